From an optimization exercise on the open Yosys and OpenROAD flow, aimed at small area, a short achievable clock period and few clock cycles; shortcuts taken in it are not production practice.
RTL that was checked went through simulation tests only; none was proved equivalent to the original.
The runs stand in the order in which they began. Some may have run side by side, so a run need not build on the results above it, and the first need not be the original design.
The series may have gaps, and a smaller design here may also do less where the tests do not look.
No functional check of the RTL was part of runs 3 to 5, 10, 30, 34, 36, 37, 40 to 43, 48, 49 and 55 to 58.
Power is estimated from default activity; no workload was simulated.

==> flow/design.v <==
module control_unit (
    input wire clk,
    input wire reset,
    input wire [3:0] opcode,
    input wire zero_flag,
    input wire carry_flag,
    output reg pc_inc,
    output reg pc_load,
    output reg ir_load,
    output reg acc_load,
    output reg mar_load,
    output reg mdr_load,
    output reg addr_sel,
    output reg mem_write
);
    localparam [2:0] 
        FETCH     = 3'b000,
        DECODE    = 3'b001,
        EXECUTE   = 3'b010,
        MEM_READ  = 3'b011,
        MEM_WRITE = 3'b100;
    reg [2:0] current_state, next_state;
    always @(posedge clk or posedge reset) begin
        if (reset)
            current_state <= FETCH;
        else
            current_state <= next_state;
    end
    always @(*) begin
        next_state = current_state;  
        case (current_state)
            FETCH: next_state = DECODE;
            DECODE: next_state = EXECUTE;
            EXECUTE: begin
                case (opcode)
                    4'b0001, 4'b0010, 4'b0011: next_state = MEM_READ;  
                    4'b0100: next_state = MEM_READ;   
                    4'b0101: next_state = MEM_WRITE;  
                    4'b1001: next_state = FETCH;      
                    4'b1010: next_state = FETCH;      
                    4'b1011: next_state = FETCH;      
                    default: next_state = FETCH;
                endcase
            end
            MEM_READ: next_state = FETCH;
            MEM_WRITE: next_state = FETCH;
            default: next_state = FETCH;
        endcase
    end
always @(*) begin
    pc_inc = 1'b0;
    pc_load = 1'b0;
    ir_load = 1'b0;
    acc_load = 1'b0;
    mar_load = 1'b0;
    mdr_load = 1'b0;
    addr_sel = 1'b0;
    mem_write = 1'b0;
    case (current_state)
        FETCH: begin
            pc_inc = 1'b1;
            ir_load = 1'b1;
        end
        DECODE: begin
            mar_load = 1'b1;
        end
        EXECUTE: begin
            case (opcode)
                4'b0101: begin   
                    mdr_load = 1'b1;
                end
                4'b0110: begin   
                    acc_load = 1'b1;
                end
                4'b0111: begin   
                    acc_load = 1'b1;
                end
                4'b1000: begin   
                    acc_load = 1'b1;
                end
                4'b1001: begin   
                    pc_load = 1'b1;
                end
                4'b1010: begin   
                    pc_load = zero_flag;
                end
                4'b1011: begin   
                    pc_load = carry_flag;
                end
                default: begin   
                end
            endcase
        end
        MEM_READ: begin   
            addr_sel = 1'b1;
            acc_load = 1'b1;
        end
        MEM_WRITE: begin
            addr_sel = 1'b1;
            mem_write = 1'b1;
        end
    endcase
end
endmodule
module datapath (
    input wire clk,
    input wire reset,
    input wire [7:0] data_in,
    input wire pc_inc,
    input wire pc_load,
    input wire ir_load,
    input wire acc_load,
    input wire mar_load,
    input wire mdr_load,
    input wire addr_sel,
    output reg [7:0] instruction,
    output reg [3:0] opcode,
    output reg [3:0] operand,
    output reg [7:0] alu_result,
    output reg zero_flag,
    output reg carry_flag,
    output reg [7:0] data_out,
    output reg [7:0] address
);
    reg [7:0] pc;         
    reg [7:0] acc;        
    reg [7:0] mar;        
    reg [7:0] mdr;        
    reg       carry;      
    reg [8:0] alu_temp;   
    always @(posedge clk or posedge reset) begin
        if (reset)
            instruction <= 8'b0;
        else if (ir_load)
            instruction <= data_in;
    end
    always @(*) begin
        opcode = instruction[7:4];
        operand = instruction[3:0];
    end
    always @(posedge clk or posedge reset) begin
        if (reset)
            pc <= 8'b0;
        else if (pc_load)
            pc <= {4'b0, operand};   
        else if (pc_inc)
            pc <= pc + 1;            
    end
    always @(posedge clk or posedge reset) begin
        if (reset) begin
            acc <= 8'b0;
            carry <= 1'b0;
        end else if (acc_load) begin
            acc <= alu_result;
            carry <= alu_temp[8];
        end
    end
    always @(posedge clk or posedge reset) begin
        if (reset)
            mar <= 8'b0;
        else if (mar_load)
            mar <= {4'b0, operand};  
    end
    always @(posedge clk or posedge reset) begin
        if (reset)
            mdr <= 8'b0;
        else if (mdr_load)
            mdr <= acc;  
    end
    always @(*) begin
        alu_temp = 9'b0;
        case (opcode)
            4'b0001: alu_temp = {1'b0, acc} + {1'b0, data_in};  
            4'b0010: alu_temp = {1'b0, acc} - {1'b0, data_in};  
            4'b0011: alu_temp = acc & data_in;                  
            4'b0100: alu_temp = data_in;                        
            4'b0110: alu_temp = ~{1'b0, acc};                   
            4'b0111: alu_temp = {acc, 1'b0};                    
            4'b1000: alu_temp = {1'b0, acc[7:1]};               
            default: alu_temp = {1'b0, acc};
        endcase
        alu_result = alu_temp[7:0];
        carry_flag = carry;
        zero_flag = (acc == 8'b0);
    end
    always @(*) begin
        data_out = mdr;
        address = (addr_sel) ? mar : pc;
    end
endmodule
module cpu_8bit (
    input wire clk,
    input wire reset,
    input wire [7:0] data_in,
    output wire [7:0] data_out,
    output wire [7:0] address,
    output wire mem_write
);
    wire [7:0] instruction;
    wire [3:0] opcode;
    wire [3:0] operand;
    wire [7:0] alu_result;
    wire zero_flag;
    wire carry_flag;
    wire pc_inc;
    wire pc_load;
    wire ir_load;
    wire acc_load;
    wire mar_load;
    wire mdr_load;
    wire addr_sel;
    control_unit ctrl (
        .clk(clk),
        .reset(reset),
        .opcode(opcode),
        .zero_flag(zero_flag),
        .carry_flag(carry_flag),
        .pc_inc(pc_inc),
        .pc_load(pc_load),
        .ir_load(ir_load),
        .acc_load(acc_load),
        .mar_load(mar_load),
        .mdr_load(mdr_load),
        .addr_sel(addr_sel),
        .mem_write(mem_write)
    );
    datapath dp (
        .clk(clk),
        .reset(reset),
        .data_in(data_in),
        .pc_inc(pc_inc),
        .pc_load(pc_load),
        .ir_load(ir_load),
        .acc_load(acc_load),
        .mar_load(mar_load),
        .mdr_load(mdr_load),
        .addr_sel(addr_sel),
        .instruction(instruction),
        .opcode(opcode),
        .operand(operand),
        .alu_result(alu_result),
        .zero_flag(zero_flag),
        .carry_flag(carry_flag),
        .data_out(data_out),
        .address(address)
    );
endmodule
==> flow/run.sh <==
#!/bin/bash
# synth_recipe.tcl (not shown) runs the flow's synth.tcl, then flattens the netlist and writes it again
# the make line also repeats each setting of config.mk as NAME=value (left out here)
make -C /OpenROAD-flow-scripts/flow DESIGN_CONFIG=/design/flow/config.mk WORK_HOME=/design/flow/orfs CLKGATE_MAP_FILE= SYNTH_SCRIPT=/design/flow/synth_recipe.tcl finish
==> flow/config.mk <==
export PLATFORM = sky130hd
export DESIGN_NAME = cpu_8bit
export DESIGN_NICKNAME = cpu_8bit
export VERILOG_FILES = /design/flow/design.v
export SDC_FILE = /design/flow/constraint.sdc
export NUM_CORES = 4
export LEC_CHECK = 0
export CAP_MARGIN = 20
export CORE_MARGIN = 2
export CORE_UTILIZATION = 40
export SLEW_MARGIN = 20
==> flow/constraint.sdc <==
create_clock -name core_clock -period 4.0 [get_ports {clk}]
set_input_delay 0.8000 -clock core_clock [delete_from_list [all_inputs] [get_ports {clk}]]
set_output_delay 0.8000 -clock core_clock [all_outputs]
set_load 0.01 [all_outputs]
==> results_dict.tcl, run 1 <==
set metrics [dict create \
    post_cts_resized 0 \
    root_buffer "clkbuf_8" \
    grt_overflow_total 0 \
    avgSynthCellArea_um2 9.56 \
    r2r_cells 10 \
    placed_cells 413 \
    tns_ps 0 \
    outcome "no timing/DRC/antenna violations" \
    synth-warning-count 2 \
    p_int_mw 1.50 \
    yosys-top-cells-count "40 x dfrtp_1, 24 x nand2_1, 22 x a21oi_1, 22 x mux2_2, 21 x nor2_1" \
    cts.sinks 40 \
    p_sw_frac 0.441 \
    pwr-share-clk 0.133 \
    yosysSeqAreaShare 0.350 \
    tightest_slew_ps 835 \
    async_flop_share 1.00 \
    routabilityCongestion 0.839 \
    synth_simple_gate_area_frac 0.209 \
    synth-xor-area-share 0.0582 \
    antenna_cells 0 \
    synth_cells 299 \
    crit_required_ps 3200 \
    die_y_um 88.5 \
    grt_setup_unrepaired "false" \
    layout_setup_ws_ps 786 \
    start_kind "flip-flop" \
    peakVddDrop_v 0.000329 \
    arrival_ps 2410 \
    first_pass_iters 5 \
    min_period_over_period 0.803 \
    yosys_most_used_dff "dfrtp_1" \
    synth_compound_area_frac 0.176 \
    cts_tree "done" \
    holdBufCountCts 0 \
    postLayoutCellArea_um2 3310 \
    grt_pass1_wl_um 12000 \
    ff2ff_setup_slack_ps 1180 \
    cap_viol_max_count 0 \
    synth_top_cell_area_share 0.350 \
    placed_cell_area_um2 3190 \
    max_freq_mhz 311 \
    whs_path_depth 2 \
    dieArea_um2 7840 \
    chipWidth_um 88.5 \
    ant_nets 0 \
    via_per_inst 5.58 \
    fillers 640 \
    crit_path_max_fanout 10 \
    p_switching_mw 1.18 \
    clk_pin_slew_ps 80 \
    final_cells 421 \
    syn_nets 321 \
    synth-seq-cells 40 \
    synth_cell_types 58 \
    area_delta_synth_final_pct 15.8 \
    numCtsBuffers 5 \
    seqPwrFrac 0.291 \
    critPathKind "reg -> out" \
    synth_edf_count 0 \
    wl_per_cell_um 17.0 \
    drive_gt1_frac 0.145 \
    muxShareOfSynthArea 0.101 \
    vias 2349 \
    core_area_um2 6870 \
    place_ws_ps 531 \
    yosysMostFrequentCell "dfrtp_1" \
    antenna_found_initial 0 \
    drt_wl_total_um 7170 \
    grt_usage 0.199 \
    synth_area_um2 2860 \
    rows 30 \
    finalCriticalPeriod_ps 3210 \
    combinationalPowerShare 0.576 \
    worstSkewPairLatency_ps 300 \
    finalHoldViolations 0 \
    grt_pass1_vias 2263 \
    drt_iter0_drc 238 \
    hold_path.class "reg -> reg" \
    p_leak_nw 1.40 \
    synth_top_cell_by_area "dfrtp_1" \
    fin_skew_ps 7.85 \
    port_buffers 26 \
    yosys.area_share.adder 0.0551 \
    max_slew_margin 0.443 \
    end_kind "primary output" \
    final_nets 346 \
    cts_htree_levels 2 \
    drc 0 \
    grt_max_degree 41 \
    dp_hpwl_um 5210 \
    io_pins 27 \
    postCtsSetupRepairBufs 0 \
    synth_top_family_by_area "simple AND/OR/NAND/NOR gates" \
    start_util 0.416 \
    setup_viol 0 \
    clockBufferDepth 2 \
    pwr_density_cell_nw_per_um2 809 \
    slew_viol_final 0 \
    synth.area.top_cells "dfrtp_1 35%, mux2_2 8.7%, ha_1 4.8%, a21oi_1 3.9%, xor2_1 3.7%" \
]
[critical path, cell delays in order (launching register included)]
cell,delay (ps)
dfrtp_1,500
nor2b_1,180
a21oi_1,540
mux2_2,400
clkdlybuf4s50_1,490
[layer usage]
layer  up-vias  global-route usage  part of all wire
met5         -                   0                 0
met4         0              0.0565             0.019
met3         9              0.0382             0.054
met2        83               0.294              0.45
met1      1126               0.296              0.48
li1       1131                   -                 -
[kinds of logic (layout without fill, tap and decap cells)]
| logic type | after synthesis | after routing |
|---|---|---|
| buf+inv | 27 | 53 |
| mux | 26 | 26 |
| simple gates | 101 | 101 |
| fa+ha+maj | 12 | 12 |
| compound gates | 74 | 74 |
| flops | 40 | 40 |
| xor+xnor | 19 | 19 |
[registers in the layout (all words and copies together), names as in the netlist]
signal	count
dp.carry	1
dp.instruction	8
ctrl.current_state	3
dp.acc	8
dp.pc	8
dp.mar	4
dp.mdr	8
[worst paths after layout]
kind	from	to
min in group asynchronous	reset	dp.instruction[3]
max in group asynchronous	reset	dp.acc[7]
setup reg to reg	dp.instruction[4]	dp.carry
setup / recovery	ctrl.current_state[0]	address[3]
hold / removal	dp.mdr[0]	dp.mdr[0]
hold reg to reg	dp.mdr[0]	dp.mdr[0]
[metrics by stage]
step	hold slack [ps]	utilization	power, mW
6_report	495	0.482	2.68
5_1_grt	516	0.482	2.90
4_1_cts	504	0.482	2.68
3_5_place_dp	481	0.464	2.32
3_3_place_gp	483	0.464	2.31
2_1_floorplan	461	-	1.91
[cell type report]
type                            instances  area (um2)  area share
Inverter                               13        48.8      0.0147
Multi-Input combinational cell        232        1710       0.518
Clock buffer                            6        82.6      0.0249
Timing Repair Buffer                   32         305      0.0922
Clock inverter                          2        38.8      0.0117
Sequential cell                        40        1000       0.302
Tap cell                               96         120      0.0363
[power by group through the flow]
| stage | Sequential (mW) | Clock (mW) | Combinational (mW) |
|---|---|---|---|
| after floorplan | 0.707 | 0 | 1.20 |
| after global placement | 0.780 | 0 | 1.53 |
| after detailed placement | 0.783 | 0 | 1.53 |
| after CTS | 0.776 | 0.367 | 1.54 |
| after global routing | 0.805 | 0.385 | 1.71 |
| final | 0.779 | 0.355 | 1.54 |
[placed cells by master (no fill, tap or decap), drive strengths merged, types with 4 or more instances in the layout]
cell           Yosys  layout
nor2              22      22
dfrtp             40      40
nor3b              5       5
nand4              6       6
nand3b             4       4
mux2              22      22
nand2b             6       6
buf               13       6
a21oi             22      22
o31ai              4       4
inv               13      13
nand3              5       5
nand2             24      24
ha                11      11
xnor2              7       7
and3b              4       4
xor2              12      12
o21ai             19      19
nor3               5       5
mux2i              4       4
nor2b              5       5
clkdlybuf4s50      0      26
clkbuf             1       6
and2               5       5
Testbench counts, summed over its fixed seeds: cycles 121,383.
==> run 2, diff against run 1 <==
==> flow/design.v (replaced) <==
module control_unit (
    input wire clk,
    input wire reset,
    input wire [7:0] data_in,
    output reg dph,
    output reg [2:0] mop,
    output reg [3:0] mopd
);
    wire is_mem = (data_in[7:4] != 4'h0) && (data_in[7:4] <= 4'h5);
    always @(posedge clk or posedge reset) begin
        if (reset)
            dph <= 1'b0;
        else
            dph <= !dph && is_mem;
    end
    always @(posedge clk) begin
        if (!dph) begin
            mop  <= data_in[6:4];
            mopd <= data_in[3:0];
        end
    end
endmodule
module datapath (
    input wire clk,
    input wire reset,
    input wire [7:0] data_in,
    input wire dph,
    input wire [2:0] mop,
    output reg [7:0] pc,
    output reg [7:0] acc,
    output reg carry
);
    wire [3:0] op  = data_in[7:4];
    wire [3:0] opd = data_in[3:0];
    wire take = (op == 4'h9) ||
                (op == 4'hA && acc == 8'h00) ||
                (op == 4'hB && carry);
    always @(posedge clk or posedge reset) begin
        if (reset)
            pc <= 8'h00;
        else if (!dph)
            pc <= take ? {4'h0, opd} : pc + 8'h01;
    end
    wire       sub = (mop == 3'b010);
    wire [8:0] sum = {1'b0, acc} + {1'b0, data_in ^ {8{sub}}} + {8'h00, sub};
    reg [7:0] acc_n;
    reg       c_n;
    always @(*) begin
        acc_n = acc;
        c_n   = carry;
        if (dph) begin
            case (mop)
                3'b001, 3'b010: begin acc_n = sum[7:0]; c_n = sum[8] ^ sub; end
                3'b011: begin acc_n = acc & data_in; c_n = 1'b0; end
                3'b100: begin acc_n = data_in; c_n = 1'b0; end
                default: ;
            endcase
        end else begin
            case (op)
                4'h6: begin acc_n = ~acc; c_n = 1'b1; end
                4'h7: begin acc_n = {acc[6:0], 1'b0}; c_n = acc[7]; end
                4'h8: begin acc_n = {1'b0, acc[7:1]}; c_n = 1'b0; end
                default: ;
            endcase
        end
    end
    always @(posedge clk or posedge reset) begin
        if (reset) begin
            acc   <= 8'h00;
            carry <= 1'b0;
        end else begin
            acc   <= acc_n;
            carry <= c_n;
        end
    end
endmodule
module cpu_8bit (
    input wire clk,
    input wire reset,
    input wire [7:0] data_in,
    output wire [7:0] data_out,
    output wire [7:0] address,
    output wire mem_write
);
    wire [7:0] pc;
    wire [7:0] acc;
    wire       carry;
    wire       dph;        
    wire [2:0] mop;        
    wire [3:0] mopd;       
    control_unit ctrl (
        .clk(clk),
        .reset(reset),
        .data_in(data_in),
        .dph(dph),
        .mop(mop),
        .mopd(mopd)
    );
    datapath dp (
        .clk(clk),
        .reset(reset),
        .data_in(data_in),
        .dph(dph),
        .mop(mop),
        .pc(pc),
        .acc(acc),
        .carry(carry)
    );
    assign address   = dph ? {4'b0, mopd} : pc;
    assign data_out  = acc;
    assign mem_write = dph & (mop == 3'b101);
endmodule
==> results_dict.tcl, run 2 <==
set metrics [dict create \
    outcome "no timing/DRC/antenna violations" \
    synth_cell_types 52 \
    routabilityCongestion 0.892 \
    arrival_ps 3370 \
    combinationalPowerShare 0.532 \
    tightest_slew_ps 938 \
    fillers 473 \
    grt_pass1_wl_um 8450 \
    pwr-share-clk 0.116 \
    vias 1838 \
    layout_setup_ws_ps 788 \
    numCtsBuffers 3 \
    pwr.group.clock_uw 156 \
    holdBufCountCts 0 \
    setup_viol 0 \
    end_kind "flip-flop" \
    drt_iter0_drc 72 \
    max_freq_mhz 311 \
    pwr_density_cell_nw_per_um2 563 \
    final_util 0.501 \
    root_buffer "clkbuf_8" \
    drc 0 \
    final_nets 281 \
    p_sw_frac 0.421 \
    dp_hpwl_um 3750 \
    chipWidth_um 75.0 \
    ant_nets 0 \
    yosysMostFrequentCell "nand2_1" \
    critPathKind "reg -> reg" \
    grt_setup_unrepaired "false" \
    path_buf_inv 1 \
    wl_per_cell_um 15.6 \
    start_util 0.422 \
    rows 25 \
    sequentialPower_uw 476 \
    avgSynthCellArea_um2 8.55 \
    power_leader "combinational logic" \
    synth-seq-cells 25 \
    min_period_over_period 0.803 \
    cap_viol_max_count 0 \
    slowest_stage "nor2b_1" \
    drt_wl_total_um 5090 \
    p_comb_uw 717 \
    area_delta_synth_final_pct 18.7 \
    clk_pin_slew_ps 90 \
    p_switching_uw 568 \
    yosysSeqAreaShare 0.327 \
    io_pins 27 \
    synth_edf_count 7 \
    grt_max_degree 23 \
    final_common_cell "nand2_1" \
    reg_top3 "dp.acc (8), dp.pc (8), ctrl.mopd (4)" \
    synth_cells 236 \
    syn_nets 257 \
    p_leak_nw 1.01 \
    crit_path_max_fanout 8 \
    async_flop_share 0.720 \
    antenna_cells 0 \
    crit_top_cell "nor2b_1" \
    synth-warning-count 2 \
    antenna_found_initial 0 \
    grt_usage 0.194 \
    crit_required_ps 4160 \
    synth_area_um2 2020 \
    tns_ps 0 \
    dieArea_um2 5630 \
    fin_skew_ps 2.40 \
    synth.area.top_cells "dfrtp_1 22%, edfxtp_1 10%, ha_1 6.2%, nand2_1 5.2%, a21oi_1 5.0%" \
    cts.sinks 25 \
    max_stage_delay_ps 520 \
    finalCriticalPeriod_ps 3210 \
    die_y_um 75.0 \
    grt_pass1_vias 1691 \
    hold_path.class "reg -> reg" \
    mostFrequentLayoutCells "28 x nand2_1, 26 x clkdlybuf4s50_1, 20 x o21ai_0, 20 x a21oi_1, 18 x dfrtp_1" \
    postLayoutCellArea_um2 2400 \
    seqPwrFrac 0.353 \
    via_per_inst 5.64 \
    place_ws_ps 681 \
    start_kind "flip-flop" \
    port_buffers 26 \
    worstSkewPairLatency_ps 270 \
    total_power_mw 1.35 \
    p_int_uw 781 \
    synth_top_cell_by_area "dfrtp_1" \
    yosys_most_used_dff "dfrtp_1" \
    clockBufferDepth 2 \
    post_cts_resized 0 \
    cts_tree "done" \
    cts_htree_levels 1 \
    placed_cell_area_um2 2350 \
    slew_viol_final 0 \
    core_area_um2 4790 \
    critical_path.cell_chain "buf_4 > nor2b_1 > nor2b_1 > xor2_1 > fa_1 > a211o_1 > o211ai_1 > nand2b_1 > a21oi_1 > xnor2_1 > a221o_1" \
    cp_top_family "simple AND/OR/NAND/NOR gates" \
    max_slew_margin 0.357 \
    synth_top_cell_area_share 0.223 \
    postCtsSetupRepairBufs 0 \
    grt_overflow_total 0 \
    finalHoldViolations 0 \
    yosys-top-cells-count "28 x nand2_1, 20 x a21oi_1, 20 x o21ai_0, 18 x dfrtp_1, 17 x nor2_1" \
    drive_gt1_frac 0.0695 \
    first_pass_iters 4 \
    peakVddDrop_v 0.000279 \
]
-- run 2: cell count changes in the layout (fill, tap and decap cells not counted), moves of 4 or more --
cell | previous run | this run
dfrtp_1 | 40 | 18
inv_1 | 13 | 7
nand2_1 | 24 | 28
and2_1 | 5 | 1
mux2_2 | 22 | 4
nor2_1 | 21 | 17
nor3b_1 | 4 | 0
a21o_1 | 2 | 6
edfxtp_1 | 0 | 7
-- run 2: per-layer routing --
layer,wire [um],track usage
met1,2470,0.277
met2,2400,0.319
met3,176,0.0201
met4,36,0.0437
met5,0,0
-- run 2: worst min-delay path: stages (launching register included) --
cell     delay [ps]
dfrtp_1         370
inv_1            70
a32oi_1          60
-- run 2: cell families (layout without fill, tap and decap cells) --
kind of cell,Yosys count,in the layout,share of synthesized area
fa+ha+maj,11,11,0.0719
flops,25,25,0.327
simple gates,81,81,0.208
xor+xnor,15,15,0.0651
compound gates,77,77,0.250
buf+inv,21,44,0.0446
mux,6,6,0.0322
-- run 2: layout make-up --
cell class	instances	area (um2)	share of cell area
well taps	67	83.8	0.0350
clock buffers	4	45.0	0.0188
inverters	7	26.3	0.0110
multi-input cells	190	1270	0.529
flip-flops and latches	25	661	0.276
repair buffers	33	313	0.131
-- run 2: final timing paths --
path | end | depth (start not counted) | slack [ps] | startpoint
setup / recovery | dp.acc[6] | 11 | 790 | ctrl.mop[1]
max in group asynchronous | dp.acc[2] | 2 | 2540 | reset
min in group asynchronous | dp.pc[7] | 2 | 970 | reset
hold / removal | dp.carry | 2 | 540 | dp.carry
setup reg to reg | dp.acc[6] | 11 | 790 | ctrl.mop[1]
hold reg to reg | dp.carry | 2 | 540 | dp.carry
-- run 2: metrics by stage --
step / hold slack (ps) / std cells
3_3_place_gp: 511 / 322
3_5_place_dp: 520 / 322
4_1_cts: 534 / 326
2_1_floorplan: 486 / 236
6_report: 536 / 326
5_1_grt: 569 / 326
Testbench counts for the RTL of run 2, summed over its fixed seeds: cycles 52,861.
==> run 3, diff against run 2 <==
--- a/flow/design.v
+++ b/flow/design.v
@@ -15,8 +15,6 @@
     end
     always @(posedge clk) begin
-        if (!dph) begin
-            mop  <= data_in[6:4];
-            mopd <= data_in[3:0];
-        end
+        mop  <= data_in[6:4];
+        mopd <= data_in[3:0];
     end
 endmodule
--- a/flow/config.mk
+++ b/flow/config.mk
@@ -6,4 +6,5 @@
 export NUM_CORES = 4
 export LEC_CHECK = 0
+export ABC_AREA = 1
 export CAP_MARGIN = 20
 export CORE_MARGIN = 2
==> results_dict.tcl, run 3 <==
set metrics [dict create \
    synth_simple_gate_area_frac 0.325 \
    placed_cell_area_um2 2400 \
    critical_path.cell_chain "buf_4 > clkinv_1 > buf_4 > nor4_1 > clkdlybuf4s50_1" \
    max_freq_mhz 336 \
    via_per_inst 5.16 \
    die_y_um 76.0 \
    finalCriticalPeriod_ps 2980 \
    max_stage_delay_ps 600 \
    postLayoutCellArea_um2 2450 \
    root_buffer "clkbuf_8" \
    drt_iter0_drc 136 \
    synth.area.top_cells "dfrtp_1 22%, nand2_1 12%, nand3_1 8.4%, inv_1 8.0%, dfxtp_1 6.8%" \
    holdBufCountCts 0 \
    crit_required_ps 3200 \
    first_pass_iters 4 \
    avgSynthCellArea_um2 6.83 \
    synth_top_cell_by_area "dfrtp_1" \
    final_nets 352 \
    async_flop_share 0.720 \
    final_cells 400 \
    synth-xor-area-share 0.0549 \
    crit_path_max_fanout 26 \
    pwr_density_cell_nw_per_um2 543 \
    placed_cells 396 \
    post_cts_resized 0 \
    numCtsBuffers 3 \
    tightest_slew_ps 735 \
    mostFrequentLayoutCells "64 x nand2_1, 44 x inv_1, 35 x nand3_1" \
    grt_pass1_wl_um 9720 \
    synth_cell_types 38 \
    critPathKind "reg -> out" \
    crit_top_cell "buf_4" \
    met2_length_um 2720 \
    peakVddDrop_v 0.000222 \
    vias 2062 \
    antenna_found_initial 0 \
    core_area_um2 5040 \
    synth_compound_area_frac 0.156 \
    synth-warning-count 2 \
    p_leak_nw 1.18 \
    io_pins 27 \
    dieArea_um2 5780 \
    synth_cells 304 \
    synth_top_family_by_area "simple AND/OR/NAND/NOR gates" \
    arrival_ps 2180 \
    total_power_mw 1.33 \
    clockBufferDepth 2 \
    dp_hpwl_um 4430 \
    holdWs_ps 554 \
    rows 26 \
    dr_wl_met3_um 334 \
    yosys_most_used_dff "dfrtp_1" \
    postCtsSetupRepairBufs 0 \
    place_ws_ps 961 \
    grt_overflow_total 0 \
    start_kind "flip-flop" \
    synth_top_cell_area_share 0.217 \
    worstSkewPairLatency_ps 280 \
    reg_top3 "dp.acc (8), dp.pc (8), ctrl.mopd (4)" \
    drive_gt1_frac 0.0727 \
    finalHoldViolations 0 \
    end_kind "primary output" \
    ant_nets 0 \
    slowest_stage "clkdlybuf4s50_1" \
    final_common_cell "nand2_1" \
    syn_nets 325 \
    yosysSeqAreaShare 0.285 \
    min_period_over_period 0.745 \
    drc 0 \
    met1_length_um 2610 \
    antenna_cells 0 \
    tns_ps 0 \
    muxShareOfSynthArea 0 \
    final_util 0.486 \
    grt_max_degree 27 \
    cts.sinks 25 \
    max_slew_margin 0.509 \
    synth_area_um2 2080 \
    cts_htree_levels 1 \
    yosys-top-cells-count "64 x nand2_1, 44 x inv_1, 35 x nand3_1, 29 x nor2_1, 18 x dfrtp_1" \
    layout_setup_ws_ps 1020 \
    route.top_layer_used "met4" \
    yosysMostFrequentCell "nand2_1" \
    synth-seq-cells 25 \
    port_buffers 26 \
    chipWidth_um 76.0 \
    cap_viol_max_count 0 \
    clk_pin_slew_ps 100 \
    grt_setup_unrepaired "false" \
    hold_path.class "reg -> reg" \
    fillers 532 \
    area_delta_synth_final_pct 18.1 \
    setup_viol 0 \
    drt_wl_total_um 5720 \
    wl_per_cell_um 14.3 \
    synth_edf_count 0 \
    start_util 0.412 \
    cts_tree "done" \
    grt_usage 0.208 \
    routabilityCongestion 0.924 \
    outcome "no timing/DRC/antenna violations" \
    grt_pass1_vias 1957 \
    slew_viol_final 0 \
    yosys.area_share.adder 0.0699 \
    fin_skew_ps 9.12 \
]
-- run 3: cell types whose count changed after synthesis, sizes merged, moves of 5 or more --
| cell | previous run | this run |
|---|---|---|
| a21o | 6 | 0 |
| a22oi | 5 | 0 |
| nor2 | 17 | 33 |
| dfxtp | 0 | 7 |
| inv | 7 | 47 |
| edfxtp | 7 | 0 |
| nor2b | 6 | 0 |
| nand3 | 5 | 36 |
| nand2 | 28 | 67 |
-- run 3: layout make-up --
cell class / count / area (um2) / area share
clock inverters: 1 / 7.51 / 0.00306
well taps: 70 / 87.6 / 0.0357
flip-flops and latches: 25 / 591 / 0.241
clock buffers: 3 / 41.3 / 0.0168
repair buffers: 28 / 275 / 0.112
inverters: 49 / 190 / 0.0776
multi-input cells: 224 / 1260 / 0.514
-- run 3: path summary, 6_finish.rpt --
check,from,end,slack [ps],cells past startpoint
max,ctrl.dph,mem_write,1020,5
min reg2reg,dp.pc[0],dp.pc[0],550,2
min in group asynchronous,reset,dp.acc[7],930,2
min,dp.pc[0],dp.pc[0],550,2
max reg2reg,ctrl.mop[2],dp.acc[6],1400,11
max in group asynchronous,reset,dp.pc[0],2600,2
-- run 3: routing by layer --
| metal | track usage | up-vias |
|---|---|---|
| met5 | 0 | - |
| met4 | 0.0400 | 0 |
| met3 | 0.0355 | 4 |
| met2 | 0.355 | 67 |
| met1 | 0.281 | 936 |
| li1 | - | 1055 |
-- run 3: cell families after synthesis --
kind of cell | Yosys count
AND/OR/NAND/NOR | 149
XOR/XNOR | 13
adder cells (fa/ha/maj) | 11
flip-flops | 25
buffers and inverters | 55
AO/OA/AOI/OAI | 51
-- run 3: critical path, delay by kind of cell, from the launching register on --
kind / cells / cell delay, ps
flip-flops: 1 / 330
buffers and inverters: 4 / 1200
AND/OR/NAND/NOR: 1 / 360
-- run 3: power by group --
group | total, mW | switching (mW) | internal, mW | leakage (nW)
sequential | 0.439 | 0.120 | 0.320 | 0.281
combinational | 0.730 | 0.405 | 0.325 | 0.882
clock | 0.161 | 0.0905 | 0.0708 | 0.0217
==> run 4, diff against run 3 <==
--- a/flow/config.mk
+++ b/flow/config.mk
@@ -10,3 +10,4 @@
 export CORE_MARGIN = 2
 export CORE_UTILIZATION = 40
+export SETUP_SLACK_MARGIN = 1.5
 export SLEW_MARGIN = 20
==> results_dict.tcl, run 4 <==
set metrics [dict create \
    syn_nets 325 \
    synth_cell_types 38 \
    port_buffers 26 \
    cap_viol_max_count 0 \
    start_kind "flip-flop" \
    rows 26 \
    async_flop_share 0.720 \
    synth_simple_gate_area_frac 0.325 \
    grt_overflow_total 0 \
    max_freq_mhz 416 \
    cts_tree "done" \
    core_area_um2 5040 \
    slew_viol_final 0 \
    wl_per_cell_um 14.6 \
    avgSynthCellArea_um2 6.83 \
    antenna_found_initial 0 \
    pwr_density_cell_nw_per_um2 540 \
    worstSkewPairLatency_ps 280 \
    fin_skew_ps 7.83 \
    synth_area_um2 2080 \
    synth_top_cell_area_share 0.217 \
    vias 2075 \
    dieArea_um2 5780 \
    route.top_layer_used "met4" \
    crit_required_ps 3200 \
    io_pins 27 \
    via_per_inst 5.15 \
    reg_top3 "dp.acc (8), dp.pc (8), ctrl.mopd (4)" \
    routabilityCongestion 0.924 \
    drive_gt1_frac 0.114 \
    met2_length_um 2740 \
    placed_cell_area_um2 2400 \
    clk_pin_slew_ps 100 \
    area_delta_synth_final_pct 21.6 \
    finalCriticalPeriod_ps 2410 \
    synth_compound_area_frac 0.156 \
    synth-warning-count 2 \
    setup_viol 0 \
    cts.sinks 25 \
    finalHoldViolations 0 \
    synth_top_cell_by_area "dfrtp_1" \
    hold_path.class "reg -> reg" \
    tns_ps 0 \
    end_kind "primary output" \
    muxShareOfSynthArea 0 \
    yosys_most_used_dff "dfrtp_1" \
    critPathKind "reg -> out" \
    grt_usage 0.212 \
    postLayoutCellArea_um2 2520 \
    total_power_mw 1.36 \
    final_nets 355 \
    p_leak_nw 1.24 \
    grt_max_degree 27 \
    mostFrequentLayoutCells "63 x nand2_1, 43 x inv_1, 32 x nand3_1" \
    final_util 0.500 \
    antenna_cells 0 \
    min_period_over_period 0.601 \
    chipWidth_um 76.0 \
    drc 0 \
    synth-seq-cells 25 \
    cts_htree_levels 1 \
    crit_path_max_fanout 26 \
    synth.area.top_cells "dfrtp_1 22%, nand2_1 12%, nand3_1 8.4%, inv_1 8.0%, dfxtp_1 6.8%" \
    multi_input_area_um2 1300 \
    met1_length_um 2770 \
    grt_setup_unrepaired "true" \
    synth_cells 304 \
    numCtsBuffers 3 \
    grt_pass1_vias 1973 \
    arrival_ps 1610 \
    synth_top_family_by_area "simple AND/OR/NAND/NOR gates" \
    holdBufCountCts 0 \
    final_common_cell "nand2_1" \
    dr_wl_met3_um 303 \
    yosys.area_share.adder 0.0699 \
    synth_edf_count 0 \
    first_pass_iters 4 \
    dp_hpwl_um 4430 \
    drt_wl_total_um 5870 \
    tightest_slew_ps 734 \
    synth-xor-area-share 0.0549 \
    start_util 0.412 \
    ant_nets 0 \
    root_buffer "clkbuf_8" \
    die_y_um 76.0 \
    drt_iter0_drc 134 \
    outcome "no timing/DRC/antenna violations" \
    yosys-top-cells-count "64 x nand2_1, 44 x inv_1, 35 x nand3_1, 29 x nor2_1, 18 x dfrtp_1" \
    fillers 522 \
    max_slew_margin 0.510 \
    grt_pass1_wl_um 9870 \
    peakVddDrop_v 0.000227 \
    clockBufferDepth 2 \
    yosysSeqAreaShare 0.285 \
    yosysMostFrequentCell "nand2_1" \
    regArea_um2 591 \
]
-- run 4: path summary, 6_finish.rpt --
| check | cells past startpoint | slack [ps] | endpoint | from |
|---|---|---|---|---|
| min in group asynchronous | 2 | 930 | dp.acc[7] | reset |
| min | 2 | 550 | dp.pc[0] | dp.pc[0] |
| max | 5 | 1590 | mem_write | ctrl.dph |
| max reg2reg | 13 | 1820 | dp.acc[7] | ctrl.mop[2] |
| max in group asynchronous | 2 | 2600 | dp.pc[0] | reset |
| min reg2reg | 2 | 550 | dp.pc[0] | dp.pc[0] |
-- run 4: critical path: stages (launching register included) --
cell and delay (ps):
dfrtp_1 380, buf_12 180, clkinv_1 120, buf_12 170, nor4_2 290, clkbuf_2 180
-- run 4: logic make-up after synthesis --
family	Yosys count
buf+inv	55
simple gates	149
xor+xnor	13
fa+ha+maj	11
compound gates	51
flops	25
-- run 4: timing repair --
item                                    4_1_cts  5_1_grt
endpoints found under the setup margin       10        5
setup buffers                                 2        1
gates resized for setup                      28        7
pin swaps                                     5        1
-- run 4: routing by layer --
layer | vias to the layer above | global-route usage
met3 | 4 | 0.0355
met1 | 947 | 0.286
met4 | 0 | 0.0400
met5 | - | 0
li1 | 1065 | -
met2 | 59 | 0.361
-- run 4: layout make-up --
type | count | area share
timing repair buffer | 31 | 0.120
clock buffer | 3 | 0.0164
inverter | 49 | 0.0754
multi-input combinational | 224 | 0.517
tap | 70 | 0.0347
clock inverter | 1 | 0.00297
sequential | 25 | 0.234
-- run 4: power by group --
| part | internal, mW | switching (mW) |
|---|---|---|
| clock | 0.0709 | 0.0907 |
| sequential | 0.320 | 0.121 |
| combinational | 0.338 | 0.423 |
-- run 4: per-stage QoR --
stage,hold WS [ps],setup WS (ps),cells
global route,579,1440,403
finish,552,1590,403
floorplan,497,1790,304
detailed placement,535,961,396
CTS,559,1480,402
global placement,526,958,396
==> run 5, diff against run 4 <==
==> flow/design.v (replaced) <==
module control_unit (
    input wire clk,
    input wire reset,
    input wire [7:0] data_in,
    output reg rd,
    output reg wr,
    output reg [1:0] mop
);
    wire       fetch = !rd && !wr;
    wire [3:0] op    = data_in[7:4];
    always @(posedge clk or posedge reset) begin
        if (reset) begin
            rd <= 1'b0;
            wr <= 1'b0;
        end else begin
            rd <= fetch && (op == 4'h1 || op == 4'h2 || op == 4'h3 || op == 4'h4);
            wr <= fetch && (op == 4'h5);
        end
    end
    always @(posedge clk)
        mop <= data_in[5:4];
endmodule
module datapath (
    input wire clk,
    input wire reset,
    input wire [7:0] data_in,
    input wire rd,
    input wire wr,
    input wire [1:0] mop,
    output reg [7:0] acc,
    output reg [7:0] addr
);
    reg [7:0] pc;      
    reg       carry;
    wire       fetch = !rd && !wr;
    wire [3:0] op    = data_in[7:4];
    wire [3:0] opd   = data_in[3:0];
    wire take = (op == 4'h9) ||
                (op == 4'hA && acc == 8'h00) ||
                (op == 4'hB && carry);
    wire mem  = (op == 4'h1 || op == 4'h2 || op == 4'h3 || op == 4'h4 || op == 4'h5);
    wire [7:0] pc_n = take ? {4'h0, opd} : pc + 8'h01;
    always @(posedge clk or posedge reset) begin
        if (reset) begin
            pc   <= 8'h00;
            addr <= 8'h00;
        end else if (fetch) begin
            pc   <= pc_n;
            addr <= mem ? {4'h0, opd} : pc_n;
        end else begin
            addr <= pc;
        end
    end
    wire       sub = (mop == 2'b10);
    wire [7:0] ax  = acc ^ {8{sub}};
    wire [8:0] s   = {1'b0, ax} + {1'b0, data_in};
    reg [7:0] acc_n;
    reg       c_n;
    always @(*) begin
        acc_n = acc;
        c_n   = carry;
        if (rd) begin
            case (mop)
                2'b01, 2'b10: begin acc_n = s[7:0] ^ {8{sub}}; c_n = s[8]; end
                2'b11: begin acc_n = acc & data_in; c_n = 1'b0; end
                default: begin acc_n = data_in; c_n = 1'b0; end
            endcase
        end else if (fetch) begin
            case (op)
                4'h6: begin acc_n = ~acc; c_n = 1'b1; end
                4'h7: begin acc_n = {acc[6:0], 1'b0}; c_n = acc[7]; end
                4'h8: begin acc_n = {1'b0, acc[7:1]}; c_n = 1'b0; end
                default: ;
            endcase
        end
    end
    always @(posedge clk or posedge reset) begin
        if (reset) begin
            acc   <= 8'h00;
            carry <= 1'b0;
        end else begin
            acc   <= acc_n;
            carry <= c_n;
        end
    end
endmodule
module cpu_8bit (
    input wire clk,
    input wire reset,
    input wire [7:0] data_in,
    output wire [7:0] data_out,
    output wire [7:0] address,
    output wire mem_write
);
    wire       rd;         
    wire       wr;         
    wire [1:0] mop;        
    wire [7:0] acc;
    control_unit ctrl (
        .clk(clk),
        .reset(reset),
        .data_in(data_in),
        .rd(rd),
        .wr(wr),
        .mop(mop)
    );
    datapath dp (
        .clk(clk),
        .reset(reset),
        .data_in(data_in),
        .rd(rd),
        .wr(wr),
        .mop(mop),
        .acc(acc),
        .addr(address)
    );
    assign data_out  = acc;
    assign mem_write = wr;
endmodule
==> results_dict.tcl, run 5 <==
set metrics [dict create \
    outcome "no timing/DRC/antenna violations" \
    design.seq.count 29 \
    finalCriticalPeriod_ps 2350 \
    drt_iter0_drc 187 \
    combinationalPowerShare 0.498 \
    antenna_cells 0 \
    grt_max_degree 28 \
    synth_top_cell_area_share 0.290 \
    yosysMostFrequentCell "nand2_1" \
    port_buffers 26 \
    grt_pass1_vias 2100 \
    grt_setup_unrepaired "true" \
    seq-cell-share 0.255 \
    cp_top_family "buffers and inverters" \
    synth_cells 339 \
    final_cells 439 \
    multi_input_area_share 0.506 \
    clk_pin_slew_ps 70 \
    synth-seq-cells 29 \
    start_util 0.418 \
    min_period_over_period 0.588 \
    fillers 562 \
    regArea_um2 716 \
    crit_required_ps 4180 \
    routabilityCongestion 0.876 \
    n_tap_cell 72 \
    setup_viol 0 \
    final_common_cell "nand2_1" \
    first_pass_iters 4 \
    area_delta_synth_final_pct 20.3 \
    io_pins 27 \
    wl_per_cell_um 13.5 \
    placed_cells 431 \
    clockBufferDepth 2 \
    chipWidth_um 80.3 \
    slew_viol_final 0 \
    final_nets 389 \
    via_per_inst 5.05 \
    clkCellAreaFrac 0.0415 \
    dieArea_um2 6450 \
    cts_htree_levels 2 \
    vias 2219 \
    crit_path_max_fanout 6 \
    cap_viol_max_count 0 \
    arrival_ps 2540 \
    multi_input_cells 252 \
    n_all_buffers 26 \
    rows 27 \
    nClkBuffers 7 \
    cts.sinks 29 \
    yosys-top-cells-count "100 x nand2_1, 42 x inv_1, 30 x nand3_1, 27 x dfrtp_1, 19 x a21oi_1" \
    synth-warning-count 2 \
    synth_edf_count 0 \
    core_area_um2 5570 \
    syn_nets 362 \
    multi_input_area_um2 1420 \
    final_util 0.503 \
    hold_path.class "reg -> reg" \
    antenna_found_initial 0 \
    mostFrequentLayoutCells "100 x nand2_1, 41 x inv_1, 30 x nand3_1" \
    yosysSeqAreaShare 0.307 \
    pwr-share-clk 0.200 \
    pwr_density_cell_nw_per_um2 565 \
    peakVddDrop_v 0.000235 \
    numCtsBuffers 5 \
    yosys_most_used_dff "dfrtp_1" \
    grt_overflow_total 0 \
    critPathKind "in -> reg" \
    total_power_mw 1.58 \
    worstSkewPairLatency_ps 290 \
    end_kind "flip-flop" \
    holdWs_ps 520 \
    dp_hpwl_um 4570 \
    ant_nets 0 \
    tns_ps 0 \
    path_buf_inv 1 \
    grt_usage 0.208 \
    drt_wl_total_um 5930 \
    drc 0 \
    holdBufCountCts 0 \
    drive_gt1_frac 0.0899 \
    cts_tree "done" \
    synth.area.top_cells "dfrtp_1 29%, nand2_1 16%, inv_1 6.8%, ha_1 6.4%, nand3_1 6.4%" \
    async_flop_share 0.931 \
    max_freq_mhz 425 \
    seqPwrFrac 0.302 \
    crit_top_cell "nand2_1" \
    p_sw_frac 0.408 \
    tightest_slew_ps 674 \
    reg_top3 "dp.acc (8), dp.addr (8), dp.pc (8)" \
    synth_cell_types 36 \
    max_slew_margin 0.549 \
    root_buffer "clkbuf_8" \
    largest_cell_class "multi-input combinational cells" \
    synth_top_cell_by_area "dfrtp_1" \
    critical_path.cell_chain "clkdlybuf4s50_1 > ha_1 > a21oi_1 > a21boi_0 > nand3_1 > nand3_1 > nand2_1 > nand2_1 > nand2_1" \
    inverters 52 \
    avgSynthCellArea_um2 6.88 \
    p_leak_nw 1.46 \
    synth_area_um2 2330 \
    finalHoldViolations 0 \
    start_kind "primary input" \
    grt_pass1_wl_um 10300 \
    p_switching_uw 647 \
    max_stage_delay_ps 510 \
    die_y_um 80.3 \
    slowest_stage "clkdlybuf4s50_1" \
    fin_skew_ps 6.23 \
    buf_share 0.0937 \
    p_int_uw 938 \
]
## run 5: cell count changes after synthesis, sizes merged, moves of 3 or more
cell	delta
a21oi	+3
nand2	+38
dfrtp	+9
nand3	-5
xor2	+3
inv	+4
nor2	-16
dfxtp	-5
o21ai	+7
nor4	-4
## run 5: kinds of logic (layout without fill, tap and decap cells)
| kind of cell | after synthesis | count (layout) | share of synthesized area |
|---|---|---|---|
| buf+inv | 58 | 86 | 0.0977 |
| flops | 29 | 29 | 0.307 |
| compound gates | 58 | 58 | 0.144 |
| xor+xnor | 18 | 18 | 0.0676 |
| simple gates | 163 | 163 | 0.311 |
| fa+ha+maj | 13 | 13 | 0.0730 |
## run 5: power by group through the flow
stage	sequential (mW)	clock, mW	combinational [mW]
after floorplan	0.484	0	0.513
after global placement	0.482	0	0.765
after detailed placement	0.481	0	0.770
after CTS	0.477	0.323	0.775
after global routing	0.489	0.340	0.909
final	0.479	0.317	0.789
## run 5: worst paths after layout
check | cells after the start | start | endpoint | slack, ps
min in group asynchronous | 2 | reset | dp.acc[7] | 880
setup / recovery | 9 | data_in[6] | dp.acc[7] | 1650
setup reg to reg | 11 | ctrl.mop[0] | dp.acc[1] | 1740
max in group asynchronous | 2 | reset | dp.pc[0] | 2740
hold / removal | 2 | dp.pc[7] | dp.addr[7] | 520
hold reg to reg | 2 | dp.pc[7] | dp.addr[7] | 520
## run 5: tightest hold or removal path, stage by stage (launching register included)
cell and delay, ps:
dfrtp_1 350, nand2_1 70, o21ai_1 70
## run 5: layer usage
metal,wire length [um],up-vias,GRT usage
met1,3070,1002,0.311
met2,2460,55,0.294
met4,82,0,0.0576
li1,-,1154,-
met5,0,-,0
met3,322,8,0.0539
## run 5: per-stage QoR
| stage | cell area (um2) | setup slack, ps |
|---|---|---|
| floorplan | 2330 | 1760 |
| global placement | 2650 | 1170 |
| detailed placement | 2650 | 1120 |
| CTS | 2770 | 1510 |
| global route | 2800 | 1420 |
| finish | 2800 | 1650 |
## run 5: what timing repair did
item,in CTS,in global routing
gates resized for setup,4,6
setup buffers,0,0
pin swaps,0,0
endpoints found under the setup margin,7,7
==> run 6, diff against run 5 <==
==> flow/design.v (replaced) <==
module control_unit (
    input wire clk,
    input wire reset,
    input wire [7:0] data_in,
    output reg rd,
    output reg wr,
    output reg dsel,
    output reg sub,
    output reg [1:0] mop,
    output reg [3:0] mopd
);
    wire [3:0] op    = data_in[7:4];
    wire       ld    = !dsel && (op == 4'h1 || op == 4'h2 || op == 4'h3 || op == 4'h4);
    wire       st    = !dsel && (op == 4'h5);
    always @(posedge clk or posedge reset) begin
        if (reset) begin
            rd   <= 1'b0;
            wr   <= 1'b0;
            dsel <= 1'b0;
        end else begin
            rd   <= ld;
            wr   <= st;
            dsel <= ld || st;
        end
    end
    always @(posedge clk) begin
        sub  <= (op == 4'h2);
        mop  <= data_in[5:4];
        mopd <= data_in[3:0];
    end
endmodule
module datapath (
    input wire clk,
    input wire reset,
    input wire [7:0] data_in,
    input wire rd,
    input wire dsel,
    input wire sub,
    input wire [1:0] mop,
    output reg [7:0] pc,
    output reg [7:0] acc
);
    reg        carry;
    wire [3:0] op  = data_in[7:4];
    wire [3:0] opd = data_in[3:0];
    wire take = (op == 4'h9) ||
                (op == 4'hA && acc == 8'h00) ||
                (op == 4'hB && carry);
    always @(posedge clk or posedge reset) begin
        if (reset)
            pc <= 8'h00;
        else if (!dsel)
            pc <= take ? {4'h0, opd} : pc + 8'h01;
    end
    wire [7:0] ax = acc ^ {8{sub}};
    wire [8:0] s  = {1'b0, ax} + {1'b0, data_in};
    reg [7:0] acc_n;
    reg       c_n;
    always @(*) begin
        acc_n = acc;
        c_n   = carry;
        if (rd) begin
            case (mop)
                2'b01, 2'b10: begin acc_n = s[7:0] ^ {8{sub}}; c_n = s[8]; end
                2'b11: begin acc_n = acc & data_in; c_n = 1'b0; end
                default: begin acc_n = data_in; c_n = 1'b0; end
            endcase
        end else if (!dsel) begin
            case (op)
                4'h6: begin acc_n = ~acc; c_n = 1'b1; end
                4'h7: begin acc_n = {acc[6:0], 1'b0}; c_n = acc[7]; end
                4'h8: begin acc_n = {1'b0, acc[7:1]}; c_n = 1'b0; end
                default: ;
            endcase
        end
    end
    always @(posedge clk or posedge reset) begin
        if (reset) begin
            acc   <= 8'h00;
            carry <= 1'b0;
        end else begin
            acc   <= acc_n;
            carry <= c_n;
        end
    end
endmodule
module cpu_8bit (
    input wire clk,
    input wire reset,
    input wire [7:0] data_in,
    output wire [7:0] data_out,
    output wire [7:0] address,
    output wire mem_write
);
    wire       rd;         
    wire       wr;         
    wire       dsel;       
    wire       sub;        
    wire [1:0] mop;        
    wire [3:0] mopd;       
    wire [7:0] pc;
    wire [7:0] acc;
    control_unit ctrl (
        .clk(clk),
        .reset(reset),
        .data_in(data_in),
        .rd(rd),
        .wr(wr),
        .dsel(dsel),
        .sub(sub),
        .mop(mop),
        .mopd(mopd)
    );
    datapath dp (
        .clk(clk),
        .reset(reset),
        .data_in(data_in),
        .rd(rd),
        .dsel(dsel),
        .sub(sub),
        .mop(mop),
        .pc(pc),
        .acc(acc)
    );
    assign address   = dsel ? {4'h0, mopd} : pc;
    assign data_out  = acc;
    assign mem_write = wr;
endmodule
--- a/flow/config.mk
+++ b/flow/config.mk
@@ -10,4 +10,4 @@
 export CORE_MARGIN = 2
 export CORE_UTILIZATION = 40
-export SETUP_SLACK_MARGIN = 1.5
+export SETUP_SLACK_MARGIN = 2.0
 export SLEW_MARGIN = 20
==> results_dict.tcl, run 6 <==
set metrics [dict create \
    crit_required_ps 4160 \
    end_kind "flip-flop" \
    clk_pin_slew_ps 100 \
    cp_num_cells 10 \
    arrival_ps 2230 \
    clockBufferDepth 2 \
    setup_viol 0 \
    vias 2205 \
    drt_iter0_drc 198 \
    mostFrequentLayoutCells "74 x nand2_1, 46 x inv_1, 20 x nand3_1" \
    synth_cells 315 \
    antenna_cells 0 \
    final_nets 386 \
    routabilityCongestion 0.881 \
    yosys_most_used_dff "dfrtp_1" \
    max_freq_mhz 483 \
    synth-warning-count 2 \
    die_y_um 77.5 \
    async_flop_share 0.741 \
    finalCriticalPeriod_ps 2070 \
    drc 0 \
    startpoint "data_in[0]" \
    grt_usage 0.212 \
    grt_max_degree 21 \
    synth.area.top_cells "dfrtp_1 23%, nand2_1 14%, inv_1 8.7%, dfxtp_1 6.5%, ha_1 6.4%" \
    critPathKind "in -> reg" \
    area_delta_synth_final_pct 33.8 \
    tightest_slew_ps 833 \
    synth-seq-cells 27 \
    r2r_end "dp.acc[1]" \
    regToRegStartpoint "ctrl.sub" \
    synth_edf_count 0 \
    reg_top3 "dp.acc (8), dp.pc (8), ctrl.mopd (4)" \
    syn_nets 337 \
    outcome "no timing/DRC/antenna violations" \
    synth_area_um2 2160 \
    synth_top_cell_by_area "dfrtp_1" \
    root_buffer "clkbuf_8" \
    cts_tree "done" \
    drt_wl_total_um 6090 \
    holdBufCountCts 0 \
    io_pins 27 \
    cp_top_family "compound AO/OA/AOI/OAI gates" \
    peakVddDrop_v 0.000205 \
    grt_pass1_vias 2071 \
    yosysSeqAreaShare 0.296 \
    dp_hpwl_um 4220 \
    path_buf_inv 2 \
    numCtsBuffers 3 \
    avgSynthCellArea_um2 6.86 \
    fin_skew_ps 4.34 \
    finalHoldViolations 0 \
    final_common_cell "nand2_1" \
    critical_path.cell_chain "buf_12 > inv_8 > a21oi_4 > nand2_2 > fa_2 > or2_4 > nand2_2 > a21oi_2 > o31ai_1 > o21ai_1" \
    start_util 0.418 \
    wl_per_cell_um 14.1 \
    first_pass_iters 4 \
    slowest_stage "fa_2" \
    crit_path_max_fanout 3 \
    min_period_over_period 0.517 \
    cts_htree_levels 1 \
    pwr_density_cell_nw_per_um2 526 \
    chipWidth_um 77.5 \
    rows 26 \
    dieArea_um2 6010 \
    crit_top_cell "nand2_2" \
    drive_gt1_frac 0.273 \
    grt_pass1_wl_um 10200 \
    antenna_found_initial 0 \
    final_util 0.559 \
    crit_path_end "dp.acc[1]" \
    slew_viol_final 0 \
    ff2ff_setup_slack_ps 1970 \
    cts.sinks 27 \
    port_buffers 26 \
    core_area_um2 5170 \
    grt_overflow_total 0 \
    via_per_inst 5.09 \
    max_stage_delay_ps 470 \
    synth_cell_types 35 \
    yosys-top-cells-count "81 x nand2_1, 50 x inv_1, 23 x nand3_1, 20 x dfrtp_1, 20 x nor2_1" \
    max_slew_margin 0.444 \
    ant_nets 0 \
    grt_setup_unrepaired "true" \
    p_leak_nw 1.50 \
    start_kind "primary input" \
    r2r_cells 10 \
    total_power_mw 1.52 \
    tns_ps 0 \
    yosysMostFrequentCell "nand2_1" \
    worstSkewPairLatency_ps 280 \
    synth_top_cell_area_share 0.232 \
    cap_viol_max_count 0 \
    hold_path.class "reg -> reg" \
]
-- run 6: metrics by stage --
| step | hold slack (ps) | setup slack [ps] | cell area [um2] | cells |
|---|---|---|---|---|
| final | 537 | 1930 | 2890 | 433 |
| after global routing | 582 | 1900 | 2890 | 433 |
| after CTS | 547 | 1940 | 2740 | 427 |
| after detailed placement | 526 | 1110 | 2510 | 407 |
| after global placement | 521 | 1140 | 2510 | 407 |
| after floorplan | 489 | 1850 | 2180 | 315 |
-- run 6: worst min path at each step --
stage               cells past startpoint      start        to
global route                            1  ctrl.dsel   ctrl.rd
global placement                        2   dp.carry  dp.carry
detailed placement                      2   dp.carry  dp.carry
finish                                  2   dp.carry  dp.carry
floorplan                               2   dp.carry  dp.carry
CTS                                     2   dp.carry  dp.carry
-- run 6: cells by family (layout without fill, tap and decap cells) --
family                   count (synthesis)  count (layout)  synth area share
AO/OA/AOI/OAI                           53              53             0.140
XOR/XNOR                                15              15            0.0608
adder cells (fa/ha/maj)                 12              12            0.0730
buffers and inverters                   60             108             0.108
flip-flops                              27              27             0.296
AND/OR/NAND/NOR                        148             148             0.321
-- run 6: final cells by class --
type,count,area [um2]
Sequential cell,27,652
Clock inverter,1,5.00
Fill cell,501,2280
Clock buffer,3,41.3
Tap cell,70,87.6
Timing Repair Buffer,49,425
Multi-Input combinational cell,228,1460
Inverter,55,221
-- run 6: worst min-delay path, stage by stage (launching register included) --
cell     delay (ps)
dfrtp_1         350
nor2_1           50
a21oi_1         100
-- run 6: timing repair --
action | CTS | global route
setup endpoints to repair | 34 | 20
gates resized for setup | 85 | 41
pin swaps | 4 | 12
setup buffers | 16 | 6
-- run 6: where the power goes --
part / total (mW) / switching [mW] / internal (mW)
combinational: 0.938 / 0.512 / 0.426
clock: 0.161 / 0.0910 / 0.0700
sequential: 0.421 / 0.0759 / 0.345
total: 1.52 / 0.679 / 0.842
-- run 6: metal layers --
metal,track usage,share of wire,up-vias
met4,0.0339,0.0051,0
met3,0.0314,0.039,2
met2,0.342,0.47,52
li1,-,-,1115
met5,0,0,-
met1,0.306,0.49,1036
Testbench counts for the RTL of run 6, summed over its fixed seeds: cycles 52,861.
==> run 7, diff against run 6 <==
==> flow/flow/run.sh (new file) <==
#!/bin/bash
# Standard layout, except: no full/half-adder cells in synthesis, plain
# buffers on the ports, and resizing free to change a cell's footprint.
export BUFFER_PORTS_ARGS="-buffer_cell sky130_fd_sc_hd__buf_2"
bash standard.sh ADDER_MAP_FILE= MATCH_CELL_FOOTPRINT=0 finish > standard.log 2>&1
==> flow/standard.sh (new file) <==
#!/bin/bash
# synth_recipe.tcl (not shown) runs the flow's synth.tcl, then flattens the netlist and writes it again
# the make line also repeats each setting of config.mk as NAME=value (left out here)
make -C /OpenROAD-flow-scripts/flow DESIGN_CONFIG=/design/flow/config.mk WORK_HOME=/design/flow/orfs CLKGATE_MAP_FILE= SYNTH_SCRIPT=/design/flow/synth_recipe.tcl "${@:-finish}"
--- a/flow/config.mk
+++ b/flow/config.mk
@@ -10,4 +10,4 @@
 export CORE_MARGIN = 2
 export CORE_UTILIZATION = 40
-export SETUP_SLACK_MARGIN = 2.0
+export SETUP_SLACK_MARGIN = 2.3
 export SLEW_MARGIN = 20
removed: flow/run.sh
==> results_dict.tcl, run 7 <==
set metrics [dict create \
    max_freq_mhz 501 \
    finalCriticalPeriod_ps 1990 \
    final_util 0.621 \
    avgSynthCellArea_um2 6.50 \
    first_pass_iters 4 \
    die_y_um 77.3 \
    layout_setup_ws_ps 2010 \
    mostFrequentLayoutCells "71 x nand2_1, 41 x buf_4, 26 x inv_1" \
    setup_viol 0 \
    clockBufferDepth 2 \
    dieArea_um2 5980 \
    drive_gt1_frac 0.448 \
    area_delta_synth_final_pct 48.3 \
    io_pins 27 \
    grt_overflow_total 0 \
    place_ws_ps 1740 \
    routabilityCongestion 0.851 \
    port_buffers 26 \
    cts.sinks 27 \
    start_util 0.418 \
    synth_edf_count 0 \
    regToRegStartpoint "ctrl.sub" \
    cap_viol_max_count 0 \
    start_kind "flip-flop" \
    synth.area.top_cells "dfrtp_1 23%, nand2_1 16%, inv_1 6.6%, dfxtp_1 6.5%, nand3_1 6.5%" \
    grt_pass1_wl_um 10700 \
    synth_top_cell_by_area "dfrtp_1" \
    ant_nets 0 \
    grt_max_degree 21 \
    antenna_found_initial 0 \
    placed_cells 420 \
    slew_viol_final 0 \
    async_flop_share 0.741 \
    vias 2512 \
    chipWidth_um 77.3 \
    holdWs_ps 557 \
    postLayoutCellArea_um2 3190 \
    tns_ps 0 \
    rows 26 \
    crit_required_ps 3200 \
    end_kind "primary output" \
    core_area_um2 5140 \
    p_leak_nw 1.54 \
    startpoint "ctrl.dsel" \
    root_buffer "clkbuf_8" \
    worstSkewPairLatency_ps 290 \
    yosys-top-cells-count "94 x nand2_1, 38 x inv_1, 34 x nor2_1, 28 x nand3_1, 22 x o21ai_0" \
    syn_nets 341 \
    yosysSeqAreaShare 0.298 \
    pwr_density_cell_nw_per_um2 473 \
    hold_path.class "reg -> reg" \
    cts_htree_levels 1 \
    synth_area_um2 2150 \
    via_per_inst 5.34 \
    max_slew_margin 0.462 \
    synth_cell_types 41 \
    synth-warning-count 2 \
    yosys_most_used_dff "dfrtp_1" \
    clk_pin_slew_ps 100 \
    arrival_ps 1190 \
    final_cells 470 \
    grt_usage 0.221 \
    drt_iter0_drc 200 \
    outcome "no timing/DRC/antenna violations" \
    wl_per_cell_um 14.6 \
    finalHoldViolations 0 \
    reg_top3 "dp.acc (8), dp.pc (8), ctrl.mopd (4)" \
    hp-start "dp.pc[7]" \
    grt_setup_unrepaired "true" \
    yosysMostFrequentCell "nand2_1" \
    min_period_over_period 0.499 \
    peakVddDrop_v 0.000258 \
    final_nets 411 \
    numCtsBuffers 3 \
    total_power_mw 1.51 \
    drc 0 \
    fillers 497 \
    critPathKind "reg -> out" \
    grt_pass1_vias 2228 \
    dp_hpwl_um 4560 \
    drt_wl_total_um 6840 \
    synth_cells 331 \
    synth-seq-cells 27 \
    crit_path_max_fanout 6 \
    tightest_slew_ps 807 \
    fin_skew_ps 8.90 \
    synth_top_cell_area_share 0.233 \
    final_common_cell "nand2_1" \
    antenna_cells 0 \
    placed_cell_area_um2 2350 \
    cts_tree "done" \
]
[run 7: cell count changes after synthesis, sizes merged, moves of 5 or more]
cell   change
nand2     +16
nand3      +8
nor2      +16
inv       -12
ha        -11
xor2       -5
o21ai      +6
[run 7: metal layers]
metal  vias to the layer above  share of wire  track usage
met1                      1163           0.46        0.314
li1                       1225              -            -
met2                       103           0.46        0.349
met4                         0          0.022       0.0643
met3                        21          0.056       0.0337
met5                         -              0            0
[run 7: logic make-up (layout without fill, tap and decap cells)]
logic type / count (synthesis) / in the layout / share of synthesized area
compound gates: 59 / 59 / 0.165
xor+xnor: 9 / 9 / 0.0367
buf+inv: 51 / 119 / 0.106
flops: 27 / 27 / 0.298
simple gates: 185 / 186 / 0.394
[run 7: critical path, cell delays in order (launching register included)]
cell and delay [ps]:
dfrtp_2 490, nor2_1 200, nor2_1 80, buf_2 140
[run 7: cell type report]
type	instances	area [um2]	area share
sequential	27	656	0.205
inverter	43	213	0.0667
clock inverter	1	7.51	0.00235
multi-input combinational	254	1570	0.492
tap	70	87.6	0.0275
timing repair buffer	72	616	0.193
clock buffer	3	41.3	0.0129
[run 7: power breakdown]
part	switching [mW]	internal, mW	total [mW]
logic	0.510	0.400	0.910
registers	0.0871	0.344	0.431
clock network	0.0955	0.0710	0.167
total	0.692	0.815	1.51
[run 7: repair_timing]
item | CTS | global route
gates cloned | 0 | 1
pin swaps | 18 | 39
resized for setup | 52 | 79
hold buffers | 0 | 0
setup buffers | 28 | 17
endpoints found under the setup margin | 30 | 29
[run 7: worst paths after layout]
path	endpoint	slack, ps	cells after the start
setup / recovery	address[0]	2010	3
hold / removal	dp.pc[7]	560	2
setup reg to reg	dp.acc[6]	2290	11
hold reg to reg	dp.pc[7]	560	2
max in group asynchronous	dp.acc[2]	2790	2
min in group asynchronous	dp.pc[7]	650	2
==> run 8, diff against run 7 <==
--- a/flow/config.mk
+++ b/flow/config.mk
@@ -10,4 +10,4 @@
 export CORE_MARGIN = 2
 export CORE_UTILIZATION = 40
-export SETUP_SLACK_MARGIN = 2.3
+export SETUP_SLACK_MARGIN = 2.6
 export SLEW_MARGIN = 20
==> results_dict.tcl, run 8 <==
set metrics [dict create \
    outcome "no timing/DRC/antenna violations" \
    syn_nets 341 \
    peakVddDrop_v 0.000301 \
    yosys_most_used_dff "dfrtp_1" \
    min_period_over_period 0.505 \
    start_util 0.418 \
    layout_setup_ws_ps 1980 \
    first_pass_iters 5 \
    p_leak_nw 1.70 \
    async_flop_share 0.741 \
    synth_compound_area_frac 0.165 \
    chipWidth_um 77.3 \
    fillers 409 \
    holdBufCountCts 0 \
    cts_tree "done" \
    synth-warning-count 2 \
    grt_max_degree 21 \
    drt_iter0_drc 228 \
    cts_htree_levels 1 \
    worstSkewPairLatency_ps 280 \
    placed_cell_area_um2 2400 \
    synth_top_cell_by_area "dfrtp_1" \
    mostFrequentLayoutCells "57 x nand2_1, 51 x buf_4, 33 x nand2_2" \
    wl_per_cell_um 15.7 \
    synth-seq-cells 27 \
    postLayoutCellArea_um2 3660 \
    synth-xor-area-share 0.0366 \
    max_stage_delay_ps 550 \
    port_buffers 26 \
    grt_pass1_vias 2239 \
    max_freq_mhz 495 \
    hold_path.class "in -> async" \
    antenna_cells 0 \
    reg_top3 "dp.acc (8), dp.pc (8), ctrl.mopd (4)" \
    synth_top_cell_area_share 0.233 \
    r2r_cells 15 \
    critical_path.cell_chain "buf_6 > o21ai_2 > buf_2" \
    avgSynthCellArea_um2 6.50 \
    numCtsBuffers 3 \
    grt_usage 0.222 \
    core_area_um2 5140 \
    cap_viol_max_count 0 \
    critPathKind "reg -> out" \
    cts.sinks 27 \
    antenna_found_initial 0 \
    drive_gt1_frac 0.548 \
    rows 26 \
    finalCriticalPeriod_ps 2020 \
    crit_required_ps 3200 \
    finalHoldViolations 0 \
    drt_wl_total_um 7650 \
    final_nets 429 \
    slowest_stage "dfrtp_4" \
    dieArea_um2 5980 \
    start_kind "flip-flop" \
    synth_edf_count 0 \
    routabilityCongestion 0.880 \
    synth.area.top_cells "dfrtp_1 23%, nand2_1 16%, inv_1 6.6%, dfxtp_1 6.5%, nand3_1 6.5%" \
    slew_viol_final 0 \
    total_power_mw 1.72 \
    setup_viol 0 \
    io_pins 27 \
    multi_input_area_um2 1760 \
    pwr_density_cell_nw_per_um2 470 \
    synth_top_family_by_area "simple AND/OR/NAND/NOR gates" \
    tns_ps 0 \
    yosysSeqAreaShare 0.298 \
    yosysMostFrequentCell "nand2_1" \
    r2r_end "dp.acc[7]" \
    grt_setup_unrepaired "true" \
    synth_cell_types 41 \
    crit_path_max_fanout 5 \
    dp_hpwl_um 4380 \
    arrival_ps 1220 \
    max_slew_margin 0.669 \
    cp_top_family "flip-flops" \
    clk_pin_slew_ps 100 \
    regToRegStartpoint "dp.acc[0]" \
    grt_pass1_wl_um 10900 \
    via_per_inst 5.32 \
    tightest_slew_ps 495 \
    ant_nets 0 \
    grt_overflow_total 0 \
    die_y_um 77.3 \
    place_ws_ps 1770 \
    yosys.area_share.adder 0 \
    ff2ff_setup_slack_ps 2290 \
    vias 2596 \
    yosys-top-cells-count "94 x nand2_1, 38 x inv_1, 34 x nor2_1, 28 x nand3_1, 22 x o21ai_0" \
    synth_area_um2 2150 \
    path_buf_inv 2 \
    synth_cells 331 \
    clockBufferDepth 2 \
    synth_simple_gate_area_frac 0.394 \
    muxShareOfSynthArea 0 \
    end_kind "primary output" \
    regArea_um2 657 \
    area_delta_synth_final_pct 70.0 \
    drc 0 \
    final_common_cell "nand2_1" \
    fin_skew_ps 4.04 \
    root_buffer "clkbuf_8" \
]
==> run 8: layout make-up <==
type	count	share of cell area
sequential	27	0.180
tap	70	0.0240
inverter	43	0.0681
clock buffer	4	0.0123
multi-input combinational	253	0.481
timing repair buffer	91	0.235
==> run 8: logic make-up (layout without fill, tap and decap cells) <==
family          count (synthesis)  in the layout
compound gates                 59             59
simple gates                  185            185
xor+xnor                        9              9
flops                          27             27
buf+inv                        51            138
==> run 8: worst max-delay path by stage <==
stage,slack [ps],cells after the start,from,end
6_report,1980,3,ctrl.dsel,address[2]
5_1_grt,1940,3,ctrl.dsel,address[2]
4_1_cts,1990,3,ctrl.dsel,address[2]
3_5_place_dp,1770,9,data_in[5],dp.acc[4]
3_3_place_gp,1790,9,data_in[5],dp.acc[4]
2_1_floorplan,2170,9,data_in[4],dp.acc[4]
==> run 8: what timing repair did <==
action	in CTS	in global routing
endpoints found under the setup margin	35	43
pin swaps	11	46
buffers inserted	28	36
resized for setup	88	123
==> run 8: per-layer routing <==
layer / up-vias / GRT usage / part of all wire
li1: 1258 / - / -
met1: 1233 / 0.324 / 0.43
met2: 89 / 0.350 / 0.50
met3: 16 / 0.0302 / 0.055
met4: 0 / 0.0500 / 0.020
met5: - / 0 / 0
==> run 8: per-stage QoR <==
stage	util	cells	hold WS [ps]
6_report	0.711	488	534
5_1_grt	0.711	488	567
4_1_cts	0.575	452	551
3_5_place_dp	0.467	420	531
3_3_place_gp	0.467	420	531
2_1_floorplan	-	331	495
==> run 8: report_power, final <==
part,internal [mW],switching (mW)
combinational,0.520,0.600
clock,0.0716,0.0923
sequential,0.344,0.0889
==> run 9, diff against run 8 <==
--- a/flow/config.mk
+++ b/flow/config.mk
@@ -10,4 +10,4 @@
 export CORE_MARGIN = 2
 export CORE_UTILIZATION = 40
-export SETUP_SLACK_MARGIN = 2.6
+export SETUP_SLACK_MARGIN = 2.0
 export SLEW_MARGIN = 20
==> results_dict.tcl, run 9 <==
set metrics [dict create \
    vias 2296 \
    synth_cells 331 \
    max_stage_delay_ps 500 \
    root_buffer "clkbuf_8" \
    peakVddDrop_v 0.000291 \
    antenna_found_initial 0 \
    worstSkewPairLatency_ps 270 \
    critical_path.cell_chain "buf_4 > nand2_1 > o21ai_0 > buf_2" \
    routabilityCongestion 0.945 \
    drt_wl_total_um 5920 \
    synth_cell_types 41 \
    grt_overflow_total 0 \
    arrival_ps 1190 \
    synth_area_um2 2150 \
    whs_path_depth 2 \
    syn_nets 341 \
    cp_num_cells 4 \
    cts_tree "done" \
    drc 0 \
    synth-xor-area-share 0.0366 \
    yosys_most_used_dff "dfrtp_1" \
    start_kind "flip-flop" \
    final_common_cell "nand2_1" \
    start_util 0.418 \
    crit_required_ps 3200 \
    avgSynthCellArea_um2 6.50 \
    yosysSeqAreaShare 0.298 \
    cts.sinks 27 \
    synth_edf_count 0 \
    cp_top_family "flip-flops" \
    final_nets 374 \
    drive_gt1_frac 0.212 \
    crit_path_max_fanout 8 \
    wl_per_cell_um 13.7 \
    port_buffers 26 \
    core_area_um2 5140 \
    max_freq_mhz 504 \
    dp_hpwl_um 4500 \
    yosys-top-cells-count "94 x nand2_1, 38 x inv_1, 34 x nor2_1, 28 x nand3_1, 22 x o21ai_0" \
    mostFrequentLayoutCells "94 x nand2_1, 35 x inv_1, 29 x nor2_1" \
    final_cells 433 \
    synth-warning-count 2 \
    rows 26 \
    synth_top_cell_by_area "dfrtp_1" \
    chipWidth_um 77.3 \
    critPathKind "reg -> out" \
    synth-seq-cells 27 \
    cts_htree_levels 1 \
    path_buf_inv 2 \
    synth_simple_gate_area_frac 0.394 \
    reg_top3 "dp.acc (8), dp.pc (8), ctrl.mopd (4)" \
    die_y_um 77.3 \
    finalCriticalPeriod_ps 1990 \
    muxShareOfSynthArea 0 \
    slew_viol_final 0 \
    first_pass_iters 5 \
    p_leak_nw 1.25 \
    r2r_cells 10 \
    tns_ps 0 \
    synth_top_cell_area_share 0.233 \
    ant_nets 0 \
    end_kind "primary output" \
    grt_pass1_vias 2098 \
    drt_iter0_drc 133 \
    async_flop_share 0.741 \
    total_power_mw 1.23 \
    setup_viol 0 \
    clockBufferDepth 2 \
    grt_usage 0.205 \
    area_delta_synth_final_pct 14.8 \
    fin_skew_ps 2.97 \
    placed_cells 419 \
    synth_top_family_by_area "simple AND/OR/NAND/NOR gates" \
    synth.area.top_cells "dfrtp_1 23%, nand2_1 16%, inv_1 6.6%, dfxtp_1 6.5%, nand3_1 6.5%" \
    antenna_cells 0 \
    min_period_over_period 0.496 \
    tightest_slew_ps 826 \
    grt_setup_unrepaired "true" \
    synth_compound_area_frac 0.165 \
    via_per_inst 5.30 \
    io_pins 27 \
    yosysMostFrequentCell "nand2_1" \
    outcome "no timing/DRC/antenna violations" \
    pwr_density_cell_nw_per_um2 497 \
    yosys.area_share.adder 0 \
    slowest_stage "dfrtp_2" \
    grt_max_degree 21 \
    hold_path.class "reg -> reg" \
    dieArea_um2 5980 \
    clk_pin_slew_ps 90 \
    finalHoldViolations 0 \
    max_slew_margin 0.449 \
    grt_pass1_wl_um 10100 \
    numCtsBuffers 3 \
    cap_viol_max_count 0 \
]
run 9: layer usage:
metal  routed length (um)  track usage  part of all wire  up-vias
met5                    0            0                 0        -
met4                   56       0.0518            0.0095        0
met3                  398       0.0302             0.067        6
met2                 2580        0.316              0.44      101
met1                 2880        0.302              0.49     1035
li1                     -            -                 -     1154
run 9: layout make-up:
cell class | instances | area, um2
multi-input cells | 253 | 1310
fillers | 557 | 2670
repair buffers | 36 | 209
flip-flops and latches | 27 | 646
clock buffers | 4 | 45.0
well taps | 70 | 87.6
inverters | 43 | 171
run 9: final timing paths:
kind	from	slack (ps)	end
max	ctrl.dsel	2010	address[2]
min	dp.carry	550	dp.carry
max reg2reg	dp.acc[4]	2100	dp.carry
min reg2reg	dp.carry	550	dp.carry
max in group asynchronous	reset	2760	ctrl.dsel
min in group asynchronous	reset	670	dp.pc[6]
run 9: cells by family after synthesis:
group / Yosys count
flops: 27
compound gates: 59
buf+inv: 51
simple gates: 185
xor+xnor: 9
run 9: worst min-delay path: cells and delay by family (launching register included):
| family | cells | cell delay, ps |
|---|---|---|
| AOI/OAI and AO/OA | 1 | 110 |
| DFF | 1 | 350 |
| and+or+nand+nor | 1 | 50 |
run 9: what timing repair did:
item                                    CTS  global route
endpoints found under the setup margin   10            19
hold endpoints to repair                  0             0
pin swaps                                 0             2
resized for setup                         5            13
setup buffers                             4             6
hold buffers                              0             0
run 9: power by group:
part	switching [mW]	internal, mW	leakage, nW
clock network	0.0864	0.0714	0.0228
logic	0.389	0.245	0.923
registers	0.0965	0.338	0.304
run 9: through the flow:
step	cell area (um2)	worst slack [ps]	hold slack, ps	util
floorplan	2150	2030	489	-
global placement	2300	1650	514	0.448
detailed placement	2300	1670	528	0.448
CTS	2380	2020	545	0.464
global route	2470	1930	582	0.481
finish	2470	2010	552	0.481
==> run 10, diff against run 9 <==
==> flow/design.v (replaced) <==
module control_unit (
    input wire clk,
    input wire reset,
    input wire [7:0] data_in,
    output reg rd,
    output reg wr,
    output reg sub,
    output reg [1:0] mop
);
    wire       fetch = !rd && !wr;
    wire [3:0] op    = data_in[7:4];
    always @(posedge clk or posedge reset) begin
        if (reset) begin
            rd <= 1'b0;
            wr <= 1'b0;
        end else begin
            rd <= fetch && (op == 4'h1 || op == 4'h2 || op == 4'h3 || op == 4'h4);
            wr <= fetch && (op == 4'h5);
        end
    end
    always @(posedge clk) begin
        sub <= (op == 4'h2);
        mop <= data_in[5:4];
    end
endmodule
module datapath (
    input wire clk,
    input wire reset,
    input wire [7:0] data_in,
    input wire rd,
    input wire wr,
    input wire sub,
    input wire [1:0] mop,
    output reg [7:0] acc,
    output reg [7:0] addr
);
    reg [7:0] pc;      
    reg       carry;
    wire       fetch = !rd && !wr;
    wire [3:0] op    = data_in[7:4];
    wire [3:0] opd   = data_in[3:0];
    wire take = (op == 4'h9) ||
                (op == 4'hA && acc == 8'h00) ||
                (op == 4'hB && carry);
    wire mem  = (op == 4'h1 || op == 4'h2 || op == 4'h3 || op == 4'h4 || op == 4'h5);
    wire [7:0] pc_n = take ? {4'h0, opd} : pc + 8'h01;
    always @(posedge clk or posedge reset) begin
        if (reset) begin
            pc   <= 8'h00;
            addr <= 8'h00;
        end else if (fetch) begin
            pc   <= pc_n;
            addr <= mem ? {4'h0, opd} : pc_n;
        end else begin
            addr <= pc;
        end
    end
    wire [7:0] ax  = acc ^ {8{sub}};
    wire [8:0] s   = {1'b0, ax} + {1'b0, data_in};
    reg [7:0] acc_n;
    reg       c_n;
    always @(*) begin
        acc_n = acc;
        c_n   = carry;
        if (rd) begin
            case (mop)
                2'b01, 2'b10: begin acc_n = s[7:0] ^ {8{sub}}; c_n = s[8]; end
                2'b11: begin acc_n = acc & data_in; c_n = 1'b0; end
                default: begin acc_n = data_in; c_n = 1'b0; end
            endcase
        end else if (fetch) begin
            case (op)
                4'h6: begin acc_n = ~acc; c_n = 1'b1; end
                4'h7: begin acc_n = {acc[6:0], 1'b0}; c_n = acc[7]; end
                4'h8: begin acc_n = {1'b0, acc[7:1]}; c_n = 1'b0; end
                default: ;
            endcase
        end
    end
    always @(posedge clk or posedge reset) begin
        if (reset) begin
            acc   <= 8'h00;
            carry <= 1'b0;
        end else begin
            acc   <= acc_n;
            carry <= c_n;
        end
    end
endmodule
module cpu_8bit (
    input wire clk,
    input wire reset,
    input wire [7:0] data_in,
    output wire [7:0] data_out,
    output wire [7:0] address,
    output wire mem_write
);
    wire       rd;         
    wire       wr;         
    wire       sub;        
    wire [1:0] mop;        
    wire [7:0] acc;
    control_unit ctrl (
        .clk(clk),
        .reset(reset),
        .data_in(data_in),
        .rd(rd),
        .wr(wr),
        .sub(sub),
        .mop(mop)
    );
    datapath dp (
        .clk(clk),
        .reset(reset),
        .data_in(data_in),
        .rd(rd),
        .wr(wr),
        .sub(sub),
        .mop(mop),
        .acc(acc),
        .addr(address)
    );
    assign data_out  = acc;
    assign mem_write = wr;
endmodule
==> results_dict.tcl, run 10 <==
set metrics [dict create \
    nClkBuffers 6 \
    hold_path.class "reg -> reg" \
    yosys-top-cells-count "112 x nand2_1, 36 x inv_1, 27 x dfrtp_1, 23 x nand3_1, 23 x nor2_1" \
    cts_tree "done" \
    syn_nets 370 \
    reg_top3 "dp.acc (8), dp.addr (8), dp.pc (8)" \
    clockBufferDepth 2 \
    synth-seq-cells 30 \
    fillers 625 \
    synth_top_cell_area_share 0.279 \
    multi_input_cells 278 \
    numCtsBuffers 5 \
    core_area_um2 5890 \
    async_flop_share 0.900 \
    pwr_density_cell_nw_per_um2 547 \
    synth.area.top_cells "dfrtp_1 28%, nand2_1 17%, inv_1 5.6%, nand3_1 4.8%, nand3_2 3.7%" \
    critPathKind "in -> reg" \
    final_cells 461 \
    clkCellAreaFrac 0.0352 \
    tightest_slew_ps 620 \
    final_nets 395 \
    mostFrequentLayoutCells "110 x nand2_1, 33 x inv_1, 26 x dfrtp_1" \
    yosysSeqAreaShare 0.304 \
    placed_cells 451 \
    finalCriticalPeriod_ps 1930 \
    cp_top_family "buffers and inverters" \
    root_buffer "clkbuf_8" \
    port_buffers 26 \
    synth_cell_types 37 \
    n_tap_cell 75 \
    design.seq.count 30 \
    first_pass_iters 5 \
    regArea_um2 741 \
    holdBufCountCts 0 \
    inverters 43 \
    fin_skew_ps 9.23 \
    finalHoldViolations 0 \
    wl_per_cell_um 15.1 \
    path_buf_inv 4 \
    crit_required_ps 4180 \
    tns_ps 0 \
    yosys_most_used_dff "dfrtp_1" \
    clk_pin_slew_ps 70 \
    multi_input_area_share 0.540 \
    slowest_stage "buf_2" \
    post_cts_resized 1 \
    ant_nets 0 \
    n_all_buffers 27 \
    rows 28 \
    min_period_over_period 0.483 \
    largest_cell_class "multi-input combinational cells" \
    start_util 0.411 \
    vias 2471 \
    dp_hpwl_um 5140 \
    antenna_found_initial 0 \
    p_leak_nw 1.37 \
    buf_share 0.0528 \
    end_kind "flip-flop" \
    postCtsSetupRepairBufs 0 \
    cts.sinks 30 \
    grt_overflow_total 0 \
    drt_wl_total_um 6980 \
    multi_input_area_um2 1460 \
    synth_area_um2 2420 \
    crit_path_max_fanout 7 \
    routabilityCongestion 0.992 \
    avgSynthCellArea_um2 6.73 \
    setup_viol 0 \
    seq-cell-share 0.274 \
    cap_viol_max_count 0 \
    max_slew_margin 0.586 \
    drc 0 \
    io_pins 27 \
    synth-warning-count 2 \
    final_util 0.459 \
    antenna_cells 0 \
    grt_pass1_vias 2163 \
    drt_iter0_drc 137 \
    critical_path.cell_chain "buf_2 > inv_4 > nor2_4 > nand2_4 > clkinv_2 > nor2_4 > buf_4 > a21oi_1 > o21ai_0 > nand2_1 > o21ai_0" \
    synth_edf_count 0 \
    grt_usage 0.220 \
    final_common_cell "nand2_1" \
    grt_pass1_wl_um 10900 \
    max_freq_mhz 517 \
    synth_top_cell_by_area "dfrtp_1" \
    peakVddDrop_v 0.000262 \
    die_y_um 81.8 \
    yosysMostFrequentCell "nand2_1" \
    slew_viol_final 0 \
    via_per_inst 5.36 \
    area_delta_synth_final_pct 11.5 \
    worstSkewPairLatency_ps 300 \
    grt_max_degree 28 \
    cts_htree_levels 2 \
    arrival_ps 2110 \
    chipWidth_um 81.8 \
    start_kind "primary input" \
    drive_gt1_frac 0.228 \
    synth_cells 360 \
    grt_setup_unrepaired "true" \
    outcome "no timing/DRC/antenna violations" \
    dieArea_um2 6690 \
    max_stage_delay_ps 220 \
]
run 10: cell types whose count changed after synthesis, moves of 4 or more:
cell,previous run,this run
nand3_1,28,23
nand2_1,94,112
nor2_1,34,23
nand3_2,2,9
dfxtp_1,7,3
nand2_2,9,13
dfrtp_1,20,27
o31ai_1,1,5
o21ai_0,22,18
o21ai_1,1,11
run 10: per-layer routing:
layer	vias to the layer above	wire, um	track usage	share of wire
li1	1234	-	-	-
met1	1138	3170	0.289	0.45
met2	82	3150	0.344	0.45
met3	17	443	0.0473	0.063
met4	0	219	0.100	0.031
met5	-	0	0	0
run 10: power by group:
group          total (mW)  switching (mW)  leakage [nW]  internal (mW)
Clock               0.267           0.129        0.0472          0.138
Sequential          0.509           0.110         0.359          0.399
Combinational       0.701           0.444         0.961          0.257
run 10: per-stage QoR:
stage,area (um2),setup WS (ps),total power [mW],hold slack [ps]
5_1_grt,2700,1980,1.61,547
6_report,2700,2070,1.48,509
4_1_cts,2660,2020,1.46,515
2_1_floorplan,2420,2010,1.01,465
3_5_place_dp,2560,1740,1.20,498
3_3_place_gp,2560,1710,1.20,490
run 10: worst register-to-register path, cell delays in order (launching register included):
cell and delay [ps]:
dfrtp_1 480, inv_2 170, nand4_1 190, o31ai_4 360, nand2_2 180, o21ai_1 190, nand2_1 70, nand2_1 60
nand2_1 40
run 10: kinds of logic after synthesis:
logic type,count (synthesis),synth area share
flip-flops,30,0.304
AO/OA/AOI/OAI,67,0.166
AND/OR/NAND/NOR,203,0.401
XOR/XNOR,7,0.0253
buffers and inverters,53,0.104
run 10: path summary, 6_finish.rpt:
kind | startpoint | to | slack [ps] | cells past startpoint
max | data_in[5] | dp.acc[4] | 2070 | 11
min | dp.pc[6] | dp.addr[6] | 510 | 2
max reg2reg | dp.acc[2] | dp.addr[2] | 2150 | 8
min reg2reg | dp.pc[6] | dp.addr[6] | 510 | 2
max in group asynchronous | reset | dp.acc[4] | 3040 | 2
min in group asynchronous | reset | dp.carry | 550 | 2
==> run 11, diff against run 10 <==
==> flow/design.v: back to that of run 6 <==
--- a/flow/config.mk
+++ b/flow/config.mk
@@ -6,5 +6,5 @@
 export NUM_CORES = 4
 export LEC_CHECK = 0
-export ABC_AREA = 1
+export ABC_AREA = 0
 export CAP_MARGIN = 20
 export CORE_MARGIN = 2
==> results_dict.tcl, run 11 <==
set metrics [dict create \
    outcome "no timing/DRC/antenna violations" \
    end_kind "flip-flop" \
    clk_pin_slew_ps 100 \
    area_delta_synth_final_pct 41.0 \
    finalCriticalPeriod_ps 2240 \
    peakVddDrop_v 0.000251 \
    postCtsSetupRepairBufs 25 \
    grt_overflow_total 0 \
    pwr_density_cell_nw_per_um2 486 \
    clockBufferDepth 2 \
    root_buffer "clkbuf_8" \
    dp_hpwl_um 3890 \
    slew_viol_final 0 \
    max_slew_margin 0.412 \
    syn_nets 297 \
    hold_path.class "reg -> reg" \
    fin_skew_ps 6.54 \
    met1_length_um 3350 \
    avgSynthCellArea_um2 8.02 \
    arrival_ps 2450 \
    cts_htree_levels 1 \
    crit_path_max_fanout 6 \
    holdBufCountCts 0 \
    met2_length_um 3480 \
    drive_gt1_frac 0.406 \
    ant_nets 0 \
    vias 2516 \
    antenna_cells 0 \
    place_ws_ps 1120 \
    layout_setup_ws_ps 1760 \
    grt_pass1_wl_um 10600 \
    tightest_slew_ps 881 \
    mostFrequentLayoutCells "56 x buf_4, 22 x nand2_1, 16 x buf_2" \
    die_y_um 79.8 \
    synth_area_um2 2300 \
    cap_viol_max_count 0 \
    chipWidth_um 79.8 \
    dr_wl_met3_um 463 \
    wl_per_cell_um 17.7 \
    synth_edf_count 0 \
    synth_cells 287 \
    synth_cell_types 63 \
    routabilityCongestion 0.871 \
    antenna_found_initial 0 \
    yosys_most_used_dff "dfrtp_1" \
    finalHoldViolations 0 \
    dieArea_um2 6380 \
    synth-seq-cells 27 \
    drt_wl_total_um 7390 \
    grt_pass1_vias 2089 \
    drt_iter0_drc 176 \
    max_freq_mhz 447 \
    final_nets 356 \
    numCtsBuffers 3 \
    final_util 0.586 \
    crit_required_ps 4210 \
    worstSkewPairLatency_ps 280 \
    start_kind "primary input" \
    drc 0 \
    grt_setup_unrepaired "true" \
    via_per_inst 6.03 \
    grtUsageMet3 0.0238 \
    p_leak_nw 1.36 \
    yosysMostFrequentCell "nand2_1" \
    route.top_layer_used "met4" \
    cts.sinks 27 \
    tns_ps 0 \
    grt_use_met1 0.302 \
    reg_top3 "dp.acc (8), dp.pc (8), ctrl.mopd (4)" \
    yosys-top-cells-count "23 x nand2_1, 20 x dfrtp_1, 19 x o21ai_0, 16 x nor2_1, 15 x nand3_1" \
    port_buffers 26 \
    async_flop_share 0.741 \
    rows 27 \
    critPathKind "in -> reg" \
    first_pass_iters 5 \
    post_cts_resized 59 \
    holdWs_ps 516 \
    met2_usage 0.334 \
    start_util 0.415 \
    final_common_cell "buf_4" \
    synth_top_cell_area_share 0.218 \
    synth_top_cell_by_area "dfrtp_1" \
    core_area_um2 5540 \
    grt_max_degree 25 \
    synth-warning-count 2 \
    grt_usage 0.210 \
    cts_tree "done" \
    io_pins 27 \
    top_usage_layer "met2" \
    yosysSeqAreaShare 0.278 \
    setup_viol 0 \
    min_period_over_period 0.559 \
    synth.area.top_cells "dfrtp_1 22%, dfxtp_1 6.1%, xor2_1 5.3%, o21ai_0 4.1%, nand2_1 3.8%" \
]
run 11: cell count changes in the layout (fill, tap and decap cells not counted), moves of 8 or more:
cell | before | now
xor2_1 | 5 | 13
buf_6 | 0 | 9
nand3_2 | 9 | 0
nand3_1 | 23 | 15
o21ai_1 | 12 | 4
nand2_1 | 110 | 22
buf_4 | 1 | 56
nor2_1 | 23 | 15
nand2_2 | 16 | 1
dfrtp_1 | 26 | 14
inv_1 | 33 | 8
buf_2 | 24 | 16
run 11: path summary, 6_finish.rpt:
check / startpoint / to / slack, ps / cells past startpoint
worst min-delay path: dp.pc[4] / dp.pc[4] / 520 / 1
max in group asynchronous: reset / ctrl.dsel / 2670 / 2
worst max-delay path: data_in[1] / dp.acc[5] / 1760 / 8
worst min register to register: dp.pc[4] / dp.pc[4] / 520 / 1
min in group asynchronous: reset / dp.acc[3] / 690 / 2
worst max register to register: dp.acc[3] / dp.acc[7] / 1790 / 7
run 11: layout make-up:
cell class	count	area, um2
fill	512	2300
multi-input combinational	218	1670
timing repair buffer	88	754
sequential	27	659
tap	72	90.1
clock buffer	4	45.0
inverter	8	30.0
run 11: per-stage QoR:
stage	area, um2	power (mW)	std cells
after floorplan	2370	0.991	287
after global placement	2380	1.11	352
after detailed placement	2380	1.12	352
after CTS	2830	1.46	381
after global routing	3240	1.68	417
final	3240	1.58	417
run 11: report_power, final:
part	total, mW	internal (mW)	switching (mW)
Combinational	0.936	0.472	0.464
Clock	0.162	0.0715	0.0900
Sequential	0.480	0.348	0.132
run 11: kinds of logic after synthesis:
logic type / after synthesis / synth area share
AOI/OAI and AO/OA: 93 / 0.286
muxes: 10 / 0.0484
buffers and inverters: 42 / 0.0837
xor gates and xnor gates: 17 / 0.0647
and+or+nand+nor: 96 / 0.229
DFF: 27 / 0.278
adders and majority gates: 2 / 0.00979
run 11: worst max-delay path, stage by stage:
cell,delay (ps)
buf_12,100
mux2_4,260
a32oi_4,220
nand2_2,90
maj3_2,380
a21boi_2,200
mux2_4,310
nand4b_1,80
Testbench counts for the RTL of run 11, summed over its fixed seeds: cycles 52,861.
==> run 12, diff against run 11 <==
==> flow/flow/run.sh (replaced) <==
#!/bin/bash
# Standard layout, except: no full/half-adder cells in synthesis, plain
# buffers on the ports, and resizing free to change a cell's footprint.
export BUFFER_PORTS_ARGS="-buffer_cell sky130_fd_sc_hd__buf_1"
bash standard.sh ADDER_MAP_FILE= MATCH_CELL_FOOTPRINT=0 finish > standard.log 2>&1
--- a/flow/config.mk
+++ b/flow/config.mk
@@ -6,5 +6,5 @@
 export NUM_CORES = 4
 export LEC_CHECK = 0
-export ABC_AREA = 0
+export ABC_AREA = 1
 export CAP_MARGIN = 20
 export CORE_MARGIN = 2
==> results_dict.tcl, run 12 <==
set metrics [dict create \
    outcome "no timing/DRC/antenna violations" \
    multi_input_area_share 0.540 \
    numCtsBuffers 3 \
    clockBufferDepth 2 \
    synth_area_um2 2150 \
    rows 26 \
    synth_simple_gate_area_frac 0.394 \
    min_period_over_period 0.506 \
    via_per_inst 5.24 \
    hold_path.class "reg -> reg" \
    synth_top_cell_area_share 0.233 \
    seq-cell-share 0.266 \
    yosysMostFrequentCell "nand2_1" \
    routabilityCongestion 0.869 \
    start_util 0.418 \
    async_flop_share 0.741 \
    largest_cell_class "multi-input combinational cells" \
    antenna_cells 0 \
    vias 2255 \
    end_kind "primary output" \
    arrival_ps 1220 \
    syn_nets 341 \
    final_common_cell "nand2_1" \
    die_y_um 77.3 \
    finalHoldViolations 0 \
    multi_input_area_um2 1310 \
    cts.sinks 27 \
    worstSkewPairLatency_ps 270 \
    cap_viol_max_count 0 \
    first_pass_iters 5 \
    crit_path_max_fanout 8 \
    synth_compound_area_frac 0.165 \
    chipWidth_um 77.3 \
    dieArea_um2 5980 \
    max_stage_delay_ps 460 \
    tightest_slew_ps 823 \
    max_freq_mhz 494 \
    final_nets 371 \
    synth-xor-area-share 0.0366 \
    critPathKind "reg -> out" \
    grt_max_degree 21 \
    inverters 43 \
    holdBufCountCts 0 \
    pwr_density_cell_nw_per_um2 504 \
    synth-seq-cells 27 \
    synth_cells 331 \
    critical_path.cell_chain "buf_6 > nor2_2 > nor2_1 > clkbuf_2" \
    root_buffer "clkbuf_8" \
    muxShareOfSynthArea 0 \
    synth_edf_count 0 \
    top_usage_layer "met2" \
    wl_per_cell_um 14.0 \
    nClkBuffers 3 \
    total_power_mw 1.22 \
    n_all_buffers 33 \
    ant_nets 0 \
    slew_viol_final 0 \
    drc 0 \
    slowest_stage "dfrtp_2" \
    start_kind "flip-flop" \
    peakVddDrop_v 0.000201 \
    core_area_um2 5140 \
    grt_setup_unrepaired "true" \
    crit_required_ps 3200 \
    yosys_most_used_dff "dfrtp_1" \
    synth.area.top_cells "dfrtp_1 23%, nand2_1 16%, inv_1 6.6%, dfxtp_1 6.5%, nand3_1 6.5%" \
    grt_pass1_wl_um 10100 \
    clk_pin_slew_ps 90 \
    grt_use_met1 0.296 \
    synth_top_family_by_area "simple AND/OR/NAND/NOR gates" \
    grt_overflow_total 0 \
    synth_top_cell_by_area "dfrtp_1" \
    drt_iter0_drc 138 \
    synth-warning-count 2 \
    setup_viol 0 \
    p_leak_nw 1.19 \
    io_pins 27 \
    cts_htree_levels 1 \
    max_slew_margin 0.451 \
    finalCriticalPeriod_ps 2020 \
    synth_cell_types 41 \
    cp_top_family "flip-flops" \
    yosys-top-cells-count "94 x nand2_1, 38 x inv_1, 34 x nor2_1, 28 x nand3_1, 22 x o21ai_0" \
    yosysSeqAreaShare 0.298 \
    mostFrequentLayoutCells "92 x nand2_1, 36 x inv_1, 30 x nor2_1" \
    path_buf_inv 2 \
    design.seq.count 27 \
    antenna_found_initial 0 \
    drive_gt1_frac 0.172 \
    drt_wl_total_um 6020 \
    dp_hpwl_um 4490 \
    met2_usage 0.336 \
    cts_tree "done" \
    regArea_um2 646 \
    clkCellAreaFrac 0.0191 \
    yosys.area_share.adder 0 \
    grt_usage 0.206 \
    tns_ps 0 \
    port_buffers 26 \
    fillers 570 \
    grt_pass1_vias 2093 \
    grtUsageMet3 0.0302 \
    n_tap_cell 70 \
    fin_skew_ps 5.46 \
    reg_top3 "dp.acc (8), dp.pc (8), ctrl.mopd (4)" \
    area_delta_synth_final_pct 12.8 \
    multi_input_cells 253 \
    buf_share 0.0691 \
    avgSynthCellArea_um2 6.50 \
]
run 12: changes by cell type in the layout (fill, tap and decap cells not counted), sizes merged, moves of 7 or more:
| cell | previous run | this run |
|---|---|---|
| inv | 8 | 42 |
| nor2 | 17 | 39 |
| xor2 | 14 | 7 |
| nand3 | 15 | 31 |
| clkbuf | 5 | 13 |
| nor2b | 10 | 0 |
| o211ai | 10 | 3 |
| nand2 | 23 | 104 |
| buf | 87 | 23 |
run 12: worst min-delay path: cells and delay by family (launching register included):
family,cells,cell delay [ps]
buffers and inverters,1,80
flip-flops,1,370
AO/OA/AOI/OAI,1,60
run 12: power by group:
| group | switching [mW] | leakage, nW | internal [mW] | total, mW |
|---|---|---|---|---|
| Clock | 0.0858 | 0.0255 | 0.0698 | 0.156 |
| Combinational | 0.400 | 0.860 | 0.233 | 0.633 |
| Sequential | 0.0969 | 0.304 | 0.338 | 0.435 |
| Total | 0.583 | 1.19 | 0.640 | 1.22 |
run 12: through the flow:
stage                     hold slack (ps)  utilization  setup slack [ps]  area [um2]  cells
final                                 539        0.472              1980        2430    430
after global routing                  576        0.472              1930        2430    430
after floorplan                       489            -              2030        2150    331
after CTS                             541        0.463              1980        2380    429
after detailed placement              529        0.443              1610        2280    420
after global placement                505        0.443              1670        2280    420
run 12: routing by layer:
metal | wire length, um | vias to the layer above
met5 | 0 | -
met4 | 26 | 0
met3 | 333 | 4
met2 | 2790 | 79
met1 | 2870 | 1034
li1 | - | 1138
run 12: what timing repair did:
action / in CTS / in global routing
resized for setup: 8 / 20
endpoints found under the setup margin: 13 / 20
buffers inserted: 5 / 1
pin swaps: 0 / 2
run 12: final timing paths:
path                            from         end  slack, ps  depth (start not counted)
setup / recovery           ctrl.dsel  address[0]       1980                          4
hold / removal              dp.pc[7]    dp.pc[7]        540                          2
setup reg to reg           dp.acc[4]   dp.acc[7]       2180                         13
hold reg to reg             dp.pc[7]    dp.pc[7]        540                          2
max in group asynchronous      reset   ctrl.dsel       2800                          2
min in group asynchronous      reset    dp.pc[5]        640                          2
==> run 13, diff against run 12 <==
==> flow/flow/run.sh (replaced) <==
#!/bin/bash
# Standard layout, except: no full/half-adder cells in synthesis, plain
# buffers on the ports, and resizing free to change a cell's footprint.
export BUFFER_PORTS_ARGS="-buffer_cell sky130_fd_sc_hd__buf_2"
bash standard.sh ADDER_MAP_FILE= MATCH_CELL_FOOTPRINT=0 finish > standard.log 2>&1
--- a/flow/config.mk
+++ b/flow/config.mk
@@ -10,4 +10,4 @@
 export CORE_MARGIN = 2
 export CORE_UTILIZATION = 40
-export SETUP_SLACK_MARGIN = 2.0
+export SETUP_SLACK_MARGIN = 1.8
 export SLEW_MARGIN = 20
==> results_dict.tcl, run 13 <==
set metrics [dict create \
    drc 0 \
    synth_area_um2 2150 \
    met1_length_um 2830 \
    root_buffer "clkbuf_8" \
    chipWidth_um 77.3 \
    yosys-top-cells-count "94 x nand2_1, 38 x inv_1, 34 x nor2_1, 28 x nand3_1, 22 x o21ai_0" \
    synth_cells 331 \
    first_pass_iters 5 \
    met2_length_um 2540 \
    crit_top_cell "nand2_1" \
    ant_nets 0 \
    slowest_stage "dfrtp_2" \
    fin_skew_ps 2.29 \
    drt_wl_total_um 5840 \
    antenna_cells 0 \
    arrival_ps 1290 \
    critPathKind "reg -> out" \
    grt_setup_unrepaired "true" \
    cts.sinks 27 \
    setup_viol 0 \
    port_buffers 26 \
    pwr_density_cell_nw_per_um2 509 \
    end_kind "primary output" \
    max_stage_delay_ps 490 \
    tightest_slew_ps 836 \
    crit_required_ps 3200 \
    synth_top_cell_by_area "dfrtp_1" \
    core_area_um2 5140 \
    avgSynthCellArea_um2 6.50 \
    critical_path.cell_chain "clkinvlp_4 > nand2_1 > nand2_1 > buf_2" \
    peakVddDrop_v 0.000286 \
    route.top_layer_used "met4" \
    reg_top3 "dp.acc (8), dp.pc (8), ctrl.mopd (4)" \
    hold_path.class "reg -> reg" \
    async_flop_share 0.741 \
    grt_use_met1 0.299 \
    place_ws_ps 1670 \
    dp_hpwl_um 4500 \
    yosysSeqAreaShare 0.298 \
    placed_cell_area_um2 2300 \
    min_period_over_period 0.524 \
    top_usage_layer "met2" \
    worstSkewPairLatency_ps 270 \
    antenna_found_initial 0 \
    synth_edf_count 0 \
    synth_top_cell_area_share 0.233 \
    dr_wl_met3_um 402 \
    start_util 0.418 \
    p_leak_nw 1.20 \
    finalCriticalPeriod_ps 2090 \
    holdBufCountCts 0 \
    outcome "no timing/DRC/antenna violations" \
    max_slew_margin 0.442 \
    layout_setup_ws_ps 1910 \
    clk_pin_slew_ps 90 \
    via_per_inst 5.29 \
    final_nets 366 \
    mostFrequentLayoutCells "94 x nand2_1, 36 x inv_1, 34 x nor2_1" \
    vias 2247 \
    yosysMostFrequentCell "nand2_1" \
    yosys_most_used_dff "dfrtp_1" \
    syn_nets 341 \
    numCtsBuffers 3 \
    regArea_um2 643 \
    wl_per_cell_um 13.7 \
    synth-warning-count 2 \
    postLayoutCellArea_um2 2370 \
    start_kind "flip-flop" \
    die_y_um 77.3 \
    grt_overflow_total 0 \
    crit_path_max_fanout 9 \
    max_freq_mhz 477 \
    synth-seq-cells 27 \
    routabilityCongestion 0.945 \
    grt_pass1_vias 2066 \
    clockBufferDepth 2 \
    grt_max_degree 21 \
    synth_cell_types 41 \
    grt_pass1_wl_um 9960 \
    fillers 565 \
    grt_usage 0.203 \
    cts_tree "done" \
    cts_htree_levels 1 \
    synth.area.top_cells "dfrtp_1 23%, nand2_1 16%, inv_1 6.6%, dfxtp_1 6.5%, nand3_1 6.5%" \
    finalHoldViolations 0 \
    dieArea_um2 5980 \
    tns_ps 0 \
    met2_usage 0.315 \
    io_pins 27 \
    cap_viol_max_count 0 \
    grtUsageMet3 0.0302 \
    area_delta_synth_final_pct 10.2 \
    drive_gt1_frac 0.177 \
    rows 26 \
    multi_input_area_um2 1280 \
    final_common_cell "nand2_1" \
    slew_viol_final 0 \
    drt_iter0_drc 188 \
]
run 13: cell counts after synthesis:
No cell type changed its count.
run 13: cell type report:
| class | count | share of cell area |
|---|---|---|
| Sequential cell | 27 | 0.271 |
| Clock buffer | 4 | 0.0190 |
| Timing Repair Buffer | 28 | 0.0612 |
| Tap cell | 70 | 0.0370 |
| Multi-Input combinational cell | 253 | 0.541 |
| Inverter | 43 | 0.0707 |
run 13: cells by family (layout without fill, tap and decap cells):
family	count (synthesis)	count (layout)	synth area share
AO/OA/AOI/OAI	59	59	0.165
buffers and inverters	51	75	0.106
flip-flops	27	27	0.298
AND/OR/NAND/NOR	185	185	0.394
XOR/XNOR	9	9	0.0367
run 13: timing repair:
action / CTS / global route
endpoints found under the setup margin: 3 / 9
buffers inserted: 0 / 2
endpoints found under the hold margin: 0 / 0
gates resized for setup: 1 / 3
run 13: metrics by stage:
stage / util / total power [mW] / hold slack, ps / std cells
floorplan: - / 0.877 / 489 / 331
global placement: 0.448 / 1.05 / 514 / 419
detailed placement: 0.448 / 1.05 / 528 / 419
CTS: 0.457 / 1.20 / 545 / 423
global route: 0.461 / 1.33 / 580 / 425
finish: 0.461 / 1.21 / 539 / 425
run 13: power by group:
group / switching [mW] / total (mW) / internal, mW
Sequential: 0.0961 / 0.434 / 0.338
Combinational: 0.384 / 0.616 / 0.232
Clock: 0.0857 / 0.157 / 0.0714
run 13: critical path, delay by kind of cell (launching register included):
| kind | cells | cell delay (ps) |
|---|---|---|
| simple gates | 2 | 180 |
| buf+inv | 2 | 340 |
| flops | 1 | 490 |
run 13: final timing paths:
path / startpoint / to / slack (ps) / depth (start not counted)
setup / recovery: ctrl.dsel / address[3] / 1910 / 4
hold / removal: dp.pc[7] / dp.pc[7] / 540 / 2
setup reg to reg: ctrl.mop[0] / dp.carry / 2020 / 9
hold reg to reg: dp.pc[7] / dp.pc[7] / 540 / 2
max in group asynchronous: reset / ctrl.dsel / 2750 / 2
min in group asynchronous: reset / dp.pc[6] / 680 / 2
==> run 14, diff against run 13 <==
--- a/flow/design.v
+++ b/flow/design.v
@@ -44,33 +44,79 @@
     wire [3:0] op  = data_in[7:4];
     wire [3:0] opd = data_in[3:0];
-    wire take = (op == 4'h9) ||
-                (op == 4'hA && acc == 8'h00) ||
-                (op == 4'hB && carry);
+    wire       fetch = !dsel;
+    wire       zero = (acc == 8'h00);
+    reg        cond;
+    always @(*) begin
+        case (op[1:0])
+            2'b00: cond = 1'b0;      
+            2'b01: cond = 1'b1;      
+            2'b10: cond = zero;      
+            default: cond = carry;   
+        endcase
+    end
+    wire       take = (op[3:2] == 2'b10) && cond;
+    wire [7:0] inc  = pc + 8'h01;
     always @(posedge clk or posedge reset) begin
         if (reset)
             pc <= 8'h00;
-        else if (!dsel)
-            pc <= take ? {4'h0, opd} : pc + 8'h01;
+        else if (fetch)
+            pc <= take ? {4'h0, opd} : inc;
     end
     wire [7:0] ax = acc ^ {8{sub}};
-    wire [8:0] s  = {1'b0, ax} + {1'b0, data_in};
+    wire [7:0] g0 = ax & data_in;
+    wire [7:0] p0 = ax | data_in;
+    wire [7:0] g1, p1, g2, p2, g3;
+    genvar i;
+    generate
+        for (i = 0; i < 8; i = i + 1) begin : pf
+            if (i >= 1) begin : l1
+                assign g1[i] = g0[i] | (p0[i] & g0[i-1]);
+                assign p1[i] = p0[i] & p0[i-1];
+            end else begin : l1z
+                assign g1[i] = g0[i];
+                assign p1[i] = p0[i];
+            end
+            if (i >= 2) begin : l2
+                assign g2[i] = g1[i] | (p1[i] & g1[i-2]);
+                assign p2[i] = p1[i] & p1[i-2];
+            end else begin : l2z
+                assign g2[i] = g1[i];
+                assign p2[i] = p1[i];
+            end
+            if (i >= 4) begin : l3
+                assign g3[i] = g2[i] | (p2[i] & g2[i-4]);
+            end else begin : l3z
+                assign g3[i] = g2[i];
+            end
+        end
+    endgenerate
+    wire [8:0] c   = {g3, 1'b0};                 
+    wire [7:0] sum = acc ^ data_in ^ c[7:0];
+    wire is_ar  = rd && (mop[1] ^ mop[0]);       
+    wire is_and = rd && (mop == 2'b11);
+    wire is_ld  = rd && (mop == 2'b00);
+    wire [7:0] k = {8{is_ld}} | ({8{is_and}} & acc);
+    wire is_nl = (op[3:1] == 3'b011);            
+    wire is_sr = (op == 4'h8);                   
+    wire [7:0] nl = op[0] ? {acc[6:0], 1'b0} : ~acc;
+    wire [7:0] sr = {1'b0, acc[7:1]};
+    wire       c_nl = op[0] ? acc[7] : 1'b1;
+    wire [7:0] f_acc = is_nl ? nl : (is_sr ? sr : acc);
+    wire       f_c   = is_nl ? c_nl : (is_sr ? 1'b0 : carry);
     reg [7:0] acc_n;
     reg       c_n;
     always @(*) begin
-        acc_n = acc;
-        c_n   = carry;
-        if (rd) begin
-            case (mop)
-                2'b01, 2'b10: begin acc_n = s[7:0] ^ {8{sub}}; c_n = s[8]; end
-                2'b11: begin acc_n = acc & data_in; c_n = 1'b0; end
-                default: begin acc_n = data_in; c_n = 1'b0; end
-            endcase
-        end else if (!dsel) begin
-            case (op)
-                4'h6: begin acc_n = ~acc; c_n = 1'b1; end
-                4'h7: begin acc_n = {acc[6:0], 1'b0}; c_n = acc[7]; end
-                4'h8: begin acc_n = {1'b0, acc[7:1]}; c_n = 1'b0; end
-                default: ;
-            endcase
+        if (is_ar) begin
+            acc_n = sum;
+            c_n   = c[8];
+        end else if (rd) begin
+            acc_n = data_in & k;
+            c_n   = 1'b0;
+        end else if (fetch) begin
+            acc_n = f_acc;
+            c_n   = f_c;
+        end else begin
+            acc_n = acc;
+            c_n   = carry;
         end
     end
--- a/flow/config.mk
+++ b/flow/config.mk
@@ -10,4 +10,4 @@
 export CORE_MARGIN = 2
 export CORE_UTILIZATION = 40
-export SETUP_SLACK_MARGIN = 1.8
+export SETUP_SLACK_MARGIN = 2.0
 export SLEW_MARGIN = 20
==> results_dict.tcl, run 14 <==
set metrics [dict create \
    outcome "no timing/DRC/antenna violations" \
    start_util 0.410 \
    port_buffers 26 \
    max_stage_delay_ps 500 \
    io_pins 27 \
    arrival_ps 1180 \
    synth_cells 322 \
    critPathKind "reg -> out" \
    slew_viol_final 0 \
    grt_pass1_vias 2115 \
    synth_top_family_by_area "simple AND/OR/NAND/NOR gates" \
    numCtsBuffers 3 \
    synth_top_cell_area_share 0.242 \
    synth_compound_area_frac 0.166 \
    root_buffer "clkbuf_8" \
    critical_path.cell_chain "buf_4 > nand2_1 > o21ai_0 > buf_2" \
    yosysSeqAreaShare 0.310 \
    hold_path.class "reg -> reg" \
    grt_setup_unrepaired "true" \
    core_area_um2 5040 \
    clk_pin_slew_ps 100 \
    synth-xor-area-share 0.0508 \
    drive_gt1_frac 0.161 \
    cap_viol_max_count 0 \
    synth_top_cell_by_area "dfrtp_1" \
    worstSkewPairLatency_ps 270 \
    avgSynthCellArea_um2 6.42 \
    yosys_most_used_dff "dfrtp_1" \
    final_nets 364 \
    wl_per_cell_um 13.9 \
    start_kind "flip-flop" \
    grt_overflow_total 0 \
    synth_area_um2 2070 \
    synth.area.top_cells "dfrtp_1 24%, nand2_1 18%, dfxtp_1 6.8%, nand3_1 6.8%, inv_1 6.5%" \
    drt_iter0_drc 143 \
    synth_edf_count 0 \
    setup_viol 0 \
    syn_nets 332 \
    final_common_cell "nand2_1" \
    dp_hpwl_um 4390 \
    reg_top3 "dp.acc (8), dp.pc (8), ctrl.mopd (4)" \
    fillers 557 \
    grt_pass1_wl_um 10100 \
    clockBufferDepth 2 \
    antenna_found_initial 0 \
    mostFrequentLayoutCells "98 x nand2_1, 35 x inv_1, 31 x nor2_1" \
    synth_cell_types 41 \
    fin_skew_ps 1.98 \
    finalCriticalPeriod_ps 1980 \
    tns_ps 0 \
    cts.sinks 27 \
    chipWidth_um 75.9 \
    pwr_density_cell_nw_per_um2 542 \
    muxShareOfSynthArea 0 \
    total_power_mw 1.27 \
    drt_wl_total_um 5900 \
    p_leak_nw 1.24 \
    rows 26 \
    max_slew_margin 0.441 \
    via_per_inst 5.22 \
    async_flop_share 0.741 \
    grt_usage 0.211 \
    cts_tree "done" \
    antenna_cells 0 \
    area_delta_synth_final_pct 13.6 \
    tightest_slew_ps 837 \
    cts_htree_levels 1 \
    yosysMostFrequentCell "nand2_1" \
    slowest_stage "dfrtp_2" \
    synth-warning-count 2 \
    finalHoldViolations 0 \
    max_freq_mhz 504 \
    peakVddDrop_v 0.000200 \
    holdBufCountCts 0 \
    ant_nets 0 \
    crit_required_ps 3200 \
    crit_path_max_fanout 6 \
    grt_max_degree 21 \
    yosys-top-cells-count "98 x nand2_1, 36 x inv_1, 31 x nor2_1, 28 x nand3_1, 23 x o21ai_0" \
    vias 2208 \
    yosys.area_share.adder 0 \
    min_period_over_period 0.496 \
    routabilityCongestion 0.916 \
    synth-seq-cells 27 \
    first_pass_iters 5 \
    die_y_um 75.9 \
    dieArea_um2 5760 \
    drc 0 \
    synth_simple_gate_area_frac 0.364 \
    end_kind "primary output" \
]
## run 14: worst paths after layout
path | cells past startpoint | startpoint | to | slack (ps)
worst max-delay path | 4 | ctrl.dsel | address[3] | 2020
worst min-delay path | 3 | dp.pc[7] | dp.pc[7] | 550
worst max register to register | 10 | ctrl.sub | dp.acc[3] | 2210
worst min register to register | 3 | dp.pc[7] | dp.pc[7] | 550
max in group asynchronous | 2 | reset | ctrl.dsel | 2760
min in group asynchronous | 2 | reset | ctrl.rd | 680
## run 14: per-layer routing
layer | share of wire | track usage | up-vias | routed length [um]
li1 | - | - | 1103 | -
met1 | 0.45 | 0.281 | 1007 | 2650
met2 | 0.47 | 0.372 | 84 | 2760
met3 | 0.063 | 0.0179 | 14 | 369
met4 | 0.019 | 0.0473 | 0 | 112
met5 | 0 | 0 | - | 0
## run 14: kinds of logic (layout without fill, tap and decap cells)
family	Yosys count	after routing
AO/OA/AOI/OAI	57	57
XOR/XNOR	12	12
buffers and inverters	51	82
flip-flops	27	27
AND/OR/NAND/NOR	175	175
## run 14: cell type report
cell class,count,area [um2],share of cell area
multi-input cells,244,1200,0.511
clock buffers,4,45.0,0.0192
well taps,70,87.6,0.0373
flip-flops and latches,27,642,0.273
repair buffers,35,204,0.0868
inverters,43,171,0.0729
## run 14: critical path: cells and delay by family, from the launching register on
family	cells	cell delay, ps
buf+inv	2	300
compound gates	1	60
flops	1	500
simple gates	1	40
## run 14: power by group
part,switching [mW],internal (mW)
registers,0.113,0.342
logic,0.402,0.255
clock network,0.0896,0.0715
## run 14: what timing repair did
action                     CTS  global route
cloned                       0             0
setup endpoints to repair    8            10
resized for setup            2             6
pin swaps                    0             1
buffers inserted             2             7
## run 14: per-stage QoR
step           utilization  setup WS (ps)  instances  hold slack, ps  instance area [um2]
3_5_place_dp         0.441           1820        410             536                 2220
5_1_grt              0.466           1950        423             589                 2350
4_1_cts              0.454           1990        416             553                 2290
2_1_floorplan            -           2140        322             490                 2070
6_report             0.466           2020        423             549                 2350
3_3_place_gp         0.441           1820        410             523                 2220
Testbench counts for the RTL of run 14, summed over its fixed seeds: cycles 52,861.
==> run 15, diff against run 14 <==
--- a/flow/config.mk
+++ b/flow/config.mk
@@ -10,4 +10,4 @@
 export CORE_MARGIN = 2
 export CORE_UTILIZATION = 40
-export SETUP_SLACK_MARGIN = 2.0
+export SETUP_SLACK_MARGIN = 2.2
 export SLEW_MARGIN = 20
==> results_dict.tcl, run 15 <==
set metrics [dict create \
    yosys-top-cells-count "98 x nand2_1, 36 x inv_1, 31 x nor2_1, 28 x nand3_1, 23 x o21ai_0" \
    clk_pin_slew_ps 100 \
    whs_path_depth 2 \
    hold_path.class "reg -> reg" \
    slew_viol_final 0 \
    synth_cell_types 41 \
    synth_area_um2 2070 \
    setup_viol 0 \
    cts.sinks 27 \
    end_kind "primary output" \
    grtUsageMet3 0.0179 \
    yosysSeqAreaShare 0.310 \
    peakVddDrop_v 0.000257 \
    finalCriticalPeriod_ps 1960 \
    synth_top_cell_by_area "dfrtp_1" \
    start_kind "flip-flop" \
    via_per_inst 5.21 \
    synth_cells 322 \
    grt_max_degree 21 \
    grt_overflow_total 0 \
    pwr_density_cell_nw_per_um2 525 \
    synth.area.top_cells "dfrtp_1 24%, nand2_1 18%, dfxtp_1 6.8%, nand3_1 6.8%, inv_1 6.5%" \
    synth-warning-count 2 \
    yosys_most_used_dff "dfrtp_1" \
    met2_usage 0.362 \
    synth_top_cell_area_share 0.242 \
    async_flop_share 0.741 \
    postLayoutCellArea_um2 2500 \
    crit_required_ps 3200 \
    routabilityCongestion 0.851 \
    numCtsBuffers 3 \
    syn_nets 332 \
    yosysMostFrequentCell "nand2_1" \
    holdBufCountCts 0 \
    synth_edf_count 0 \
    drc 0 \
    final_common_cell "nand2_1" \
    max_freq_mhz 509 \
    drt_iter0_drc 156 \
    dp_hpwl_um 4390 \
    wl_per_cell_um 14.0 \
    final_cells 428 \
    final_nets 369 \
    worstHoldEndpoint "dp.pc[6]" \
    avgSynthCellArea_um2 6.42 \
    slowest_stage "dfrtp_2" \
    area_delta_synth_final_pct 21.0 \
    layout_setup_ws_ps 2040 \
    reg_top3 "dp.acc (8), dp.pc (8), ctrl.mopd (4)" \
    mostFrequentLayoutCells "90 x nand2_1, 35 x inv_1, 29 x nor2_1" \
    arrival_ps 1160 \
    holdWs_ps 547 \
    start_util 0.410 \
    p_leak_nw 1.28 \
    drt_wl_total_um 5980 \
    cts_htree_levels 1 \
    total_power_mw 1.31 \
    first_pass_iters 4 \
    grt_setup_unrepaired "true" \
    worstSkewPairLatency_ps 270 \
    grt_pass1_vias 2136 \
    antenna_cells 0 \
    chipWidth_um 75.9 \
    placed_cell_area_um2 2240 \
    core_area_um2 5040 \
    crit_path_max_fanout 6 \
    grt_usage 0.212 \
    min_period_over_period 0.491 \
    cts_tree "done" \
    max_slew_margin 0.464 \
    clockBufferDepth 2 \
    grt_pass1_wl_um 10100 \
    port_buffers 26 \
    final_util 0.496 \
    vias 2229 \
    io_pins 27 \
    critPathKind "reg -> out" \
    drive_gt1_frac 0.229 \
    regToRegStartpoint "ctrl.dsel" \
    critical_path.cell_chain "buf_6 > nand2_2 > nand2_1 > buf_2" \
    r2r_end "ctrl.dsel" \
    synth-seq-cells 27 \
    rows 26 \
    die_y_um 75.9 \
    outcome "no timing/DRC/antenna violations" \
    dieArea_um2 5760 \
    grt_use_met1 0.284 \
    tns_ps 0 \
    hp-start "dp.pc[6]" \
    finalHoldViolations 0 \
    place_ws_ps 1820 \
    cap_viol_max_count 0 \
    fillers 527 \
    fin_skew_ps 2.73 \
    ant_nets 0 \
    antenna_found_initial 0 \
    ff2ff_setup_slack_ps 2340 \
    root_buffer "clkbuf_8" \
    r2r_cells 6 \
    tightest_slew_ps 803 \
    max_stage_delay_ps 500 \
    top_usage_layer "met2" \
    placed_cells 410 \
]
run 15: cell counts after synthesis:
Identical to the previous run, type by type.
run 15: report_power, final:
part / internal (mW) / switching (mW)
combinational: 0.271 / 0.419
clock: 0.0715 / 0.0889
sequential: 0.347 / 0.116
run 15: what timing repair did:
| item | 4_1_cts | 5_1_grt |
|---|---|---|
| gates cloned | 0 | 1 |
| gates resized for setup | 16 | 29 |
| setup buffers | 9 | 4 |
| pin swaps | 5 | 5 |
| endpoints found under the setup margin | 13 | 27 |
run 15: final cells by class:
class / count / area [um2] / area share
inverter: 43 / 190 / 0.0760
timing repair inverter: 1 / 5.00 / 0.00200
multi-input combinational: 244 / 1270 / 0.507
timing repair buffer: 39 / 256 / 0.103
clock buffer: 4 / 45.0 / 0.0180
sequential: 27 / 649 / 0.260
tap: 70 / 87.6 / 0.0350
run 15: how the worst max path moves through the flow:
stage,from,end,depth (start not counted),slack (ps)
floorplan,data_in[6],dp.acc[3],11,2160
global placement,data_in[6],dp.acc[5],6,1820
detailed placement,data_in[4],dp.acc[3],10,1820
CTS,ctrl.dsel,address[1],4,2030
global route,ctrl.dsel,address[1],4,1990
finish,ctrl.dsel,address[0],4,2040
run 15: critical path, delay by kind of cell (launching register included):
kind                   cells  cell delay, ps
AND/OR/NAND/NOR            2              90
flip-flops                 1             500
buffers and inverters      2             300
run 15: logic make-up (layout without fill, tap and decap cells):
logic type             count (synthesis)  in the layout  share of synthesized area
buffers and inverters                 51             87                      0.110
AND/OR/NAND/NOR                      175            175                      0.364
flip-flops                            27             27                      0.310
XOR/XNOR                              12             12                     0.0508
AO/OA/AOI/OAI                         57             57                      0.166
run 15: per-layer routing:
metal	vias to the layer above	share of wire
li1	1110	-
met1	1028	0.45
met2	75	0.48
met3	16	0.050
met4	0	0.022
met5	-	0
==> run 16, diff against run 15 <==
--- a/flow/config.mk
+++ b/flow/config.mk
@@ -10,4 +10,4 @@
 export CORE_MARGIN = 2
 export CORE_UTILIZATION = 40
-export SETUP_SLACK_MARGIN = 2.2
+export SETUP_SLACK_MARGIN = 2.1
 export SLEW_MARGIN = 20
==> results_dict.tcl, run 16 <==
set metrics [dict create \
    async_flop_share 0.741 \
    grt_setup_unrepaired "true" \
    routabilityCongestion 0.916 \
    synth_edf_count 0 \
    final_nets 366 \
    yosys_most_used_dff "dfrtp_1" \
    yosysSeqAreaShare 0.310 \
    root_buffer "clkbuf_8" \
    holdBufCountCts 0 \
    max_freq_mhz 509 \
    hp-start "dp.pc[7]" \
    crit_required_ps 3200 \
    clockBufferDepth 2 \
    synth-warning-count 2 \
    area_delta_synth_final_pct 17.1 \
    finalHoldViolations 0 \
    crit_path_max_fanout 5 \
    core_area_um2 5040 \
    antenna_found_initial 0 \
    syn_nets 332 \
    postLayoutCellArea_um2 2420 \
    place_ws_ps 1820 \
    worstHoldEndpoint "dp.pc[7]" \
    whs_path_depth 3 \
    regToRegStartpoint "dp.acc[7]" \
    critical_path.cell_chain "buf_4 > nand2_1 > nand2_1 > buf_2" \
    total_power_mw 1.30 \
    fin_skew_ps 3.62 \
    dp_hpwl_um 4390 \
    numCtsBuffers 3 \
    tightest_slew_ps 849 \
    antenna_cells 0 \
    slowest_stage "dfrtp_2" \
    setup_viol 0 \
    synth_cell_types 41 \
    clk_pin_slew_ps 100 \
    min_period_over_period 0.491 \
    end_kind "primary output" \
    outcome "no timing/DRC/antenna violations" \
    p_leak_nw 1.25 \
    synth_top_cell_by_area "dfrtp_1" \
    multi_input_area_um2 1240 \
    r2r_cells 7 \
    rows 26 \
    worstSkewPairLatency_ps 270 \
    grt_pass1_wl_um 10400 \
    cap_viol_max_count 0 \
    ant_nets 0 \
    final_cells 425 \
    fillers 557 \
    cts_tree "done" \
    grt_overflow_total 0 \
    io_pins 27 \
    arrival_ps 1170 \
    pwr_density_cell_nw_per_um2 536 \
    start_util 0.410 \
    r2r_end "dp.pc[1]" \
    first_pass_iters 4 \
    final_util 0.480 \
    peakVddDrop_v 0.000199 \
    grt_max_degree 21 \
    holdWs_ps 548 \
    slew_viol_final 0 \
    finalCriticalPeriod_ps 1970 \
    grt_usage 0.217 \
    start_kind "flip-flop" \
    synth_cells 322 \
    ff2ff_setup_slack_ps 2330 \
    drive_gt1_frac 0.189 \
    tns_ps 0 \
    max_slew_margin 0.433 \
    layout_setup_ws_ps 2030 \
    port_buffers 26 \
    grt_pass1_vias 2149 \
    max_stage_delay_ps 500 \
    dieArea_um2 5760 \
    final_common_cell "nand2_1" \
    via_per_inst 5.24 \
    vias 2229 \
    crit_top_cell "nand2_1" \
    placed_cell_area_um2 2220 \
    drt_wl_total_um 6060 \
    synth_top_cell_area_share 0.242 \
    cts.sinks 27 \
    die_y_um 75.9 \
    synth-seq-cells 27 \
    drc 0 \
    yosysMostFrequentCell "nand2_1" \
    drt_iter0_drc 148 \
    placed_cells 410 \
    yosys-top-cells-count "98 x nand2_1, 36 x inv_1, 31 x nor2_1, 28 x nand3_1, 23 x o21ai_0" \
    reg_top3 "dp.acc (8), dp.pc (8), ctrl.mopd (4)" \
    cts_htree_levels 1 \
    avgSynthCellArea_um2 6.42 \
    hold_path.class "reg -> reg" \
    synth_area_um2 2070 \
    regArea_um2 643 \
    critPathKind "reg -> out" \
    wl_per_cell_um 14.3 \
    mostFrequentLayoutCells "96 x nand2_1, 35 x inv_1, 28 x nand3_1" \
    synth.area.top_cells "dfrtp_1 24%, nand2_1 18%, dfxtp_1 6.8%, nand3_1 6.8%, inv_1 6.5%" \
    chipWidth_um 75.9 \
]
run 16: cell count changes in the layout (fill, tap and decap cells not counted), sizes merged:
cell      delta
clkinvlp     -1
buf          -2
run 16: what timing repair did:
action / 4_1_cts / 5_1_grt
cloned: 0 / 0
endpoints found under the setup margin: 8 / 20
pin swaps: 5 / 4
gates resized for setup: 10 / 17
buffers inserted: 6 / 5
run 16: cell families after synthesis:
logic type | after synthesis | synth area share
and+or+nand+nor | 175 | 0.364
AOI/OAI and AO/OA | 57 | 0.166
buffers and inverters | 51 | 0.110
DFF | 27 | 0.310
xor gates and xnor gates | 12 | 0.0508
run 16: critical path: cells and delay by family, from the launching register on:
family	cells	cell delay (ps)
DFF	1	500
buffers and inverters	2	300
and+or+nand+nor	2	100
run 16: worst max path at each step:
stage | endpoint | start | depth (start not counted) | slack (ps)
4_1_cts | address[0] | ctrl.dsel | 4 | 2040
2_1_floorplan | dp.acc[3] | data_in[6] | 11 | 2140
6_report | address[0] | ctrl.dsel | 4 | 2030
3_5_place_dp | dp.acc[3] | data_in[4] | 10 | 1820
3_3_place_gp | dp.pc[0] | data_in[5] | 8 | 1820
5_1_grt | address[1] | ctrl.dsel | 4 | 1970
run 16: final cells by class:
class,count,area share
well taps,70,0.0362
repair buffers,37,0.0972
inverters,43,0.0718
flip-flops and latches,27,0.266
multi-input cells,244,0.511
clock buffers,4,0.0186
run 16: power breakdown:
group | internal, mW | switching [mW]
combinational | 0.267 | 0.414
clock | 0.0715 | 0.0903
sequential | 0.342 | 0.114
run 16: per-layer routing:
| layer | GRT usage | wire, um | part of all wire | vias up |
|---|---|---|---|---|
| li1 | - | - | - | 1106 |
| met1 | 0.283 | 2660 | 0.44 | 1033 |
| met2 | 0.380 | 2870 | 0.47 | 80 |
| met3 | 0.0333 | 433 | 0.071 | 10 |
| met4 | 0.0473 | 94 | 0.016 | 0 |
| met5 | 0 | 0 | 0 | - |
==> run 17, diff against run 16 <==
==> flow/flow/run.sh (replaced) <==
#!/bin/bash
# Standard layout, except:
#  - synthesis maps with flow/abc.script and without full/half-adder cells,
#  - the ports get plain buffers,
#  - resizing may change a cell's footprint.
F=$(pwd)/flow
export FLOW_ABC_SCRIPT=$F/abc.script
export BUFFER_PORTS_ARGS="-buffer_cell sky130_fd_sc_hd__buf_2"
bash standard.sh SYNTH_SCRIPT=$F/synth_abc.tcl ADDER_MAP_FILE= MATCH_CELL_FOOTPRINT=0 finish > standard.log 2>&1
==> flow/flow/abc.script (new file) <==
strash
dch
map -a
topo
stime -c
==> flow/flow/synth_abc.tcl (new file) <==
# synth_recipe.tcl with one change: abc runs the script in flow/abc.script
# instead of ORFS's abc_area.script. Everything else is the same.
proc synth {args} { yosys synth -nofsm -noshare {*}$args }
proc abc {args} {
  set i [lsearch -exact $args -script]
  if { $i >= 0 } { lset args [expr {$i + 1}] $::env(FLOW_ABC_SCRIPT) }
  yosys abc {*}$args
}
source $::env(SCRIPTS_DIR)/synth.tcl
# left out here: clear keep_hierarchy, flatten, clean up, hide names made inside functions, write 1_2_yosys.v
--- a/flow/config.mk
+++ b/flow/config.mk
@@ -10,4 +10,4 @@
 export CORE_MARGIN = 2
 export CORE_UTILIZATION = 40
-export SETUP_SLACK_MARGIN = 2.1
+export SETUP_SLACK_MARGIN = 2.0
 export SLEW_MARGIN = 20
==> results_dict.tcl, run 17 <==
set metrics [dict create \
    drt_iter0_drc 108 \
    rows 24 \
    antenna_found_initial 0 \
    cts_tree "done" \
    numCtsBuffers 3 \
    dr_wl_met3_um 192 \
    cp_top_family "flip-flops" \
    p_sw_frac 0.442 \
    outcome "no timing/DRC/antenna violations" \
    clockBufferDepth 2 \
    postLayoutCellArea_um2 2450 \
    grt_setup_unrepaired "true" \
    grt_usage 0.214 \
    worstSkewPairLatency_ps 270 \
    synth_cell_types 27 \
    critical_path.cell_chain "buf_6 > o21ai_1 > buf_2" \
    avgSynthCellArea_um2 6.95 \
    arrival_ps 1190 \
    grt_max_degree 24 \
    met1_length_um 2350 \
    fillers 424 \
    path_buf_inv 2 \
    crit_path_max_fanout 4 \
    end_kind "primary output" \
    final_nets 329 \
    synth_edf_count 0 \
    max_slew_margin 0.488 \
    final_common_cell "nand2_1" \
    finalCriticalPeriod_ps 1990 \
    p_leak_nw 1.05 \
    antenna_cells 0 \
    via_per_inst 5.33 \
    chipWidth_um 71.1 \
    regToRegStartpoint "ctrl.rd" \
    startpoint "ctrl.dsel" \
    sequentialPower_uw 456 \
    die_y_um 71.1 \
    grtUsageMet3 0.0214 \
    pwr.group.clock_uw 153 \
    route.top_layer_used "met4" \
    synth_cells 259 \
    critPathKind "reg -> out" \
    hp-start "dp.pc[7]" \
    met2_usage 0.364 \
    fin_skew_ps 1.80 \
    finalHoldViolations 0 \
    drc 0 \
    yosys-top-cells-count "53 x nand2_1, 35 x clkinv_1, 34 x nor2_1, 27 x o21ai_0, 20 x dfrtp_1" \
    dieArea_um2 5050 \
    max_stage_delay_ps 530 \
    yosys_most_used_dff "dfrtp_1" \
    crit_required_ps 3200 \
    pwr-share-clk 0.123 \
    synth-seq-cells 27 \
    reg_top3 "dp.acc (8), dp.pc (8), ctrl.mopd (4)" \
    start_util 0.413 \
    root_buffer "clkbuf_8" \
    seqPwrFrac 0.367 \
    met2_length_um 2590 \
    core_area_um2 4350 \
    vias 1972 \
    final_util 0.563 \
    pwr_density_cell_nw_per_um2 507 \
    grt_overflow_total 0 \
    peakVddDrop_v 0.000247 \
    cap_viol_max_count 0 \
    slew_viol_final 0 \
    port_buffers 26 \
    synth-warning-count 2 \
    clk_pin_slew_ps 90 \
    grt_use_met1 0.280 \
    synth_top_cell_by_area "dfrtp_1" \
    synth_top_cell_area_share 0.278 \
    regArea_um2 652 \
    routabilityCongestion 0.825 \
    wl_per_cell_um 14.3 \
    syn_nets 269 \
    min_period_over_period 0.496 \
    hold_path.class "reg -> reg" \
    async_flop_share 0.741 \
    combinationalPowerShare 0.509 \
    tns_ps 0 \
    p_comb_uw 632 \
    slowest_stage "dfrtp_4" \
    multi_input_area_um2 1150 \
    top_usage_layer "met2" \
    drive_gt1_frac 0.305 \
    power_leader "combinational logic" \
    synth.area.top_cells "dfrtp_1 28%, nand2_1 11%, dfxtp_1 7.8%, o21ai_0 7.5%, clkinv_1 7.3%" \
    synth_area_um2 1800 \
    mostFrequentLayoutCells "49 x nand2_1, 28 x clkinv_1, 28 x nor2_1" \
    tightest_slew_ps 764 \
    area_delta_synth_final_pct 36.2 \
    first_pass_iters 4 \
    setup_viol 0 \
    cts_htree_levels 1 \
    ant_nets 0 \
    yosysSeqAreaShare 0.356 \
    p_switching_uw 549 \
    grt_pass1_wl_um 8610 \
    cts.sinks 27 \
    grt_pass1_vias 1848 \
    p_int_uw 692 \
    drt_wl_total_um 5280 \
    placed_cell_area_um2 2060 \
    max_freq_mhz 504 \
    io_pins 27 \
    dp_hpwl_um 3570 \
    start_kind "flip-flop" \
    yosysMostFrequentCell "nand2_1" \
]
==> run 17: cell count changes in the layout (fill, tap and decap cells not counted), moves of 3 or more <==
| cell | previous run | this run |
|---|---|---|
| clkinv_1 | 1 | 28 |
| o211ai_1 | 0 | 5 |
| nand3_1 | 28 | 4 |
| dfrtp_1 | 19 | 16 |
| inv_1 | 35 | 0 |
| nand2_1 | 96 | 49 |
| xor2_1 | 6 | 13 |
| a21oi_2 | 0 | 3 |
| nor3_1 | 1 | 5 |
| a211oi_2 | 0 | 3 |
| buf_4 | 9 | 24 |
| buf_6 | 4 | 7 |
| a31oi_1 | 2 | 9 |
==> run 17: path summary, 6_finish.rpt <==
path                         endpoint  slack [ps]  depth (start not counted)
max                        address[2]        2010                          3
min                          dp.pc[7]         540                          2
max reg2reg                 dp.acc[7]        2100                          7
min reg2reg                  dp.pc[7]         540                          2
max in group asynchronous   ctrl.dsel        3030                          2
min in group asynchronous    dp.pc[7]         560                          2
==> run 17: area by class of cell <==
type,instances,area share
multi-input combinational,198,0.471
sequential,27,0.266
timing repair buffer,54,0.159
inverter,35,0.0592
tap,52,0.0266
clock buffer,4,0.0184
==> run 17: timing repair <==
item | in CTS | in global routing
hold buffers | 0 | 0
endpoints found under the setup margin | 21 | 25
resized for setup | 9 | 37
buffers inserted | 14 | 13
gates cloned | 1 | 0
pin swaps | 3 | 17
==> run 17: stage by stage <==
stage          power, mW  worst slack (ps)  hold slack [ps]  std cells
2_1_floorplan      0.836              1950              496        259
3_3_place_gp        1.01              1380              520        338
3_5_place_dp        1.01              1390              528        338
4_1_cts             1.19              1950              537        357
5_1_grt             1.35              1950              583        370
6_report            1.24              2010              539        370
==> run 17: kinds of logic (layout without fill, tap and decap cells) <==
kind of cell / count (synthesis) / count (layout) / share of synthesized area
AO/OA/AOI/OAI: 74 / 74 / 0.243
XOR/XNOR: 19 / 19 / 0.0925
flip-flops: 27 / 27 / 0.356
buffers and inverters: 35 / 93 / 0.0730
AND/OR/NAND/NOR: 104 / 105 / 0.235
==> run 18, diff against run 17 <==
==> flow/flow/abc.script (replaced) <==
strash
dch
map -B 0.9 -D 1200
topo
stime -c
buffer -c
upsize -c -D 1200
dnsize -c -D 1200
==> results_dict.tcl, run 18 <==
set metrics [dict create \
    reg_top3 "dp.acc (8), dp.pc (8), ctrl.mopd (4)" \
    tns_ps 0 \
    async_flop_share 0.741 \
    hold_path.class "reg -> reg" \
    grt_usage 0.224 \
    cts_htree_levels 1 \
    dr_wl_met3_um 291 \
    wl_per_cell_um 14.1 \
    sequentialPower_uw 448 \
    top_usage_layer "met2" \
    pwr.group.clock_uw 160 \
    yosysSeqAreaShare 0.317 \
    final_cells 427 \
    hp-start "dp.pc[7]" \
    met2_length_um 2890 \
    arrival_ps 2120 \
    cap_viol_max_count 0 \
    crit_required_ps 4160 \
    routabilityCongestion 0.884 \
    synth_cell_types 34 \
    worstSkewPairLatency_ps 270 \
    grt_pass1_wl_um 9480 \
    synth_cells 322 \
    max_slew_margin 0.438 \
    avgSynthCellArea_um2 6.27 \
    setup_viol 0 \
    core_area_um2 4790 \
    chipWidth_um 75.1 \
    power_leader "combinational logic" \
    mostFrequentLayoutCells "98 x nand2_1, 37 x inv_1, 32 x nor2_1" \
    met2_usage 0.378 \
    min_period_over_period 0.490 \
    start_kind "primary input" \
    tightest_slew_ps 842 \
    dieArea_um2 5630 \
    antenna_found_initial 0 \
    drt_iter0_drc 174 \
    pwr_density_cell_nw_per_um2 534 \
    end_kind "flip-flop" \
    grt_use_met1 0.296 \
    critPathKind "in -> reg" \
    p_switching_uw 609 \
    start_util 0.422 \
    cts.sinks 27 \
    area_delta_synth_final_pct 19.6 \
    drc 0 \
    dp_hpwl_um 4290 \
    final_common_cell "nand2_1" \
    placed_cells 407 \
    cts_tree "done" \
    ant_nets 0 \
    drive_gt1_frac 0.181 \
    antenna_cells 0 \
    rows 25 \
    yosys-top-cells-count "99 x nand2_1, 40 x inv_1, 35 x nor2_1, 29 x nand3_1, 26 x o21ai_0" \
    yosysMostFrequentCell "nand2_1" \
    outcome "no timing/DRC/antenna violations" \
    combinationalPowerShare 0.528 \
    synth_top_cell_by_area "dfrtp_1" \
    peakVddDrop_v 0.000305 \
    yosys_most_used_dff "dfrtp_1" \
    r2r_end "dp.pc[7]" \
    grt_max_degree 21 \
    synth.area.top_cells "dfrtp_1 25%, nand2_1 18%, inv_1 7.4%, nand3_1 7.2%, dfxtp_1 6.9%" \
    route.top_layer_used "met4" \
    syn_nets 332 \
    grt_overflow_total 0 \
    grt_setup_unrepaired "true" \
    synth-warning-count 2 \
    p_comb_uw 682 \
    worstHoldEndpoint "dp.pc[7]" \
    pwr-share-clk 0.124 \
    clk_pin_slew_ps 100 \
    regToRegStartpoint "ctrl.dsel" \
    numCtsBuffers 3 \
    max_freq_mhz 510 \
    vias 2215 \
    p_int_uw 681 \
    finalCriticalPeriod_ps 1960 \
    root_buffer "clkbuf_8" \
    finalHoldViolations 0 \
    fin_skew_ps 3.23 \
    r2r_cells 11 \
    synth_edf_count 0 \
    first_pass_iters 4 \
    p_leak_nw 1.28 \
    clockBufferDepth 2 \
    synth_area_um2 2020 \
    crit_path_max_fanout 7 \
    whs_path_depth 3 \
    synth_top_cell_area_share 0.248 \
    met1_length_um 2690 \
    seqPwrFrac 0.348 \
    synth-seq-cells 27 \
    slew_viol_final 0 \
    via_per_inst 5.19 \
    port_buffers 26 \
    io_pins 27 \
    grtUsageMet3 0.0228 \
    final_nets 371 \
    grt_pass1_vias 2026 \
    drt_wl_total_um 6010 \
    p_sw_frac 0.472 \
    die_y_um 75.1 \
    ff2ff_setup_slack_ps 2210 \
]
## run 18: cell count changes after synthesis, sizes merged, moves of 3 or more
cell,change
a31oi,-7
buf,+5
clkbuf,+3
clkinv,-34
inv,+42
nand2,+47
nand3,+23
nor3,-4
o211ai,-5
xor2,-8
## run 18: metrics by stage
stage / util / cell area, um2 / hold slack (ps) / power (mW) / setup slack [ps]
after global placement: 0.457 / 2190 / 521 / 1.08 / 1660
after CTS: 0.478 / 2290 / 547 / 1.26 / 2010
after detailed placement: 0.457 / 2190 / 531 / 1.08 / 1660
final: 0.505 / 2420 / 544 / 1.29 / 2040
after floorplan: - / 2020 / 490 / 0.902 / 2020
after global routing: 0.505 / 2420 / 594 / 1.42 / 1960
## run 18: worst max-delay path by stage
stage                from   endpoint  slack (ps)  depth (start not counted)
2_1_floorplan  data_in[6]  dp.acc[3]        2020                         11
3_3_place_gp   data_in[5]   dp.pc[3]        1660                          8
3_5_place_dp   data_in[5]   dp.pc[3]        1660                          8
4_1_cts        data_in[7]  dp.acc[5]        2010                          7
5_1_grt        data_in[6]  dp.acc[3]        1960                         11
6_report       data_in[6]  dp.acc[5]        2040                          9
## run 18: critical path, stage by stage
cell	delay, ps
buf_2	170
inv_2	70
nor2_1	190
nand2_2	120
nand2_1	130
a21oi_4	100
buf_4	170
a221oi_1	260
a21oi_1	110
## run 18: cell type report
class,count,area [um2]
Multi-Input combinational cell,244,1200
Clock buffer,4,45.0
Tap cell,67,83.8
Timing Repair Buffer,42,267
Fill cell,492,2370
Sequential cell,27,643
Inverter,43,174
## run 18: repair_timing
item / 4_1_cts / 5_1_grt
setup endpoints to repair: 17 / 18
hold buffers: 0 / 0
buffers inserted: 4 / 12
pin swaps: 0 / 3
gates cloned: 0 / 0
resized for setup: 6 / 15
## run 18: kinds of logic after synthesis
family,synth area share
xor gates and xnor gates,0.0520
and+or+nand+nor,0.359
buffers and inverters,0.102
AOI/OAI and AO/OA,0.170
DFF,0.317
==> run 19, diff against run 18 <==
==> flow/flow/abc.script (replaced) <==
strash
dch
map -B 0.9
topo
stime -c
==> results_dict.tcl, run 19 <==
set metrics [dict create \
    grt_max_degree 21 \
    synth-warning-count 2 \
    final_common_cell "nand2_1" \
    vias 2217 \
    hold_path.class "in -> async" \
    die_y_um 73.8 \
    r2r_end "dp.acc[2]" \
    ff2ff_setup_slack_ps 2180 \
    grt_pass1_wl_um 9580 \
    synth_top_cell_area_share 0.257 \
    tns_ps 0 \
    dieArea_um2 5440 \
    routabilityCongestion 0.941 \
    critPathKind "reg -> out" \
    p_switching_uw 608 \
    r2r_cells 10 \
    synth.area.top_cells "dfrtp_1 26%, nand2_1 19%, clkinv_1 8.3%, nand3_1 7.5%, dfxtp_1 7.2%" \
    drt_wl_total_um 5870 \
    drc 0 \
    p_comb_uw 672 \
    finalHoldViolations 0 \
    mostFrequentLayoutCells "96 x nand2_1, 38 x clkinv_1, 29 x nor2_1" \
    dp_hpwl_um 4290 \
    cap_viol_max_count 0 \
    p_int_uw 679 \
    clk_pin_slew_ps 90 \
    power_leader "combinational logic" \
    multi_input_area_um2 1220 \
    core_area_um2 4720 \
    drt_iter0_drc 114 \
    regArea_um2 643 \
    yosysMostFrequentCell "nand2_1" \
    final_nets 367 \
    synth_area_um2 1950 \
    cts_tree "done" \
    cts.sinks 27 \
    synth_cells 314 \
    synth_edf_count 0 \
    start_kind "flip-flop" \
    setup_viol 0 \
    sequentialPower_uw 456 \
    pwr_density_cell_nw_per_um2 534 \
    yosysSeqAreaShare 0.329 \
    yosys-top-cells-count "100 x nand2_1, 43 x clkinv_1, 35 x nor2_1, 29 x nand3_1, 27 x o21ai_0" \
    p_sw_frac 0.473 \
    numCtsBuffers 3 \
    drive_gt1_frac 0.185 \
    syn_nets 324 \
    chipWidth_um 73.8 \
    finalCriticalPeriod_ps 1970 \
    grt_overflow_total 0 \
    fin_skew_ps 2.48 \
    tightest_slew_ps 736 \
    wl_per_cell_um 13.9 \
    start_util 0.412 \
    regToRegStartpoint "ctrl.sub" \
    grt_usage 0.226 \
    root_buffer "clkbuf_8" \
    pwr-share-clk 0.123 \
    async_flop_share 0.741 \
    cts_htree_levels 1 \
    grt_setup_unrepaired "true" \
    max_freq_mhz 509 \
    seqPwrFrac 0.354 \
    holdBufCountCts 0 \
    outcome "no timing/DRC/antenna violations" \
    synth_top_cell_by_area "dfrtp_1" \
    max_slew_margin 0.507 \
    via_per_inst 5.24 \
    p_leak_nw 1.11 \
    grt_pass1_vias 1971 \
    worstSkewPairLatency_ps 270 \
    peakVddDrop_v 0.000254 \
    synth_cell_types 24 \
    first_pass_iters 4 \
    placed_cells 407 \
    ant_nets 0 \
    slew_viol_final 0 \
    pwr.group.clock_uw 159 \
    arrival_ps 1170 \
    reg_top3 "dp.acc (8), dp.pc (8), ctrl.mopd (4)" \
    fillers 505 \
    crit_required_ps 3200 \
    antenna_cells 0 \
    rows 25 \
    avgSynthCellArea_um2 6.20 \
    area_delta_synth_final_pct 23.7 \
    port_buffers 26 \
    io_pins 27 \
    end_kind "primary output" \
    crit_path_max_fanout 5 \
    final_cells 423 \
    min_period_over_period 0.491 \
    synth-seq-cells 27 \
    clockBufferDepth 2 \
    combinationalPowerShare 0.522 \
    antenna_found_initial 0 \
    yosys_most_used_dff "dfrtp_1" \
]
run 19: worst max path at each step:
| stage | from | slack (ps) | to |
|---|---|---|---|
| global route | data_in[6] | 1970 | dp.acc[3] |
| CTS | ctrl.dsel | 2000 | address[2] |
| detailed placement | data_in[5] | 1540 | dp.pc[3] |
| global placement | data_in[5] | 1480 | dp.pc[3] |
| finish | ctrl.dsel | 2030 | address[2] |
| floorplan | data_in[6] | 2040 | dp.acc[3] |
run 19: timing repair:
action | 4_1_cts | 5_1_grt
setup buffers | 6 | 5
gates cloned | 0 | 1
pin swaps | 2 | 1
resized for setup | 12 | 22
endpoints found under the setup margin | 17 | 23
run 19: cell type report:
class / count / area share
multi-input combinational: 244 / 0.507
sequential: 27 / 0.267
timing repair buffer: 38 / 0.0966
inverter: 43 / 0.0743
tap: 67 / 0.0348
clock buffer: 3 / 0.0171
clock inverter: 1 / 0.00312
run 19: logic make-up (layout without fill, tap and decap cells):
logic type	after synthesis	count (layout)	synth area share
and+or+nand+nor	175	175	0.371
AOI/OAI and AO/OA	57	57	0.163
buffers and inverters	43	85	0.0829
DFF	27	27	0.329
xor gates and xnor gates	12	12	0.0540
run 19: routing by layer:
metal | wire [um] | vias up | global-route usage | share of wire
li1 | - | 1117 | - | -
met1 | 2750 | 1026 | 0.337 | 0.47
met2 | 2740 | 70 | 0.351 | 0.47
met3 | 331 | 4 | 0.0370 | 0.056
met4 | 46 | 0 | 0.0283 | 0.0078
met5 | 0 | - | 0 | 0
run 19: worst max-delay path: stages (launching register included):
cell and delay, ps:
dfrtp_2 480, buf_6 160, o21ai_1 120, buf_2 140
run 19: through the flow:
step | setup slack, ps | instance area [um2] | hold WS, ps | utilization | total power, mW
CTS | 2000 | 2310 | 542 | 0.488 | 1.26
detailed placement | 1540 | 2160 | 530 | 0.458 | 1.08
finish | 2030 | 2410 | 535 | 0.510 | 1.29
global placement | 1480 | 2160 | 526 | 0.458 | 1.07
global route | 1970 | 2410 | 574 | 0.510 | 1.41
floorplan | 2040 | 1950 | 490 | - | 0.889
==> run 20, diff against run 19 <==
==> flow/flow/abc.script (replaced) <==
strash
dch
map -a -B 0.9
topo
stime -c
buffer -c
upsize -c
dnsize -c
==> results_dict.tcl, run 20 <==
set metrics [dict create \
    syn_nets 284 \
    drive_gt1_frac 0.236 \
    placed_cells 357 \
    drt_wl_total_um 5180 \
    synth-warning-count 2 \
    ant_nets 0 \
    finalCriticalPeriod_ps 1930 \
    port_buffers 26 \
    reg_top3 "dp.acc (8), dp.pc (8), ctrl.mopd (4)" \
    crit_path_max_fanout 13 \
    pwr-share-clk 0.126 \
    yosys-top-cells-count "37 x nand2_1, 37 x nor2_1, 36 x inv_1, 26 x o21ai_0" \
    max_freq_mhz 517 \
    synth-seq-cells 27 \
    chipWidth_um 73.8 \
    io_pins 27 \
    wl_per_cell_um 13.9 \
    holdWs_ps 573 \
    worstSkewPairLatency_ps 280 \
    whs_path_depth 2 \
    via_per_inst 5.17 \
    grt_setup_unrepaired "false" \
    fin_skew_ps 10.8 \
    final_util 0.490 \
    synth_top_cell_by_area "dfrtp_1" \
    grt_max_degree 21 \
    finalHoldViolations 0 \
    drt_iter0_drc 80 \
    slew_viol_final 0 \
    clockBufferDepth 2 \
    post_cts_resized 5 \
    mostFrequentLayoutCells "36 x nor2_1, 35 x nand2_1, 33 x inv_1" \
    hp-start "dp.pc[6]" \
    cts_htree_levels 1 \
    postLayoutCellArea_um2 2320 \
    r2r_end "dp.carry" \
    dieArea_um2 5450 \
    pwr_density_cell_nw_per_um2 545 \
    synth_cells 274 \
    min_period_over_period 0.484 \
    seqPwrFrac 0.360 \
    start_kind "flip-flop" \
    slowest_stage "dfrtp_2" \
    synth_edf_count 0 \
    avgSynthCellArea_um2 7.12 \
    final_cells 372 \
    place_ws_ps 1510 \
    cts_tree "done" \
    area_delta_synth_final_pct 18.7 \
    critPathKind "reg -> out" \
    ff2ff_setup_slack_ps 2130 \
    grt_usage 0.201 \
    grt_overflow_total 0 \
    drc 0 \
    combinationalPowerShare 0.514 \
    outcome "no timing/DRC/antenna violations" \
    startpoint "ctrl.dsel" \
    tightest_slew_ps 780 \
    synth_cell_types 38 \
    final_common_cell "nor2_1" \
    postCtsSetupRepairBufs 3 \
    crit_required_ps 3200 \
    total_power_mw 1.26 \
    fillers 500 \
    yosysSeqAreaShare 0.328 \
    p_int_uw 682 \
    setup_viol 0 \
    grt_pass1_wl_um 8420 \
    cts.sinks 27 \
    max_stage_delay_ps 430 \
    placed_cell_area_um2 2120 \
    die_y_um 73.8 \
    grt_pass1_vias 1801 \
    first_pass_iters 4 \
    clk_pin_slew_ps 90 \
    worstHoldEndpoint "dp.pc[6]" \
    holdBufCountCts 0 \
    synth.area.top_cells "dfrtp_1 26%, dfxtp_1 7.2%, xor2_1 7.2%, nand2_1 7.1%, nor2_1 7.1%" \
    end_kind "primary output" \
    synth_top_cell_area_share 0.257 \
    cap_viol_max_count 0 \
    max_slew_margin 0.479 \
    routabilityCongestion 0.904 \
    synth_area_um2 1950 \
    core_area_um2 4720 \
    yosys_most_used_dff "dfrtp_1" \
    root_buffer "clkbuf_8" \
    peakVddDrop_v 0.000187 \
    p_leak_nw 1.09 \
    r2r_cells 6 \
    layout_setup_ws_ps 2070 \
    p_sw_frac 0.459 \
    antenna_found_initial 0 \
    dp_hpwl_um 3680 \
    hold_path.class "reg -> reg" \
    rows 25 \
    p_switching_uw 580 \
    arrival_ps 1130 \
    vias 1925 \
    tns_ps 0 \
    start_util 0.413 \
    numCtsBuffers 3 \
    critical_path.cell_chain "buf_6 > o21ai_0 > buf_2" \
    antenna_cells 0 \
    final_nets 316 \
    async_flop_share 0.741 \
    regToRegStartpoint "dp.acc[1]" \
]
-- run 20: cell types whose count changed in the layout (fill, tap and decap cells not counted), sizes merged, moves of 10 or more --
cell	previous run	this run
xor2	6	16
clkinv	38	1
nand2	100	37
inv	1	41
nand3	29	5
-- run 20: final cells by class --
class | count | area [um2] | share of cell area
Clock buffer | 4 | 45.0 | 0.0194
Inverter | 43 | 173 | 0.0746
Multi-Input combinational cell | 194 | 1130 | 0.489
Sequential cell | 27 | 644 | 0.278
Tap cell | 67 | 83.8 | 0.0362
Timing Repair Buffer | 36 | 229 | 0.0989
Timing Repair inverter | 1 | 7.51 | 0.00324
-- run 20: worst max-delay path by stage --
stage	endpoint	slack (ps)	depth (start not counted)
2_1_floorplan	dp.pc[0]	2010	8
3_3_place_gp	dp.pc[0]	1570	9
3_5_place_dp	dp.pc[0]	1510	9
4_1_cts	dp.acc[2]	2010	10
5_1_grt	dp.pc[0]	1980	9
6_report	address[3]	2070	3
-- run 20: power by group through the flow --
| stage | sequential (mW) | combinational [mW] | clock (mW) |
|---|---|---|---|
| after floorplan | 0.429 | 0.481 | 0 |
| final | 0.455 | 0.648 | 0.159 |
| after global routing | 0.468 | 0.741 | 0.170 |
| after detailed placement | 0.463 | 0.611 | 0 |
| after global placement | 0.463 | 0.611 | 0 |
| after CTS | 0.452 | 0.629 | 0.160 |
-- run 20: routing by layer --
| layer | wire length (um) | up-vias | share of wire | GRT usage |
|---|---|---|---|---|
| met1 | 2290 | 895 | 0.44 | 0.266 |
| met4 | 79 | 0 | 0.015 | 0.0667 |
| met2 | 2630 | 49 | 0.51 | 0.342 |
| met5 | 0 | - | 0 | 0 |
| li1 | - | 974 | - | - |
| met3 | 179 | 7 | 0.035 | 0.0206 |
-- run 20: logic make-up after synthesis --
logic type / share of synthesized area
AND/OR/NAND/NOR: 0.212
AO/OA/AOI/OAI: 0.274
buffers and inverters: 0.109
flip-flops: 0.328
XOR/XNOR: 0.0763
-- run 20: critical path, delay by kind of cell (launching register included) --
kind / cells / cell delay [ps]
compound gates: 1 / 140
buf+inv: 2 / 290
flops: 1 / 430
==> run 21, diff against run 20 <==
==> flow/design.v: back to that of run 6 <==
==> results_dict.tcl, run 21 <==
set metrics [dict create \
    outcome "no timing/DRC/antenna violations" \
    clk_pin_slew_ps 100 \
    synth_edf_count 0 \
    max_freq_mhz 451 \
    cts_tree "done" \
    arrival_ps 2380 \
    antenna_found_initial 0 \
    dieArea_um2 5300 \
    synth_area_um2 1890 \
    final_nets 332 \
    dp_hpwl_um 3680 \
    cts.sinks 27 \
    holdWs_ps 522 \
    crit_path_max_fanout 3 \
    start_util 0.409 \
    cts_htree_levels 1 \
    place_ws_ps 1430 \
    post_cts_resized 21 \
    p_int_uw 763 \
    drt_wl_total_um 5320 \
    end_kind "flip-flop" \
    async_flop_share 0.741 \
    synth_top_cell_area_share 0.264 \
    antenna_cells 0 \
    critPathKind "in -> reg" \
    root_buffer "clkbuf_8" \
    p_comb_uw 752 \
    clockBufferDepth 2 \
    peakVddDrop_v 0.000309 \
    synth-seq-cells 27 \
    power_leader "combinational logic" \
    vias 1992 \
    core_area_um2 4630 \
    cap_viol_max_count 0 \
    reg_top3 "dp.acc (8), dp.pc (8), ctrl.mopd (4)" \
    fin_skew_ps 9.30 \
    seqPwrFrac 0.332 \
    pwr-share-clk 0.116 \
    setup_viol 0 \
    final_common_cell "nor2_1" \
    holdBufCountCts 0 \
    area_delta_synth_final_pct 29.7 \
    numCtsBuffers 3 \
    met2_length_um 2590 \
    yosys_most_used_dff "dfrtp_1" \
    yosysSeqAreaShare 0.338 \
    postLayoutCellArea_um2 2460 \
    min_period_over_period 0.555 \
    worstSkewPairLatency_ps 280 \
    synth-warning-count 2 \
    max_slew_margin 0.436 \
    tns_ps 0 \
    synth.area.top_cells "dfrtp_1 26%, inv_1 8.7%, nor2_1 8.5%, nand2_1 7.5%, dfxtp_1 7.4%" \
    layout_setup_ws_ps 1780 \
    final_util 0.531 \
    p_leak_nw 1.18 \
    sequentialPower_uw 453 \
    crit_required_ps 4170 \
    p_sw_frac 0.441 \
    placed_cell_area_um2 2080 \
    avgSynthCellArea_um2 6.91 \
    final_cells 375 \
    yosys-top-cells-count "44 x inv_1, 43 x nor2_1, 38 x nand2_1, 25 x o21ai_0, 20 x dfrtp_1" \
    mostFrequentLayoutCells "37 x nor2_1, 36 x nand2_1, 35 x inv_1" \
    combinationalPowerShare 0.551 \
    grt_pass1_vias 1722 \
    grt_overflow_total 0 \
    io_pins 27 \
    via_per_inst 5.31 \
    met1_length_um 2420 \
    finalCriticalPeriod_ps 2220 \
    die_y_um 72.8 \
    drt_iter0_drc 97 \
    fillers 474 \
    drive_gt1_frac 0.312 \
    chipWidth_um 72.8 \
    ff2ff_setup_slack_ps 1790 \
    tightest_slew_ps 845 \
    synth_cells 274 \
    pwr.group.clock_uw 158 \
    routabilityCongestion 0.859 \
    p_switching_uw 601 \
    grt_pass1_wl_um 8140 \
    postCtsSetupRepairBufs 13 \
    ant_nets 0 \
    first_pass_iters 4 \
    drc 0 \
    rows 25 \
    wl_per_cell_um 14.2 \
    route.top_layer_used "met4" \
    hold_path.class "reg -> reg" \
    grt_setup_unrepaired "true" \
    placed_cells 344 \
    syn_nets 284 \
    grt_usage 0.198 \
    total_power_mw 1.36 \
    grt_max_degree 21 \
    synth_top_cell_by_area "dfrtp_1" \
    yosysMostFrequentCell "inv_1" \
    start_kind "primary input" \
    slew_viol_final 0 \
    synth_cell_types 38 \
    pwr_density_cell_nw_per_um2 555 \
    dr_wl_met3_um 235 \
    finalHoldViolations 0 \
    port_buffers 26 \
]
## run 21: changes by cell type after synthesis, sizes merged, moves of 3 or more
cell | before | now
inv | 42 | 46
xor2 | 16 | 8
o221ai | 0 | 5
nand3 | 5 | 9
nor3 | 7 | 4
clkbuf | 4 | 7
xnor2 | 1 | 9
nor2 | 41 | 46
buf | 6 | 3
a211oi | 4 | 1
a21oi | 22 | 13
## run 21: critical path, stage by stage
cell,delay [ps]
buf_8,80
o21ai_4,40
a21oi_2,140
nand3_2,90
inv_2,100
nor2_4,50
o21ai_2,170
nand4_2,130
a21oi_2,170
inv_1,60
nand2_1,60
xor2_1,150
nor2_1,60
a311oi_1,210
o21ai_1,80
## run 21: worst paths after layout
| check | start | cells past startpoint | end |
|---|---|---|---|
| min in group asynchronous | reset | 2 | ctrl.rd |
| max | data_in[0] | 15 | dp.acc[6] |
| min reg2reg | dp.carry | 1 | dp.carry |
| max reg2reg | dp.acc[1] | 15 | dp.acc[6] |
| min | dp.carry | 1 | dp.carry |
| max in group asynchronous | reset | 2 | dp.acc[2] |
## run 21: metal layers
layer / track usage / vias to the layer above
met4: 0.0226 / 0
met3: 0.0318 / 6
met2: 0.360 / 57
met5: 0 / -
met1: 0.255 / 928
li1: - / 1001
## run 21: cells by family (layout without fill, tap and decap cells)
| kind of cell | count (synthesis) | after routing | share of synthesized area |
|---|---|---|---|
| AO/OA/AOI/OAI | 69 | 69 | 0.223 |
| XOR/XNOR | 17 | 17 | 0.0865 |
| buffers and inverters | 57 | 104 | 0.118 |
| flip-flops | 27 | 27 | 0.338 |
| AND/OR/NAND/NOR | 104 | 104 | 0.234 |
## run 21: area by class of cell
type	count	area [um2]	area share
Sequential cell	27	648	0.264
Tap cell	54	67.6	0.0275
Timing Repair Buffer	52	372	0.151
Inverter	47	184	0.0749
Multi-Input combinational cell	190	1130	0.462
Timing Repair inverter	1	5.00	0.00204
Clock buffer	4	45.0	0.0183
Testbench counts for the RTL of run 21, summed over its fixed seeds: cycles 52,861.
==> run 22, diff against run 21 <==
==> flow/design.v: back to that of run 14 <==
--- a/flow/flow/run.sh
+++ b/flow/flow/run.sh
@@ -6,4 +6,4 @@
 F=$(pwd)/flow
 export FLOW_ABC_SCRIPT=$F/abc.script
-export BUFFER_PORTS_ARGS="-buffer_cell sky130_fd_sc_hd__buf_2"
+export BUFFER_PORTS_ARGS="-buffer_cell sky130_fd_sc_hd__buf_1"
 bash standard.sh SYNTH_SCRIPT=$F/synth_abc.tcl ADDER_MAP_FILE= MATCH_CELL_FOOTPRINT=0 finish > standard.log 2>&1
==> results_dict.tcl, run 22 <==
set metrics [dict create \
    layout_setup_ws_ps 2000 \
    finalHoldViolations 0 \
    reg_top3 "dp.acc (8), dp.pc (8), ctrl.mopd (4)" \
    final_cells 378 \
    multi_input_area_um2 1170 \
    die_y_um 73.8 \
    final_common_cell "nand2_1" \
    yosysSeqAreaShare 0.328 \
    via_per_inst 5.11 \
    whs_path_depth 2 \
    cts.sinks 27 \
    ant_nets 0 \
    worstSkewPairLatency_ps 280 \
    synth-warning-count 2 \
    yosys_most_used_dff "dfrtp_1" \
    setup_viol 0 \
    grt_pass1_vias 1770 \
    synth_area_um2 1950 \
    syn_nets 284 \
    rows 25 \
    grt_pass1_wl_um 8420 \
    peakVddDrop_v 0.000189 \
    dieArea_um2 5450 \
    place_ws_ps 1350 \
    cts_htree_levels 1 \
    clockBufferDepth 2 \
    drt_iter0_drc 99 \
    first_pass_iters 4 \
    tightest_slew_ps 781 \
    grt_max_degree 21 \
    tns_ps 0 \
    end_kind "primary output" \
    wl_per_cell_um 13.5 \
    chipWidth_um 73.8 \
    total_power_mw 1.29 \
    min_period_over_period 0.500 \
    placed_cell_area_um2 2090 \
    mostFrequentLayoutCells "34 x nand2_1, 32 x inv_1, 32 x nor2_1" \
    numCtsBuffers 3 \
    synth-seq-cells 27 \
    synth_top_cell_by_area "dfrtp_1" \
    async_flop_share 0.741 \
    synth_cell_types 38 \
    drt_wl_total_um 5090 \
    vias 1932 \
    r2r_cells 8 \
    placed_cells 357 \
    fin_skew_ps 12.8 \
    io_pins 27 \
    arrival_ps 1200 \
    start_kind "flip-flop" \
    core_area_um2 4720 \
    regToRegStartpoint "dp.acc[0]" \
    holdWs_ps 569 \
    yosys-top-cells-count "37 x nand2_1, 37 x nor2_1, 36 x inv_1, 26 x o21ai_0" \
    antenna_found_initial 0 \
    hold_path.class "reg -> reg" \
    start_util 0.413 \
    grt_overflow_total 0 \
    clk_pin_slew_ps 80 \
    synth_cells 274 \
    crit_path_max_fanout 6 \
    fillers 480 \
    grt_usage 0.203 \
    antenna_cells 0 \
    port_buffers 26 \
    synth_edf_count 0 \
    drive_gt1_frac 0.238 \
    outcome "no timing/DRC/antenna violations" \
    root_buffer "clkbuf_8" \
    max_freq_mhz 500 \
    dp_hpwl_um 3710 \
    avgSynthCellArea_um2 7.12 \
    pwr_density_cell_nw_per_um2 544 \
    critPathKind "reg -> out" \
    drc 0 \
    finalCriticalPeriod_ps 2000 \
    regArea_um2 646 \
    final_nets 322 \
    synth.area.top_cells "dfrtp_1 26%, dfxtp_1 7.2%, xor2_1 7.2%, nand2_1 7.1%, nor2_1 7.1%" \
    area_delta_synth_final_pct 21.5 \
    hp-start "dp.carry" \
    cts_tree "done" \
    cap_viol_max_count 0 \
    slew_viol_final 0 \
    final_util 0.502 \
    postLayoutCellArea_um2 2370 \
    crit_required_ps 3200 \
    max_slew_margin 0.479 \
    p_leak_nw 1.08 \
    routabilityCongestion 0.881 \
    startpoint "ctrl.dsel" \
    grt_setup_unrepaired "true" \
    synth_top_cell_area_share 0.257 \
]
run 22: cell count changes in the layout (fill, tap and decap cells not counted), sizes merged, moves of 3 or more:
cell    previous run  this run
a211oi             1         4
o221ai             5         0
xnor2              9         1
nor2              46        41
nand3              9         5
a21oi             13        22
inv               47        42
buf               52        40
xor2               8        16
nor3               4         7
run 22: kinds of logic (layout without fill, tap and decap cells):
group                  count (synthesis)  after routing  synth area share
AND/OR/NAND/NOR                       94             94             0.212
flip-flops                            27             27             0.328
buffers and inverters                 53             90             0.109
AO/OA/AOI/OAI                         83             83             0.274
XOR/XNOR                              17             17            0.0763
run 22: cell type report:
cell class	instances	area share
tap	67	0.0354
multi-input combinational	194	0.496
clock buffer	3	0.0174
timing repair buffer	42	0.102
timing repair inverter	1	0.00317
inverter	43	0.0702
clock inverter	1	0.00317
sequential	27	0.272
run 22: power breakdown:
group / total [mW] / switching (mW) / internal [mW] / leakage, nW
combinational: 0.672 / 0.408 / 0.264 / 0.756
sequential: 0.458 / 0.106 / 0.352 / 0.302
clock: 0.160 / 0.0887 / 0.0709 / 0.0217
total: 1.29 / 0.603 / 0.687 / 1.08
run 22: worst paths after layout:
kind	slack, ps	endpoint
hold / removal	570	dp.carry
max in group asynchronous	2800	ctrl.dsel
min in group asynchronous	620	dp.pc[4]
setup / recovery	2000	address[1]
setup reg to reg	2100	dp.carry
hold reg to reg	570	dp.carry
run 22: what timing repair did:
action                     in CTS  in global routing
pin swaps                       2                  8
resized for setup              26                 31
setup buffers                   9                  7
hold buffers                    0                  0
setup endpoints to repair      25                 20
cloned                          0                  1
run 22: routing by layer:
metal | GRT usage | vias up | part of all wire
met5 | 0 | - | 0
met4 | 0.0667 | 0 | 0.0077
met3 | 0.0233 | 4 | 0.034
met2 | 0.351 | 33 | 0.51
met1 | 0.261 | 905 | 0.45
li1 | - | 990 | -
run 22: critical path, stage by stage (launching register included):
cell     delay (ps)
dfrtp_4         530
buf_4           150
nand2_1          60
o21ai_2          50
buf_2           130
Testbench counts for the RTL of run 22, summed over its fixed seeds: cycles 52,861.
==> run 23, diff against run 22 <==
--- a/flow/flow/run.sh
+++ b/flow/flow/run.sh
@@ -6,4 +6,4 @@
 F=$(pwd)/flow
 export FLOW_ABC_SCRIPT=$F/abc.script
-export BUFFER_PORTS_ARGS="-buffer_cell sky130_fd_sc_hd__buf_1"
+export BUFFER_PORTS_ARGS="-buffer_cell sky130_fd_sc_hd__buf_2"
 bash standard.sh SYNTH_SCRIPT=$F/synth_abc.tcl ADDER_MAP_FILE= MATCH_CELL_FOOTPRINT=0 finish > standard.log 2>&1
==> flow/flow/abc.script (replaced) <==
strash
map -a -B 0.9
topo
stime -c
buffer -c
upsize -c
dnsize -c
==> results_dict.tcl, run 23 <==
set metrics [dict create \
    core_area_um2 5040 \
    critPathKind "reg -> out" \
    regArea_um2 649 \
    slew_viol_final 0 \
    final_common_cell "o21ai_0" \
    p_switching_uw 638 \
    port_buffers 26 \
    fillers 508 \
    crit_required_ps 3200 \
    worstHoldEndpoint "dp.carry" \
    finalHoldViolations 0 \
    numCtsBuffers 3 \
    yosys_most_used_dff "dfrtp_1" \
    arrival_ps 1220 \
    antenna_found_initial 0 \
    dieArea_um2 5760 \
    drive_gt1_frac 0.213 \
    io_pins 27 \
    reg_top3 "dp.acc (8), dp.pc (8), ctrl.mopd (4)" \
    crit_top_cell "nand2_1" \
    mostFrequentLayoutCells "44 x o21ai_0, 43 x nand2_1, 30 x nor2_1" \
    via_per_inst 5.33 \
    r2r_cells 10 \
    final_nets 344 \
    max_stage_delay_ps 500 \
    start_util 0.410 \
    yosysMostFrequentCell "o21ai_0" \
    antenna_cells 0 \
    cts_tree "done" \
    p_leak_nw 1.11 \
    seqPwrFrac 0.336 \
    synth_edf_count 0 \
    synth_cell_types 39 \
    die_y_um 75.9 \
    pwr_density_cell_nw_per_um2 540 \
    finalCriticalPeriod_ps 2020 \
    p_sw_frac 0.468 \
    critical_path.cell_chain "buf_12 > clkinvlp_4 > nand2_1 > nand2_1 > buf_2" \
    synth.area.top_cells "dfrtp_1 24%, o21ai_0 12%, nand2_1 8.0%, dfxtp_1 6.8%, xor2_1 6.4%" \
    tightest_slew_ps 882 \
    async_flop_share 0.741 \
    cp_top_family "flip-flops" \
    vias 2148 \
    multi_input_area_um2 1330 \
    synth-warning-count 2 \
    area_delta_synth_final_pct 22.2 \
    grt_usage 0.206 \
    p_comb_uw 738 \
    crit_path_max_fanout 10 \
    clockBufferDepth 2 \
    rows 26 \
    slowest_stage "dfrtp_4" \
    ff2ff_setup_slack_ps 2130 \
    holdWs_ps 569 \
    max_slew_margin 0.411 \
    yosysSeqAreaShare 0.310 \
    regToRegStartpoint "dp.acc[1]" \
    r2r_end "dp.acc[7]" \
    power_leader "combinational logic" \
    max_freq_mhz 495 \
    grt_pass1_vias 1916 \
    hp-start "dp.carry" \
    setup_viol 0 \
    combinationalPowerShare 0.542 \
    ant_nets 0 \
    synth_area_um2 2070 \
    outcome "no timing/DRC/antenna violations" \
    hold_path.class "reg -> reg" \
    grt_overflow_total 0 \
    wl_per_cell_um 14.4 \
    avgSynthCellArea_um2 6.86 \
    pwr.group.clock_uw 166 \
    tns_ps 0 \
    start_kind "flip-flop" \
    synth_top_cell_by_area "dfrtp_1" \
    root_buffer "clkbuf_8" \
    p_int_uw 724 \
    dp_hpwl_um 3920 \
    drt_iter0_drc 105 \
    synth_top_cell_area_share 0.242 \
    clk_pin_slew_ps 100 \
    final_cells 403 \
    placed_cells 385 \
    end_kind "primary output" \
    path_buf_inv 3 \
    synth-seq-cells 27 \
    worstSkewPairLatency_ps 280 \
    pwr-share-clk 0.122 \
    grt_setup_unrepaired "true" \
    grt_pass1_wl_um 9120 \
    cap_viol_max_count 0 \
    fin_skew_ps 4.56 \
    whs_path_depth 2 \
    peakVddDrop_v 0.000233 \
    routabilityCongestion 0.857 \
    grt_max_degree 22 \
    cts.sinks 27 \
    syn_nets 311 \
    drc 0 \
    first_pass_iters 5 \
    yosys-top-cells-count "49 x o21ai_0, 44 x nand2_1, 33 x nor2_1, 29 x inv_1, 20 x dfrtp_1" \
    sequentialPower_uw 458 \
    drt_wl_total_um 5800 \
    chipWidth_um 75.9 \
    cts_htree_levels 1 \
    min_period_over_period 0.505 \
    synth_cells 301 \
]
run 23: worst reg2reg max path, delay by kind of cell (launching register included):
family / cells / cell delay (ps)
AO/OA/AOI/OAI: 5 / 610
AND/OR/NAND/NOR: 3 / 260
flip-flops: 1 / 490
XOR/XNOR: 2 / 410
run 23: worst max path at each step:
stage	from	slack, ps	endpoint	depth (start not counted)
floorplan	data_in[5]	2000	dp.carry	8
global placement	data_in[5]	1280	dp.acc[1]	7
detailed placement	data_in[5]	1290	dp.acc[3]	7
CTS	ctrl.dsel	1970	address[1]	3
global route	ctrl.dsel	1920	address[3]	5
finish	ctrl.dsel	1980	address[3]	5
run 23: metrics by stage:
stage,worst slack [ps],power (mW),util,instance area (um2)
after floorplan,2000,0.939,-,2090
after global placement,1280,1.12,0.443,2230
after detailed placement,1290,1.12,0.443,2230
after CTS,1970,1.31,0.475,2400
after global routing,1920,1.48,0.500,2520
final,1980,1.36,0.500,2520
run 23: per-layer routing:
layer	share of wire	vias up	global-route usage
li1	-	1071	-
met1	0.45	1013	0.282
met2	0.50	59	0.356
met3	0.040	5	0.0198
met4	0.0095	0	0.0370
met5	0	-	0
run 23: timing repair:
action / in CTS / in global routing
pin swaps: 2 / 2
setup buffers: 7 / 7
endpoints found under the hold margin: 0 / 0
endpoints found under the setup margin: 25 / 25
gates resized for setup: 9 / 22
hold buffers: 0 / 0
run 23: final cells by class:
| class | count | share of cell area |
|---|---|---|
| timing repair buffer | 41 | 0.115 |
| inverter | 32 | 0.0506 |
| tap | 70 | 0.0347 |
| multi-input combinational | 229 | 0.525 |
| clock buffer | 4 | 0.0178 |
| sequential | 27 | 0.257 |
run 23: logic make-up after synthesis:
kind of cell / synth area share
AO/OA/AOI/OAI: 0.228
flip-flops: 0.310
XOR/XNOR: 0.119
multiplexers: 0.00969
buffers and inverters: 0.0914
AND/OR/NAND/NOR: 0.242
==> run 24, diff against run 23 <==
--- a/flow/design.v
+++ b/flow/design.v
@@ -6,11 +6,13 @@
     output reg wr,
     output reg dsel,
+    output reg asel,
     output reg sub,
     output reg [1:0] mop,
     output reg [3:0] mopd
 );
-    wire [3:0] op    = data_in[7:4];
-    wire       ld    = !dsel && (op == 4'h1 || op == 4'h2 || op == 4'h3 || op == 4'h4);
-    wire       st    = !dsel && (op == 4'h5);
+    wire [3:0] op = data_in[7:4];
+    wire ld = !dsel && (op[3:2] == 2'b00) && (op[1:0] != 2'b00) ||
+              !dsel && (op == 4'h4);
+    wire st = !dsel && (op == 4'h5);
     always @(posedge clk or posedge reset) begin
         if (reset) begin
@@ -18,8 +20,10 @@
             wr   <= 1'b0;
             dsel <= 1'b0;
+            asel <= 1'b0;
         end else begin
             rd   <= ld;
             wr   <= st;
             dsel <= ld || st;
+            asel <= !dsel && (op != 4'h0) && (op[3:1] <= 3'b010);
         end
     end
@@ -35,4 +39,5 @@
     input wire [7:0] data_in,
     input wire rd,
+    input wire wr,
     input wire dsel,
     input wire sub,
@@ -42,4 +47,5 @@
 );
     reg        carry;
+    wire [7:0] d   = data_in;
     wire [3:0] op  = data_in[7:4];
     wire [3:0] opd = data_in[3:0];
@@ -55,15 +61,16 @@
         endcase
     end
-    wire       take = (op[3:2] == 2'b10) && cond;
-    wire [7:0] inc  = pc + 8'h01;
+    wire       tk   = fetch && (op[3:2] == 2'b10) && cond;    
+    wire [7:0] pc_s = dsel ? pc : pc + 8'h01;                  
+    wire [7:0] pc_n = tk ? {4'h0, opd} : pc_s;
     always @(posedge clk or posedge reset) begin
         if (reset)
             pc <= 8'h00;
-        else if (fetch)
-            pc <= take ? {4'h0, opd} : inc;
+        else
+            pc <= pc_n;
     end
     wire [7:0] ax = acc ^ {8{sub}};
-    wire [7:0] g0 = ax & data_in;
-    wire [7:0] p0 = ax | data_in;
+    wire [7:0] g0 = ax & d;
+    wire [7:0] p0 = ax | d;
     wire [7:0] g1, p1, g2, p2, g3;
     genvar i;
@@ -91,34 +98,21 @@
         end
     endgenerate
-    wire [8:0] c   = {g3, 1'b0};                 
-    wire [7:0] sum = acc ^ data_in ^ c[7:0];
-    wire is_ar  = rd && (mop[1] ^ mop[0]);       
+    wire [7:0] c = {g3[6:0], 1'b0};              
+    wire [7:0] h = acc ^ d;                      
+    wire is_ar = rd && (mop[1] ^ mop[0]);        
     wire is_and = rd && (mop == 2'b11);
     wire is_ld  = rd && (mop == 2'b00);
     wire [7:0] k = {8{is_ld}} | ({8{is_and}} & acc);
-    wire is_nl = (op[3:1] == 3'b011);            
-    wire is_sr = (op == 4'h8);                   
+    wire is_nl = fetch && (op[3:1] == 3'b011);
+    wire is_sr = fetch && (op == 4'h8);
     wire [7:0] nl = op[0] ? {acc[6:0], 1'b0} : ~acc;
     wire [7:0] sr = {1'b0, acc[7:1]};
     wire       c_nl = op[0] ? acc[7] : 1'b1;
-    wire [7:0] f_acc = is_nl ? nl : (is_sr ? sr : acc);
-    wire       f_c   = is_nl ? c_nl : (is_sr ? 1'b0 : carry);
-    reg [7:0] acc_n;
-    reg       c_n;
-    always @(*) begin
-        if (is_ar) begin
-            acc_n = sum;
-            c_n   = c[8];
-        end else if (rd) begin
-            acc_n = data_in & k;
-            c_n   = 1'b0;
-        end else if (fetch) begin
-            acc_n = f_acc;
-            c_n   = f_c;
-        end else begin
-            acc_n = acc;
-            c_n   = carry;
-        end
-    end
+    wire [7:0] y   = is_nl ? nl : (is_sr ? sr : ((d & k) | (acc & {8{!rd}})));
+    wire       y_c = is_nl ? c_nl : (!is_sr && !rd && carry);
+    wire [7:0] r1 = is_ar ? ~h : y;
+    wire [7:0] r0 = is_ar ?  h : y;
+    wire [7:0] acc_n = (c & r1) | (~c & r0);
+    wire       c_n   = is_ar ? g3[7] : y_c;
     always @(posedge clk or posedge reset) begin
         if (reset) begin
@@ -142,4 +136,5 @@
     wire       wr;         
     wire       dsel;       
+    wire       asel;       
     wire       sub;        
     wire [1:0] mop;        
@@ -154,4 +149,5 @@
         .wr(wr),
         .dsel(dsel),
+        .asel(asel),
         .sub(sub),
         .mop(mop),
@@ -163,4 +159,5 @@
         .data_in(data_in),
         .rd(rd),
+        .wr(wr),
         .dsel(dsel),
         .sub(sub),
@@ -169,5 +166,5 @@
         .acc(acc)
     );
-    assign address   = dsel ? {4'h0, mopd} : pc;
+    assign address   = asel ? {4'h0, mopd} : pc;
     assign data_out  = acc;
     assign mem_write = wr;
==> flow/flow/abc.script (replaced) <==
strash
dch
map -a -B 0.9
topo
stime -c
buffer -c
upsize -c
dnsize -c
==> results_dict.tcl, run 24 <==
set metrics [dict create \
    outcome "no timing/DRC/antenna violations" \
    yosys-top-cells-count "46 x nand2_1, 41 x nor2_1, 29 x inv_1, 25 x a21oi_1, 21 x dfrtp_1" \
    synth_top_cell_by_area "dfrtp_1" \
    reg_top3 "dp.acc (8), dp.pc (8), ctrl.mopd (4)" \
    drt_iter0_drc 172 \
    r2r_end "dp.carry" \
    cts_htree_levels 1 \
    io_pins 27 \
    arrival_ps 1140 \
    rows 25 \
    area_delta_synth_final_pct 12.3 \
    combinationalPowerShare 0.441 \
    total_power_mw 1.24 \
    cp_num_cells 2 \
    grt_max_degree 23 \
    antenna_cells 0 \
    cts.sinks 28 \
    grt_usage 0.196 \
    ff2ff_setup_slack_ps 2190 \
    mostFrequentLayoutCells "45 x nand2_1, 40 x nor2_1, 29 x inv_1" \
    startpoint "ctrl.asel" \
    chipWidth_um 74.5 \
    start_kind "flip-flop" \
    synth_edf_count 0 \
    drt_wl_total_um 5010 \
    cts_tree "done" \
    regToRegStartpoint "ctrl.sub" \
    p_sw_frac 0.424 \
    crit_path_max_fanout 12 \
    cap_viol_max_count 0 \
    grt_pass1_vias 1701 \
    ant_nets 0 \
    cp_top_family "flip-flops" \
    holdBufCountCts 0 \
    p_leak_nw 1.04 \
    r2r_cells 9 \
    yosysMostFrequentCell "nand2_1" \
    max_freq_mhz 515 \
    final_nets 314 \
    pwr_density_cell_nw_per_um2 554 \
    slowest_stage "dfrtp_2" \
    worstSkewPairLatency_ps 290 \
    wl_per_cell_um 13.5 \
    drive_gt1_frac 0.228 \
    final_common_cell "nand2_1" \
    peakVddDrop_v 0.000188 \
    slew_viol_final 0 \
    dp_hpwl_um 3680 \
    yosys_most_used_dff "dfrtp_1" \
    finalCriticalPeriod_ps 1940 \
    synth-warning-count 2 \
    final_util 0.469 \
    max_stage_delay_ps 500 \
    antenna_found_initial 0 \
    grt_pass1_wl_um 8310 \
    clockBufferDepth 2 \
    core_area_um2 4750 \
    crit_path_end "address[2]" \
    end_kind "primary output" \
    path_buf_inv 1 \
    fin_skew_ps 4.65 \
    start_util 0.418 \
    via_per_inst 5.20 \
    async_flop_share 0.750 \
    synth.area.top_cells "dfrtp_1 26%, nand2_1 8.7%, nor2_1 7.7%, dfxtp_1 7.1%, a21oi_1 6.3%" \
    root_buffer "clkbuf_8" \
    synth_area_um2 1990 \
    synth-seq-cells 28 \
    vias 1923 \
    placed_cells 363 \
    critPathKind "reg -> out" \
    fillers 529 \
    setup_viol 0 \
    pwr-share-clk 0.191 \
    p_int_uw 713 \
    p_switching_uw 524 \
    final_cells 370 \
    drc 0 \
    seqPwrFrac 0.368 \
    hold_path.class "reg -> reg" \
    dieArea_um2 5550 \
    critical_path.cell_chain "o21ai_0 > buf_2" \
    clk_pin_slew_ps 100 \
    max_slew_margin 0.414 \
    crit_required_ps 3200 \
    synth_cell_types 43 \
    numCtsBuffers 3 \
    hp-start "ctrl.dsel" \
    grt_overflow_total 0 \
    finalHoldViolations 0 \
    die_y_um 74.5 \
    avgSynthCellArea_um2 7.05 \
    routabilityCongestion 0.875 \
    min_period_over_period 0.486 \
    synth_top_cell_area_share 0.264 \
    grt_setup_unrepaired "true" \
    synth_cells 282 \
    syn_nets 292 \
    tightest_slew_ps 878 \
    yosysSeqAreaShare 0.335 \
    tns_ps 0 \
    first_pass_iters 5 \
    port_buffers 26 \
]
-- run 24: final cells by class --
| class | instances | area [um2] | area share |
|---|---|---|---|
| Inverter | 41 | 154 | 0.0689 |
| Timing Repair Buffer | 29 | 155 | 0.0695 |
| Multi-Input combinational cell | 201 | 1100 | 0.492 |
| Clock buffer | 3 | 41.3 | 0.0185 |
| Tap cell | 67 | 83.8 | 0.0376 |
| Clock inverter | 1 | 30.0 | 0.0135 |
| Sequential cell | 28 | 669 | 0.300 |
-- run 24: routing by layer --
metal	global-route usage	up-vias	wire, um
li1	-	967	-
met1	0.296	885	2430
met2	0.299	66	2230
met3	0.0217	5	298
met4	0.0536	0	49
met5	0	-	0
-- run 24: timing repair --
action | CTS | global route
pin swaps | 0 | 1
endpoints found under the hold margin | 0 | 0
buffers inserted | 0 | 3
setup endpoints to repair | 2 | 15
gates resized for setup | 1 | 7
-- run 24: cell families (layout without fill, tap and decap cells) --
kind of cell,count (synthesis),in the layout,synth area share
buffers and inverters,53,74,0.118
DFF,28,28,0.335
AOI/OAI and AO/OA,75,75,0.227
xor gates and xnor gates,14,14,0.0730
and+or+nand+nor,112,112,0.247
-- run 24: how the worst min path moves through the flow --
stage	to	slack (ps)	depth (start not counted)
floorplan	dp.pc[1]	490	2
global placement	dp.pc[4]	510	2
detailed placement	dp.pc[4]	520	2
CTS	dp.pc[0]	550	1
global route	dp.pc[0]	570	1
finish	dp.pc[0]	540	1
-- run 24: stage by stage --
stage / worst slack, ps / hold WS [ps] / instance area, um2
global route: 1990 / 572 / 2230
CTS: 2010 / 547 / 2190
floorplan: 2070 / 489 / 1990
finish: 2060 / 543 / 2230
global placement: 1730 / 514 / 2120
detailed placement: 1730 / 524 / 2120
-- run 24: power groups by stage --
| stage | registers, mW | clock network, mW | logic, mW |
|---|---|---|---|
| detailed placement | 0.459 | 0 | 0.536 |
| CTS | 0.453 | 0.239 | 0.538 |
| floorplan | 0.416 | 0 | 0.456 |
| global route | 0.473 | 0.246 | 0.624 |
| finish | 0.455 | 0.236 | 0.546 |
| global placement | 0.459 | 0 | 0.529 |
Testbench counts for the RTL of run 24, summed over its fixed seeds: cycles 52,861.
==> run 25, diff against run 24 <==
--- a/flow/config.mk
+++ b/flow/config.mk
@@ -10,4 +10,4 @@
 export CORE_MARGIN = 2
 export CORE_UTILIZATION = 40
-export SETUP_SLACK_MARGIN = 2.0
+export SETUP_SLACK_MARGIN = 2.15
 export SLEW_MARGIN = 20
==> results_dict.tcl, run 25 <==
set metrics [dict create \
    final_util 0.548 \
    avgSynthCellArea_um2 7.05 \
    total_power_mw 1.41 \
    grt_max_degree 23 \
    dieArea_um2 5550 \
    drive_gt1_frac 0.365 \
    end_kind "primary output" \
    synth-warning-count 2 \
    start_util 0.418 \
    area_delta_synth_final_pct 31.2 \
    placed_cell_area_um2 2130 \
    reg_top3 "dp.acc (8), dp.pc (8), ctrl.mopd (4)" \
    synth_cells 282 \
    via_per_inst 5.26 \
    drt_iter0_drc 209 \
    hold_path.class "reg -> reg" \
    dp_hpwl_um 3740 \
    place_ws_ps 1680 \
    setup_viol 0 \
    fin_skew_ps 6.25 \
    synth-seq-cells 28 \
    met2_usage 0.314 \
    yosysSeqAreaShare 0.335 \
    final_nets 340 \
    top_usage_layer "met2" \
    chipWidth_um 74.5 \
    mostFrequentLayoutCells "38 x nand2_1, 37 x nor2_1, 27 x inv_1" \
    synth_top_cell_area_share 0.264 \
    tns_ps 0 \
    crit_required_ps 3200 \
    rows 25 \
    synth_edf_count 0 \
    worstSkewPairLatency_ps 270 \
    async_flop_share 0.750 \
    peakVddDrop_v 0.000269 \
    max_slew_margin 0.423 \
    finalCriticalPeriod_ps 1910 \
    critPathKind "reg -> out" \
    grt_use_met1 0.308 \
    holdBufCountCts 0 \
    antenna_cells 0 \
    port_buffers 26 \
    start_kind "flip-flop" \
    final_common_cell "nand2_1" \
    cts.sinks 28 \
    ant_nets 0 \
    synth_top_cell_by_area "dfrtp_1" \
    holdWs_ps 550 \
    grt_setup_unrepaired "true" \
    fillers 476 \
    cts_htree_levels 1 \
    antenna_found_initial 0 \
    grt_pass1_vias 1783 \
    routabilityCongestion 0.914 \
    finalHoldViolations 0 \
    wl_per_cell_um 14.4 \
    clockBufferDepth 2 \
    syn_nets 292 \
    first_pass_iters 5 \
    yosys-top-cells-count "46 x nand2_1, 41 x nor2_1, 29 x inv_1, 25 x a21oi_1, 21 x dfrtp_1" \
    numCtsBuffers 3 \
    pwr_density_cell_nw_per_um2 539 \
    vias 2084 \
    arrival_ps 1110 \
    grt_overflow_total 0 \
    grt_pass1_wl_um 8870 \
    tightest_slew_ps 865 \
    outcome "no timing/DRC/antenna violations" \
    synth_cell_types 43 \
    final_cells 396 \
    crit_path_max_fanout 6 \
    yosys_most_used_dff "dfrtp_1" \
    yosysMostFrequentCell "nand2_1" \
    cap_viol_max_count 0 \
    io_pins 27 \
    synth_area_um2 1990 \
    root_buffer "clkbuf_8" \
    cts_tree "done" \
    grtUsageMet3 0.0352 \
    clk_pin_slew_ps 100 \
    p_leak_nw 1.20 \
    layout_setup_ws_ps 2090 \
    max_freq_mhz 524 \
    ff2ff_setup_slack_ps 2140 \
    postLayoutCellArea_um2 2610 \
    drc 0 \
    core_area_um2 4750 \
    synth.area.top_cells "dfrtp_1 26%, nand2_1 8.7%, nor2_1 7.7%, dfxtp_1 7.1%, a21oi_1 6.3%" \
    drt_wl_total_um 5690 \
    min_period_over_period 0.477 \
    slew_viol_final 0 \
    die_y_um 74.5 \
    grt_usage 0.209 \
    placed_cells 363 \
]
[run 25: cell counts after synthesis]
No cell type changed its count.
[run 25: logic make-up after synthesis]
logic type	Yosys count	share of synthesized area
AOI/OAI and AO/OA	75	0.227
and+or+nand+nor	112	0.247
buffers and inverters	53	0.118
DFF	28	0.335
xor gates and xnor gates	14	0.0730
[run 25: worst max-delay path: stages, from the launching register on]
cell	delay, ps
dfrtp_2	460
buf_6	150
nand2_1	50
o21ai_1	50
buf_2	130
[run 25: power breakdown]
group / switching (mW) / internal, mW / total [mW]
combinational: 0.398 / 0.330 / 0.728
sequential: 0.0938 / 0.360 / 0.453
clock: 0.0904 / 0.134 / 0.224
total: 0.582 / 0.824 / 1.41
[run 25: routing by layer]
| metal | wire length (um) | vias to the layer above |
|---|---|---|
| met4 | 108 | 0 |
| met5 | 0 | - |
| met3 | 349 | 12 |
| li1 | - | 1026 |
| met1 | 2630 | 952 |
| met2 | 2600 | 94 |
[run 25: repair_timing]
action	4_1_cts	5_1_grt
endpoints found under the hold margin	0	0
setup buffers	7	22
cloned	0	0
pin swaps	9	16
endpoints found under the setup margin	21	24
resized for setup	20	46
[run 25: path summary, 6_finish.rpt]
path                           start          to  depth (start not counted)
hold / removal              dp.pc[4]    dp.pc[4]                          2
hold reg to reg             dp.pc[4]    dp.pc[4]                          2
min in group asynchronous      reset    dp.carry                          2
setup / recovery           ctrl.asel  address[3]                          4
max in group asynchronous      reset   dp.acc[1]                          2
setup reg to reg           dp.acc[3]    dp.carry                          7
[run 25: layout make-up]
cell class | instances | area, um2 | share of cell area
flip-flops and latches | 28 | 681 | 0.261
multi-input cells | 201 | 1220 | 0.469
repair buffers | 55 | 387 | 0.148
well taps | 67 | 83.8 | 0.0322
inverters | 41 | 161 | 0.0619
clock buffers | 3 | 41.3 | 0.0158
clock inverters | 1 | 30.0 | 0.0115
==> run 26, diff against run 25 <==
--- a/flow/config.mk
+++ b/flow/config.mk
@@ -10,4 +10,4 @@
 export CORE_MARGIN = 2
 export CORE_UTILIZATION = 40
-export SETUP_SLACK_MARGIN = 2.15
+export SETUP_SLACK_MARGIN = 2.3
 export SLEW_MARGIN = 20
==> results_dict.tcl, run 26 <==
set metrics [dict create \
    drt_iter0_drc 142 \
    wl_per_cell_um 14.4 \
    grt_pass1_vias 1957 \
    drive_gt1_frac 0.453 \
    synth_cell_types 43 \
    routabilityCongestion 0.859 \
    yosys.area_share.adder 0 \
    peakVddDrop_v 0.000204 \
    r2r_cells 8 \
    dieArea_um2 5550 \
    path_buf_inv 2 \
    clockBufferDepth 2 \
    rows 25 \
    synth_area_um2 1990 \
    finalCriticalPeriod_ps 1910 \
    end_kind "primary output" \
    grt_max_degree 23 \
    pwr_density_cell_nw_per_um2 523 \
    io_pins 27 \
    synth_top_cell_by_area "dfrtp_1" \
    finalHoldViolations 0 \
    start_util 0.418 \
    fin_skew_ps 14.5 \
    chipWidth_um 74.5 \
    max_slew_margin 0.384 \
    setup_viol 0 \
    synth_cells 282 \
    cts.sinks 28 \
    cp_top_family "flip-flops" \
    max_freq_mhz 522 \
    cts_tree "done" \
    synth_simple_gate_area_frac 0.247 \
    slowest_stage "dfrtp_2" \
    root_buffer "clkbuf_8" \
    synth_top_cell_area_share 0.264 \
    grt_overflow_total 0 \
    outcome "no timing/DRC/antenna violations" \
    drt_wl_total_um 5900 \
    worstHoldEndpoint "dp.pc[5]" \
    hold_path.class "reg -> reg" \
    max_stage_delay_ps 450 \
    synth-warning-count 2 \
    synth_edf_count 0 \
    clk_pin_slew_ps 100 \
    worstSkewPairLatency_ps 300 \
    crit_path_max_fanout 5 \
    p_leak_nw 1.31 \
    final_common_cell "buf_4" \
    critPathKind "reg -> out" \
    synth_compound_area_frac 0.227 \
    synth-seq-cells 28 \
    core_area_um2 4750 \
    first_pass_iters 5 \
    antenna_cells 0 \
    tns_ps 0 \
    ant_nets 0 \
    mostFrequentLayoutCells "36 x buf_4, 33 x nand2_1, 31 x nor2_1" \
    area_delta_synth_final_pct 46.7 \
    whs_path_depth 2 \
    via_per_inst 5.15 \
    cts_htree_levels 1 \
    yosysSeqAreaShare 0.335 \
    async_flop_share 0.750 \
    synth-xor-area-share 0.0730 \
    yosys-top-cells-count "46 x nand2_1, 41 x nor2_1, 29 x inv_1, 25 x a21oi_1, 21 x dfrtp_1" \
    dp_hpwl_um 3700 \
    tightest_slew_ps 923 \
    crit_required_ps 3200 \
    critical_path.cell_chain "buf_12 > o21ai_2 > buf_2" \
    cap_viol_max_count 0 \
    yosys_most_used_dff "dfrtp_1" \
    numCtsBuffers 3 \
    avgSynthCellArea_um2 7.05 \
    vias 2107 \
    reg_top3 "dp.acc (8), dp.pc (8), ctrl.mopd (4)" \
    slew_viol_final 0 \
    regToRegStartpoint "dp.acc[1]" \
    antenna_found_initial 0 \
    final_nets 353 \
    placed_cell_area_um2 2160 \
    arrival_ps 1110 \
    yosysMostFrequentCell "nand2_1" \
    die_y_um 74.5 \
    ff2ff_setup_slack_ps 2230 \
    grt_pass1_wl_um 9470 \
    port_buffers 26 \
    synth.area.top_cells "dfrtp_1 26%, nand2_1 8.7%, nor2_1 7.7%, dfxtp_1 7.1%, a21oi_1 6.3%" \
    r2r_end "dp.carry" \
    grt_usage 0.225 \
    min_period_over_period 0.479 \
    drc 0 \
    muxShareOfSynthArea 0 \
    start_kind "flip-flop" \
    syn_nets 292 \
    postLayoutCellArea_um2 2920 \
    grt_setup_unrepaired "true" \
    synth_top_family_by_area "simple AND/OR/NAND/NOR gates" \
    hp-start "dp.pc[5]" \
]
[run 26: cell counts after synthesis]
No cell type changed its count.
[run 26: worst max path at each step]
stage / depth (start not counted) / slack (ps) / start / endpoint
6_report: 3 / 2090 / ctrl.asel / address[1]
5_1_grt: 4 / 2030 / ctrl.asel / address[0]
4_1_cts: 4 / 2080 / ctrl.asel / address[1]
3_5_place_dp: 9 / 1690 / data_in[6] / dp.acc[3]
3_3_place_gp: 9 / 1650 / data_in[6] / dp.acc[3]
2_1_floorplan: 10 / 2100 / data_in[6] / dp.carry
[run 26: routing by layer]
| metal | vias up | GRT usage | part of all wire |
|---|---|---|---|
| met5 | - | 0 | 0 |
| met4 | 0 | 0.0754 | 0.025 |
| met1 | 977 | 0.327 | 0.46 |
| li1 | 1054 | - | - |
| met2 | 65 | 0.349 | 0.47 |
| met3 | 11 | 0.0244 | 0.045 |
[run 26: area by class of cell]
class | count | area (um2)
clock inverters | 1 | 30.0
clock buffers | 3 | 41.3
well taps | 67 | 83.8
fillers | 437 | 1840
flip-flops and latches | 28 | 681
multi-input cells | 202 | 1340
repair buffers | 67 | 569
inverters | 41 | 175
[run 26: metrics by stage]
step	total power, mW	utilization	cells	worst slack (ps)	hold slack, ps
3_3_place_gp	1.00	0.453	363	1650	518
3_5_place_dp	1.00	0.453	363	1690	533
6_report	1.52	0.613	409	2090	549
4_1_cts	1.38	0.534	390	2080	557
2_1_floorplan	0.882	-	282	2100	489
5_1_grt	1.64	0.613	409	2030	606
[run 26: worst reg2reg max path: stages, from the launching register on]
cell and delay [ps]:
dfrtp_2 460, xnor2_2 200, nor2_4 60, o21ai_4 200, o31ai_4 110, a21oi_2 200, nor3_2 80, a2111oi_4 300
a21oi_2 50
[run 26: power breakdown]
part	switching, mW	internal [mW]
sequential	0.0656	0.360
combinational	0.462	0.397
clock	0.105	0.134
[run 26: timing repair]
action | in CTS | in global routing
gates resized for setup | 50 | 58
buffers inserted | 22 | 19
hold buffers | 0 | 0
endpoints found under the setup margin | 28 | 26
gates cloned | 1 | 0
pin swaps | 15 | 22
==> run 27, diff against run 26 <==
==> flow/flow/abc.script (replaced) <==
strash
dc2
dch
map -a -B 0.9
topo
stime -c
buffer -c
upsize -c
dnsize -c
--- a/flow/config.mk
+++ b/flow/config.mk
@@ -10,4 +10,4 @@
 export CORE_MARGIN = 2
 export CORE_UTILIZATION = 40
-export SETUP_SLACK_MARGIN = 2.3
+export SETUP_SLACK_MARGIN = 2.0
 export SLEW_MARGIN = 20
==> results_dict.tcl, run 27 <==
set metrics [dict create \
    outcome "no timing/DRC/antenna violations" \
    via_per_inst 5.27 \
    crit_required_ps 4160 \
    fillers 461 \
    synth_cell_types 39 \
    first_pass_iters 4 \
    grt_use_met1 0.294 \
    finalHoldViolations 0 \
    antenna_cells 0 \
    grt_usage 0.206 \
    mostFrequentLayoutCells "34 x inv_1, 32 x nand2_1, 30 x a21oi_1" \
    pwr-share-clk 0.144 \
    multi_input_area_um2 1030 \
    reg_top3 "dp.acc (8), dp.pc (8), ctrl.mopd (4)" \
    combinationalPowerShare 0.493 \
    grt_pass1_wl_um 8340 \
    area_delta_synth_final_pct 23.9 \
    worstSkewPairLatency_ps 280 \
    seq-cell-share 0.295 \
    ant_nets 0 \
    multi_input_area_share 0.454 \
    start_util 0.419 \
    p_switching_uw 499 \
    seqPwrFrac 0.363 \
    max_freq_mhz 438 \
    total_power_mw 1.22 \
    r2r_end "dp.acc[7]" \
    met1_length_um 2350 \
    start_kind "primary input" \
    drt_wl_total_um 4930 \
    pwr_density_cell_nw_per_um2 536 \
    startpoint "data_in[1]" \
    critPathKind "in -> reg" \
    clk_pin_slew_ps 90 \
    max_slew_margin 0.428 \
    grt_overflow_total 0 \
    p_sw_frac 0.409 \
    final_common_cell "inv_1" \
    port_buffers 26 \
    avgSynthCellArea_um2 7.15 \
    peakVddDrop_v 0.000240 \
    yosys-top-cells-count "35 x inv_1, 35 x nand2_1, 30 x a21oi_1, 24 x nor2_1, 22 x o21ai_0" \
    root_buffer "clkbuf_8" \
    top_usage_layer "met2" \
    routabilityCongestion 0.850 \
    synth_area_um2 1840 \
    tns_ps 0 \
    syn_nets 267 \
    cts.sinks 28 \
    yosysSeqAreaShare 0.362 \
    drc 0 \
    async_flop_share 0.750 \
    finalCriticalPeriod_ps 2280 \
    multi_input_cells 179 \
    cap_viol_max_count 0 \
    grtUsageMet3 0.0338 \
    holdBufCountCts 0 \
    antenna_found_initial 0 \
    drt_iter0_drc 143 \
    regArea_um2 672 \
    nClkBuffers 4 \
    io_pins 27 \
    synth_edf_count 0 \
    clkCellAreaFrac 0.0242 \
    yosys_most_used_dff "dfrtp_1" \
    dp_hpwl_um 3400 \
    inverters 41 \
    hold_path.class "reg -> reg" \
    min_period_over_period 0.570 \
    dr_wl_met3_um 222 \
    chipWidth_um 71.8 \
    place_ws_ps 1330 \
    met2_usage 0.328 \
    fin_skew_ps 9.70 \
    grt_pass1_vias 1706 \
    die_y_um 71.8 \
    end_kind "flip-flop" \
    synth-warning-count 2 \
    regToRegStartpoint "dp.acc[1]" \
    grt_setup_unrepaired "true" \
    buf_share 0.127 \
    crit_path_max_fanout 3 \
    synth_cells 257 \
    rows 24 \
    wl_per_cell_um 14.1 \
    numCtsBuffers 3 \
    crit_path_end "dp.acc[7]" \
    cts_tree "done" \
    setup_viol 0 \
    vias 1840 \
    drive_gt1_frac 0.279 \
    r2r_cells 17 \
    final_nets 308 \
    met2_length_um 2330 \
    tightest_slew_ps 857 \
    grt_max_degree 22 \
    dieArea_um2 5150 \
    layout_setup_ws_ps 1720 \
    route.top_layer_used "met4" \
    slew_viol_final 0 \
    ff2ff_setup_slack_ps 1760 \
    n_tap_cell 52 \
    synth-seq-cells 28 \
    synth_top_cell_area_share 0.286 \
    p_leak_nw 1.06 \
    synth_top_cell_by_area "dfrtp_1" \
    cts_htree_levels 1 \
    arrival_ps 2440 \
    design.seq.count 28 \
    p_int_uw 721 \
    n_all_buffers 45 \
    largest_cell_class "multi-input combinational cells" \
    core_area_um2 4380 \
    clockBufferDepth 2 \
    synth.area.top_cells "dfrtp_1 29%, a21oi_1 8.2%, dfxtp_1 7.6%, inv_1 7.2%, nand2_1 7.2%" \
]
run 27: cell types whose count changed in the layout (fill, tap and decap cells not counted), moves of 9 or more:
cell and delta:
a21oi_1 +9, nor2_1 -11, buf_2 +10, buf_4 -17, buf_6 -10, o21ai_0 +12
run 27: cells by family (layout without fill, tap and decap cells):
group,after synthesis,count (layout),share of synthesized area
xor+xnor,12,12,0.0572
simple gates,85,85,0.200
fa+ha+maj,2,2,0.0136
compound gates,80,80,0.260
buf+inv,50,90,0.107
flops,28,28,0.362
run 27: worst max-delay path, stage by stage:
cell and delay (ps):
buf_8 80, inv_4 30, or2_1 220, nand2_2 80, inv_2 40, maj3_2 300
nand2_2 60, nand2_2 60, inv_2 60, nand2_2 40, nand2_2 70, maj3_4 180
nand2_2 50, o21a_4 120, inv_4 60, o21ai_2 50, a21oi_2 120, a21oi_2 40
run 27: power by group through the flow:
| stage | Sequential (mW) | Combinational [mW] | Clock [mW] |
|---|---|---|---|
| floorplan | 0.419 | 0.388 | 0 |
| global placement | 0.453 | 0.487 | 0 |
| detailed placement | 0.454 | 0.489 | 0 |
| CTS | 0.441 | 0.574 | 0.183 |
| global route | 0.458 | 0.676 | 0.194 |
| finish | 0.442 | 0.601 | 0.176 |
run 27: repair_timing:
action                                  4_1_cts  5_1_grt
resized for setup                            16        4
endpoints found under the setup margin        9       17
buffers inserted                             14        5
pin swaps                                    13       10
run 27: through the flow:
stage	utilization	hold slack [ps]	std cells	cell area [um2]
detailed placement	0.460	515	326	2020
CTS	0.506	531	344	2220
finish	0.519	534	349	2280
global route	0.519	561	349	2280
floorplan	-	464	257	1860
global placement	0.460	504	326	2020
run 27: worst min-delay path by stage:
stage                   start        to  cells past startpoint
floorplan           ctrl.dsel  dp.pc[0]                      1
global placement    ctrl.dsel  dp.pc[0]                      1
detailed placement   dp.pc[3]  dp.pc[3]                      2
CTS                 ctrl.dsel  dp.pc[0]                      1
global route         dp.pc[3]  dp.pc[3]                      2
finish              ctrl.dsel  dp.pc[0]                      1
==> run 28, diff against run 27 <==
==> flow/flow/abc.script (replaced) <==
strash
dch
map -a -B 0.9
mfs2
topo
stime -c
buffer -c
upsize -c
dnsize -c
==> results_dict.tcl, run 28 <==
set metrics [dict create \
    stop_stage "synthesis (1_2_yosys)" \
    error "ERROR: ABC script did not complete successfully" \
    synth-warning-count 2 \
    outcome "did not finish" \
]
==> run 29, diff against run 28 <==
==> flow/flow/abc.script (replaced) <==
strash
dc2
resyn2
dch
map -a -B 0.9
topo
stime -c
buffer -c
upsize -c
dnsize -c
==> results_dict.tcl, run 29 <==
set metrics [dict create \
    synth-warning-count 2 \
    error "ERROR: ABC script did not complete successfully" \
    outcome "did not finish" \
    stop_stage "synthesis (1_2_yosys)" \
]
==> run 30, diff against run 29 <==
--- a/flow/design.v
+++ b/flow/design.v
@@ -5,7 +5,6 @@
     output reg rd,
     output reg wr,
-    output reg dsel,
+    output wire dsel,
     output reg asel,
-    output reg sub,
     output reg [1:0] mop,
     output reg [3:0] mopd
@@ -15,19 +14,17 @@
               !dsel && (op == 4'h4);
     wire st = !dsel && (op == 4'h5);
+    assign dsel = rd || wr;
     always @(posedge clk or posedge reset) begin
         if (reset) begin
             rd   <= 1'b0;
             wr   <= 1'b0;
-            dsel <= 1'b0;
             asel <= 1'b0;
         end else begin
             rd   <= ld;
             wr   <= st;
-            dsel <= ld || st;
-            asel <= !dsel && (op != 4'h0) && (op[3:1] <= 3'b010);
+            asel <= ld || st;
         end
     end
     always @(posedge clk) begin
-        sub  <= (op == 4'h2);
         mop  <= data_in[5:4];
         mopd <= data_in[3:0];
@@ -41,5 +38,4 @@
     input wire wr,
     input wire dsel,
-    input wire sub,
     input wire [1:0] mop,
     output reg [7:0] pc,
@@ -51,4 +47,5 @@
     wire [3:0] opd = data_in[3:0];
     wire       fetch = !dsel;
+    wire       sub   = (mop == 2'b10);
     wire       zero = (acc == 8'h00);
     reg        cond;
@@ -137,5 +134,4 @@
     wire       dsel;       
     wire       asel;       
-    wire       sub;        
     wire [1:0] mop;        
     wire [3:0] mopd;       
@@ -150,5 +146,4 @@
         .dsel(dsel),
         .asel(asel),
-        .sub(sub),
         .mop(mop),
         .mopd(mopd)
@@ -161,5 +156,4 @@
         .wr(wr),
         .dsel(dsel),
-        .sub(sub),
         .mop(mop),
         .pc(pc),
==> flow/flow/abc.script (replaced) <==
strash
dch
map -a
topo
stime -c
buffer -c
upsize -c
dnsize -c
==> results_dict.tcl, run 30 <==
set metrics [dict create \
    outcome "no timing/DRC/antenna violations" \
    p_sw_frac 0.435 \
    async_flop_share 0.769 \
    peakVddDrop_v 0.000220 \
    ant_nets 0 \
    grt_pass1_wl_um 7990 \
    final_common_cell "inv_1" \
    antenna_cells 0 \
    area_delta_synth_final_pct 19.9 \
    numCtsBuffers 3 \
    syn_nets 275 \
    first_pass_iters 4 \
    antenna_found_initial 0 \
    finalCriticalPeriod_ps 1890 \
    min_period_over_period 0.473 \
    combinationalPowerShare 0.482 \
    synth.area.top_cells "dfrtp_1 27%, a21oi_1 9.2%, inv_1 8.7%, nor2_1 7.1%, o21ai_0 7.1%" \
    p_switching_uw 557 \
    crit_path_max_fanout 12 \
    chipWidth_um 71.9 \
    synth-seq-cells 26 \
    final_nets 309 \
    slew_viol_final 0 \
    total_power_mw 1.28 \
    finalHoldViolations 0 \
    synth_cells 265 \
    core_area_um2 4410 \
    dieArea_um2 5170 \
    routabilityCongestion 0.889 \
    arrival_ps 1090 \
    end_kind "primary output" \
    clockBufferDepth 2 \
    max_stage_delay_ps 490 \
    synth_top_cell_by_area "dfrtp_1" \
    max_freq_mhz 529 \
    clk_pin_slew_ps 100 \
    p_int_uw 724 \
    drt_iter0_drc 91 \
    crit_required_ps 3200 \
    drt_wl_total_um 4960 \
    max_slew_margin 0.446 \
    holdBufCountCts 0 \
    io_pins 27 \
    post_cts_resized 2 \
    avgSynthCellArea_um2 6.96 \
    place_ws_ps 1640 \
    fin_skew_ps 7.00 \
    yosysMostFrequentCell "inv_1" \
    slowest_stage "dfrtp_2" \
    critPathKind "reg -> out" \
    p_leak_nw 1.08 \
    start_kind "flip-flop" \
    grt_usage 0.196 \
    reg_top3 "dp.acc (8), dp.pc (8), ctrl.mopd (4)" \
    synth-warning-count 2 \
    start_util 0.418 \
    seqPwrFrac 0.342 \
    vias 1856 \
    pwr-share-clk 0.176 \
    mostFrequentLayoutCells "41 x inv_1, 33 x a21oi_1, 31 x nor2_1" \
    synth_cell_types 38 \
    tightest_slew_ps 829 \
    rows 24 \
    yosys_most_used_dff "dfrtp_1" \
    setup_viol 0 \
    grt_max_degree 22 \
    critical_path.cell_chain "o21ai_0 > buf_2" \
    cap_viol_max_count 0 \
    synth_top_cell_area_share 0.271 \
    hold_path.class "reg -> reg" \
    yosysSeqAreaShare 0.336 \
    final_util 0.501 \
    pwr_density_cell_nw_per_um2 579 \
    cts.sinks 26 \
    drive_gt1_frac 0.228 \
    cts_htree_levels 1 \
    wl_per_cell_um 14.2 \
    port_buffers 26 \
    grt_overflow_total 0 \
    cts_tree "done" \
    yosys-top-cells-count "43 x inv_1, 35 x nor2_1, 34 x a21oi_1, 30 x nand2_1, 26 x o21ai_0" \
    drc 0 \
    postCtsSetupRepairBufs 0 \
    root_buffer "clkbuf_8" \
    tns_ps 0 \
    grt_pass1_vias 1657 \
    layout_setup_ws_ps 2110 \
    synth_edf_count 0 \
    grt_setup_unrepaired "false" \
    worstSkewPairLatency_ps 280 \
    via_per_inst 5.30 \
    dp_hpwl_um 3600 \
    synth_area_um2 1850 \
    die_y_um 71.9 \
]
## run 30: power by group through the flow
stage | registers (mW) | logic (mW) | clock network, mW
2_1_floorplan | 0.417 | 0.451 | 0
3_3_place_gp | 0.441 | 0.591 | 0
3_5_place_dp | 0.443 | 0.593 | 0
4_1_cts | 0.437 | 0.596 | 0.228
5_1_grt | 0.454 | 0.692 | 0.240
6_report | 0.439 | 0.617 | 0.225
## run 30: cells by family (layout without fill, tap and decap cells)
logic type                 after synthesis  in the layout  share of synthesized area
AOI/OAI and AO/OA                       88             88                      0.282
DFF                                     26             26                      0.336
buffers and inverters                   53             86                      0.109
and+or+nand+nor                         81             81                      0.191
xor gates and xnor gates                16             16                     0.0759
adders and majority gates                1              1                    0.00610
## run 30: final timing paths
path | slack (ps) | cells past startpoint | to | start
min in group asynchronous | 670 | 2 | dp.pc[5] | reset
hold reg to reg | 500 | 1 | dp.pc[6] | dp.pc[6]
max in group asynchronous | 2770 | 2 | ctrl.asel | reset
setup reg to reg | 2120 | 12 | dp.acc[6] | ctrl.mop[1]
hold / removal | 500 | 1 | dp.pc[6] | dp.pc[6]
setup / recovery | 2110 | 2 | address[3] | ctrl.asel
## run 30: metrics by stage
step / instance area, um2 / cells / hold slack [ps]
finish: 2210 / 350 / 495
floorplan: 1850 / 265 / 455
detailed placement: 2030 / 338 / 482
global route: 2210 / 350 / 535
global placement: 2030 / 338 / 473
CTS: 2110 / 342 / 499
## run 30: critical path, delay by kind of cell (launching register included)
kind	cells	cell delay [ps]
AO/OA/AOI/OAI	1	170
flip-flops	1	490
buffers and inverters	1	150
## run 30: final cells by class
class,count,area (um2)
fill,476,2200
multi-input combinational,186,1070
sequential,26,626
timing repair buffer,35,200
inverter,47,181
tap,52,65.1
clock buffer,3,41.3
clock inverter,1,30.0
## run 30: routing by layer
layer / wire length (um) / vias up / GRT usage
met5: 0 / - / 0
met3: 199 / 9 / 0.0306
li1: - / 947 / -
met4: 70 / 0 / 0.0503
met2: 2390 / 47 / 0.328
met1: 2300 / 853 / 0.266
==> run 31, diff against run 30 <==
--- a/flow/design.v
+++ b/flow/design.v
@@ -5,6 +5,7 @@
     output reg rd,
     output reg wr,
-    output wire dsel,
+    output reg dsel,
     output reg asel,
+    output reg sub,
     output reg [1:0] mop,
     output reg [3:0] mopd
@@ -14,17 +15,19 @@
               !dsel && (op == 4'h4);
     wire st = !dsel && (op == 4'h5);
-    assign dsel = rd || wr;
     always @(posedge clk or posedge reset) begin
         if (reset) begin
             rd   <= 1'b0;
             wr   <= 1'b0;
+            dsel <= 1'b0;
             asel <= 1'b0;
         end else begin
             rd   <= ld;
             wr   <= st;
-            asel <= ld || st;
+            dsel <= ld || st;
+            asel <= !dsel && (op != 4'h0) && (op[3:1] <= 3'b010);
         end
     end
     always @(posedge clk) begin
+        sub  <= (op == 4'h2);
         mop  <= data_in[5:4];
         mopd <= data_in[3:0];
@@ -38,4 +41,5 @@
     input wire wr,
     input wire dsel,
+    input wire sub,
     input wire [1:0] mop,
     output reg [7:0] pc,
@@ -47,5 +51,4 @@
     wire [3:0] opd = data_in[3:0];
     wire       fetch = !dsel;
-    wire       sub   = (mop == 2'b10);
     wire       zero = (acc == 8'h00);
     reg        cond;
@@ -134,4 +137,5 @@
     wire       dsel;       
     wire       asel;       
+    wire       sub;        
     wire [1:0] mop;        
     wire [3:0] mopd;       
@@ -146,4 +150,5 @@
         .dsel(dsel),
         .asel(asel),
+        .sub(sub),
         .mop(mop),
         .mopd(mopd)
@@ -156,4 +161,5 @@
         .wr(wr),
         .dsel(dsel),
+        .sub(sub),
         .mop(mop),
         .pc(pc),
==> results_dict.tcl, run 31 <==
set metrics [dict create \
    dieArea_um2 5590 \
    rows 25 \
    vias 1860 \
    end_kind "primary output" \
    final_nets 302 \
    max_slew_margin 0.422 \
    met2_length_um 2360 \
    grt_setup_unrepaired "true" \
    synth_top_cell_area_share 0.262 \
    ant_nets 0 \
    reg_top3 "dp.acc (8), dp.pc (8), ctrl.mopd (4)" \
    dr_wl_met3_um 267 \
    hold_path.class "reg -> reg" \
    synth_edf_count 0 \
    max_stage_delay_ps 500 \
    worstSkewPairLatency_ps 280 \
    synth_cells 273 \
    yosys_most_used_dff "dfrtp_1" \
    mostFrequentLayoutCells "39 x nor2_1, 28 x nand2_1, 26 x inv_1" \
    outcome "no timing/DRC/antenna violations" \
    start_kind "flip-flop" \
    grt_max_degree 22 \
    yosysSeqAreaShare 0.332 \
    wl_per_cell_um 13.6 \
    slew_viol_final 0 \
    grt_overflow_total 0 \
    drive_gt1_frac 0.251 \
    start_util 0.419 \
    antenna_found_initial 0 \
    holdBufCountCts 0 \
    pwr_density_cell_nw_per_um2 579 \
    avgSynthCellArea_um2 7.34 \
    syn_nets 283 \
    io_pins 27 \
    chipWidth_um 74.8 \
    r2r_cells 4 \
    cts_htree_levels 1 \
    max_freq_mhz 527 \
    grt_pass1_vias 1806 \
    crit_path_end "address[2]" \
    p_leak_nw 1.02 \
    clockBufferDepth 2 \
    port_buffers 26 \
    final_util 0.466 \
    synth-warning-count 2 \
    crit_required_ps 3200 \
    critical_path.cell_chain "o21ai_0 > buf_2" \
    setup_viol 0 \
    async_flop_share 0.750 \
    synth_area_um2 2000 \
    final_common_cell "nor2_1" \
    cap_viol_max_count 0 \
    met1_length_um 2170 \
    startpoint "ctrl.asel" \
    tightest_slew_ps 866 \
    routabilityCongestion 0.861 \
    die_y_um 74.8 \
    regToRegStartpoint "ctrl.rd" \
    tns_ps 0 \
    slowest_stage "dfrtp_2" \
    area_delta_synth_final_pct 11.4 \
    finalHoldViolations 0 \
    dp_hpwl_um 3600 \
    root_buffer "clkbuf_8" \
    whs_path_depth 2 \
    grt_pass1_wl_um 8400 \
    min_period_over_period 0.475 \
    fin_skew_ps 4.66 \
    arrival_ps 1100 \
    grt_usage 0.196 \
    finalCriticalPeriod_ps 1900 \
    critPathKind "reg -> out" \
    r2r_end "dp.carry" \
    clk_pin_slew_ps 100 \
    drt_wl_total_um 4870 \
    ff2ff_setup_slack_ps 2160 \
    cts_tree "done" \
    holdWs_ps 537 \
    post_cts_resized 1 \
    synth_top_cell_by_area "dfrtp_1" \
    peakVddDrop_v 0.000222 \
    synth_cell_types 44 \
    crit_path_max_fanout 12 \
    drt_iter0_drc 76 \
    yosys-top-cells-count "41 x nor2_1, 28 x nand2_1, 26 x inv_1, 23 x a21oi_1, 21 x dfrtp_1" \
    yosysMostFrequentCell "nor2_1" \
    via_per_inst 5.20 \
    first_pass_iters 4 \
    drc 0 \
    synth-seq-cells 28 \
    route.top_layer_used "met4" \
    antenna_cells 0 \
    cts.sinks 28 \
    numCtsBuffers 3 \
    core_area_um2 4790 \
    synth.area.top_cells "dfrtp_1 26%, nor2_1 7.7%, dfxtp_1 7.0%, a21oi_1 5.7%, nand2_1 5.2%" \
    postCtsSetupRepairBufs 0 \
]
run 31: cell families (layout without fill, tap and decap cells):
kind of cell,after synthesis,in the layout,share of synthesized area
AO/OA/AOI/OAI,77,77,0.250
XOR/XNOR,16,16,0.0775
buffers and inverters,56,74,0.116
flip-flops,28,28,0.332
multiplexers,2,2,0.00999
AND/OR/NAND/NOR,94,94,0.214
run 31: through the flow:
stage / setup WS, ps / power, mW / cells / instance area, um2
3_5_place_dp: 1730 / 1.07 / 354 / 2150
2_1_floorplan: 2160 / 0.926 / 273 / 2000
4_1_cts: 2020 / 1.30 / 358 / 2220
5_1_grt: 1990 / 1.41 / 358 / 2230
3_3_place_gp: 1770 / 1.06 / 354 / 2150
6_report: 2100 / 1.29 / 358 / 2230
run 31: worst min path at each step:
stage | from | end | slack, ps
floorplan | dp.pc[7] | dp.pc[7] | 500
global placement | dp.pc[1] | dp.pc[1] | 520
detailed placement | dp.pc[7] | dp.pc[7] | 520
CTS | dp.pc[1] | dp.pc[1] | 540
global route | dp.pc[7] | dp.pc[7] | 570
finish | dp.pc[7] | dp.pc[7] | 540
run 31: per-layer routing:
layer | up-vias | track usage
li1 | 938 | -
met1 | 852 | 0.260
met2 | 64 | 0.332
met3 | 6 | 0.0201
met4 | 0 | 0.0675
met5 | - | 0
run 31: where the power goes:
part | switching, mW | internal [mW] | leakage, nW | total (mW)
sequential | 0.105 | 0.357 | 0.318 | 0.462
clock | 0.0958 | 0.134 | 0.0357 | 0.230
combinational | 0.353 | 0.245 | 0.669 | 0.599
run 31: critical path, delay by kind of cell, from the launching register on:
family,cells,cell delay (ps)
flops,1,500
compound gates,1,170
buf+inv,1,150
run 31: cell type report:
class                      count  area [um2]
sequential                    28         668
inverter                      44         165
multi-input combinational    189        1110
tap                           67        83.8
fill                         504        2550
clock inverter                 1        30.0
clock buffer                   3        41.3
timing repair buffer          26         133
Testbench counts for the RTL of run 31, summed over its fixed seeds: cycles 52,861.
==> run 32, diff against run 31 <==
==> flow/flow/abc.script (replaced) <==
strash
dch
map -a
topo
stime -c
buffer -c
upsize -c
dnsize -c
strash
dch
map -a
topo
stime -c
buffer -c
upsize -c
dnsize -c
==> results_dict.tcl, run 32 <==
set metrics [dict create \
    outcome "no timing/DRC/antenna violations" \
    tns_ps 0 \
    drt_iter0_drc 108 \
    holdBufCountCts 0 \
    cts_tree "done" \
    min_period_over_period 0.526 \
    synth_edf_count 0 \
    core_area_um2 4440 \
    cts.sinks 28 \
    start_kind "primary input" \
    clk_pin_slew_ps 110 \
    arrival_ps 2330 \
    place_ws_ps 1520 \
    avgSynthCellArea_um2 7.07 \
    yosysSeqAreaShare 0.355 \
    antenna_found_initial 0 \
    synth.area.top_cells "dfrtp_1 28%, inv_1 8.6%, a21oi_1 7.5%, dfxtp_1 7.5%, nand2_1 7.4%" \
    final_nets 309 \
    vias 1904 \
    routabilityCongestion 0.895 \
    rows 24 \
    syn_nets 275 \
    grt_max_degree 22 \
    yosys-top-cells-count "43 x inv_1, 37 x nand2_1, 33 x nor2_1, 28 x a21oi_1, 22 x o21ai_0" \
    ant_nets 0 \
    area_delta_synth_final_pct 23.2 \
    p_leak_nw 1.09 \
    synth-warning-count 2 \
    regArea_um2 668 \
    drc 0 \
    hold_path.class "reg -> reg" \
    pwr_density_cell_nw_per_um2 543 \
    io_pins 27 \
    drive_gt1_frac 0.242 \
    max_stage_delay_ps 340 \
    dp_hpwl_um 3580 \
    crit_required_ps 4220 \
    reg_top3 "dp.acc (8), dp.pc (8), ctrl.mopd (4)" \
    via_per_inst 5.44 \
    ff2ff_setup_slack_ps 1940 \
    port_buffers 26 \
    first_pass_iters 4 \
    async_flop_share 0.750 \
    setup_viol 0 \
    antenna_cells 0 \
    end_kind "flip-flop" \
    layout_setup_ws_ps 1890 \
    crit_top_cell "a21oi_4" \
    clockBufferDepth 2 \
    numCtsBuffers 3 \
    tightest_slew_ps 854 \
    dieArea_um2 5250 \
    fin_skew_ps 11.1 \
    synth_cells 265 \
    synth_area_um2 1870 \
    slowest_stage "maj3_2" \
    root_buffer "clkbuf_8" \
    final_common_cell "inv_1" \
    synth_cell_types 39 \
    cts_htree_levels 1 \
    grt_setup_unrepaired "true" \
    synth_top_cell_by_area "dfrtp_1" \
    multi_input_area_um2 1070 \
    crit_path_max_fanout 4 \
    wl_per_cell_um 14.7 \
    finalCriticalPeriod_ps 2110 \
    synth_top_cell_area_share 0.280 \
    grt_pass1_vias 1731 \
    grt_overflow_total 0 \
    grt_usage 0.200 \
    chipWidth_um 72.5 \
    yosys_most_used_dff "dfrtp_1" \
    mostFrequentLayoutCells "37 x inv_1, 36 x nand2_1, 31 x nor2_1" \
    fillers 453 \
    cap_viol_max_count 0 \
    critPathKind "in -> reg" \
    die_y_um 72.5 \
    start_util 0.422 \
    synth-seq-cells 28 \
    finalHoldViolations 0 \
    grt_pass1_wl_um 8270 \
    max_slew_margin 0.430 \
    critical_path.cell_chain "buf_12 > inv_8 > a21oi_4 > o21ai_2 > maj3_2 > nand2_2 > nand2_4 > a21oi_4 > inv_2 > a211oi_2 > a21oi_2 > nand3b_1 > a31oi_1" \
    yosysMostFrequentCell "inv_1" \
    max_freq_mhz 475 \
    worstSkewPairLatency_ps 290 \
    slew_viol_final 0 \
    peakVddDrop_v 0.000271 \
    drt_wl_total_um 5150 \
]
## run 32: timing repair
item / CTS / global route
buffers inserted: 0 / 12
pin swaps: 3 / 7
endpoints found under the setup margin: 6 / 15
gates resized for setup: 8 / 20
## run 32: path summary, 6_finish.rpt
path	start	to	depth (start not counted)
max	data_in[0]	dp.carry	13
min	dp.pc[2]	dp.pc[2]	1
max reg2reg	dp.acc[0]	dp.carry	11
min reg2reg	dp.pc[2]	dp.pc[2]	1
max in group asynchronous	reset	ctrl.asel	2
min in group asynchronous	reset	dp.acc[7]	2
## run 32: worst max-delay path: cells and delay by family
family	cells	cell delay [ps]
AO/OA/AOI/OAI	6	710
adder cells (fa/ha/maj)	1	340
AND/OR/NAND/NOR	3	310
buffers and inverters	3	180
## run 32: cell families after synthesis
family / synth area share
flops: 0.355
fa+ha+maj: 0.00601
simple gates: 0.194
buf+inv: 0.113
compound gates: 0.272
xor+xnor: 0.0607
## run 32: metrics by stage
step / instances / hold slack, ps / instance area [um2] / total power [mW] / util
2_1_floorplan: 265 / 473 / 1900 / 0.832 / -
3_3_place_gp: 334 / 493 / 2060 / 0.973 / 0.463
3_5_place_dp: 334 / 497 / 2060 / 0.974 / 0.463
4_1_cts: 338 / 522 / 2150 / 1.22 / 0.483
5_1_grt: 350 / 543 / 2310 / 1.36 / 0.520
6_report: 350 / 522 / 2310 / 1.25 / 0.520
## run 32: layout make-up
class                   count  area share
well taps                  52      0.0282
inverters                  44      0.0764
clock buffers               3      0.0179
flip-flops and latches     28       0.289
multi-input cells         183       0.463
repair buffers             39       0.113
clock inverters             1      0.0130
## run 32: power breakdown
part           switching, mW  internal, mW
Clock                  0.104         0.134
Sequential            0.0964         0.354
Combinational          0.321         0.245
## run 32: metal layers
metal  global-route usage  up-vias  wire, um
met5                    0        -         0
met4               0.0597        0        68
met3               0.0222        7       279
met2                0.317       58      2340
li1                     -      949         -
met1                0.289      890      2450
==> run 33, diff against run 32 <==
==> flow/flow/abc.script (replaced) <==
strash
dch
map -a
topo
stime -c
upsize -c
dnsize -c
==> results_dict.tcl, run 33 <==
set metrics [dict create \
    outcome "no timing/DRC/antenna violations" \
    final_cells 349 \
    grt_usage 0.199 \
    via_per_inst 5.40 \
    p_sw_frac 0.428 \
    critPathKind "in -> reg" \
    max_slew_margin 0.441 \
    crit_path_max_fanout 7 \
    grt_max_degree 22 \
    design.seq.count 28 \
    yosys_most_used_dff "dfrtp_1" \
    port_buffers 26 \
    final_util 0.509 \
    n_all_buffers 31 \
    clockBufferDepth 2 \
    multi_input_cells 189 \
    first_pass_iters 4 \
    synth_edf_count 0 \
    seq-cell-share 0.299 \
    grt_pass1_vias 1679 \
    combinationalPowerShare 0.455 \
    pwr-share-clk 0.180 \
    p_int_uw 727 \
    arrival_ps 2110 \
    grt_setup_unrepaired "true" \
    worstSkewPairLatency_ps 280 \
    drt_wl_total_um 4930 \
    core_area_um2 4380 \
    yosysSeqAreaShare 0.361 \
    inverters 45 \
    finalHoldViolations 0 \
    setup_viol 0 \
    postLayoutCellArea_um2 2230 \
    multi_input_area_share 0.483 \
    crit_required_ps 4200 \
    avgSynthCellArea_um2 7.03 \
    peakVddDrop_v 0.000240 \
    cap_viol_max_count 0 \
    fillers 453 \
    placed_cell_area_um2 2030 \
    antenna_found_initial 0 \
    synth-seq-cells 28 \
    area_delta_synth_final_pct 21.1 \
    nClkBuffers 3 \
    dieArea_um2 5170 \
    syn_nets 272 \
    yosysMostFrequentCell "nor2_1" \
    placed_cells 339 \
    wl_per_cell_um 14.1 \
    start_util 0.420 \
    regArea_um2 668 \
    antenna_cells 0 \
    hp-start "dp.pc[1]" \
    multi_input_area_um2 1080 \
    cts_htree_levels 1 \
    synth_cells 262 \
    finalCriticalPeriod_ps 1910 \
    root_buffer "clkbuf_8" \
    final_nets 308 \
    regToRegStartpoint "ctrl.rd" \
    startpoint "data_in[7]" \
    hold_path.class "reg -> reg" \
    chipWidth_um 71.9 \
    clk_pin_slew_ps 100 \
    vias 1886 \
    slowest_stage "a221oi_2" \
    buf_share 0.0774 \
    tns_ps 0 \
    tightest_slew_ps 833 \
    drive_gt1_frac 0.222 \
    fin_skew_ps 4.10 \
    synth-warning-count 2 \
    synth_cell_types 32 \
    max_stage_delay_ps 240 \
    synth_top_cell_by_area "dfrtp_1" \
    p_leak_nw 0.940 \
    pwr_density_cell_nw_per_um2 569 \
    slew_viol_final 0 \
    cts_tree "done" \
    cp_top_family "compound AO/OA/AOI/OAI gates" \
    end_kind "flip-flop" \
    place_ws_ps 1580 \
    cts.sinks 28 \
    grt_overflow_total 0 \
    min_period_over_period 0.477 \
    reg_top3 "dp.acc (8), dp.pc (8), ctrl.mopd (4)" \
    synth.area.top_cells "dfrtp_1 29%, nor2_1 9.8%, clkinv_1 7.7%, dfxtp_1 7.6%, a21oi_1 6.5%" \
    seqPwrFrac 0.365 \
    drt_iter0_drc 100 \
    max_freq_mhz 524 \
    ant_nets 0 \
    die_y_um 71.9 \
    synth_top_cell_area_share 0.285 \
    dp_hpwl_um 3600 \
    async_flop_share 0.750 \
    numCtsBuffers 3 \
    mostFrequentLayoutCells "42 x nor2_1, 36 x clkinv_1, 28 x nand2_1" \
    drc 0 \
    n_tap_cell 52 \
    synth_area_um2 1840 \
    grt_pass1_wl_um 8060 \
    path_buf_inv 3 \
    layout_setup_ws_ps 2090 \
    clkCellAreaFrac 0.0320 \
    final_common_cell "nor2_1" \
    rows 24 \
    start_kind "primary input" \
    critical_path.cell_chain "buf_2 > clkinv_1 > nor3_4 > nand2_2 > inv_2 > a31oi_1 > a221oi_2 > a21oi_1 > o22ai_1" \
    largest_cell_class "multi-input combinational cells" \
    p_switching_uw 544 \
    yosys-top-cells-count "48 x nor2_1, 38 x clkinv_1, 31 x nand2_1, 24 x a21oi_1, 21 x dfrtp_1" \
    io_pins 27 \
    routabilityCongestion 0.852 \
]
## run 33: what timing repair did
| action | 4_1_cts | 5_1_grt |
|---|---|---|
| pin swaps | 0 | 1 |
| hold buffers | 0 | 0 |
| endpoints found under the setup margin | 5 | 19 |
| cloned | 0 | 1 |
| endpoints found under the hold margin | 0 | 0 |
| gates resized for setup | 5 | 19 |
| buffers inserted | 0 | 5 |
## run 33: logic make-up after synthesis
group	synth area share
AOI/OAI and AO/OA	0.255
buffers and inverters	0.0916
xor gates and xnor gates	0.0760
DFF	0.361
muxes	0.0109
and+or+nand+nor	0.206
## run 33: metal layers
layer,vias to the layer above,routed length (um),GRT usage
li1,959,-,-
met1,885,2330,0.274
met2,40,2430,0.340
met3,2,154,0.0309
met4,0,17,0.0252
met5,-,0,0
## run 33: through the flow
stage | hold slack, ps | power [mW]
after detailed placement | 526 | 1.02
after global routing | 572 | 1.39
after CTS | 541 | 1.25
after global placement | 525 | 1.02
after floorplan | 492 | 0.856
final | 545 | 1.27
## run 33: power by group through the flow
stage | clock, mW | combinational (mW) | sequential (mW)
6_report | 0.229 | 0.579 | 0.464
3_3_place_gp | 0 | 0.554 | 0.465
5_1_grt | 0.244 | 0.662 | 0.480
2_1_floorplan | 0 | 0.398 | 0.458
4_1_cts | 0.231 | 0.561 | 0.461
3_5_place_dp | 0 | 0.557 | 0.467
## run 33: worst min-delay path, cell delays in order (launching register included)
cell and delay, ps:
dfrtp_1 380, clkinv_1 80, a21oi_1 60
## run 33: path summary, 6_finish.rpt
path                        endpoint  slack (ps)  cells after the start
max                        dp.acc[5]        2090                      9
min reg2reg                 dp.pc[1]         540                      2
min in group asynchronous  dp.acc[3]         570                      2
min                         dp.pc[1]         540                      2
max in group asynchronous  ctrl.asel        3010                      2
max reg2reg                dp.acc[5]        2130                      6
==> run 34, diff against run 33 <==
--- a/flow/design.v
+++ b/flow/design.v
@@ -62,5 +62,5 @@
     end
     wire       tk   = fetch && (op[3:2] == 2'b10) && cond;    
-    wire [7:0] pc_s = dsel ? pc : pc + 8'h01;                  
+    wire [7:0] pc_s = pc + {7'h00, fetch};                     
     wire [7:0] pc_n = tk ? {4'h0, opd} : pc_s;
     always @(posedge clk or posedge reset) begin
==> flow/flow/abc.script (replaced) <==
strash
dch
map -a
topo
stime -c
buffer -c
upsize -c
dnsize -c
==> results_dict.tcl, run 34 <==
set metrics [dict create \
    clk_pin_slew_ps 90 \
    yosys_most_used_dff "dfrtp_1" \
    antenna_cells 0 \
    core_area_um2 4750 \
    final_util 0.481 \
    synth-warning-count 2 \
    fillers 501 \
    pwr_density_cell_nw_per_um2 559 \
    port_buffers 26 \
    avgSynthCellArea_um2 7.40 \
    slew_viol_final 0 \
    grt_usage 0.188 \
    rows 25 \
    grt_setup_unrepaired "true" \
    dp_hpwl_um 3550 \
    synth_cells 267 \
    cts_tree "done" \
    max_freq_mhz 519 \
    dr_wl_met3_um 161 \
    layout_setup_ws_ps 2070 \
    finalCriticalPeriod_ps 1930 \
    ant_nets 0 \
    top_usage_layer "met2" \
    end_kind "primary output" \
    numCtsBuffers 3 \
    start_util 0.416 \
    r2r_end "dp.acc[5]" \
    cap_viol_max_count 0 \
    drt_iter0_drc 94 \
    holdWs_ps 538 \
    drc 0 \
    root_buffer "clkbuf_8" \
    crit_required_ps 3200 \
    multi_input_area_um2 1090 \
    die_y_um 74.3 \
    r2r_cells 6 \
    met2_usage 0.311 \
    crit_path_max_fanout 12 \
    cts.sinks 28 \
    wl_per_cell_um 13.6 \
    cts_htree_levels 1 \
    chipWidth_um 74.3 \
    reg_top3 "dp.acc (8), dp.pc (8), ctrl.mopd (4)" \
    mostFrequentLayoutCells "42 x nor2_1, 29 x nand2_1, 26 x inv_1" \
    ff2ff_setup_slack_ps 2140 \
    arrival_ps 1130 \
    drt_wl_total_um 4910 \
    peakVddDrop_v 0.000228 \
    fin_skew_ps 6.36 \
    crit_path_end "address[0]" \
    grt_overflow_total 0 \
    io_pins 27 \
    regArea_um2 668 \
    area_delta_synth_final_pct 15.6 \
    drive_gt1_frac 0.256 \
    met1_length_um 2330 \
    clockBufferDepth 2 \
    placed_cells 348 \
    synth_top_cell_area_share 0.266 \
    tightest_slew_ps 860 \
    final_cells 360 \
    critPathKind "reg -> out" \
    postLayoutCellArea_um2 2280 \
    min_period_over_period 0.482 \
    worstSkewPairLatency_ps 270 \
    setup_viol 0 \
    final_common_cell "nor2_1" \
    hold_path.class "reg -> reg" \
    finalHoldViolations 0 \
    p_leak_nw 1.05 \
    synth_top_cell_by_area "dfrtp_1" \
    async_flop_share 0.750 \
    synth-seq-cells 28 \
    met2_length_um 2310 \
    route.top_layer_used "met4" \
    tns_ps 0 \
    start_kind "flip-flop" \
    dieArea_um2 5520 \
    grt_use_met1 0.260 \
    synth.area.top_cells "dfrtp_1 27%, nor2_1 8.4%, dfxtp_1 7.1%, nand2_1 5.5%, inv_1 5.1%" \
    total_power_mw 1.28 \
    antenna_found_initial 0 \
    placed_cell_area_um2 2110 \
    routabilityCongestion 0.851 \
    synth_cell_types 43 \
    vias 1819 \
    regToRegStartpoint "ctrl.rd" \
    startpoint "ctrl.asel" \
    outcome "no timing/DRC/antenna violations" \
    first_pass_iters 4 \
    final_nets 304 \
    max_slew_margin 0.426 \
    grt_max_degree 22 \
    place_ws_ps 1590 \
    yosys-top-cells-count "44 x nor2_1, 29 x nand2_1, 27 x inv_1, 21 x dfrtp_1, 17 x o21ai_0" \
    grtUsageMet3 0.0190 \
    via_per_inst 5.05 \
    yosysMostFrequentCell "nor2_1" \
    synth_area_um2 1980 \
    synth_edf_count 0 \
    syn_nets 277 \
    grt_pass1_wl_um 7990 \
    yosysSeqAreaShare 0.337 \
    grt_pass1_vias 1663 \
]
run 34: cell types whose count changed in the layout (fill, tap and decap cells not counted), sizes merged, moves of 2 or more:
cell / previous run / this run
a211oi: 4 / 1
nand2: 31 / 29
buf: 29 / 32
o221ai: 2 / 4
a21oi: 26 / 18
inv: 6 / 42
clkinv: 36 / 1
o211ai: 3 / 5
clkinvlp: 3 / 0
run 34: cells by family (layout without fill, tap and decap cells):
logic type / after synthesis / count (layout) / share of synthesized area
multiplexers: 3 / 3 / 0.0152
flip-flops: 28 / 28 / 0.337
AND/OR/NAND/NOR: 94 / 94 / 0.221
buffers and inverters: 55 / 81 / 0.120
AO/OA/AOI/OAI: 71 / 71 / 0.236
XOR/XNOR: 16 / 16 / 0.0709
run 34: worst max-delay path, stage by stage, from the launching register on:
cell	delay, ps
dfrtp_2	490
o21ai_0	210
buf_2	160
run 34: cell type report:
cell class | count | area share
tap | 67 | 0.0367
clock buffer | 3 | 0.0181
clock inverter | 1 | 0.0131
inverter | 43 | 0.0706
multi-input combinational | 184 | 0.479
sequential | 28 | 0.292
timing repair buffer | 34 | 0.0898
run 34: timing repair:
action / in CTS / in global routing
hold buffers: 0 / 0
endpoints found under the setup margin: 12 / 19
cloned: 0 / 1
gates resized for setup: 2 / 14
buffers inserted: 1 / 6
pin swaps: 1 / 3
run 34: worst min path at each step:
stage              from        to  slack [ps]  depth (start not counted)
6_report       dp.pc[7]  dp.pc[7]         540                          2
3_3_place_gp   dp.pc[7]  dp.pc[7]         530                          2
5_1_grt        dp.pc[7]  dp.pc[7]         550                          2
3_5_place_dp   dp.pc[7]  dp.pc[7]         520                          2
2_1_floorplan  dp.pc[7]  dp.pc[7]         490                          2
4_1_cts        dp.pc[7]  dp.pc[7]         540                          2
run 34: power by group:
| group | leakage [nW] | switching (mW) | internal [mW] |
|---|---|---|---|
| Sequential | 0.319 | 0.108 | 0.357 |
| Clock | 0.0357 | 0.0880 | 0.134 |
| Combinational | 0.697 | 0.348 | 0.243 |
==> run 35, diff against run 34 <==
--- a/flow/design.v
+++ b/flow/design.v
@@ -62,5 +62,5 @@
     end
     wire       tk   = fetch && (op[3:2] == 2'b10) && cond;    
-    wire [7:0] pc_s = pc + {7'h00, fetch};                     
+    wire [7:0] pc_s = dsel ? pc : pc + 8'h01;                  
     wire [7:0] pc_n = tk ? {4'h0, opd} : pc_s;
     always @(posedge clk or posedge reset) begin
--- a/flow/config.mk
+++ b/flow/config.mk
@@ -10,4 +10,6 @@
 export CORE_MARGIN = 2
 export CORE_UTILIZATION = 40
+export CTS_CLUSTER_DIAMETER = 200
+export CTS_CLUSTER_SIZE = 40
 export SETUP_SLACK_MARGIN = 2.0
 export SLEW_MARGIN = 20
==> results_dict.tcl, run 35 <==
set metrics [dict create \
    tightest_slew_ps 866 \
    drive_gt1_frac 0.251 \
    synth_cell_types 44 \
    mostFrequentLayoutCells "39 x nor2_1, 28 x nand2_1, 26 x inv_1" \
    yosys_most_used_dff "dfrtp_1" \
    worstSkewPairLatency_ps 280 \
    min_period_over_period 0.475 \
    max_slew_margin 0.422 \
    synth_edf_count 0 \
    finalCriticalPeriod_ps 1900 \
    clockBufferDepth 2 \
    placed_cells 354 \
    muxShareOfSynthArea 0.00999 \
    grt_max_degree 22 \
    vias 1860 \
    dp_hpwl_um 3600 \
    antenna_cells 0 \
    slew_viol_final 0 \
    numCtsBuffers 3 \
    area_delta_synth_final_pct 11.4 \
    drt_iter0_drc 76 \
    chipWidth_um 74.8 \
    final_common_cell "nor2_1" \
    final_nets 302 \
    rows 25 \
    synth-seq-cells 28 \
    synth_top_family_by_area "compound AO/OA/AOI/OAI gates" \
    grt_pass1_wl_um 8400 \
    synth_area_um2 2000 \
    outcome "no timing/DRC/antenna violations" \
    synth-xor-area-share 0.0775 \
    synth_cells 273 \
    fin_skew_ps 4.66 \
    port_buffers 26 \
    clk_pin_slew_ps 100 \
    async_flop_share 0.750 \
    die_y_um 74.8 \
    root_buffer "clkbuf_8" \
    critPathKind "reg -> out" \
    synth_top_cell_by_area "dfrtp_1" \
    wl_per_cell_um 13.6 \
    cts_htree_levels 1 \
    dieArea_um2 5590 \
    total_power_mw 1.29 \
    cts_tree "done" \
    ant_nets 0 \
    core_area_um2 4790 \
    holdWs_ps 537 \
    via_per_inst 5.20 \
    routabilityCongestion 0.861 \
    avgSynthCellArea_um2 7.34 \
    synth_simple_gate_area_frac 0.214 \
    final_cells 358 \
    reg_top3 "dp.acc (8), dp.pc (8), ctrl.mopd (4)" \
    synth.area.top_cells "dfrtp_1 26%, nor2_1 7.7%, dfxtp_1 7.0%, a21oi_1 5.7%, nand2_1 5.2%" \
    cap_viol_max_count 0 \
    start_util 0.419 \
    cts.sinks 28 \
    end_kind "primary output" \
    grt_overflow_total 0 \
    crit_required_ps 3200 \
    yosys.area_share.adder 0 \
    yosysMostFrequentCell "nor2_1" \
    p_leak_nw 1.02 \
    finalHoldViolations 0 \
    synth_compound_area_frac 0.250 \
    synth-warning-count 2 \
    synth_top_cell_area_share 0.262 \
    max_freq_mhz 527 \
    syn_nets 283 \
    pwr_density_cell_nw_per_um2 579 \
    peakVddDrop_v 0.000222 \
    drt_wl_total_um 4870 \
    holdBufCountCts 0 \
    tns_ps 0 \
    hold_path.class "reg -> reg" \
    arrival_ps 1100 \
    start_kind "flip-flop" \
    io_pins 27 \
    grt_usage 0.196 \
    antenna_found_initial 0 \
    first_pass_iters 4 \
    grt_pass1_vias 1806 \
    yosysSeqAreaShare 0.332 \
    yosys-top-cells-count "41 x nor2_1, 28 x nand2_1, 26 x inv_1, 23 x a21oi_1, 21 x dfrtp_1" \
    crit_path_max_fanout 12 \
    drc 0 \
    grt_setup_unrepaired "true" \
    setup_viol 0 \
]
[run 35: area by class of cell]
cell class	count	area [um2]
well taps	67	83.8
repair buffers	26	133
clock buffers	3	41.3
inverters	44	165
multi-input cells	189	1110
clock inverters	1	30.0
fillers	504	2550
flip-flops and latches	28	668
[run 35: final timing paths]
check	start	to	slack (ps)	depth (start not counted)
max	ctrl.asel	address[2]	2100	2
min in group asynchronous	reset	dp.carry	680	2
min reg2reg	dp.pc[7]	dp.pc[7]	540	2
max in group asynchronous	reset	ctrl.asel	2730	2
max reg2reg	ctrl.rd	dp.carry	2160	4
min	dp.pc[7]	dp.pc[7]	540	2
[run 35: routing by layer]
metal  global-route usage  up-vias  wire length, um
li1                     -      938                -
met1                0.260      852             2170
met2                0.332       64             2360
met3               0.0201        6              267
met4               0.0675        0               71
met5                    0        -                0
[run 35: critical path, cell delays in order, from the launching register on]
cell     delay, ps
dfrtp_2        500
o21ai_0        170
buf_2          150
[run 35: logic make-up (layout without fill, tap and decap cells)]
group,Yosys count,in the layout
flops,28,28
buf+inv,56,74
simple gates,94,94
xor+xnor,16,16
compound gates,77,77
mux,2,2
[run 35: power by group]
group	internal, mW	total (mW)	switching [mW]
clock network	0.134	0.230	0.0958
registers	0.357	0.462	0.105
logic	0.245	0.599	0.353
total	0.737	1.29	0.554
[run 35: stage by stage]
stage | setup slack, ps | area, um2 | util
floorplan | 2160 | 2000 | -
global placement | 1770 | 2150 | 0.449
detailed placement | 1730 | 2150 | 0.449
CTS | 2020 | 2220 | 0.464
global route | 1990 | 2230 | 0.466
finish | 2100 | 2230 | 0.466
[run 35: timing repair]
| action | in CTS | in global routing |
|---|---|---|
| setup endpoints to repair | 1 | 9 |
| gates resized for setup | 1 | 4 |
| setup buffers | 0 | 0 |
Testbench counts for the RTL of run 35, summed over its fixed seeds: cycles 52,861.
==> run 36, diff against run 35 <==
--- a/flow/design.v
+++ b/flow/design.v
@@ -73,30 +73,17 @@
     wire [7:0] g0 = ax & d;
     wire [7:0] p0 = ax | d;
-    wire [7:0] g1, p1, g2, p2, g3;
-    genvar i;
-    generate
-        for (i = 0; i < 8; i = i + 1) begin : pf
-            if (i >= 1) begin : l1
-                assign g1[i] = g0[i] | (p0[i] & g0[i-1]);
-                assign p1[i] = p0[i] & p0[i-1];
-            end else begin : l1z
-                assign g1[i] = g0[i];
-                assign p1[i] = p0[i];
-            end
-            if (i >= 2) begin : l2
-                assign g2[i] = g1[i] | (p1[i] & g1[i-2]);
-                assign p2[i] = p1[i] & p1[i-2];
-            end else begin : l2z
-                assign g2[i] = g1[i];
-                assign p2[i] = p1[i];
-            end
-            if (i >= 4) begin : l3
-                assign g3[i] = g2[i] | (p2[i] & g2[i-4]);
-            end else begin : l3z
-                assign g3[i] = g2[i];
-            end
-        end
-    endgenerate
-    wire [7:0] c = {g3[6:0], 1'b0};              
+    wire G10 = g0[1] | (p0[1] & g0[0]);
+    wire G32 = g0[3] | (p0[3] & g0[2]), P32 = p0[3] & p0[2];
+    wire G54 = g0[5] | (p0[5] & g0[4]), P54 = p0[5] & p0[4];
+    wire G76 = g0[7] | (p0[7] & g0[6]), P76 = p0[7] & p0[6];
+    wire G20 = g0[2] | (p0[2] & G10);
+    wire G30 = G32 | (P32 & G10);
+    wire G64 = g0[6] | (p0[6] & G54), P64 = p0[6] & P54;
+    wire G74 = G76 | (P76 & G54),     P74 = P76 & P54;
+    wire G40 = g0[4] | (p0[4] & G30);
+    wire G50 = G54 | (P54 & G30);
+    wire G60 = G64 | (P64 & G30);
+    wire G70 = G74 | (P74 & G30);
+    wire [7:0] c = {G60, G50, G40, G30, G20, G10, g0[0], 1'b0};    
     wire [7:0] h = acc ^ d;                      
     wire is_ar = rd && (mop[1] ^ mop[0]);        
@@ -114,5 +101,5 @@
     wire [7:0] r0 = is_ar ?  h : y;
     wire [7:0] acc_n = (c & r1) | (~c & r0);
-    wire       c_n   = is_ar ? g3[7] : y_c;
+    wire       c_n   = is_ar ? G70 : y_c;
     always @(posedge clk or posedge reset) begin
         if (reset) begin
--- a/flow/config.mk
+++ b/flow/config.mk
@@ -10,6 +10,4 @@
 export CORE_MARGIN = 2
 export CORE_UTILIZATION = 40
-export CTS_CLUSTER_DIAMETER = 200
-export CTS_CLUSTER_SIZE = 40
 export SETUP_SLACK_MARGIN = 2.0
 export SLEW_MARGIN = 20
==> results_dict.tcl, run 36 <==
set metrics [dict create \
    cap_viol_max_count 0 \
    final_common_cell "nor2_1" \
    crit_top_cell "buf_2" \
    wl_per_cell_um 13.4 \
    grt_pass1_vias 1641 \
    end_kind "primary output" \
    crit_required_ps 3200 \
    cts.sinks 28 \
    final_nets 297 \
    via_per_inst 5.17 \
    synth_top_cell_area_share 0.270 \
    drt_iter0_drc 163 \
    drive_gt1_frac 0.217 \
    finalCriticalPeriod_ps 1970 \
    crit_path_max_fanout 7 \
    whs_path_depth 1 \
    critical_path.cell_chain "buf_2 > nand2_1 > o21ai_0 > buf_2" \
    peakVddDrop_v 0.000204 \
    yosysMostFrequentCell "nor2_1" \
    yosys-top-cells-count "42 x nor2_1, 34 x inv_1, 30 x nand2_1, 24 x a21oi_1, 23 x o21ai_0" \
    path_buf_inv 2 \
    async_flop_share 0.750 \
    grt_setup_unrepaired "true" \
    cts_tree "done" \
    drc 0 \
    io_pins 27 \
    max_slew_margin 0.445 \
    slowest_stage "dfrtp_2" \
    reg_top3 "dp.acc (8), dp.pc (8), ctrl.mopd (4)" \
    ant_nets 0 \
    r2r_cells 13 \
    synth_area_um2 1950 \
    die_y_um 73.8 \
    tns_ps 0 \
    clk_pin_slew_ps 100 \
    first_pass_iters 4 \
    hold_path.class "reg -> reg" \
    synth_cells 265 \
    clockBufferDepth 2 \
    cts_htree_levels 1 \
    vias 1825 \
    core_area_um2 4720 \
    area_delta_synth_final_pct 13.8 \
    dp_hpwl_um 3440 \
    synth.area.top_cells "dfrtp_1 27%, nor2_1 8.1%, dfxtp_1 7.2%, inv_1 6.6%, a21oi_1 6.2%" \
    ff2ff_setup_slack_ps 2100 \
    cp_top_family "flip-flops" \
    synth-seq-cells 28 \
    grt_max_degree 22 \
    yosysSeqAreaShare 0.342 \
    dieArea_um2 5440 \
    outcome "no timing/DRC/antenna violations" \
    holdWs_ps 498 \
    fin_skew_ps 5.78 \
    antenna_found_initial 0 \
    worstHoldEndpoint "dp.pc[6]" \
    regToRegStartpoint "dp.acc[1]" \
    syn_nets 275 \
    r2r_end "dp.acc[7]" \
    antenna_cells 0 \
    finalHoldViolations 0 \
    setup_viol 0 \
    root_buffer "clkbuf_8" \
    pwr_density_cell_nw_per_um2 540 \
    port_buffers 26 \
    avgSynthCellArea_um2 7.35 \
    yosys_most_used_dff "dfrtp_1" \
    synth_cell_types 40 \
    min_period_over_period 0.492 \
    numCtsBuffers 3 \
    drt_wl_total_um 4730 \
    hp-start "dp.pc[6]" \
    grt_usage 0.186 \
    start_util 0.412 \
    p_leak_nw 1.03 \
    worstSkewPairLatency_ps 270 \
    rows 25 \
    mostFrequentLayoutCells "41 x nor2_1, 30 x inv_1, 29 x nand2_1" \
    grt_overflow_total 0 \
    grt_pass1_wl_um 7860 \
    synth_top_cell_by_area "dfrtp_1" \
    chipWidth_um 73.8 \
    synth-warning-count 2 \
    critPathKind "reg -> out" \
    arrival_ps 1170 \
    max_freq_mhz 508 \
    max_stage_delay_ps 460 \
    start_kind "flip-flop" \
    synth_edf_count 0 \
    routabilityCongestion 0.887 \
    slew_viol_final 0 \
    tightest_slew_ps 832 \
]
==> run 36: metrics by stage <==
stage / area [um2] / utilization / total power [mW] / setup slack (ps) / instances
floorplan: 1950 / - / 0.849 / 1950 / 265
global placement: 2060 / 0.436 / 0.951 / 1650 / 343
detailed placement: 2060 / 0.436 / 0.955 / 1650 / 343
CTS: 2150 / 0.455 / 1.18 / 1960 / 349
global route: 2210 / 0.469 / 1.30 / 1920 / 353
finish: 2210 / 0.469 / 1.19 / 2030 / 353
==> run 36: layer usage <==
layer | GRT usage | part of all wire | vias up | wire (um)
met3 | 0.0219 | 0.047 | 4 | 223
met2 | 0.288 | 0.45 | 50 | 2140
met4 | 0.0384 | 0.0072 | 0 | 34
li1 | - | - | 932 | -
met1 | 0.279 | 0.49 | 839 | 2330
met5 | 0 | 0 | - | 0
==> run 36: layout make-up <==
cell class	instances	area (um2)
fill	472	2510
multi-input combinational	186	1070
sequential	28	672
timing repair buffer	32	183
inverter	36	138
tap	67	83.8
clock buffer	3	41.3
clock inverter	1	30.0
==> run 36: timing repair <==
item | 4_1_cts | 5_1_grt
endpoints found under the setup margin | 5 | 12
pin swaps | 1 | 8
buffers inserted | 2 | 4
hold buffers | 0 | 0
gates resized for setup | 2 | 16
==> run 36: worst max-delay path by stage <==
stage / end / slack (ps) / startpoint / depth (start not counted)
global route: dp.acc[7] / 1920 / data_in[0] / 15
finish: address[0] / 2030 / ctrl.asel / 4
detailed placement: dp.acc[7] / 1650 / data_in[0] / 15
global placement: dp.acc[7] / 1650 / data_in[0] / 15
CTS: dp.acc[7] / 1960 / data_in[0] / 15
floorplan: dp.acc[7] / 1950 / data_in[0] / 14
==> run 36: logic make-up after synthesis <==
logic type / share of synthesized area
and+or+nand+nor: 0.198
AOI/OAI and AO/OA: 0.264
buffers and inverters: 0.125
DFF: 0.342
xor gates and xnor gates: 0.0713
==> run 36: report_power, final <==
group / switching, mW / internal, mW / leakage [nW] / total, mW
registers: 0.0966 / 0.351 / 0.318 / 0.447
logic: 0.301 / 0.223 / 0.674 / 0.524
clock network: 0.0897 / 0.134 / 0.0357 / 0.224
==> run 37, diff against run 36 <==
==> flow/flow/abc.script (replaced) <==
strash
dch
map -a -B 0.9
topo
stime -c
buffer -c
upsize -c
dnsize -c
==> results_dict.tcl, run 37 <==
set metrics [dict create \
    outcome "no timing/DRC/antenna violations" \
    die_y_um 74.8 \
    synth_cell_types 46 \
    root_buffer "clkbuf_8" \
    syn_nets 282 \
    cts.sinks 28 \
    cts_htree_levels 1 \
    max_stage_delay_ps 230 \
    slew_viol_final 0 \
    synth_edf_count 0 \
    cap_viol_max_count 0 \
    core_area_um2 4790 \
    place_ws_ps 1690 \
    drt_iter0_drc 111 \
    critical_path.cell_chain "clkbuf_4 > inv_2 > nor3_4 > nand2_4 > clkinv_2 > nor2_2 > a22o_1 > nand2_1 > o21ai_1 > nor2_1 > a31oi_1" \
    start_kind "primary input" \
    tns_ps 0 \
    chipWidth_um 74.8 \
    synth_top_cell_by_area "dfrtp_1" \
    cp_num_cells 11 \
    via_per_inst 5.23 \
    async_flop_share 0.750 \
    worstSkewPairLatency_ps 270 \
    yosysSeqAreaShare 0.332 \
    yosys.area_share.adder 0 \
    wl_per_cell_um 13.6 \
    end_kind "flip-flop" \
    final_common_cell "nor2_1" \
    crit_required_ps 4160 \
    reg_top3 "dp.acc (8), dp.pc (8), ctrl.mopd (4)" \
    total_power_mw 1.22 \
    synth-xor-area-share 0.0742 \
    slowest_stage "nor3_4" \
    first_pass_iters 4 \
    critPathKind "in -> reg" \
    routabilityCongestion 0.919 \
    whs_path_depth 2 \
    grt_pass1_vias 1692 \
    synth-warning-count 2 \
    grt_pass1_wl_um 8000 \
    synth_area_um2 2010 \
    tightest_slew_ps 834 \
    holdWs_ps 536 \
    drt_wl_total_um 4910 \
    rows 25 \
    yosysMostFrequentCell "nor2_1" \
    area_delta_synth_final_pct 13.3 \
    cp_top_family "simple AND/OR/NAND/NOR gates" \
    peakVddDrop_v 0.000262 \
    vias 1889 \
    drc 0 \
    yosys-top-cells-count "37 x nor2_1, 36 x inv_1, 29 x nand2_1, 25 x a21oi_1, 23 x o21ai_0" \
    max_slew_margin 0.444 \
    synth-seq-cells 28 \
    fin_skew_ps 3.44 \
    final_nets 305 \
    hold_path.class "reg -> reg" \
    crit_path_max_fanout 8 \
    antenna_cells 0 \
    clockBufferDepth 2 \
    dp_hpwl_um 3660 \
    muxShareOfSynthArea 0 \
    p_leak_nw 1.05 \
    yosys_most_used_dff "dfrtp_1" \
    avgSynthCellArea_um2 7.38 \
    layout_setup_ws_ps 2070 \
    synth_compound_area_frac 0.249 \
    min_period_over_period 0.482 \
    cts_tree "done" \
    io_pins 27 \
    synth_simple_gate_area_frac 0.218 \
    pwr_density_cell_nw_per_um2 539 \
    r2r_cells 9 \
    grt_max_degree 22 \
    synth_cells 272 \
    start_util 0.419 \
    finalHoldViolations 0 \
    regArea_um2 674 \
    max_freq_mhz 519 \
    setup_viol 0 \
    synth_top_family_by_area "compound AO/OA/AOI/OAI gates" \
    numCtsBuffers 3 \
    fillers 493 \
    grt_setup_unrepaired "true" \
    synth_top_cell_area_share 0.262 \
    antenna_found_initial 0 \
    mostFrequentLayoutCells "37 x nor2_1, 35 x inv_1, 28 x nand2_1" \
    synth.area.top_cells "dfrtp_1 26%, dfxtp_1 7.0%, nor2_1 6.9%, inv_1 6.7%, a21oi_1 6.2%" \
    path_buf_inv 3 \
    grt_overflow_total 0 \
    multi_input_area_um2 1100 \
    finalCriticalPeriod_ps 1930 \
    ant_nets 0 \
    port_buffers 26 \
    grt_usage 0.185 \
    arrival_ps 2090 \
    dieArea_um2 5600 \
    drive_gt1_frac 0.235 \
    holdBufCountCts 0 \
    clk_pin_slew_ps 90 \
]
[run 37: cell types whose count changed after synthesis, sizes merged, moves of 3 or more]
cell	change
nor3	+3
clkbuf	-6
buf	+4
inv	+6
[run 37: worst paths after layout]
path	start	to	slack, ps
hold reg to reg	dp.pc[1]	dp.pc[1]	540
min in group asynchronous	reset	dp.acc[4]	680
setup reg to reg	ctrl.rd	dp.acc[7]	2180
max in group asynchronous	reset	dp.acc[2]	2760
setup / recovery	data_in[7]	dp.acc[7]	2070
hold / removal	dp.pc[1]	dp.pc[1]	540
[run 37: cell families after synthesis]
family          Yosys count
compound gates           81
xor+xnor                 14
buf+inv                  56
flops                    28
simple gates             93
[run 37: area by class of cell]
type                       count  share of cell area
clock buffer                   3              0.0182
multi-input combinational    188               0.483
timing repair buffer          31              0.0782
inverter                      43              0.0737
clock inverter                 1              0.0132
sequential                    28               0.297
tap                           67              0.0369
[run 37: stage by stage]
step,area (um2),cells,util
6_report,2270,361,0.475
3_3_place_gp,2130,352,0.445
5_1_grt,2270,361,0.475
2_1_floorplan,2010,272,-
3_5_place_dp,2130,352,0.445
4_1_cts,2210,356,0.461
[run 37: tightest hold or removal path, cell delays in order, from the launching register on]
cell and delay (ps):
dfrtp_1 330, inv_1 60, a21oi_1 110
[run 37: where the power goes]
| part | internal [mW] | switching, mW |
|---|---|---|
| Clock | 0.134 | 0.0880 |
| Sequential | 0.356 | 0.0993 |
| Combinational | 0.225 | 0.323 |
| Total | 0.715 | 0.510 |
[run 37: timing repair]
| item | in CTS | in global routing |
|---|---|---|
| resized for setup | 3 | 14 |
| setup endpoints to repair | 6 | 15 |
| pin swaps | 0 | 4 |
| setup buffers | 0 | 5 |
[run 37: routing by layer]
metal,wire [um],GRT usage
met1,2300,0.261
met2,2340,0.296
met3,231,0.0308
met4,38,0.0437
met5,0,0
==> run 38, diff against run 37 <==
--- a/flow/design.v
+++ b/flow/design.v
@@ -73,17 +73,30 @@
     wire [7:0] g0 = ax & d;
     wire [7:0] p0 = ax | d;
-    wire G10 = g0[1] | (p0[1] & g0[0]);
-    wire G32 = g0[3] | (p0[3] & g0[2]), P32 = p0[3] & p0[2];
-    wire G54 = g0[5] | (p0[5] & g0[4]), P54 = p0[5] & p0[4];
-    wire G76 = g0[7] | (p0[7] & g0[6]), P76 = p0[7] & p0[6];
-    wire G20 = g0[2] | (p0[2] & G10);
-    wire G30 = G32 | (P32 & G10);
-    wire G64 = g0[6] | (p0[6] & G54), P64 = p0[6] & P54;
-    wire G74 = G76 | (P76 & G54),     P74 = P76 & P54;
-    wire G40 = g0[4] | (p0[4] & G30);
-    wire G50 = G54 | (P54 & G30);
-    wire G60 = G64 | (P64 & G30);
-    wire G70 = G74 | (P74 & G30);
-    wire [7:0] c = {G60, G50, G40, G30, G20, G10, g0[0], 1'b0};    
+    wire [7:0] g1, p1, g2, p2, g3;
+    genvar i;
+    generate
+        for (i = 0; i < 8; i = i + 1) begin : pf
+            if (i >= 1) begin : l1
+                assign g1[i] = g0[i] | (p0[i] & g0[i-1]);
+                assign p1[i] = p0[i] & p0[i-1];
+            end else begin : l1z
+                assign g1[i] = g0[i];
+                assign p1[i] = p0[i];
+            end
+            if (i >= 2) begin : l2
+                assign g2[i] = g1[i] | (p1[i] & g1[i-2]);
+                assign p2[i] = p1[i] & p1[i-2];
+            end else begin : l2z
+                assign g2[i] = g1[i];
+                assign p2[i] = p1[i];
+            end
+            if (i >= 4) begin : l3
+                assign g3[i] = g2[i] | (p2[i] & g2[i-4]);
+            end else begin : l3z
+                assign g3[i] = g2[i];
+            end
+        end
+    endgenerate
+    wire [7:0] c = {g3[6:0], 1'b0};              
     wire [7:0] h = acc ^ d;                      
     wire is_ar = rd && (mop[1] ^ mop[0]);        
@@ -101,5 +114,5 @@
     wire [7:0] r0 = is_ar ?  h : y;
     wire [7:0] acc_n = (c & r1) | (~c & r0);
-    wire       c_n   = is_ar ? G70 : y_c;
+    wire       c_n   = is_ar ? g3[7] : y_c;
     always @(posedge clk or posedge reset) begin
         if (reset) begin
==> flow/flow/abc.script (replaced) <==
strash
dch
map -a
topo
stime -c
buffer -c
upsize -c
dnsize -c
--- a/flow/config.mk
+++ b/flow/config.mk
@@ -10,4 +10,4 @@
 export CORE_MARGIN = 2
 export CORE_UTILIZATION = 40
-export SETUP_SLACK_MARGIN = 2.0
+export SETUP_SLACK_MARGIN = 1.9
 export SLEW_MARGIN = 20
==> results_dict.tcl, run 38 <==
set metrics [dict create \
    outcome "no timing/DRC/antenna violations" \
    finalCriticalPeriod_ps 1960 \
    drt_wl_total_um 4910 \
    synth_top_family_by_area "compound AO/OA/AOI/OAI gates" \
    arrival_ps 1160 \
    first_pass_iters 4 \
    max_slew_margin 0.422 \
    critical_path.cell_chain "nand2_1 > o21ai_0 > buf_2" \
    worstSkewPairLatency_ps 280 \
    io_pins 27 \
    layout_setup_ws_ps 2040 \
    pwr_density_cell_nw_per_um2 580 \
    final_nets 302 \
    synth_cells 273 \
    cts_tree "done" \
    routabilityCongestion 0.861 \
    synth_top_cell_by_area "dfrtp_1" \
    grt_overflow_total 0 \
    tightest_slew_ps 866 \
    cts.sinks 28 \
    slew_viol_final 0 \
    crit_path_max_fanout 12 \
    synth_cell_types 44 \
    synth_edf_count 0 \
    grt_pass1_vias 1806 \
    clockBufferDepth 2 \
    end_kind "primary output" \
    grt_usage 0.196 \
    muxShareOfSynthArea 0.00999 \
    max_stage_delay_ps 570 \
    placed_cell_area_um2 2150 \
    synth-xor-area-share 0.0775 \
    max_freq_mhz 510 \
    synth_simple_gate_area_frac 0.214 \
    numCtsBuffers 3 \
    cap_viol_max_count 0 \
    finalHoldViolations 0 \
    final_common_cell "nor2_1" \
    start_util 0.419 \
    rows 25 \
    dp_hpwl_um 3600 \
    postCtsSetupRepairBufs 0 \
    avgSynthCellArea_um2 7.34 \
    yosys_most_used_dff "dfrtp_1" \
    vias 1841 \
    yosys-top-cells-count "41 x nor2_1, 28 x nand2_1, 26 x inv_1, 23 x a21oi_1, 21 x dfrtp_1" \
    root_buffer "clkbuf_8" \
    yosysSeqAreaShare 0.332 \
    hold_path.class "reg -> reg" \
    min_period_over_period 0.490 \
    drc 0 \
    via_per_inst 5.14 \
    dieArea_um2 5590 \
    setup_viol 0 \
    drt_iter0_drc 85 \
    postLayoutCellArea_um2 2220 \
    synth-warning-count 2 \
    fin_skew_ps 4.85 \
    grt_setup_unrepaired "true" \
    mostFrequentLayoutCells "40 x nor2_1, 28 x nand2_1, 26 x inv_1, 26 x buf_2, 23 x a21oi_1" \
    peakVddDrop_v 0.000222 \
    yosysMostFrequentCell "nor2_1" \
    place_ws_ps 1730 \
    synth.area.top_cells "dfrtp_1 26%, nor2_1 7.7%, dfxtp_1 7.0%, a21oi_1 5.7%, nand2_1 5.2%" \
    port_buffers 26 \
    cts_htree_levels 1 \
    grt_pass1_wl_um 8400 \
    wl_per_cell_um 13.7 \
    clk_pin_slew_ps 100 \
    synth-seq-cells 28 \
    p_leak_nw 1.02 \
    die_y_um 74.8 \
    core_area_um2 4790 \
    chipWidth_um 74.8 \
    reg_top3 "dp.acc (8), dp.pc (8), ctrl.mopd (4)" \
    antenna_found_initial 0 \
    critPathKind "reg -> out" \
    cp_top_family "flip-flops" \
    drive_gt1_frac 0.244 \
    synth_top_cell_area_share 0.262 \
    ant_nets 0 \
    area_delta_synth_final_pct 11.1 \
    fillers 500 \
    syn_nets 283 \
    ff2ff_setup_slack_ps 2150 \
    grt_max_degree 22 \
    yosys.area_share.adder 0 \
    path_buf_inv 1 \
    crit_required_ps 3200 \
    antenna_cells 0 \
    start_kind "flip-flop" \
    synth_compound_area_frac 0.250 \
    slowest_stage "dfrtp_1" \
    async_flop_share 0.750 \
    tns_ps 0 \
    synth_area_um2 2000 \
]
-- run 38: through the flow --
step / total power, mW / hold WS (ps) / cells / utilization
global route: 1.41 / 574 / 358 / 0.465
detailed placement: 1.07 / 521 / 354 / 0.449
global placement: 1.06 / 517 / 354 / 0.449
CTS: 1.30 / 544 / 358 / 0.464
finish: 1.29 / 537 / 358 / 0.465
floorplan: 0.926 / 496 / 273 / -
-- run 38: path summary, 6_finish.rpt --
kind,startpoint,to,depth (start not counted)
setup / recovery,ctrl.asel,address[2],3
hold reg to reg,dp.pc[7],dp.pc[7],2
min in group asynchronous,reset,dp.carry,2
setup reg to reg,ctrl.rd,dp.carry,4
max in group asynchronous,reset,dp.acc[0],2
hold / removal,dp.pc[7],dp.pc[7],2
-- run 38: final cells by class --
type,count,area [um2],area share
Clock inverter,1,30.0,0.0135
Multi-Input combinational cell,189,1110,0.498
Sequential cell,28,667,0.300
Inverter,44,165,0.0742
Clock buffer,3,41.3,0.0186
Timing Repair Buffer,26,130,0.0585
Tap cell,67,83.8,0.0377
-- run 38: per-layer routing --
layer / track usage / share of wire
met1: 0.260 / 0.46
met2: 0.332 / 0.49
met4: 0.0675 / 0.012
met3: 0.0201 / 0.041
met5: 0 / 0
-- run 38: timing repair --
item | in CTS | in global routing
resized for setup | 0 | 2
setup endpoints to repair | 0 | 3
hold buffers | 0 | 0
-- run 38: cells by family after synthesis --
group	count (synthesis)
XOR/XNOR	16
AND/OR/NAND/NOR	94
AO/OA/AOI/OAI	77
buffers and inverters	56
flip-flops	28
multiplexers	2
-- run 38: worst min-delay path: cells and delay by family, from the launching register on --
family | cells | cell delay (ps)
flip-flops | 1 | 350
AND/OR/NAND/NOR | 2 | 140
-- run 38: power breakdown --
group | switching [mW] | internal [mW]
clock | 0.0958 | 0.134
sequential | 0.106 | 0.357
combinational | 0.353 | 0.245
total | 0.555 | 0.736
Testbench counts for the RTL of run 38, summed over its fixed seeds: cycles 52,861.
==> run 39, diff against run 38 <==
--- a/flow/flow/run.sh
+++ b/flow/flow/run.sh
@@ -6,4 +6,4 @@
 F=$(pwd)/flow
 export FLOW_ABC_SCRIPT=$F/abc.script
-export BUFFER_PORTS_ARGS="-buffer_cell sky130_fd_sc_hd__buf_2"
+export BUFFER_PORTS_ARGS="-buffer_cell sky130_fd_sc_hd__buf_1"
 bash standard.sh SYNTH_SCRIPT=$F/synth_abc.tcl ADDER_MAP_FILE= MATCH_CELL_FOOTPRINT=0 finish > standard.log 2>&1
--- a/flow/config.mk
+++ b/flow/config.mk
@@ -10,4 +10,4 @@
 export CORE_MARGIN = 2
 export CORE_UTILIZATION = 40
-export SETUP_SLACK_MARGIN = 1.9
+export SETUP_SLACK_MARGIN = 2.0
 export SLEW_MARGIN = 20
==> results_dict.tcl, run 39 <==
set metrics [dict create \
    core_area_um2 4790 \
    cp_top_family "flip-flops" \
    vias 1820 \
    crit_required_ps 3200 \
    yosys_most_used_dff "dfrtp_1" \
    finalHoldViolations 0 \
    synth.area.top_cells "dfrtp_1 26%, nor2_1 7.7%, dfxtp_1 7.0%, a21oi_1 5.7%, nand2_1 5.2%" \
    synth_cells 273 \
    wl_per_cell_um 13.4 \
    tns_ps 0 \
    clockBufferDepth 2 \
    first_pass_iters 4 \
    fin_skew_ps 11.8 \
    grt_overflow_total 0 \
    worstSkewPairLatency_ps 290 \
    rows 25 \
    tightest_slew_ps 875 \
    final_common_cell "nor2_1" \
    synth_edf_count 0 \
    cap_viol_max_count 0 \
    synth-warning-count 2 \
    port_buffers 26 \
    end_kind "primary output" \
    via_per_inst 5.04 \
    yosys-top-cells-count "41 x nor2_1, 28 x nand2_1, 26 x inv_1, 23 x a21oi_1, 21 x dfrtp_1" \
    routabilityCongestion 0.854 \
    multi_input_area_um2 1110 \
    ant_nets 0 \
    start_util 0.419 \
    antenna_found_initial 0 \
    arrival_ps 1180 \
    final_nets 305 \
    max_slew_margin 0.416 \
    numCtsBuffers 3 \
    max_stage_delay_ps 450 \
    yosysSeqAreaShare 0.332 \
    crit_path_max_fanout 5 \
    critical_path.cell_chain "buf_4 > o21ai_0 > buf_1" \
    synth-seq-cells 28 \
    drt_iter0_drc 70 \
    place_ws_ps 1420 \
    mostFrequentLayoutCells "40 x nor2_1, 28 x nand2_1, 26 x inv_1" \
    setup_viol 0 \
    syn_nets 283 \
    grt_pass1_vias 1624 \
    finalCriticalPeriod_ps 1980 \
    drc 0 \
    grt_usage 0.186 \
    synth_top_cell_area_share 0.262 \
    async_flop_share 0.750 \
    grt_max_degree 22 \
    root_buffer "clkbuf_8" \
    drive_gt1_frac 0.184 \
    hold_path.class "reg -> reg" \
    die_y_um 74.8 \
    slew_viol_final 0 \
    dieArea_um2 5590 \
    pwr_density_cell_nw_per_um2 576 \
    synth_top_cell_by_area "dfrtp_1" \
    fillers 502 \
    grt_pass1_wl_um 7960 \
    min_period_over_period 0.495 \
    area_delta_synth_final_pct 11.2 \
    dp_hpwl_um 3560 \
    avgSynthCellArea_um2 7.34 \
    reg_top3 "dp.acc (8), dp.pc (8), ctrl.mopd (4)" \
    chipWidth_um 74.8 \
    p_leak_nw 0.971 \
    synth_area_um2 2000 \
    cts.sinks 28 \
    start_kind "flip-flop" \
    cts_tree "done" \
    path_buf_inv 2 \
    drt_wl_total_um 4850 \
    cts_htree_levels 1 \
    regArea_um2 668 \
    outcome "no timing/DRC/antenna violations" \
    layout_setup_ws_ps 2020 \
    holdBufCountCts 0 \
    critPathKind "reg -> out" \
    max_freq_mhz 505 \
    io_pins 27 \
    synth_cell_types 44 \
    clk_pin_slew_ps 90 \
    slowest_stage "dfrtp_2" \
    grt_setup_unrepaired "true" \
    antenna_cells 0 \
    yosysMostFrequentCell "nor2_1" \
    peakVddDrop_v 0.000182 \
]
run 39: cell counts after synthesis:
No cell type changed its count.
run 39: layout make-up:
class,count,area share
clock inverter,1,0.0135
tap,67,0.0376
timing repair buffer,29,0.0579
sequential,28,0.300
multi-input combinational,189,0.497
clock buffer,3,0.0185
inverter,44,0.0753
run 39: cell families after synthesis:
logic type / after synthesis / synth area share
multiplexers: 2 / 0.00999
AND/OR/NAND/NOR: 94 / 0.214
buffers and inverters: 56 / 0.116
XOR/XNOR: 16 / 0.0775
flip-flops: 28 / 0.332
AO/OA/AOI/OAI: 77 / 0.250
run 39: worst paths after layout:
path,start,endpoint,slack [ps],depth (start not counted)
max,ctrl.asel,address[1],2020,3
min,dp.pc[1],dp.pc[1],540,2
max reg2reg,ctrl.rd,dp.carry,2130,4
min reg2reg,dp.pc[1],dp.pc[1],540,2
max in group asynchronous,reset,ctrl.asel,2750,2
min in group asynchronous,reset,dp.acc[6],650,2
run 39: repair_timing:
action                                 4_1_cts  5_1_grt
setup endpoints to repair                   12       12
buffers inserted                             0        3
resized for setup                            3       13
endpoints found under the hold margin        0        0
run 39: layer usage:
layer | GRT usage | part of all wire | routed length [um] | vias to the layer above
met5 | 0 | 0 | 0 | -
li1 | - | - | - | 944
met1 | 0.256 | 0.48 | 2340 | 825
met3 | 0.0228 | 0.035 | 168 | 4
met4 | 0.0456 | 0.0076 | 37 | 0
met2 | 0.314 | 0.47 | 2300 | 47
run 39: stage by stage:
stage	power, mW	instances	hold slack [ps]	utilization	area [um2]
after floorplan	0.926	273	496	-	2000
after global placement	1.04	354	516	0.442	2120
after detailed placement	1.05	354	535	0.442	2120
after CTS	1.28	358	547	0.458	2190
after global routing	1.39	361	576	0.465	2230
final	1.28	361	541	0.465	2230
run 39: report_power, final:
| group | switching [mW] | internal (mW) | leakage [nW] |
|---|---|---|---|
| Clock | 0.0961 | 0.134 | 0.0357 |
| Combinational | 0.356 | 0.233 | 0.617 |
| Sequential | 0.107 | 0.357 | 0.318 |
==> run 40, diff against run 39 <==
--- a/flow/design.v
+++ b/flow/design.v
@@ -5,32 +5,20 @@
     output reg rd,
     output reg wr,
-    output reg dsel,
-    output reg asel,
-    output reg sub,
-    output reg [1:0] mop,
-    output reg [3:0] mopd
+    output reg [1:0] mop
 );
-    wire [3:0] op = data_in[7:4];
-    wire ld = !dsel && (op[3:2] == 2'b00) && (op[1:0] != 2'b00) ||
-              !dsel && (op == 4'h4);
-    wire st = !dsel && (op == 4'h5);
+    wire [3:0] op    = data_in[7:4];
+    wire       fetch = !rd && !wr;
     always @(posedge clk or posedge reset) begin
         if (reset) begin
-            rd   <= 1'b0;
-            wr   <= 1'b0;
-            dsel <= 1'b0;
-            asel <= 1'b0;
+            rd <= 1'b0;
+            wr <= 1'b0;
         end else begin
-            rd   <= ld;
-            wr   <= st;
-            dsel <= ld || st;
-            asel <= !dsel && (op != 4'h0) && (op[3:1] <= 3'b010);
+            rd <= fetch && (op[3:2] == 2'b00) && (op[1:0] != 2'b00) ||
+                  fetch && (op == 4'h4);
+            wr <= fetch && (op == 4'h5);
         end
     end
-    always @(posedge clk) begin
-        sub  <= (op == 4'h2);
-        mop  <= data_in[5:4];
-        mopd <= data_in[3:0];
-    end
+    always @(posedge clk)
+        mop <= data_in[5:4];
 endmodule
 module datapath (
@@ -40,11 +28,12 @@
     input wire rd,
     input wire wr,
-    input wire dsel,
-    input wire sub,
     input wire [1:0] mop,
-    output reg [7:0] pc,
-    output reg [7:0] acc
+    output reg [7:0] acc,
+    output reg [7:0] addr
 );
+    reg  [7:0] pc;         
     reg        carry;
+    wire       dsel = rd || wr;
+    wire       sub  = (mop == 2'b10);
     wire [7:0] d   = data_in;
     wire [3:0] op  = data_in[7:4];
@@ -64,9 +53,14 @@
     wire [7:0] pc_s = dsel ? pc : pc + 8'h01;                  
     wire [7:0] pc_n = tk ? {4'h0, opd} : pc_s;
+    wire       mem  = fetch && (op != 4'h0) && (op[3:1] <= 3'b010);
+    wire [7:0] ad_n = mem ? {4'h0, opd} : pc_n;
     always @(posedge clk or posedge reset) begin
-        if (reset)
-            pc <= 8'h00;
-        else
-            pc <= pc_n;
+        if (reset) begin
+            pc   <= 8'h00;
+            addr <= 8'h00;
+        end else begin
+            pc   <= pc_n;
+            addr <= ad_n;
+        end
     end
     wire [7:0] ax = acc ^ {8{sub}};
@@ -135,10 +129,5 @@
     wire       rd;         
     wire       wr;         
-    wire       dsel;       
-    wire       asel;       
-    wire       sub;        
     wire [1:0] mop;        
-    wire [3:0] mopd;       
-    wire [7:0] pc;
     wire [7:0] acc;
     control_unit ctrl (
@@ -148,9 +137,5 @@
         .rd(rd),
         .wr(wr),
-        .dsel(dsel),
-        .asel(asel),
-        .sub(sub),
-        .mop(mop),
-        .mopd(mopd)
+        .mop(mop)
     );
     datapath dp (
@@ -160,11 +145,8 @@
         .rd(rd),
         .wr(wr),
-        .dsel(dsel),
-        .sub(sub),
         .mop(mop),
-        .pc(pc),
-        .acc(acc)
+        .acc(acc),
+        .addr(address)
     );
-    assign address   = asel ? {4'h0, mopd} : pc;
     assign data_out  = acc;
     assign mem_write = wr;
--- a/flow/flow/run.sh
+++ b/flow/flow/run.sh
@@ -6,4 +6,4 @@
 F=$(pwd)/flow
 export FLOW_ABC_SCRIPT=$F/abc.script
-export BUFFER_PORTS_ARGS="-buffer_cell sky130_fd_sc_hd__buf_1"
+export BUFFER_PORTS_ARGS="-buffer_cell sky130_fd_sc_hd__buf_2"
 bash standard.sh SYNTH_SCRIPT=$F/synth_abc.tcl ADDER_MAP_FILE= MATCH_CELL_FOOTPRINT=0 finish > standard.log 2>&1
==> results_dict.tcl, run 40 <==
set metrics [dict create \
    min_period_over_period 0.493 \
    slew_viol_final 0 \
    synth.area.top_cells "dfrtp_1 35%, inv_1 6.6%, nor2_1 6.4%, nand2_1 5.8%, a21oi_1 5.4%" \
    crit_path_max_fanout 23 \
    p_leak_nw 1.20 \
    arrival_ps 2130 \
    start_kind "primary input" \
    synth_area_um2 1950 \
    pwr-share-clk 0.239 \
    die_y_um 73.7 \
    clockBufferDepth 2 \
    async_flop_share 0.931 \
    max_freq_mhz 507 \
    via_per_inst 5.47 \
    combinationalPowerShare 0.431 \
    holdWs_ps 569 \
    outcome "no timing/DRC/antenna violations" \
    path_buf_inv 4 \
    postLayoutCellArea_um2 2500 \
    tightest_slew_ps 585 \
    crit_required_ps 4160 \
    mostFrequentLayoutCells "32 x nor2_1, 27 x inv_1, 27 x nand2_1" \
    cts_tree "done" \
    numCtsBuffers 5 \
    worstSkewPairLatency_ps 290 \
    grt_usage 0.202 \
    slowest_stage "o41ai_2" \
    synth_cells 259 \
    p_sw_frac 0.398 \
    yosys_most_used_dff "dfrtp_1" \
    regToRegStartpoint "ctrl.mop[1]" \
    ant_nets 0 \
    chipWidth_um 73.7 \
    port_buffers 26 \
    avgSynthCellArea_um2 7.51 \
    cap_viol_max_count 0 \
    yosysSeqAreaShare 0.368 \
    cts.sinks 29 \
    critPathKind "in -> reg" \
    grt_max_degree 28 \
    total_power_mw 1.53 \
    placed_cell_area_um2 2120 \
    finalHoldViolations 0 \
    p_switching_uw 609 \
    r2r_cells 11 \
    hold_path.class "in -> async" \
    final_common_cell "nor2_1" \
    synth_cell_types 43 \
    seqPwrFrac 0.331 \
    synth_top_cell_by_area "dfrtp_1" \
    end_kind "flip-flop" \
    tns_ps 0 \
    root_buffer "clkbuf_8" \
    max_stage_delay_ps 340 \
    reg_top3 "dp.acc (8), dp.addr (8), dp.pc (8)" \
    holdBufCountCts 0 \
    final_nets 314 \
    pwr_density_cell_nw_per_um2 612 \
    peakVddDrop_v 0.000205 \
    synth_edf_count 0 \
    first_pass_iters 4 \
    drc 0 \
    fin_skew_ps 8.68 \
    drt_iter0_drc 169 \
    synth-warning-count 2 \
    syn_nets 269 \
    io_pins 27 \
    r2r_end "dp.acc[5]" \
    grt_pass1_vias 1744 \
    grt_overflow_total 0 \
    routabilityCongestion 0.907 \
    cts_htree_levels 2 \
    rows 25 \
    drt_wl_total_um 5360 \
    yosysMostFrequentCell "inv_1" \
    antenna_cells 0 \
    drive_gt1_frac 0.321 \
    core_area_um2 4690 \
    grt_pass1_wl_um 8260 \
    critical_path.cell_chain "buf_6 > inv_4 > nand4_1 > o41ai_2 > nand2_1 > buf_6 > buf_4 > nand3_1 > o21ai_1 > nor2_1 > a21oi_1" \
    setup_viol 0 \
    dieArea_um2 5440 \
    dp_hpwl_um 3660 \
    wl_per_cell_um 14.9 \
    crit_top_cell "buf_6" \
    yosys-top-cells-count "34 x inv_1, 33 x nor2_1, 30 x nand2_1, 27 x dfrtp_1, 21 x a21oi_1" \
    grt_setup_unrepaired "true" \
    max_slew_margin 0.610 \
    cp_top_family "buffers and inverters" \
    area_delta_synth_final_pct 28.6 \
    fillers 451 \
    p_int_uw 922 \
    vias 1962 \
    clk_pin_slew_ps 70 \
    finalCriticalPeriod_ps 1970 \
    synth-seq-cells 29 \
    start_util 0.415 \
    ff2ff_setup_slack_ps 2070 \
    synth_top_cell_area_share 0.347 \
    antenna_found_initial 0 \
]
## run 40: worst max path at each step
stage | start | end | slack [ps] | cells past startpoint
after floorplan | data_in[5] | dp.addr[3] | 1980 | 7
after global placement | data_in[4] | dp.addr[3] | 1400 | 8
after detailed placement | data_in[4] | dp.addr[3] | 1410 | 8
after CTS | data_in[5] | dp.carry | 2000 | 8
after global routing | data_in[0] | dp.acc[5] | 1980 | 11
final | data_in[4] | dp.addr[2] | 2030 | 11
## run 40: power groups by stage
stage	registers (mW)	logic, mW	clock network (mW)
after CTS	0.500	0.611	0.369
after detailed placement	0.506	0.598	0
after global placement	0.506	0.601	0
after floorplan	0.496	0.439	0
final	0.506	0.659	0.366
after global routing	0.524	0.734	0.383
## run 40: what timing repair did
item,CTS,global route
buffers inserted,3,16
endpoints found under the setup margin,21,14
resized for setup,8,31
cloned,0,0
pin swaps,1,14
## run 40: layer usage
layer / vias up / wire length (um) / global-route usage
li1: 965 / - / -
met1: 907 / 2340 / 0.255
met2: 83 / 2580 / 0.319
met3: 7 / 353 / 0.0604
met4: 0 / 91 / 0.0848
met5: - / 0 / 0
## run 40: through the flow
step                       util  instances  setup WS (ps)
after floorplan               -        259           1980
after global placement    0.452        332           1400
after detailed placement  0.452        332           1410
after CTS                 0.489        343           2000
after global routing      0.533        359           1980
final                     0.533        359           2030
## run 40: cells by family (layout without fill, tap and decap cells)
kind of cell               count (synthesis)  count (layout)  share of synthesized area
DFF                                       29              29                      0.368
buffers and inverters                     49              95                     0.0990
and+or+nand+nor                           94              94                      0.227
AOI/OAI and AO/OA                         70              70                      0.227
xor gates and xnor gates                  15              15                     0.0675
adders and majority gates                  1               1                    0.00579
muxes                                      1               1                    0.00579
## run 40: area by class of cell
class                      instances  area, um2  area share
clock buffer                       5       68.8      0.0275
tap                               54       67.6      0.0270
sequential                        29        719       0.288
clock inverter                     3       65.1      0.0260
multi-input combinational        181       1090       0.435
inverter                          40        165      0.0660
timing repair buffer              47        327       0.131
==> run 41, diff against run 40 <==
--- a/flow/config.mk
+++ b/flow/config.mk
@@ -10,4 +10,4 @@
 export CORE_MARGIN = 2
 export CORE_UTILIZATION = 40
-export SETUP_SLACK_MARGIN = 2.0
+export SETUP_SLACK_MARGIN = 2.2
 export SLEW_MARGIN = 20
==> results_dict.tcl, run 41 <==
set metrics [dict create \
    syn_nets 269 \
    synth_top_cell_area_share 0.347 \
    hold_path.class "in -> async" \
    core_area_um2 4690 \
    final_nets 344 \
    synth_top_cell_by_area "dfrtp_1" \
    fillers 426 \
    clk_pin_slew_ps 70 \
    pwr_density_cell_nw_per_um2 558 \
    holdBufCountCts 0 \
    grt_setup_unrepaired "true" \
    start_kind "primary input" \
    tightest_slew_ps 604 \
    total_power_mw 1.60 \
    crit_path_max_fanout 2 \
    max_slew_margin 0.597 \
    die_y_um 73.7 \
    synth_simple_gate_area_frac 0.227 \
    synth_compound_area_frac 0.227 \
    yosysMostFrequentCell "inv_1" \
    ff2ff_setup_slack_ps 2100 \
    layout_setup_ws_ps 2050 \
    holdWs_ps 581 \
    synth_cells 259 \
    drc 0 \
    numCtsBuffers 5 \
    crit_required_ps 4140 \
    slew_viol_final 0 \
    worstSkewPairLatency_ps 280 \
    p_leak_nw 1.37 \
    yosysSeqAreaShare 0.368 \
    synth_top_family_by_area "compound AO/OA/AOI/OAI gates" \
    tns_ps 0 \
    port_buffers 26 \
    vias 2129 \
    outcome "no timing/DRC/antenna violations" \
    yosys-top-cells-count "34 x inv_1, 33 x nor2_1, 30 x nand2_1, 27 x dfrtp_1, 21 x a21oi_1" \
    chipWidth_um 73.7 \
    antenna_cells 0 \
    min_period_over_period 0.487 \
    synth-seq-cells 29 \
    fin_skew_ps 5.74 \
    rows 25 \
    synth_edf_count 0 \
    drive_gt1_frac 0.472 \
    end_kind "flip-flop" \
    final_util 0.612 \
    finalCriticalPeriod_ps 1950 \
    cts_htree_levels 2 \
    area_delta_synth_final_pct 47.5 \
    routabilityCongestion 0.910 \
    io_pins 27 \
    mostFrequentLayoutCells "40 x buf_4, 24 x inv_1, 24 x nor2_1, 24 x nand2_1, 23 x buf_2" \
    drt_wl_total_um 6020 \
    first_pass_iters 4 \
    critPathKind "in -> reg" \
    cts.sinks 29 \
    clockBufferDepth 2 \
    reg_top3 "dp.acc (8), dp.addr (8), dp.pc (8)" \
    dp_hpwl_um 3630 \
    finalHoldViolations 0 \
    grt_pass1_wl_um 9120 \
    async_flop_share 0.931 \
    start_util 0.415 \
    place_ws_ps 1460 \
    root_buffer "clkbuf_8" \
    final_common_cell "buf_4" \
    synth-xor-area-share 0.0675 \
    yosys.area_share.adder 0.00579 \
    wl_per_cell_um 15.5 \
    synth_cell_types 43 \
    dieArea_um2 5440 \
    via_per_inst 5.47 \
    ant_nets 0 \
    grt_overflow_total 0 \
    grt_usage 0.223 \
    synth.area.top_cells "dfrtp_1 35%, inv_1 6.6%, nor2_1 6.4%, nand2_1 5.8%, a21oi_1 5.4%" \
    yosys_most_used_dff "dfrtp_1" \
    cts_tree "done" \
    peakVddDrop_v 0.000228 \
    arrival_ps 2090 \
    synth_area_um2 1950 \
    muxShareOfSynthArea 0.00579 \
    max_freq_mhz 513 \
    setup_viol 0 \
    antenna_found_initial 0 \
    drt_iter0_drc 93 \
    synth-warning-count 2 \
    grt_pass1_vias 1934 \
    cap_viol_max_count 0 \
    avgSynthCellArea_um2 7.51 \
    grt_max_degree 28 \
]
-- run 41: cell counts after synthesis --
No cell type changed its count.
-- run 41: metal layers --
layer	GRT usage	vias to the layer above	wire [um]
met1	0.282	1004	2430
met4	0.0828	0	90
met2	0.376	86	3170
met3	0.0412	8	323
met5	0	-	0
li1	-	1031	-
-- run 41: timing repair --
action / in CTS / in global routing
pin swaps: 16 / 19
gates resized for setup: 36 / 52
cloned: 0 / 1
buffers inserted: 25 / 23
setup endpoints to repair: 27 / 25
-- run 41: final timing paths --
kind,depth (start not counted),to,start
max,11,dp.acc[5],data_in[0]
min,2,dp.addr[3],reset
max reg2reg,11,dp.acc[5],ctrl.mop[1]
min reg2reg,2,dp.pc[7],dp.pc[7]
max in group asynchronous,2,dp.acc[2],reset
min in group core_clock,2,dp.pc[7],dp.pc[7]
-- run 41: logic make-up (layout without fill, tap and decap cells) --
logic type                 after synthesis  in the layout
DFF                                     29             29
AOI/OAI and AO/OA                       70             70
and+or+nand+nor                         94             94
adders and majority gates                1              1
muxes                                    1              1
buffers and inverters                   49            125
xor gates and xnor gates                15             15
-- run 41: area by class of cell --
class	count	area [um2]	share of cell area
sequential	29	727	0.253
inverter	40	194	0.0676
multi-input combinational	181	1190	0.416
timing repair buffer	77	606	0.211
clock buffer	6	72.6	0.0253
tap	54	67.6	0.0235
clock inverter	2	10.0	0.00349
-- run 41: through the flow --
step / cells / area [um2]
finish: 389 / 2870
global route: 389 / 2870
CTS: 365 / 2510
detailed placement: 332 / 2150
global placement: 332 / 2150
floorplan: 259 / 2000
-- run 41: worst max-delay path, cell delays in order --
cell and delay [ps]:
buf_12 120, clkinv_16 40, a21oi_2 20, o21a_1 120, maj3_2 340, inv_2 80
nand2_2 60, a21oi_2 120, nor2_2 50, xor2_1 210, o221ai_2 130
-- run 41: report_power, final --
| part | switching [mW] | leakage [nW] | internal [mW] |
|---|---|---|---|
| clock | 0.118 | 0.0450 | 0.120 |
| sequential | 0.0964 | 0.339 | 0.403 |
| combinational | 0.461 | 0.988 | 0.403 |
==> run 42, diff against run 41 <==
==> flow/flow/abc.script (replaced) <==
strash
dch
map -a -B 0.9
topo
stime -c
buffer -c
upsize -c
dnsize -c
--- a/flow/config.mk
+++ b/flow/config.mk
@@ -10,4 +10,4 @@
 export CORE_MARGIN = 2
 export CORE_UTILIZATION = 40
-export SETUP_SLACK_MARGIN = 2.2
+export SETUP_SLACK_MARGIN = 2.0
 export SLEW_MARGIN = 20
==> results_dict.tcl, run 42 <==
set metrics [dict create \
    hold_path.class "reg -> reg" \
    chipWidth_um 74.1 \
    max_slew_margin 0.538 \
    combinationalPowerShare 0.479 \
    holdWs_ps 578 \
    regToRegStartpoint "ctrl.mop[1]" \
    start_kind "primary input" \
    r2r_cells 13 \
    hp-start "dp.pc[4]" \
    grt_pass1_vias 1695 \
    async_flop_share 0.931 \
    drc 0 \
    tightest_slew_ps 692 \
    die_y_um 74.1 \
    via_per_inst 5.31 \
    peakVddDrop_v 0.000240 \
    outcome "no timing/DRC/antenna violations" \
    yosysSeqAreaShare 0.364 \
    clockBufferDepth 2 \
    seqPwrFrac 0.337 \
    final_nets 314 \
    grt_pass1_wl_um 8140 \
    grt_usage 0.195 \
    synth_area_um2 1960 \
    drt_wl_total_um 5370 \
    critPathKind "in -> reg" \
    placed_cells 349 \
    r2r_end "dp.carry" \
    holdBufCountCts 0 \
    crit_path_max_fanout 9 \
    reg_top3 "dp.acc (8), dp.addr (8), dp.pc (8)" \
    dieArea_um2 5490 \
    root_buffer "clkbuf_8" \
    syn_nets 273 \
    arrival_ps 2130 \
    p_switching_uw 648 \
    fin_skew_ps 5.83 \
    vias 1976 \
    antenna_found_initial 0 \
    yosys_most_used_dff "dfrtp_1" \
    final_common_cell "nand2_1" \
    pwr_density_cell_nw_per_um2 598 \
    cts_htree_levels 2 \
    p_leak_nw 1.18 \
    synth.area.top_cells "dfrtp_1 34%, nand2_1 6.9%, inv_1 6.3%, nor2_1 5.9%, o21ai_0 5.1%" \
    worstHoldEndpoint "dp.pc[4]" \
    pwr-share-clk 0.184 \
    clk_pin_slew_ps 70 \
    antenna_cells 0 \
    cts_tree "done" \
    start_util 0.416 \
    p_sw_frac 0.431 \
    avgSynthCellArea_um2 7.47 \
    cts.sinks 29 \
    p_int_uw 854 \
    synth_cells 263 \
    ff2ff_setup_slack_ps 2060 \
    first_pass_iters 4 \
    grt_setup_unrepaired "true" \
    synth-seq-cells 29 \
    grt_overflow_total 0 \
    port_buffers 26 \
    numCtsBuffers 5 \
    min_period_over_period 0.490 \
    grt_max_degree 19 \
    final_util 0.532 \
    cap_viol_max_count 0 \
    dp_hpwl_um 3700 \
    crit_required_ps 4170 \
    yosys-top-cells-count "36 x nand2_1, 33 x inv_1, 31 x nor2_1, 27 x dfrtp_1, 20 x o21ai_0" \
    finalHoldViolations 0 \
    mostFrequentLayoutCells "32 x nand2_1, 29 x inv_1, 25 x nor2_1, 25 x dfrtp_1, 25 x buf_2" \
    synth_top_cell_by_area "dfrtp_1" \
    synth_edf_count 0 \
    layout_setup_ws_ps 2040 \
    synth_top_cell_area_share 0.344 \
    synth_cell_types 42 \
    total_power_mw 1.50 \
    area_delta_synth_final_pct 27.8 \
    drive_gt1_frac 0.344 \
    end_kind "flip-flop" \
    final_cells 372 \
    finalCriticalPeriod_ps 1960 \
    tns_ps 0 \
    yosysMostFrequentCell "nand2_1" \
    wl_per_cell_um 14.4 \
    worstSkewPairLatency_ps 290 \
    max_freq_mhz 510 \
    synth-warning-count 2 \
    place_ws_ps 1510 \
    whs_path_depth 3 \
    ant_nets 0 \
    io_pins 27 \
    slew_viol_final 0 \
    setup_viol 0 \
    placed_cell_area_um2 2160 \
    rows 25 \
    postLayoutCellArea_um2 2510 \
    routabilityCongestion 0.931 \
    core_area_um2 4720 \
    drt_iter0_drc 146 \
]
==> run 42: critical path, cell delays in order <==
cell     delay (ps)
buf_2           220
inv_1           130
nor2_2          240
nand2_2         190
inv_4           160
nor2_4           70
a31oi_1         230
a21oi_2          90
==> run 42: layer usage <==
layer  vias to the layer above  routed length, um  track usage
met2                        83               2520        0.295
met3                         9                363       0.0434
li1                        966                  -            -
met5                         -                  0            0
met1                       918               2380        0.267
met4                         0                102       0.0869
==> run 42: layout make-up <==
| cell class | count | area [um2] |
|---|---|---|
| clock buffer | 7 | 96.3 |
| clock inverter | 1 | 5.00 |
| fill | 433 | 2210 |
| inverter | 42 | 168 |
| multi-input combinational | 184 | 1170 |
| sequential | 29 | 721 |
| tap | 67 | 83.8 |
| timing repair buffer | 42 | 264 |
==> run 42: how the worst max path moves through the flow <==
| stage | start | slack, ps | cells after the start | to |
|---|---|---|---|---|
| floorplan | data_in[6] | 2000 | 8 | dp.acc[2] |
| global placement | data_in[4] | 1450 | 5 | dp.addr[0] |
| detailed placement | data_in[4] | 1510 | 6 | dp.addr[1] |
| CTS | data_in[4] | 1940 | 7 | dp.carry |
| global route | ctrl.wr | 1940 | 15 | dp.addr[7] |
| finish | data_in[5] | 2040 | 8 | dp.carry |
==> run 42: logic make-up after synthesis <==
group                  share of synthesized area
AO/OA/AOI/OAI                              0.234
XOR/XNOR                                  0.0745
buffers and inverters                     0.0975
flip-flops                                 0.364
AND/OR/NAND/NOR                            0.230
==> run 42: power by group through the flow <==
stage / Combinational (mW) / Sequential, mW / Clock, mW
2_1_floorplan: 0.463 / 0.498 / 0
3_3_place_gp: 0.628 / 0.503 / 0
3_5_place_dp: 0.623 / 0.502 / 0
4_1_cts: 0.634 / 0.497 / 0.278
5_1_grt: 0.797 / 0.522 / 0.292
6_report: 0.719 / 0.507 / 0.276
==> run 42: repair_timing <==
action                                  4_1_cts  5_1_grt
setup buffers                                 2       13
hold endpoints to repair                      0        0
pin swaps                                     2       13
endpoints found under the setup margin       12       18
resized for setup                             5       34
==> run 43, diff against run 42 <==
==> flow/flow/abc.script (replaced) <==
strash
dch
map -B 0.9
topo
stime -c
buffer -c
upsize -c
dnsize -c
==> results_dict.tcl, run 43 <==
set metrics [dict create \
    outcome "no timing/DRC/antenna violations" \
    setup_viol 0 \
    clk_pin_slew_ps 80 \
    yosysMostFrequentCell "nand2_1" \
    mostFrequentLayoutCells "128 x nand2_1, 37 x inv_1, 34 x nand3_1" \
    p_sw_frac 0.449 \
    dr_wl_met3_um 431 \
    cts_htree_levels 2 \
    met2_length_um 2820 \
    p_int_uw 858 \
    critPathKind "in -> reg" \
    pwr-share-clk 0.211 \
    peakVddDrop_v 0.000282 \
    start_kind "primary input" \
    placed_cell_area_um2 2490 \
    wl_per_cell_um 14.0 \
    tightest_slew_ps 474 \
    p_leak_nw 1.46 \
    drc 0 \
    cts.sinks 29 \
    worstSkewPairLatency_ps 290 \
    antenna_found_initial 0 \
    port_buffers 26 \
    holdBufCountCts 0 \
    finalCriticalPeriod_ps 1900 \
    grt_usage 0.223 \
    grt_max_degree 22 \
    first_pass_iters 5 \
    r2r_cells 7 \
    synth_edf_count 0 \
    die_y_um 80.5 \
    avgSynthCellArea_um2 6.49 \
    synth_area_um2 2340 \
    final_nets 398 \
    yosys_most_used_dff "dfrtp_1" \
    synth_cells 361 \
    regArea_um2 716 \
    finalHoldViolations 0 \
    slew_viol_final 0 \
    yosysSeqAreaShare 0.306 \
    r2r_end "dp.acc[4]" \
    grt_setup_unrepaired "false" \
    clockBufferDepth 2 \
    multi_input_area_um2 1360 \
    root_buffer "clkbuf_8" \
    seqPwrFrac 0.327 \
    max_slew_margin 0.684 \
    place_ws_ps 1780 \
    chipWidth_um 80.5 \
    pwr_density_cell_nw_per_um2 587 \
    reg_top3 "dp.acc (8), dp.addr (8), dp.pc (8)" \
    antenna_cells 0 \
    dp_hpwl_um 4950 \
    route.top_layer_used "met4" \
    synth.area.top_cells "dfrtp_1 29%, nand2_1 21%, nand3_1 7.3%, inv_1 5.9%, nor2_1 4.0%" \
    via_per_inst 5.19 \
    p_switching_uw 699 \
    dieArea_um2 6480 \
    vias 2392 \
    routabilityCongestion 0.978 \
    crit_required_ps 4180 \
    fin_skew_ps 12.9 \
    async_flop_share 0.931 \
    drt_wl_total_um 6460 \
    drive_gt1_frac 0.188 \
    rows 27 \
    layout_setup_ws_ps 2100 \
    tns_ps 0 \
    end_kind "flip-flop" \
    regToRegStartpoint "ctrl.mop[1]" \
    start_util 0.420 \
    ant_nets 0 \
    met1_length_um 3140 \
    area_delta_synth_final_pct 13.2 \
    core_area_um2 5570 \
    drt_iter0_drc 222 \
    ff2ff_setup_slack_ps 2240 \
    grt_pass1_vias 2194 \
    synth-seq-cells 29 \
    synth_top_cell_area_share 0.288 \
    numCtsBuffers 5 \
    synth-warning-count 2 \
    min_period_over_period 0.475 \
    max_freq_mhz 527 \
    grt_overflow_total 0 \
    cts_tree "done" \
    cap_viol_max_count 0 \
    grt_pass1_wl_um 11100 \
    fillers 588 \
    synth_top_cell_by_area "dfrtp_1" \
    postLayoutCellArea_um2 2650 \
    final_common_cell "nand2_1" \
    crit_path_max_fanout 21 \
    synth_cell_types 38 \
    holdWs_ps 490 \
    syn_nets 371 \
    arrival_ps 2080 \
    combinationalPowerShare 0.462 \
    hold_path.class "in -> async" \
    io_pins 27 \
    yosys-top-cells-count "128 x nand2_1, 37 x inv_1, 34 x nand3_1, 27 x dfrtp_1, 25 x nor2_1" \
]
[run 43: critical path, stage by stage]
cell and delay, ps:
buf_2 220, nor2_1 180, nand4_1 100, o21ai_1 220
nand2_2 190, buf_4 190, nand3_1 110, nor2_1 50
[run 43: power by group through the flow]
stage,logic [mW],registers [mW],clock network [mW]
floorplan,0.546,0.493,0
global placement,0.706,0.514,0
detailed placement,0.708,0.513,0
CTS,0.710,0.508,0.334
global route,0.833,0.525,0.348
finish,0.720,0.510,0.328
[run 43: how the worst max path moves through the flow]
stage	cells after the start	start	to	slack (ps)
3_3_place_gp	8	data_in[4]	dp.addr[3]	1760
4_1_cts	8	data_in[4]	dp.addr[3]	2070
6_report	8	data_in[4]	dp.addr[6]	2100
5_1_grt	9	data_in[4]	dp.addr[2]	2000
3_5_place_dp	8	data_in[4]	dp.addr[3]	1780
2_1_floorplan	11	data_in[5]	dp.acc[3]	2180
[run 43: per-layer routing]
metal	vias up	track usage
li1	1199	-
met3	8	0.0393
met2	80	0.342
met4	0	0.0576
met1	1105	0.324
met5	-	0
[run 43: cell families (layout without fill, tap and decap cells)]
kind of cell / Yosys count / after routing / synth area share
flip-flops: 29 / 29 / 0.306
multiplexers: 1 / 1 / 0.00427
XOR/XNOR: 11 / 11 / 0.0411
buffers and inverters: 60 / 88 / 0.115
AO/OA/AOI/OAI: 46 / 46 / 0.111
AND/OR/NAND/NOR: 214 / 214 / 0.423
[run 43: cell type report]
class | instances | share of cell area
Sequential cell | 29 | 0.270
Multi-Input combinational cell | 272 | 0.513
Clock buffer | 6 | 0.0311
Inverter | 49 | 0.0717
Tap cell | 72 | 0.0340
Clock inverter | 2 | 0.0142
Timing Repair Buffer | 31 | 0.0661
[run 43: through the flow]
step | cells | util | total power, mW
floorplan | 361 | - | 1.04
global placement | 448 | 0.445 | 1.22
detailed placement | 449 | 0.447 | 1.22
CTS | 457 | 0.469 | 1.55
global route | 461 | 0.476 | 1.71
finish | 461 | 0.476 | 1.56
[run 43: repair_timing]
item	CTS	global route
gates resized for setup	0	2
setup endpoints to repair	0	6
setup buffers	0	4
endpoints found under the hold margin	0	0
==> run 44, diff against run 43 <==
==> flow/design.v: back to that of run 14 <==
==> flow/flow/abc.script (replaced) <==
strash
dch
map -a
topo
stime -c
buffer -c
upsize -c
dnsize -c
==> results_dict.tcl, run 44 <==
set metrics [dict create \
    outcome "no timing/DRC/antenna violations" \
    synth_edf_count 0 \
    synth-seq-cells 27 \
    p_switching_uw 572 \
    hold_path.class "reg -> reg" \
    syn_nets 280 \
    end_kind "primary output" \
    via_per_inst 5.25 \
    cts_tree "done" \
    combinationalPowerShare 0.505 \
    async_flop_share 0.741 \
    finalCriticalPeriod_ps 1950 \
    cp_num_cells 4 \
    finalHoldViolations 0 \
    synth_top_cell_area_share 0.253 \
    final_common_cell "nand2_1" \
    grt_usage 0.199 \
    numCtsBuffers 3 \
    startpoint "ctrl.dsel" \
    clockBufferDepth 2 \
    worstSkewPairLatency_ps 280 \
    max_freq_mhz 512 \
    p_leak_nw 1.08 \
    grt_overflow_total 0 \
    tns_ps 0 \
    synth_area_um2 1980 \
    pwr_density_cell_nw_per_um2 542 \
    dieArea_um2 5530 \
    hp-start "dp.pc[7]" \
    rows 25 \
    crit_path_end "address[1]" \
    drive_gt1_frac 0.270 \
    slew_viol_final 0 \
    holdBufCountCts 0 \
    avgSynthCellArea_um2 7.34 \
    vias 1928 \
    tightest_slew_ps 817 \
    area_delta_synth_final_pct 17.1 \
    io_pins 27 \
    root_buffer "clkbuf_8" \
    yosysSeqAreaShare 0.323 \
    path_buf_inv 2 \
    start_kind "flip-flop" \
    wl_per_cell_um 14.3 \
    mostFrequentLayoutCells "48 x nand2_1, 29 x inv_1, 28 x nor2_1" \
    cap_viol_max_count 0 \
    min_period_over_period 0.488 \
    first_pass_iters 5 \
    routabilityCongestion 0.833 \
    max_slew_margin 0.455 \
    synth_cells 270 \
    port_buffers 26 \
    chipWidth_um 74.4 \
    regToRegStartpoint "ctrl.rd" \
    antenna_cells 0 \
    setup_viol 0 \
    antenna_found_initial 0 \
    p_sw_frac 0.456 \
    reg_top3 "dp.acc (8), dp.pc (8), ctrl.mopd (4)" \
    seqPwrFrac 0.360 \
    synth_cell_types 47 \
    p_int_uw 683 \
    grt_max_degree 24 \
    die_y_um 74.4 \
    max_stage_delay_ps 480 \
    crit_path_max_fanout 5 \
    critical_path.cell_chain "buf_6 > nand2_1 > o21ai_2 > buf_2" \
    drt_iter0_drc 105 \
    ff2ff_setup_slack_ps 2110 \
    cts.sinks 27 \
    r2r_cells 6 \
    critPathKind "reg -> out" \
    grt_setup_unrepaired "true" \
    peakVddDrop_v 0.000183 \
    core_area_um2 4750 \
    cts_htree_levels 1 \
    grt_pass1_wl_um 8490 \
    drc 0 \
    start_util 0.417 \
    synth.area.top_cells "dfrtp_1 25%, nand2_1 9.5%, dfxtp_1 7.1%, inv_1 6.1%, nor2_1 5.5%" \
    synth-warning-count 2 \
    cp_top_family "flip-flops" \
    arrival_ps 1150 \
    fin_skew_ps 7.16 \
    grt_pass1_vias 1750 \
    pwr-share-clk 0.135 \
    final_util 0.488 \
    r2r_end "dp.acc[1]" \
    slowest_stage "dfrtp_2" \
    yosysMostFrequentCell "nand2_1" \
    final_nets 311 \
    clk_pin_slew_ps 110 \
    crit_required_ps 3200 \
    synth_top_cell_by_area "dfrtp_1" \
    ant_nets 0 \
    yosys-top-cells-count "50 x nand2_1, 32 x inv_1, 29 x nor2_1, 20 x dfrtp_1, 20 x o21ai_0" \
    dp_hpwl_um 3700 \
    drt_wl_total_um 5240 \
    worstHoldEndpoint "dp.pc[7]" \
    whs_path_depth 2 \
    yosys_most_used_dff "dfrtp_1" \
]
-- run 44: cell count changes after synthesis, moves of 3 or more --
cell	before	now
a211oi_1	0	3
a21oi_1	11	18
a31oi_1	1	9
buf_4	4	1
dfrtp_1	27	20
dfxtp_1	2	7
inv_1	37	32
inv_2	9	1
nand2_1	128	50
nand3_1	34	4
nor2_1	25	29
xor2_1	7	12
-- run 44: kinds of logic after synthesis --
group           Yosys count  synth area share
compound gates           74             0.242
xor+xnor                 19            0.0916
buf+inv                  46             0.101
flops                    27             0.323
simple gates            104             0.242
-- run 44: power groups by stage --
stage | Clock, mW | Sequential (mW) | Combinational (mW)
floorplan | 0 | 0.416 | 0.479
global placement | 0 | 0.457 | 0.590
detailed placement | 0 | 0.458 | 0.593
CTS | 0.171 | 0.448 | 0.612
global route | 0.177 | 0.463 | 0.713
finish | 0.169 | 0.453 | 0.634
-- run 44: worst min-delay path: stages (launching register included) --
cell,delay (ps)
dfrtp_1,390
nand2_1,60
a21oi_1,60
-- run 44: layer usage --
metal / vias up / global-route usage / part of all wire
met1: 902 / 0.280 / 0.45
met5: - / 0 / 0
met4: 0 / 0.0476 / 0.0080
met2: 65 / 0.330 / 0.47
met3: 4 / 0.0190 / 0.070
li1: 957 / - / -
-- run 44: metrics by stage --
step | hold WS, ps | setup slack (ps) | power, mW | std cells | instance area, um2
global route | 557 | 1950 | 1.35 | 367 | 2320
finish | 537 | 2050 | 1.26 | 367 | 2320
global placement | 512 | 1500 | 1.05 | 353 | 2140
detailed placement | 526 | 1430 | 1.05 | 353 | 2140
CTS | 540 | 1990 | 1.23 | 364 | 2250
floorplan | 503 | 2110 | 0.895 | 270 | 1980
-- run 44: area by class of cell --
cell class	count	area, um2
repair buffers	37	229
well taps	67	83.8
inverters	35	134
flip-flops and latches	27	648
fillers	503	2440
clock buffers	3	41.3
clock inverters	1	7.51
multi-input cells	197	1170
-- run 44: what timing repair did --
action / in CTS / in global routing
gates resized for setup: 5 / 21
pin swaps: 1 / 7
setup endpoints to repair: 15 / 14
hold endpoints to repair: 0 / 0
buffers inserted: 7 / 3
Testbench counts for the RTL of run 44, summed over its fixed seeds: cycles 52,861.
==> run 45, diff against run 44 <==
==> flow/design.v: back to that of run 24 <==
--- a/flow/config.mk
+++ b/flow/config.mk
@@ -10,4 +10,5 @@
 export CORE_MARGIN = 2
 export CORE_UTILIZATION = 40
+export CTS_BUF_LIST = sky130_fd_sc_hd__clkbuf_16
 export SETUP_SLACK_MARGIN = 2.0
 export SLEW_MARGIN = 20
==> results_dict.tcl, run 45 <==
set metrics [dict create \
    end_kind "primary output" \
    holdBufCountCts 0 \
    first_pass_iters 4 \
    start_kind "flip-flop" \
    total_power_mw 1.37 \
    drt_iter0_drc 113 \
    avgSynthCellArea_um2 7.34 \
    grt_setup_unrepaired "false" \
    tns_ps 0 \
    async_flop_share 0.750 \
    yosysMostFrequentCell "nor2_1" \
    io_pins 27 \
    max_slew_margin 0.421 \
    synth_edf_count 0 \
    synth_area_um2 2000 \
    yosys_most_used_dff "dfrtp_1" \
    final_nets 304 \
    finalHoldViolations 0 \
    drc 0 \
    wl_per_cell_um 13.6 \
    tightest_slew_ps 868 \
    clockBufferDepth 2 \
    arrival_ps 1080 \
    ant_nets 0 \
    synth-seq-cells 28 \
    vias 1869 \
    placed_cells 354 \
    layout_setup_ws_ps 2120 \
    routabilityCongestion 0.861 \
    yosys-top-cells-count "41 x nor2_1, 28 x nand2_1, 26 x inv_1, 23 x a21oi_1, 21 x dfrtp_1" \
    grt_overflow_total 0 \
    synth-warning-count 2 \
    rows 25 \
    core_area_um2 4790 \
    slew_viol_final 0 \
    path_buf_inv 1 \
    worstSkewPairLatency_ps 270 \
    antenna_found_initial 0 \
    clk_pin_slew_ps 70 \
    cts_htree_levels 1 \
    pwr_density_cell_nw_per_um2 597 \
    critical_path.cell_chain "o21ai_0 > buf_2" \
    slowest_stage "dfrtp_2" \
    drive_gt1_frac 0.256 \
    fillers 498 \
    port_buffers 26 \
    die_y_um 74.8 \
    outcome "no timing/DRC/antenna violations" \
    syn_nets 283 \
    min_period_over_period 0.469 \
    max_stage_delay_ps 490 \
    final_cells 360 \
    reg_top3 "dp.acc (8), dp.pc (8), ctrl.mopd (4)" \
    cp_top_family "flip-flops" \
    p_leak_nw 1.05 \
    final_common_cell "nor2_1" \
    root_buffer "clkbuf_16" \
    grt_pass1_wl_um 8390 \
    area_delta_synth_final_pct 14.2 \
    grt_pass1_vias 1808 \
    via_per_inst 5.19 \
    drt_wl_total_um 4900 \
    synth_cell_types 44 \
    synth_top_cell_by_area "dfrtp_1" \
    mostFrequentLayoutCells "39 x nor2_1, 28 x nand2_1, 26 x inv_1" \
    crit_path_max_fanout 12 \
    dieArea_um2 5590 \
    max_freq_mhz 533 \
    peakVddDrop_v 0.000240 \
    antenna_cells 0 \
    chipWidth_um 74.8 \
    grt_max_degree 22 \
    critPathKind "reg -> out" \
    crit_required_ps 3200 \
    start_util 0.419 \
    hold_path.class "reg -> reg" \
    cts_tree "done" \
    setup_viol 0 \
    dp_hpwl_um 3600 \
    cap_viol_max_count 0 \
    synth_cells 273 \
    synth_top_cell_area_share 0.262 \
    cts.sinks 28 \
    final_util 0.478 \
    synth.area.top_cells "dfrtp_1 26%, nor2_1 7.7%, dfxtp_1 7.0%, a21oi_1 5.7%, nand2_1 5.2%" \
    grt_usage 0.196 \
    finalCriticalPeriod_ps 1880 \
    fin_skew_ps 2.77 \
    yosysSeqAreaShare 0.332 \
    numCtsBuffers 3 \
    place_ws_ps 1730 \
]
[run 45: final cells by class]
cell class              instances  area, um2  share of cell area
inverters                      44        168              0.0733
clock inverters                 1       30.0              0.0131
multi-input cells             189       1110               0.487
well taps                      67       83.8              0.0367
clock buffers                   3       75.1              0.0328
repair buffers                 28        148              0.0646
flip-flops and latches         28        668               0.292
[run 45: worst register-to-register path, cell delays in order (launching register included)]
cell and delay, ps:
dfrtp_1 490, nand3_1 390, clkinv_1 400, a311oi_1 380
a31oi_1 60
[run 45: final timing paths]
path	from	end	slack [ps]	cells after the start
min	dp.pc[7]	dp.pc[7]	530	2
max	ctrl.asel	address[2]	2120	2
min in group asynchronous	reset	dp.acc[7]	700	2
max reg2reg	ctrl.rd	dp.carry	2150	4
min reg2reg	dp.pc[7]	dp.pc[7]	530	2
max in group asynchronous	reset	ctrl.asel	2710	2
[run 45: stage by stage]
step / hold WS, ps / cell area [um2]
6_report: 530 / 2290
5_1_grt: 566 / 2290
3_5_place_dp: 521 / 2150
3_3_place_gp: 517 / 2150
4_1_cts: 537 / 2260
2_1_floorplan: 496 / 2000
[run 45: logic make-up (layout without fill, tap and decap cells)]
logic type / Yosys count / in the layout / share of synthesized area
buffers and inverters: 56 / 76 / 0.116
AOI/OAI and AO/OA: 77 / 77 / 0.250
xor gates and xnor gates: 16 / 16 / 0.0775
DFF: 28 / 28 / 0.332
muxes: 2 / 2 / 0.00999
and+or+nand+nor: 94 / 94 / 0.214
[run 45: routing by layer]
metal  vias up  wire [um]  GRT usage
met5         -          0          0
met4         0         70     0.0734
met3         5        203     0.0201
met2        53       2380      0.333
met1       869       2250      0.259
li1        942          -          -
[run 45: report_power, final]
| group | leakage (nW) | internal, mW | switching, mW |
|---|---|---|---|
| Sequential | 0.318 | 0.358 | 0.106 |
| Combinational | 0.680 | 0.247 | 0.354 |
| Clock | 0.0511 | 0.200 | 0.102 |
[run 45: repair_timing]
item | in CTS | in global routing
endpoints found under the setup margin | 1 | 9
setup buffers | 0 | 2
gates resized for setup | 1 | 6
pin swaps | 0 | 1
Testbench counts for the RTL of run 45, summed over its fixed seeds: cycles 52,861.
==> run 46, diff against run 45 <==
--- a/flow/config.mk
+++ b/flow/config.mk
@@ -10,5 +10,5 @@
 export CORE_MARGIN = 2
 export CORE_UTILIZATION = 40
-export CTS_BUF_LIST = sky130_fd_sc_hd__clkbuf_16
+export GPL_TIMING_DRIVEN = 0
 export SETUP_SLACK_MARGIN = 2.0
 export SLEW_MARGIN = 20
==> results_dict.tcl, run 46 <==
set metrics [dict create \
    outcome "no timing/DRC/antenna violations" \
    routabilityCongestion 0.837 \
    reg_top3 "dp.acc (8), dp.pc (8), ctrl.mopd (4)" \
    grt_usage 0.198 \
    core_area_um2 4790 \
    vias 1889 \
    synth_area_um2 2000 \
    tightest_slew_ps 896 \
    met2_usage 0.356 \
    grt_max_degree 22 \
    synth-warning-count 2 \
    start_util 0.419 \
    synth_top_cell_by_area "dfrtp_1" \
    wl_per_cell_um 13.5 \
    r2r_cells 5 \
    placed_cell_area_um2 2220 \
    start_kind "flip-flop" \
    max_freq_mhz 511 \
    cts_tree "done" \
    grt_overflow_total 0 \
    clockBufferDepth 2 \
    grt_use_met1 0.250 \
    cts.sinks 28 \
    crit_required_ps 3200 \
    first_pass_iters 4 \
    dieArea_um2 5590 \
    numCtsBuffers 3 \
    rows 25 \
    via_per_inst 5.06 \
    arrival_ps 1160 \
    cts_htree_levels 1 \
    yosysSeqAreaShare 0.332 \
    mostFrequentLayoutCells "38 x nor2_1, 31 x buf_2, 28 x nand2_1" \
    setup_viol 0 \
    drive_gt1_frac 0.278 \
    synth.area.top_cells "dfrtp_1 26%, nor2_1 7.7%, dfxtp_1 7.0%, a21oi_1 5.7%, nand2_1 5.2%" \
    r2r_end "dp.carry" \
    port_buffers 26 \
    worstSkewPairLatency_ps 280 \
    final_common_cell "nor2_1" \
    antenna_found_initial 0 \
    root_buffer "clkbuf_8" \
    yosys-top-cells-count "41 x nor2_1, 28 x nand2_1, 26 x inv_1, 23 x a21oi_1, 21 x dfrtp_1" \
    peakVddDrop_v 0.000225 \
    final_util 0.485 \
    grt_pass1_wl_um 8480 \
    critPathKind "reg -> out" \
    yosysMostFrequentCell "nor2_1" \
    cap_viol_max_count 0 \
    slew_viol_final 0 \
    yosys_most_used_dff "dfrtp_1" \
    io_pins 27 \
    tns_ps 0 \
    finalCriticalPeriod_ps 1960 \
    synth_edf_count 0 \
    critical_path.cell_chain "buf_4 > o21ai_0 > buf_2" \
    min_period_over_period 0.489 \
    crit_path_max_fanout 10 \
    regToRegStartpoint "ctrl.rd" \
    hp-start "dp.pc[7]" \
    grtUsageMet3 0.0254 \
    dp_hpwl_um 3730 \
    avgSynthCellArea_um2 7.34 \
    end_kind "primary output" \
    drt_iter0_drc 107 \
    hold_path.class "reg -> reg" \
    grt_setup_unrepaired "true" \
    drc 0 \
    finalHoldViolations 0 \
    max_slew_margin 0.402 \
    p_leak_nw 1.09 \
    synth_top_cell_area_share 0.262 \
    drt_wl_total_um 5040 \
    synth-seq-cells 28 \
    clk_pin_slew_ps 90 \
    syn_nets 283 \
    die_y_um 74.8 \
    holdBufCountCts 0 \
    final_nets 317 \
    area_delta_synth_final_pct 15.9 \
    postLayoutCellArea_um2 2320 \
    chipWidth_um 74.8 \
    startpoint "ctrl.asel" \
    ff2ff_setup_slack_ps 2090 \
    async_flop_share 0.750 \
    placed_cells 366 \
    synth_cells 273 \
    max_stage_delay_ps 410 \
    top_usage_layer "met2" \
    crit_path_end "address[2]" \
    slowest_stage "dfrtp_1" \
    grt_pass1_vias 1833 \
    pwr_density_cell_nw_per_um2 568 \
    final_cells 373 \
    total_power_mw 1.32 \
    antenna_cells 0 \
    fin_skew_ps 13.5 \
    synth_cell_types 44 \
    ant_nets 0 \
]
[run 46: cell counts after synthesis]
Identical to the previous run, type by type.
[run 46: what timing repair did]
item,in CTS,in global routing
gates resized for setup,3,5
setup buffers,0,3
pin swaps,0,1
endpoints found under the setup margin,8,9
[run 46: logic make-up after synthesis]
logic type      Yosys count  synth area share
simple gates             94             0.214
buf+inv                  56             0.116
compound gates           77             0.250
flops                    28             0.332
xor+xnor                 16            0.0775
mux                       2           0.00999
[run 46: worst max-delay path, delay by kind of cell, from the launching register on]
kind | cells | cell delay (ps)
AOI/OAI and AO/OA | 1 | 150
buffers and inverters | 2 | 330
DFF | 1 | 410
[run 46: cell type report]
type / count / area, um2
Clock inverter: 1 / 30.0
Inverter: 44 / 165
Sequential cell: 28 / 666
Clock buffer: 3 / 41.3
Multi-Input combinational cell: 189 / 1110
Tap cell: 67 / 83.8
Timing Repair Buffer: 29 / 153
Fill cell: 528 / 2460
Buffer: 12 / 71.3
[run 46: through the flow]
stage,worst slack [ps],hold WS (ps)
global route,1970,571
finish,2040,533
global placement,1760,513
CTS,2020,544
detailed placement,1790,521
floorplan,2160,496
[run 46: metal layers]
layer | part of all wire | routed length [um]
met1 | 0.47 | 2360
met2 | 0.49 | 2450
met3 | 0.034 | 174
met4 | 0.011 | 56
met5 | 0 | 0
[run 46: worst min-delay path by stage]
stage | to | slack, ps | cells after the start
after floorplan | dp.pc[7] | 500 | 2
after global placement | dp.pc[1] | 510 | 2
after detailed placement | dp.pc[7] | 520 | 2
after CTS | dp.pc[7] | 540 | 2
after global routing | dp.pc[7] | 570 | 2
final | dp.pc[7] | 530 | 2
[run 46: where the power goes]
group / switching, mW / internal [mW] / total (mW) / leakage, nW
clock network: 0.0943 / 0.134 / 0.228 / 0.0357
registers: 0.0559 / 0.357 / 0.413 / 0.319
logic: 0.408 / 0.269 / 0.677 / 0.733
==> run 47, diff against run 46 <==
--- a/flow/config.mk
+++ b/flow/config.mk
@@ -10,5 +10,5 @@
 export CORE_MARGIN = 2
 export CORE_UTILIZATION = 40
-export GPL_TIMING_DRIVEN = 0
+export PLACE_DENSITY = 0.75
 export SETUP_SLACK_MARGIN = 2.0
 export SLEW_MARGIN = 20
==> results_dict.tcl, run 47 <==
set metrics [dict create \
    avgSynthCellArea_um2 7.34 \
    yosysMostFrequentCell "nor2_1" \
    dp_hpwl_um 3530 \
    peakVddDrop_v 0.000280 \
    numCtsBuffers 3 \
    arrival_ps 2070 \
    synth.area.top_cells "dfrtp_1 26%, nor2_1 7.7%, dfxtp_1 7.0%, a21oi_1 5.7%, nand2_1 5.2%" \
    p_sw_frac 0.428 \
    port_buffers 26 \
    drt_iter0_drc 78 \
    fin_skew_ps 5.45 \
    total_power_mw 1.29 \
    yosys-top-cells-count "41 x nor2_1, 28 x nand2_1, 26 x inv_1, 23 x a21oi_1, 21 x dfrtp_1" \
    die_y_um 74.8 \
    end_kind "flip-flop" \
    root_buffer "clkbuf_8" \
    combinationalPowerShare 0.467 \
    synth_top_cell_area_share 0.262 \
    grt_pass1_vias 1704 \
    wl_per_cell_um 13.2 \
    worstSkewPairLatency_ps 270 \
    p_leak_nw 1.03 \
    max_freq_mhz 522 \
    p_int_uw 738 \
    drc 0 \
    fillers 481 \
    pwr-share-clk 0.173 \
    critPathKind "reg -> reg" \
    reg_top3 "dp.acc (8), dp.pc (8), ctrl.mopd (4)" \
    synth_simple_gate_area_frac 0.214 \
    regToRegStartpoint "ctrl.rd" \
    min_period_over_period 0.479 \
    mostFrequentLayoutCells "39 x nor2_1, 28 x nand2_1, 26 x inv_1" \
    via_per_inst 5.23 \
    antenna_found_initial 0 \
    synth_cell_types 44 \
    cap_viol_max_count 0 \
    holdBufCountCts 0 \
    routabilityCongestion 0.905 \
    max_slew_margin 0.411 \
    rows 25 \
    hold_path.class "reg -> reg" \
    cts_htree_levels 1 \
    cts.sinks 28 \
    chipWidth_um 74.8 \
    grt_setup_unrepaired "true" \
    async_flop_share 0.750 \
    synth-seq-cells 28 \
    synth_top_family_by_area "compound AO/OA/AOI/OAI gates" \
    clockBufferDepth 2 \
    finalCriticalPeriod_ps 1920 \
    synth-warning-count 2 \
    io_pins 27 \
    drive_gt1_frac 0.256 \
    pwr_density_cell_nw_per_um2 573 \
    hp-start "dp.pc[7]" \
    seqPwrFrac 0.360 \
    start_kind "flip-flop" \
    area_delta_synth_final_pct 12.2 \
    final_util 0.470 \
    crit_path_max_fanout 10 \
    yosysSeqAreaShare 0.332 \
    holdWs_ps 541 \
    setup_viol 0 \
    clk_pin_slew_ps 90 \
    final_common_cell "nor2_1" \
    r2r_end "dp.carry" \
    grt_pass1_wl_um 7930 \
    grt_max_degree 22 \
    slew_viol_final 0 \
    p_switching_uw 551 \
    final_nets 304 \
    synth_area_um2 2000 \
    grt_overflow_total 0 \
    vias 1883 \
    cts_tree "done" \
    ff2ff_setup_slack_ps 2080 \
    r2r_cells 4 \
    dieArea_um2 5590 \
    whs_path_depth 2 \
    yosys.area_share.adder 0 \
    outcome "no timing/DRC/antenna violations" \
    tns_ps 0 \
    synth_edf_count 0 \
    crit_required_ps 4150 \
    synth_top_cell_by_area "dfrtp_1" \
    start_util 0.419 \
    worstHoldEndpoint "dp.pc[7]" \
    synth-xor-area-share 0.0775 \
    synth_cells 273 \
    antenna_cells 0 \
    yosys_most_used_dff "dfrtp_1" \
    syn_nets 283 \
    first_pass_iters 4 \
    core_area_um2 4790 \
    tightest_slew_ps 882 \
    finalHoldViolations 0 \
    grt_usage 0.183 \
    muxShareOfSynthArea 0.00999 \
    synth_compound_area_frac 0.250 \
    ant_nets 0 \
    drt_wl_total_um 4750 \
]
## run 47: worst max path at each step
stage / cells after the start / slack, ps / endpoint / startpoint
final: 4 / 2080 / dp.carry / ctrl.rd
after global routing: 8 / 1980 / dp.acc[5] / data_in[4]
after CTS: 2 / 2020 / address[2] / ctrl.asel
after detailed placement: 8 / 1760 / dp.acc[6] / data_in[4]
after global placement: 8 / 1790 / dp.acc[6] / data_in[4]
after floorplan: 8 / 2160 / dp.acc[5] / data_in[5]
## run 47: worst max-delay path, stage by stage (launching register included)
cell      delay, ps
dfrtp_1         500
nand3_1         410
clkinv_1        420
a311oi_1        390
a31oi_1          80
## run 47: repair_timing
action / CTS / global route
setup buffers: 0 / 2
setup endpoints to repair: 0 / 12
gates resized for setup: 0 / 6
## run 47: final cells by class
class,instances,area [um2],share of cell area
clock buffer,3,41.3,0.0184
multi-input combinational,189,1110,0.494
sequential,28,668,0.297
inverter,44,168,0.0746
clock inverter,1,30.0,0.0134
tap,67,83.8,0.0373
timing repair buffer,28,148,0.0657
## run 47: cell families after synthesis
group / count (synthesis)
compound gates: 77
xor+xnor: 16
buf+inv: 56
flops: 28
mux: 2
simple gates: 94
## run 47: stage by stage
stage          setup WS, ps  area, um2  cells
2_1_floorplan          2160       2000    273
3_3_place_gp           1790       2150    354
3_5_place_dp           1760       2150    354
4_1_cts                2020       2220    358
5_1_grt                1980       2250    360
6_report               2080       2250    360
## run 47: layer usage
layer  GRT usage  vias to the layer above  wire length (um)
li1            -                      946                 -
met1       0.255                      875              2180
met2       0.313                       58              2300
met3      0.0201                        4               243
met4      0.0278                        0                22
met5           0                        -                 0
## run 47: power groups by stage
stage / clock, mW / sequential (mW) / combinational, mW
2_1_floorplan: 0 / 0.425 / 0.501
6_report: 0.224 / 0.464 / 0.602
4_1_cts: 0.230 / 0.462 / 0.602
3_5_place_dp: 0 / 0.468 / 0.599
5_1_grt: 0.238 / 0.478 / 0.682
3_3_place_gp: 0 / 0.466 / 0.587
==> run 48, diff against run 47 <==
--- a/flow/design.v
+++ b/flow/design.v
@@ -70,5 +70,7 @@
             pc <= pc_n;
     end
-    wire [7:0] ax = acc ^ {8{sub}};
+    wire is_ld  = rd && (mop == 2'b00);
+    wire is_and = rd && (mop == 2'b11);
+    wire [7:0] ax = (acc & {8{!is_ld}}) ^ {8{sub}};
     wire [7:0] g0 = ax & d;
     wire [7:0] p0 = ax | d;
@@ -99,9 +101,6 @@
     endgenerate
     wire [7:0] c = {g3[6:0], 1'b0};              
-    wire [7:0] h = acc ^ d;                      
-    wire is_ar = rd && (mop[1] ^ mop[0]);        
-    wire is_and = rd && (mop == 2'b11);
-    wire is_ld  = rd && (mop == 2'b00);
-    wire [7:0] k = {8{is_ld}} | ({8{is_and}} & acc);
+    wire [7:0] h = ax ^ d ^ {8{sub}};            
+    wire is_ar = rd && !is_and;                  
     wire is_nl = fetch && (op[3:1] == 3'b011);
     wire is_sr = fetch && (op == 4'h8);
@@ -109,5 +108,5 @@
     wire [7:0] sr = {1'b0, acc[7:1]};
     wire       c_nl = op[0] ? acc[7] : 1'b1;
-    wire [7:0] y   = is_nl ? nl : (is_sr ? sr : ((d & k) | (acc & {8{!rd}})));
+    wire [7:0] y   = is_nl ? nl : (is_sr ? sr : (is_and ? g0 : acc));
     wire       y_c = is_nl ? c_nl : (!is_sr && !rd && carry);
     wire [7:0] r1 = is_ar ? ~h : y;
--- a/flow/config.mk
+++ b/flow/config.mk
@@ -10,5 +10,4 @@
 export CORE_MARGIN = 2
 export CORE_UTILIZATION = 40
-export PLACE_DENSITY = 0.75
 export SETUP_SLACK_MARGIN = 2.0
 export SLEW_MARGIN = 20
==> results_dict.tcl, run 48 <==
set metrics [dict create \
    tns_ps 0 \
    whs_path_depth 2 \
    path_buf_inv 2 \
    numCtsBuffers 3 \
    worstSkewPairLatency_ps 280 \
    regMostFlops "dp.pc" \
    slowest_stage "dfxtp_2" \
    holdBufCountCts 0 \
    drt_wl_total_um 5240 \
    synth_cell_types 35 \
    ff2ff_setup_slack_ps 2020 \
    arrival_ps 2150 \
    synth_top_cell_area_share 0.272 \
    fin_skew_ps 7.72 \
    grt_usage 0.189 \
    synth-seq-cells 28 \
    setup_viol 0 \
    grt_pass1_vias 1697 \
    die_y_um 73.5 \
    start_util 0.412 \
    cts.sinks 28 \
    p_int_uw 818 \
    grt_setup_unrepaired "true" \
    crit_path_max_fanout 5 \
    max_stage_delay_ps 350 \
    max_slew_margin 0.417 \
    final_nets 321 \
    pwr_density_cell_nw_per_um2 612 \
    multi_input_area_um2 1240 \
    synth_area_um2 1930 \
    largest_reg_flops 8 \
    grtUsageMet3 0.0206 \
    synth_edf_count 0 \
    r2r_end "dp.acc[7]" \
    p_leak_nw 1.12 \
    fillers 484 \
    worstHoldEndpoint "dp.pc[7]" \
    port_buffers 26 \
    yosys_most_used_dff "dfrtp_1" \
    top_usage_layer "met2" \
    final_common_cell "nand2_1" \
    p_switching_uw 671 \
    clk_pin_slew_ps 110 \
    met1_length_um 2440 \
    post_cts_resized 8 \
    regToRegStartpoint "ctrl.mop[1]" \
    slew_viol_final 0 \
    rows 25 \
    routabilityCongestion 0.831 \
    start_kind "flip-flop" \
    dp_hpwl_um 3740 \
    seqPwrFrac 0.304 \
    ant_nets 0 \
    mostFrequentLayoutCells "35 x nand2_1, 34 x inv_1, 33 x o21ai_0" \
    grt_max_degree 22 \
    synth-warning-count 2 \
    wl_per_cell_um 14.4 \
    pwr-share-clk 0.139 \
    drc 0 \
    cp_top_family "simple AND/OR/NAND/NOR gates" \
    drt_iter0_drc 128 \
    dr_wl_met3_um 255 \
    grt_overflow_total 0 \
    syn_nets 286 \
    chipWidth_um 73.5 \
    postCtsSetupRepairBufs 4 \
    end_kind "flip-flop" \
    core_area_um2 4690 \
    tightest_slew_ps 874 \
    antenna_found_initial 0 \
    yosysSeqAreaShare 0.344 \
    cts_htree_levels 1 \
    regArea_um2 669 \
    synth_cells 276 \
    met2_length_um 2520 \
    grt_pass1_wl_um 8070 \
    vias 1964 \
    peakVddDrop_v 0.000232 \
    combinationalPowerShare 0.557 \
    met2_usage 0.307 \
    critPathKind "reg -> reg" \
    finalCriticalPeriod_ps 1980 \
    first_pass_iters 4 \
    io_pins 27 \
    reg_top3 "dp.pc (8), dp.acc (7), ctrl.mopd (4)" \
    max_freq_mhz 505 \
    synth_top_cell_by_area "dfrtp_1" \
    hp-start "dp.pc[7]" \
    dieArea_um2 5410 \
    final_cells 364 \
    p_sw_frac 0.451 \
    antenna_cells 0 \
    finalHoldViolations 0 \
    grt_use_met1 0.276 \
    root_buffer "clkbuf_8" \
    synth.area.top_cells "dfrtp_1 27%, o21ai_0 8.8%, inv_1 7.8%, nand2_1 7.8%, dfxtp_1 7.2%" \
    clockBufferDepth 2 \
    r2r_cells 13 \
    outcome "no timing/DRC/antenna violations" \
    placed_cells 348 \
    async_flop_share 0.750 \
    min_period_over_period 0.495 \
    avgSynthCellArea_um2 7.01 \
    cap_viol_max_count 0 \
    critical_path.cell_chain "nor3_4 > inv_4 > nand2_4 > xor2_1 > inv_1 > nor2_4 > o21ai_4 > nand2_2 > nand2_4 > nor2_4 > nor3_4 > o21a_1 > o21ai_1" \
    drive_gt1_frac 0.277 \
    crit_required_ps 4170 \
    area_delta_synth_final_pct 25.8 \
    yosys-top-cells-count "40 x inv_1, 40 x nand2_1, 37 x nor2_1, 34 x o21ai_0, 24 x a21oi_1" \
    cts_tree "done" \
    route.top_layer_used "met4" \
    hold_path.class "reg -> reg" \
    via_per_inst 5.40 \
]
-- run 48: cell types whose count changed in the layout (fill, tap and decap cells not counted), sizes merged, moves of 3 or more --
cell	change
a22oi	-3
nand3	+6
buf	+11
xor2	+6
a211oi	-3
nand2	+11
nor2	-11
xnor2	-3
o21ai	+15
-- run 48: cells by family (layout without fill, tap and decap cells) --
| kind of cell | count (synthesis) | in the layout | synth area share |
|---|---|---|---|
| AO/OA/AOI/OAI | 80 | 80 | 0.245 |
| AND/OR/NAND/NOR | 99 | 99 | 0.227 |
| XOR/XNOR | 19 | 19 | 0.0860 |
| buffers and inverters | 50 | 84 | 0.0977 |
| flip-flops | 28 | 28 | 0.344 |
-- run 48: final cells by class --
cell class,count,share of cell area
well taps,54,0.0278
repair buffers,38,0.0931
flip-flops and latches,28,0.275
clock buffers,4,0.0272
multi-input cells,198,0.511
inverters,42,0.0658
-- run 48: power by group through the flow --
stage	Clock, mW	Sequential, mW	Combinational, mW
floorplan	0	0.448	0.502
global placement	0	0.456	0.678
detailed placement	0	0.455	0.680
CTS	0.212	0.449	0.710
global route	0.218	0.468	0.919
finish	0.207	0.453	0.830
-- run 48: per-stage QoR --
step	power [mW]	setup WS [ps]	utilization	hold WS, ps	area [um2]
2_1_floorplan	0.950	2020	-	485	1940
3_3_place_gp	1.13	1590	0.448	527	2100
3_5_place_dp	1.14	1510	0.448	517	2100
4_1_cts	1.37	1980	0.474	544	2220
5_1_grt	1.60	1910	0.519	564	2430
6_report	1.49	2020	0.519	541	2430
-- run 48: worst max-delay path by stage --
stage	start	end	depth (start not counted)	slack, ps
3_5_place_dp	data_in[4]	dp.pc[0]	9	1510
4_1_cts	ctrl.rd	dp.acc[6]	12	1980
2_1_floorplan	data_in[4]	dp.pc[0]	8	2020
5_1_grt	ctrl.mop[0]	dp.acc[7]	13	1910
6_report	ctrl.mop[1]	dp.acc[7]	13	2020
3_3_place_gp	data_in[4]	dp.pc[0]	9	1590
==> run 49, diff against run 48 <==
==> flow/flow/abc.script (replaced) <==
strash
dch
map -a -B 0.9
topo
stime -c
buffer -c
upsize -c
dnsize -c
==> results_dict.tcl, run 49 <==
set metrics [dict create \
    outcome "no timing/DRC/antenna violations" \
    yosys-top-cells-count "46 x nand2_1, 38 x inv_1, 36 x nor2_1, 29 x a21oi_1, 28 x o21ai_0" \
    ff2ff_setup_slack_ps 1900 \
    slew_viol_final 0 \
    final_util 0.541 \
    ant_nets 0 \
    antenna_found_initial 0 \
    grt_overflow_total 0 \
    cap_viol_max_count 0 \
    cp_top_family "simple AND/OR/NAND/NOR gates" \
    antenna_cells 0 \
    clk_pin_slew_ps 110 \
    regToRegStartpoint "ctrl.rd" \
    grt_setup_unrepaired "true" \
    worstSkewPairLatency_ps 290 \
    syn_nets 290 \
    synth_top_cell_area_share 0.272 \
    cts_htree_levels 1 \
    grt_pass1_vias 1741 \
    synth_cells 280 \
    dp_hpwl_um 3650 \
    drive_gt1_frac 0.348 \
    finalHoldViolations 0 \
    reg_top3 "dp.pc (8), dp.acc (7), ctrl.mopd (4)" \
    arrival_ps 2290 \
    root_buffer "clkbuf_8" \
    fin_skew_ps 12.5 \
    p_leak_nw 1.19 \
    start_kind "flip-flop" \
    whs_path_depth 2 \
    via_per_inst 5.25 \
    synth_edf_count 0 \
    cts_tree "done" \
    hp-start "dp.pc[4]" \
    yosysMostFrequentCell "nand2_1" \
    first_pass_iters 4 \
    slowest_stage "dfrtp_1" \
    end_kind "flip-flop" \
    synth_top_cell_by_area "dfrtp_1" \
    yosysSeqAreaShare 0.345 \
    synth-seq-cells 28 \
    grtUsageMet3 0.0151 \
    numCtsBuffers 3 \
    synth-warning-count 2 \
    routabilityCongestion 0.850 \
    avgSynthCellArea_um2 6.90 \
    yosys_most_used_dff "dfrtp_1" \
    grt_pass1_wl_um 8120 \
    regMostFlops "dp.pc" \
    synth_area_um2 1930 \
    cts.sinks 28 \
    clockBufferDepth 2 \
    drt_iter0_drc 159 \
    io_pins 27 \
    fillers 454 \
    path_buf_inv 3 \
    crit_top_cell "inv_2" \
    met2_usage 0.316 \
    top_usage_layer "met2" \
    tns_ps 0 \
    min_period_over_period 0.525 \
    largest_reg_flops 8 \
    mostFrequentLayoutCells "39 x nand2_1, 30 x inv_1, 27 x a21oi_1, 27 x o21ai_0, 26 x nor2_1" \
    finalCriticalPeriod_ps 2100 \
    async_flop_share 0.750 \
    drc 0 \
    area_delta_synth_final_pct 31.3 \
    max_stage_delay_ps 370 \
    core_area_um2 4690 \
    final_common_cell "nand2_1" \
    synth_cell_types 33 \
    worstHoldEndpoint "dp.pc[4]" \
    wl_per_cell_um 13.9 \
    crit_path_max_fanout 5 \
    critPathKind "reg -> reg" \
    vias 1973 \
    grt_use_met1 0.279 \
    grt_usage 0.194 \
    critical_path.cell_chain "inv_2 > nor3_4 > inv_4 > nand2_4 > xor2_4 > nand2_2 > a21oi_2 > inv_2 > nor2_2 > nor3_2 > o21ai_2 > nor3_1 > a21oi_1 > nand2_1" \
    chipWidth_um 73.5 \
    peakVddDrop_v 0.000274 \
    synth.area.top_cells "dfrtp_1 27%, nand2_1 8.9%, xor2_1 8.6%, a21oi_1 7.5%, inv_1 7.4%" \
    grt_max_degree 23 \
    drt_wl_total_um 5240 \
    crit_required_ps 4190 \
    dieArea_um2 5400 \
    pwr_density_cell_nw_per_um2 606 \
    postLayoutCellArea_um2 2540 \
    tightest_slew_ps 838 \
    start_util 0.412 \
    setup_viol 0 \
    r2r_end "dp.acc[7]" \
    r2r_cells 14 \
    placed_cell_area_um2 2110 \
    max_slew_margin 0.441 \
    final_nets 333 \
    rows 25 \
    hold_path.class "reg -> reg" \
    max_freq_mhz 477 \
    port_buffers 26 \
    die_y_um 73.5 \
]
[run 49: metal layers]
layer  share of wire  vias up
met5               0        -
met4          0.0092        0
met3           0.042        4
li1                -      986
met2            0.48       46
met1            0.46      937
[run 49: how the worst max path moves through the flow]
stage	start	to	slack, ps	cells past startpoint
global placement	data_in[4]	dp.pc[1]	1470	11
finish	ctrl.rd	dp.acc[7]	1900	14
floorplan	data_in[7]	flip-flop	2050	8
global route	ctrl.rd	dp.carry	1720	12
detailed placement	data_in[4]	dp.pc[1]	1450	11
CTS	ctrl.rd	dp.carry	1940	13
[run 49: logic make-up (layout without fill, tap and decap cells)]
kind of cell | count (synthesis) | after routing | synth area share
xor+xnor | 20 | 20 | 0.0907
buf+inv | 52 | 94 | 0.102
simple gates | 107 | 107 | 0.237
compound gates | 73 | 73 | 0.226
flops | 28 | 28 | 0.345
[run 49: what timing repair did]
action | in CTS | in global routing
pin swaps | 6 | 14
endpoints found under the setup margin | 11 | 18
resized for setup | 18 | 45
setup buffers | 9 | 8
hold buffers | 0 | 0
[run 49: power breakdown]
group	internal [mW]	total (mW)	switching [mW]
clock	0.134	0.233	0.0988
combinational	0.355	0.845	0.490
sequential	0.366	0.458	0.0921
total	0.855	1.54	0.681
[run 49: final cells by class]
type | count | area [um2] | share of cell area
clock inverter | 1 | 30.0 | 0.0118
multi-input combinational | 200 | 1280 | 0.503
sequential | 28 | 669 | 0.264
tap | 54 | 67.6 | 0.0266
inverter | 46 | 180 | 0.0710
clock buffer | 3 | 41.3 | 0.0163
timing repair buffer | 44 | 272 | 0.107
[run 49: tightest hold or removal path: stages, from the launching register on]
cell     delay, ps
dfrtp_1        340
inv_1           50
a21oi_1        110
[run 49: per-stage QoR]
| stage | total power, mW | hold slack (ps) | std cells | setup WS (ps) |
|---|---|---|---|---|
| floorplan | 0.939 | 464 | 280 | 2050 |
| global placement | 1.12 | 506 | 355 | 1470 |
| detailed placement | 1.12 | 515 | 355 | 1450 |
| CTS | 1.40 | 537 | 368 | 1940 |
| global route | 1.66 | 580 | 376 | 1720 |
| finish | 1.54 | 534 | 376 | 1900 |
==> run 50, diff against run 49 <==
--- a/flow/design.v
+++ b/flow/design.v
@@ -70,7 +70,5 @@
             pc <= pc_n;
     end
-    wire is_ld  = rd && (mop == 2'b00);
-    wire is_and = rd && (mop == 2'b11);
-    wire [7:0] ax = (acc & {8{!is_ld}}) ^ {8{sub}};
+    wire [7:0] ax = acc ^ {8{sub}};
     wire [7:0] g0 = ax & d;
     wire [7:0] p0 = ax | d;
@@ -101,6 +99,9 @@
     endgenerate
     wire [7:0] c = {g3[6:0], 1'b0};              
-    wire [7:0] h = ax ^ d ^ {8{sub}};            
-    wire is_ar = rd && !is_and;                  
+    wire [7:0] h = acc ^ d;                      
+    wire is_ar = rd && (mop[1] ^ mop[0]);        
+    wire is_and = rd && (mop == 2'b11);
+    wire is_ld  = rd && (mop == 2'b00);
+    wire [7:0] k = {8{is_ld}} | ({8{is_and}} & acc);
     wire is_nl = fetch && (op[3:1] == 3'b011);
     wire is_sr = fetch && (op == 4'h8);
@@ -108,5 +109,5 @@
     wire [7:0] sr = {1'b0, acc[7:1]};
     wire       c_nl = op[0] ? acc[7] : 1'b1;
-    wire [7:0] y   = is_nl ? nl : (is_sr ? sr : (is_and ? g0 : acc));
+    wire [7:0] y   = is_nl ? nl : (is_sr ? sr : ((d & k) | (acc & {8{!rd}})));
     wire       y_c = is_nl ? c_nl : (!is_sr && !rd && carry);
     wire [7:0] r1 = is_ar ? ~h : y;
==> flow/flow/abc.script (replaced) <==
strash
dch
map -a
topo
stime -c
buffer -c
upsize -c
dnsize -c
--- a/flow/config.mk
+++ b/flow/config.mk
@@ -10,4 +10,4 @@
 export CORE_MARGIN = 2
 export CORE_UTILIZATION = 40
-export SETUP_SLACK_MARGIN = 2.0
+export SETUP_SLACK_MARGIN = 2.1
 export SLEW_MARGIN = 20
==> results_dict.tcl, run 50 <==
set metrics [dict create \
    core_area_um2 4790 \
    antenna_cells 0 \
    tightest_slew_ps 865 \
    drc 0 \
    layout_setup_ws_ps 2100 \
    synth-warning-count 2 \
    met2_length_um 2380 \
    regToRegStartpoint "dp.acc[1]" \
    dr_wl_met3_um 186 \
    via_per_inst 5.20 \
    sequentialPower_uw 466 \
    ff2ff_setup_slack_ps 2240 \
    end_kind "primary output" \
    grt_pass1_vias 1806 \
    ant_nets 0 \
    p_leak_nw 1.03 \
    port_buffers 26 \
    final_common_cell "nor2_1" \
    place_ws_ps 1730 \
    synth_top_cell_area_share 0.262 \
    routabilityCongestion 0.861 \
    cts_htree_levels 1 \
    max_slew_margin 0.423 \
    pwr-share-clk 0.178 \
    mostFrequentLayoutCells "36 x nor2_1, 28 x nand2_1, 26 x inv_1" \
    met1_length_um 2320 \
    critPathKind "reg -> out" \
    synth_edf_count 0 \
    crit_required_ps 3200 \
    final_nets 304 \
    holdWs_ps 537 \
    drt_wl_total_um 4960 \
    grt_overflow_total 0 \
    antenna_found_initial 0 \
    fin_skew_ps 5.22 \
    yosysSeqAreaShare 0.332 \
    yosysMostFrequentCell "nor2_1" \
    r2r_end "dp.pc[0]" \
    hold_path.class "reg -> reg" \
    peakVddDrop_v 0.000231 \
    chipWidth_um 74.8 \
    start_kind "flip-flop" \
    grt_max_degree 22 \
    r2r_cells 8 \
    grt_usage 0.196 \
    synth-seq-cells 28 \
    combinationalPowerShare 0.466 \
    critical_path.cell_chain "o21ai_0 > buf_2" \
    p_switching_uw 564 \
    rows 25 \
    clk_pin_slew_ps 100 \
    grt_pass1_wl_um 8400 \
    drt_iter0_drc 111 \
    min_period_over_period 0.475 \
    outcome "no timing/DRC/antenna violations" \
    numCtsBuffers 3 \
    syn_nets 283 \
    slowest_stage "dfrtp_2" \
    synth.area.top_cells "dfrtp_1 26%, nor2_1 7.7%, dfxtp_1 7.0%, a21oi_1 5.7%, nand2_1 5.2%" \
    p_comb_uw 607 \
    die_y_um 74.8 \
    dieArea_um2 5590 \
    synth_area_um2 2000 \
    path_buf_inv 1 \
    p_int_uw 740 \
    route.top_layer_used "met4" \
    setup_viol 0 \
    crit_path_max_fanout 12 \
    arrival_ps 1100 \
    finalHoldViolations 0 \
    vias 1873 \
    drive_gt1_frac 0.280 \
    area_delta_synth_final_pct 14.3 \
    finalCriticalPeriod_ps 1900 \
    pwr_density_cell_nw_per_um2 570 \
    max_freq_mhz 526 \
    pwr.group.clock_uw 232 \
    cts_tree "done" \
    worstSkewPairLatency_ps 290 \
    seqPwrFrac 0.357 \
    max_stage_delay_ps 500 \
    io_pins 27 \
    reg_top3 "dp.acc (8), dp.pc (8), ctrl.mopd (4)" \
    dp_hpwl_um 3600 \
    power_leader "combinational logic" \
    tns_ps 0 \
    yosys-top-cells-count "41 x nor2_1, 28 x nand2_1, 26 x inv_1, 23 x a21oi_1, 21 x dfrtp_1" \
    hp-start "dp.pc[7]" \
    whs_path_depth 2 \
    cap_viol_max_count 0 \
    synth_cells 273 \
    slew_viol_final 0 \
    p_sw_frac 0.432 \
    holdBufCountCts 0 \
    start_util 0.419 \
    first_pass_iters 4 \
    cp_top_family "flip-flops" \
    yosys_most_used_dff "dfrtp_1" \
    wl_per_cell_um 13.8 \
    async_flop_share 0.750 \
    grt_setup_unrepaired "true" \
    synth_top_cell_by_area "dfrtp_1" \
    worstHoldEndpoint "dp.pc[7]" \
    cts.sinks 28 \
    synth_cell_types 44 \
    avgSynthCellArea_um2 7.34 \
    clockBufferDepth 2 \
    root_buffer "clkbuf_8" \
]
[run 50: changes by cell type after synthesis, moves of 6 or more]
cell,change
xor2_1,-11
inv_2,+10
nand2_1,-18
a21oi_1,-6
o21ai_0,-12
inv_1,-12
[run 50: area by class of cell]
cell class              instances  area [um2]
multi-input cells             189        1140
clock inverters                 1        30.0
flip-flops and latches         28         672
clock buffers                   3        41.3
inverters                      44         174
repair buffers                 28         150
fillers                       499        2500
well taps                      67        83.8
[run 50: routing by layer]
metal / track usage / vias to the layer above
li1: - / 942
met1: 0.260 / 878
met2: 0.332 / 46
met3: 0.0201 / 7
met4: 0.0675 / 0
met5: 0 / -
[run 50: cells by family (layout without fill, tap and decap cells)]
group           count (synthesis)  count (layout)  synth area share
mux                             2               2           0.00999
compound gates                 77              77             0.250
flops                          28              28             0.332
xor+xnor                       16              16            0.0775
buf+inv                        56              76             0.116
simple gates                   94              94             0.214
[run 50: repair_timing]
action,in CTS,in global routing
hold endpoints to repair,0,0
gates cloned,0,0
setup buffers,0,2
resized for setup,3,15
setup endpoints to repair,10,16
pin swaps,0,1
[run 50: through the flow]
stage | utilization | total power [mW] | instance area, um2 | std cells
after global placement | 0.449 | 1.06 | 2150 | 354
final | 0.478 | 1.30 | 2290 | 360
after floorplan | - | 0.926 | 2000 | 273
after CTS | 0.465 | 1.30 | 2230 | 358
after global routing | 0.478 | 1.42 | 2290 | 360
after detailed placement | 0.449 | 1.07 | 2150 | 354
[run 50: how the worst max path moves through the flow]
stage / start / end / slack (ps) / cells after the start
6_report: ctrl.asel / address[2] / 2100 / 2
5_1_grt: ctrl.asel / address[3] / 2030 / 2
4_1_cts: ctrl.asel / address[2] / 2090 / 2
3_5_place_dp: data_in[4] / dp.acc[6] / 1730 / 8
3_3_place_gp: data_in[4] / dp.acc[6] / 1770 / 8
2_1_floorplan: data_in[5] / dp.acc[5] / 2160 / 8
[run 50: worst reg2reg max path: cells and delay by family (launching register included)]
kind | cells | cell delay (ps)
buffers and inverters | 1 | 150
AND/OR/NAND/NOR | 4 | 720
flip-flops | 1 | 520
AO/OA/AOI/OAI | 3 | 240
Testbench counts for the RTL of run 50, summed over its fixed seeds: cycles 52,861.
==> run 51, diff against run 50 <==
--- a/flow/config.mk
+++ b/flow/config.mk
@@ -10,4 +10,4 @@
 export CORE_MARGIN = 2
 export CORE_UTILIZATION = 40
-export SETUP_SLACK_MARGIN = 2.1
+export SETUP_SLACK_MARGIN = 2.05
 export SLEW_MARGIN = 20
==> results_dict.tcl, run 51 <==
set metrics [dict create \
    outcome "no timing/DRC/antenna violations" \
    cp_top_family "flip-flops" \
    cap_viol_max_count 0 \
    ant_nets 0 \
    via_per_inst 5.20 \
    first_pass_iters 4 \
    finalHoldViolations 0 \
    tns_ps 0 \
    wl_per_cell_um 13.8 \
    ff2ff_setup_slack_ps 2190 \
    async_flop_share 0.750 \
    min_period_over_period 0.475 \
    area_delta_synth_final_pct 12.9 \
    chipWidth_um 74.8 \
    path_buf_inv 1 \
    synth_top_cell_by_area "dfrtp_1" \
    grt_overflow_total 0 \
    arrival_ps 1100 \
    core_area_um2 4790 \
    cts.sinks 28 \
    synth_top_cell_area_share 0.262 \
    drive_gt1_frac 0.263 \
    dp_hpwl_um 3600 \
    grt_max_degree 22 \
    syn_nets 283 \
    synth.area.top_cells "dfrtp_1 26%, nor2_1 7.7%, dfxtp_1 7.0%, a21oi_1 5.7%, nand2_1 5.2%" \
    whs_path_depth 2 \
    drt_iter0_drc 122 \
    worstSkewPairLatency_ps 290 \
    peakVddDrop_v 0.000224 \
    synth_area_um2 2000 \
    top_usage_layer "met2" \
    yosys_most_used_dff "dfrtp_1" \
    setup_viol 0 \
    drt_wl_total_um 4960 \
    r2r_cells 4 \
    yosys-top-cells-count "41 x nor2_1, 28 x nand2_1, 26 x inv_1, 23 x a21oi_1, 21 x dfrtp_1" \
    final_nets 304 \
    cts_tree "done" \
    start_kind "flip-flop" \
    route.top_layer_used "met4" \
    synth-seq-cells 28 \
    crit_required_ps 3200 \
    vias 1872 \
    cts_htree_levels 1 \
    grt_use_met1 0.260 \
    reg_top3 "dp.acc (8), dp.pc (8), ctrl.mopd (4)" \
    start_util 0.419 \
    r2r_end "dp.carry" \
    max_slew_margin 0.423 \
    end_kind "primary output" \
    antenna_found_initial 0 \
    p_leak_nw 1.03 \
    max_stage_delay_ps 500 \
    critPathKind "reg -> out" \
    port_buffers 26 \
    met2_length_um 2430 \
    routabilityCongestion 0.861 \
    dr_wl_met3_um 214 \
    grt_pass1_wl_um 8400 \
    slew_viol_final 0 \
    critical_path.cell_chain "o21ai_0 > buf_2" \
    layout_setup_ws_ps 2100 \
    max_freq_mhz 526 \
    rows 25 \
    met2_usage 0.332 \
    clk_pin_slew_ps 100 \
    finalCriticalPeriod_ps 1900 \
    yosysSeqAreaShare 0.332 \
    cp_num_cells 2 \
    hold_path.class "reg -> reg" \
    mostFrequentLayoutCells "38 x nor2_1, 28 x nand2_1, 26 x inv_1" \
    crit_path_max_fanout 12 \
    clockBufferDepth 2 \
    synth_edf_count 0 \
    slowest_stage "dfrtp_2" \
    synth_cell_types 44 \
    drc 0 \
    fin_skew_ps 8.12 \
    fillers 502 \
    final_common_cell "nor2_1" \
    pwr_density_cell_nw_per_um2 575 \
    startpoint "ctrl.asel" \
    numCtsBuffers 3 \
    synth_cells 273 \
    grt_setup_unrepaired "true" \
    avgSynthCellArea_um2 7.34 \
    dieArea_um2 5590 \
    tightest_slew_ps 864 \
    regToRegStartpoint "ctrl.rd" \
    antenna_cells 0 \
    synth-warning-count 2 \
    grt_pass1_vias 1806 \
    holdBufCountCts 0 \
    root_buffer "clkbuf_8" \
    met1_length_um 2260 \
    io_pins 27 \
    crit_path_end "address[2]" \
    yosysMostFrequentCell "nor2_1" \
    grtUsageMet3 0.0201 \
    die_y_um 74.8 \
    place_ws_ps 1730 \
    grt_usage 0.196 \
]
run 51: cell counts after synthesis:
No cell type changed its count.
run 51: cell families (layout without fill, tap and decap cells):
logic type	count (synthesis)	in the layout	share of synthesized area
AO/OA/AOI/OAI	77	77	0.250
flip-flops	28	28	0.332
multiplexers	2	2	0.00999
AND/OR/NAND/NOR	94	94	0.214
XOR/XNOR	16	16	0.0775
buffers and inverters	56	76	0.116
run 51: per-stage QoR:
step           power (mW)  hold slack, ps  cells  area [um2]   util
3_3_place_gp         1.06             517    354        2150  0.449
5_1_grt              1.41             574    360        2260  0.473
4_1_cts              1.30             544    358        2230  0.465
2_1_floorplan       0.926             496    273        2000      -
3_5_place_dp         1.07             521    354        2150  0.449
6_report             1.30             537    360        2260  0.473
run 51: timing repair:
item	CTS	global route
endpoints found under the hold margin	0	0
pin swaps	0	1
setup endpoints to repair	6	11
setup buffers	0	2
gates resized for setup	3	7
run 51: final cells by class:
cell class              count  area [um2]  area share
clock buffers               3        41.3      0.0183
clock inverters             1        30.0      0.0133
inverters                  44         171      0.0758
multi-input cells         189        1120       0.494
flip-flops and latches     28         668       0.295
well taps                  67        83.8      0.0371
repair buffers             28         150      0.0664
run 51: worst min-delay path, delay by kind of cell, from the launching register on:
family           cells  cell delay [ps]
AND/OR/NAND/NOR      2              140
flip-flops           1              350
run 51: power breakdown:
group / internal, mW / leakage, nW / total (mW) / switching [mW]
Combinational: 0.247 / 0.678 / 0.604 / 0.357
Clock: 0.134 / 0.0357 / 0.233 / 0.0985
Sequential: 0.357 / 0.318 / 0.464 / 0.106
Total: 0.739 / 1.03 / 1.30 / 0.562
run 51: how the worst min path moves through the flow:
stage / from / endpoint / slack (ps)
after CTS: dp.pc[1] / dp.pc[1] / 540
after global placement: dp.pc[1] / dp.pc[1] / 520
after floorplan: dp.pc[7] / dp.pc[7] / 500
after global routing: dp.pc[7] / dp.pc[7] / 570
final: dp.pc[7] / dp.pc[7] / 540
after detailed placement: dp.pc[7] / dp.pc[7] / 520
==> run 52, diff against run 51 <==
==> flow/flow/abc.script (replaced) <==
strash
dch
map -D 1000
topo
stime -c
buffer -c
upsize -c -D 1000
dnsize -c -D 1000
--- a/flow/config.mk
+++ b/flow/config.mk
@@ -10,4 +10,4 @@
 export CORE_MARGIN = 2
 export CORE_UTILIZATION = 40
-export SETUP_SLACK_MARGIN = 2.05
+export SETUP_SLACK_MARGIN = 2.0
 export SLEW_MARGIN = 20
==> results_dict.tcl, run 52 <==
set metrics [dict create \
    place_ws_ps 1700 \
    placed_cell_area_um2 2120 \
    grt_overflow_total 0 \
    synth_edf_count 0 \
    grt_max_degree 22 \
    drt_iter0_drc 157 \
    worstHoldEndpoint "dp.pc[6]" \
    p_int_uw 717 \
    setup_viol 0 \
    max_slew_margin 0.405 \
    wl_per_cell_um 14.1 \
    regToRegStartpoint "dp.acc[1]" \
    arrival_ps 1150 \
    slowest_stage "dfrtp_2" \
    rows 25 \
    finalHoldViolations 0 \
    final_common_cell "nand2_1" \
    synth_top_cell_area_share 0.267 \
    pwr_density_cell_nw_per_um2 566 \
    synth-seq-cells 28 \
    cts.sinks 28 \
    mostFrequentLayoutCells "44 x nand2_1, 34 x nor2_1, 27 x a21oi_1" \
    synth_area_um2 1970 \
    drive_gt1_frac 0.214 \
    critPathKind "reg -> out" \
    tns_ps 0 \
    synth-warning-count 2 \
    combinationalPowerShare 0.446 \
    end_kind "primary output" \
    cts_tree "done" \
    root_buffer "clkbuf_8" \
    area_delta_synth_final_pct 12.1 \
    grt_usage 0.198 \
    whs_path_depth 2 \
    core_area_um2 4720 \
    start_kind "flip-flop" \
    antenna_cells 0 \
    async_flop_share 0.750 \
    yosys_most_used_dff "dfrtp_1" \
    io_pins 27 \
    yosys-top-cells-count "44 x nand2_1, 34 x nor2_1, 27 x a21oi_1, 23 x inv_1, 21 x dfrtp_1" \
    first_pass_iters 4 \
    drc 0 \
    fillers 503 \
    synth_cell_types 42 \
    antenna_found_initial 0 \
    grt_pass1_wl_um 8410 \
    startpoint "ctrl.asel" \
    layout_setup_ws_ps 2050 \
    clk_pin_slew_ps 100 \
    syn_nets 280 \
    cap_viol_max_count 0 \
    chipWidth_um 74.1 \
    worstSkewPairLatency_ps 280 \
    outcome "no timing/DRC/antenna violations" \
    dieArea_um2 5490 \
    drt_wl_total_um 5020 \
    crit_required_ps 3200 \
    total_power_mw 1.25 \
    fin_skew_ps 7.13 \
    dp_hpwl_um 3700 \
    via_per_inst 5.19 \
    clockBufferDepth 2 \
    min_period_over_period 0.487 \
    yosysSeqAreaShare 0.339 \
    crit_path_max_fanout 12 \
    vias 1852 \
    postLayoutCellArea_um2 2200 \
    holdBufCountCts 0 \
    synth_top_cell_by_area "dfrtp_1" \
    p_sw_frac 0.425 \
    ant_nets 0 \
    postCtsSetupRepairBufs 0 \
    synth_cells 270 \
    seqPwrFrac 0.368 \
    final_nets 301 \
    crit_path_end "address[2]" \
    post_cts_resized 1 \
    finalCriticalPeriod_ps 1950 \
    max_freq_mhz 514 \
    tightest_slew_ps 891 \
    avgSynthCellArea_um2 7.28 \
    p_leak_nw 1.03 \
    grt_setup_unrepaired "true" \
    p_switching_uw 531 \
    routabilityCongestion 0.820 \
    hp-start "dp.pc[6]" \
    grt_pass1_vias 1710 \
    hold_path.class "reg -> reg" \
    numCtsBuffers 3 \
    peakVddDrop_v 0.000244 \
    port_buffers 26 \
    r2r_cells 8 \
    cts_htree_levels 1 \
    yosysMostFrequentCell "nand2_1" \
    critical_path.cell_chain "o21ai_0 > buf_2" \
    r2r_end "dp.pc[0]" \
    die_y_um 74.1 \
    start_util 0.416 \
    max_stage_delay_ps 490 \
    holdWs_ps 539 \
    synth.area.top_cells "dfrtp_1 27%, nand2_1 8.4%, dfxtp_1 7.1%, a21oi_1 6.9%, nor2_1 6.5%" \
    slew_viol_final 0 \
    pwr-share-clk 0.186 \
    ff2ff_setup_slack_ps 2210 \
    reg_top3 "dp.acc (8), dp.pc (8), ctrl.mopd (4)" \
]
-- run 52: cell count changes in the layout (fill, tap and decap cells not counted), sizes merged, moves of 2 or more --
cell   before  now
nand2      31   44
nor2       50   37
inv        42   34
o21ai      22   27
a21oi      26   30
nand3       1    5
nor3        8    5
a21o        0    2
o31ai       3    1
xor2        9    7
-- run 52: cells by family (layout without fill, tap and decap cells) --
kind of cell	after synthesis	in the layout	share of synthesized area
buffers and inverters	46	66	0.101
flip-flops	28	28	0.339
multiplexers	2	2	0.0102
XOR/XNOR	13	13	0.0617
AND/OR/NAND/NOR	96	96	0.222
AO/OA/AOI/OAI	85	85	0.267
-- run 52: power groups by stage --
stage | Combinational [mW] | Clock, mW | Sequential [mW]
after floorplan | 0.436 | 0 | 0.431
after global placement | 0.554 | 0 | 0.463
after detailed placement | 0.553 | 0 | 0.463
after CTS | 0.558 | 0.237 | 0.458
after global routing | 0.636 | 0.247 | 0.472
final | 0.557 | 0.231 | 0.459
-- run 52: metrics by stage --
stage | utilization | instances
after detailed placement | 0.449 | 353
after global placement | 0.449 | 353
after global routing | 0.466 | 357
after floorplan | - | 270
final | 0.466 | 357
after CTS | 0.465 | 357
-- run 52: worst max-delay path, delay by kind of cell, from the launching register on --
kind | cells | cell delay [ps]
compound gates | 1 | 210
buf+inv | 1 | 160
flops | 1 | 490
-- run 52: final cells by class --
type | count | area (um2) | share of cell area
clock inverters | 1 | 30.0 | 0.0136
inverters | 35 | 133 | 0.0602
well taps | 67 | 83.8 | 0.0380
repair buffers | 27 | 140 | 0.0636
clock buffers | 3 | 41.3 | 0.0187
flip-flops and latches | 28 | 668 | 0.303
multi-input cells | 196 | 1110 | 0.503
-- run 52: layer usage --
layer  track usage  part of all wire  vias to the layer above
li1              -                 -                      958
met1         0.278              0.48                      842
met2         0.326              0.46                       47
met3        0.0203             0.041                        5
met4        0.0545             0.012                        0
met5             0                 0                        -
==> run 53, diff against run 52 <==
==> flow/flow/abc.script (replaced) <==
strash
dch
map -a -D 1000
topo
stime -c
buffer -c
upsize -c -D 1000
dnsize -c -D 1000
==> results_dict.tcl, run 53 <==
set metrics [dict create \
    cts_htree_levels 1 \
    chipWidth_um 74.8 \
    cap_viol_max_count 0 \
    fin_skew_ps 4.66 \
    grt_pass1_wl_um 8400 \
    synth-warning-count 2 \
    grt_max_degree 22 \
    dp_hpwl_um 3600 \
    slew_viol_final 0 \
    grt_overflow_total 0 \
    first_pass_iters 4 \
    synth.area.top_cells "dfrtp_1 26%, nor2_1 7.7%, dfxtp_1 7.0%, a21oi_1 5.7%, nand2_1 5.2%" \
    holdBufCountCts 0 \
    regToRegStartpoint "ctrl.rd" \
    mostFrequentLayoutCells "39 x nor2_1, 28 x nand2_1, 26 x inv_1" \
    die_y_um 74.8 \
    tns_ps 0 \
    p_leak_nw 1.02 \
    max_slew_margin 0.422 \
    crit_required_ps 3200 \
    ant_nets 0 \
    r2r_cells 4 \
    dieArea_um2 5590 \
    cts.sinks 28 \
    synth-seq-cells 28 \
    fillers 504 \
    start_util 0.419 \
    synth_top_cell_by_area "dfrtp_1" \
    drt_iter0_drc 76 \
    hp-start "dp.pc[7]" \
    clockBufferDepth 2 \
    cp_top_family "flip-flops" \
    syn_nets 283 \
    numCtsBuffers 3 \
    outcome "no timing/DRC/antenna violations" \
    drt_wl_total_um 4870 \
    postCtsSetupRepairBufs 0 \
    postLayoutCellArea_um2 2230 \
    synth_edf_count 0 \
    via_per_inst 5.20 \
    reg_top3 "dp.acc (8), dp.pc (8), ctrl.mopd (4)" \
    crit_path_max_fanout 12 \
    synth_cells 273 \
    worstHoldEndpoint "dp.pc[7]" \
    r2r_end "dp.carry" \
    grt_setup_unrepaired "true" \
    finalHoldViolations 0 \
    root_buffer "clkbuf_8" \
    ff2ff_setup_slack_ps 2160 \
    drive_gt1_frac 0.251 \
    pwr_density_cell_nw_per_um2 579 \
    port_buffers 26 \
    yosys-top-cells-count "41 x nor2_1, 28 x nand2_1, 26 x inv_1, 23 x a21oi_1, 21 x dfrtp_1" \
    slowest_stage "dfrtp_2" \
    final_nets 302 \
    max_freq_mhz 527 \
    grt_pass1_vias 1806 \
    vias 1860 \
    max_stage_delay_ps 500 \
    antenna_cells 0 \
    clk_pin_slew_ps 100 \
    yosysSeqAreaShare 0.332 \
    end_kind "primary output" \
    async_flop_share 0.750 \
    path_buf_inv 1 \
    core_area_um2 4790 \
    wl_per_cell_um 13.6 \
    multi_input_area_um2 1110 \
    io_pins 27 \
    start_kind "flip-flop" \
    finalCriticalPeriod_ps 1900 \
    routabilityCongestion 0.861 \
    synth_area_um2 2000 \
    critical_path.cell_chain "o21ai_0 > buf_2" \
    setup_viol 0 \
    critPathKind "reg -> out" \
    final_common_cell "nor2_1" \
    yosys_most_used_dff "dfrtp_1" \
    peakVddDrop_v 0.000222 \
    worstSkewPairLatency_ps 280 \
    synth_top_cell_area_share 0.262 \
    drc 0 \
    avgSynthCellArea_um2 7.34 \
    antenna_found_initial 0 \
    tightest_slew_ps 866 \
    grt_usage 0.196 \
    regArea_um2 668 \
    placed_cell_area_um2 2150 \
    yosysMostFrequentCell "nor2_1" \
    min_period_over_period 0.475 \
    whs_path_depth 2 \
    arrival_ps 1100 \
    cts_tree "done" \
    area_delta_synth_final_pct 11.4 \
    synth_cell_types 44 \
    hold_path.class "reg -> reg" \
    rows 25 \
]
==> run 53: layer usage <==
metal	GRT usage	share of wire	vias to the layer above
met3	0.0201	0.055	6
met4	0.0675	0.015	0
li1	-	-	938
met2	0.332	0.48	64
met1	0.260	0.45	852
met5	0	0	-
==> run 53: cell type report <==
type	count	area share
Clock buffer	3	0.0185
Clock inverter	1	0.0135
Inverter	44	0.0740
Multi-Input combinational cell	189	0.497
Sequential cell	28	0.299
Tap cell	67	0.0376
Timing Repair Buffer	26	0.0595
==> run 53: worst max path at each step <==
stage | cells past startpoint | to | start
floorplan | 8 | dp.acc[5] | data_in[5]
finish | 2 | address[2] | ctrl.asel
global route | 8 | dp.acc[6] | data_in[4]
CTS | 3 | address[2] | ctrl.asel
detailed placement | 8 | dp.acc[6] | data_in[4]
global placement | 8 | dp.acc[6] | data_in[4]
==> run 53: power breakdown <==
part	leakage, nW	internal, mW	switching (mW)	total, mW
Clock	0.0357	0.134	0.0958	0.230
Sequential	0.318	0.357	0.105	0.462
Combinational	0.669	0.245	0.353	0.599
Total	1.02	0.737	0.554	1.29
==> run 53: timing repair <==
action | in CTS | in global routing
setup endpoints to repair | 1 | 9
resized for setup | 1 | 4
pin swaps | 0 | 0
gates cloned | 0 | 0
==> run 53: stage by stage <==
| step | hold slack [ps] | setup slack [ps] | std cells | util | power [mW] |
|---|---|---|---|---|---|
| global route | 574 | 1990 | 358 | 0.466 | 1.41 |
| floorplan | 496 | 2160 | 273 | - | 0.926 |
| CTS | 544 | 2020 | 358 | 0.464 | 1.30 |
| detailed placement | 521 | 1730 | 354 | 0.449 | 1.07 |
| finish | 537 | 2100 | 358 | 0.466 | 1.29 |
| global placement | 517 | 1770 | 354 | 0.449 | 1.06 |
==> run 53: cells by family after synthesis <==
group | synth area share
xor+xnor | 0.0775
buf+inv | 0.116
simple gates | 0.214
compound gates | 0.250
mux | 0.00999
flops | 0.332
==> run 53: tightest hold or removal path, cell delays in order, from the launching register on <==
cell and delay, ps:
dfrtp_1 350, nor2_1 50, nor3_2 90
==> run 54, diff against run 53 <==
==> flow/flow/abc.script (replaced) <==
strash
dch
map -D 1300
topo
stime -c
buffer -c
upsize -c -D 1300
dnsize -c -D 1300
==> results_dict.tcl, run 54 <==
set metrics [dict create \
    outcome "no timing/DRC/antenna violations" \
    tightest_slew_ps 876 \
    vias 1929 \
    synth_cells 268 \
    synth_area_um2 1900 \
    cts_htree_levels 1 \
    final_cells 354 \
    pwr-share-clk 0.177 \
    arrival_ps 2120 \
    layout_setup_ws_ps 2040 \
    ff2ff_setup_slack_ps 2040 \
    regToRegStartpoint "ctrl.rd" \
    clockBufferDepth 2 \
    grt_usage 0.202 \
    seqPwrFrac 0.355 \
    end_kind "flip-flop" \
    grt_pass1_vias 1784 \
    synth_top_cell_by_area "dfrtp_1" \
    async_flop_share 0.750 \
    finalCriticalPeriod_ps 1960 \
    cts_tree "done" \
    cts.sinks 28 \
    wl_per_cell_um 14.2 \
    synth.area.top_cells "dfrtp_1 28%, inv_1 7.7%, nor2_1 7.7%, dfxtp_1 7.4%, a21oi_1 7.1%" \
    p_sw_frac 0.411 \
    dieArea_um2 5330 \
    postLayoutCellArea_um2 2310 \
    pwr_density_cell_nw_per_um2 553 \
    avgSynthCellArea_um2 7.10 \
    via_per_inst 5.45 \
    grt_overflow_total 0 \
    first_pass_iters 4 \
    synth_cell_types 39 \
    holdBufCountCts 0 \
    area_delta_synth_final_pct 21.4 \
    numCtsBuffers 3 \
    setup_viol 0 \
    final_util 0.496 \
    routabilityCongestion 0.866 \
    max_slew_margin 0.415 \
    drt_wl_total_um 5030 \
    synth_top_family_by_area "compound AO/OA/AOI/OAI gates" \
    drt_iter0_drc 96 \
    startpoint "ctrl.rd" \
    total_power_mw 1.28 \
    max_freq_mhz 510 \
    combinationalPowerShare 0.468 \
    rows 25 \
    finalHoldViolations 0 \
    synth-xor-area-share 0.0736 \
    crit_path_max_fanout 9 \
    slew_viol_final 0 \
    r2r_end "dp.carry" \
    tns_ps 0 \
    clk_pin_slew_ps 100 \
    place_ws_ps 1630 \
    drc 0 \
    yosys.area_share.adder 0 \
    mostFrequentLayoutCells "34 x nor2_1, 34 x nand2_1, 33 x inv_1" \
    p_switching_uw 525 \
    synth-seq-cells 28 \
    start_util 0.408 \
    r2r_cells 4 \
    peakVddDrop_v 0.000272 \
    yosysSeqAreaShare 0.350 \
    synth-warning-count 2 \
    yosys_most_used_dff "dfrtp_1" \
    synth_edf_count 0 \
    crit_required_ps 4150 \
    antenna_cells 0 \
    dp_hpwl_um 3670 \
    synth_compound_area_frac 0.251 \
    chipWidth_um 73.0 \
    reg_top3 "dp.acc (8), dp.pc (8), ctrl.mopd (4)" \
    synth_top_cell_area_share 0.276 \
    placed_cells 337 \
    io_pins 27 \
    muxShareOfSynthArea 0.0105 \
    crit_path_end "dp.carry" \
    p_leak_nw 1.11 \
    cap_viol_max_count 0 \
    final_nets 311 \
    critPathKind "reg -> reg" \
    min_period_over_period 0.491 \
    grt_pass1_wl_um 8440 \
    root_buffer "clkbuf_8" \
    syn_nets 278 \
    drive_gt1_frac 0.240 \
    holdWs_ps 534 \
    die_y_um 73.0 \
    start_kind "flip-flop" \
    grt_max_degree 22 \
    hold_path.class "reg -> reg" \
    grt_setup_unrepaired "true" \
    worstSkewPairLatency_ps 270 \
    ant_nets 0 \
    antenna_found_initial 0 \
    core_area_um2 4660 \
    yosys-top-cells-count "39 x inv_1, 39 x nor2_1, 36 x nand2_1, 27 x a21oi_1, 21 x dfrtp_1" \
    synth_simple_gate_area_frac 0.202 \
    fin_skew_ps 4.49 \
    port_buffers 26 \
    p_int_uw 753 \
    placed_cell_area_um2 2040 \
]
## run 54: cell types whose count changed after synthesis, sizes merged, moves of 3 or more
cell   before  now
nand2      31   36
or2         0    3
nor3        8    4
nor2       50   40
o21ai      22   19
## run 54: cell families (layout without fill, tap and decap cells)
kind of cell	count (synthesis)	after routing
AOI/OAI and AO/OA	77	77
xor gates and xnor gates	16	16
buffers and inverters	53	85
DFF	28	28
muxes	2	2
and+or+nand+nor	92	92
## run 54: routing by layer
metal,vias up,track usage,part of all wire
met5,-,0,0
met4,0,0.0494,0.0095
met3,8,0.0249,0.038
met2,58,0.339,0.47
met1,903,0.278,0.48
li1,960,-,-
## run 54: repair_timing
action	CTS	global route
buffers inserted	0	13
pin swaps	0	6
resized for setup	4	25
setup endpoints to repair	7	11
## run 54: area by class of cell
type	instances	area, um2
Sequential cell	28	669
Fill cell	481	2350
Clock buffer	3	41.3
Timing Repair Buffer	39	251
Tap cell	54	67.6
Inverter	42	165
Multi-Input combinational cell	187	1090
Clock inverter	1	30.0
## run 54: how the worst min path moves through the flow
stage          startpoint        to  slack (ps)  cells after the start
5_1_grt          dp.pc[4]  dp.pc[4]         570                      2
2_1_floorplan   ctrl.dsel  dp.pc[0]         460                      1
4_1_cts          dp.pc[6]  dp.pc[6]         540                      2
6_report         dp.pc[6]  dp.pc[6]         530                      2
3_5_place_dp     dp.pc[6]  dp.pc[6]         520                      2
3_3_place_gp     dp.pc[4]  dp.pc[4]         510                      2
## run 54: power by group through the flow
stage | Combinational [mW] | Clock, mW | Sequential (mW)
global route | 0.682 | 0.239 | 0.466
detailed placement | 0.533 | 0 | 0.462
global placement | 0.526 | 0 | 0.460
floorplan | 0.432 | 0 | 0.416
CTS | 0.537 | 0.230 | 0.456
finish | 0.598 | 0.226 | 0.454
## run 54: critical path, stage by stage, from the launching register on
cell and delay, ps:
dfrtp_1 490, nand3_1 420, clkinv_1 420, a311oi_1 440, a31oi_1 70
==> run 55, diff against run 54 <==
--- a/flow/design.v
+++ b/flow/design.v
@@ -5,32 +5,20 @@
     output reg rd,
     output reg wr,
-    output reg dsel,
-    output reg asel,
-    output reg sub,
-    output reg [1:0] mop,
-    output reg [3:0] mopd
+    output reg [1:0] mop
 );
-    wire [3:0] op = data_in[7:4];
-    wire ld = !dsel && (op[3:2] == 2'b00) && (op[1:0] != 2'b00) ||
-              !dsel && (op == 4'h4);
-    wire st = !dsel && (op == 4'h5);
+    wire [3:0] op    = data_in[7:4];
+    wire       fetch = !rd && !wr;
     always @(posedge clk or posedge reset) begin
         if (reset) begin
-            rd   <= 1'b0;
-            wr   <= 1'b0;
-            dsel <= 1'b0;
-            asel <= 1'b0;
+            rd <= 1'b0;
+            wr <= 1'b0;
         end else begin
-            rd   <= ld;
-            wr   <= st;
-            dsel <= ld || st;
-            asel <= !dsel && (op != 4'h0) && (op[3:1] <= 3'b010);
+            rd <= fetch && (op[3:2] == 2'b00) && (op[1:0] != 2'b00) ||
+                  fetch && (op == 4'h4);
+            wr <= fetch && (op == 4'h5);
         end
     end
-    always @(posedge clk) begin
-        sub  <= (op == 4'h2);
-        mop  <= data_in[5:4];
-        mopd <= data_in[3:0];
-    end
+    always @(posedge clk)
+        mop <= data_in[5:4];
 endmodule
 module datapath (
@@ -40,11 +28,12 @@
     input wire rd,
     input wire wr,
-    input wire dsel,
-    input wire sub,
     input wire [1:0] mop,
-    output reg [7:0] pc,
-    output reg [7:0] acc
+    output reg [7:0] acc,
+    output reg [7:0] addr
 );
+    reg  [7:0] pc;         
     reg        carry;
+    wire       dsel = rd || wr;
+    wire       sub  = (mop == 2'b10);
     wire [7:0] d   = data_in;
     wire [3:0] op  = data_in[7:4];
@@ -52,21 +41,28 @@
     wire       fetch = !dsel;
     wire       zero = (acc == 8'h00);
-    reg        cond;
+    reg        jmp, opa;
     always @(*) begin
-        case (op[1:0])
-            2'b00: cond = 1'b0;      
-            2'b01: cond = 1'b1;      
-            2'b10: cond = zero;      
-            default: cond = carry;   
+        case (op)
+            4'h1, 4'h2, 4'h3, 4'h4, 4'h5:
+                     begin jmp = 1'b0;  opa = 1'b1;  end
+            4'h9:    begin jmp = 1'b1;  opa = 1'b1;  end
+            4'hA:    begin jmp = zero;  opa = zero;  end
+            4'hB:    begin jmp = carry; opa = carry; end
+            default: begin jmp = 1'b0;  opa = 1'b0;  end
         endcase
     end
-    wire       tk   = fetch && (op[3:2] == 2'b10) && cond;    
-    wire [7:0] pc_s = dsel ? pc : pc + 8'h01;                  
+    wire       tk   = fetch && jmp;
+    wire       ao   = fetch && opa;
+    wire [7:0] pc_s = pc + {7'h00, fetch};
     wire [7:0] pc_n = tk ? {4'h0, opd} : pc_s;
+    wire [7:0] ad_n = ao ? {4'h0, opd} : pc_s;
     always @(posedge clk or posedge reset) begin
-        if (reset)
-            pc <= 8'h00;
-        else
-            pc <= pc_n;
+        if (reset) begin
+            pc   <= 8'h00;
+            addr <= 8'h00;
+        end else begin
+            pc   <= pc_n;
+            addr <= ad_n;
+        end
     end
     wire [7:0] ax = acc ^ {8{sub}};
@@ -135,10 +131,5 @@
     wire       rd;         
     wire       wr;         
-    wire       dsel;       
-    wire       asel;       
-    wire       sub;        
     wire [1:0] mop;        
-    wire [3:0] mopd;       
-    wire [7:0] pc;
     wire [7:0] acc;
     control_unit ctrl (
@@ -148,9 +139,5 @@
         .rd(rd),
         .wr(wr),
-        .dsel(dsel),
-        .asel(asel),
-        .sub(sub),
-        .mop(mop),
-        .mopd(mopd)
+        .mop(mop)
     );
     datapath dp (
@@ -160,11 +147,8 @@
         .rd(rd),
         .wr(wr),
-        .dsel(dsel),
-        .sub(sub),
         .mop(mop),
-        .pc(pc),
-        .acc(acc)
+        .acc(acc),
+        .addr(address)
     );
-    assign address   = asel ? {4'h0, mopd} : pc;
     assign data_out  = acc;
     assign mem_write = wr;
==> flow/flow/abc.script (replaced) <==
strash
dch
map -a
topo
stime -c
buffer -c
upsize -c
dnsize -c
==> results_dict.tcl, run 55 <==
set metrics [dict create \
    outcome "no timing/DRC/antenna violations" \
    start_kind "primary input" \
    synth-seq-cells 29 \
    arrival_ps 2160 \
    final_nets 323 \
    clk_pin_slew_ps 70 \
    yosys_most_used_dff "dfrtp_1" \
    drc 0 \
    grt_overflow_total 0 \
    postLayoutCellArea_um2 2520 \
    clockBufferDepth 2 \
    dieArea_um2 5610 \
    p_leak_nw 1.19 \
    pwr_density_cell_nw_per_um2 603 \
    synth_cell_types 39 \
    antenna_cells 0 \
    critPathKind "in -> reg" \
    min_period_over_period 0.485 \
    cap_viol_max_count 0 \
    placed_cell_area_um2 2240 \
    dp_hpwl_um 3800 \
    synth-warning-count 2 \
    synth_cells 280 \
    grt_pass1_wl_um 8550 \
    grt_max_degree 21 \
    drive_gt1_frac 0.248 \
    ff2ff_setup_slack_ps 2100 \
    wl_per_cell_um 14.1 \
    drt_iter0_drc 108 \
    reg_top3 "dp.acc (8), dp.addr (8), dp.pc (8)" \
    slew_viol_final 0 \
    grt_usage 0.201 \
    io_pins 27 \
    mostFrequentLayoutCells "49 x nor2_1, 42 x nand2_1, 30 x inv_1" \
    rows 25 \
    yosys-top-cells-count "56 x nor2_1, 44 x nand2_1, 32 x inv_1, 28 x o21ai_0, 27 x dfrtp_1" \
    worstSkewPairLatency_ps 290 \
    cp_top_family "simple AND/OR/NAND/NOR gates" \
    r2r_end "dp.acc[6]" \
    vias 1975 \
    final_common_cell "nor2_1" \
    grt_pass1_vias 1744 \
    async_flop_share 0.931 \
    regToRegStartpoint "ctrl.rd" \
    drt_wl_total_um 5360 \
    max_freq_mhz 515 \
    synth_edf_count 0 \
    path_buf_inv 3 \
    crit_path_max_fanout 14 \
    core_area_um2 4790 \
    synth_area_um2 2010 \
    first_pass_iters 5 \
    cts_tree "done" \
    start_util 0.420 \
    crit_top_cell "inv_1" \
    peakVddDrop_v 0.000233 \
    max_stage_delay_ps 340 \
    chipWidth_um 74.9 \
    yosysMostFrequentCell "nor2_1" \
    r2r_cells 9 \
    holdBufCountCts 0 \
    grt_setup_unrepaired "false" \
    port_buffers 26 \
    crit_required_ps 4220 \
    tns_ps 0 \
    hold_path.class "in -> async" \
    critical_path.cell_chain "buf_2 > inv_1 > nor2_1 > nand2_4 > inv_1 > a21oi_1 > o311ai_0 > o21ai_0 > o21ai_1" \
    end_kind "flip-flop" \
    synth.area.top_cells "dfrtp_1 34%, nor2_1 10%, nand2_1 8.2%, o21ai_0 7.0%, inv_1 6.0%" \
    finalCriticalPeriod_ps 1940 \
    routabilityCongestion 0.881 \
    finalHoldViolations 0 \
    numCtsBuffers 5 \
    avgSynthCellArea_um2 7.19 \
    setup_viol 0 \
    synth_top_cell_area_share 0.336 \
    max_slew_margin 0.692 \
    syn_nets 290 \
    cts.sinks 29 \
    synth_top_cell_by_area "dfrtp_1" \
    slowest_stage "nor2_1" \
    die_y_um 74.9 \
    place_ws_ps 1470 \
    yosysSeqAreaShare 0.356 \
    antenna_found_initial 0 \
    total_power_mw 1.52 \
    fin_skew_ps 12.2 \
    via_per_inst 5.18 \
    tightest_slew_ps 459 \
    root_buffer "clkbuf_8" \
    final_cells 381 \
    area_delta_synth_final_pct 25.2 \
    ant_nets 0 \
    cts_htree_levels 2 \
    layout_setup_ws_ps 2060 \
    placed_cells 366 \
]
[run 55: layer usage]
metal | vias to the layer above | share of wire | global-route usage
met5 | - | 0 | 0
met4 | 0 | 0.021 | 0.0615
met3 | 13 | 0.068 | 0.0428
met2 | 73 | 0.48 | 0.328
met1 | 884 | 0.43 | 0.266
li1 | 1005 | - | -
[run 55: report_power, final]
group,switching (mW),leakage (nW),internal [mW],total [mW]
Combinational,0.382,0.772,0.261,0.643
Sequential,0.113,0.351,0.396,0.510
Clock,0.121,0.0681,0.247,0.368
Total,0.616,1.19,0.904,1.52
[run 55: logic make-up (layout without fill, tap and decap cells)]
family | count (synthesis) | in the layout | synth area share
compound gates | 73 | 73 | 0.241
buf+inv | 45 | 76 | 0.0864
xor+xnor | 17 | 17 | 0.0777
flops | 29 | 29 | 0.356
simple gates | 116 | 119 | 0.239
[run 55: what timing repair did]
item                                    CTS  global route
endpoints found under the setup margin   25            24
cloned                                    1             2
gates resized for setup                  14            18
buffers inserted                          0             4
pin swaps                                 2             7
[run 55: layout make-up]
type | count | area [um2]
flip-flops and latches | 29 | 721
clock buffers | 5 | 68.8
fillers | 477 | 2270
repair buffers | 32 | 201
inverters | 36 | 135
multi-input cells | 209 | 1240
well taps | 67 | 83.8
clock inverters | 3 | 65.1
[run 55: worst max path at each step]
stage / start / end / slack [ps] / depth (start not counted)
2_1_floorplan: data_in[4] / dp.addr[0] / 1990 / 9
6_report: data_in[6] / dp.acc[6] / 2060 / 9
5_1_grt: data_in[6] / dp.acc[6] / 1960 / 9
4_1_cts: ctrl.mop[1] / dp.acc[7] / 2000 / 9
3_3_place_gp: data_in[4] / dp.addr[1] / 1450 / 8
3_5_place_dp: data_in[4] / dp.addr[1] / 1470 / 8
[run 55: metrics by stage]
| stage | hold WS, ps | utilization |
|---|---|---|
| final | 453 | 0.527 |
| after global routing | 469 | 0.527 |
| after CTS | 460 | 0.505 |
| after detailed placement | 534 | 0.468 |
| after global placement | 528 | 0.462 |
| after floorplan | 514 | - |
==> run 56, diff against run 55 <==
--- a/flow/config.mk
+++ b/flow/config.mk
@@ -10,4 +10,4 @@
 export CORE_MARGIN = 2
 export CORE_UTILIZATION = 40
-export SETUP_SLACK_MARGIN = 2.0
+export SETUP_SLACK_MARGIN = 2.3
 export SLEW_MARGIN = 20
==> results_dict.tcl, run 56 <==
set metrics [dict create \
    route.top_layer_used "met4" \
    synth_cells 280 \
    min_period_over_period 0.471 \
    grt_overflow_total 0 \
    synth_top_cell_area_share 0.336 \
    syn_nets 290 \
    synth_cell_types 39 \
    synth-seq-cells 29 \
    pwr_density_cell_nw_per_um2 541 \
    finalCriticalPeriod_ps 1880 \
    yosysMostFrequentCell "nor2_1" \
    met1_length_um 2670 \
    first_pass_iters 4 \
    area_delta_synth_final_pct 54.8 \
    drive_gt1_frac 0.458 \
    grt_pass1_wl_um 9270 \
    via_per_inst 5.19 \
    synth_compound_area_frac 0.241 \
    max_freq_mhz 531 \
    dieArea_um2 5610 \
    regToRegStartpoint "ctrl.mop[1]" \
    setup_viol 0 \
    end_kind "flip-flop" \
    port_buffers 26 \
    r2r_cells 13 \
    crit_required_ps 4170 \
    start_util 0.420 \
    slew_viol_final 0 \
    outcome "no timing/DRC/antenna violations" \
    arrival_ps 2050 \
    chipWidth_um 74.9 \
    ff2ff_setup_slack_ps 2120 \
    avgSynthCellArea_um2 7.19 \
    die_y_um 74.9 \
    hp-start "dp.pc[7]" \
    max_slew_margin 0.563 \
    crit_path_max_fanout 7 \
    yosys.area_share.adder 0 \
    dr_wl_met3_um 265 \
    whs_path_depth 2 \
    routabilityCongestion 0.821 \
    fillers 396 \
    yosysSeqAreaShare 0.356 \
    synth_edf_count 0 \
    synth.area.top_cells "dfrtp_1 34%, nor2_1 10%, nand2_1 8.2%, o21ai_0 7.0%, inv_1 6.0%" \
    grt_max_degree 16 \
    total_power_mw 1.69 \
    fin_skew_ps 10.4 \
    placed_cells 366 \
    r2r_end "dp.acc[7]" \
    ant_nets 0 \
    final_nets 363 \
    dp_hpwl_um 3730 \
    core_area_um2 4790 \
    yosys_most_used_dff "dfrtp_1" \
    synth_simple_gate_area_frac 0.239 \
    vias 2184 \
    antenna_found_initial 0 \
    tns_ps 0 \
    met2_length_um 3130 \
    worstHoldEndpoint "dp.pc[7]" \
    root_buffer "clkbuf_8" \
    io_pins 27 \
    clockBufferDepth 2 \
    grt_pass1_vias 2033 \
    numCtsBuffers 5 \
    cts_tree "done" \
    drt_wl_total_um 6220 \
    drt_iter0_drc 117 \
    p_leak_nw 1.42 \
    hold_path.class "reg -> reg" \
    antenna_cells 0 \
    drc 0 \
    final_cells 421 \
    start_kind "flip-flop" \
    yosys-top-cells-count "56 x nor2_1, 44 x nand2_1, 32 x inv_1, 28 x o21ai_0, 27 x dfrtp_1" \
    synth-warning-count 2 \
    async_flop_share 0.931 \
    clk_pin_slew_ps 70 \
    cap_viol_max_count 0 \
    grt_usage 0.219 \
    final_common_cell "nand2_1" \
    grt_setup_unrepaired "true" \
    rows 25 \
    reg_top3 "dp.acc (8), dp.addr (8), dp.pc (8)" \
    cts.sinks 29 \
    muxShareOfSynthArea 0 \
    synth_top_family_by_area "compound AO/OA/AOI/OAI gates" \
    startpoint "ctrl.mop[1]" \
    finalHoldViolations 0 \
    critPathKind "reg -> reg" \
    tightest_slew_ps 655 \
    mostFrequentLayoutCells "39 x nand2_1, 38 x buf_4, 35 x nor2_1" \
    synth_top_cell_by_area "dfrtp_1" \
    wl_per_cell_um 14.8 \
    cts_htree_levels 2 \
    crit_path_end "dp.acc[7]" \
    worstSkewPairLatency_ps 290 \
    synth-xor-area-share 0.0777 \
    synth_area_um2 2010 \
    peakVddDrop_v 0.000277 \
]
run 56: cell counts after synthesis:
Identical to the previous run, type by type.
run 56: layer usage:
metal / GRT usage / vias to the layer above
met5: 0 / -
met4: 0.105 / 0
met3: 0.0375 / 16
met2: 0.369 / 69
met1: 0.272 / 1021
li1: - / 1078
run 56: kinds of logic after synthesis:
group / Yosys count
AO/OA/AOI/OAI: 73
XOR/XNOR: 17
buffers and inverters: 45
flip-flops: 29
AND/OR/NAND/NOR: 116
run 56: per-stage QoR:
| stage | cell area (um2) | setup WS, ps | hold WS [ps] | utilization |
|---|---|---|---|---|
| 6_report | 3110 | 2120 | 564 | 0.651 |
| 2_1_floorplan | 2100 | 1990 | 514 | - |
| 3_5_place_dp | 2250 | 1640 | 538 | 0.470 |
| 3_3_place_gp | 2250 | 1680 | 531 | 0.470 |
| 4_1_cts | 2690 | 2190 | 546 | 0.562 |
| 5_1_grt | 3110 | 1990 | 625 | 0.651 |
run 56: final cells by class:
type / count / area, um2 / area share
Clock buffer: 5 / 68.8 / 0.0221
Clock inverter: 3 / 17.5 / 0.00562
Inverter: 36 / 148 / 0.0474
Multi-Input combinational cell: 208 / 1440 / 0.462
Sequential cell: 29 / 732 / 0.235
Tap cell: 67 / 83.8 / 0.0269
Timing Repair Buffer: 73 / 624 / 0.200
run 56: repair_timing:
item                       CTS  global route
gates resized for setup     55            61
setup endpoints to repair   32            30
pin swaps                   20            31
gates cloned                 3             0
hold buffers                 0             0
setup buffers               17            27
run 56: critical path, cell delays in order, from the launching register on:
cell and delay [ps]:
dfxtp_2 350, inv_4 50, nor2_8 160, buf_6 130, xor2_2 140, nand2_1 70
nand2_1 80, nand2_2 60, inv_2 70, a21oi_4 70, a32oi_2 300, nand2_1 80
nand2_1 80, o221ai_2 90
run 56: power by group:
part           internal [mW]  leakage (nW)  total (mW)  switching (mW)
Clock                  0.120        0.0439       0.249           0.129
Sequential             0.402         0.344       0.501          0.0985
Combinational          0.429          1.03       0.936           0.507
==> run 57, diff against run 56 <==
==> flow/flow/abc.script (replaced) <==
strash
dch
map -D 800
topo
stime -c
buffer -c
upsize -c -D 800
dnsize -c -D 800
--- a/flow/config.mk
+++ b/flow/config.mk
@@ -10,4 +10,4 @@
 export CORE_MARGIN = 2
 export CORE_UTILIZATION = 40
-export SETUP_SLACK_MARGIN = 2.3
+export SETUP_SLACK_MARGIN = 2.2
 export SLEW_MARGIN = 20
==> results_dict.tcl, run 57 <==
set metrics [dict create \
    finalHoldViolations 0 \
    synth.area.top_cells "dfrtp_1 30%, nand2_1 12%, nand3_1 7.4%, a21oi_1 5.2%, inv_1 4.4%" \
    root_buffer "clkbuf_8" \
    max_freq_mhz 561 \
    cap_viol_max_count 0 \
    critPathKind "reg -> out" \
    slew_viol_final 0 \
    muxShareOfSynthArea 0 \
    rows 27 \
    dp_hpwl_um 4700 \
    finalCriticalPeriod_ps 1780 \
    start_util 0.416 \
    yosys-top-cells-count "75 x nand2_1, 34 x nand3_1, 27 x dfrtp_1, 27 x inv_1, 25 x nor2_1" \
    yosysMostFrequentCell "nand2_1" \
    tightest_slew_ps 611 \
    setup_viol 0 \
    dieArea_um2 6340 \
    via_per_inst 5.86 \
    r2r_end "dp.acc[4]" \
    first_pass_iters 8 \
    drive_gt1_frac 0.290 \
    antenna_cells 0 \
    max_slew_margin 0.592 \
    numCtsBuffers 5 \
    cts_tree "done" \
    chipWidth_um 79.6 \
    vias 2625 \
    synth_top_cell_by_area "dfrtp_1" \
    final_common_cell "nand2_1" \
    fin_skew_ps 10.6 \
    drt_iter0_drc 203 \
    cts.sinks 29 \
    grt_pass1_wl_um 11600 \
    die_y_um 79.6 \
    synth-xor-area-share 0.0268 \
    avgSynthCellArea_um2 7.04 \
    place_ws_ps 1680 \
    final_nets 385 \
    synth_top_cell_area_share 0.295 \
    crit_path_end "data_out[4]" \
    startpoint "dp.acc[4]" \
    layout_setup_ws_ps 2220 \
    ant_nets 0 \
    synth_simple_gate_area_frac 0.335 \
    total_power_mw 1.59 \
    async_flop_share 0.931 \
    grt_overflow_total 0 \
    final_cells 448 \
    grt_setup_unrepaired "true" \
    synth_edf_count 0 \
    pwr_density_cell_nw_per_um2 545 \
    clockBufferDepth 2 \
    peakVddDrop_v 0.000222 \
    area_delta_synth_final_pct 27.0 \
    port_buffers 26 \
    synth_cell_types 40 \
    start_kind "flip-flop" \
    yosys.area_share.adder 0 \
    slowest_stage "dfrtp_2" \
    ff2ff_setup_slack_ps 2280 \
    syn_nets 335 \
    crit_required_ps 3200 \
    critical_path.cell_chain "buf_6 > buf_6" \
    max_stage_delay_ps 450 \
    synth_cells 325 \
    final_util 0.528 \
    r2r_cells 8 \
    grt_usage 0.235 \
    clk_pin_slew_ps 70 \
    reg_top3 "dp.acc (8), dp.addr (8), dp.pc (8)" \
    grt_pass1_vias 2376 \
    synth_area_um2 2290 \
    routabilityCongestion 0.859 \
    synth-warning-count 2 \
    worstSkewPairLatency_ps 290 \
    outcome "no timing/DRC/antenna violations" \
    yosys_most_used_dff "dfrtp_1" \
    p_leak_nw 1.37 \
    crit_top_cell "buf_6" \
    hold_path.class "in -> async" \
    io_pins 27 \
    grt_max_degree 28 \
    cts_htree_levels 2 \
    drc 0 \
    mostFrequentLayoutCells "73 x nand2_1, 32 x nand3_1, 26 x buf_4" \
    antenna_found_initial 0 \
    synth_compound_area_frac 0.226 \
    tns_ps 0 \
    yosysSeqAreaShare 0.313 \
    wl_per_cell_um 16.4 \
    placed_cell_area_um2 2430 \
    regToRegStartpoint "ctrl.mop[0]" \
    end_kind "primary output" \
    synth-seq-cells 29 \
    min_period_over_period 0.446 \
    synth_top_family_by_area "simple AND/OR/NAND/NOR gates" \
    arrival_ps 980 \
    holdWs_ps 577 \
    drt_wl_total_um 7340 \
    postLayoutCellArea_um2 2910 \
    crit_path_max_fanout 5 \
    core_area_um2 5510 \
    placed_cells 409 \
]
==> run 57: changes by cell type after synthesis, sizes merged, moves of 6 or more <==
| cell | delta |
|---|---|
| buf | +7 |
| nand4 | +6 |
| nand2 | +34 |
| a21oi | +9 |
| nand3 | +33 |
| xor2 | -6 |
| nor2 | -27 |
==> run 57: worst min-delay path by stage <==
stage	start	endpoint	slack (ps)
floorplan	dp.pc[7]	dp.addr[7]	540
global placement	dp.pc[7]	dp.pc[7]	580
detailed placement	dp.pc[7]	dp.pc[7]	580
CTS	dp.pc[7]	dp.pc[7]	590
global route	reset	dp.pc[6]	630
finish	reset	dp.acc[4]	580
==> run 57: repair_timing <==
action | 4_1_cts | 5_1_grt
hold buffers | 0 | 0
pin swaps | 4 | 15
buffers inserted | 11 | 17
setup endpoints to repair | 28 | 26
cloned | 1 | 2
resized for setup | 15 | 35
endpoints found under the hold margin | 0 | 0
==> run 57: cell families (layout without fill, tap and decap cells) <==
group	count (synthesis)	in the layout
buffers and inverters	47	96
AOI/OAI and AO/OA	82	82
xor gates and xnor gates	7	7
DFF	29	29
and+or+nand+nor	160	162
==> run 57: critical path, delay by kind of cell (launching register included) <==
kind / cells / cell delay, ps
buf+inv: 2 / 240
flops: 1 / 450
==> run 57: area by class of cell <==
class | count | area (um2)
Timing Repair Buffer | 55 | 433
Fill cell | 549 | 2600
Tap cell | 72 | 90.1
Sequential cell | 29 | 731
Multi-Input combinational cell | 251 | 1430
Clock buffer | 6 | 72.6
Clock inverter | 2 | 10.0
Inverter | 33 | 144
==> run 57: power breakdown <==
| group | switching [mW] | internal [mW] | total, mW |
|---|---|---|---|
| clock | 0.129 | 0.121 | 0.250 |
| combinational | 0.487 | 0.339 | 0.826 |
| sequential | 0.105 | 0.404 | 0.509 |
==> run 57: layer usage <==
layer | wire, um | vias up | global-route usage
li1 | - | 1236 | -
met1 | 2990 | 1209 | 0.302
met2 | 3570 | 148 | 0.396
met3 | 590 | 32 | 0.0419
met4 | 189 | 0 | 0.0828
met5 | 0 | - | 0
==> run 58, diff against run 57 <==
==> flow/flow/abc.script (replaced) <==
strash
dch
map -D 1000
topo
stime -c
buffer -c
upsize -c -D 1000
dnsize -c -D 1000
==> results_dict.tcl, run 58 <==
set metrics [dict create \
    holdBufCountCts 0 \
    yosys-top-cells-count "51 x nand2_1, 45 x nor2_1, 30 x o21ai_0, 27 x dfrtp_1, 26 x inv_1" \
    port_buffers 26 \
    slowest_stage "nor2_4" \
    cts.sinks 29 \
    critPathKind "in -> reg" \
    placed_cell_area_um2 2250 \
    final_nets 350 \
    vias 2170 \
    clockBufferDepth 2 \
    synth.area.top_cells "dfrtp_1 33%, nand2_1 9.3%, nor2_1 8.2%, o21ai_0 7.3%, inv_1 4.7%" \
    root_buffer "clkbuf_8" \
    yosysMostFrequentCell "nand2_1" \
    drt_iter0_drc 137 \
    tightest_slew_ps 602 \
    synth_edf_count 0 \
    dp_hpwl_um 3980 \
    place_ws_ps 1570 \
    crit_path_max_fanout 4 \
    p_leak_nw 1.27 \
    dieArea_um2 5730 \
    cap_viol_max_count 0 \
    total_power_mw 1.52 \
    antenna_found_initial 0 \
    syn_nets 299 \
    chipWidth_um 75.7 \
    antenna_cells 0 \
    arrival_ps 1960 \
    start_kind "primary input" \
    first_pass_iters 4 \
    synth_top_cell_area_share 0.328 \
    grt_pass1_vias 2024 \
    drt_wl_total_um 6290 \
    finalCriticalPeriod_ps 1800 \
    holdWs_ps 554 \
    synth_cells 289 \
    numCtsBuffers 5 \
    cts_tree "done" \
    max_stage_delay_ps 160 \
    placed_cells 377 \
    crit_top_cell "o21ai_1" \
    start_util 0.408 \
    yosysSeqAreaShare 0.348 \
    worstSkewPairLatency_ps 290 \
    fin_skew_ps 9.22 \
    crit_required_ps 4170 \
    synth-seq-cells 29 \
    postLayoutCellArea_um2 2750 \
    final_util 0.545 \
    max_freq_mhz 557 \
    ant_nets 0 \
    grt_setup_unrepaired "true" \
    grt_pass1_wl_um 9890 \
    setup_viol 0 \
    mostFrequentLayoutCells "46 x nand2_1, 38 x nor2_1, 22 x buf_2, 22 x buf_4, 21 x o21ai_0" \
    outcome "no timing/DRC/antenna violations" \
    rows 26 \
    pwr_density_cell_nw_per_um2 553 \
    final_cells 411 \
    cts_htree_levels 2 \
    avgSynthCellArea_um2 7.12 \
    finalHoldViolations 0 \
    core_area_um2 5040 \
    slew_viol_final 0 \
    synth_top_cell_by_area "dfrtp_1" \
    final_common_cell "nand2_1" \
    grt_overflow_total 0 \
    die_y_um 75.7 \
    reg_top3 "dp.acc (8), dp.addr (8), dp.pc (8)" \
    async_flop_share 0.931 \
    drc 0 \
    min_period_over_period 0.449 \
    max_slew_margin 0.598 \
    critical_path.cell_chain "clkbuf_4 > clkinvlp_4 > nor2_4 > buf_4 > nand3_2 > o211ai_1 > o21ai_1 > o21ai_1 > o21ai_1" \
    drive_gt1_frac 0.358 \
    synth_cell_types 41 \
    fillers 501 \
    wl_per_cell_um 15.3 \
    synth-warning-count 2 \
    grt_max_degree 28 \
    layout_setup_ws_ps 2200 \
    hold_path.class "reg -> reg" \
    synth_area_um2 2060 \
    yosys_most_used_dff "dfrtp_1" \
    via_per_inst 5.28 \
    routabilityCongestion 0.874 \
    peakVddDrop_v 0.000259 \
    area_delta_synth_final_pct 33.6 \
    clk_pin_slew_ps 60 \
    end_kind "flip-flop" \
    tns_ps 0 \
    io_pins 27 \
    grt_usage 0.234 \
]
==> run 58: cell types whose count changed in the layout (fill, tap and decap cells not counted), moves of 6 or more <==
cell     delta
a21oi_1     -6
inv_1       -6
nand2_1    -27
nand3_1    -28
nand4_1     -8
nor2_1     +15
o21ai_0     +7
o21ai_1     +6
==> run 58: cell type report <==
cell class / count / area [um2] / share of cell area
clock buffers: 5 / 68.8 / 0.0250
clock inverters: 3 / 17.5 / 0.00637
inverters: 32 / 134 / 0.0487
multi-input cells: 223 / 1360 / 0.495
flip-flops and latches: 29 / 731 / 0.266
well taps: 70 / 87.6 / 0.0319
repair buffers: 49 / 350 / 0.127
==> run 58: final timing paths <==
kind,from,to,slack [ps],depth (start not counted)
max in group asynchronous,reset,ctrl.rd,2990,2
min,dp.pc[7],dp.pc[7],550,2
max,data_in[7],dp.acc[7],2200,9
min reg2reg,dp.pc[7],dp.pc[7],550,2
min in group asynchronous,reset,dp.acc[4],570,2
max reg2reg,dp.acc[5],dp.addr[6],2230,8
==> run 58: kinds of logic after synthesis <==
family,count (synthesis),share of synthesized area
DFF,29,0.348
xor gates and xnor gates,16,0.0681
AOI/OAI and AO/OA,82,0.233
buffers and inverters,40,0.0797
and+or+nand+nor,122,0.271
==> run 58: worst max-delay path: cells and delay by family <==
kind	cells	cell delay [ps]
AND/OR/NAND/NOR	2	260
AO/OA/AOI/OAI	4	470
buffers and inverters	3	430
==> run 58: metal layers <==
| layer | track usage | part of all wire |
|---|---|---|
| met1 | 0.283 | 0.40 |
| met2 | 0.400 | 0.50 |
| met3 | 0.0516 | 0.074 |
| met4 | 0.101 | 0.031 |
| met5 | 0 | 0 |
==> run 58: power by group <==
part	total [mW]	leakage (nW)	switching (mW)	internal, mW
registers	0.518	0.346	0.116	0.402
logic	0.756	0.883	0.429	0.327
clock network	0.246	0.0439	0.126	0.120
total	1.52	1.27	0.671	0.849
==> run 58: repair_timing <==
action,in CTS,in global routing
gates resized for setup,29,37
endpoints found under the setup margin,25,27
gates cloned,3,1
setup buffers,11,11
pin swaps,15,18
==> run 59, diff against run 58 <==
==> flow/design.v: back to that of run 24 <==
==> flow/flow/abc.script (replaced) <==
strash
dch
map -a
topo
stime -c
buffer -c
upsize -c
dnsize -c
--- a/flow/config.mk
+++ b/flow/config.mk
@@ -9,5 +9,5 @@
 export CAP_MARGIN = 20
 export CORE_MARGIN = 2
-export CORE_UTILIZATION = 40
-export SETUP_SLACK_MARGIN = 2.2
+export CORE_UTILIZATION = 50
+export SETUP_SLACK_MARGIN = 2.0
 export SLEW_MARGIN = 20
==> results_dict.tcl, run 59 <==
set metrics [dict create \
    outcome "no timing/DRC/antenna violations" \
    max_freq_mhz 531 \
    final_common_cell "nor2_1" \
    synth-warning-count 2 \
    clockBufferDepth 2 \
    chipWidth_um 67.3 \
    tns_ps 0 \
    core_area_um2 3910 \
    setup_viol 0 \
    slowest_stage "nor2_4" \
    grt_usage 0.227 \
    drt_wl_total_um 4930 \
    p_leak_nw 1.01 \
    placed_cells 337 \
    arrival_ps 2050 \
    rows 23 \
    first_pass_iters 5 \
    fin_skew_ps 6.53 \
    grt_setup_unrepaired "false" \
    ff2ff_setup_slack_ps 2210 \
    place_ws_ps 1770 \
    mostFrequentLayoutCells "39 x nor2_1, 28 x nand2_1, 26 x inv_1" \
    end_kind "flip-flop" \
    syn_nets 283 \
    avgSynthCellArea_um2 7.34 \
    min_period_over_period 0.470 \
    grt_pass1_vias 1633 \
    cts.sinks 28 \
    async_flop_share 0.750 \
    numCtsBuffers 3 \
    clk_pin_slew_ps 100 \
    ant_nets 0 \
    dp_hpwl_um 3680 \
    total_power_mw 1.24 \
    synth_cell_types 44 \
    yosysMostFrequentCell "nor2_1" \
    final_cells 341 \
    synth_top_cell_by_area "dfrtp_1" \
    crit_path_max_fanout 7 \
    holdBufCountCts 0 \
    vias 1847 \
    yosysSeqAreaShare 0.332 \
    root_buffer "clkbuf_8" \
    grt_overflow_total 0 \
    start_util 0.512 \
    io_pins 27 \
    dieArea_um2 4530 \
    final_nets 302 \
    cap_viol_max_count 0 \
    yosys_most_used_dff "dfrtp_1" \
    hold_path.class "reg -> reg" \
    synth-seq-cells 28 \
    cts_tree "done" \
    via_per_inst 5.42 \
    port_buffers 26 \
    synth_area_um2 2000 \
    placed_cell_area_um2 2130 \
    grt_pass1_wl_um 7780 \
    drt_iter0_drc 76 \
    max_stage_delay_ps 200 \
    slew_viol_final 0 \
    crit_required_ps 4170 \
    yosys-top-cells-count "41 x nor2_1, 28 x nand2_1, 26 x inv_1, 23 x a21oi_1, 21 x dfrtp_1" \
    finalHoldViolations 0 \
    finalCriticalPeriod_ps 1880 \
    crit_top_cell "inv_2" \
    postLayoutCellArea_um2 2200 \
    worstSkewPairLatency_ps 280 \
    pwr_density_cell_nw_per_um2 565 \
    die_y_um 67.3 \
    area_delta_synth_final_pct 9.81 \
    postCtsSetupRepairBufs 0 \
    grt_max_degree 22 \
    post_cts_resized 0 \
    critPathKind "in -> reg" \
    antenna_cells 0 \
    synth_top_cell_area_share 0.262 \
    reg_top3 "dp.acc (8), dp.pc (8), ctrl.mopd (4)" \
    antenna_found_initial 0 \
    wl_per_cell_um 14.4 \
    drive_gt1_frac 0.254 \
    peakVddDrop_v 0.000259 \
    synth.area.top_cells "dfrtp_1 26%, nor2_1 7.7%, dfxtp_1 7.0%, a21oi_1 5.7%, nand2_1 5.2%" \
    critical_path.cell_chain "buf_2 > inv_2 > nor3_2 > inv_2 > nor2_4 > inv_2 > a211oi_1 > a21oi_1 > o211ai_1 > o21ai_1" \
    final_util 0.562 \
    drc 0 \
    cts_htree_levels 1 \
    tightest_slew_ps 877 \
    routabilityCongestion 0.883 \
    layout_setup_ws_ps 2120 \
    synth_cells 273 \
    max_slew_margin 0.414 \
    synth_edf_count 0 \
    start_kind "primary input" \
    holdWs_ps 537 \
]
run 59: changes by cell type after synthesis, sizes merged, moves of 4 or more:
cell / before / now
a21oi: 20 / 26
dfrtp: 27 / 21
dfxtp: 2 / 7
inv: 32 / 42
nand2: 53 / 31
nand3: 9 / 1
o21ai: 39 / 22
o311ai: 4 / 0
run 59: worst max-delay path: cells and delay by family:
kind,cells,cell delay (ps)
AO/OA/AOI/OAI,4,410
buffers and inverters,4,470
AND/OR/NAND/NOR,2,360
run 59: cells by family (layout without fill, tap and decap cells):
group,Yosys count,count (layout),synth area share
AND/OR/NAND/NOR,94,94,0.214
AO/OA/AOI/OAI,77,77,0.250
buffers and inverters,56,74,0.116
flip-flops,28,28,0.332
XOR/XNOR,16,16,0.0775
multiplexers,2,2,0.00999
run 59: layout make-up:
type | instances | area [um2]
clock buffers | 4 | 55.1
fillers | 397 | 1710
inverters | 44 | 171
multi-input cells | 189 | 1110
flip-flops and latches | 28 | 668
well taps | 50 | 62.6
repair buffers | 26 | 133
run 59: path summary, 6_finish.rpt:
kind | from | to | cells after the start
worst max-delay path | data_in[6] | dp.acc[6] | 10
worst min-delay path | dp.pc[1] | dp.pc[1] | 2
worst max register to register | ctrl.rd | dp.carry | 4
worst min register to register | dp.pc[1] | dp.pc[1] | 2
max in group asynchronous | reset | ctrl.asel | 2
min in group asynchronous | reset | dp.acc[5] | 2
run 59: where the power goes:
group	total (mW)	switching (mW)	internal, mW
Clock	0.179	0.0913	0.0882
Combinational	0.600	0.355	0.246
Sequential	0.462	0.105	0.357
Total	1.24	0.551	0.691
run 59: routing by layer:
metal,vias to the layer above,wire length (um),track usage
met5,-,0,0
met4,0,47,0.0510
met3,5,226,0.0317
met2,47,2430,0.403
met1,854,2220,0.291
li1,941,-,-
Testbench counts for the RTL of run 59, summed over its fixed seeds: cycles 52,861.
==> run 60, diff against run 59 <==
--- a/flow/config.mk
+++ b/flow/config.mk
@@ -9,5 +9,5 @@
 export CAP_MARGIN = 20
 export CORE_MARGIN = 2
-export CORE_UTILIZATION = 50
+export CORE_UTILIZATION = 30
 export SETUP_SLACK_MARGIN = 2.0
 export SLEW_MARGIN = 20
==> results_dict.tcl, run 60 <==
set metrics [dict create \
    routabilityCongestion 0.810 \
    pwr-share-clk 0.176 \
    place_ws_ps 1770 \
    grt_overflow_total 0 \
    crit_required_ps 3200 \
    cap_viol_max_count 0 \
    p_switching_uw 559 \
    postLayoutCellArea_um2 2270 \
    pwr_density_cell_nw_per_um2 571 \
    synth_compound_area_frac 0.250 \
    grt_max_degree 22 \
    placed_cell_area_um2 2160 \
    max_freq_mhz 524 \
    tightest_slew_ps 870 \
    drc 0 \
    port_buffers 26 \
    final_nets 305 \
    slowest_stage "dfrtp_2" \
    drive_gt1_frac 0.262 \
    synth-seq-cells 28 \
    critical_path.cell_chain "o21ai_0 > buf_2" \
    synth_simple_gate_area_frac 0.214 \
    max_slew_margin 0.420 \
    grt_setup_unrepaired "false" \
    root_buffer "clkbuf_8" \
    first_pass_iters 4 \
    holdBufCountCts 0 \
    yosysSeqAreaShare 0.332 \
    io_pins 27 \
    slew_viol_final 0 \
    synth_top_cell_area_share 0.262 \
    clockBufferDepth 2 \
    avgSynthCellArea_um2 7.34 \
    reg_top3 "dp.acc (8), dp.pc (8), ctrl.mopd (4)" \
    drt_wl_total_um 5050 \
    antenna_cells 0 \
    grt_pass1_wl_um 8630 \
    vias 1854 \
    start_kind "flip-flop" \
    yosysMostFrequentCell "nor2_1" \
    fillers 699 \
    combinationalPowerShare 0.465 \
    fin_skew_ps 9.62 \
    synth_cells 273 \
    synth.area.top_cells "dfrtp_1 26%, nor2_1 7.7%, dfxtp_1 7.0%, a21oi_1 5.7%, nand2_1 5.2%" \
    drt_iter0_drc 118 \
    grt_usage 0.145 \
    cts_tree "done" \
    tns_ps 0 \
    synth_area_um2 2000 \
    synth-xor-area-share 0.0775 \
    setup_viol 0 \
    mostFrequentLayoutCells "39 x nor2_1, 28 x nand2_1, 26 x inv_1" \
    crit_path_max_fanout 12 \
    peakVddDrop_v 0.000260 \
    numCtsBuffers 3 \
    total_power_mw 1.30 \
    final_common_cell "nor2_1" \
    end_kind "primary output" \
    finalCriticalPeriod_ps 1910 \
    area_delta_synth_final_pct 13.4 \
    wl_per_cell_um 13.6 \
    die_y_um 85.7 \
    arrival_ps 1110 \
    dp_hpwl_um 3750 \
    critPathKind "reg -> out" \
    grt_pass1_vias 1735 \
    worstSkewPairLatency_ps 280 \
    chipWidth_um 85.7 \
    antenna_found_initial 0 \
    layout_setup_ws_ps 2090 \
    clk_pin_slew_ps 100 \
    finalHoldViolations 0 \
    min_period_over_period 0.477 \
    yosys_most_used_dff "dfrtp_1" \
    p_int_uw 738 \
    start_util 0.314 \
    outcome "no timing/DRC/antenna violations" \
    core_area_um2 6390 \
    rows 29 \
    yosys-top-cells-count "41 x nor2_1, 28 x nand2_1, 26 x inv_1, 23 x a21oi_1, 21 x dfrtp_1" \
    seqPwrFrac 0.359 \
    dieArea_um2 7350 \
    synth_top_cell_by_area "dfrtp_1" \
    synth-warning-count 2 \
    synth_top_family_by_area "compound AO/OA/AOI/OAI gates" \
    syn_nets 283 \
    hold_path.class "reg -> reg" \
    synth_edf_count 0 \
    async_flop_share 0.750 \
    ant_nets 0 \
    cts.sinks 28 \
    yosys.area_share.adder 0 \
    max_stage_delay_ps 500 \
    muxShareOfSynthArea 0.00999 \
    p_sw_frac 0.431 \
    p_leak_nw 1.04 \
    cts_htree_levels 1 \
    via_per_inst 5.00 \
    synth_cell_types 44 \
]
-- run 60: area by class of cell --
type | instances | area, um2 | share of cell area
inverter | 44 | 171 | 0.0754
sequential | 28 | 668 | 0.294
tap | 77 | 96.3 | 0.0424
clock buffer | 3 | 41.3 | 0.0182
timing repair buffer | 29 | 155 | 0.0683
multi-input combinational | 189 | 1110 | 0.488
clock inverter | 1 | 30.0 | 0.0132
-- run 60: worst paths after layout --
kind                           start          to  slack (ps)  cells past startpoint
hold / removal              dp.pc[7]    dp.pc[7]         530                      2
hold reg to reg             dp.pc[7]    dp.pc[7]         530                      2
min in group asynchronous      reset    dp.carry         680                      2
max in group asynchronous      reset   ctrl.asel        2720                      2
setup / recovery           ctrl.asel  address[3]        2090                      2
setup reg to reg             ctrl.rd    dp.carry        2150                      4
-- run 60: per-layer routing --
metal / global-route usage / part of all wire
met3: 0.0260 / 0.054
met1: 0.212 / 0.49
met2: 0.225 / 0.45
met4: 0.0317 / 0.0044
met5: 0 / 0
-- run 60: critical path, delay by kind of cell (launching register included) --
| family | cells | cell delay, ps |
|---|---|---|
| compound gates | 1 | 180 |
| buf+inv | 1 | 150 |
| flops | 1 | 500 |
-- run 60: through the flow --
step | util | cells | hold WS [ps]
after floorplan | - | 273 | 496
after global placement | 0.339 | 364 | 520
after detailed placement | 0.339 | 364 | 517
after CTS | 0.350 | 368 | 542
after global routing | 0.356 | 371 | 584
final | 0.356 | 371 | 533
-- run 60: power by group through the flow --
stage	Sequential (mW)	Combinational (mW)	Clock (mW)
5_1_grt	0.481	0.687	0.245
3_5_place_dp	0.470	0.604	0
3_3_place_gp	0.469	0.594	0
2_1_floorplan	0.425	0.501	0
6_report	0.466	0.604	0.228
4_1_cts	0.464	0.607	0.236
-- run 60: what timing repair did --
item | 4_1_cts | 5_1_grt
endpoints found under the setup margin | 0 | 12
gates resized for setup | 0 | 7
buffers inserted | 0 | 3

## what the ideal ports hide
No port has a modelled driver above. Below, the same layouts with a new extraction and two added sets of constraints.
Step 1 (the two cells are an assumption about what drives the block):
set clk [get_ports {clk}]
set_driving_cell -lib_cell sky130_fd_sc_hd__clkbuf_16 $clk
set_driving_cell -lib_cell sky130_fd_sc_hd__buf_2 [delete_from_list [all_inputs] $clk]
Step 2, shift: input delay + t, output delay - t, t = (earliest + latest rising clock arrival at the registers) / 2. This alone moves slack from input paths to output paths.
Slacks: ideal ports / drivers / drivers and shift; pairs: ideal ports / drivers.
run	shift t [ns]	setup slack, ns	worst setup path at the end
run 1	0.326	0.786 / 0.758 / 0.527	input to register
run 2	0.290	0.788 / 0.788 / 0.657	input to register
run 3	0.303	1.021 / 0.993 / 0.947	input to register
run 4	0.306	1.595 / 1.565 / 1.369	input to register
run 5	0.311	1.646 / 1.653 / 1.342	input to register
run 6	0.303	1.930 / 1.893 / 1.590	input to register
run 7	0.311	2.006 / 1.976 / 1.923	input to register
run 8	0.304	1.979 / 1.950 / 1.940	input to register
run 9	0.294	2.015 / 1.990 / 1.794	input to register
run 10	0.325	2.066 / 2.080 / 1.755	input to register
run 11	0.303	1.762 / 1.745 / 1.441	input to register
run 12	0.295	1.976 / 1.951 / 1.813	input to register
run 13	0.294	1.906 / 1.881 / 1.739	input to register
run 14	0.296	2.017 / 1.992 / 1.796	input to register
run 15	0.298	2.037 / 2.010 / 1.993	input to register
run 16	0.296	2.034 / 2.010 / 1.857	input to register
run 17	0.292	2.014 / 1.990 / 1.768	input to register
run 18	0.300	2.040 / 2.017 / 1.746	input to register
run 19	0.301	2.035 / 2.006 / 1.768	input to register
run 20	0.302	2.066 / 2.039 / 1.781	input to register
run 21	0.294	1.782 / 1.753 / 1.459	input to register
run 22	0.303	2.001 / 1.975 / 1.801	input to register
run 23	0.301	1.980 / 1.953 / 1.800	input to register
run 24	0.312	2.057 / 2.028 / 1.824	input to register
run 25	0.298	2.092 / 2.064 / 1.849	input to register
run 26	0.314	2.086 / 2.060 / 1.902	input to register
run 27	0.298	1.718 / 1.690 / 1.392	input to register
run 30	0.302	2.109 / 2.083 / 1.818	input to register
run 31	0.310	2.101 / 2.072 / 1.863	input to register
run 32	0.314	1.895 / 1.852 / 1.538	input to register
run 33	0.303	2.091 / 2.085 / 1.794	input to register
run 34	0.297	2.072 / 2.046 / 1.782	input to register
run 35	0.310	2.101 / 2.072 / 1.863	input to register
run 36	0.299	2.031 / 2.004 / 1.707	input to register
run 37	0.296	2.074 / 2.073 / 1.777	input to register
run 38	0.310	2.038 / 2.009 / 1.799	input to register
run 39	0.310	2.020 / 1.992 / 1.856	input to register
run 40	0.312	2.027 / 2.022 / 1.709	input to register
run 41	0.308	2.051 / 2.034 / 1.726	input to register
run 42	0.313	2.038 / 2.046 / 1.733	input to register
run 43	0.307	2.101 / 2.109 / 1.801	input to register
run 44	0.302	2.047 / 2.020 / 1.809	input to register
run 45	0.299	2.123 / 2.089 / 1.865	input to register
run 46	0.307	2.043 / 2.013 / 1.818	input to register
run 47	0.296	2.084 / 2.060 / 1.860	input to register
run 48	0.299	2.022 / 2.022 / 1.858	input to register
run 49	0.306	1.902 / 1.902 / 1.809	input to register
run 50	0.314	2.099 / 2.069 / 1.872	input to register
run 51	0.313	2.101 / 2.071 / 1.860	input to register
run 52	0.310	2.054 / 2.024 / 1.842	input to register
run 53	0.310	2.101 / 2.072 / 1.863	input to register
run 54	0.298	2.037 / 2.037 / 1.768	input to register
run 55	0.309	2.060 / 2.064 / 1.755	input to register
run 56	0.316	2.117 / 2.117 / 1.839	input to register
run 57	0.318	2.217 / 2.187 / 1.885	input to register
run 58	0.316	2.204 / 2.146 / 1.831	input to register
run 59	0.301	2.119 / 2.095 / 1.827	input to register
run 60	0.304	2.092 / 2.064 / 1.868	input to register
After both steps every run listed still meets setup and hold. The setup slack of run 58, which loses most, moves by -0.058 ns with the drivers and by -0.373 ns with both steps.
